What follows belongs to an exercise in optimizing a design on an open flow for small area, a short achievable clock period and few clock cycles; a production flow would make more cautious choices.
The RTL was checked by simulation tests, not by an equivalence proof against the original design.
Runs are listed by start time; runs that overlapped did not see each other's results, and the first one shown may already differ from the original design.
Not every run is shown, and edits may drop behaviour that the tests do not exercise.

==> flow/design.v <==
module  IP(input [1:64] in,
		   output [1:32] L_i_var,
		   output [1:32] R_i_var);	
assign  {L_i_var, R_i_var} = {in[58],in[50],in[42],in[34],in[26],in[18],in[10],in[2],
						              		  in[60],in[52],in[44],in[36],in[28],in[20],in[12],in[4],
					               			  in[62],in[54],in[46],in[38],in[30],in[22],in[14],in[6],
							                in[64],in[56],in[48],in[40],in[32],in[24],in[16],in[8],
								              in[57],in[49],in[41],in[33],in[25],in[17],in[9],in[1],
								              in[59],in[51],in[43],in[35],in[27],in[19],in[11],in[3],
								              in[61],in[53],in[45],in[37],in[29],in[21],in[13],in[5],
								              in[63],in[55],in[47],in[39],in[31],in[23],in[15],in[7]};
endmodule 
module IP_ni(input [1:64] in,
			       output [1:64] out);
	assign   out = {in[40],in[8],in[48],in[16],in[56],in[24],in[64],in[32],
				         	in[39],in[7],in[47],in[15],in[55],in[23],in[63],in[31],
					        in[38],in[6],in[46],in[14],in[54],in[22],in[62],in[30],
				          in[37],in[5],in[45],in[13],in[53],in[21],in[61],in[29],
					        in[36],in[4],in[44],in[12],in[52],in[20],in[60],in[28],
					        in[35],in[3],in[43],in[11],in[51],in[19],in[59],in[27],
				         	in[34],in[2],in[42],in[10],in[50],in[18],in[58],in[26],
				         	in[33],in[1],in[41],in[9],in[49],in[17],in[57],in[25]};
endmodule 
module pc_1(input [1:64] key_i,
	          output [1:28] C0,
	          output [1:28] D0);
assign     C0={key_i[57],key_i[49],key_i[41],key_i[33],key_i[25],key_i[17],key_i[9],
				       key_i[1],key_i[58],key_i[50],key_i[42],key_i[34],key_i[26],key_i[18],
				       key_i[10],key_i[2],key_i[59],key_i[51],key_i[43],key_i[35],key_i[27],
				       key_i[19],key_i[11],key_i[3],key_i[60],key_i[52],key_i[44],key_i[36]};
assign         D0={key_i[63],key_i[55],key_i[47],key_i[39],key_i[31],key_i[33],key_i[15],
				           key_i[7],key_i[62],key_i[54],key_i[46],key_i[38],key_i[30],key_i[22],
				           key_i[14],key_i[6],key_i[61],key_i[53],key_i[45],key_i[37],key_i[29],
				           key_i[21],key_i[13],key_i[5],key_i[28],key_i[20],key_i[12],key_i[4]};
endmodule
module s1(stage1_input,stage1_output);
input [5:0] stage1_input;
output [3:0] stage1_output;
reg [3:0] stage1_output;
always @(  stage1_input)
begin
   case(stage1_input)					 
	    0: stage1_output = 4'd14; 
        1: stage1_output = 4'd0; 
        2: stage1_output = 4'd4; 
        3: stage1_output = 4'd15; 
        4: stage1_output = 4'd13; 
        5: stage1_output = 4'd7; 
        6: stage1_output = 4'd1; 
        7: stage1_output = 4'd4; 
        8: stage1_output = 4'd2; 
        9: stage1_output = 4'd14; 
        10: stage1_output = 4'd15; 
        11: stage1_output = 4'd2; 
        12: stage1_output = 4'd11; 
        13: stage1_output = 4'd13; 
        14: stage1_output = 4'd8; 
        15: stage1_output = 4'd1; 
        16: stage1_output = 4'd3; 
        17: stage1_output = 4'd10; 
        18: stage1_output = 4'd10; 
        19: stage1_output = 4'd6; 
        20: stage1_output = 4'd6; 
        21: stage1_output = 4'd12; 
        22: stage1_output = 4'd12; 
        23: stage1_output = 4'd11; 
        24: stage1_output = 4'd5; 
        25: stage1_output = 4'd9; 
        26: stage1_output = 4'd9; 
        27: stage1_output = 4'd5; 
        28: stage1_output = 4'd0; 
        29: stage1_output = 4'd3; 
        30: stage1_output = 4'd7; 
        31: stage1_output = 4'd8; 
        32: stage1_output = 4'd4; 
        33: stage1_output = 4'd15; 
        34: stage1_output = 4'd1; 
        35: stage1_output = 4'd12; 
        36: stage1_output = 4'd14; 
        37: stage1_output = 4'd8; 
        38: stage1_output = 4'd8; 
        39: stage1_output = 4'd2; 
        40: stage1_output = 4'd13; 
        41: stage1_output = 4'd4; 
        42: stage1_output = 4'd6; 
        43: stage1_output = 4'd9; 
        44: stage1_output = 4'd2; 
        45: stage1_output = 4'd1; 
        46: stage1_output = 4'd11; 
        47: stage1_output = 4'd7; 
        48: stage1_output = 4'd15; 
        49: stage1_output = 4'd5; 
        50: stage1_output = 4'd12; 
        51: stage1_output = 4'd11; 
        52: stage1_output = 4'd9; 
        53: stage1_output = 4'd3; 
        54: stage1_output = 4'd7; 
        55: stage1_output = 4'd14; 
        56: stage1_output = 4'd3; 
        57: stage1_output = 4'd10; 
        58: stage1_output = 4'd10; 
        59: stage1_output = 4'd0; 
        60: stage1_output = 4'd5; 
        61: stage1_output = 4'd6; 
        62: stage1_output = 4'd0; 
        63: stage1_output = 4'd13;   
   endcase
end
endmodule
module s2(stage1_input,stage1_output);
input [5:0] stage1_input;
output [3:0] stage1_output;
reg [3:0] stage1_output;
always @( stage1_input)
begin
   case(stage1_input)			 
        0: stage1_output = 4'd15; 
        1: stage1_output = 4'd3; 
        2: stage1_output = 4'd1; 
        3: stage1_output = 4'd13; 
        4: stage1_output = 4'd8; 
        5: stage1_output = 4'd4; 
        6: stage1_output = 4'd14; 
        7: stage1_output = 4'd7; 
        8: stage1_output = 4'd6; 
        9: stage1_output = 4'd15; 
        10: stage1_output = 4'd11; 
        11: stage1_output = 4'd2; 
        12: stage1_output = 4'd3; 
        13: stage1_output = 4'd8; 
        14: stage1_output = 4'd4; 
        15: stage1_output = 4'd14; 
        16: stage1_output = 4'd9; 
        17: stage1_output = 4'd12; 
        18: stage1_output = 4'd7; 
        19: stage1_output = 4'd0; 
        20: stage1_output = 4'd2; 
        21: stage1_output = 4'd1; 
        22: stage1_output = 4'd13; 
        23: stage1_output = 4'd10; 
        24: stage1_output = 4'd12; 
        25: stage1_output = 4'd6; 
        26: stage1_output = 4'd0; 
        27: stage1_output = 4'd9; 
        28: stage1_output = 4'd5; 
        29: stage1_output = 4'd11; 
        30: stage1_output = 4'd10; 
        31: stage1_output = 4'd5; 
        32: stage1_output = 4'd0; 
        33: stage1_output = 4'd13; 
        34: stage1_output = 4'd14; 
        35: stage1_output = 4'd8; 
        36: stage1_output = 4'd7; 
        37: stage1_output = 4'd10; 
        38: stage1_output = 4'd11; 
        39: stage1_output = 4'd1; 
        40: stage1_output = 4'd10; 
        41: stage1_output = 4'd3; 
        42: stage1_output = 4'd4; 
        43: stage1_output = 4'd15; 
        44: stage1_output = 4'd13; 
        45: stage1_output = 4'd4; 
        46: stage1_output = 4'd1; 
        47: stage1_output = 4'd2; 
        48: stage1_output = 4'd5; 
        49: stage1_output = 4'd11; 
        50: stage1_output = 4'd8; 
        51: stage1_output = 4'd6; 
        52: stage1_output = 4'd12; 
        53: stage1_output = 4'd7; 
        54: stage1_output = 4'd6; 
        55: stage1_output = 4'd12; 
        56: stage1_output = 4'd9; 
        57: stage1_output = 4'd0; 
        58: stage1_output = 4'd3; 
        59: stage1_output = 4'd5; 
        60: stage1_output = 4'd2; 
        61: stage1_output = 4'd14; 
        62: stage1_output = 4'd15; 
        63: stage1_output = 4'd9;   
  endcase
end
endmodule 
module s3(stage1_input,stage1_output);
input [5:0] stage1_input;
output [3:0] stage1_output;
reg [3:0] stage1_output;
always @(  stage1_input)
begin
   case(stage1_input)   			 
        0: stage1_output = 4'd10 ; 
        1: stage1_output = 4'd13 ; 
        2: stage1_output = 4'd0 ; 
        3: stage1_output = 4'd7 ; 
        4: stage1_output = 4'd9 ; 
        5: stage1_output = 4'd0 ; 
        6: stage1_output = 4'd14 ; 
        7: stage1_output = 4'd9 ; 
        8: stage1_output = 4'd6 ; 
        9: stage1_output = 4'd3 ; 
        10: stage1_output = 4'd3 ; 
        11: stage1_output = 4'd4 ; 
        12: stage1_output = 4'd15 ; 
        13: stage1_output = 4'd6 ; 
        14: stage1_output = 4'd5 ; 
        15: stage1_output = 4'd10 ; 
        16: stage1_output = 4'd1 ; 
        17: stage1_output = 4'd2 ; 
        18: stage1_output = 4'd13 ; 
        19: stage1_output = 4'd8 ; 
        20: stage1_output = 4'd12 ; 
        21: stage1_output = 4'd5 ; 
        22: stage1_output = 4'd7 ; 
        23: stage1_output = 4'd14 ; 
        24: stage1_output = 4'd11 ; 
        25: stage1_output = 4'd12 ; 
        26: stage1_output = 4'd4 ; 
        27: stage1_output = 4'd11 ; 
        28: stage1_output = 4'd2 ; 
        29: stage1_output = 4'd15 ; 
        30: stage1_output = 4'd8 ; 
        31: stage1_output = 4'd1 ; 
        32: stage1_output = 4'd13 ; 
        33: stage1_output = 4'd1 ; 
        34: stage1_output = 4'd6 ; 
        35: stage1_output = 4'd10 ; 
        36: stage1_output = 4'd4 ; 
        37: stage1_output = 4'd13 ; 
        38: stage1_output = 4'd9 ; 
        39: stage1_output = 4'd0 ; 
        40: stage1_output = 4'd8 ; 
        41: stage1_output = 4'd6 ; 
        42: stage1_output = 4'd15 ; 
        43: stage1_output = 4'd9 ; 
        44: stage1_output = 4'd3 ; 
        45: stage1_output = 4'd8 ; 
        46: stage1_output = 4'd0 ; 
        47: stage1_output = 4'd7 ; 
        48: stage1_output = 4'd11 ; 
        49: stage1_output = 4'd4 ; 
        50: stage1_output = 4'd1 ; 
        51: stage1_output = 4'd15 ; 
        52: stage1_output = 4'd2 ; 
        53: stage1_output = 4'd14 ; 
        54: stage1_output = 4'd12 ; 
        55: stage1_output = 4'd3 ; 
        56: stage1_output = 4'd5 ; 
        57: stage1_output = 4'd11 ; 
        58: stage1_output = 4'd10 ; 
        59: stage1_output = 4'd5 ; 
        60: stage1_output = 4'd14 ; 
        61: stage1_output = 4'd2 ; 
        62: stage1_output = 4'd7 ; 
        63: stage1_output = 4'd12 ; 
   endcase
end
endmodule
module s4(stage1_input,stage1_output);
input [5:0] stage1_input;
output [3:0] stage1_output;
reg [3:0] stage1_output;
always @(  stage1_input)
begin
   case(stage1_input)			 
        0: stage1_output = 4'd7; 
        1: stage1_output = 4'd13; 
        2: stage1_output = 4'd13; 
        3: stage1_output = 4'd8; 
        4: stage1_output = 4'd14; 
        5: stage1_output = 4'd11; 
        6: stage1_output = 4'd3; 
        7: stage1_output = 4'd5; 
        8: stage1_output = 4'd0; 
        9: stage1_output = 4'd6; 
        10: stage1_output = 4'd6; 
        11: stage1_output = 4'd15; 
        12: stage1_output = 4'd9; 
        13: stage1_output = 4'd0; 
        14: stage1_output = 4'd10; 
        15: stage1_output = 4'd3; 
        16: stage1_output = 4'd1; 
        17: stage1_output = 4'd4; 
        18: stage1_output = 4'd2; 
        19: stage1_output = 4'd7; 
        20: stage1_output = 4'd8; 
        21: stage1_output = 4'd2; 
        22: stage1_output = 4'd5; 
        23: stage1_output = 4'd12; 
        24: stage1_output = 4'd11; 
        25: stage1_output = 4'd1; 
        26: stage1_output = 4'd12; 
        27: stage1_output = 4'd10; 
        28: stage1_output = 4'd4; 
        29: stage1_output = 4'd14; 
        30: stage1_output = 4'd15; 
        31: stage1_output = 4'd9; 
        32: stage1_output = 4'd10; 
        33: stage1_output = 4'd3; 
        34: stage1_output = 4'd6; 
        35: stage1_output = 4'd15; 
        36: stage1_output = 4'd9; 
        37: stage1_output = 4'd0; 
        38: stage1_output = 4'd0; 
        39: stage1_output = 4'd6; 
        40: stage1_output = 4'd12; 
        41: stage1_output = 4'd10; 
        42: stage1_output = 4'd11; 
        43: stage1_output = 4'd1; 
        44: stage1_output = 4'd7; 
        45: stage1_output = 4'd13; 
        46: stage1_output = 4'd13; 
        47: stage1_output = 4'd8; 
        48: stage1_output = 4'd15; 
        49: stage1_output = 4'd9; 
        50: stage1_output = 4'd1; 
        51: stage1_output = 4'd4; 
        52: stage1_output = 4'd3; 
        53: stage1_output = 4'd5; 
        54: stage1_output = 4'd14; 
        55: stage1_output = 4'd11; 
        56: stage1_output = 4'd5; 
        57: stage1_output = 4'd12; 
        58: stage1_output = 4'd2; 
        59: stage1_output = 4'd7; 
        60: stage1_output = 4'd8; 
        61: stage1_output = 4'd2; 
        62: stage1_output = 4'd4; 
        63: stage1_output = 4'd14; 
   endcase
end
endmodule
module s5(stage1_input,stage1_output);
input [5:0] stage1_input;
output [3:0] stage1_output;
reg [3:0] stage1_output;
always @(  stage1_input)
begin
   case(stage1_input)			 
        0: stage1_output = 4'd2; 
        1: stage1_output = 4'd14; 
        2: stage1_output = 4'd12; 
        3: stage1_output = 4'd11; 
        4: stage1_output = 4'd4; 
        5: stage1_output = 4'd2; 
        6: stage1_output = 4'd1; 
        7: stage1_output = 4'd12; 
        8: stage1_output = 4'd7; 
        9: stage1_output = 4'd4; 
        10: stage1_output = 4'd10; 
        11: stage1_output = 4'd7; 
        12: stage1_output = 4'd11; 
        13: stage1_output = 4'd13; 
        14: stage1_output = 4'd6; 
        15: stage1_output = 4'd1; 
        16: stage1_output = 4'd8; 
        17: stage1_output = 4'd5; 
        18: stage1_output = 4'd5; 
        19: stage1_output = 4'd0; 
        20: stage1_output = 4'd3; 
        21: stage1_output = 4'd15; 
        22: stage1_output = 4'd15; 
        23: stage1_output = 4'd10; 
        24: stage1_output = 4'd13; 
        25: stage1_output = 4'd3; 
        26: stage1_output = 4'd0; 
        27: stage1_output = 4'd9; 
        28: stage1_output = 4'd14; 
        29: stage1_output = 4'd8; 
        30: stage1_output = 4'd9; 
        31: stage1_output = 4'd6; 
        32: stage1_output = 4'd4; 
        33: stage1_output = 4'd11; 
        34: stage1_output = 4'd2; 
        35: stage1_output = 4'd8; 
        36: stage1_output = 4'd1; 
        37: stage1_output = 4'd12; 
        38: stage1_output = 4'd11; 
        39: stage1_output = 4'd7; 
        40: stage1_output = 4'd10; 
        41: stage1_output = 4'd1; 
        42: stage1_output = 4'd13; 
        43: stage1_output = 4'd14; 
        44: stage1_output = 4'd7; 
        45: stage1_output = 4'd2; 
        46: stage1_output = 4'd8; 
        47: stage1_output = 4'd13; 
        48: stage1_output = 4'd15; 
        49: stage1_output = 4'd6; 
        50: stage1_output = 4'd9; 
        51: stage1_output = 4'd15; 
        52: stage1_output = 4'd12; 
        53: stage1_output = 4'd0; 
        54: stage1_output = 4'd5; 
        55: stage1_output = 4'd9; 
        56: stage1_output = 4'd6; 
        57: stage1_output = 4'd10; 
        58: stage1_output = 4'd3; 
        59: stage1_output = 4'd4; 
        60: stage1_output = 4'd0; 
        61: stage1_output = 4'd5; 
        62: stage1_output = 4'd14; 
        63: stage1_output = 4'd3; 
   endcase
end
endmodule 
module s6(stage1_input,stage1_output);
input [5:0] stage1_input;
output [3:0] stage1_output;
reg [3:0] stage1_output;
always @(  stage1_input)
begin
   case(stage1_input)			 
        0: stage1_output = 4'd12; 
        1: stage1_output = 4'd10; 
        2: stage1_output = 4'd1; 
        3: stage1_output = 4'd15; 
        4: stage1_output = 4'd10; 
        5: stage1_output = 4'd4; 
        6: stage1_output = 4'd15; 
        7: stage1_output = 4'd2; 
        8: stage1_output = 4'd9; 
        9: stage1_output = 4'd7; 
        10: stage1_output = 4'd2; 
        11: stage1_output = 4'd12; 
        12: stage1_output = 4'd6; 
        13: stage1_output = 4'd9; 
        14: stage1_output = 4'd8; 
        15: stage1_output = 4'd5; 
        16: stage1_output = 4'd0; 
        17: stage1_output = 4'd6; 
        18: stage1_output = 4'd13; 
        19: stage1_output = 4'd1; 
        20: stage1_output = 4'd3; 
        21: stage1_output = 4'd13; 
        22: stage1_output = 4'd4; 
        23: stage1_output = 4'd14; 
        24: stage1_output = 4'd14; 
        25: stage1_output = 4'd0; 
        26: stage1_output = 4'd7; 
        27: stage1_output = 4'd11; 
        28: stage1_output = 4'd5; 
        29: stage1_output = 4'd3; 
        30: stage1_output = 4'd11; 
        31: stage1_output = 4'd8; 
        32: stage1_output = 4'd9; 
        33: stage1_output = 4'd4; 
        34: stage1_output = 4'd14; 
        35: stage1_output = 4'd3; 
        36: stage1_output = 4'd15; 
        37: stage1_output = 4'd2; 
        38: stage1_output = 4'd5; 
        39: stage1_output = 4'd12; 
        40: stage1_output = 4'd2; 
        41: stage1_output = 4'd9; 
        42: stage1_output = 4'd8; 
        43: stage1_output = 4'd5; 
        44: stage1_output = 4'd12; 
        45: stage1_output = 4'd15; 
        46: stage1_output = 4'd3; 
        47: stage1_output = 4'd10; 
        48: stage1_output = 4'd7; 
        49: stage1_output = 4'd11; 
        50: stage1_output = 4'd0; 
        51: stage1_output = 4'd14; 
        52: stage1_output = 4'd4; 
        53: stage1_output = 4'd1; 
        54: stage1_output = 4'd10; 
        55: stage1_output = 4'd7; 
        56: stage1_output = 4'd1; 
        57: stage1_output = 4'd6; 
        58: stage1_output = 4'd13; 
        59: stage1_output = 4'd0; 
        60: stage1_output = 4'd11; 
        61: stage1_output = 4'd8; 
        62: stage1_output = 4'd6; 
        63: stage1_output = 4'd13; 
   endcase
end
endmodule
module s7(stage1_input,stage1_output);
input [5:0] stage1_input;
output [3:0] stage1_output;
reg [3:0] stage1_output;
always @(  stage1_input)
begin
   case(stage1_input)			 
        0: stage1_output = 4'd4; 
        1: stage1_output = 4'd13; 
        2: stage1_output = 4'd11; 
        3: stage1_output = 4'd0; 
        4: stage1_output = 4'd2; 
        5: stage1_output = 4'd11; 
        6: stage1_output = 4'd14; 
        7: stage1_output = 4'd7; 
        8: stage1_output = 4'd15; 
        9: stage1_output = 4'd4; 
        10: stage1_output = 4'd0; 
        11: stage1_output = 4'd9; 
        12: stage1_output = 4'd8; 
        13: stage1_output = 4'd1; 
        14: stage1_output = 4'd13; 
        15: stage1_output = 4'd10; 
        16: stage1_output = 4'd3; 
        17: stage1_output = 4'd14; 
        18: stage1_output = 4'd12; 
        19: stage1_output = 4'd3; 
        20: stage1_output = 4'd9; 
        21: stage1_output = 4'd5; 
        22: stage1_output = 4'd7; 
        23: stage1_output = 4'd12; 
        24: stage1_output = 4'd5; 
        25: stage1_output = 4'd2; 
        26: stage1_output = 4'd10; 
        27: stage1_output = 4'd15; 
        28: stage1_output = 4'd6; 
        29: stage1_output = 4'd8; 
        30: stage1_output = 4'd1; 
        31: stage1_output = 4'd6; 
        32: stage1_output = 4'd1; 
        33: stage1_output = 4'd6; 
        34: stage1_output = 4'd4; 
        35: stage1_output = 4'd11; 
        36: stage1_output = 4'd11; 
        37: stage1_output = 4'd13; 
        38: stage1_output = 4'd13; 
        39: stage1_output = 4'd8; 
        40: stage1_output = 4'd12; 
        41: stage1_output = 4'd1; 
        42: stage1_output = 4'd3; 
        43: stage1_output = 4'd4; 
        44: stage1_output = 4'd7; 
        45: stage1_output = 4'd10; 
        46: stage1_output = 4'd14; 
        47: stage1_output = 4'd7; 
        48: stage1_output = 4'd10; 
        49: stage1_output = 4'd9; 
        50: stage1_output = 4'd15; 
        51: stage1_output = 4'd5; 
        52: stage1_output = 4'd6; 
        53: stage1_output = 4'd0; 
        54: stage1_output = 4'd8; 
        55: stage1_output = 4'd15; 
        56: stage1_output = 4'd0; 
        57: stage1_output = 4'd14; 
        58: stage1_output = 4'd5; 
        59: stage1_output = 4'd2; 
        60: stage1_output = 4'd9; 
        61: stage1_output = 4'd3; 
        62: stage1_output = 4'd2; 
        63: stage1_output = 4'd12; 
   endcase
end
endmodule
module s8(stage1_input,stage1_output);
input [5:0] stage1_input;
output [3:0] stage1_output;
reg [3:0] stage1_output;
always @(stage1_input)
begin
   case(stage1_input)			 
        0: stage1_output = 4'd13; 
        1: stage1_output = 4'd1; 
        2: stage1_output = 4'd2; 
        3: stage1_output = 4'd15; 
        4: stage1_output = 4'd8; 
        5: stage1_output = 4'd13; 
        6: stage1_output = 4'd4; 
        7: stage1_output = 4'd8; 
        8: stage1_output = 4'd6; 
        9: stage1_output = 4'd10; 
        10: stage1_output = 4'd15; 
        11: stage1_output = 4'd3; 
        12: stage1_output = 4'd11; 
        13: stage1_output = 4'd7; 
        14: stage1_output = 4'd1; 
        15: stage1_output = 4'd4; 
        16: stage1_output = 4'd10; 
        17: stage1_output = 4'd12; 
        18: stage1_output = 4'd9; 
        19: stage1_output = 4'd5; 
        20: stage1_output = 4'd3; 
        21: stage1_output = 4'd6; 
        22: stage1_output = 4'd14; 
        23: stage1_output = 4'd11; 
        24: stage1_output = 4'd5; 
        25: stage1_output = 4'd0; 
        26: stage1_output = 4'd0; 
        27: stage1_output = 4'd14; 
        28: stage1_output = 4'd12; 
        29: stage1_output = 4'd9; 
        30: stage1_output = 4'd7; 
        31: stage1_output = 4'd2; 
        32: stage1_output = 4'd7; 
        33: stage1_output = 4'd2; 
        34: stage1_output = 4'd11; 
        35: stage1_output = 4'd1; 
        36: stage1_output = 4'd4; 
        37: stage1_output = 4'd14; 
        38: stage1_output = 4'd1; 
        39: stage1_output = 4'd7; 
        40: stage1_output = 4'd9; 
        41: stage1_output = 4'd4; 
        42: stage1_output = 4'd12; 
        43: stage1_output = 4'd10; 
        44: stage1_output = 4'd14; 
        45: stage1_output = 4'd8; 
        46: stage1_output = 4'd2; 
        47: stage1_output = 4'd13; 
        48: stage1_output = 4'd0; 
        49: stage1_output = 4'd15; 
        50: stage1_output = 4'd6; 
        51: stage1_output = 4'd12; 
        52: stage1_output = 4'd10; 
        53: stage1_output = 4'd9; 
        54: stage1_output = 4'd13; 
        55: stage1_output = 4'd0; 
        56: stage1_output = 4'd15; 
        57: stage1_output = 4'd3; 
        58: stage1_output = 4'd3; 
        59: stage1_output = 4'd5; 
        60: stage1_output = 4'd5; 
        61: stage1_output = 4'd6; 
        62: stage1_output = 4'd8; 
        63: stage1_output = 4'd11; 
   endcase
end
endmodule
module key_get(input [1:56] pre_key,
			   input des_mode,
               input [3:0] inter_num,
               output wire [1:48] new_key,
               output reg [1:56] out_key);
  reg pre_key_0, pre_key_1;
  reg [1:56] pre_key_var;
  always @(*)
  begin
  pre_key_0 = 1'b0;
  pre_key_1 = 1'b0;
  pre_key_var = pre_key;
  if(des_mode == 1'b0)
	  begin
		case(inter_num)
		 4'd0, 4'd1, 4'd8, 4'd15:
		 begin
		   pre_key_var = pre_key;
		   pre_key_0 = pre_key_var[1];
		   pre_key_var[1:28] =  pre_key_var[1:28] << 1;
		   pre_key_var[28] = pre_key_0;
		   pre_key_0 = pre_key_var[29];
		   pre_key_var[29:56] =  pre_key_var[29:56] << 1;
		   pre_key_var[56] = pre_key_0;  
		 end     
		4'd2, 4'd3, 4'd4, 4'd5, 4'd6, 4'd7, 4'd9, 4'd10, 4'd11, 4'd12, 4'd13, 4'd14:
		 begin
		   pre_key_var = pre_key;
		   {pre_key_1, pre_key_0} = pre_key_var[1:2];
		   pre_key_var[1:28] =  pre_key_var[1:28] << 2;
		   pre_key_var[27:28] = {pre_key_1, pre_key_0};
		   {pre_key_1, pre_key_0} = pre_key_var[29:30];
		   pre_key_var[29:56] =  pre_key_var[29:56] << 2;
		   pre_key_var[55:56] = {pre_key_1, pre_key_0};  
		end  
	  endcase
	  end
	else
	begin
	    case(inter_num)
			4'd0: pre_key_var = pre_key;
			4'd1, 4'd8, 4'd15:
			begin
			   pre_key_var = pre_key;
			   pre_key_0 = pre_key_var[28];
			   pre_key_var[1:28] =  pre_key_var[1:28] >> 1;
			   pre_key_var[1] = pre_key_0;
			   pre_key_0 = pre_key_var[56];
			   pre_key_var[29:56] =  pre_key_var[29:56] >> 1;
			   pre_key_var[29] = pre_key_0;  
			 end     
			default: 
			 begin   
			   pre_key_var = pre_key;
			   {pre_key_1, pre_key_0} = pre_key_var[27:28];
			   pre_key_var[1:28] =  pre_key_var[1:28] >> 2;
			   pre_key_var[1:2] = {pre_key_1, pre_key_0};
			   {pre_key_1, pre_key_0} = pre_key_var[55:56];
			   pre_key_var[29:56] =  pre_key_var[29:56] >> 2;
			   pre_key_var[29:30] = {pre_key_1, pre_key_0};  
			end  
		endcase
	end
	out_key = pre_key_var;
  end
    assign   new_key  =  {pre_key_var[14],pre_key_var[17],pre_key_var[11],pre_key_var[24],pre_key_var[1],pre_key_var[5],
						  pre_key_var[3],pre_key_var[28],pre_key_var[15],pre_key_var[6],pre_key_var[21],pre_key_var[10],
					      pre_key_var[23],pre_key_var[19],pre_key_var[12],pre_key_var[4],pre_key_var[26],pre_key_var[8],
					      pre_key_var[16],pre_key_var[7],pre_key_var[27],pre_key_var[20],pre_key_var[13],pre_key_var[2],
					      pre_key_var[41],pre_key_var[52],pre_key_var[31],pre_key_var[37],pre_key_var[47],pre_key_var[55],
				          pre_key_var[30],pre_key_var[40],pre_key_var[51],pre_key_var[45],pre_key_var[33],pre_key_var[48],
				          pre_key_var[44],pre_key_var[49],pre_key_var[39],pre_key_var[56],pre_key_var[34],pre_key_var[53],
				          pre_key_var[46],pre_key_var[42],pre_key_var[50],pre_key_var[36],pre_key_var[29],pre_key_var[32]};
endmodule 
module des_f(input clk,
		     input reset,
			 input des_mode,
			 input hold,
		     input [3:0] inter_num_i,
		     input [1:32] R_i,
			 input [1:32] L_i,
			 input [1:56] Key_i,
			 output reg [1:32] R_o,
			 output reg [1:32] L_o,
			 output reg [1:56] Key_o);
	reg [1:32] next_R;
	wire [1:48] expandedR;
	reg [1:56] pre_key;
	reg [1:48] new_key_tmp;
	reg [3:0] inter_num;
	wire [1:32] p;
	reg [1:48] address_s;
	reg [1:32] Soutput;
	wire [1:32] Soutput_wire;
	wire [1:48] new_key;
	wire [1:56] out_key;
	key_get  key_get(.pre_key(pre_key), .des_mode(des_mode), .inter_num(inter_num), .new_key(new_key), .out_key(out_key));
	s1 sbox1(.stage1_input(address_s[1:6]), .stage1_output(Soutput_wire[1:4]));
	s2 sbox2(.stage1_input(address_s[7:12]), .stage1_output(Soutput_wire[5:8]));
	s3 sbox3(.stage1_input(address_s[13:18]), .stage1_output(Soutput_wire[9:12]));
	s4 sbox4(.stage1_input(address_s[19:24]), .stage1_output(Soutput_wire[13:16]));
	s5 sbox5(.stage1_input(address_s[25:30]), .stage1_output(Soutput_wire[17:20]));
	s6 sbox6(.stage1_input(address_s[31:36]), .stage1_output(Soutput_wire[21:24]));
	s7 sbox7(.stage1_input(address_s[37:42]),  .stage1_output(Soutput_wire[25:28]));
	s8 sbox8(.stage1_input(address_s[43:48]),   .stage1_output(Soutput_wire[29:32]));
	always @(posedge clk or negedge reset)
	begin
		if(reset == 1'b0)
		begin
			R_o <= 32'd0;
			L_o <= 32'd0;
			Key_o <= 56'd0;
		end
		else if(!hold)
		begin
			Key_o <= out_key;
			if(inter_num == 4'b1111)
			begin
			R_o <= R_i;
			L_o <= next_R;			
			end
			else
			begin
			R_o <= next_R;
			L_o <= R_i;
			end			
		end
	end
	assign   expandedR  ={R_i[32],R_i[1],R_i[2],R_i[3],R_i[4],R_i[5],
			              		 	R_i[4],R_i[5],R_i[6],R_i[7],R_i[8],R_i[9],
					              R_i[8],R_i[9],R_i[10],R_i[11],R_i[12],R_i[13],
					              R_i[12],R_i[13],R_i[14],R_i[15],R_i[16],R_i[17],
				              		R_i[16],R_i[17],R_i[18],R_i[19],R_i[20],R_i[21],
				               	R_i[20],R_i[21],R_i[22],R_i[23],R_i[24],R_i[25],
				              		R_i[24],R_i[25],R_i[26],R_i[27],R_i[28],R_i[29],
				              		R_i[28],R_i[29],R_i[30],R_i[31],R_i[32],R_i[1]};
	assign    p = {Soutput[16],Soutput[7],Soutput[20],Soutput[21],
				         Soutput[29],Soutput[12],Soutput[28],Soutput[17],
			           Soutput[1],Soutput[15],Soutput[23],Soutput[26],
				         Soutput[5],Soutput[18],Soutput[31],Soutput[10],
			           Soutput[2],Soutput[8],Soutput[24],Soutput[14],
				         Soutput[32],Soutput[27],Soutput[3],Soutput[9],
				         Soutput[19],Soutput[13],Soutput[30],Soutput[6],
				         Soutput[22],Soutput[11],Soutput[4],Soutput[25]};  
	always @(*)
	begin
	pre_key = Key_i;
	inter_num = inter_num_i;
	new_key_tmp = new_key;
	address_s = new_key_tmp ^ expandedR;
	Soutput = Soutput_wire;
	next_R = (L_i^p); 
	end
endmodule
module contrl(output [1:64] data_o_var_t,
			        output reg [3:0] inter_num_curr,
		          output reg [1:56] Key_i_var_out,
		          output reg [1:32] R_i, L_i,
		          output reg ready_o,
		          input [1:32] L_o,
		          input [1:32] R_o,
		          input [1:32] R_i_var, L_i_var,
			        input [1:56] Key_o,
		          input [1:28] C0, D0,
		          input clk, reset, des_enable);
  reg [3:0] inter_num_next;
	assign data_o_var_t = (ready_o == 1'b1)?{L_o,R_o}:64'h0000000000000000;
	always @(posedge clk or negedge reset)
		if(reset == 1'b0)
			begin  
				inter_num_curr <= 4'd0; 
			end
		else  if(des_enable)
				begin
				if(ready_o == 1'b0)
					inter_num_curr <= inter_num_next;
				end
	always @(posedge clk or negedge reset)
		  begin
			if(reset == 1'b0)	ready_o <= 1'b0;
			else if(inter_num_curr == 4'd15)  ready_o <= 1'b1;
				 else ready_o <= 1'b0;
		  end
		always @(*)	
		    begin
				R_i = R_o;
				L_i = L_o;
				Key_i_var_out = Key_o;
				inter_num_next = inter_num_curr;
				case(inter_num_curr)
				4'd0:begin
						 R_i = R_i_var;
						 L_i = L_i_var;
						 Key_i_var_out = {C0, D0};
						 inter_num_next = 4'd1;
					   end
				4'd1: begin
						R_i = R_o;
						L_i = L_o;
						Key_i_var_out = Key_o;
						inter_num_next = 4'd2;
						end
				4'd2: begin
						R_i = R_o;
						L_i = L_o;
						Key_i_var_out = Key_o;
						inter_num_next = 4'd3;
						end
				4'd3: begin
						R_i = R_o;
						L_i = L_o;
						Key_i_var_out = Key_o;
						inter_num_next = 4'd4;
						end
				4'd4: begin
						R_i = R_o;
						L_i = L_o;
						Key_i_var_out = Key_o;
						inter_num_next = 4'd5;
						end
				4'd5: begin
						R_i = R_o;
						L_i = L_o;
						Key_i_var_out = Key_o;
						inter_num_next = 4'd6;
						end
				4'd6: begin
						R_i = R_o;
						L_i = L_o;
						Key_i_var_out = Key_o;
						inter_num_next = 4'd7;
						end						
				4'd7: begin
						R_i = R_o;
						L_i = L_o;
						Key_i_var_out = Key_o;
						inter_num_next = 4'd8;
						end
				4'd8: begin
						R_i = R_o;
						L_i = L_o;
						Key_i_var_out = Key_o;
						inter_num_next = 4'd9;
						end
				4'd9: begin
						R_i = R_o;
						L_i = L_o;
						Key_i_var_out = Key_o;
						inter_num_next = 4'd10;
						end
				4'd10: begin
						R_i = R_o;
						L_i = L_o;
						Key_i_var_out = Key_o;
						inter_num_next = 4'd11;
						end	
				4'd11: begin
						R_i = R_o;
						L_i = L_o;
						Key_i_var_out = Key_o;
						inter_num_next = 4'd12;
						end
				4'd12: begin
						R_i = R_o;
						L_i = L_o;
						Key_i_var_out = Key_o;
						inter_num_next = 4'd13;
						end	
				4'd13: begin
						R_i = R_o;
						L_i = L_o;
						Key_i_var_out = Key_o;
						inter_num_next = 4'd14;
						end						
				4'd14: begin
						R_i = R_o;
						L_i = L_o;
						Key_i_var_out = Key_o;
						inter_num_next = 4'd15;
						end
				4'd15:if(ready_o == 1'b0)
				      begin
					    R_i = R_o;  
					    L_i = L_o;
					    Key_i_var_out = Key_o;
					   end
			  endcase
		end
endmodule
module  des(input clk,
			    input des_enable,
			    input reset,
			    input des_mode,
		        input [1:64] data_i,
		        input [1:64] key_i,
			    output wire [1:64] data_o,
				output ready_o);
	wire [3:0] inter_num_curr;
	wire [1:32] R_i_var, L_i_var;
	wire [1:56] Key_i_var_out;
	wire [1:64] data_o_var_t;
	wire [1:32] R_i, L_i;
	wire [1:32] R_o, L_o;
	wire [1:56] Key_o;
	wire [1:28] C0, D0;
	IP IP1(.in(data_i), 
	       .L_i_var(L_i_var),
	       .R_i_var(R_i_var));
	IP_ni	IP_ni(.in(data_o_var_t), 
	            .out(data_o));	
	pc_1 pc_1(.key_i(key_i), 
	          .C0(C0), 
	          .D0(D0));
	des_f  des_f1(.clk(clk), 
	              .reset(reset),
				        .des_mode(des_mode),
				        .hold(ready_o),
	              .inter_num_i(inter_num_curr),
	              .R_i(R_i), 
				        .L_i(L_i), 
				        .Key_i(Key_i_var_out), 
			       	  .R_o(R_o), .L_o(L_o), 
				        .Key_o(Key_o)); 
	contrl contrl1(.data_o_var_t(data_o_var_t),
				         .inter_num_curr(inter_num_curr),
		             .Key_i_var_out(Key_i_var_out),
		             .R_i(R_i),
		             .L_i(L_i),
		             .ready_o(ready_o),
		             .L_o(L_o),
		             .R_o(R_o),
		             .R_i_var(R_i_var),
		             .L_i_var(L_i_var),
			           .Key_o(Key_o),
		             .C0(C0),
		             .D0(D0),
		             .clk(clk),
		             .reset(reset),
					       .des_enable(des_enable));
endmodule	
==> flow/run.sh <==
#!/bin/bash
# synth_recipe.tcl (not shown) runs the flow's synth.tcl, then flattens the netlist and writes it again
# the make line also repeats each setting of config.mk as NAME=value (left out here)
make -C /OpenROAD-flow-scripts/flow DESIGN_CONFIG=/design/flow/config.mk WORK_HOME=/design/flow/orfs CLKGATE_MAP_FILE= SYNTH_SCRIPT=/design/flow/synth_recipe.tcl finish
==> flow/config.mk <==
export PLATFORM = sky130hd
export DESIGN_NAME = des
export DESIGN_NICKNAME = des
export VERILOG_FILES = /design/flow/design.v
export SDC_FILE = /design/flow/constraint.sdc
export NUM_CORES = 4
export LEC_CHECK = 0
export CAP_MARGIN = 20
export CORE_MARGIN = 2
export CORE_UTILIZATION = 40
export PLACE_DENSITY = 0.6
export SLEW_MARGIN = 20
==> flow/constraint.sdc <==
create_clock -name core_clock -period 5.0 [get_ports {clk}]
set_input_delay 1.0000 -clock core_clock [delete_from_list [all_inputs] [get_ports {clk}]]
set_output_delay 1.0000 -clock core_clock [all_outputs]
set_load 0.01 [all_outputs]
==> reports/metrics.csv, run 1 <==
stage,metric,value,unit
setup_path,path_buf_inv,4,
clock_tree,cts_max_level,4,
clock_tree,clk_path_buf_depth,2,
timing,fin_crit,4.755,ns
logic_synthesis,yosysSeqAreaShare,0.2061,
grt,grt_pass1_vias,15630,
die,die_h,198.8,um
setup_path,cp-end-kind,register,
layout,num-fill-cells,3689,
clock_tree,clock_sinks,125,
clock_tree,cts_tree,built,
grt,grt_max_degree,83,
timing,worst_slew_pin_slew,1.104,ns
grt,antenna_found_initial,0,
die,start_util,0.4049,
layout,finalNetCount,2350,
setup_path,path_cells,buf_4 -> nand4_4 -> buf_4 -> o21ai_4 -> buf_4 -> a221oi_1 -> a22o_1 -> xor2_1 -> inv_1 -> ha_1 -> nor2_1 -> nor2_1 -> o21ai_0 -> a311oi_1 -> or3_1 -> nor3b_1 -> or4_1,
die,pin_count,197,
logic_synthesis,syn-cell-area,15180,um^2
drt,drtAntennaViolNets,0,
logic_synthesis,synth_nets,2141,
layout,finish.utilization,0.5030,
logic_synthesis,ys.flop_type,dfrtp_1,
setup_path,crit_path_top_delay_cell,dfrtp_1,
clock_tree,cts_root_buffer,clkbuf_16,
place,numPortBuffers,187,
setup_path,criticalPathCategory,reg -> reg,
timing,slew-limit-headroom,0.2587,
logic_synthesis,syn_avg_cell_area,7.741,um^2
drt,dr.pass1.iters,8,
logic_synthesis,yosysWarningCount,11,
setup_path,cpMostUsedCell,buf_4,
clock_tree,numCtsBuffers,17,
grt,grt_usage,0.3065,
setup_path,worst-endpoint-required,5.33,ns
layout,syn_to_final_growth,24.22,%
drt,wl,60710,um
die,rows,71,
setup_path,crit_family,simple AND/OR/NAND/NOR gates,
die,core,37490,um^2
clock_tree,clock_latency,0.46,ns
clock_tree,postCtsHoldBufs,0,
flow_run,maxCapViolations,0,
timing,setup_violations,0,
timing,finClkSkew,0.01254,ns
die,dieArea,39520,um^2
place,gp_congestion,0.9440,
timing,period_share,0.9510,
logic_synthesis,synthCells,1961,
timing,hold_violations,0,
hold_path,holdCritPathClass,in -> async,
clock_tree,cts_setup_buffers,0,
layout,drive_gt1_frac,0.1354,
drt,first_iter_violations,1622,
die,die_x,198.8,um
drt,drc,0,
timing,grt_setup_unrepaired,false,
grt,grt_overflow,0,
setup_path,slowest_delay,0.50,ns
logic_synthesis,ys_types,96,
place,dp_hpwl,45290,um
setup_path,cp_max_fo,17,
drt,detail_route.wl_per_cell,22.56,um
clock_tree,clk_pin_slew,0.06,ns
outcome,status,finished clean,
drt,vias,16740,
logic_synthesis,synth_edf_count,0,
setup_path,crit_arrival,5.08,ns
drt,viasPerCell,6.221,
logic_synthesis,async_flop_share,1.000,
grt,grt_pass1_wl,93040,um
setup_path,startpoint_type,register,
timing,fmax,210.3,MHz
logic_synthesis,ys_ff_latch,125,
timing,slew_violations,0,
-- synth_stat cells, types with 7 or more instances --
cell	n	area, um^2
o22ai_1	22	137.6
a211oi_1	30	225.2
a211o_1	18	157.7
nor2_1	104	390.4
dfrtp_1	125	3128
and2_1	69	431.7
a21o_1	20	150.1
a22o_1	13	113.9
o221ai_1	21	183.9
xor2_1	31	271.5
o21ai_0	133	665.6
buf_4	16	120.1
nand4_1	8	50.05
inv_1	40	150.1
and3_1	30	187.7
a21oi_1	127	635.6
nand3b_1	9	67.56
o31ai_1	8	60.06
or3_1	17	106.4
a2111oi_0	12	105.1
clkbuf_1	87	326.6
nor3_1	59	295.3
nor3b_1	9	67.56
a22oi_1	11	82.58
mux2i_1	97	970.9
o211ai_1	24	180.2
buf_1	11	41.29
or4_1	11	82.58
mux4_2	15	337.8
nand2_1	261	979.7
a221o_1	13	130.1
a31o_2	7	61.31
xnor2_1	62	543.0
ha_1	48	600.6
nand2b_1	10	62.56
buf_2	49	245.2
nand3_1	78	390.4
a221oi_1	46	402.9
mux2_2	22	247.7
o21bai_1	9	67.56
a32oi_1	16	140.1
a31oi_1	23	143.9
o211a_1	9	90.09
o21a_1	8	60.06
-- sequential cells by signal, indices dropped and copies added (netlist names) --
signal                  flops
des_f1.Key_o               56
des_f1.L_o                 32
des_f1.R_o                 32
contrl1.inter_num_curr      4
contrl1.ready_o             1
-- layout by cell type (no fill, tap or decap), types with 10 or more instances in the layout --
cell | synthesis | routed
a2111oi_0 | 12 | 11
a211o_1 | 18 | 18
a211oi_1 | 30 | 30
a21o_1 | 20 | 20
a21oi_1 | 127 | 127
a221o_1 | 13 | 13
a221oi_1 | 46 | 46
a22o_1 | 13 | 13
a22oi_1 | 11 | 11
a31oi_1 | 23 | 23
a32oi_1 | 16 | 16
and2_1 | 69 | 69
and3_1 | 30 | 30
buf_4 | 16 | 164
clkbuf_16 | 0 | 17
clkdlybuf4s50_1 | 0 | 185
dfrtp_1 | 125 | 124
ha_1 | 48 | 48
inv_1 | 40 | 40
mux2_2 | 22 | 22
mux2i_1 | 97 | 97
mux4_2 | 15 | 15
nand2_1 | 261 | 260
nand2b_1 | 10 | 10
nand3_1 | 78 | 78
nor2_1 | 104 | 101
nor3_1 | 59 | 59
o211ai_1 | 24 | 24
o21ai_0 | 133 | 133
o221ai_1 | 21 | 21
o22ai_1 | 22 | 22
or3_1 | 17 | 17
or4_1 | 11 | 11
xnor2_1 | 62 | 61
xor2_1 | 31 | 31
-- worst register-to-register path: cells and delay by family (launching register included) --
| family | cells | cell delay, ns |
|---|---|---|
| XOR/XNOR | 1 | 0.32 |
| adder cells (fa/ha/maj) | 1 | 0.29 |
| AND/OR/NAND/NOR | 6 | 1.50 |
| buffers and inverters | 4 | 0.85 |
| flip-flops | 1 | 0.50 |
| AO/OA/AOI/OAI | 5 | 1.18 |
-- final cells by class --
class                           instances  area, um^2  area share
Clock inverter                          8       95.09    0.005043
Timing Repair Buffer                  358        3239      0.1718
Multi-Input combinational cell       1621       11110      0.5894
Antenna cell                            1       2.502   0.0001327
Inverter                               47       176.4    0.009356
Clock buffer                           20       456.7     0.02422
Tap cell                              511       639.4     0.03391
Sequential cell                       125        3132      0.1661
-- path summary, 6_finish.rpt --
check / startpoint / cells after the start / slack [ns] / to
setup / recovery: contrl1.inter_num_curr[1] / 17 / 0.24 / des_f1.L_o[27]
hold / removal: reset / 1 / 0.49 / des_f1.Key_o[22]
setup reg to reg: contrl1.inter_num_curr[1] / 17 / 0.24 / des_f1.L_o[27]
hold reg to reg: des_f1.Key_o[45] / 2 / 0.51 / des_f1.Key_o[45]
max in group asynchronous: reset / 2 / 3.46 / des_f1.L_o[21]
min in group core_clock: des_f1.Key_o[45] / 2 / 0.51 / des_f1.Key_o[45]
-- kinds of logic after synthesis --
group,Yosys count,synth area share
AOI/OAI and AO/OA,645,0.2994
DFF,125,0.2061
buffers and inverters,215,0.06363
xor gates and xnor gates,105,0.06841
and+or+nand+nor,685,0.2169
adders and majority gates,51,0.04154
muxes,135,0.1040
-- through the flow --
stage                     area, um^2  hold WS, ns  instances  setup WS [ns]  setup TNS, ns
after floorplan                15180       0.4594       1961         0.1390              0
after global placement         18290       0.4857       2662        0.03896              0
after detailed placement       18290       0.4989       2662       -0.04112       -0.04112
after CTS                      18840       0.4901       2690         0.1490              0
after global routing           18850       0.5172       2690        0.02790              0
final                          18860       0.4939       2691         0.2450              0
-- per-layer routing --
layer | vias up | share of wire | GRT usage
met1 | 8100 | 0.46 | 0.4432
li1 | 7763 | - | -
met2 | 805 | 0.45 | 0.4724
met5 | - | 0 | 0
met4 | 0 | 0.019 | 0.08651
met3 | 74 | 0.076 | 0.04476
-- repair_timing --
| action | in CTS | in global routing |
|---|---|---|
| endpoints found under the setup margin | 0 | 1 |
| endpoints found under the hold margin | 0 | 0 |
| resized for setup | 0 | 2 |
Testbench counts, summed over its fixed seeds: cycles 40,800.
Power of run 1 is not shown: default switching activity piles up to over one toggle a cycle in this logic, so the estimate is an artifact.
==> run 2, diff against run 1 <==
--- a/flow/design.v
+++ b/flow/design.v
@@ -625,343 +625,104 @@
    endcase
 end
 endmodule
-module key_get(input [1:56] pre_key,
-			   input des_mode,
-               input [3:0] inter_num,
-               output wire [1:48] new_key,
-               output reg [1:56] out_key);
-  reg pre_key_0, pre_key_1;
-  reg [1:56] pre_key_var;
-  always @(*)
-  begin
-  pre_key_0 = 1'b0;
-  pre_key_1 = 1'b0;
-  pre_key_var = pre_key;
-  if(des_mode == 1'b0)
-	  begin
-		case(inter_num)
-		 4'd0, 4'd1, 4'd8, 4'd15:
-		 begin
-		   pre_key_var = pre_key;
-		   pre_key_0 = pre_key_var[1];
-		   pre_key_var[1:28] =  pre_key_var[1:28] << 1;
-		   pre_key_var[28] = pre_key_0;
-		   pre_key_0 = pre_key_var[29];
-		   pre_key_var[29:56] =  pre_key_var[29:56] << 1;
-		   pre_key_var[56] = pre_key_0;  
-		 end     
-		4'd2, 4'd3, 4'd4, 4'd5, 4'd6, 4'd7, 4'd9, 4'd10, 4'd11, 4'd12, 4'd13, 4'd14:
-		 begin
-		   pre_key_var = pre_key;
-		   {pre_key_1, pre_key_0} = pre_key_var[1:2];
-		   pre_key_var[1:28] =  pre_key_var[1:28] << 2;
-		   pre_key_var[27:28] = {pre_key_1, pre_key_0};
-		   {pre_key_1, pre_key_0} = pre_key_var[29:30];
-		   pre_key_var[29:56] =  pre_key_var[29:56] << 2;
-		   pre_key_var[55:56] = {pre_key_1, pre_key_0};  
-		end  
-	  endcase
-	  end
-	else
-	begin
-	    case(inter_num)
-			4'd0: pre_key_var = pre_key;
-			4'd1, 4'd8, 4'd15:
-			begin
-			   pre_key_var = pre_key;
-			   pre_key_0 = pre_key_var[28];
-			   pre_key_var[1:28] =  pre_key_var[1:28] >> 1;
-			   pre_key_var[1] = pre_key_0;
-			   pre_key_0 = pre_key_var[56];
-			   pre_key_var[29:56] =  pre_key_var[29:56] >> 1;
-			   pre_key_var[29] = pre_key_0;  
-			 end     
-			default: 
-			 begin   
-			   pre_key_var = pre_key;
-			   {pre_key_1, pre_key_0} = pre_key_var[27:28];
-			   pre_key_var[1:28] =  pre_key_var[1:28] >> 2;
-			   pre_key_var[1:2] = {pre_key_1, pre_key_0};
-			   {pre_key_1, pre_key_0} = pre_key_var[55:56];
-			   pre_key_var[29:56] =  pre_key_var[29:56] >> 2;
-			   pre_key_var[29:30] = {pre_key_1, pre_key_0};  
-			end  
-		endcase
-	end
-	out_key = pre_key_var;
-  end
-    assign   new_key  =  {pre_key_var[14],pre_key_var[17],pre_key_var[11],pre_key_var[24],pre_key_var[1],pre_key_var[5],
-						  pre_key_var[3],pre_key_var[28],pre_key_var[15],pre_key_var[6],pre_key_var[21],pre_key_var[10],
-					      pre_key_var[23],pre_key_var[19],pre_key_var[12],pre_key_var[4],pre_key_var[26],pre_key_var[8],
-					      pre_key_var[16],pre_key_var[7],pre_key_var[27],pre_key_var[20],pre_key_var[13],pre_key_var[2],
-					      pre_key_var[41],pre_key_var[52],pre_key_var[31],pre_key_var[37],pre_key_var[47],pre_key_var[55],
-				          pre_key_var[30],pre_key_var[40],pre_key_var[51],pre_key_var[45],pre_key_var[33],pre_key_var[48],
-				          pre_key_var[44],pre_key_var[49],pre_key_var[39],pre_key_var[56],pre_key_var[34],pre_key_var[53],
-				          pre_key_var[46],pre_key_var[42],pre_key_var[50],pre_key_var[36],pre_key_var[29],pre_key_var[32]};
-endmodule 
-module des_f(input clk,
-		     input reset,
-			 input des_mode,
-			 input hold,
-		     input [3:0] inter_num_i,
-		     input [1:32] R_i,
-			 input [1:32] L_i,
-			 input [1:56] Key_i,
-			 output reg [1:32] R_o,
-			 output reg [1:32] L_o,
-			 output reg [1:56] Key_o);
-	reg [1:32] next_R;
-	wire [1:48] expandedR;
-	reg [1:56] pre_key;
-	reg [1:48] new_key_tmp;
-	reg [3:0] inter_num;
-	wire [1:32] p;
-	reg [1:48] address_s;
-	reg [1:32] Soutput;
-	wire [1:32] Soutput_wire;
-	wire [1:48] new_key;
-	wire [1:56] out_key;
-	key_get  key_get(.pre_key(pre_key), .des_mode(des_mode), .inter_num(inter_num), .new_key(new_key), .out_key(out_key));
-	s1 sbox1(.stage1_input(address_s[1:6]), .stage1_output(Soutput_wire[1:4]));
-	s2 sbox2(.stage1_input(address_s[7:12]), .stage1_output(Soutput_wire[5:8]));
-	s3 sbox3(.stage1_input(address_s[13:18]), .stage1_output(Soutput_wire[9:12]));
-	s4 sbox4(.stage1_input(address_s[19:24]), .stage1_output(Soutput_wire[13:16]));
-	s5 sbox5(.stage1_input(address_s[25:30]), .stage1_output(Soutput_wire[17:20]));
-	s6 sbox6(.stage1_input(address_s[31:36]), .stage1_output(Soutput_wire[21:24]));
-	s7 sbox7(.stage1_input(address_s[37:42]),  .stage1_output(Soutput_wire[25:28]));
-	s8 sbox8(.stage1_input(address_s[43:48]),   .stage1_output(Soutput_wire[29:32]));
-	always @(posedge clk or negedge reset)
-	begin
-		if(reset == 1'b0)
-		begin
-			R_o <= 32'd0;
-			L_o <= 32'd0;
-			Key_o <= 56'd0;
-		end
-		else if(!hold)
-		begin
-			Key_o <= out_key;
-			if(inter_num == 4'b1111)
-			begin
-			R_o <= R_i;
-			L_o <= next_R;			
-			end
-			else
-			begin
-			R_o <= next_R;
-			L_o <= R_i;
-			end			
-		end
-	end
-	assign   expandedR  ={R_i[32],R_i[1],R_i[2],R_i[3],R_i[4],R_i[5],
-			              		 	R_i[4],R_i[5],R_i[6],R_i[7],R_i[8],R_i[9],
-					              R_i[8],R_i[9],R_i[10],R_i[11],R_i[12],R_i[13],
-					              R_i[12],R_i[13],R_i[14],R_i[15],R_i[16],R_i[17],
-				              		R_i[16],R_i[17],R_i[18],R_i[19],R_i[20],R_i[21],
-				               	R_i[20],R_i[21],R_i[22],R_i[23],R_i[24],R_i[25],
-				              		R_i[24],R_i[25],R_i[26],R_i[27],R_i[28],R_i[29],
-				              		R_i[28],R_i[29],R_i[30],R_i[31],R_i[32],R_i[1]};
-	assign    p = {Soutput[16],Soutput[7],Soutput[20],Soutput[21],
-				         Soutput[29],Soutput[12],Soutput[28],Soutput[17],
-			           Soutput[1],Soutput[15],Soutput[23],Soutput[26],
-				         Soutput[5],Soutput[18],Soutput[31],Soutput[10],
-			           Soutput[2],Soutput[8],Soutput[24],Soutput[14],
-				         Soutput[32],Soutput[27],Soutput[3],Soutput[9],
-				         Soutput[19],Soutput[13],Soutput[30],Soutput[6],
-				         Soutput[22],Soutput[11],Soutput[4],Soutput[25]};  
-	always @(*)
-	begin
-	pre_key = Key_i;
-	inter_num = inter_num_i;
-	new_key_tmp = new_key;
-	address_s = new_key_tmp ^ expandedR;
-	Soutput = Soutput_wire;
-	next_R = (L_i^p); 
-	end
+module key_get(input [1:56] K,
+               input [1:28] C0, D0,
+               input des_mode,
+               input idle,
+               input [3:0] cnt,
+               output [1:56] K_next);
+	wire one = (cnt == 4'd0) || (cnt == 4'd7) || (cnt == 4'd14);
+	wire [1:28] C = K[1:28];
+	wire [1:28] D = K[29:56];
+	wire [1:56] load = des_mode ? {C0, D0} : {C0[2:28], C0[1], D0[2:28], D0[1]};
+	wire [1:56] rl1 = {C[2:28], C[1], D[2:28], D[1]};
+	wire [1:56] rl2 = {C[3:28], C[1:2], D[3:28], D[1:2]};
+	wire [1:56] rr1 = {C[28], C[1:27], D[28], D[1:27]};
+	wire [1:56] rr2 = {C[27:28], C[1:26], D[27:28], D[1:26]};
+	assign K_next = idle ? load :
+	                des_mode ? (one ? rr1 : rr2) : (one ? rl1 : rl2);
 endmodule
-module contrl(output [1:64] data_o_var_t,
-			        output reg [3:0] inter_num_curr,
-		          output reg [1:56] Key_i_var_out,
-		          output reg [1:32] R_i, L_i,
-		          output reg ready_o,
-		          input [1:32] L_o,
-		          input [1:32] R_o,
-		          input [1:32] R_i_var, L_i_var,
-			        input [1:56] Key_o,
-		          input [1:28] C0, D0,
-		          input clk, reset, des_enable);
-  reg [3:0] inter_num_next;
-	assign data_o_var_t = (ready_o == 1'b1)?{L_o,R_o}:64'h0000000000000000;
-	always @(posedge clk or negedge reset)
-		if(reset == 1'b0)
-			begin  
-				inter_num_curr <= 4'd0; 
-			end
-		else  if(des_enable)
-				begin
-				if(ready_o == 1'b0)
-					inter_num_curr <= inter_num_next;
-				end
+module des_f(input [1:32] R,
+             input [1:56] K,
+             output [1:32] f);
+	wire [1:48] expandedR = {R[32],R[1],R[2],R[3],R[4],R[5],
+	                         R[4],R[5],R[6],R[7],R[8],R[9],
+	                         R[8],R[9],R[10],R[11],R[12],R[13],
+	                         R[12],R[13],R[14],R[15],R[16],R[17],
+	                         R[16],R[17],R[18],R[19],R[20],R[21],
+	                         R[20],R[21],R[22],R[23],R[24],R[25],
+	                         R[24],R[25],R[26],R[27],R[28],R[29],
+	                         R[28],R[29],R[30],R[31],R[32],R[1]};
+	wire [1:48] subkey = {K[14],K[17],K[11],K[24],K[1],K[5],
+	                      K[3],K[28],K[15],K[6],K[21],K[10],
+	                      K[23],K[19],K[12],K[4],K[26],K[8],
+	                      K[16],K[7],K[27],K[20],K[13],K[2],
+	                      K[41],K[52],K[31],K[37],K[47],K[55],
+	                      K[30],K[40],K[51],K[45],K[33],K[48],
+	                      K[44],K[49],K[39],K[56],K[34],K[53],
+	                      K[46],K[42],K[50],K[36],K[29],K[32]};
+	wire [1:48] a = expandedR ^ subkey;
+	wire [1:32] s;
+	s1 sbox1(.stage1_input(a[1:6]),   .stage1_output(s[1:4]));
+	s2 sbox2(.stage1_input(a[7:12]),  .stage1_output(s[5:8]));
+	s3 sbox3(.stage1_input(a[13:18]), .stage1_output(s[9:12]));
+	s4 sbox4(.stage1_input(a[19:24]), .stage1_output(s[13:16]));
+	s5 sbox5(.stage1_input(a[25:30]), .stage1_output(s[17:20]));
+	s6 sbox6(.stage1_input(a[31:36]), .stage1_output(s[21:24]));
+	s7 sbox7(.stage1_input(a[37:42]), .stage1_output(s[25:28]));
+	s8 sbox8(.stage1_input(a[43:48]), .stage1_output(s[29:32]));
+	assign f = {s[16],s[7],s[20],s[21],s[29],s[12],s[28],s[17],
+	            s[1],s[15],s[23],s[26],s[5],s[18],s[31],s[10],
+	            s[2],s[8],s[24],s[14],s[32],s[27],s[3],s[9],
+	            s[19],s[13],s[30],s[6],s[22],s[11],s[4],s[25]};
+endmodule
+module contrl(input clk,
+              input reset,
+              input des_enable,
+              input idle,
+              input last,
+              output reg active,
+              output reg ready_o);
 	always @(posedge clk or negedge reset)
-		  begin
-			if(reset == 1'b0)	ready_o <= 1'b0;
-			else if(inter_num_curr == 4'd15)  ready_o <= 1'b1;
-				 else ready_o <= 1'b0;
-		  end
-		always @(*)	
-		    begin
-				R_i = R_o;
-				L_i = L_o;
-				Key_i_var_out = Key_o;
-				inter_num_next = inter_num_curr;
-				case(inter_num_curr)
-				4'd0:begin
-						 R_i = R_i_var;
-						 L_i = L_i_var;
-						 Key_i_var_out = {C0, D0};
-						 inter_num_next = 4'd1;
-					   end
-				4'd1: begin
-						R_i = R_o;
-						L_i = L_o;
-						Key_i_var_out = Key_o;
-						inter_num_next = 4'd2;
-						end
-				4'd2: begin
-						R_i = R_o;
-						L_i = L_o;
-						Key_i_var_out = Key_o;
-						inter_num_next = 4'd3;
-						end
-				4'd3: begin
-						R_i = R_o;
-						L_i = L_o;
-						Key_i_var_out = Key_o;
-						inter_num_next = 4'd4;
-						end
-				4'd4: begin
-						R_i = R_o;
-						L_i = L_o;
-						Key_i_var_out = Key_o;
-						inter_num_next = 4'd5;
-						end
-				4'd5: begin
-						R_i = R_o;
-						L_i = L_o;
-						Key_i_var_out = Key_o;
-						inter_num_next = 4'd6;
-						end
-				4'd6: begin
-						R_i = R_o;
-						L_i = L_o;
-						Key_i_var_out = Key_o;
-						inter_num_next = 4'd7;
-						end						
-				4'd7: begin
-						R_i = R_o;
-						L_i = L_o;
-						Key_i_var_out = Key_o;
-						inter_num_next = 4'd8;
-						end
-				4'd8: begin
-						R_i = R_o;
-						L_i = L_o;
-						Key_i_var_out = Key_o;
-						inter_num_next = 4'd9;
-						end
-				4'd9: begin
-						R_i = R_o;
-						L_i = L_o;
-						Key_i_var_out = Key_o;
-						inter_num_next = 4'd10;
-						end
-				4'd10: begin
-						R_i = R_o;
-						L_i = L_o;
-						Key_i_var_out = Key_o;
-						inter_num_next = 4'd11;
-						end	
-				4'd11: begin
-						R_i = R_o;
-						L_i = L_o;
-						Key_i_var_out = Key_o;
-						inter_num_next = 4'd12;
-						end
-				4'd12: begin
-						R_i = R_o;
-						L_i = L_o;
-						Key_i_var_out = Key_o;
-						inter_num_next = 4'd13;
-						end	
-				4'd13: begin
-						R_i = R_o;
-						L_i = L_o;
-						Key_i_var_out = Key_o;
-						inter_num_next = 4'd14;
-						end						
-				4'd14: begin
-						R_i = R_o;
-						L_i = L_o;
-						Key_i_var_out = Key_o;
-						inter_num_next = 4'd15;
-						end
-				4'd15:if(ready_o == 1'b0)
-				      begin
-					    R_i = R_o;  
-					    L_i = L_o;
-					    Key_i_var_out = Key_o;
-					   end
-			  endcase
+		if (reset == 1'b0) begin
+			active <= 1'b0;
+			ready_o <= 1'b0;
+		end else begin
+			active <= idle ? des_enable : (active & ~last);
+			ready_o <= ready_o | (active & last);
 		end
 endmodule
 module  des(input clk,
-			    input des_enable,
-			    input reset,
-			    input des_mode,
-		        input [1:64] data_i,
-		        input [1:64] key_i,
-			    output wire [1:64] data_o,
-				output ready_o);
-	wire [3:0] inter_num_curr;
-	wire [1:32] R_i_var, L_i_var;
-	wire [1:56] Key_i_var_out;
-	wire [1:64] data_o_var_t;
-	wire [1:32] R_i, L_i;
-	wire [1:32] R_o, L_o;
-	wire [1:56] Key_o;
+            input des_enable,
+            input reset,
+            input des_mode,
+            input [1:64] data_i,
+            input [1:64] key_i,
+            output wire [1:64] data_o,
+            output reg ready_o);
+	wire [1:32] L_i_var, R_i_var;
 	wire [1:28] C0, D0;
-	IP IP1(.in(data_i), 
-	       .L_i_var(L_i_var),
-	       .R_i_var(R_i_var));
-	IP_ni	IP_ni(.in(data_o_var_t), 
-	            .out(data_o));	
-	pc_1 pc_1(.key_i(key_i), 
-	          .C0(C0), 
-	          .D0(D0));
-	des_f  des_f1(.clk(clk), 
-	              .reset(reset),
-				        .des_mode(des_mode),
-				        .hold(ready_o),
-	              .inter_num_i(inter_num_curr),
-	              .R_i(R_i), 
-				        .L_i(L_i), 
-				        .Key_i(Key_i_var_out), 
-			       	  .R_o(R_o), .L_o(L_o), 
-				        .Key_o(Key_o)); 
-	contrl contrl1(.data_o_var_t(data_o_var_t),
-				         .inter_num_curr(inter_num_curr),
-		             .Key_i_var_out(Key_i_var_out),
-		             .R_i(R_i),
-		             .L_i(L_i),
-		             .ready_o(ready_o),
-		             .L_o(L_o),
-		             .R_o(R_o),
-		             .R_i_var(R_i_var),
-		             .L_i_var(L_i_var),
-			           .Key_o(Key_o),
-		             .C0(C0),
-		             .D0(D0),
-		             .clk(clk),
-		             .reset(reset),
-					       .des_enable(des_enable));
-endmodule	
+	wire [1:32] f;
+	wire [1:56] Key_next;
+	reg [1:32] L, R;
+	reg [1:56] K;
+	reg active;
+	reg [3:0] cnt;
+	wire idle = ~active & ~ready_o;
+	wire last = (cnt == 4'd15);
+	IP IP1(.in(data_i), .L_i_var(L_i_var), .R_i_var(R_i_var));
+	IP_ni IP_ni(.in({R, L}), .out(data_o));
+	pc_1 pc_1(.key_i(key_i), .C0(C0), .D0(D0));
+	des_f des_f1(.R(R), .K(K), .f(f));
+	key_get key_get(.K(K), .C0(C0), .D0(D0), .des_mode(des_mode), .idle(idle),
+	                .cnt(cnt), .K_next(Key_next));
+	wire [1:32] L_sel = idle ? R_i_var : (ready_o ? R : L);
+	always @(posedge clk) begin
+		R <= L_sel ^ (f & {32{active}});
+		L <= idle ? L_i_var : (ready_o ? L : R);
+		K <= Key_next;
+		cnt <= active ? cnt + 4'd1 : 4'd0;
+	end
+	contrl contrl1(.clk(clk), .reset(reset), .des_enable(des_enable), .idle(idle),
+	               .last(last), .active(active), .ready_o(ready_o));
+endmodule
==> run 2 against run 1 <==
Compared with the run above: synthesized cell count shrank 28%; final cell count shrank 28%; first-iteration DRC count is 26% lower.
==> reports/metrics.csv, run 2 <==
stage,metric,value,unit
layout,finalNetCount,1728,
setup_path,cp_max_fo,10,
drt,drtAntennaViolNets,0,
setup_path,crit_path_top_delay_cell,xnor2_1,
layout,finalNonFillerCells,1949,
logic_synthesis,synth_common_cells,"nor2_1 (138), nand2_1 (104), mux2i_1 (102)",
timing,finClkSkew,0.01072,ns
hold_path,holdCritStartpoint,cnt[0],
logic_synthesis,ys_ff_latch,126,
drt,first_iter_violations,1205,
place,dp_cells,1917,
clock_tree,cts_resized,0,
clock_tree,numCtsBuffers,17,
layout,diodes,0,
die,start_util,0.4077,
place,numPortBuffers,187,
layout,largest_reg_flops,56,
clock_tree,clock_sinks,126,
outcome,status,finished clean,
flow_run,maxCapViolations,0,
clock_tree,cts_setup_buffers,0,
clock_tree,cts_tree,built,
layout,reg_top3,"K (56), L (32), R (32)",
logic_synthesis,synth_nets,1600,
layout,regMostFlops,K,
timing,fmax,288.0,MHz
grt,grt_max_degree,74,
logic_synthesis,syn-cell-area,12930,um^2
timing,hold_violations,0,
timing,slew_violations,0,
grt,grt_pass1_vias,11220,
die,rows,65,
setup_path,worst-endpoint-required,5.35,ns
timing,slew-limit-headroom,0.2259,
logic_synthesis,ys_types,74,
logic_synthesis,yosysTopAreaCell,mux4_2,
timing,period_share,0.6945,
die,die_h,183.8,um
setup_path,slowest_delay,0.77,ns
die,dieArea,33780,um^2
setup_path,crit_arrival,3.83,ns
place,place_ws,1.584,ns
timing,worst_slew_pin_slew,1.153,ns
drt,dr.pass1.iters,7,
clock_tree,postCtsHoldBufs,0,
logic_synthesis,synthCells,1406,
setup_path,cp-end-kind,register,
die,core,31720,um^2
logic_synthesis,ys.flop_type,dfxtp_1,
drt,viasPerCell,5.989,
layout,layout_commonest_cell,clkdlybuf4s50_1,
grt,antenna_found_initial,0,
setup_path,criticalPathCategory,reg -> reg,
logic_synthesis,synth.top_cell.area_share,0.1428,
drt,vias,11670,
timing,grt_setup_unrepaired,false,
grt,grt_overflow,0,
layout,drive_gt1_frac,0.1429,
logic_synthesis,yosysSeqAreaShare,0.2206,
place,gp_congestion,0.9253,
logic_synthesis,syn_avg_cell_area,9.197,um^2
timing,fin_crit,3.472,ns
drt,detail_route.wl_per_cell,21.14,um
setup_path,cpMostUsedCell,xnor2_1,
die,pin_count,197,
setup_path,startpoint_type,register,
drt,drc,0,
setup_path,path_cells,xnor2_1 -> inv_1 -> ha_1 -> clkinv_1 -> xnor2_1 -> mux4_2 -> nor2_1 -> a31oi_1 -> xor2_1 -> a32oi_1,
timing,finalSetupTns,0,ns
timing,setup_slack,1.528,ns
logic_synthesis,synth_edf_count,32,
clock_tree,clk_path_buf_depth,2,
logic_synthesis,async_flop_share,0.01587,
logic_synthesis,synth.most_common_cell,nor2_1,
grt,grt_usage,0.2432,
setup_path,cp-startpoint,R[5],
layout,syn_to_final_growth,21.43,%
setup_path,regToRegStartpoint,R[5],
clock_tree,cts_max_level,4,
timing,whs,0.4493,ns
clock_tree,clk_pin_slew,0.06,ns
hold_path,holdCritPathClass,reg -> reg,
grt,grt_pass1_wl,63710,um
drt,wl,41200,um
timing,setup_violations,0,
clock_tree,cts_root_buffer,clkbuf_16,
place,dp_hpwl,30300,um
die,die_x,183.8,um
clock_tree,clock_latency,0.44,ns
logic_synthesis,netlist_top_cells_area,"mux4_2 (14%), dfxtp_1 (14%), mux2i_1 (7.9%)",
logic_synthesis,yosysWarningCount,10,
layout,mostFrequentLayoutCells,"clkdlybuf4s50_1 (186), nor2_1 (137), nand2_1 (104)",
## run 2: through the flow
stage | area [um^2] | utilization
finish | 15700 | 0.4951
global route | 15700 | 0.4951
CTS | 15700 | 0.4951
detailed placement | 15110 | 0.4763
global placement | 15110 | 0.4763
floorplan | 12930 | -
## run 2: final timing paths
kind	endpoint	slack [ns]	cells past startpoint
worst max-delay path	R[17]	1.53	10
worst min-delay path	cnt[0]	0.45	1
worst max register to register	R[17]	1.53	10
worst min register to register	cnt[0]	0.45	1
max in group asynchronous	contrl1.ready_o	4.14	1
min in group asynchronous	contrl1.active	0.72	1
## run 2: logic make-up (layout without fill, tap and decap cells)
kind of cell,count (synthesis),count (layout),share of synthesized area
simple gates,344,344,0.1137
compound gates,330,330,0.1734
mux,233,233,0.2668
xor+xnor,160,160,0.1179
buf+inv,151,292,0.04761
flops,126,126,0.2206
fa+ha+maj,62,62,0.05999
## run 2: per-layer routing
layer | wire length [um] | GRT usage | vias up | share of wire
met5 | 0 | 0 | - | 0
met2 | 19310 | 0.3953 | 380 | 0.47
met4 | 1818 | 0.1114 | 0 | 0.044
met1 | 18030 | 0.3175 | 5714 | 0.44
met3 | 2043 | 0.03942 | 80 | 0.050
li1 | - | - | 5499 | -
## run 2: critical path, delay by kind of cell (launching register included)
family / cells / cell delay [ns]
compound gates: 2 / 0.23
xor+xnor: 3 / 1.14
fa+ha+maj: 1 / 0.44
buf+inv: 2 / 0.49
flops: 1 / 0.45
mux: 1 / 0.52
simple gates: 1 / 0.12
## run 2: final cells by class
class                   instances  area [um^2]
repair buffers                215         2092
clock buffers                  18        450.4
well taps                     402        503.0
clock inverters                14        143.9
multi-input cells            1129         9489
inverters                      45        168.9
flip-flops and latches        126         2855
fillers                      2941        16020
Testbench counts for the RTL of run 2, summed over its fixed seeds: cycles 43,200.
Power of run 2 is left out for the same reason.
==> run 3, diff against run 2 <==
==> flow/config.mk (replaced) <==
export PLATFORM = sky130hd
export DESIGN_NAME = des
export DESIGN_NICKNAME = des
export VERILOG_FILES = /design/flow/design.v
export SDC_FILE = /design/flow/constraint.sdc
export NUM_CORES = 4
export LEC_CHECK = 0
export ABC_CLOCK_PERIOD_IN_PS = 1500
export CAP_MARGIN = 20
export CORE_MARGIN = 2
export CORE_UTILIZATION = 60
export PLACE_DENSITY = 0.7
export SETUP_SLACK_MARGIN = 3.2
export SLEW_MARGIN = 20
==> run 3 against run 2 <==
Compared with the run above: the flow now stops in global routing (5_1_grt); synthesized area unchanged; synthesized cell count unchanged.
==> reports/metrics.csv, run 3 <==
stage,metric,value,unit
logic_synthesis,netlist_top_cells_area,"mux4_2 (14%), dfxtp_1 (14%), mux2i_1 (7.9%)",
place,numPortBuffers,187,
die,pin_count,197,
logic_synthesis,synth_common_cells,"nor2_1 (138), nand2_1 (104), mux2i_1 (102)",
clock_tree,cts_root_buffer,clkbuf_16,
logic_synthesis,ys_types,74,
grt,grt_max_degree,79,
clock_tree,clk_path_buf_depth,2,
timing,grt-worst-endpoint,R[27]$_DFF_P_/D,
clock_tree,clock_sinks,126,
logic_synthesis,async_flop_share,0.01587,
logic_synthesis,ys.flop_type,dfxtp_1,
logic_synthesis,yosysTopAreaCell,mux4_2,
clock_tree,postCtsHoldBufs,0,
die,die_x,150.8,um
logic_synthesis,synth.most_common_cell,nor2_1,
place,dp_cells,1784,
grt,grt_overflow,2183,
clock_tree,cts_max_level,4,
logic_synthesis,synthCells,1406,
die,start_util,0.6132,
logic_synthesis,yosysSeqAreaShare,0.2206,
place,gp_congestion,0.9595,
outcome,lastStage,global routing (5_1_grt),
clock_tree,numCtsBuffers,17,
die,die_h,150.8,um
logic_synthesis,synth_edf_count,32,
logic_synthesis,yosysWarningCount,10,
die,rows,53,
logic_synthesis,ys_ff_latch,126,
grt,grt_usage,1.063,
outcome,firstError,[ERROR GRT-0232] Routing congestion too high. Check the congestion heatmap in the GUI.,
logic_synthesis,synth_nets,1600,
logic_synthesis,syn_avg_cell_area,9.197,um^2
logic_synthesis,synth.top_cell.area_share,0.1428,
outcome,status,did not finish,
timing,worst-ep-kind,register data pin,
place,dp_hpwl,28570,um
logic_synthesis,syn-cell-area,12930,um^2
run 3: timing repair:
action                                  CTS
gates cloned                             11
endpoints found under the setup margin  203
pin swaps                                75
buffers inserted                        214
resized for setup                       577
run 3: layer usage:
layer	GRT usage	overflow
met1	0.9274	59
met2	1.335	1522
met3	0.8633	75
met4	1.208	522
met5	0.7114	5
run 3: cell families after synthesis:
group	after synthesis	share of synthesized area
buffers and inverters	151	0.04761
AO/OA/AOI/OAI	330	0.1734
multiplexers	233	0.2668
AND/OR/NAND/NOR	344	0.1137
flip-flops	126	0.2206
XOR/XNOR	160	0.1179
adder cells (fa/ha/maj)	62	0.05999
run 3: worst min path at each step:
| stage | slack [ns] | cells after the start | to | startpoint |
|---|---|---|---|---|
| 3_3_place_gp | 0.43 | 1 | cnt[0] | cnt[0] |
| 3_5_place_dp | 0.43 | 1 | cnt[0] | cnt[0] |
| 2_1_floorplan | 0.41 | 1 | cnt[0] | cnt[0] |
| 4_1_cts | 0.46 | 1 | cnt[0] | cnt[0] |
run 3: per-stage QoR:
stage,instance area [um^2],setup slack (ns)
4_1_cts,19290,2.541
3_5_place_dp,15500,2.060
3_3_place_gp,15490,2.110
2_1_floorplan,13940,2.577
==> run 4, diff against run 3 <==
==> flow/config.mk (replaced) <==
export PLATFORM = sky130hd
export DESIGN_NAME = des
export DESIGN_NICKNAME = des
export VERILOG_FILES = /design/flow/design.v
export SDC_FILE = /design/flow/constraint.sdc
export NUM_CORES = 4
export LEC_CHECK = 0
export ABC_CLOCK_PERIOD_IN_PS = 2000
export CAP_MARGIN = 20
export CORE_MARGIN = 2
export CORE_UTILIZATION = 40
export PLACE_DENSITY = 0.6
export SETUP_SLACK_MARGIN = 3.0
export SLEW_MARGIN = 20
==> run 4 against run 3 <==
Compared with the run above: the run now finishes clean; synthesized cell count stayed put; synthesized area stayed put.
==> reports/metrics.csv, run 4 <==
stage,metric,value,unit
logic_synthesis,synth_common_cells,"nor2_1 (138), nand2_1 (104), mux2i_1 (102)",
layout,finalNetCount,2009,
setup_path,cp_max_fo,5,
setup_path,cp-end-kind,register,
grt,grt_max_degree,78,
clock_tree,clock_sinks,126,
layout,reg_top3,"K (56), L (32), R (32)",
timing,finalSetupTns,0,ns
logic_synthesis,yosysSeqAreaShare,0.2206,
logic_synthesis,yosysWarningCount,10,
logic_synthesis,synthCells,1406,
drt,met1_length,20780,um
drt,highest_layer,met4,
grt,grt_usage,0.2777,
die,core,31720,um^2
outcome,status,finished clean,
grt,antenna_found_initial,2,
die,rows,65,
grt,grt_pass1_wl,71500,um
logic_synthesis,ys_ff_latch,126,
logic_synthesis,synth_nets,1600,
setup_path,crit_arrival,2.84,ns
clock_tree,cts_tree,built,
drt,drc,0,
die,start_util,0.4077,
setup_path,startpoint_type,register,
layout,finalNonFillerCells,2231,
grt,grt_pass1_vias,12410,
timing,hold_violations,0,
timing,finClkSkew,0.01777,ns
logic_synthesis,yosysTopAreaCell,mux4_2,
die,pin_count,197,
setup_path,criticalPathCategory,reg -> reg,
drt,route.met3.wl,3997,um
setup_path,crit_path_top_delay_cell,mux4_2,
drt,dr.pass1.iters,6,
logic_synthesis,syn-cell-area,12930,um^2
timing,period_share,0.5043,
logic_synthesis,synth.most_common_cell,nor2_1,
logic_synthesis,syn_avg_cell_area,9.197,um^2
logic_synthesis,netlist_top_cells_area,"mux4_2 (14%), dfxtp_1 (14%), mux2i_1 (7.9%)",
setup_path,cpMostUsedCell,mux4_2,
clock_tree,cts_root_buffer,clkbuf_16,
timing,worst_slew_pin_slew,0.6859,ns
setup_path,path_cells,xor2_4 -> buf_6 -> ha_4 -> mux4_2 -> mux4_2 -> nand2_2 -> xor2_2 -> a22oi_2,
place,gp_congestion,0.9306,
timing,setup_violations,0,
drt,vias,13540,
logic_synthesis,ys_types,74,
flow_run,maxCapViolations,0,
drt,wl,50370,um
logic_synthesis,async_flop_share,0.01587,
timing,slew_violations,0,
grt,grt_overflow,0,
timing,fmax,396.6,MHz
logic_synthesis,synth_edf_count,32,
place,dp_hpwl,30080,um
logic_synthesis,synth.top_cell.area_share,0.1428,
drt,viasPerCell,6.069,
setup_path,crit_family,multiplexers,
layout,drive_gt1_frac,0.4748,
layout,layout_commonest_cell,buf_4,
layout,mostFrequentLayoutCells,"buf_4 (223), clkdlybuf4s50_1 (121), nor2_1 (102)",
place,dp_cells,1912,
clock_tree,clock_latency,0.45,ns
die,die_h,183.8,um
setup_path,path_buf_inv,1,
drt,first_iter_violations,1447,
clock_tree,cts_max_level,4,
setup_path,worst-endpoint-required,5.32,ns
timing,slew-limit-headroom,0.5422,
timing,grt_setup_unrepaired,true,
drt,wl_met2,23890,um
hold_path,holdCritPathClass,reg -> reg,
clock_tree,postCtsHoldBufs,0,
layout,syn_to_final_growth,58.09,%
timing,fin_crit,2.522,ns
clock_tree,clk_pin_slew,0.06,ns
layout,regMostFlops,K,
drt,drtAntennaViolNets,0,
setup_path,slowest_delay,0.53,ns
die,dieArea,33780,um^2
drt,detail_route.wl_per_cell,22.58,um
die,die_x,183.8,um
place,numPortBuffers,187,
logic_synthesis,ys.flop_type,dfxtp_1,
clock_tree,clk_path_buf_depth,2,
layout,largest_reg_flops,56,
clock_tree,numCtsBuffers,17,
## run 4: cell counts after synthesis
Identical to the previous run, type by type.
## run 4: final timing paths
kind                        start         endpoint  slack, ns  depth (start not counted)
max                         K[48]            R[11]       2.48                          8
min                        cnt[0]           cnt[0]       0.46                          1
min in group asynchronous   reset   contrl1.active       0.73                          1
min reg2reg                cnt[0]           cnt[0]       0.46                          1
max in group asynchronous   reset  contrl1.ready_o       4.14                          1
max reg2reg                 K[48]            R[11]       2.48                          8
## run 4: layout make-up
type,count,area (um^2)
multi-input combinational,1132,11530
fill,2425,11270
timing repair buffer,493,4582
sequential,126,3058
clock buffer,27,525.5
tap,402,503.0
inverter,45,219.0
clock inverter,5,26.28
antenna,1,2.502
## run 4: logic make-up (layout without fill, tap and decap cells)
group / count (synthesis) / count (layout) / share of synthesized area
other: 0 / 1 / 0
flip-flops: 126 / 126 / 0.2206
multiplexers: 233 / 233 / 0.2668
buffers and inverters: 151 / 570 / 0.04761
adder cells (fa/ha/maj): 62 / 62 / 0.05999
AO/OA/AOI/OAI: 330 / 330 / 0.1734
AND/OR/NAND/NOR: 344 / 345 / 0.1137
XOR/XNOR: 160 / 162 / 0.1179
## run 4: timing repair
action / in CTS / in global routing
pin swaps: 71 / 79
cloned: 5 / 6
gates resized for setup: 529 / 208
setup buffers: 191 / 84
endpoints found under the setup margin: 186 / 145
## run 4: per-stage QoR
stage / instance area [um^2] / utilization / hold slack [ns] / setup slack, ns
6_report: 20440 / 0.6445 / 0.4610 / 2.478
3_3_place_gp: 15660 / 0.4938 / 0.4335 / 2.085
4_1_cts: 18690 / 0.5892 / 0.4588 / 2.514
5_1_grt: 20440 / 0.6445 / 0.4751 / 2.436
2_1_floorplan: 13830 / - / 0.4145 / 2.576
3_5_place_dp: 15660 / 0.4938 / 0.4341 / 2.002
## run 4: layer usage
layer  track usage  vias up
li1              -     6071
met1        0.3697     6682
met2        0.4460      705
met3       0.05388       81
met4        0.1072        0
met5             0        -
Power of run 4 is left out for the same reason.
==> run 5, diff against run 4 <==
==> flow/design.v (replaced) <==
module  IP(input [1:64] in,
		   output [1:32] L_i_var,
		   output [1:32] R_i_var);	
assign  {L_i_var, R_i_var} = {in[58],in[50],in[42],in[34],in[26],in[18],in[10],in[2],
						              		  in[60],in[52],in[44],in[36],in[28],in[20],in[12],in[4],
					               			  in[62],in[54],in[46],in[38],in[30],in[22],in[14],in[6],
							                in[64],in[56],in[48],in[40],in[32],in[24],in[16],in[8],
								              in[57],in[49],in[41],in[33],in[25],in[17],in[9],in[1],
								              in[59],in[51],in[43],in[35],in[27],in[19],in[11],in[3],
								              in[61],in[53],in[45],in[37],in[29],in[21],in[13],in[5],
								              in[63],in[55],in[47],in[39],in[31],in[23],in[15],in[7]};
endmodule 
module IP_ni(input [1:64] in,
			       output [1:64] out);
	assign   out = {in[40],in[8],in[48],in[16],in[56],in[24],in[64],in[32],
				         	in[39],in[7],in[47],in[15],in[55],in[23],in[63],in[31],
					        in[38],in[6],in[46],in[14],in[54],in[22],in[62],in[30],
				          in[37],in[5],in[45],in[13],in[53],in[21],in[61],in[29],
					        in[36],in[4],in[44],in[12],in[52],in[20],in[60],in[28],
					        in[35],in[3],in[43],in[11],in[51],in[19],in[59],in[27],
				         	in[34],in[2],in[42],in[10],in[50],in[18],in[58],in[26],
				         	in[33],in[1],in[41],in[9],in[49],in[17],in[57],in[25]};
endmodule 
module pc_1(input [1:64] key_i,
	          output [1:28] C0,
	          output [1:28] D0);
assign     C0={key_i[57],key_i[49],key_i[41],key_i[33],key_i[25],key_i[17],key_i[9],
				       key_i[1],key_i[58],key_i[50],key_i[42],key_i[34],key_i[26],key_i[18],
				       key_i[10],key_i[2],key_i[59],key_i[51],key_i[43],key_i[35],key_i[27],
				       key_i[19],key_i[11],key_i[3],key_i[60],key_i[52],key_i[44],key_i[36]};
assign         D0={key_i[63],key_i[55],key_i[47],key_i[39],key_i[31],key_i[33],key_i[15],
				           key_i[7],key_i[62],key_i[54],key_i[46],key_i[38],key_i[30],key_i[22],
				           key_i[14],key_i[6],key_i[61],key_i[53],key_i[45],key_i[37],key_i[29],
				           key_i[21],key_i[13],key_i[5],key_i[28],key_i[20],key_i[12],key_i[4]};
endmodule
module s1_core ( 
    x5, x4, x3, x2, x1, x0,
    y3, y2, y1, y0  );
  input  x5, x4, x3, x2, x1, x0;
  output y3, y2, y1, y0;
  wire new_n11, new_n12, new_n13, new_n14, new_n15, new_n16, new_n17,
    new_n18, new_n19, new_n20, new_n21, new_n22, new_n23, new_n24, new_n25,
    new_n26, new_n27, new_n28, new_n29, new_n30, new_n31, new_n32, new_n33,
    new_n34, new_n35, new_n36, new_n37, new_n38, new_n39, new_n40, new_n41,
    new_n42, new_n43, new_n44, new_n45, new_n46, new_n47, new_n48, new_n49,
    new_n50, new_n51, new_n52, new_n54, new_n55, new_n56, new_n57, new_n58,
    new_n59, new_n60, new_n61, new_n62, new_n63, new_n64, new_n65, new_n66,
    new_n67, new_n68, new_n69, new_n70, new_n71, new_n72, new_n73, new_n74,
    new_n75, new_n76, new_n77, new_n78, new_n79, new_n80, new_n81, new_n83,
    new_n84, new_n85, new_n86, new_n87, new_n88, new_n89, new_n90, new_n91,
    new_n92, new_n93, new_n94, new_n95, new_n96, new_n97, new_n98, new_n99,
    new_n100, new_n101, new_n102, new_n103, new_n104, new_n106, new_n107,
    new_n108, new_n109, new_n110, new_n111, new_n112, new_n113, new_n114,
    new_n115, new_n116, new_n117, new_n118, new_n119, new_n120, new_n121,
    new_n122, new_n123, new_n124;
  assign new_n11 = x1 & ~x0;
  assign new_n12 = ~x1 & x0;
  assign new_n13 = ~new_n11 & ~new_n12;
  assign new_n14 = ~x5 & x3;
  assign new_n15 = ~x2 & new_n14;
  assign new_n16 = ~x4 & x2;
  assign new_n17 = ~x5 & x2;
  assign new_n18 = ~x4 & new_n17;
  assign new_n19 = x1 & ~new_n18;
  assign new_n20 = ~x0 & ~new_n19;
  assign new_n21 = new_n16 & ~new_n20;
  assign new_n22 = ~new_n15 & ~new_n21;
  assign new_n23 = new_n13 & ~new_n22;
  assign new_n24 = x2 & ~x1;
  assign new_n25 = x4 & ~x2;
  assign new_n26 = ~new_n16 & ~new_n25;
  assign new_n27 = ~new_n13 & new_n26;
  assign new_n28 = ~new_n24 & ~new_n27;
  assign new_n29 = x3 & ~new_n28;
  assign new_n30 = ~x5 & ~x4;
  assign new_n31 = new_n29 & ~new_n30;
  assign new_n32 = x5 & ~x0;
  assign new_n33 = ~x5 & x0;
  assign new_n34 = ~new_n32 & ~new_n33;
  assign new_n35 = new_n26 & ~new_n34;
  assign new_n36 = x5 & ~x3;
  assign new_n37 = x4 & ~new_n12;
  assign new_n38 = ~x2 & x0;
  assign new_n39 = x1 & ~new_n38;
  assign new_n40 = new_n37 & ~new_n39;
  assign new_n41 = new_n36 & ~new_n40;
  assign new_n42 = new_n35 & new_n41;
  assign new_n43 = ~x4 & ~x3;
  assign new_n44 = ~new_n36 & ~new_n43;
  assign new_n45 = x5 & ~x4;
  assign new_n46 = ~new_n32 & ~new_n45;
  assign new_n47 = ~new_n13 & new_n46;
  assign new_n48 = ~new_n44 & new_n47;
  assign new_n49 = ~new_n36 & new_n40;
  assign new_n50 = ~new_n48 & ~new_n49;
  assign new_n51 = ~new_n42 & new_n50;
  assign new_n52 = ~new_n31 & new_n51;
  assign y3 = ~new_n23 & new_n52;
  assign new_n54 = ~new_n36 & ~new_n45;
  assign new_n55 = x2 & ~new_n14;
  assign new_n56 = new_n54 & new_n55;
  assign new_n57 = ~x2 & ~new_n54;
  assign new_n58 = ~x0 & new_n43;
  assign new_n59 = ~new_n57 & ~new_n58;
  assign new_n60 = ~new_n56 & new_n59;
  assign new_n61 = x0 & new_n18;
  assign new_n62 = ~x1 & ~new_n61;
  assign new_n63 = new_n60 & new_n62;
  assign new_n64 = x5 & x2;
  assign new_n65 = ~new_n43 & new_n64;
  assign new_n66 = x1 & x0;
  assign new_n67 = new_n43 & ~new_n64;
  assign new_n68 = new_n66 & ~new_n67;
  assign new_n69 = ~new_n65 & new_n68;
  assign new_n70 = ~x5 & ~new_n38;
  assign new_n71 = ~new_n13 & new_n70;
  assign new_n72 = ~new_n28 & new_n71;
  assign new_n73 = x4 & new_n36;
  assign new_n74 = new_n11 & ~new_n73;
  assign new_n75 = ~new_n72 & new_n74;
  assign new_n76 = ~new_n69 & ~new_n75;
  assign new_n77 = ~new_n63 & new_n76;
  assign new_n78 = ~x2 & new_n29;
  assign new_n79 = ~new_n15 & ~new_n33;
  assign new_n80 = new_n40 & ~new_n79;
  assign new_n81 = ~new_n78 & ~new_n80;
  assign y2 = new_n77 | ~new_n81;
  assign new_n83 = ~x3 & new_n11;
  assign new_n84 = ~new_n60 & new_n83;
  assign new_n85 = ~new_n14 & new_n35;
  assign new_n86 = ~x1 & ~new_n85;
  assign new_n87 = new_n38 & new_n45;
  assign new_n88 = new_n19 & ~new_n87;
  assign new_n89 = ~new_n86 & ~new_n88;
  assign new_n90 = ~new_n37 & ~new_n87;
  assign new_n91 = ~x0 & ~new_n24;
  assign new_n92 = ~new_n64 & new_n91;
  assign new_n93 = x3 & ~new_n92;
  assign new_n94 = ~new_n90 & new_n93;
  assign new_n95 = ~x2 & new_n36;
  assign new_n96 = ~new_n16 & ~new_n95;
  assign new_n97 = new_n12 & ~new_n67;
  assign new_n98 = ~new_n96 & new_n97;
  assign new_n99 = ~new_n94 & ~new_n98;
  assign new_n100 = ~new_n89 & new_n99;
  assign new_n101 = ~new_n84 & new_n100;
  assign new_n102 = new_n17 & new_n58;
  assign new_n103 = new_n14 & new_n25;
  assign new_n104 = ~new_n102 & ~new_n103;
  assign y1 = new_n101 & new_n104;
  assign new_n106 = new_n95 & new_n101;
  assign new_n107 = x5 & ~new_n25;
  assign new_n108 = new_n66 & new_n107;
  assign new_n109 = ~x2 & ~x1;
  assign new_n110 = new_n32 & new_n109;
  assign new_n111 = ~new_n108 & ~new_n110;
  assign new_n112 = ~new_n21 & new_n111;
  assign new_n113 = ~new_n72 & new_n112;
  assign new_n114 = x3 & ~new_n113;
  assign new_n115 = x4 & ~x0;
  assign new_n116 = ~new_n17 & new_n115;
  assign new_n117 = ~new_n18 & ~new_n73;
  assign new_n118 = ~new_n116 & new_n117;
  assign new_n119 = ~x1 & ~new_n118;
  assign new_n120 = ~x3 & x1;
  assign new_n121 = new_n35 & new_n120;
  assign new_n122 = new_n104 & ~new_n121;
  assign new_n123 = ~new_n119 & new_n122;
  assign new_n124 = ~new_n114 & new_n123;
  assign y0 = new_n106 | ~new_n124;
endmodule
module s1(input [5:0] stage1_input, output [3:0] stage1_output);
  s1_core c(.x5(stage1_input[5]), .x4(stage1_input[4]), .x3(stage1_input[3]), .x2(stage1_input[2]), .x1(stage1_input[1]), .x0(stage1_input[0]),
    .y3(stage1_output[3]), .y2(stage1_output[2]), .y1(stage1_output[1]), .y0(stage1_output[0]));
endmodule
module s2_core ( 
    x5, x4, x3, x2, x1, x0,
    y3, y2, y1, y0  );
  input  x5, x4, x3, x2, x1, x0;
  output y3, y2, y1, y0;
  wire new_n11, new_n12, new_n13, new_n14, new_n15, new_n16, new_n17,
    new_n18, new_n19, new_n20, new_n21, new_n22, new_n23, new_n24, new_n25,
    new_n26, new_n27, new_n28, new_n29, new_n30, new_n31, new_n32, new_n33,
    new_n34, new_n35, new_n36, new_n37, new_n38, new_n39, new_n40, new_n41,
    new_n42, new_n43, new_n44, new_n45, new_n46, new_n47, new_n48, new_n49,
    new_n50, new_n51, new_n52, new_n53, new_n54, new_n55, new_n56, new_n57,
    new_n58, new_n59, new_n60, new_n61, new_n62, new_n63, new_n64, new_n65,
    new_n66, new_n67, new_n68, new_n70, new_n71, new_n72, new_n73, new_n74,
    new_n75, new_n76, new_n77, new_n78, new_n79, new_n80, new_n81, new_n82,
    new_n83, new_n85, new_n86, new_n87, new_n88, new_n89, new_n90, new_n91,
    new_n92, new_n93, new_n94, new_n95, new_n96, new_n97, new_n98, new_n99,
    new_n100, new_n101, new_n102, new_n103, new_n104, new_n105, new_n106,
    new_n108, new_n109, new_n110, new_n111, new_n112, new_n113, new_n114,
    new_n115, new_n116, new_n117, new_n118, new_n119, new_n120, new_n121,
    new_n122;
  assign new_n11 = x5 & ~x0;
  assign new_n12 = ~x2 & ~x1;
  assign new_n13 = new_n11 & ~new_n12;
  assign new_n14 = x4 & ~x0;
  assign new_n15 = ~x5 & ~x1;
  assign new_n16 = x5 & x1;
  assign new_n17 = ~new_n15 & ~new_n16;
  assign new_n18 = new_n14 & new_n17;
  assign new_n19 = ~new_n14 & ~new_n17;
  assign new_n20 = x2 & ~new_n19;
  assign new_n21 = ~new_n18 & new_n20;
  assign new_n22 = new_n13 & ~new_n21;
  assign new_n23 = x4 & x2;
  assign new_n24 = ~x1 & ~new_n23;
  assign new_n25 = ~x5 & ~x4;
  assign new_n26 = new_n24 & ~new_n25;
  assign new_n27 = ~new_n11 & new_n26;
  assign new_n28 = ~x5 & x2;
  assign new_n29 = ~x0 & new_n28;
  assign new_n30 = x1 & new_n29;
  assign new_n31 = ~new_n27 & ~new_n30;
  assign new_n32 = ~new_n22 & new_n31;
  assign new_n33 = ~x3 & ~new_n32;
  assign new_n34 = ~x4 & x0;
  assign new_n35 = ~new_n14 & ~new_n34;
  assign new_n36 = ~x3 & ~new_n35;
  assign new_n37 = ~x1 & ~new_n14;
  assign new_n38 = ~x3 & x1;
  assign new_n39 = x0 & ~new_n38;
  assign new_n40 = ~new_n37 & ~new_n39;
  assign new_n41 = ~new_n17 & ~new_n40;
  assign new_n42 = ~new_n36 & new_n41;
  assign new_n43 = x3 & ~x0;
  assign new_n44 = new_n25 & ~new_n43;
  assign new_n45 = new_n42 & new_n44;
  assign new_n46 = ~new_n28 & new_n34;
  assign new_n47 = x4 & x0;
  assign new_n48 = x1 & ~new_n47;
  assign new_n49 = ~new_n37 & ~new_n48;
  assign new_n50 = ~x0 & ~new_n23;
  assign new_n51 = x3 & ~new_n50;
  assign new_n52 = ~new_n24 & new_n51;
  assign new_n53 = ~new_n49 & new_n52;
  assign new_n54 = ~new_n46 & new_n53;
  assign new_n55 = new_n26 & new_n43;
  assign new_n56 = ~new_n54 & ~new_n55;
  assign new_n57 = ~new_n45 & new_n56;
  assign new_n58 = ~new_n33 & new_n57;
  assign new_n59 = ~x5 & x3;
  assign new_n60 = x1 & new_n35;
  assign new_n61 = new_n59 & ~new_n60;
  assign new_n62 = new_n47 & ~new_n59;
  assign new_n63 = x2 & ~new_n62;
  assign new_n64 = ~x2 & ~new_n34;
  assign new_n65 = ~new_n59 & new_n64;
  assign new_n66 = x1 & ~new_n65;
  assign new_n67 = ~new_n63 & new_n66;
  assign new_n68 = ~new_n61 & new_n67;
  assign y3 = ~new_n58 | new_n68;
  assign new_n70 = ~x5 & new_n49;
  assign new_n71 = new_n17 & ~new_n21;
  assign new_n72 = new_n46 & ~new_n71;
  assign new_n73 = ~new_n70 & ~new_n72;
  assign new_n74 = ~x3 & ~new_n73;
  assign new_n75 = ~new_n36 & new_n71;
  assign new_n76 = ~x1 & new_n23;
  assign new_n77 = ~x2 & ~x0;
  assign new_n78 = ~x4 & new_n77;
  assign new_n79 = ~new_n76 & ~new_n78;
  assign new_n80 = new_n22 & new_n79;
  assign new_n81 = x2 & new_n42;
  assign new_n82 = ~new_n80 & ~new_n81;
  assign new_n83 = ~new_n75 & new_n82;
  assign y2 = ~new_n74 & new_n83;
  assign new_n85 = ~x5 & ~x3;
  assign new_n86 = new_n14 & new_n85;
  assign new_n87 = new_n58 & new_n86;
  assign new_n88 = x5 & ~x3;
  assign new_n89 = x0 & new_n88;
  assign new_n90 = x5 & ~new_n89;
  assign new_n91 = ~new_n79 & new_n90;
  assign new_n92 = new_n12 & ~new_n88;
  assign new_n93 = ~new_n38 & ~new_n92;
  assign new_n94 = new_n47 & ~new_n93;
  assign new_n95 = ~x4 & x2;
  assign new_n96 = x5 & ~new_n95;
  assign new_n97 = ~new_n29 & ~new_n96;
  assign new_n98 = ~x3 & ~new_n17;
  assign new_n99 = ~new_n97 & new_n98;
  assign new_n100 = ~new_n94 & ~new_n99;
  assign new_n101 = ~new_n91 & new_n100;
  assign new_n102 = ~x1 & ~new_n77;
  assign new_n103 = new_n61 & ~new_n102;
  assign new_n104 = ~new_n30 & ~new_n39;
  assign new_n105 = new_n95 & ~new_n104;
  assign new_n106 = ~new_n103 & ~new_n105;
  assign y0 = new_n101 & new_n106;
  assign new_n108 = ~x4 & x3;
  assign new_n109 = ~x5 & new_n108;
  assign new_n110 = y0 & new_n109;
  assign new_n111 = ~x3 & new_n21;
  assign new_n112 = ~new_n14 & ~new_n62;
  assign new_n113 = new_n92 & new_n112;
  assign new_n114 = x4 & ~x3;
  assign new_n115 = ~new_n108 & ~new_n114;
  assign new_n116 = new_n13 & new_n115;
  assign new_n117 = new_n64 & new_n89;
  assign new_n118 = ~new_n116 & ~new_n117;
  assign new_n119 = ~new_n113 & new_n118;
  assign new_n120 = ~new_n53 & new_n119;
  assign new_n121 = ~new_n111 & new_n120;
  assign new_n122 = ~new_n110 & new_n121;
  assign y1 = new_n87 | ~new_n122;
endmodule
module s2(input [5:0] stage1_input, output [3:0] stage1_output);
  s2_core c(.x5(stage1_input[5]), .x4(stage1_input[4]), .x3(stage1_input[3]), .x2(stage1_input[2]), .x1(stage1_input[1]), .x0(stage1_input[0]),
    .y3(stage1_output[3]), .y2(stage1_output[2]), .y1(stage1_output[1]), .y0(stage1_output[0]));
endmodule
module s3_core ( 
    x5, x4, x3, x2, x1, x0,
    y3, y2, y1, y0  );
  input  x5, x4, x3, x2, x1, x0;
  output y3, y2, y1, y0;
  wire new_n11, new_n12, new_n13, new_n14, new_n15, new_n16, new_n17,
    new_n18, new_n19, new_n20, new_n21, new_n22, new_n23, new_n24, new_n25,
    new_n26, new_n27, new_n28, new_n29, new_n30, new_n31, new_n32, new_n33,
    new_n34, new_n35, new_n36, new_n37, new_n38, new_n39, new_n40, new_n41,
    new_n42, new_n43, new_n44, new_n45, new_n46, new_n47, new_n48, new_n49,
    new_n50, new_n51, new_n52, new_n53, new_n54, new_n55, new_n57, new_n58,
    new_n59, new_n60, new_n61, new_n62, new_n63, new_n64, new_n65, new_n66,
    new_n67, new_n68, new_n69, new_n70, new_n71, new_n72, new_n73, new_n75,
    new_n76, new_n77, new_n78, new_n79, new_n80, new_n81, new_n82, new_n83,
    new_n84, new_n85, new_n86, new_n87, new_n88, new_n89, new_n90, new_n91,
    new_n92, new_n93, new_n94, new_n95, new_n96, new_n98, new_n99,
    new_n100, new_n101, new_n102, new_n103, new_n104, new_n105, new_n106,
    new_n107, new_n108;
  assign new_n11 = x3 & x1;
  assign new_n12 = ~x3 & ~x1;
  assign new_n13 = ~new_n11 & ~new_n12;
  assign new_n14 = x5 & new_n13;
  assign new_n15 = ~x5 & new_n11;
  assign new_n16 = x5 & ~x1;
  assign new_n17 = ~x5 & x1;
  assign new_n18 = ~new_n16 & ~new_n17;
  assign new_n19 = x2 & ~new_n11;
  assign new_n20 = new_n18 & new_n19;
  assign new_n21 = ~new_n15 & ~new_n20;
  assign new_n22 = ~new_n14 & new_n21;
  assign new_n23 = ~x2 & ~x0;
  assign new_n24 = ~x4 & new_n11;
  assign new_n25 = x4 & ~new_n11;
  assign new_n26 = ~new_n24 & ~new_n25;
  assign new_n27 = x3 & ~new_n17;
  assign new_n28 = new_n26 & new_n27;
  assign new_n29 = new_n23 & ~new_n28;
  assign new_n30 = ~new_n22 & new_n29;
  assign new_n31 = x4 & x3;
  assign new_n32 = new_n16 & ~new_n31;
  assign new_n33 = ~x5 & x4;
  assign new_n34 = ~new_n11 & ~new_n33;
  assign new_n35 = ~new_n32 & new_n34;
  assign new_n36 = x2 & ~x0;
  assign new_n37 = ~new_n13 & new_n33;
  assign new_n38 = new_n36 & ~new_n37;
  assign new_n39 = ~new_n35 & new_n38;
  assign new_n40 = ~new_n30 & ~new_n39;
  assign new_n41 = ~new_n28 & ~new_n32;
  assign new_n42 = ~x2 & x0;
  assign new_n43 = ~new_n41 & new_n42;
  assign new_n44 = ~new_n18 & ~new_n31;
  assign new_n45 = x2 & x0;
  assign new_n46 = new_n18 & new_n31;
  assign new_n47 = new_n45 & ~new_n46;
  assign new_n48 = ~new_n44 & new_n47;
  assign new_n49 = x4 & ~new_n12;
  assign new_n50 = ~x4 & new_n12;
  assign new_n51 = ~x5 & ~x2;
  assign new_n52 = ~new_n50 & new_n51;
  assign new_n53 = ~new_n49 & new_n52;
  assign new_n54 = ~new_n48 & ~new_n53;
  assign new_n55 = ~new_n43 & new_n54;
  assign y3 = new_n40 & new_n55;
  assign new_n57 = ~x3 & ~new_n54;
  assign new_n58 = x1 & ~new_n36;
  assign new_n59 = ~new_n12 & ~new_n58;
  assign new_n60 = ~x4 & new_n42;
  assign new_n61 = x4 & ~x0;
  assign new_n62 = ~new_n60 & ~new_n61;
  assign new_n63 = x5 & ~new_n62;
  assign new_n64 = ~x5 & new_n62;
  assign new_n65 = ~new_n63 & ~new_n64;
  assign new_n66 = new_n59 & new_n65;
  assign new_n67 = ~new_n59 & ~new_n65;
  assign new_n68 = ~new_n66 & ~new_n67;
  assign new_n69 = ~new_n57 & new_n68;
  assign new_n70 = x4 & x2;
  assign new_n71 = ~new_n60 & ~new_n70;
  assign new_n72 = ~x5 & ~x3;
  assign new_n73 = ~new_n71 & new_n72;
  assign y2 = new_n69 | new_n73;
  assign new_n75 = ~new_n41 & new_n61;
  assign new_n76 = ~new_n33 & new_n42;
  assign new_n77 = ~x1 & new_n36;
  assign new_n78 = ~new_n76 & ~new_n77;
  assign new_n79 = ~new_n12 & ~new_n78;
  assign new_n80 = new_n17 & new_n36;
  assign new_n81 = ~x5 & ~x1;
  assign new_n82 = x4 & new_n45;
  assign new_n83 = ~new_n81 & new_n82;
  assign new_n84 = ~new_n80 & ~new_n83;
  assign new_n85 = ~new_n79 & new_n84;
  assign new_n86 = ~new_n11 & ~new_n85;
  assign new_n87 = new_n24 & ~new_n36;
  assign new_n88 = x3 & new_n81;
  assign new_n89 = ~new_n87 & ~new_n88;
  assign new_n90 = ~new_n42 & ~new_n89;
  assign new_n91 = ~x4 & new_n23;
  assign new_n92 = new_n18 & new_n91;
  assign new_n93 = new_n37 & new_n42;
  assign new_n94 = ~new_n92 & ~new_n93;
  assign new_n95 = ~new_n90 & new_n94;
  assign new_n96 = ~new_n86 & new_n95;
  assign y1 = new_n75 | ~new_n96;
  assign new_n98 = ~x4 & x0;
  assign new_n99 = ~new_n61 & ~new_n98;
  assign new_n100 = new_n22 & ~new_n99;
  assign new_n101 = ~new_n75 & new_n100;
  assign new_n102 = new_n21 & ~new_n79;
  assign new_n103 = new_n99 & ~new_n102;
  assign new_n104 = new_n28 & new_n36;
  assign new_n105 = ~new_n16 & new_n26;
  assign new_n106 = new_n29 & ~new_n105;
  assign new_n107 = ~new_n104 & ~new_n106;
  assign new_n108 = ~new_n103 & new_n107;
  assign y0 = new_n101 | ~new_n108;
endmodule
module s3(input [5:0] stage1_input, output [3:0] stage1_output);
  s3_core c(.x5(stage1_input[5]), .x4(stage1_input[4]), .x3(stage1_input[3]), .x2(stage1_input[2]), .x1(stage1_input[1]), .x0(stage1_input[0]),
    .y3(stage1_output[3]), .y2(stage1_output[2]), .y1(stage1_output[1]), .y0(stage1_output[0]));
endmodule
module s4_core ( 
    x5, x4, x3, x2, x1, x0,
    y3, y2, y1, y0  );
  input  x5, x4, x3, x2, x1, x0;
  output y3, y2, y1, y0;
  wire new_n11, new_n12, new_n13, new_n14, new_n15, new_n16, new_n17,
    new_n18, new_n19, new_n20, new_n21, new_n22, new_n23, new_n24, new_n25,
    new_n26, new_n27, new_n28, new_n29, new_n30, new_n31, new_n32, new_n33,
    new_n34, new_n35, new_n36, new_n37, new_n38, new_n39, new_n40, new_n41,
    new_n42, new_n43, new_n44, new_n45, new_n46, new_n47, new_n48, new_n49,
    new_n50, new_n51, new_n52, new_n53, new_n54, new_n55, new_n56, new_n57,
    new_n58, new_n59, new_n60, new_n61, new_n62, new_n63, new_n64, new_n65,
    new_n66, new_n68, new_n69, new_n70, new_n71, new_n72, new_n73, new_n74,
    new_n75, new_n76, new_n77, new_n78, new_n79, new_n80, new_n81, new_n82,
    new_n83, new_n84, new_n85, new_n87, new_n88, new_n89, new_n90, new_n91,
    new_n92, new_n93, new_n94, new_n95, new_n96, new_n97, new_n98, new_n99,
    new_n100, new_n101, new_n102, new_n103, new_n104, new_n105, new_n106,
    new_n107, new_n108, new_n109, new_n110, new_n112, new_n113, new_n114,
    new_n115, new_n116, new_n117;
  assign new_n11 = x1 & x0;
  assign new_n12 = x5 & new_n11;
  assign new_n13 = x3 & ~new_n12;
  assign new_n14 = ~x1 & ~x0;
  assign new_n15 = ~x5 & new_n14;
  assign new_n16 = ~x3 & ~new_n15;
  assign new_n17 = ~new_n13 & ~new_n16;
  assign new_n18 = x2 & new_n17;
  assign new_n19 = x4 & ~x2;
  assign new_n20 = x1 & new_n19;
  assign new_n21 = new_n13 & new_n20;
  assign new_n22 = ~x4 & x2;
  assign new_n23 = ~new_n19 & ~new_n22;
  assign new_n24 = x5 & ~x2;
  assign new_n25 = new_n14 & new_n24;
  assign new_n26 = x3 & ~x1;
  assign new_n27 = ~new_n25 & ~new_n26;
  assign new_n28 = new_n23 & ~new_n27;
  assign new_n29 = ~new_n21 & ~new_n28;
  assign new_n30 = ~new_n18 & new_n29;
  assign new_n31 = x4 & x2;
  assign new_n32 = ~x1 & new_n31;
  assign new_n33 = new_n30 & new_n32;
  assign new_n34 = x5 & x4;
  assign new_n35 = ~x5 & ~x4;
  assign new_n36 = ~new_n34 & ~new_n35;
  assign new_n37 = x2 & new_n36;
  assign new_n38 = new_n26 & new_n37;
  assign new_n39 = x3 & ~x2;
  assign new_n40 = ~new_n36 & new_n39;
  assign new_n41 = ~new_n38 & ~new_n40;
  assign new_n42 = ~x0 & ~new_n41;
  assign new_n43 = ~x1 & x0;
  assign new_n44 = ~x4 & x3;
  assign new_n45 = ~new_n19 & ~new_n44;
  assign new_n46 = x5 & ~new_n45;
  assign new_n47 = ~x5 & new_n45;
  assign new_n48 = ~new_n46 & ~new_n47;
  assign new_n49 = new_n43 & new_n48;
  assign new_n50 = ~x3 & ~new_n23;
  assign new_n51 = x1 & new_n50;
  assign new_n52 = ~x5 & x2;
  assign new_n53 = new_n11 & new_n52;
  assign new_n54 = ~x4 & new_n53;
  assign new_n55 = ~new_n51 & ~new_n54;
  assign new_n56 = ~new_n49 & new_n55;
  assign new_n57 = ~x2 & new_n17;
  assign new_n58 = x3 & ~new_n34;
  assign new_n59 = ~new_n24 & ~new_n52;
  assign new_n60 = ~x3 & new_n59;
  assign new_n61 = ~new_n58 & ~new_n60;
  assign new_n62 = x1 & ~x0;
  assign new_n63 = new_n61 & new_n62;
  assign new_n64 = ~new_n57 & ~new_n63;
  assign new_n65 = new_n56 & new_n64;
  assign new_n66 = ~new_n42 & new_n65;
  assign y3 = ~new_n33 & new_n66;
  assign new_n68 = ~new_n50 & ~new_n61;
  assign new_n69 = new_n11 & ~new_n68;
  assign new_n70 = ~x4 & ~x3;
  assign new_n71 = new_n25 & ~new_n70;
  assign new_n72 = ~new_n38 & ~new_n71;
  assign new_n73 = ~x2 & new_n62;
  assign new_n74 = ~new_n15 & ~new_n73;
  assign new_n75 = new_n70 & ~new_n74;
  assign new_n76 = x0 & new_n40;
  assign new_n77 = ~new_n75 & ~new_n76;
  assign new_n78 = new_n72 & new_n77;
  assign new_n79 = new_n43 & new_n60;
  assign new_n80 = ~new_n37 & new_n79;
  assign new_n81 = x3 & new_n59;
  assign new_n82 = ~new_n31 & ~new_n81;
  assign new_n83 = new_n62 & ~new_n82;
  assign new_n84 = ~new_n80 & ~new_n83;
  assign new_n85 = new_n78 & new_n84;
  assign y2 = new_n69 | ~new_n85;
  assign new_n87 = ~x3 & new_n37;
  assign new_n88 = x3 & new_n23;
  assign new_n89 = x5 & ~x3;
  assign new_n90 = ~new_n70 & ~new_n89;
  assign new_n91 = ~new_n81 & new_n90;
  assign new_n92 = ~new_n88 & ~new_n91;
  assign new_n93 = ~x1 & ~new_n92;
  assign new_n94 = ~new_n87 & ~new_n93;
  assign new_n95 = ~x0 & ~new_n94;
  assign new_n96 = ~x3 & ~x2;
  assign new_n97 = x1 & new_n96;
  assign new_n98 = ~new_n36 & new_n97;
  assign new_n99 = new_n19 & new_n43;
  assign new_n100 = ~new_n44 & new_n53;
  assign new_n101 = ~new_n99 & ~new_n100;
  assign new_n102 = ~new_n98 & new_n101;
  assign new_n103 = ~new_n35 & new_n62;
  assign new_n104 = new_n81 & new_n103;
  assign new_n105 = x2 & new_n43;
  assign new_n106 = ~new_n12 & ~new_n105;
  assign new_n107 = new_n44 & ~new_n106;
  assign new_n108 = ~new_n79 & ~new_n107;
  assign new_n109 = ~new_n104 & new_n108;
  assign new_n110 = new_n102 & new_n109;
  assign y1 = ~new_n95 & new_n110;
  assign new_n112 = ~new_n87 & ~new_n98;
  assign new_n113 = x0 & ~new_n112;
  assign new_n114 = new_n48 & new_n62;
  assign new_n115 = new_n43 & new_n91;
  assign new_n116 = ~new_n114 & ~new_n115;
  assign new_n117 = new_n30 & new_n116;
  assign y0 = ~new_n113 & new_n117;
endmodule
module s4(input [5:0] stage1_input, output [3:0] stage1_output);
  s4_core c(.x5(stage1_input[5]), .x4(stage1_input[4]), .x3(stage1_input[3]), .x2(stage1_input[2]), .x1(stage1_input[1]), .x0(stage1_input[0]),
    .y3(stage1_output[3]), .y2(stage1_output[2]), .y1(stage1_output[1]), .y0(stage1_output[0]));
endmodule
module s5_core ( 
    x5, x4, x3, x2, x1, x0,
    y3, y2, y1, y0  );
  input  x5, x4, x3, x2, x1, x0;
  output y3, y2, y1, y0;
  wire new_n11, new_n12, new_n13, new_n14, new_n15, new_n16, new_n17,
    new_n18, new_n19, new_n20, new_n21, new_n22, new_n23, new_n24, new_n25,
    new_n26, new_n27, new_n28, new_n29, new_n30, new_n31, new_n32, new_n33,
    new_n34, new_n35, new_n36, new_n37, new_n38, new_n39, new_n40, new_n41,
    new_n42, new_n43, new_n44, new_n45, new_n46, new_n47, new_n48, new_n49,
    new_n50, new_n51, new_n52, new_n53, new_n54, new_n55, new_n56, new_n57,
    new_n58, new_n60, new_n61, new_n62, new_n63, new_n64, new_n65, new_n66,
    new_n67, new_n68, new_n69, new_n70, new_n71, new_n72, new_n73, new_n74,
    new_n75, new_n76, new_n77, new_n78, new_n79, new_n80, new_n81, new_n82,
    new_n83, new_n84, new_n85, new_n86, new_n87, new_n88, new_n89, new_n90,
    new_n91, new_n93, new_n94, new_n95, new_n96, new_n97, new_n98, new_n99,
    new_n100, new_n101, new_n102, new_n103, new_n104, new_n105, new_n106,
    new_n107, new_n108, new_n109, new_n110, new_n111, new_n112, new_n113,
    new_n114, new_n115, new_n117, new_n118, new_n119, new_n120, new_n121,
    new_n122, new_n123, new_n124, new_n125, new_n126, new_n127, new_n128,
    new_n129, new_n130, new_n131, new_n132, new_n133, new_n134, new_n135,
    new_n136, new_n137;
  assign new_n11 = ~x3 & x1;
  assign new_n12 = x3 & ~x1;
  assign new_n13 = ~new_n11 & ~new_n12;
  assign new_n14 = x5 & new_n13;
  assign new_n15 = x5 & ~x0;
  assign new_n16 = x2 & ~x0;
  assign new_n17 = new_n15 & ~new_n16;
  assign new_n18 = ~new_n14 & ~new_n17;
  assign new_n19 = ~x3 & ~x0;
  assign new_n20 = ~x4 & ~new_n19;
  assign new_n21 = x4 & ~x3;
  assign new_n22 = ~x0 & new_n21;
  assign new_n23 = ~new_n20 & ~new_n22;
  assign new_n24 = ~new_n18 & ~new_n23;
  assign new_n25 = x4 & x1;
  assign new_n26 = ~x4 & ~x1;
  assign new_n27 = ~new_n25 & ~new_n26;
  assign new_n28 = ~x5 & ~x2;
  assign new_n29 = ~x0 & new_n28;
  assign new_n30 = new_n27 & new_n29;
  assign new_n31 = x5 & ~x4;
  assign new_n32 = x2 & x0;
  assign new_n33 = ~new_n31 & new_n32;
  assign new_n34 = new_n11 & new_n33;
  assign new_n35 = ~new_n30 & ~new_n34;
  assign new_n36 = ~x2 & x0;
  assign new_n37 = ~x4 & new_n36;
  assign new_n38 = ~x3 & new_n37;
  assign new_n39 = x1 & new_n15;
  assign new_n40 = x2 & ~new_n21;
  assign new_n41 = new_n39 & new_n40;
  assign new_n42 = ~new_n38 & ~new_n41;
  assign new_n43 = new_n35 & new_n42;
  assign new_n44 = ~new_n24 & new_n43;
  assign new_n45 = ~x3 & x0;
  assign new_n46 = new_n25 & ~new_n45;
  assign new_n47 = ~x5 & ~new_n46;
  assign new_n48 = x4 & new_n36;
  assign new_n49 = ~new_n14 & new_n48;
  assign new_n50 = ~new_n47 & new_n49;
  assign new_n51 = ~x1 & x0;
  assign new_n52 = x1 & ~x0;
  assign new_n53 = ~new_n51 & ~new_n52;
  assign new_n54 = x4 & ~new_n53;
  assign new_n55 = ~new_n12 & ~new_n54;
  assign new_n56 = ~x5 & x2;
  assign new_n57 = ~new_n55 & new_n56;
  assign new_n58 = ~new_n50 & ~new_n57;
  assign y3 = ~new_n44 | ~new_n58;
  assign new_n60 = new_n12 & new_n16;
  assign new_n61 = ~new_n12 & ~new_n16;
  assign new_n62 = new_n31 & ~new_n61;
  assign new_n63 = ~new_n60 & new_n62;
  assign new_n64 = new_n13 & new_n29;
  assign new_n65 = ~new_n17 & ~new_n37;
  assign new_n66 = new_n11 & ~new_n65;
  assign new_n67 = ~new_n64 & ~new_n66;
  assign new_n68 = ~new_n63 & new_n67;
  assign new_n69 = x5 & x2;
  assign new_n70 = x4 & new_n12;
  assign new_n71 = new_n16 & ~new_n70;
  assign new_n72 = new_n21 & ~new_n36;
  assign new_n73 = ~new_n16 & ~new_n25;
  assign new_n74 = ~new_n72 & new_n73;
  assign new_n75 = ~new_n71 & ~new_n74;
  assign new_n76 = new_n69 & new_n75;
  assign new_n77 = ~x4 & x2;
  assign new_n78 = new_n53 & new_n77;
  assign new_n79 = ~new_n54 & ~new_n78;
  assign new_n80 = ~x3 & new_n56;
  assign new_n81 = new_n79 & new_n80;
  assign new_n82 = ~new_n76 & ~new_n81;
  assign new_n83 = x3 & ~new_n69;
  assign new_n84 = ~new_n79 & new_n83;
  assign new_n85 = ~x5 & x4;
  assign new_n86 = x5 & ~new_n25;
  assign new_n87 = ~new_n85 & ~new_n86;
  assign new_n88 = ~new_n27 & ~new_n87;
  assign new_n89 = new_n36 & new_n88;
  assign new_n90 = ~new_n84 & ~new_n89;
  assign new_n91 = new_n82 & new_n90;
  assign y2 = new_n68 & new_n91;
  assign new_n93 = ~x0 & new_n87;
  assign new_n94 = new_n25 & new_n32;
  assign new_n95 = ~new_n93 & ~new_n94;
  assign new_n96 = x3 & ~new_n95;
  assign new_n97 = ~x5 & new_n53;
  assign new_n98 = ~x4 & ~new_n97;
  assign new_n99 = ~x2 & ~new_n85;
  assign new_n100 = ~new_n46 & new_n99;
  assign new_n101 = ~new_n98 & new_n100;
  assign new_n102 = ~new_n13 & new_n36;
  assign new_n103 = new_n13 & ~new_n36;
  assign new_n104 = new_n31 & ~new_n103;
  assign new_n105 = ~new_n102 & new_n104;
  assign new_n106 = ~new_n101 & ~new_n105;
  assign new_n107 = new_n12 & new_n48;
  assign new_n108 = ~new_n38 & ~new_n56;
  assign new_n109 = x3 & x0;
  assign new_n110 = ~x1 & ~new_n19;
  assign new_n111 = ~new_n109 & new_n110;
  assign new_n112 = ~new_n21 & ~new_n111;
  assign new_n113 = ~new_n108 & ~new_n112;
  assign new_n114 = ~new_n107 & ~new_n113;
  assign new_n115 = new_n106 & new_n114;
  assign y1 = new_n96 | ~new_n115;
  assign new_n117 = new_n33 & ~new_n85;
  assign new_n118 = ~new_n39 & ~new_n97;
  assign new_n119 = ~x2 & ~new_n118;
  assign new_n120 = ~new_n117 & ~new_n119;
  assign new_n121 = ~x3 & ~new_n37;
  assign new_n122 = ~new_n120 & ~new_n121;
  assign new_n123 = new_n75 & ~new_n106;
  assign new_n124 = ~new_n37 & ~new_n78;
  assign new_n125 = new_n88 & ~new_n124;
  assign new_n126 = ~new_n13 & new_n71;
  assign new_n127 = x2 & new_n12;
  assign new_n128 = ~new_n16 & ~new_n51;
  assign new_n129 = new_n85 & ~new_n128;
  assign new_n130 = ~new_n127 & new_n129;
  assign new_n131 = x5 & new_n32;
  assign new_n132 = ~new_n22 & ~new_n131;
  assign new_n133 = x1 & ~new_n132;
  assign new_n134 = ~new_n130 & ~new_n133;
  assign new_n135 = ~new_n126 & new_n134;
  assign new_n136 = ~new_n125 & new_n135;
  assign new_n137 = ~new_n123 & new_n136;
  assign y0 = new_n122 | ~new_n137;
endmodule
module s5(input [5:0] stage1_input, output [3:0] stage1_output);
  s5_core c(.x5(stage1_input[5]), .x4(stage1_input[4]), .x3(stage1_input[3]), .x2(stage1_input[2]), .x1(stage1_input[1]), .x0(stage1_input[0]),
    .y3(stage1_output[3]), .y2(stage1_output[2]), .y1(stage1_output[1]), .y0(stage1_output[0]));
endmodule
module s6_core ( 
    x5, x4, x3, x2, x1, x0,
    y3, y2, y1, y0  );
  input  x5, x4, x3, x2, x1, x0;
  output y3, y2, y1, y0;
  wire new_n11, new_n12, new_n13, new_n14, new_n15, new_n16, new_n17,
    new_n18, new_n19, new_n20, new_n21, new_n22, new_n23, new_n24, new_n25,
    new_n26, new_n27, new_n28, new_n29, new_n30, new_n31, new_n32, new_n33,
    new_n34, new_n35, new_n36, new_n37, new_n38, new_n39, new_n40, new_n41,
    new_n42, new_n43, new_n44, new_n45, new_n46, new_n47, new_n48, new_n49,
    new_n50, new_n51, new_n52, new_n54, new_n55, new_n56, new_n57, new_n58,
    new_n59, new_n60, new_n61, new_n62, new_n63, new_n64, new_n65, new_n66,
    new_n67, new_n68, new_n69, new_n70, new_n71, new_n72, new_n73, new_n74,
    new_n75, new_n76, new_n77, new_n78, new_n79, new_n80, new_n81, new_n82,
    new_n83, new_n84, new_n86, new_n87, new_n88, new_n89, new_n90, new_n91,
    new_n92, new_n93, new_n94, new_n95, new_n96, new_n97, new_n98, new_n99,
    new_n100, new_n101, new_n102, new_n103, new_n104, new_n105, new_n106,
    new_n107, new_n108, new_n109, new_n110, new_n111, new_n112, new_n113,
    new_n114, new_n115, new_n116, new_n118, new_n119, new_n120, new_n121,
    new_n122, new_n123, new_n124, new_n125, new_n126, new_n127, new_n128;
  assign new_n11 = x1 & ~x0;
  assign new_n12 = x4 & ~x3;
  assign new_n13 = x2 & ~x1;
  assign new_n14 = x3 & ~x1;
  assign new_n15 = x5 & x0;
  assign new_n16 = ~x5 & ~x0;
  assign new_n17 = ~new_n15 & ~new_n16;
  assign new_n18 = new_n14 & new_n17;
  assign new_n19 = ~new_n13 & ~new_n18;
  assign new_n20 = ~new_n12 & new_n19;
  assign new_n21 = ~new_n11 & ~new_n20;
  assign new_n22 = x5 & x2;
  assign new_n23 = ~x5 & ~x2;
  assign new_n24 = ~new_n22 & ~new_n23;
  assign new_n25 = new_n11 & ~new_n12;
  assign new_n26 = ~new_n24 & ~new_n25;
  assign new_n27 = ~new_n21 & new_n26;
  assign new_n28 = x3 & x0;
  assign new_n29 = ~x4 & ~x1;
  assign new_n30 = new_n28 & new_n29;
  assign new_n31 = x0 & new_n12;
  assign new_n32 = ~new_n25 & ~new_n31;
  assign new_n33 = ~new_n30 & new_n32;
  assign new_n34 = new_n24 & ~new_n33;
  assign new_n35 = ~x4 & x2;
  assign new_n36 = x4 & ~x2;
  assign new_n37 = ~new_n35 & ~new_n36;
  assign new_n38 = x1 & x0;
  assign new_n39 = new_n37 & new_n38;
  assign new_n40 = ~x4 & ~x3;
  assign new_n41 = ~new_n36 & ~new_n40;
  assign new_n42 = ~x1 & ~x0;
  assign new_n43 = ~new_n41 & new_n42;
  assign new_n44 = ~new_n39 & ~new_n43;
  assign new_n45 = x4 & new_n28;
  assign new_n46 = ~x4 & ~x0;
  assign new_n47 = ~new_n45 & ~new_n46;
  assign new_n48 = ~new_n44 & ~new_n47;
  assign new_n49 = x5 & x3;
  assign new_n50 = new_n13 & new_n49;
  assign new_n51 = ~new_n48 & ~new_n50;
  assign new_n52 = ~new_n34 & new_n51;
  assign y3 = new_n27 | ~new_n52;
  assign new_n54 = ~x5 & x3;
  assign new_n55 = x2 & new_n54;
  assign new_n56 = ~new_n33 & new_n55;
  assign new_n57 = x4 & new_n42;
  assign new_n58 = new_n49 & new_n57;
  assign new_n59 = ~new_n56 & ~new_n58;
  assign new_n60 = ~x4 & ~x2;
  assign new_n61 = x5 & ~x3;
  assign new_n62 = new_n60 & ~new_n61;
  assign new_n63 = ~new_n60 & new_n61;
  assign new_n64 = ~new_n62 & ~new_n63;
  assign new_n65 = ~new_n35 & ~new_n64;
  assign new_n66 = ~x3 & ~x1;
  assign new_n67 = ~x0 & ~new_n66;
  assign new_n68 = new_n65 & new_n67;
  assign new_n69 = ~new_n17 & new_n60;
  assign new_n70 = new_n17 & ~new_n60;
  assign new_n71 = ~new_n69 & ~new_n70;
  assign new_n72 = new_n66 & new_n71;
  assign new_n73 = ~x2 & x1;
  assign new_n74 = ~new_n13 & ~new_n73;
  assign new_n75 = ~x4 & new_n49;
  assign new_n76 = new_n74 & new_n75;
  assign new_n77 = ~new_n72 & ~new_n76;
  assign new_n78 = ~new_n68 & new_n77;
  assign new_n79 = new_n59 & new_n78;
  assign new_n80 = new_n38 & ~new_n41;
  assign new_n81 = new_n64 & new_n80;
  assign new_n82 = x5 & ~new_n13;
  assign new_n83 = new_n45 & ~new_n82;
  assign new_n84 = ~new_n81 & ~new_n83;
  assign y2 = new_n79 & new_n84;
  assign new_n86 = ~x3 & ~x2;
  assign new_n87 = ~x0 & new_n86;
  assign new_n88 = ~new_n79 & new_n87;
  assign new_n89 = ~new_n15 & ~new_n61;
  assign new_n90 = ~new_n74 & new_n89;
  assign new_n91 = new_n15 & new_n66;
  assign new_n92 = x4 & ~new_n91;
  assign new_n93 = ~new_n90 & new_n92;
  assign new_n94 = ~new_n31 & ~new_n93;
  assign new_n95 = ~new_n19 & ~new_n94;
  assign new_n96 = new_n42 & ~new_n49;
  assign new_n97 = new_n29 & ~new_n96;
  assign new_n98 = ~new_n71 & new_n97;
  assign new_n99 = new_n11 & new_n12;
  assign new_n100 = ~x3 & x1;
  assign new_n101 = new_n23 & new_n100;
  assign new_n102 = ~new_n99 & ~new_n101;
  assign new_n103 = ~new_n65 & ~new_n102;
  assign new_n104 = x1 & new_n28;
  assign new_n105 = ~new_n96 & ~new_n104;
  assign new_n106 = ~new_n12 & new_n37;
  assign new_n107 = ~new_n105 & new_n106;
  assign new_n108 = ~new_n54 & ~new_n61;
  assign new_n109 = x1 & new_n35;
  assign new_n110 = ~new_n108 & new_n109;
  assign new_n111 = new_n49 & new_n73;
  assign new_n112 = ~new_n110 & ~new_n111;
  assign new_n113 = ~new_n107 & new_n112;
  assign new_n114 = ~new_n103 & new_n113;
  assign new_n115 = ~new_n98 & new_n114;
  assign new_n116 = ~new_n95 & new_n115;
  assign y1 = ~new_n88 & new_n116;
  assign new_n118 = new_n59 & new_n93;
  assign new_n119 = ~new_n23 & new_n46;
  assign new_n120 = ~x4 & ~new_n14;
  assign new_n121 = ~new_n55 & new_n120;
  assign new_n122 = ~new_n119 & ~new_n121;
  assign new_n123 = ~new_n118 & new_n122;
  assign new_n124 = x5 & ~new_n44;
  assign new_n125 = new_n11 & new_n35;
  assign new_n126 = ~new_n54 & new_n125;
  assign new_n127 = ~new_n101 & ~new_n126;
  assign new_n128 = ~new_n124 & new_n127;
  assign y0 = new_n123 | ~new_n128;
endmodule
module s6(input [5:0] stage1_input, output [3:0] stage1_output);
  s6_core c(.x5(stage1_input[5]), .x4(stage1_input[4]), .x3(stage1_input[3]), .x2(stage1_input[2]), .x1(stage1_input[1]), .x0(stage1_input[0]),
    .y3(stage1_output[3]), .y2(stage1_output[2]), .y1(stage1_output[1]), .y0(stage1_output[0]));
endmodule
module s7_core ( 
    x5, x4, x3, x2, x1, x0,
    y3, y2, y1, y0  );
  input  x5, x4, x3, x2, x1, x0;
  output y3, y2, y1, y0;
  wire new_n11, new_n12, new_n13, new_n14, new_n15, new_n16, new_n17,
    new_n18, new_n19, new_n20, new_n21, new_n22, new_n23, new_n24, new_n25,
    new_n26, new_n27, new_n28, new_n29, new_n30, new_n31, new_n32, new_n33,
    new_n34, new_n35, new_n36, new_n37, new_n38, new_n39, new_n40, new_n41,
    new_n42, new_n43, new_n44, new_n45, new_n46, new_n47, new_n48, new_n49,
    new_n50, new_n51, new_n52, new_n53, new_n55, new_n56, new_n57, new_n58,
    new_n59, new_n60, new_n61, new_n62, new_n63, new_n64, new_n65, new_n66,
    new_n67, new_n68, new_n69, new_n70, new_n71, new_n72, new_n73, new_n74,
    new_n75, new_n76, new_n77, new_n78, new_n80, new_n81, new_n82, new_n83,
    new_n84, new_n85, new_n86, new_n87, new_n88, new_n89, new_n90, new_n91,
    new_n92, new_n93, new_n94, new_n95, new_n96, new_n97, new_n98, new_n99,
    new_n100, new_n102, new_n103, new_n104, new_n105, new_n106, new_n107,
    new_n108, new_n109, new_n110, new_n111, new_n112, new_n113, new_n114,
    new_n115, new_n116, new_n117, new_n118, new_n119, new_n120, new_n121,
    new_n122;
  assign new_n11 = x5 & x2;
  assign new_n12 = ~x1 & ~x0;
  assign new_n13 = new_n11 & new_n12;
  assign new_n14 = ~x2 & x1;
  assign new_n15 = x2 & ~x1;
  assign new_n16 = ~new_n14 & ~new_n15;
  assign new_n17 = ~x5 & new_n16;
  assign new_n18 = x5 & ~new_n16;
  assign new_n19 = ~new_n17 & ~new_n18;
  assign new_n20 = x0 & new_n19;
  assign new_n21 = ~new_n13 & ~new_n20;
  assign new_n22 = x3 & ~new_n21;
  assign new_n23 = ~x3 & ~x2;
  assign new_n24 = x3 & x2;
  assign new_n25 = ~x5 & ~new_n24;
  assign new_n26 = ~new_n23 & ~new_n25;
  assign new_n27 = ~x0 & ~new_n17;
  assign new_n28 = ~new_n26 & new_n27;
  assign new_n29 = x0 & new_n16;
  assign new_n30 = ~x3 & new_n29;
  assign new_n31 = x4 & ~new_n30;
  assign new_n32 = ~new_n28 & new_n31;
  assign new_n33 = ~new_n22 & new_n32;
  assign new_n34 = x3 & ~x0;
  assign new_n35 = x2 & new_n34;
  assign new_n36 = ~x2 & ~new_n34;
  assign new_n37 = ~new_n35 & ~new_n36;
  assign new_n38 = x5 & ~new_n37;
  assign new_n39 = ~x3 & x0;
  assign new_n40 = ~x5 & ~new_n39;
  assign new_n41 = ~new_n34 & new_n40;
  assign new_n42 = ~x1 & ~new_n41;
  assign new_n43 = ~new_n38 & new_n42;
  assign new_n44 = x5 & new_n39;
  assign new_n45 = ~new_n35 & ~new_n44;
  assign new_n46 = ~new_n41 & new_n45;
  assign new_n47 = x1 & ~new_n46;
  assign new_n48 = ~x4 & ~new_n47;
  assign new_n49 = ~new_n43 & new_n48;
  assign new_n50 = ~new_n33 & ~new_n49;
  assign new_n51 = x5 & ~x3;
  assign new_n52 = x2 & x1;
  assign new_n53 = new_n51 & new_n52;
  assign y3 = new_n50 | new_n53;
  assign new_n55 = ~new_n25 & ~new_n35;
  assign new_n56 = new_n16 & ~new_n55;
  assign new_n57 = x1 & x0;
  assign new_n58 = ~new_n12 & ~new_n57;
  assign new_n59 = x3 & ~new_n58;
  assign new_n60 = ~x3 & new_n58;
  assign new_n61 = ~new_n59 & ~new_n60;
  assign new_n62 = x5 & ~new_n61;
  assign new_n63 = ~new_n56 & ~new_n62;
  assign new_n64 = ~x4 & ~new_n63;
  assign new_n65 = new_n12 & new_n51;
  assign new_n66 = ~new_n57 & ~new_n65;
  assign new_n67 = x2 & ~new_n66;
  assign new_n68 = ~x5 & x3;
  assign new_n69 = ~new_n57 & new_n68;
  assign new_n70 = ~new_n51 & ~new_n69;
  assign new_n71 = ~new_n11 & new_n58;
  assign new_n72 = new_n70 & new_n71;
  assign new_n73 = ~new_n58 & new_n68;
  assign new_n74 = new_n14 & new_n51;
  assign new_n75 = ~new_n73 & ~new_n74;
  assign new_n76 = ~new_n72 & new_n75;
  assign new_n77 = ~new_n67 & new_n76;
  assign new_n78 = x4 & ~new_n77;
  assign y2 = new_n64 | new_n78;
  assign new_n80 = x1 & ~x0;
  assign new_n81 = ~x2 & ~new_n80;
  assign new_n82 = ~x5 & ~new_n81;
  assign new_n83 = ~new_n14 & new_n61;
  assign new_n84 = new_n14 & ~new_n61;
  assign new_n85 = ~new_n83 & ~new_n84;
  assign new_n86 = ~new_n82 & ~new_n85;
  assign new_n87 = ~new_n23 & ~new_n35;
  assign new_n88 = x1 & ~new_n39;
  assign new_n89 = ~new_n87 & new_n88;
  assign new_n90 = new_n87 & ~new_n88;
  assign new_n91 = ~x5 & ~new_n90;
  assign new_n92 = ~new_n89 & new_n91;
  assign new_n93 = x4 & ~new_n92;
  assign new_n94 = ~new_n86 & new_n93;
  assign new_n95 = ~new_n70 & new_n81;
  assign new_n96 = new_n85 & new_n95;
  assign new_n97 = ~new_n65 & ~new_n70;
  assign new_n98 = ~new_n81 & ~new_n97;
  assign new_n99 = ~x4 & ~new_n98;
  assign new_n100 = ~new_n96 & new_n99;
  assign y1 = ~new_n94 & ~new_n100;
  assign new_n102 = ~x0 & ~new_n19;
  assign new_n103 = x5 & ~x4;
  assign new_n104 = ~x5 & x4;
  assign new_n105 = ~new_n103 & ~new_n104;
  assign new_n106 = new_n15 & new_n105;
  assign new_n107 = ~x5 & new_n14;
  assign new_n108 = ~new_n106 & ~new_n107;
  assign new_n109 = x0 & ~new_n108;
  assign new_n110 = new_n29 & new_n103;
  assign new_n111 = x3 & ~new_n110;
  assign new_n112 = ~new_n109 & new_n111;
  assign new_n113 = ~new_n102 & new_n112;
  assign new_n114 = ~new_n82 & ~new_n108;
  assign new_n115 = ~x0 & ~new_n14;
  assign new_n116 = new_n105 & ~new_n115;
  assign new_n117 = ~new_n114 & new_n116;
  assign new_n118 = ~x0 & new_n14;
  assign new_n119 = ~new_n105 & ~new_n118;
  assign new_n120 = ~new_n29 & new_n119;
  assign new_n121 = ~x3 & ~new_n120;
  assign new_n122 = ~new_n117 & new_n121;
  assign y0 = ~new_n113 & ~new_n122;
endmodule
module s7(input [5:0] stage1_input, output [3:0] stage1_output);
  s7_core c(.x5(stage1_input[5]), .x4(stage1_input[4]), .x3(stage1_input[3]), .x2(stage1_input[2]), .x1(stage1_input[1]), .x0(stage1_input[0]),
    .y3(stage1_output[3]), .y2(stage1_output[2]), .y1(stage1_output[1]), .y0(stage1_output[0]));
endmodule
module s8_core ( 
    x5, x4, x3, x2, x1, x0,
    y3, y2, y1, y0  );
  input  x5, x4, x3, x2, x1, x0;
  output y3, y2, y1, y0;
  wire new_n11, new_n12, new_n13, new_n14, new_n15, new_n16, new_n17,
    new_n18, new_n19, new_n20, new_n21, new_n22, new_n23, new_n24, new_n25,
    new_n26, new_n27, new_n28, new_n29, new_n30, new_n31, new_n32, new_n33,
    new_n34, new_n35, new_n36, new_n37, new_n38, new_n39, new_n40, new_n41,
    new_n42, new_n43, new_n44, new_n45, new_n46, new_n47, new_n48, new_n49,
    new_n50, new_n51, new_n52, new_n53, new_n54, new_n55, new_n56, new_n57,
    new_n58, new_n59, new_n60, new_n61, new_n62, new_n63, new_n64, new_n65,
    new_n67, new_n68, new_n69, new_n70, new_n71, new_n72, new_n73, new_n74,
    new_n75, new_n76, new_n77, new_n78, new_n79, new_n80, new_n81, new_n82,
    new_n83, new_n84, new_n85, new_n86, new_n87, new_n88, new_n89, new_n90,
    new_n91, new_n92, new_n94, new_n95, new_n96, new_n97, new_n98, new_n99,
    new_n100, new_n101, new_n102, new_n103, new_n104, new_n105, new_n106,
    new_n107, new_n108, new_n110, new_n111, new_n112, new_n113, new_n114,
    new_n115, new_n116, new_n117, new_n118, new_n119, new_n120, new_n121,
    new_n122, new_n123, new_n124, new_n125, new_n126;
  assign new_n11 = x5 & x4;
  assign new_n12 = x3 & new_n11;
  assign new_n13 = ~x3 & ~x1;
  assign new_n14 = ~x4 & new_n13;
  assign new_n15 = ~new_n12 & ~new_n14;
  assign new_n16 = ~x3 & x1;
  assign new_n17 = ~x5 & ~x4;
  assign new_n18 = ~new_n11 & ~new_n17;
  assign new_n19 = new_n16 & new_n18;
  assign new_n20 = x4 & new_n19;
  assign new_n21 = new_n15 & ~new_n20;
  assign new_n22 = ~x2 & x0;
  assign new_n23 = ~new_n21 & new_n22;
  assign new_n24 = x1 & ~x0;
  assign new_n25 = ~x1 & x0;
  assign new_n26 = ~new_n24 & ~new_n25;
  assign new_n27 = x3 & ~new_n26;
  assign new_n28 = x4 & ~x2;
  assign new_n29 = new_n27 & new_n28;
  assign new_n30 = x5 & ~x4;
  assign new_n31 = ~x3 & new_n30;
  assign new_n32 = new_n26 & new_n31;
  assign new_n33 = x3 & ~x1;
  assign new_n34 = ~x5 & x2;
  assign new_n35 = ~new_n33 & new_n34;
  assign new_n36 = ~new_n16 & new_n35;
  assign new_n37 = new_n15 & new_n36;
  assign new_n38 = ~new_n32 & ~new_n37;
  assign new_n39 = ~new_n29 & new_n38;
  assign new_n40 = x1 & new_n17;
  assign new_n41 = x5 & ~x2;
  assign new_n42 = ~x1 & new_n41;
  assign new_n43 = ~new_n40 & ~new_n42;
  assign new_n44 = ~x2 & ~x0;
  assign new_n45 = ~new_n11 & ~new_n44;
  assign new_n46 = new_n33 & ~new_n45;
  assign new_n47 = new_n43 & ~new_n46;
  assign new_n48 = ~x3 & ~x0;
  assign new_n49 = x3 & x0;
  assign new_n50 = ~new_n48 & ~new_n49;
  assign new_n51 = ~new_n43 & new_n50;
  assign new_n52 = ~new_n47 & ~new_n51;
  assign new_n53 = ~x4 & x2;
  assign new_n54 = ~x2 & new_n11;
  assign new_n55 = ~new_n53 & ~new_n54;
  assign new_n56 = new_n24 & ~new_n55;
  assign new_n57 = x2 & x0;
  assign new_n58 = x3 & ~new_n17;
  assign new_n59 = new_n57 & ~new_n58;
  assign new_n60 = x5 & x1;
  assign new_n61 = ~x3 & ~new_n60;
  assign new_n62 = new_n59 & ~new_n61;
  assign new_n63 = ~new_n56 & ~new_n62;
  assign new_n64 = ~new_n52 & new_n63;
  assign new_n65 = new_n39 & new_n64;
  assign y3 = ~new_n23 & new_n65;
  assign new_n67 = ~x1 & ~new_n54;
  assign new_n68 = new_n52 & new_n67;
  assign new_n69 = ~new_n26 & new_n34;
  assign new_n70 = x4 & ~new_n57;
  assign new_n71 = ~new_n48 & new_n70;
  assign new_n72 = ~new_n69 & ~new_n71;
  assign new_n73 = x4 & ~x0;
  assign new_n74 = new_n13 & new_n73;
  assign new_n75 = ~new_n35 & ~new_n74;
  assign new_n76 = new_n55 & ~new_n75;
  assign new_n77 = new_n27 & ~new_n59;
  assign new_n78 = ~new_n76 & new_n77;
  assign new_n79 = ~new_n72 & ~new_n78;
  assign new_n80 = ~new_n44 & ~new_n57;
  assign new_n81 = ~x4 & ~new_n16;
  assign new_n82 = ~new_n33 & new_n81;
  assign new_n83 = ~new_n80 & new_n82;
  assign new_n84 = x5 & new_n53;
  assign new_n85 = new_n26 & new_n84;
  assign new_n86 = ~new_n11 & ~new_n22;
  assign new_n87 = x5 & x0;
  assign new_n88 = new_n16 & ~new_n87;
  assign new_n89 = ~new_n86 & new_n88;
  assign new_n90 = ~new_n85 & ~new_n89;
  assign new_n91 = ~new_n83 & new_n90;
  assign new_n92 = ~new_n79 & new_n91;
  assign y2 = new_n68 | ~new_n92;
  assign new_n94 = ~new_n18 & ~new_n73;
  assign new_n95 = new_n33 & new_n94;
  assign new_n96 = ~x3 & new_n41;
  assign new_n97 = ~new_n26 & new_n96;
  assign new_n98 = ~new_n12 & ~new_n31;
  assign new_n99 = new_n44 & ~new_n98;
  assign new_n100 = ~new_n97 & ~new_n99;
  assign new_n101 = ~new_n95 & new_n100;
  assign new_n102 = x1 & new_n49;
  assign new_n103 = new_n55 & new_n102;
  assign new_n104 = new_n101 & ~new_n103;
  assign new_n105 = ~x2 & new_n40;
  assign new_n106 = new_n50 & new_n84;
  assign new_n107 = ~new_n105 & ~new_n106;
  assign new_n108 = ~new_n76 & new_n107;
  assign y1 = ~new_n104 | ~new_n108;
  assign new_n110 = ~x2 & ~new_n104;
  assign new_n111 = ~new_n50 & new_n60;
  assign new_n112 = ~new_n110 & new_n111;
  assign new_n113 = x2 & ~x0;
  assign new_n114 = new_n39 & ~new_n113;
  assign new_n115 = ~new_n101 & ~new_n114;
  assign new_n116 = new_n13 & new_n94;
  assign new_n117 = ~new_n19 & ~new_n116;
  assign new_n118 = ~new_n113 & ~new_n117;
  assign new_n119 = ~new_n27 & ~new_n74;
  assign new_n120 = new_n34 & ~new_n119;
  assign new_n121 = new_n46 & ~new_n94;
  assign new_n122 = ~new_n48 & new_n105;
  assign new_n123 = ~new_n121 & ~new_n122;
  assign new_n124 = ~new_n120 & new_n123;
  assign new_n125 = ~new_n118 & new_n124;
  assign new_n126 = ~new_n115 & new_n125;
  assign y0 = new_n112 | ~new_n126;
endmodule
module s8(input [5:0] stage1_input, output [3:0] stage1_output);
  s8_core c(.x5(stage1_input[5]), .x4(stage1_input[4]), .x3(stage1_input[3]), .x2(stage1_input[2]), .x1(stage1_input[1]), .x0(stage1_input[0]),
    .y3(stage1_output[3]), .y2(stage1_output[2]), .y1(stage1_output[1]), .y0(stage1_output[0]));
endmodule
module key_get(input [1:56] K,
               input [1:28] C0, D0,
               input des_mode,
               input idle,
               input one_l, one_r, two_l, two_r,
               output [1:56] K_next);
	wire [1:28] C = K[1:28];
	wire [1:28] D = K[29:56];
	wire [1:56] load = des_mode ? {C0, D0} : {C0[2:28], C0[1], D0[2:28], D0[1]};
	wire [1:56] rl1 = {C[2:28], C[1], D[2:28], D[1]};
	wire [1:56] rl2 = {C[3:28], C[1:2], D[3:28], D[1:2]};
	wire [1:56] rr1 = {C[28], C[1:27], D[28], D[1:27]};
	wire [1:56] rr2 = {C[27:28], C[1:26], D[27:28], D[1:26]};
	assign K_next = idle ? load :
	                (rl1 & {56{one_l}}) | (rl2 & {56{two_l}}) |
	                (rr1 & {56{one_r}}) | (rr2 & {56{two_r}});
endmodule
module des_f(input [1:48] A,
             output [1:32] f);
	wire [1:32] s;
	s1 sbox1(.stage1_input(A[1:6]),   .stage1_output(s[1:4]));
	s2 sbox2(.stage1_input(A[7:12]),  .stage1_output(s[5:8]));
	s3 sbox3(.stage1_input(A[13:18]), .stage1_output(s[9:12]));
	s4 sbox4(.stage1_input(A[19:24]), .stage1_output(s[13:16]));
	s5 sbox5(.stage1_input(A[25:30]), .stage1_output(s[17:20]));
	s6 sbox6(.stage1_input(A[31:36]), .stage1_output(s[21:24]));
	s7 sbox7(.stage1_input(A[37:42]), .stage1_output(s[25:28]));
	s8 sbox8(.stage1_input(A[43:48]), .stage1_output(s[29:32]));
	assign f = {s[16],s[7],s[20],s[21],s[29],s[12],s[28],s[17],
	            s[1],s[15],s[23],s[26],s[5],s[18],s[31],s[10],
	            s[2],s[8],s[24],s[14],s[32],s[27],s[3],s[9],
	            s[19],s[13],s[30],s[6],s[22],s[11],s[4],s[25]};
endmodule
module contrl(input clk,
              input reset,
              input des_enable,
              input des_mode,
              output reg idle,
              output reg active,
              output reg ready_o,
              output reg one_l,
              output reg one_r,
              output reg two_l,
              output reg two_r);
	reg [3:0] cnt;
	wire last = (cnt == 4'd15);
	wire [3:0] cnt_n = active ? cnt + 4'd1 : 4'd0;
	wire one_n = (cnt_n == 4'd0) || (cnt_n == 4'd7) || (cnt_n == 4'd14);
	always @(posedge clk or negedge reset)
		if (reset == 1'b0) begin
			idle <= 1'b1;
			active <= 1'b0;
			ready_o <= 1'b0;
		end else begin
			idle <= idle & ~des_enable;
			active <= idle ? des_enable : (active & ~last);
			ready_o <= ready_o | (active & last);
		end
	always @(posedge clk) begin
		cnt <= cnt_n;
		one_l <= one_n & ~des_mode;
		one_r <= one_n & des_mode;
		two_l <= ~one_n & ~des_mode;
		two_r <= ~one_n & des_mode;
	end
endmodule
module  des(input clk,
            input des_enable,
            input reset,
            input des_mode,
            input [1:64] data_i,
            input [1:64] key_i,
            output wire [1:64] data_o,
            output reg ready_o);
	wire [1:32] L_i_var, R_i_var;
	wire [1:28] C0, D0;
	wire [1:32] f;
	wire [1:56] Key_next;
	reg [1:32] L, R;
	reg [1:48] A;
	reg [1:56] K;
	wire idle, active, one_l, one_r, two_l, two_r;
	IP IP1(.in(data_i), .L_i_var(L_i_var), .R_i_var(R_i_var));
	IP_ni IP_ni(.in({R, L}), .out(data_o));
	pc_1 pc_1(.key_i(key_i), .C0(C0), .D0(D0));
	des_f des_f1(.A(A), .f(f));
	key_get key_get(.K(K), .C0(C0), .D0(D0), .des_mode(des_mode), .idle(idle),
	                .one_l(one_l), .one_r(one_r), .two_l(two_l), .two_r(two_r),
	                .K_next(Key_next));
	wire [1:32] L_sel = idle ? R_i_var : (ready_o ? R : L);
	wire [1:32] g = f & {32{active}};
	wire [1:32] R_next = L_sel ^ g;
	wire [1:48] A_pre = expand(L_sel) ^ pc2(Key_next);
	always @(posedge clk) begin
		R <= R_next;
		A <= A_pre ^ expand(g);
		L <= idle ? L_i_var : (ready_o ? L : R);
		K <= Key_next;
	end
	contrl contrl1(.clk(clk), .reset(reset), .des_enable(des_enable), .des_mode(des_mode),
	               .idle(idle), .active(active), .ready_o(ready_o),
	               .one_l(one_l), .one_r(one_r), .two_l(two_l), .two_r(two_r));
	function [1:48] expand(input [1:32] x);
		expand = {x[32],x[1],x[2],x[3],x[4],x[5],
		          x[4],x[5],x[6],x[7],x[8],x[9],
		          x[8],x[9],x[10],x[11],x[12],x[13],
		          x[12],x[13],x[14],x[15],x[16],x[17],
		          x[16],x[17],x[18],x[19],x[20],x[21],
		          x[20],x[21],x[22],x[23],x[24],x[25],
		          x[24],x[25],x[26],x[27],x[28],x[29],
		          x[28],x[29],x[30],x[31],x[32],x[1]};
	endfunction
	function [1:48] pc2(input [1:56] k);
		pc2 = {k[14],k[17],k[11],k[24],k[1],k[5],
		       k[3],k[28],k[15],k[6],k[21],k[10],
		       k[23],k[19],k[12],k[4],k[26],k[8],
		       k[16],k[7],k[27],k[20],k[13],k[2],
		       k[41],k[52],k[31],k[37],k[47],k[55],
		       k[30],k[40],k[51],k[45],k[33],k[48],
		       k[44],k[49],k[39],k[56],k[34],k[53],
		       k[46],k[42],k[50],k[36],k[29],k[32]};
	endfunction
endmodule
==> flow/config.mk (replaced) <==
export PLATFORM = sky130hd
export DESIGN_NAME = des
export DESIGN_NICKNAME = des
export VERILOG_FILES = /design/flow/design.v
export SDC_FILE = /design/flow/constraint.sdc
export NUM_CORES = 4
export LEC_CHECK = 0
export CAP_MARGIN = 20
export CORE_MARGIN = 2
export CORE_UTILIZATION = 40
export PLACE_DENSITY = 0.6
export SETUP_SLACK_MARGIN = 2.8
export SLEW_MARGIN = 20
==> run 5 against run 4 <==
Compared with the run above: worst setup slack improved by 0.30 ns; synthesized area decreased by 2.3%; critical path depth increased by 1; via count decreased by 11%; register-to-register slack improved by 0.30 ns; flip-flop and latch count increased by 53; wire length decreased by 18%; non-clock buffer count decreased by 214.
==> reports/metrics.csv, run 5 <==
stage,metric,value,unit
drt,drc,0,
die,pin_count,197,
grt,grt_usage,0.2361,
layout,num-fill-cells,2835,
grt,antenna_found_initial,2,
timing,period_share,0.4447,
die,die_x,181.7,um
place,place_ws,2.195,ns
hold_path,holdCritStartpoint,contrl1.cnt[0],
setup_path,crit_arrival,2.58,ns
layout,finalNetCount,1818,
timing,hold_violations,0,
clock_tree,clk_path_buf_depth,2,
clock_tree,cts_max_level,4,
flow_run,maxCapViolations,0,
logic_synthesis,yosysSeqAreaShare,0.3103,
outcome,status,finished clean,
grt,grt_overflow,0,
setup_path,cp-end-kind,register,
place,dp_cells,1929,
clock_tree,clk_pin_slew,0.07,ns
logic_synthesis,synth_common_cells,"dfxtp_1 (144), a21oi_1 (123), a22o_1 (113)",
hold_path,holdCritPathClass,reg -> reg,
timing,fmax,449.7,MHz
timing,grt_setup_unrepaired,true,
layout,mostFrequentLayoutCells,"clkdlybuf4s50_1 (121), a21oi_1 (118), a22o_1 (113)",
setup_path,cpMostUsedCell,xnor2_2,
setup_path,path_cells,inv_1 -> ha_4 -> xnor2_2 -> o22a_1 -> a311oi_2 -> o221a_2 -> o41ai_2 -> xnor2_2 -> xor2_1,
timing,finalSetupTns,0,ns
clock_tree,cts_tree,built,
grt,grt_max_degree,109,
setup_path,cp_max_fo,3,
setup_path,regToRegStartpoint,A[32],
drt,dr.pass1.iters,5,
clock_tree,clock_sinks,179,
logic_synthesis,synth.top_cell.area_share,0.2282,
setup_path,worst-endpoint-required,5.36,ns
logic_synthesis,syn_avg_cell_area,8.773,um^2
clock_tree,numCtsBuffers,17,
logic_synthesis,netlist_top_cells_area,"dfxtp_1 (23%), a22o_1 (7.8%), edfxtp_1 (7.6%)",
logic_synthesis,async_flop_share,0.01676,
layout,syn_to_final_growth,34.12,%
timing,slew-limit-headroom,0.4555,
drt,viasPerCell,5.878,
logic_synthesis,ys_types,95,
die,core,31310,um^2
setup_path,startpoint_type,register,
logic_synthesis,syn-cell-area,12630,um^2
clock_tree,postCtsHoldBufs,0,
timing,setup_violations,0,
logic_synthesis,synthCells,1440,
drt,vias,12030,
drt,wl,41210,um
timing,slew_violations,0,
layout,reg_top3,"K (56), A (48)",
grt,grt_pass1_vias,11220,
logic_synthesis,yosysWarningCount,2,
logic_synthesis,synth_edf_count,32,
timing,fin_crit,2.224,ns
setup_path,cp-startpoint,A[32],
logic_synthesis,yosysTopAreaCell,dfxtp_1,
place,numPortBuffers,187,
clock_tree,cts_root_buffer,clkbuf_16,
die,die_h,181.7,um
logic_synthesis,ys.flop_type,dfxtp_1,
grt,grt_pass1_wl,61840,um
place,gp_congestion,0.9233,
setup_path,r2r_cells,9,
hold_path,hold_depth,1,
logic_synthesis,synth.most_common_cell,dfxtp_1,
timing,finClkSkew,0.01714,ns
setup_path,slowest_delay,0.36,ns
logic_synthesis,synth_nets,1628,
die,dieArea,33020,um^2
place,dp_hpwl,27700,um
setup_path,criticalPathCategory,reg -> reg,
logic_synthesis,ys_ff_latch,179,
die,start_util,0.4035,
timing,worst_slew_pin_slew,0.8159,ns
setup_path,crit_path_top_delay_cell,dfxtp_4,
drt,detail_route.wl_per_cell,20.14,um
layout,largest_reg_flops,56,
clock_tree,clock_latency,0.44,ns
drt,first_iter_violations,987,
drt,drtAntennaViolNets,0,
die,rows,65,
layout,drive_gt1_frac,0.2222,
layout,finalNonFillerCells,2046,
layout,regMostFlops,K,
timing,setup_slack,2.776,ns
layout,layout_commonest_cell,clkdlybuf4s50_1,
[run 5: cell types whose count changed after synthesis, moves of 15 or more]
cell | previous run | this run
mux4_2 | 82 | 0
xnor2_1 | 88 | 40
a21oi_1 | 99 | 123
o21ai_0 | 32 | 58
dfxtp_1 | 92 | 144
a22o_1 | 5 | 113
nor2b_1 | 1 | 24
clkbuf_1 | 60 | 45
nand2_1 | 104 | 72
a211oi_1 | 26 | 7
nor3_1 | 33 | 81
nor2_1 | 138 | 76
nand2b_1 | 8 | 31
o211ai_1 | 33 | 12
[run 5: logic make-up after synthesis]
kind of cell | synth area share
AO/OA/AOI/OAI | 0.2453
AND/OR/NAND/NOR | 0.1536
flip-flops | 0.3103
buffers and inverters | 0.05407
multiplexers | 0.1054
XOR/XNOR | 0.07339
adder cells (fa/ha/maj) | 0.05794
[run 5: area by class of cell]
class,instances,area (um^2),area share
sequential,179,4085,0.2411
clock buffer,21,493.0,0.02909
clock inverter,11,87.58,0.005169
tap,402,503.0,0.02969
inverter,52,222.7,0.01314
multi-input combinational,1101,8970,0.5294
timing repair buffer,279,2580,0.1523
antenna,1,2.502,0.0001477
[run 5: routing by layer]
metal	GRT usage	share of wire	wire length (um)	vias up
li1	-	-	-	5738
met1	0.3297	0.45	18640	5736
met2	0.3709	0.46	18930	505
met3	0.03630	0.064	2656	47
met4	0.08228	0.024	990	0
met5	0	0	0	-
[run 5: stage by stage]
step	area (um^2)	utilization	hold WS, ns
final	16940	0.5411	0.4995
after CTS	16160	0.5162	0.5035
after global routing	16940	0.5411	0.5290
after detailed placement	14630	0.4671	0.4868
after floorplan	12680	-	0.4503
after global placement	14630	0.4671	0.4752
[run 5: worst max-delay path, delay by kind of cell (launching register included)]
| kind | cells | cell delay, ns |
|---|---|---|
| compound gates | 4 | 0.83 |
| xor+xnor | 3 | 0.67 |
| fa+ha+maj | 1 | 0.20 |
| buf+inv | 1 | 0.10 |
| flops | 1 | 0.36 |
[run 5: what timing repair did]
| action | CTS | global route |
|---|---|---|
| gates cloned | 0 | 1 |
| endpoints found under the setup margin | 147 | 65 |
| gates resized for setup | 225 | 109 |
| buffers inserted | 53 | 30 |
| pin swaps | 36 | 58 |
[run 5: final timing paths]
| path | to | slack, ns |
|---|---|---|
| max | A[16] | 2.78 |
| min in group asynchronous | contrl1.ready_o | 0.76 |
| max in group asynchronous | contrl1.idle | 4.01 |
| min | contrl1.cnt[0] | 0.50 |
| max reg2reg | A[16] | 2.78 |
| min reg2reg | contrl1.cnt[0] | 0.50 |
Testbench counts for the RTL of run 5, summed over its fixed seeds: cycles 43,200.
Power of run 5 is not shown: the default activity estimate is doubtful for this run.
==> run 6, diff against run 5 <==
--- a/flow/config.mk
+++ b/flow/config.mk
@@ -9,5 +9,5 @@
 export CORE_MARGIN = 2
 export CORE_UTILIZATION = 40
 export PLACE_DENSITY = 0.6
-export SETUP_SLACK_MARGIN = 2.8
+export SETUP_SLACK_MARGIN = 2.4
 export SLEW_MARGIN = 20
==> run 6 against run 5 <==
Compared with the run above: sequential share of layout area increased by 1.5 points; global-route usage down 0.67 points; still clean; die area unchanged; critical path type unchanged; largest cell class unchanged.
==> reports/metrics.csv, run 6 <==
stage,metric,value,unit
outcome,status,finished clean,
die,pin_count,197,
clock_tree,postCtsHoldBufs,0,
drt,wl,38310,um
setup_path,crit_arrival,2.91,ns
setup_path,cp.depth,10,
timing,grt_setup_unrepaired,true,
logic_synthesis,netlist_top_cells_area,"dfxtp_1 (23%), a22o_1 (7.8%), edfxtp_1 (7.6%)",
drt,drtAntennaViolNets,0,
clock_tree,clock_latency,0.44,ns
setup_path,path_buf_inv,1,
grt,grt_usage,0.2294,
die,die_h,181.7,um
layout,mostFrequentLayoutCells,"clkdlybuf4s50_1 (186), a21oi_1 (123), a22o_1 (113)",
layout,largest_reg_flops,56,
timing,slew-limit-headroom,0.3125,
clock_tree,numCtsBuffers,17,
grt,grt_pass1_vias,10950,
setup_path,startpoint_type,register,
layout,finalNetCount,1748,
clock_tree,cts_root_buffer,clkbuf_16,
grt,grt_overflow,0,
die,rows,65,
setup_path,slowest_delay,0.36,ns
logic_synthesis,yosysSeqAreaShare,0.3103,
hold_path,hold_depth,1,
logic_synthesis,synth_common_cells,"dfxtp_1 (144), a21oi_1 (123), a22o_1 (113)",
drt,first_iter_violations,1003,
timing,hold_violations,0,
logic_synthesis,ys.flop_type,dfxtp_1,
timing,fin_crit,2.570,ns
place,numPortBuffers,187,
layout,num-fill-cells,2971,
setup_path,r2r_cells,10,
timing,finalSetupTns,0,ns
setup_path,path_cells,inv_1 -> ha_4 -> ha_1 -> a32oi_1 -> nor2_1 -> a311oi_1 -> a22oi_1 -> o21ai_2 -> xnor2_4 -> xor2_2,
die,dieArea,33020,um^2
timing,worst_slew_pin_slew,1.031,ns
logic_synthesis,synth.most_common_cell,dfxtp_1,
clock_tree,clk_path_buf_depth,2,
setup_path,worst-endpoint-required,5.34,ns
place,dp_hpwl,27620,um
drt,vias,11520,
logic_synthesis,synth_edf_count,32,
layout,layout_commonest_cell,clkdlybuf4s50_1,
clock_tree,clock_sinks,179,
drt,dr.pass1.iters,8,
setup_path,criticalPathCategory,reg -> reg,
logic_synthesis,synthCells,1440,
logic_synthesis,synth.top_cell.area_share,0.2282,
layout,drive_gt1_frac,0.1151,
logic_synthesis,async_flop_share,0.01676,
timing,finClkSkew,0.01302,ns
die,die_x,181.7,um
setup_path,crit_path_top_delay_cell,o21ai_2,
clock_tree,clk_pin_slew,0.07,ns
grt,grt_pass1_wl,60500,um
setup_path,crit_family,compound AO/OA/AOI/OAI gates,
die,start_util,0.4035,
flow_run,maxCapViolations,0,
layout,regMostFlops,K,
timing,period_share,0.5139,
drt,drc,0,
clock_tree,cts_tree,built,
logic_synthesis,yosysWarningCount,2,
logic_synthesis,syn-cell-area,12630,um^2
logic_synthesis,ys_types,95,
layout,syn_to_final_growth,23.10,%
grt,grt_max_degree,74,
logic_synthesis,synth_nets,1628,
timing,setup_violations,0,
die,core,31310,um^2
grt,met2_usage,0.3664,
grt,gr-usage-met1,0.3217,
timing,fmax,389.2,MHz
hold_path,holdCritPathClass,reg -> reg,
layout,diodes,0,
setup_path,cp_max_fo,5,
grt,antenna_found_initial,0,
drt,viasPerCell,5.833,
place,gp_congestion,0.9235,
grt,grt.busiest_layer,met2,
setup_path,cp-end-kind,register,
logic_synthesis,ys_ff_latch,179,
logic_synthesis,yosysTopAreaCell,dfxtp_1,
layout,reg_top3,"K (56), A (48)",
clock_tree,cts_max_level,4,
timing,slew_violations,0,
grt,globalRouteMet3Util,0.03771,
logic_synthesis,syn_avg_cell_area,8.773,um^2
drt,detail_route.wl_per_cell,19.40,um
[run 6: cell counts after synthesis]
Identical to the previous run, type by type.
[run 6: kinds of logic (layout without fill, tap and decap cells)]
family,count (synthesis),count (layout),share of synthesized area
AO/OA/AOI/OAI,436,436,0.2453
AND/OR/NAND/NOR,379,379,0.1536
flip-flops,179,179,0.3103
buffers and inverters,160,293,0.05407
multiplexers,128,128,0.1054
XOR/XNOR,99,99,0.07339
adder cells (fa/ha/maj),59,59,0.05794
[run 6: path summary, 6_finish.rpt]
path	from	slack (ns)	end
max in group asynchronous	reset	4.05	contrl1.idle
worst max-delay path	A[41]	2.43	A[47]
worst max register to register	A[41]	2.43	A[47]
min in group asynchronous	reset	0.73	contrl1.ready_o
worst min register to register	contrl1.cnt[0]	0.50	contrl1.cnt[0]
worst min-delay path	contrl1.cnt[0]	0.50	contrl1.cnt[0]
[run 6: final cells by class]
| type | count | area [um^2] | area share |
|---|---|---|---|
| clock buffers | 19 | 452.9 | 0.02913 |
| well taps | 402 | 503.0 | 0.03234 |
| repair buffers | 209 | 2059 | 0.1324 |
| flip-flops and latches | 179 | 3989 | 0.2565 |
| inverters | 52 | 198.9 | 0.01279 |
| multi-input cells | 1101 | 8253 | 0.5307 |
| clock inverters | 13 | 95.09 | 0.006115 |
[run 6: what timing repair did]
action	CTS	global route
setup buffers	2	10
pin swaps	6	10
resized for setup	35	42
setup endpoints to repair	37	46
[run 6: metrics by stage]
step | setup slack [ns] | cells | instance area, um^2 | hold slack, ns | util
3_5_place_dp | 1.869 | 1931 | 14610 | 0.4805 | 0.4667
6_report | 2.430 | 1975 | 15550 | 0.5013 | 0.4967
4_1_cts | 2.401 | 1965 | 15330 | 0.4989 | 0.4897
2_1_floorplan | 2.693 | 1440 | 12640 | 0.4503 | -
3_3_place_gp | 1.911 | 1931 | 14610 | 0.4773 | 0.4667
5_1_grt | 2.292 | 1975 | 15550 | 0.5540 | 0.4967
[run 6: worst register-to-register path, stage by stage, from the launching register on]
cell and delay [ns]:
dfxtp_4 0.34, inv_1 0.12, ha_4 0.24, ha_1 0.31, a32oi_1 0.17, nor2_1 0.06
a311oi_1 0.26, a22oi_1 0.14, o21ai_2 0.36, xnor2_4 0.22, xor2_2 0.25
[run 6: layer usage]
metal	routed length, um	vias to the layer above	share of wire
met4	731	0	0.019
met5	0	-	0
met1	17970	5461	0.47
met2	17340	435	0.45
met3	2272	40	0.059
li1	-	5584	-
Power of run 6 is not shown: the default activity estimate is doubtful for this run.
==> run 7, diff against run 6 <==
--- a/flow/design.v
+++ b/flow/design.v
@@ -1182,6 +1182,7 @@
               input des_enable,
               input des_mode,
               output reg idle,
+              output reg first,
               output reg active,
               output reg ready_o,
               output reg one_l,
@@ -1204,6 +1205,7 @@
 		end
 	always @(posedge clk) begin
 		cnt <= cnt_n;
+		first <= idle;
 		one_l <= one_n & ~des_mode;
 		one_r <= one_n & des_mode;
 		two_l <= ~one_n & ~des_mode;
@@ -1225,7 +1227,7 @@
 	reg [1:32] L, R;
 	reg [1:48] A;
 	reg [1:56] K;
-	wire idle, active, one_l, one_r, two_l, two_r;
+	wire idle, first, active, one_l, one_r, two_l, two_r;
 	IP IP1(.in(data_i), .L_i_var(L_i_var), .R_i_var(R_i_var));
 	IP_ni IP_ni(.in({R, L}), .out(data_o));
 	pc_1 pc_1(.key_i(key_i), .C0(C0), .D0(D0));
@@ -1233,18 +1235,18 @@
 	key_get key_get(.K(K), .C0(C0), .D0(D0), .des_mode(des_mode), .idle(idle),
 	                .one_l(one_l), .one_r(one_r), .two_l(two_l), .two_r(two_r),
 	                .K_next(Key_next));
-	wire [1:32] L_sel = idle ? R_i_var : (ready_o ? R : L);
+	wire [1:32] L_sel = idle ? R_i_var : first ? L_i_var : (ready_o ? R : L);
 	wire [1:32] g = f & {32{active}};
 	wire [1:32] R_next = L_sel ^ g;
 	wire [1:48] A_pre = expand(L_sel) ^ pc2(Key_next);
 	always @(posedge clk) begin
 		R <= R_next;
 		A <= A_pre ^ expand(g);
-		L <= idle ? L_i_var : (ready_o ? L : R);
+		if (!ready_o) L <= R;
 		K <= Key_next;
 	end
 	contrl contrl1(.clk(clk), .reset(reset), .des_enable(des_enable), .des_mode(des_mode),
-	               .idle(idle), .active(active), .ready_o(ready_o),
+	               .idle(idle), .first(first), .active(active), .ready_o(ready_o),
 	               .one_l(one_l), .one_r(one_r), .two_l(two_l), .two_r(two_r));
 	function [1:48] expand(input [1:32] x);
 		expand = {x[32],x[1],x[2],x[3],x[4],x[5],
--- a/flow/config.mk
+++ b/flow/config.mk
@@ -9,5 +9,5 @@
 export CORE_MARGIN = 2
 export CORE_UTILIZATION = 40
 export PLACE_DENSITY = 0.6
-export SETUP_SLACK_MARGIN = 2.4
+export SETUP_SLACK_MARGIN = 3.0
 export SLEW_MARGIN = 20
==> run 7 against run 6 <==
Compared with the run above: still clean; utilization grew 8.1 points; critical path depth decreased by 1; hold slack got worse by 0.058 ns; clock skew decreased by 0.0011 ns; synthesized area down 1.9%; worst setup slack gained 0.16 ns; register-to-register slack gained 0.16 ns; fmax rose by 6.5%; critical endpoint is now A[30]; highest routed layer unchanged.
==> reports/metrics.csv, run 7 <==
stage,metric,value,unit
layout,reg_top3,"K (56), A (48)",
logic_synthesis,syn-cell-area,12400,um^2
clock_tree,clk_pin_slew,0.07,ns
drt,drc,0,
layout,num-fill-cells,2639,
drt,viasPerCell,5.942,
die,die_x,180.1,um
clock_tree,numCtsBuffers,17,
logic_synthesis,async_flop_share,0.01667,
timing,slew-limit-headroom,0.5486,
logic_synthesis,synth_top_family_by_area,compound AO/OA/AOI/OAI gates,
setup_path,cp_max_fo,7,
setup_path,r2r_slack,2.59,ns
clock_tree,clk_path_buf_depth,2,
logic_synthesis,ys.flop_type,dfxtp_1,
logic_synthesis,synth_xor_area_frac,0.07468,
hold_path,holdCritStartpoint,R[8],
setup_path,path_cells,inv_2 -> ha_4 -> or4_4 -> a31oi_1 -> nor3_1 -> o41ai_4 -> xnor2_2 -> buf_6 -> xor2_2,
setup_path,timing.rr.end,A[30],
logic_synthesis,yosysWarningCount,2,
die,dieArea,32420,um^2
logic_synthesis,synth_edf_count,32,
setup_path,crit_arrival,2.74,ns
hold_path,holdCritPathClass,reg -> reg,
clock_tree,clock_latency,0.43,ns
grt,grt_usage,0.2526,
setup_path,crit_path_top_delay_cell,or4_4,
drt,drtAntennaViolNets,0,
timing,worst_slew_pin_slew,0.6771,ns
timing,period_share,0.4828,
layout,regMostFlops,K,
setup_path,r2r_cells,9,
setup_path,cp-end-kind,register,
layout,finalNetCount,1907,
timing,grt_setup_unrepaired,true,
die,rows,64,
outcome,status,finished clean,
logic_synthesis,synth.top_cell.area_share,0.2341,
grt,grt_pass1_vias,11680,
place,numPortBuffers,187,
clock_tree,cts_root_buffer,clkbuf_16,
logic_synthesis,yosysSeqAreaShare,0.3178,
logic_synthesis,ys_ff_latch,180,
die,core,30590,um^2
logic_synthesis,synth_compound_area_frac,0.2564,
die,start_util,0.4053,
timing,slew_violations,0,
drt,dr.pass1.iters,6,
drt,detail_route.wl_per_cell,21.00,um
layout,mostFrequentLayoutCells,"buf_4 (131), clkdlybuf4s50_1 (121), a22o_1 (113)",
timing,fin_crit,2.414,ns
layout,layout_commonest_cell,buf_4,
logic_synthesis,synth-simple-area-share,0.1562,
timing,finalSetupTns,0,ns
hold_path,hold_depth,0,
layout,syn_to_final_growth,42.59,%
logic_synthesis,syn_avg_cell_area,8.469,um^2
logic_synthesis,synth_mux_area_frac,0.07952,
die,pin_count,197,
clock_tree,cts_tree,built,
logic_synthesis,ys_types,83,
drt,vias,12640,
setup_path,regToRegStartpoint,A[43],
flow_run,maxCapViolations,0,
setup_path,startpoint_type,register,
layout,largest_reg_flops,56,
place,dp_hpwl,27720,um
setup_path,slowest_delay,0.49,ns
logic_synthesis,netlist_top_cells_area,"dfxtp_1 (23%), a22o_1 (8.0%), edfxtp_1 (7.8%)",
layout,drive_gt1_frac,0.3233,
setup_path,path_buf_inv,2,
setup_path,worst-endpoint-required,5.33,ns
grt,grt_overflow,0,
setup_path,crit_family,simple AND/OR/NAND/NOR gates,
logic_synthesis,synth_common_cells,"dfxtp_1 (145), a21oi_1 (134), a22o_1 (113)",
die,die_h,180.1,um
timing,hold_violations,0,
logic_synthesis,synthCells,1464,
hold_path,holdPathEnd,L[8],
logic_synthesis,synth_nets,1652,
timing,setup_violations,0,
grt,grt_max_degree,63,
logic_synthesis,synth.most_common_cell,dfxtp_1,
drt,first_iter_violations,1339,
grt,antenna_found_initial,1,
clock_tree,clock_sinks,180,
clock_tree,cts_max_level,4,
setup_path,criticalPathCategory,reg -> reg,
layout,diodes,0,
place,gp_congestion,0.9208,
drt,wl,44690,um
grt,grt_pass1_wl,66060,um
logic_synthesis,yosysTopAreaCell,dfxtp_1,
timing,finClkSkew,0.01189,ns
logic_synthesis,synthAdderAreaFrac,0.05813,
timing,fmax,414.3,MHz
## run 7: changes by cell type in the layout (fill, tap and decap cells not counted), moves of 19 or more
cell             previous run  this run
ha_1                       52        26
o21ai_1                     6        26
dfxtp_4                     9        43
ha_4                        2        29
clkdlybuf4s50_1           186       121
buf_4                      21       131
buf_2                       0        62
buf_6                       0        20
dfxtp_1                   111        67
mux2_2                     36         4
inv_1                      47        28
a21oi_2                     1        22
## run 7: layout make-up
cell class | count | area (um^2) | area share
Clock buffer | 21 | 460.4 | 0.02605
Clock inverter | 11 | 77.57 | 0.004388
Inverter | 56 | 282.8 | 0.01600
Multi-Input combinational cell | 1113 | 9153 | 0.5177
Sequential cell | 180 | 4153 | 0.2349
Tap cell | 396 | 495.5 | 0.02803
Timing Repair Buffer | 351 | 3057 | 0.1729
## run 7: worst reg2reg max path: stages (launching register included)
cell and delay, ns:
dfxtp_4 0.41, inv_2 0.07, ha_4 0.23, or4_4 0.49, a31oi_1 0.17, nor3_1 0.11
o41ai_4 0.32, xnor2_2 0.16, buf_6 0.14, xor2_2 0.21
## run 7: how the worst max path moves through the flow
stage             to  startpoint  slack, ns  cells after the start
2_1_floorplan  A[30]       A[44]       2.92                      8
3_3_place_gp    A[7]       A[35]       2.08                      8
3_5_place_dp    A[1]   data_i[8]       2.09                      5
4_1_cts        A[30]       A[43]       2.71                      8
5_1_grt        A[30]       A[44]       2.53                     10
6_report       A[30]       A[43]       2.59                      9
## run 7: cell families (layout without fill, tap and decap cells)
| family | after synthesis | count (layout) |
|---|---|---|
| mux | 97 | 97 |
| compound gates | 468 | 468 |
| xor+xnor | 104 | 104 |
| buf+inv | 171 | 439 |
| flops | 180 | 180 |
| simple gates | 386 | 386 |
| fa+ha+maj | 58 | 58 |
## run 7: per-layer routing
| metal | share of wire | track usage |
|---|---|---|
| met3 | 0.071 | 0.04365 |
| met4 | 0.024 | 0.06548 |
| met2 | 0.46 | 0.4070 |
| met1 | 0.44 | 0.3506 |
| met5 | 0 | 0 |
## run 7: per-stage QoR
stage          utilization  area (um^2)  setup slack [ns]  instances  hold WS (ns)
3_5_place_dp        0.4762        14570             2.086       1945        0.4527
3_3_place_gp        0.4762        14570             2.082       1945        0.4447
2_1_floorplan            -        12690             2.916       1464        0.3942
6_report            0.5779        17680             2.586       2128        0.4432
4_1_cts             0.5454        16680             2.715       2067        0.4448
5_1_grt             0.5779        17680             2.532       2128        0.4511
## run 7: repair_timing
action,in CTS,in global routing
cloned,0,1
resized for setup,524,157
setup endpoints to repair,203,110
pin swaps,83,80
hold endpoints to repair,0,0
buffers inserted,90,60
hold buffers,0,0
Testbench counts for the RTL of run 7, summed over its fixed seeds: cycles 43,200.
Power of run 7 is not shown: the default activity estimate is doubtful for this run.
==> run 8, diff against run 7 <==
--- a/flow/config.mk
+++ b/flow/config.mk
@@ -9,5 +9,5 @@
 export CORE_MARGIN = 2
 export CORE_UTILIZATION = 40
 export PLACE_DENSITY = 0.6
-export SETUP_SLACK_MARGIN = 3.0
+export SETUP_SLACK_MARGIN = 2.8
 export SLEW_MARGIN = 20
==> run 8 against run 7 <==
Compared with the run above: synthesized area unchanged; still clean on timing, DRC and antenna; clock skew up 0.00085 ns; die area did not move; highest routed layer unchanged; sequential share of layout area grew 0.88 points; final cell count is 3.0% lower; utilization fell by 2.8 points; via count decreased by 4.4%; register-to-register slack better by 0.06 ns; flip-flop and latch count did not move; critical path type unchanged.
==> reports/metrics.csv, run 8 <==
stage,metric,value,unit
outcome,status,finished clean,
setup_path,cp-end-kind,register,
logic_synthesis,ys_types,83,
timing,whs,0.4510,ns
layout,regMostFlops,K,
setup_path,r2r_slack,2.65,ns
timing,period_share,0.4699,
grt,grt_pass1_vias,10950,
logic_synthesis,synth_edf_count,32,
setup_path,slowest_delay,0.38,ns
hold_path,holdCritPathClass,reg -> reg,
layout,diodes,0,
setup_path,regToRegStartpoint,A[48],
timing,setup_violations,0,
clock_tree,clk_pin_slew,0.07,ns
setup_path,cpMostUsedCell,buf_4,
drt,detail_route.wl_per_cell,20.15,um
timing,finClkSkew,0.01274,ns
timing,slew-limit-headroom,0.5578,
grt,grt_pass1_wl,61840,um
layout,reg_top3,"K (56), A (48)",
logic_synthesis,synth_nets,1652,
grt,antenna_found_initial,0,
layout,drive_gt1_frac,0.1989,
drt,drc,0,
place,gp_congestion,0.9145,
timing,fmax,425.6,MHz
grt,grt_overflow,0,
logic_synthesis,syn-cell-area,12400,um^2
place,dp_cells,1944,
grt,grt_usage,0.2385,
setup_path,crit_arrival,2.66,ns
logic_synthesis,yosysSeqAreaShare,0.3178,
layout,mostFrequentLayoutCells,"a21oi_1 (129), clkdlybuf4s50_1 (121), a22o_1 (113)",
logic_synthesis,yosysWarningCount,2,
logic_synthesis,synth.most_common_cell,dfxtp_1,
setup_path,worst-endpoint-required,5.31,ns
drt,vias,12090,
die,start_util,0.4053,
timing,fin_crit,2.350,ns
die,rows,64,
clock_tree,cts_root_buffer,clkbuf_16,
grt,grt_max_degree,63,
setup_path,criticalPathCategory,reg -> reg,
clock_tree,clk_path_buf_depth,2,
setup_path,cp_max_fo,3,
logic_synthesis,syn_avg_cell_area,8.469,um^2
timing,finalSetupTns,0,ns
layout,num-fill-cells,2765,
logic_synthesis,netlist_top_cells_area,"dfxtp_1 (23%), a22o_1 (8.0%), edfxtp_1 (7.8%)",
timing,hold_violations,0,
layout,finalNetCount,1845,
layout,syn_to_final_growth,35.71,%
logic_synthesis,ys_ff_latch,180,
clock_tree,cts_tree,built,
die,dieArea,32420,um^2
die,die_x,180.1,um
drt,wl,41620,um
clock_tree,clock_latency,0.43,ns
drt,first_iter_violations,1168,
clock_tree,clock_sinks,180,
die,core,30590,um^2
drt,viasPerCell,5.856,
logic_synthesis,async_flop_share,0.01667,
drt,dr.pass1.iters,8,
logic_synthesis,ys.flop_type,dfxtp_1,
flow_run,maxCapViolations,0,
die,pin_count,197,
logic_synthesis,yosysTopAreaCell,dfxtp_1,
logic_synthesis,synth.top_cell.area_share,0.2341,
setup_path,cp-startpoint,A[48],
setup_path,r2r_cells,10,
logic_synthesis,synth_common_cells,"dfxtp_1 (145), a21oi_1 (134), a22o_1 (113)",
layout,layout_commonest_cell,a21oi_1,
die,die_h,180.1,um
place,dp_hpwl,27880,um
drt,drtAntennaViolNets,0,
clock_tree,numCtsBuffers,17,
setup_path,startpoint_type,register,
layout,finalNonFillerCells,2065,
clock_tree,cts_max_level,4,
place,numPortBuffers,187,
setup_path,crit_path_top_delay_cell,dfxtp_4,
setup_path,path_cells,inv_6 -> ha_4 -> nor2_4 -> and3_4 -> a311oi_4 -> buf_4 -> nand4_1 -> xnor2_2 -> buf_4 -> xor2_1,
timing,slew_violations,0,
setup_path,timing.rr.end,A[6],
logic_synthesis,synthCells,1464,
timing,worst_slew_pin_slew,0.6634,ns
layout,largest_reg_flops,56,
timing,grt_setup_unrepaired,true,
setup_path,crit_path_end,A[6],
run 8: cell counts after synthesis:
No cell type changed its count.
run 8: kinds of logic after synthesis:
| group | after synthesis | share of synthesized area |
|---|---|---|
| fa+ha+maj | 58 | 0.05813 |
| xor+xnor | 104 | 0.07468 |
| simple gates | 386 | 0.1562 |
| compound gates | 468 | 0.2564 |
| buf+inv | 171 | 0.05722 |
| flops | 180 | 0.3178 |
| mux | 97 | 0.07952 |
run 8: worst min path at each step:
stage | startpoint | end | slack [ns] | cells past startpoint
CTS | R[6] | L[6] | 0.46 | 0
global route | R[20] | L[20] | 0.47 | 0
global placement | R[21] | L[21] | 0.44 | 0
floorplan | contrl1.idle | contrl1.first | 0.39 | 0
detailed placement | R[16] | L[16] | 0.44 | 0
finish | R[6] | L[6] | 0.45 | 0
run 8: repair_timing:
item / in CTS / in global routing
setup endpoints to repair: 151 / 58
setup buffers: 51 / 38
resized for setup: 260 / 92
pin swaps: 50 / 40
hold buffers: 0 / 0
gates cloned: 1 / 0
run 8: cell type report:
cell class | instances | area, um^2 | share of cell area
Clock buffer | 26 | 550.5 | 0.03272
Clock inverter | 5 | 38.79 | 0.002305
Inverter | 56 | 251.5 | 0.01495
Multi-Input combinational cell | 1113 | 8706 | 0.5174
Sequential cell | 180 | 4101 | 0.2438
Tap cell | 396 | 495.5 | 0.02945
Timing Repair Buffer | 289 | 2683 | 0.1594
run 8: metal layers:
metal | GRT usage | share of wire | vias up
met5 | 0 | 0 | -
met4 | 0.07097 | 0.024 | 0
met3 | 0.03496 | 0.061 | 66
met2 | 0.3798 | 0.46 | 504
met1 | 0.3350 | 0.45 | 5737
li1 | - | - | 5785
run 8: metrics by stage:
| step | util | cell area [um^2] | worst slack [ns] |
|---|---|---|---|
| 2_1_floorplan | - | 12420 | 2.753 |
| 3_3_place_gp | 0.4700 | 14380 | 1.864 |
| 3_5_place_dp | 0.4700 | 14380 | 1.899 |
| 4_1_cts | 0.5273 | 16130 | 2.591 |
| 5_1_grt | 0.5501 | 16830 | 2.590 |
| 6_report | 0.5501 | 16830 | 2.650 |
run 8: critical path, delay by kind of cell (launching register included):
family	cells	cell delay (ns)
AOI/OAI and AO/OA	1	0.30
xor gates and xnor gates	2	0.38
adders and majority gates	1	0.28
DFF	1	0.38
and+or+nand+nor	3	0.51
buffers and inverters	3	0.37
Power of run 8 is not shown: the default activity estimate is doubtful for this run.
==> run 9, diff against run 8 <==
--- a/flow/config.mk
+++ b/flow/config.mk
@@ -7,7 +7,7 @@
 export LEC_CHECK = 0
 export CAP_MARGIN = 20
 export CORE_MARGIN = 2
-export CORE_UTILIZATION = 40
-export PLACE_DENSITY = 0.6
+export CORE_UTILIZATION = 50
+export PLACE_DENSITY = 0.65
 export SETUP_SLACK_MARGIN = 2.8
 export SLEW_MARGIN = 20
==> run 9 against run 8 <==
Compared with the run above: clock-buffer cell count shrank 5; largest cell class unchanged; critical path type unchanged; first-iteration DRC count shrank 4.8%; still clean on timing, DRC and antenna; worst setup slack gained 0.054 ns; synthesized area is the same; via count is essentially flat.
==> reports/metrics.csv, run 9 <==
stage,metric,value,unit
timing,slew-limit-headroom,0.5532,
drt,detail_route.wl_per_cell,20.58,um
clock_tree,clk_pin_slew,0.07,ns
setup_path,cp-startpoint,A[43],
timing,fmax,435.6,MHz
grt,grt_overflow,0,
setup_path,cp_max_fo,7,
layout,multi_input_area,8707,um^2
clock_tree,clock_sinks,180,
place,gp_congestion,0.9474,
grt,antenna_found_initial,2,
layout,largest_reg_flops,56,
grt,grt_pass1_vias,11220,
clock_tree,clock_latency,0.44,ns
logic_synthesis,ys.flop_type,dfxtp_1,
logic_synthesis,synth.most_common_cell,dfxtp_1,
timing,fin_crit,2.295,ns
logic_synthesis,ys_ff_latch,180,
die,dieArea,26070,um^2
outcome,status,finished clean,
layout,layout_commonest_cell,a21oi_1,
logic_synthesis,synth.top_cell.area_share,0.2341,
die,die_h,161.5,um
drt,drtAntennaViolNets,0,
die,rows,57,
clock_tree,clk_path_buf_depth,2,
clock_tree,numCtsBuffers,17,
logic_synthesis,ys_types,83,
setup_path,regToRegStartpoint,A[43],
timing,whs,0.4535,ns
setup_path,worst-endpoint-required,5.33,ns
place,dp_cells,1871,
layout,regMostFlops,K,
logic_synthesis,synthCells,1464,
layout,drive_gt1_frac,0.2000,
grt,grt_pass1_wl,61790,um
timing,finalSetupTns,0,ns
drt,vias,12090,
die,die_x,161.5,um
logic_synthesis,yosysWarningCount,2,
place,dp_hpwl,26610,um
grt,grt_max_degree,66,
logic_synthesis,syn_avg_cell_area,8.469,um^2
timing,hold_violations,0,
timing,setup_violations,0,
hold_path,holdCritStartpoint,R[4],
place,numPortBuffers,187,
logic_synthesis,async_flop_share,0.01667,
timing,finClkSkew,0.01334,ns
logic_synthesis,syn-cell-area,12400,um^2
setup_path,startpoint_type,register,
layout,finalNetCount,1840,
drt,drc,0,
layout,ff_latch_area,4113,um^2
drt,first_iter_violations,1112,
layout,syn_to_final_growth,34.96,%
place,dpl_cell_area,14290,um^2
grt,grt_usage,0.2980,
layout,num-fill-cells,2056,
clock_tree,cts_max_level,4,
setup_path,criticalPathCategory,reg -> reg,
clock_tree,cts_root_buffer,clkbuf_16,
clock_tree,postCtsHoldBufs,0,
timing,grt_setup_unrepaired,true,
flow_run,maxCapViolations,0,
layout,finalNonFillerCells,1991,
clock_tree,cts_tree,built,
logic_synthesis,synth_edf_count,32,
drt,viasPerCell,6.072,
layout,fin_area,16730,um^2
layout,reg_top3,"K (56), A (48)",
logic_synthesis,yosysSeqAreaShare,0.3178,
timing,period_share,0.4591,
logic_synthesis,yosysTopAreaCell,dfxtp_1,
timing,slew_violations,0,
timing,worst_slew_pin_slew,0.6702,ns
die,start_util,0.5098,
setup_path,crit_arrival,2.63,ns
die,core,24320,um^2
setup_path,cp-end-kind,register,
die,pin_count,197,
drt,dr.pass1.iters,7,
logic_synthesis,synth_nets,1652,
logic_synthesis,synth_common_cells,"dfxtp_1 (145), a21oi_1 (134), a22o_1 (113)",
layout,mostFrequentLayoutCells,"a21oi_1 (130), clkdlybuf4s50_1 (121), a22o_1 (113)",
logic_synthesis,netlist_top_cells_area,"dfxtp_1 (23%), a22o_1 (8.0%), edfxtp_1 (7.8%)",
hold_path,holdCritPathClass,reg -> reg,
drt,wl,40980,um
## run 9: logic make-up after synthesis
kind of cell    Yosys count  share of synthesized area
flops                   180                     0.3178
mux                      97                    0.07952
buf+inv                 171                    0.05722
compound gates          468                     0.2564
xor+xnor                104                    0.07468
simple gates            386                     0.1562
fa+ha+maj                58                    0.05813
## run 9: worst paths after layout
check                      cells past startpoint              to  slack, ns
hold / removal                                 0            L[4]       0.45
setup / recovery                               8           A[32]       2.70
min in group asynchronous                      1  contrl1.active       0.75
hold reg to reg                                0            L[4]       0.45
max in group asynchronous                      1    contrl1.idle       4.03
setup reg to reg                               8           A[32]       2.70
## run 9: timing repair
action                                  CTS  global route
buffers inserted                         54            31
pin swaps                                54            61
hold endpoints to repair                  0             0
gates resized for setup                 258           118
endpoints found under the setup margin  173            52
gates cloned                              1             0
## run 9: critical path, stage by stage, from the launching register on
cell     delay [ns]
dfxtp_4        0.40
inv_4          0.05
ha_4           0.23
or4_4          0.48
a31oi_1        0.16
nor3_1         0.08
o41ai_2        0.36
xnor2_2        0.19
xor2_1         0.25
## run 9: final cells by class
class | instances | share of cell area
inverters | 56 | 0.01563
well taps | 324 | 0.02423
repair buffers | 284 | 0.1602
flip-flops and latches | 180 | 0.2458
multi-input cells | 1113 | 0.5204
clock inverters | 11 | 0.005234
diodes | 2 | 0.0002991
clock buffers | 21 | 0.02819
## run 9: metrics by stage
stage            util  setup slack, ns
4_1_cts        0.6565            2.760
3_5_place_dp   0.5877            1.950
5_1_grt        0.6878            2.656
6_report       0.6880            2.705
2_1_floorplan       -            2.753
3_3_place_gp   0.5877            1.969
## run 9: layer usage
layer	up-vias	share of wire	track usage
met5	-	0	0
met4	0	0.020	0.08888
met1	5759	0.44	0.4159
met2	487	0.47	0.4767
met3	58	0.066	0.04597
li1	5785	-	-
Power of run 9 is not shown: the default activity estimate is doubtful for this run.
==> run 10, diff against run 9 <==
--- a/flow/design.v
+++ b/flow/design.v
@@ -1224,7 +1224,8 @@
 	wire [1:28] C0, D0;
 	wire [1:32] f;
 	wire [1:56] Key_next;
-	reg [1:32] L, R;
+	reg [1:32] L;
+	wire [1:32] R = unexpand(A ^ pc2(K));
 	reg [1:48] A;
 	reg [1:56] K;
 	wire idle, first, active, one_l, one_r, two_l, two_r;
@@ -1237,10 +1238,8 @@
 	                .K_next(Key_next));
 	wire [1:32] L_sel = idle ? R_i_var : first ? L_i_var : (ready_o ? R : L);
 	wire [1:32] g = f & {32{active}};
-	wire [1:32] R_next = L_sel ^ g;
 	wire [1:48] A_pre = expand(L_sel) ^ pc2(Key_next);
 	always @(posedge clk) begin
-		R <= R_next;
 		A <= A_pre ^ expand(g);
 		if (!ready_o) L <= R;
 		K <= Key_next;
@@ -1258,6 +1257,9 @@
 		          x[24],x[25],x[26],x[27],x[28],x[29],
 		          x[28],x[29],x[30],x[31],x[32],x[1]};
 	endfunction
+	function [1:32] unexpand(input [1:48] x);
+		unexpand = {x[2],x[3],x[4],x[5],x[6],x[9],x[10],x[11],x[12],x[15],x[16],x[17],x[18],x[21],x[22],x[23],x[24],x[27],x[28],x[29],x[30],x[33],x[34],x[35],x[36],x[39],x[40],x[41],x[42],x[45],x[46],x[1]};
+	endfunction
 	function [1:48] pc2(input [1:56] k);
 		pc2 = {k[14],k[17],k[11],k[24],k[1],k[5],
 		       k[3],k[28],k[15],k[6],k[21],k[10],
--- a/flow/config.mk
+++ b/flow/config.mk
@@ -7,7 +7,7 @@
 export LEC_CHECK = 0
 export CAP_MARGIN = 20
 export CORE_MARGIN = 2
-export CORE_UTILIZATION = 50
-export PLACE_DENSITY = 0.65
+export CORE_UTILIZATION = 40
+export PLACE_DENSITY = 0.6
 export SETUP_SLACK_MARGIN = 2.8
 export SLEW_MARGIN = 20
==> run 10 against run 9 <==
Compared with the run above: sequential share of layout area down 4.7 points; cell area increased by 8.7%; first-iteration DRC count is 29% higher; flip-flop and latch count down 32; largest cell class unchanged.
==> reports/metrics.csv, run 10 <==
stage,metric,value,unit
place,dp_hpwl,31680,um
timing,worst_slew_pin_slew,0.5558,ns
layout,multi_input_area,9926,um^2
logic_synthesis,ys_ff_latch,148,
grt,grt_pass1_vias,12410,
logic_synthesis,netlist_top_cells_area,"dfxtp_1 (18%), edfxtp_1 (7.7%), a22o_1 (6.2%)",
clock_tree,numCtsBuffers,17,
flow_run,maxCapViolations,0,
setup_path,cp-end-kind,register,
clock_tree,clock_latency,0.43,ns
setup_path,crit_arrival,2.63,ns
clock_tree,clk_pin_slew,0.07,ns
layout,reg_top3,"K (56), A (48), L (32)",
grt,grt_pass1_wl,72980,um
clock_tree,cts_root_buffer,clkbuf_16,
logic_synthesis,yosysWarningCount,2,
place,gp_congestion,0.9011,
layout,diodes,0,
setup_path,worst-endpoint-required,5.34,ns
setup_path,crit_path_end,A[32],
die,start_util,0.4071,
die,die_h,180.4,um
die,rows,64,
clock_tree,cts_tree,built,
grt,antenna_found_initial,0,
grt,grt_overflow,0,
grt,globalRouteMet3Util,0.05457,
die,dieArea,32560,um^2
layout,layout_commonest_cell,buf_4,
logic_synthesis,synth.most_common_cell,a21oi_1,
logic_synthesis,synth.top_cell.area_share,0.1817,
timing,finalSetupTns,0,ns
setup_path,r2r_slack,2.71,ns
hold_path,holdCritPathClass,reg -> reg,
layout,mostFrequentLayoutCells,"buf_4 (133), a21oi_1 (127), clkdlybuf4s50_1 (121)",
grt,grt_usage,0.2851,
drt,vias,13340,
logic_synthesis,synthCells,1528,
grt,grt.busiest_layer,met2,
clock_tree,clock_sinks,148,
drt,detail_route.wl_per_cell,22.46,um
layout,drive_gt1_frac,0.2781,
logic_synthesis,ys.flop_type,dfxtp_1,
timing,period_share,0.4585,
layout,ff_latch_area,3607,um^2
timing,slew-limit-headroom,0.6295,
timing,setup_violations,0,
timing,fmax,436.2,MHz
logic_synthesis,ys_types,79,
drt,drc,0,
logic_synthesis,synth_common_cells,"a21oi_1 (135), nor2_1 (121), dfxtp_1 (113)",
drt,viasPerCell,6.099,
clock_tree,clk_path_buf_depth,2,
setup_path,cp_max_fo,4,
timing,hold_violations,0,
timing,fin_crit,2.292,ns
place,numPortBuffers,187,
grt,met2_usage,0.4472,
drt,first_iter_violations,1436,
grt,grt_max_degree,77,
layout,largest_reg_flops,56,
drt,wl,49130,um
outcome,status,finished clean,
die,die_x,180.4,um
logic_synthesis,yosysTopAreaCell,dfxtp_1,
grt,gr-usage-met1,0.3876,
setup_path,timing.rr.end,A[32],
setup_path,regToRegStartpoint,A[48],
logic_synthesis,synth_nets,1716,
setup_path,criticalPathCategory,reg -> reg,
timing,grt_setup_unrepaired,true,
setup_path,startpoint_type,register,
layout,regMostFlops,K,
die,core,30590,um^2
die,pin_count,197,
logic_synthesis,synth_edf_count,32,
timing,slew_violations,0,
logic_synthesis,yosysSeqAreaShare,0.2649,
logic_synthesis,syn-cell-area,12450,um^2
drt,dr.pass1.iters,6,
drt,drtAntennaViolNets,0,
setup_path,r2r_cells,8,
timing,finClkSkew,0.01078,ns
setup_path,cp-startpoint,A[48],
clock_tree,cts_max_level,4,
logic_synthesis,async_flop_share,0.02027,
logic_synthesis,syn_avg_cell_area,8.150,um^2
layout,finalNetCount,1966,
layout,num-fill-cells,2623,
layout,syn_to_final_growth,46.07,%
==> run 10: changes by cell type after synthesis, moves of 11 or more <==
| cell | change |
|---|---|
| mux2i_1 | -26 |
| nor2b_1 | +18 |
| o21ai_0 | -45 |
| o31a_1 | +14 |
| buf_2 | +16 |
| xor2_1 | +32 |
| a22o_1 | -25 |
| nor2_1 | +40 |
| dfxtp_1 | -32 |
| or3_1 | +18 |
| a221oi_1 | +12 |
| xnor2_1 | -11 |
| a22oi_1 | +29 |
==> run 10: worst min path at each step <==
| stage | slack (ns) | endpoint | cells past startpoint | start |
|---|---|---|---|---|
| floorplan | 0.39 | contrl1.first | 0 | contrl1.idle |
| finish | 0.48 | contrl1.cnt[0] | 1 | contrl1.cnt[0] |
| global placement | 0.46 | contrl1.cnt[0] | 1 | contrl1.cnt[0] |
| detailed placement | 0.46 | contrl1.cnt[0] | 1 | contrl1.cnt[0] |
| CTS | 0.48 | contrl1.cnt[0] | 1 | contrl1.cnt[0] |
| global route | 0.52 | contrl1.cnt[0] | 1 | contrl1.cnt[0] |
==> run 10: logic make-up (layout without fill, tap and decap cells) <==
group / after synthesis / after routing / synth area share
AND/OR/NAND/NOR: 461 / 461 / 0.1859
adder cells (fa/ha/maj): 58 / 58 / 0.05787
flip-flops: 148 / 148 / 0.2649
AO/OA/AOI/OAI: 487 / 487 / 0.2780
XOR/XNOR: 131 / 131 / 0.1011
buffers and inverters: 176 / 439 / 0.05787
multiplexers: 67 / 67 / 0.05436
==> run 10: cell type report <==
class	count	share of cell area
clock buffer	19	0.02490
clock inverter	13	0.008598
inverter	51	0.01314
multi-input combinational	1204	0.5457
sequential	148	0.1983
tap	396	0.02724
timing repair buffer	356	0.1821
==> run 10: timing repair <==
item                       4_1_cts  5_1_grt
gates resized for setup        496      115
cloned                           1        0
hold buffers                     0        0
pin swaps                       66       53
setup endpoints to repair      137       61
buffers inserted               104       51
==> run 10: stage by stage <==
stage	instance area [um^2]	cells	util	worst slack (ns)	hold WS [ns]
5_1_grt	18190	2187	0.5947	2.649	0.5177
3_5_place_dp	14410	1999	0.4712	1.953	0.4647
4_1_cts	17230	2136	0.5632	2.613	0.4814
2_1_floorplan	12490	1528	-	2.740	0.3942
6_report	18190	2187	0.5947	2.708	0.4751
3_3_place_gp	14410	1999	0.4712	1.962	0.4552
==> run 10: critical path: stages, from the launching register on <==
cell and delay (ns):
dfxtp_4 0.37, clkinvlp_4 0.11, ha_4 0.30, nor2_2 0.04
a221oi_2 0.25, a31oi_2 0.10, or4_4 0.56, a31oi_4 0.24
xor2_2 0.21
==> run 10: per-layer routing <==
metal / up-vias / share of wire
li1: 6165 / -
met1: 6442 / 0.43
met2: 641 / 0.46
met3: 91 / 0.073
met4: 0 / 0.038
met5: - / 0
Testbench counts for the RTL of run 10, summed over its fixed seeds: cycles 43,200.
Power of run 10 is not shown: the default activity estimate is doubtful for this run.
==> run 11, diff against run 10 <==
--- a/flow/design.v
+++ b/flow/design.v
@@ -1224,8 +1224,7 @@
 	wire [1:28] C0, D0;
 	wire [1:32] f;
 	wire [1:56] Key_next;
-	reg [1:32] L;
-	wire [1:32] R = unexpand(A ^ pc2(K));
+	reg [1:32] L, R;
 	reg [1:48] A;
 	reg [1:56] K;
 	wire idle, first, active, one_l, one_r, two_l, two_r;
@@ -1238,8 +1237,10 @@
 	                .K_next(Key_next));
 	wire [1:32] L_sel = idle ? R_i_var : first ? L_i_var : (ready_o ? R : L);
 	wire [1:32] g = f & {32{active}};
+	wire [1:32] R_next = L_sel ^ g;
 	wire [1:48] A_pre = expand(L_sel) ^ pc2(Key_next);
 	always @(posedge clk) begin
+		R <= R_next;
 		A <= A_pre ^ expand(g);
 		if (!ready_o) L <= R;
 		K <= Key_next;
@@ -1257,9 +1258,6 @@
 		          x[24],x[25],x[26],x[27],x[28],x[29],
 		          x[28],x[29],x[30],x[31],x[32],x[1]};
 	endfunction
-	function [1:32] unexpand(input [1:48] x);
-		unexpand = {x[2],x[3],x[4],x[5],x[6],x[9],x[10],x[11],x[12],x[15],x[16],x[17],x[18],x[21],x[22],x[23],x[24],x[27],x[28],x[29],x[30],x[33],x[34],x[35],x[36],x[39],x[40],x[41],x[42],x[45],x[46],x[1]};
-	endfunction
 	function [1:48] pc2(input [1:56] k);
 		pc2 = {k[14],k[17],k[11],k[24],k[1],k[5],
 		       k[3],k[28],k[15],k[6],k[21],k[10],
--- a/flow/config.mk
+++ b/flow/config.mk
@@ -9,5 +9,6 @@
 export CORE_MARGIN = 2
 export CORE_UTILIZATION = 40
 export PLACE_DENSITY = 0.6
-export SETUP_SLACK_MARGIN = 2.8
+export SETUP_SLACK_MARGIN = 3.0
 export SLEW_MARGIN = 20
+export TNS_END_PERCENT = 0
==> run 11 against run 10 <==
Compared with the run above: still clean on timing, DRC and antenna; register-to-register slack worse by 0.10 ns; sequential share of layout area up 6.1 points; synthesized cell count down 4.2%; wire length down 19%; cell area down 14%; non-clock buffer count down 127; synthesized area down 0.44%; via count down 11%; global-route usage down 4.7 points; fmax down 4.2%; critical path depth up 2; worst setup slack worse by 0.10 ns; critical endpoint is now A[16].
==> reports/metrics.csv, run 11 <==
stage,metric,value,unit
logic_synthesis,syn-cell-area,12400,um^2
layout,finish.utilization,0.5111,
setup_path,worst-endpoint-required,5.30,ns
place,dp_hpwl,28260,um
setup_path,cp-end-kind,register,
clock_tree,clk_pin_slew,0.08,ns
die,die_x,180.1,um
logic_synthesis,async_flop_share,0.01667,
clock_tree,cts_max_level,4,
timing,fin_crit,2.394,ns
die,dieArea,32420,um^2
timing,slew-limit-headroom,0.3888,
setup_path,cp_max_fo,5,
clock_tree,clock_latency,0.44,ns
grt,gr-usage-met1,0.3511,
timing,hold_violations,0,
logic_synthesis,yosysSeqAreaShare,0.3178,
drt,drtAntennaViolNets,0,
setup_path,r2r_cells,10,
grt,antenna_found_initial,0,
drt,dr.pass1.iters,7,
layout,reg_top3,"K (56), A (48)",
layout,drive_gt1_frac,0.1236,
setup_path,regToRegStartpoint,A[33],
timing,fmax,417.7,MHz
timing,grt_setup_unrepaired,true,
die,start_util,0.4053,
logic_synthesis,synth_common_cells,"dfxtp_1 (145), a21oi_1 (134), a22o_1 (113)",
grt,met2_usage,0.3562,
setup_path,criticalPathCategory,reg -> reg,
logic_synthesis,yosysTopAreaCell,dfxtp_1,
layout,syn_to_final_growth,26.10,%
timing,finClkSkew,0.01501,ns
layout,finalNetCount,1785,
timing,finalSetupTns,0,ns
timing,worst_slew_pin_slew,0.9168,ns
setup_path,r2r_slack,2.61,ns
layout,largest_reg_flops,56,
grt,grt_pass1_vias,10870,
hold_path,holdCritPathClass,reg -> reg,
place,gp_congestion,0.9183,
die,core,30590,um^2
drt,detail_route.wl_per_cell,19.78,um
setup_path,timing.rr.end,A[16],
timing,setup_violations,0,
drt,first_iter_violations,1146,
hold_path,holdCritStartpoint,R[18],
grt,grt.busiest_layer,met2,
logic_synthesis,synth_edf_count,32,
timing,period_share,0.4788,
logic_synthesis,synth.most_common_cell,dfxtp_1,
clock_tree,cts_root_buffer,clkbuf_16,
grt,grt_overflow,0,
logic_synthesis,ys_ff_latch,180,
grt,grt_usage,0.2377,
die,pin_count,197,
die,die_h,180.1,um
logic_synthesis,syn_avg_cell_area,8.469,um^2
logic_synthesis,ys.flop_type,dfxtp_1,
setup_path,startpoint_type,register,
logic_synthesis,synthCells,1464,
drt,viasPerCell,5.889,
place,numPortBuffers,187,
layout,layout_commonest_cell,a21oi_1,
die,rows,64,
flow_run,maxCapViolations,0,
logic_synthesis,yosysWarningCount,2,
drt,vias,11820,
clock_tree,clock_sinks,180,
logic_synthesis,ys_types,83,
logic_synthesis,synth_nets,1652,
clock_tree,cts_tree,built,
drt,drc,0,
drt,wl,39690,um
logic_synthesis,synth.top_cell.area_share,0.2341,
outcome,status,finished clean,
setup_path,crit_path_end,A[16],
grt,globalRouteMet3Util,0.03234,
grt,grt_max_degree,63,
logic_synthesis,netlist_top_cells_area,"dfxtp_1 (23%), a22o_1 (8.0%), edfxtp_1 (7.8%)",
grt,grt_pass1_wl,61650,um
setup_path,cp-startpoint,A[33],
layout,regMostFlops,K,
timing,slew_violations,0,
clock_tree,numCtsBuffers,17,
setup_path,crit_arrival,2.70,ns
layout,mostFrequentLayoutCells,"a21oi_1 (133), clkdlybuf4s50_1 (125), a22o_1 (113)",
clock_tree,clk_path_buf_depth,2,
==> run 11: changes by cell type after synthesis, sizes merged, moves of 11 or more <==
cell | previous run | this run
o21ai | 49 | 88
nor2b | 49 | 31
a22o | 88 | 113
xor2 | 76 | 43
xnor2 | 48 | 61
nor2 | 121 | 81
dfxtp | 113 | 145
a221oi | 18 | 7
or3 | 21 | 3
mux2i | 62 | 88
o31a | 16 | 2
a22oi | 32 | 3
==> run 11: cell type report <==
type / count / area [um^2]
fillers: 2952 / 14960
multi-input cells: 1113 / 8130
flip-flops and latches: 180 / 4053
repair buffers: 229 / 2141
well taps: 396 / 495.5
clock buffers: 17 / 425.4
inverters: 56 / 227.7
clock inverters: 15 / 158.9
diodes: 1 / 2.502
==> run 11: logic make-up after synthesis <==
family                   synth area share
AO/OA/AOI/OAI                      0.2564
XOR/XNOR                          0.07468
adder cells (fa/ha/maj)           0.05813
buffers and inverters             0.05722
flip-flops                         0.3178
multiplexers                      0.07952
AND/OR/NAND/NOR                    0.1562
==> run 11: per-layer routing <==
layer | part of all wire | wire, um
met2 | 0.43 | 17200
met5 | 0 | 0
met3 | 0.067 | 2653
met4 | 0.028 | 1111
met1 | 0.47 | 18730
==> run 11: how the worst min path moves through the flow <==
stage	slack, ns	depth (start not counted)	to
final	0.45	0	L[18]
after global routing	0.47	0	L[18]
after CTS	0.46	0	L[18]
after detailed placement	0.45	0	L[18]
after global placement	0.44	0	L[17]
after floorplan	0.39	0	contrl1.first
==> run 11: what timing repair did <==
item	4_1_cts	5_1_grt
resized for setup	169	4
endpoints found under the setup margin	198	198
setup buffers	29	1
pin swaps	28	2
hold buffers	0	0
==> run 11: critical path, stage by stage, from the launching register on <==
cell       delay (ns)
dfxtp_4          0.35
inv_1            0.10
ha_1             0.26
xnor2_2          0.21
a2111oi_0        0.10
a311oi_1         0.26
nand3_1          0.15
a311o_1          0.38
xnor2_2          0.14
buf_4            0.17
xor2_1           0.14
==> run 11: through the flow <==
stage,hold WS (ns),area (um^2),instances,setup slack (ns)
3_3_place_gp,0.4442,14460,1944,1.921
5_1_grt,0.4664,15630,2006,2.485
2_1_floorplan,0.3942,12520,1464,2.911
3_5_place_dp,0.4451,14460,1944,1.881
6_report,0.4546,15630,2007,2.606
4_1_cts,0.4573,15610,2005,2.665
Testbench counts for the RTL of run 11, summed over its fixed seeds: cycles 43,200.
Power of run 11 is not shown: the default activity estimate is doubtful for this run.
==> run 12, diff against run 11 <==
--- a/flow/design.v
+++ b/flow/design.v
@@ -1182,7 +1182,6 @@
               input des_enable,
               input des_mode,
               output reg idle,
-              output reg first,
               output reg active,
               output reg ready_o,
               output reg one_l,
@@ -1205,7 +1204,6 @@
 		end
 	always @(posedge clk) begin
 		cnt <= cnt_n;
-		first <= idle;
 		one_l <= one_n & ~des_mode;
 		one_r <= one_n & des_mode;
 		two_l <= ~one_n & ~des_mode;
@@ -1227,7 +1225,7 @@
 	reg [1:32] L, R;
 	reg [1:48] A;
 	reg [1:56] K;
-	wire idle, first, active, one_l, one_r, two_l, two_r;
+	wire idle, active, one_l, one_r, two_l, two_r;
 	IP IP1(.in(data_i), .L_i_var(L_i_var), .R_i_var(R_i_var));
 	IP_ni IP_ni(.in({R, L}), .out(data_o));
 	pc_1 pc_1(.key_i(key_i), .C0(C0), .D0(D0));
@@ -1235,18 +1233,18 @@
 	key_get key_get(.K(K), .C0(C0), .D0(D0), .des_mode(des_mode), .idle(idle),
 	                .one_l(one_l), .one_r(one_r), .two_l(two_l), .two_r(two_r),
 	                .K_next(Key_next));
-	wire [1:32] L_sel = idle ? R_i_var : first ? L_i_var : (ready_o ? R : L);
+	wire [1:32] L_sel = idle ? R_i_var : (ready_o ? R : L);
 	wire [1:32] g = f & {32{active}};
 	wire [1:32] R_next = L_sel ^ g;
 	wire [1:48] A_pre = expand(L_sel) ^ pc2(Key_next);
 	always @(posedge clk) begin
 		R <= R_next;
 		A <= A_pre ^ expand(g);
-		if (!ready_o) L <= R;
+		L <= idle ? L_i_var : (ready_o ? L : R);
 		K <= Key_next;
 	end
 	contrl contrl1(.clk(clk), .reset(reset), .des_enable(des_enable), .des_mode(des_mode),
-	               .idle(idle), .first(first), .active(active), .ready_o(ready_o),
+	               .idle(idle), .active(active), .ready_o(ready_o),
 	               .one_l(one_l), .one_r(one_r), .two_l(two_l), .two_r(two_r));
 	function [1:48] expand(input [1:32] x);
 		expand = {x[32],x[1],x[2],x[3],x[4],x[5],
==> run 12 against run 11 <==
Compared with the run above: hold slack improved by 0.058 ns; via count shrank 0.71%; clock skew is 0.0038 ns lower; cell area grew 3.5%; worst setup slack gained 0.15 ns; critical path depth decreased by 2; sequential share of layout area down 0.84 points; wire length shrank 0.41%; critical path type unchanged; largest cell class unchanged.
==> reports/metrics.csv, run 12 <==
stage,metric,value,unit
outcome,status,finished clean,
grt,grt_pass1_vias,10970,
drt,wl_met2,18030,um
setup_path,slowest_delay,0.49,ns
timing,worst_slew_pin_slew,0.6695,ns
logic_synthesis,synthCells,1440,
layout,finalNetCount,1773,
grt,grt_pass1_wl,61060,um
timing,hold_violations,0,
setup_path,cp-end-kind,register,
setup_path,worst-endpoint-required,5.30,ns
setup_path,crit_path_top_delay_cell,dfxtp_2,
drt,route.met3.wl,2359,um
clock_tree,numCtsBuffers,17,
timing,grt_setup_unrepaired,true,
clock_tree,postCtsHoldBufs,0,
clock_tree,clock_sinks,179,
grt,antenna_found_initial,1,
grt,grt_usage,0.2324,
clock_tree,cts_tree,built,
drt,met1_length,18260,um
logic_synthesis,yosysTopAreaCell,dfxtp_1,
hold_path,holdCritStartpoint,contrl1.cnt[0],
setup_path,path_buf_inv,1,
hold_path,holdPathEnd,contrl1.cnt[0],
die,dieArea,33020,um^2
layout,syn_to_final_growth,28.10,%
timing,fin_crit,2.245,ns
layout,mostFrequentLayoutCells,"clkdlybuf4s50_1 (121), a21oi_1 (120), a22o_1 (113)",
place,numPortBuffers,187,
hold_path,holdCritPathClass,reg -> reg,
drt,viasPerCell,5.865,
setup_path,regToRegStartpoint,A[45],
logic_synthesis,synth-simple-area-share,0.1536,
setup_path,r2r_cells,8,
setup_path,r2r_slack,2.75,ns
logic_synthesis,ys_types,95,
logic_synthesis,synth.most_common_cell,dfxtp_1,
setup_path,crit_family,compound AO/OA/AOI/OAI gates,
timing,setup_slack,2.755,ns
die,die_h,181.7,um
logic_synthesis,synth_nets,1628,
drt,wl,39530,um
setup_path,timing.rr.end,A[30],
logic_synthesis,synth_common_cells,"dfxtp_1 (144), a21oi_1 (123), a22o_1 (113)",
layout,reg_top3,"K (56), A (48)",
clock_tree,cts_max_level,4,
drt,first_iter_violations,1156,
drt,vias,11740,
timing,slew-limit-headroom,0.5537,
logic_synthesis,ys.flop_type,dfxtp_1,
logic_synthesis,syn-cell-area,12630,um^2
logic_synthesis,synth_top_family_by_area,compound AO/OA/AOI/OAI gates,
timing,slew_violations,0,
clock_tree,clk_pin_slew,0.08,ns
setup_path,path_cells,mux2_2 -> a32oi_2 -> and2_4 -> nor2_2 -> o41ai_4 -> xnor2_2 -> buf_6 -> xor2_2,
logic_synthesis,synthAdderAreaFrac,0.05794,
timing,finalSetupTns,0,ns
logic_synthesis,synth_edf_count,32,
drt,drtAntennaViolNets,0,
die,start_util,0.4035,
logic_synthesis,async_flop_share,0.01676,
drt,highest_layer,met4,
grt,grt_max_degree,83,
logic_synthesis,synth.top_cell.area_share,0.2282,
layout,regMostFlops,K,
timing,fmax,445.4,MHz
drt,drc,0,
setup_path,cp_max_fo,13,
die,core,31310,um^2
timing,period_share,0.4490,
logic_synthesis,synth_mux_area_frac,0.1054,
timing,setup_violations,0,
logic_synthesis,synth_compound_area_frac,0.2453,
die,rows,65,
clock_tree,clock_latency,0.43,ns
logic_synthesis,yosysSeqAreaShare,0.3103,
setup_path,crit_arrival,2.55,ns
place,gp_congestion,0.9164,
clock_tree,clk_path_buf_depth,2,
layout,layout_commonest_cell,clkdlybuf4s50_1,
logic_synthesis,synth_xor_area_frac,0.07339,
logic_synthesis,netlist_top_cells_area,"dfxtp_1 (23%), a22o_1 (7.8%), edfxtp_1 (7.6%)",
setup_path,startpoint_type,register,
clock_tree,cts_root_buffer,clkbuf_16,
place,dp_hpwl,27410,um
logic_synthesis,ys_ff_latch,179,
logic_synthesis,syn_avg_cell_area,8.773,um^2
logic_synthesis,yosysWarningCount,2,
hold_path,hold_depth,1,
grt,grt_overflow,0,
setup_path,criticalPathCategory,reg -> reg,
die,die_x,181.7,um
timing,finClkSkew,0.01120,ns
place,place_ws,2.185,ns
flow_run,maxCapViolations,0,
die,pin_count,197,
layout,drive_gt1_frac,0.1690,
drt,dr.pass1.iters,5,
layout,largest_reg_flops,56,
drt,detail_route.wl_per_cell,19.75,um
-- run 12: cell types whose count changed in the layout (fill, tap and decap cells not counted), sizes merged, moves of 7 or more --
cell,delta
a21oi,-10
o21ai,-26
mux2,+28
nand2b,+7
xor2,+9
xnor2,-14
nand2,-15
-- run 12: logic make-up after synthesis --
family                   after synthesis
multiplexers                         128
adder cells (fa/ha/maj)               59
AND/OR/NAND/NOR                      379
buffers and inverters                160
XOR/XNOR                              99
flip-flops                           179
AO/OA/AOI/OAI                        436
-- run 12: how the worst max path moves through the flow --
stage | startpoint | to | slack [ns] | cells after the start
detailed placement | A[36] | A[7] | 2.18 | 7
finish | A[45] | A[30] | 2.75 | 8
global placement | A[36] | A[7] | 2.20 | 7
floorplan | A[17] | A[23] | 2.91 | 11
global route | A[2] | A[14] | 2.66 | 8
CTS | A[41] | A[47] | 2.77 | 10
-- run 12: layout make-up --
class | instances | area (um^2)
inverter | 52 | 202.7
clock buffer | 20 | 489.2
fill | 2872 | 15130
timing repair buffer | 234 | 2211
sequential | 179 | 4059
antenna | 1 | 2.502
tap | 402 | 503.0
multi-input combinational | 1101 | 8587
clock inverter | 12 | 128.9
-- run 12: worst reg2reg max path: stages, from the launching register on --
cell     delay, ns
dfxtp_2       0.49
mux2_2        0.38
a32oi_2       0.20
and2_4        0.19
nor2_2        0.05
o41ai_4       0.36
xnor2_2       0.11
buf_6         0.15
xor2_2        0.18
-- run 12: layer usage --
| metal | up-vias | global-route usage |
|---|---|---|
| met2 | 415 | 0.3718 |
| met5 | - | 0 |
| met1 | 5634 | 0.3256 |
| met3 | 35 | 0.03410 |
| li1 | 5651 | - |
| met4 | 0 | 0.06667 |
-- run 12: repair_timing --
action / CTS / global route
setup buffers: 38 / 0
resized for setup: 204 / 23
pin swaps: 32 / 15
endpoints found under the setup margin: 214 / 181
-- run 12: per-stage QoR --
stage,hold WS (ns),std cells,instance area [um^2],utilization
finish,0.5127,2001,16180,0.5168
global placement,0.4786,1930,14680,0.4690
global route,0.5446,2000,16180,0.5168
CTS,0.5151,2000,16090,0.5140
floorplan,0.4503,1440,12730,-
detailed placement,0.4984,1930,14680,0.4690
Testbench counts for the RTL of run 12, summed over its fixed seeds: cycles 43,200.
Power of run 12 is not shown: the default activity estimate is doubtful for this run.
## Run 13: large edit since run 12, in outline
flow/design.v: 1269 -> 1516 lines; modules unchanged: 13
  s1_core: edited, 136 -> 164 lines
  s2_core: edited, 134 -> 161 lines
  s3_core: edited, 118 -> 167 lines, not shown
  s4_core: edited, 128 -> 161 lines
  s5_core: edited, 151 -> 162 lines
  s6_core: edited, 140 -> 168 lines, not shown
  s7_core: edited, 134 -> 174 lines, shown in part
  s8_core: edited, 138 -> 167 lines, not shown
  contrl: edited, 33 -> 35 lines
  des: edited, 57 -> 57 lines
==> module s1_core as of run 13 <==
module s1_core ( 
    x5, x4, x3, x2, x1, x0,
    y3, y2, y1, y0  );
  input  x5, x4, x3, x2, x1, x0;
  output y3, y2, y1, y0;
  wire new_n11, new_n12, new_n13, new_n14, new_n15, new_n16, new_n17,
    new_n18, new_n19, new_n20, new_n21, new_n22, new_n23, new_n24, new_n25,
    new_n26, new_n27, new_n28, new_n29, new_n30, new_n31, new_n32, new_n33,
    new_n34, new_n35, new_n36, new_n37, new_n38, new_n39, new_n40, new_n41,
    new_n42, new_n43, new_n44, new_n45, new_n46, new_n47, new_n48, new_n49,
    new_n50, new_n51, new_n52, new_n53, new_n54, new_n56, new_n57, new_n58,
    new_n59, new_n60, new_n61, new_n62, new_n63, new_n64, new_n65, new_n66,
    new_n67, new_n68, new_n69, new_n70, new_n71, new_n72, new_n73, new_n74,
    new_n75, new_n76, new_n77, new_n78, new_n79, new_n80, new_n81, new_n82,
    new_n83, new_n84, new_n85, new_n86, new_n88, new_n89, new_n90, new_n91,
    new_n92, new_n93, new_n94, new_n95, new_n96, new_n97, new_n98, new_n99,
    new_n100, new_n101, new_n102, new_n103, new_n104, new_n105, new_n106,
    new_n107, new_n108, new_n109, new_n110, new_n111, new_n112, new_n113,
    new_n114, new_n115, new_n116, new_n117, new_n119, new_n120, new_n121,
    new_n122, new_n123, new_n124, new_n125, new_n126, new_n127, new_n128,
    new_n129, new_n130, new_n131, new_n132, new_n133, new_n134, new_n135,
    new_n136, new_n137, new_n138, new_n139, new_n140, new_n141, new_n142,
    new_n143, new_n144, new_n145, new_n146, new_n147, new_n148, new_n149;
  assign new_n11 = x5 & ~x3;
  assign new_n12 = x4 & ~x0;
  assign new_n13 = ~x1 & new_n12;
  assign new_n14 = ~new_n11 & new_n13;
  assign new_n15 = ~x2 & ~x1;
  assign new_n16 = ~x5 & x3;
  assign new_n17 = ~x0 & new_n15;
  assign new_n18 = new_n16 & new_n17;
  assign new_n19 = ~x4 & x0;
  assign new_n20 = ~x1 & x0;
  assign new_n21 = ~x4 & ~x2;
  assign new_n22 = ~new_n20 & ~new_n21;
  assign new_n23 = new_n11 & ~new_n19;
  assign new_n24 = ~new_n22 & new_n23;
  assign new_n25 = ~new_n11 & ~new_n16;
  assign new_n26 = ~x4 & new_n20;
  assign new_n27 = new_n25 & new_n26;
  assign new_n28 = ~x5 & ~x4;
  assign new_n29 = x3 & x0;
  assign new_n30 = ~x3 & ~x0;
  assign new_n31 = ~new_n29 & ~new_n30;
  assign new_n32 = x1 & ~new_n31;
  assign new_n33 = new_n28 & new_n32;
  assign new_n34 = x2 & new_n12;
  assign new_n35 = x2 & ~x1;
  assign new_n36 = ~new_n28 & new_n35;
  assign new_n37 = ~new_n34 & ~new_n36;
  assign new_n38 = x3 & ~new_n37;
  assign new_n39 = x1 & ~x0;
  assign new_n40 = x4 & ~x2;
  assign new_n41 = ~x4 & x2;
  assign new_n42 = ~new_n40 & ~new_n41;
  assign new_n43 = x5 & new_n42;
  assign new_n44 = new_n39 & new_n43;
  assign new_n45 = x1 & x0;
  assign new_n46 = ~x2 & new_n11;
  assign new_n47 = ~new_n42 & new_n45;
  assign new_n48 = ~new_n46 & new_n47;
  assign new_n49 = ~new_n14 & ~new_n18;
  assign new_n50 = ~new_n24 & ~new_n27;
  assign new_n51 = new_n49 & new_n50;
  assign new_n52 = ~new_n33 & ~new_n38;
  assign new_n53 = ~new_n44 & ~new_n48;
  assign new_n54 = new_n52 & new_n53;
  assign y3 = new_n51 & new_n54;
  assign new_n56 = x0 & ~new_n40;
  assign new_n57 = ~x0 & ~new_n42;
  assign new_n58 = ~x5 & x1;
  assign new_n59 = ~new_n56 & new_n58;
  assign new_n60 = ~new_n57 & new_n59;
  assign new_n61 = ~x4 & ~x3;
  assign new_n62 = x5 & x2;
  assign new_n63 = new_n45 & new_n62;
  assign new_n64 = ~new_n61 & new_n63;
  assign new_n65 = ~x1 & ~x0;
  assign new_n66 = new_n61 & new_n65;
  assign new_n67 = x5 & ~x4;
  assign new_n68 = new_n35 & ~new_n67;
  assign new_n69 = new_n25 & new_n68;
  assign new_n70 = x5 & new_n21;
  assign new_n71 = ~new_n32 & new_n70;
  assign new_n72 = new_n13 & new_n16;
  assign new_n73 = ~x2 & new_n72;
  assign new_n74 = ~x3 & ~new_n45;
  assign new_n75 = x3 & ~new_n20;
  assign new_n76 = new_n28 & ~new_n74;
  assign new_n77 = ~new_n75 & new_n76;
  assign new_n78 = x1 & ~new_n12;
  assign new_n79 = new_n11 & ~new_n35;
  assign new_n80 = ~new_n78 & new_n79;
  assign new_n81 = ~new_n64 & ~new_n66;
  assign new_n82 = ~new_n69 & ~new_n80;
  assign new_n83 = new_n81 & new_n82;
  assign new_n84 = ~new_n60 & ~new_n71;
  assign new_n85 = ~new_n73 & ~new_n77;
  assign new_n86 = new_n84 & new_n85;
  assign y2 = ~new_n83 | ~new_n86;
  assign new_n88 = ~x5 & ~x3;
  assign new_n89 = new_n20 & new_n42;
  assign new_n90 = x2 & new_n39;
  assign new_n91 = ~new_n89 & ~new_n90;
  assign new_n92 = new_n88 & ~new_n91;
  assign new_n93 = ~new_n46 & ~new_n61;
  assign new_n94 = new_n39 & ~new_n93;
  assign new_n95 = x4 & x3;
  assign new_n96 = new_n45 & new_n95;
  assign new_n97 = x5 & new_n20;
  assign new_n98 = new_n41 & new_n97;
  assign new_n99 = x5 & x3;
  assign new_n100 = new_n34 & new_n99;
  assign new_n101 = ~new_n29 & ~new_n45;
  assign new_n102 = new_n70 & ~new_n101;
  assign new_n103 = ~x3 & ~new_n20;
  assign new_n104 = ~new_n25 & new_n40;
  assign new_n105 = ~new_n103 & new_n104;
  assign new_n106 = new_n43 & new_n65;
  assign new_n107 = x2 & new_n28;
  assign new_n108 = ~x1 & new_n31;
  assign new_n109 = new_n107 & ~new_n108;
  assign new_n110 = ~new_n72 & ~new_n96;
  assign new_n111 = ~new_n98 & ~new_n100;
  assign new_n112 = ~new_n102 & new_n111;
  assign new_n113 = ~new_n94 & new_n110;
  assign new_n114 = ~new_n105 & ~new_n106;
  assign new_n115 = ~new_n109 & new_n114;
  assign new_n116 = new_n112 & new_n113;
  assign new_n117 = ~new_n92 & new_n116;
  assign y1 = new_n115 & new_n117;
  assign new_n119 = ~new_n39 & ~new_n40;
  assign new_n120 = new_n16 & ~new_n41;
  assign new_n121 = ~new_n119 & new_n120;
  assign new_n122 = new_n30 & new_n107;
  assign new_n123 = x2 & new_n99;
  assign new_n124 = new_n78 & new_n123;
  assign new_n125 = x5 & ~new_n29;
  assign new_n126 = x1 & ~new_n29;
  assign new_n127 = new_n41 & ~new_n125;
  assign new_n128 = ~new_n126 & new_n127;
  assign new_n129 = ~x5 & new_n29;
  assign new_n130 = ~new_n125 & ~new_n129;
  assign new_n131 = x4 & ~x1;
  assign new_n132 = ~new_n130 & new_n131;
  assign new_n133 = ~new_n30 & new_n125;
  assign new_n134 = ~new_n12 & ~new_n133;
  assign new_n135 = new_n15 & ~new_n134;
  assign new_n136 = new_n42 & new_n88;
  assign new_n137 = ~x4 & new_n99;
  assign new_n138 = ~new_n136 & ~new_n137;
  assign new_n139 = new_n45 & ~new_n138;
  assign new_n140 = new_n15 & ~new_n40;
  assign new_n141 = new_n11 & ~new_n56;
  assign new_n142 = ~new_n140 & new_n141;
  assign new_n143 = ~new_n57 & new_n142;
  assign new_n144 = ~new_n121 & ~new_n122;
  assign new_n145 = ~new_n124 & new_n144;
  assign new_n146 = ~new_n128 & ~new_n132;
  assign new_n147 = new_n145 & new_n146;
  assign new_n148 = ~new_n135 & ~new_n139;
  assign new_n149 = ~new_n143 & new_n148;
  assign y0 = ~new_n147 | ~new_n149;
endmodule
==> module s2_core as of run 13 <==
module s2_core ( 
    x5, x4, x3, x2, x1, x0,
    y3, y2, y1, y0  );
  input  x5, x4, x3, x2, x1, x0;
  output y3, y2, y1, y0;
  wire new_n11, new_n12, new_n13, new_n14, new_n15, new_n16, new_n17,
    new_n18, new_n19, new_n20, new_n21, new_n22, new_n23, new_n24, new_n25,
    new_n26, new_n27, new_n28, new_n29, new_n30, new_n31, new_n32, new_n33,
    new_n34, new_n35, new_n36, new_n37, new_n38, new_n39, new_n40, new_n41,
    new_n42, new_n43, new_n44, new_n45, new_n46, new_n47, new_n48, new_n49,
    new_n50, new_n51, new_n52, new_n54, new_n55, new_n56, new_n57, new_n58,
    new_n59, new_n60, new_n61, new_n62, new_n63, new_n64, new_n65, new_n66,
    new_n67, new_n68, new_n69, new_n70, new_n71, new_n72, new_n73, new_n74,
    new_n75, new_n76, new_n77, new_n78, new_n79, new_n80, new_n81, new_n82,
    new_n83, new_n84, new_n85, new_n86, new_n87, new_n88, new_n89, new_n90,
    new_n91, new_n92, new_n94, new_n95, new_n96, new_n97, new_n98, new_n99,
    new_n100, new_n101, new_n102, new_n103, new_n104, new_n105, new_n106,
    new_n107, new_n108, new_n109, new_n110, new_n111, new_n112, new_n113,
    new_n114, new_n115, new_n116, new_n117, new_n118, new_n119, new_n120,
    new_n121, new_n122, new_n124, new_n125, new_n126, new_n127, new_n128,
    new_n129, new_n130, new_n131, new_n132, new_n133, new_n134, new_n135,
    new_n136, new_n137, new_n138, new_n139, new_n140, new_n141, new_n142,
    new_n143, new_n144, new_n145, new_n146;
  assign new_n11 = ~x3 & ~x0;
  assign new_n12 = x3 & x0;
  assign new_n13 = ~new_n11 & ~new_n12;
  assign new_n14 = x5 & ~x4;
  assign new_n15 = ~x1 & new_n14;
  assign new_n16 = x2 & ~x1;
  assign new_n17 = ~x2 & x1;
  assign new_n18 = x4 & ~new_n16;
  assign new_n19 = ~new_n17 & new_n18;
  assign new_n20 = ~new_n15 & ~new_n19;
  assign new_n21 = new_n13 & ~new_n20;
  assign new_n22 = ~x5 & x3;
  assign new_n23 = x0 & new_n22;
  assign new_n24 = x4 & ~x2;
  assign new_n25 = x1 & new_n24;
  assign new_n26 = ~x1 & ~new_n24;
  assign new_n27 = ~new_n25 & ~new_n26;
  assign new_n28 = new_n23 & ~new_n27;
  assign new_n29 = ~x0 & ~new_n22;
  assign new_n30 = ~x4 & new_n17;
  assign new_n31 = ~new_n23 & new_n30;
  assign new_n32 = ~new_n29 & new_n31;
  assign new_n33 = x5 & x4;
  assign new_n34 = x2 & new_n33;
  assign new_n35 = new_n12 & new_n34;
  assign new_n36 = ~x5 & ~x4;
  assign new_n37 = x2 & new_n36;
  assign new_n38 = ~new_n13 & new_n37;
  assign new_n39 = x5 & ~x1;
  assign new_n40 = ~x5 & x1;
  assign new_n41 = ~new_n39 & ~new_n40;
  assign new_n42 = ~x2 & new_n41;
  assign new_n43 = x2 & x1;
  assign new_n44 = ~new_n33 & new_n43;
  assign new_n45 = ~x1 & new_n34;
  assign new_n46 = ~new_n42 & ~new_n44;
  assign new_n47 = ~new_n45 & new_n46;
  assign new_n48 = new_n11 & ~new_n47;
  assign new_n49 = ~new_n35 & ~new_n38;
  assign new_n50 = ~new_n28 & new_n49;
  assign new_n51 = ~new_n32 & new_n50;
  assign new_n52 = ~new_n21 & new_n51;
  assign y3 = new_n48 | ~new_n52;
  assign new_n54 = ~x3 & x0;
  assign new_n55 = new_n33 & new_n54;
  assign new_n56 = x1 & new_n55;
  assign new_n57 = new_n12 & new_n17;
  assign new_n58 = new_n11 & new_n16;
  assign new_n59 = ~new_n57 & ~new_n58;
  assign new_n60 = x5 & ~new_n59;
  assign new_n61 = x2 & new_n12;
  assign new_n62 = x4 & new_n11;
  assign new_n63 = ~new_n61 & ~new_n62;
  assign new_n64 = ~new_n41 & ~new_n63;
  assign new_n65 = ~x4 & ~x0;
  assign new_n66 = new_n42 & new_n65;
  assign new_n67 = ~x2 & ~x1;
  assign new_n68 = ~new_n43 & ~new_n54;
  assign new_n69 = new_n36 & ~new_n67;
  assign new_n70 = ~new_n68 & new_n69;
  assign new_n71 = x1 & ~x0;
  assign new_n72 = x3 & ~new_n71;
  assign new_n73 = new_n34 & ~new_n72;
  assign new_n74 = new_n14 & new_n54;
  assign new_n75 = ~x5 & x4;
  assign new_n76 = x0 & new_n75;
  assign new_n77 = ~new_n22 & ~new_n74;
  assign new_n78 = ~new_n76 & new_n77;
  assign new_n79 = new_n67 & ~new_n78;
  assign new_n80 = x4 & x3;
  assign new_n81 = ~x1 & ~x0;
  assign new_n82 = ~x5 & new_n80;
  assign new_n83 = new_n81 & new_n82;
  assign new_n84 = x3 & new_n14;
  assign new_n85 = new_n16 & new_n84;
  assign new_n86 = ~new_n56 & ~new_n70;
  assign new_n87 = ~new_n73 & ~new_n83;
  assign new_n88 = ~new_n85 & new_n87;
  assign new_n89 = ~new_n60 & new_n86;
  assign new_n90 = ~new_n64 & ~new_n66;
  assign new_n91 = new_n89 & new_n90;
  assign new_n92 = ~new_n79 & new_n88;
  assign y2 = ~new_n91 | ~new_n92;
  assign new_n94 = x2 & ~new_n81;
  assign new_n95 = new_n22 & ~new_n94;
  assign new_n96 = ~new_n16 & new_n72;
  assign new_n97 = ~new_n95 & ~new_n96;
  assign new_n98 = ~x4 & ~new_n97;
  assign new_n99 = ~x2 & new_n55;
  assign new_n100 = ~x5 & new_n11;
  assign new_n101 = new_n25 & new_n100;
  assign new_n102 = x2 & new_n54;
  assign new_n103 = ~new_n41 & new_n102;
  assign new_n104 = ~new_n12 & ~new_n100;
  assign new_n105 = new_n16 & ~new_n104;
  assign new_n106 = x3 & ~x0;
  assign new_n107 = ~x5 & ~new_n43;
  assign new_n108 = ~new_n67 & new_n106;
  assign new_n109 = ~new_n107 & new_n108;
  assign new_n110 = ~new_n105 & ~new_n109;
  assign new_n111 = x4 & ~new_n110;
  assign new_n112 = new_n14 & ~new_n67;
  assign new_n113 = new_n43 & ~new_n75;
  assign new_n114 = ~new_n112 & ~new_n113;
  assign new_n115 = new_n11 & ~new_n114;
  assign new_n116 = ~new_n23 & ~new_n36;
  assign new_n117 = new_n67 & ~new_n116;
  assign new_n118 = ~new_n99 & ~new_n101;
  assign new_n119 = ~new_n103 & new_n118;
  assign new_n120 = ~new_n115 & ~new_n117;
  assign new_n121 = new_n119 & new_n120;
  assign new_n122 = ~new_n98 & new_n121;
  assign y1 = new_n111 | ~new_n122;
  assign new_n124 = x1 & ~new_n104;
  assign new_n125 = x2 & new_n23;
  assign new_n126 = ~new_n124 & ~new_n125;
  assign new_n127 = x4 & ~new_n126;
  assign new_n128 = new_n41 & new_n106;
  assign new_n129 = ~x0 & new_n14;
  assign new_n130 = ~new_n128 & ~new_n129;
  assign new_n131 = x2 & ~new_n130;
  assign new_n132 = x5 & new_n57;
  assign new_n133 = ~x4 & ~new_n43;
  assign new_n134 = ~new_n18 & new_n54;
  assign new_n135 = ~new_n133 & new_n134;
  assign new_n136 = new_n36 & ~new_n72;
  assign new_n137 = new_n33 & new_n106;
  assign new_n138 = ~new_n136 & ~new_n137;
  assign new_n139 = ~x2 & ~new_n138;
  assign new_n140 = ~new_n65 & new_n67;
  assign new_n141 = ~new_n80 & new_n140;
  assign new_n142 = ~new_n76 & new_n141;
  assign new_n143 = ~new_n132 & ~new_n135;
  assign new_n144 = ~new_n142 & new_n143;
  assign new_n145 = ~new_n131 & ~new_n139;
  assign new_n146 = new_n144 & new_n145;
  assign y0 = new_n127 | ~new_n146;
endmodule
==> module s4_core as of run 13 <==
module s4_core ( 
    x5, x4, x3, x2, x1, x0,
    y3, y2, y1, y0  );
  input  x5, x4, x3, x2, x1, x0;
  output y3, y2, y1, y0;
  wire new_n11, new_n12, new_n13, new_n14, new_n15, new_n16, new_n17,
    new_n18, new_n19, new_n20, new_n21, new_n22, new_n23, new_n24, new_n25,
    new_n26, new_n27, new_n28, new_n29, new_n30, new_n31, new_n32, new_n33,
    new_n34, new_n35, new_n36, new_n37, new_n38, new_n39, new_n40, new_n41,
    new_n42, new_n43, new_n44, new_n45, new_n46, new_n47, new_n48, new_n49,
    new_n50, new_n51, new_n52, new_n53, new_n54, new_n55, new_n56, new_n57,
    new_n58, new_n59, new_n61, new_n62, new_n63, new_n64, new_n65, new_n66,
    new_n67, new_n68, new_n69, new_n70, new_n71, new_n72, new_n73, new_n74,
    new_n75, new_n76, new_n77, new_n78, new_n79, new_n80, new_n81, new_n82,
    new_n83, new_n84, new_n85, new_n86, new_n87, new_n88, new_n90, new_n91,
    new_n92, new_n93, new_n94, new_n95, new_n96, new_n97, new_n98, new_n99,
    new_n100, new_n101, new_n102, new_n103, new_n104, new_n105, new_n106,
    new_n107, new_n108, new_n109, new_n110, new_n111, new_n112, new_n113,
    new_n114, new_n115, new_n116, new_n117, new_n118, new_n119, new_n120,
    new_n122, new_n123, new_n124, new_n125, new_n126, new_n127, new_n128,
    new_n129, new_n130, new_n131, new_n132, new_n133, new_n134, new_n135,
    new_n136, new_n137, new_n138, new_n139, new_n140, new_n141, new_n142,
    new_n143, new_n144, new_n145, new_n146;
  assign new_n11 = x5 & x4;
  assign new_n12 = ~x5 & ~x4;
  assign new_n13 = ~new_n11 & ~new_n12;
  assign new_n14 = x1 & x0;
  assign new_n15 = ~x1 & ~x0;
  assign new_n16 = ~new_n14 & ~new_n15;
  assign new_n17 = ~x3 & new_n16;
  assign new_n18 = x2 & ~x1;
  assign new_n19 = x3 & ~x0;
  assign new_n20 = new_n18 & new_n19;
  assign new_n21 = ~new_n17 & ~new_n20;
  assign new_n22 = new_n13 & ~new_n21;
  assign new_n23 = ~x5 & x0;
  assign new_n24 = x3 & ~new_n23;
  assign new_n25 = ~x4 & x1;
  assign new_n26 = x2 & new_n25;
  assign new_n27 = ~new_n24 & new_n26;
  assign new_n28 = ~x5 & ~x2;
  assign new_n29 = ~x4 & ~x1;
  assign new_n30 = ~x0 & new_n29;
  assign new_n31 = new_n28 & new_n30;
  assign new_n32 = x4 & ~x1;
  assign new_n33 = x5 & x2;
  assign new_n34 = ~new_n28 & ~new_n33;
  assign new_n35 = x0 & new_n32;
  assign new_n36 = ~new_n34 & new_n35;
  assign new_n37 = ~x2 & ~new_n13;
  assign new_n38 = new_n19 & new_n37;
  assign new_n39 = x5 & ~x3;
  assign new_n40 = new_n18 & new_n39;
  assign new_n41 = ~x3 & new_n28;
  assign new_n42 = ~new_n40 & ~new_n41;
  assign new_n43 = x4 & ~new_n42;
  assign new_n44 = x4 & x1;
  assign new_n45 = x5 & ~x2;
  assign new_n46 = x5 & new_n19;
  assign new_n47 = ~new_n45 & ~new_n46;
  assign new_n48 = new_n44 & ~new_n47;
  assign new_n49 = ~x1 & ~new_n12;
  assign new_n50 = x3 & x0;
  assign new_n51 = x1 & ~new_n45;
  assign new_n52 = ~new_n49 & new_n50;
  assign new_n53 = ~new_n51 & new_n52;
  assign new_n54 = ~new_n27 & ~new_n31;
  assign new_n55 = ~new_n36 & new_n54;
  assign new_n56 = ~new_n38 & ~new_n43;
  assign new_n57 = ~new_n48 & ~new_n53;
  assign new_n58 = new_n56 & new_n57;
  assign new_n59 = ~new_n22 & new_n55;
  assign y3 = new_n58 & new_n59;
  assign new_n61 = ~x5 & x3;
  assign new_n62 = ~new_n39 & ~new_n61;
  assign new_n63 = new_n30 & new_n62;
  assign new_n64 = ~x2 & new_n12;
  assign new_n65 = new_n16 & new_n64;
  assign new_n66 = x3 & new_n18;
  assign new_n67 = new_n13 & new_n66;
  assign new_n68 = new_n19 & ~new_n32;
  assign new_n69 = ~new_n45 & new_n68;
  assign new_n70 = new_n13 & new_n69;
  assign new_n71 = ~x2 & new_n62;
  assign new_n72 = ~x3 & x0;
  assign new_n73 = x2 & ~new_n72;
  assign new_n74 = new_n25 & ~new_n73;
  assign new_n75 = ~new_n71 & new_n74;
  assign new_n76 = new_n16 & ~new_n50;
  assign new_n77 = x4 & new_n45;
  assign new_n78 = ~new_n76 & new_n77;
  assign new_n79 = x0 & new_n43;
  assign new_n80 = x0 & ~new_n62;
  assign new_n81 = x2 & new_n44;
  assign new_n82 = ~new_n80 & new_n81;
  assign new_n83 = ~new_n63 & ~new_n65;
  assign new_n84 = ~new_n67 & new_n83;
  assign new_n85 = ~new_n70 & ~new_n75;
  assign new_n86 = ~new_n78 & ~new_n82;
  assign new_n87 = new_n85 & new_n86;
  assign new_n88 = ~new_n79 & new_n84;
  assign y2 = ~new_n87 | ~new_n88;
  assign new_n90 = ~x4 & ~new_n50;
  assign new_n91 = new_n62 & new_n90;
  assign new_n92 = x4 & x0;
  assign new_n93 = ~new_n39 & new_n92;
  assign new_n94 = ~new_n91 & ~new_n93;
  assign new_n95 = new_n18 & ~new_n94;
  assign new_n96 = new_n44 & new_n45;
  assign new_n97 = ~x5 & new_n25;
  assign new_n98 = ~new_n96 & ~new_n97;
  assign new_n99 = x3 & ~new_n98;
  assign new_n100 = ~x2 & ~new_n32;
  assign new_n101 = ~x5 & ~new_n18;
  assign new_n102 = new_n19 & new_n101;
  assign new_n103 = ~new_n100 & new_n102;
  assign new_n104 = x2 & ~new_n14;
  assign new_n105 = ~x4 & new_n39;
  assign new_n106 = ~new_n104 & new_n105;
  assign new_n107 = ~x0 & new_n25;
  assign new_n108 = new_n34 & new_n107;
  assign new_n109 = ~x3 & new_n15;
  assign new_n110 = ~new_n13 & new_n109;
  assign new_n111 = ~new_n34 & new_n44;
  assign new_n112 = ~x2 & new_n29;
  assign new_n113 = x3 & new_n112;
  assign new_n114 = ~new_n111 & ~new_n113;
  assign new_n115 = ~new_n19 & ~new_n114;
  assign new_n116 = ~new_n106 & ~new_n108;
  assign new_n117 = ~new_n110 & new_n116;
  assign new_n118 = ~new_n99 & ~new_n103;
  assign new_n119 = new_n117 & new_n118;
  assign new_n120 = ~new_n95 & ~new_n115;
  assign y1 = ~new_n119 | ~new_n120;
  assign new_n122 = x1 & new_n37;
  assign new_n123 = new_n13 & ~new_n100;
  assign new_n124 = ~new_n122 & ~new_n123;
  assign new_n125 = new_n72 & ~new_n124;
  assign new_n126 = ~new_n13 & new_n16;
  assign new_n127 = new_n28 & new_n44;
  assign new_n128 = ~new_n112 & ~new_n127;
  assign new_n129 = ~new_n126 & new_n128;
  assign new_n130 = x3 & ~new_n129;
  assign new_n131 = new_n39 & new_n107;
  assign new_n132 = ~x3 & ~x0;
  assign new_n133 = ~x4 & ~new_n132;
  assign new_n134 = ~x5 & new_n18;
  assign new_n135 = ~new_n133 & new_n134;
  assign new_n136 = ~x0 & new_n111;
  assign new_n137 = ~x4 & ~new_n14;
  assign new_n138 = x4 & ~x3;
  assign new_n139 = new_n33 & ~new_n138;
  assign new_n140 = ~new_n137 & new_n139;
  assign new_n141 = new_n30 & new_n45;
  assign new_n142 = ~new_n131 & ~new_n135;
  assign new_n143 = ~new_n140 & ~new_n141;
  assign new_n144 = new_n142 & new_n143;
  assign new_n145 = ~new_n136 & new_n144;
  assign new_n146 = ~new_n130 & new_n145;
  assign y0 = ~new_n125 & new_n146;
endmodule
==> module s5_core as of run 13 <==
module s5_core ( 
    x5, x4, x3, x2, x1, x0,
    y3, y2, y1, y0  );
  input  x5, x4, x3, x2, x1, x0;
  output y3, y2, y1, y0;
  wire new_n11, new_n12, new_n13, new_n14, new_n15, new_n16, new_n17,
    new_n18, new_n19, new_n20, new_n21, new_n22, new_n23, new_n24, new_n25,
    new_n26, new_n27, new_n28, new_n29, new_n30, new_n31, new_n32, new_n33,
    new_n34, new_n35, new_n36, new_n37, new_n38, new_n39, new_n40, new_n41,
    new_n42, new_n43, new_n44, new_n45, new_n46, new_n47, new_n48, new_n49,
    new_n50, new_n51, new_n52, new_n53, new_n54, new_n55, new_n56, new_n58,
    new_n59, new_n60, new_n61, new_n62, new_n63, new_n64, new_n65, new_n66,
    new_n67, new_n68, new_n69, new_n70, new_n71, new_n72, new_n73, new_n74,
    new_n75, new_n76, new_n77, new_n78, new_n79, new_n80, new_n81, new_n82,
    new_n83, new_n84, new_n85, new_n86, new_n87, new_n88, new_n89, new_n90,
    new_n91, new_n92, new_n93, new_n94, new_n95, new_n96, new_n97, new_n99,
    new_n100, new_n101, new_n102, new_n103, new_n104, new_n105, new_n106,
    new_n107, new_n108, new_n109, new_n110, new_n111, new_n112, new_n113,
    new_n114, new_n115, new_n116, new_n117, new_n118, new_n119, new_n120,
    new_n121, new_n122, new_n123, new_n125, new_n126, new_n127, new_n128,
    new_n129, new_n130, new_n131, new_n132, new_n133, new_n134, new_n135,
    new_n136, new_n137, new_n138, new_n139, new_n140, new_n141, new_n142,
    new_n143, new_n144, new_n145, new_n146, new_n147;
  assign new_n11 = x5 & ~x0;
  assign new_n12 = x4 & ~x3;
  assign new_n13 = x2 & x1;
  assign new_n14 = ~new_n12 & new_n13;
  assign new_n15 = ~x4 & ~x2;
  assign new_n16 = x3 & new_n15;
  assign new_n17 = ~new_n14 & ~new_n16;
  assign new_n18 = new_n11 & ~new_n17;
  assign new_n19 = new_n11 & ~new_n13;
  assign new_n20 = x5 & x1;
  assign new_n21 = x0 & new_n20;
  assign new_n22 = ~new_n19 & ~new_n21;
  assign new_n23 = new_n12 & ~new_n22;
  assign new_n24 = ~x4 & x3;
  assign new_n25 = new_n20 & new_n24;
  assign new_n26 = ~x4 & ~x3;
  assign new_n27 = ~x2 & x0;
  assign new_n28 = new_n26 & new_n27;
  assign new_n29 = ~x5 & ~x1;
  assign new_n30 = ~new_n20 & ~new_n29;
  assign new_n31 = x0 & new_n26;
  assign new_n32 = x4 & x3;
  assign new_n33 = new_n27 & new_n32;
  assign new_n34 = ~new_n31 & ~new_n33;
  assign new_n35 = new_n30 & ~new_n34;
  assign new_n36 = x4 & ~x2;
  assign new_n37 = ~x4 & x2;
  assign new_n38 = ~new_n36 & ~new_n37;
  assign new_n39 = ~x5 & ~x0;
  assign new_n40 = x1 & new_n39;
  assign new_n41 = new_n38 & new_n40;
  assign new_n42 = new_n36 & new_n39;
  assign new_n43 = ~x1 & new_n42;
  assign new_n44 = ~x5 & x0;
  assign new_n45 = new_n12 & new_n44;
  assign new_n46 = x2 & new_n45;
  assign new_n47 = x3 & ~x1;
  assign new_n48 = x2 & new_n47;
  assign new_n49 = ~x5 & new_n48;
  assign new_n50 = ~new_n25 & ~new_n28;
  assign new_n51 = ~new_n41 & new_n50;
  assign new_n52 = ~new_n43 & ~new_n46;
  assign new_n53 = ~new_n49 & new_n52;
  assign new_n54 = ~new_n18 & new_n51;
  assign new_n55 = ~new_n23 & ~new_n35;
  assign new_n56 = new_n54 & new_n55;
  assign y3 = ~new_n53 | ~new_n56;
  assign new_n58 = ~x3 & new_n37;
  assign new_n59 = new_n39 & new_n58;
  assign new_n60 = ~new_n45 & ~new_n59;
  assign new_n61 = ~x1 & ~new_n60;
  assign new_n62 = x1 & new_n12;
  assign new_n63 = ~new_n37 & new_n47;
  assign new_n64 = ~new_n62 & ~new_n63;
  assign new_n65 = new_n39 & ~new_n64;
  assign new_n66 = new_n13 & new_n31;
  assign new_n67 = ~x4 & ~x1;
  assign new_n68 = ~new_n24 & ~new_n67;
  assign new_n69 = ~x5 & new_n27;
  assign new_n70 = ~new_n68 & new_n69;
  assign new_n71 = ~x4 & new_n47;
  assign new_n72 = new_n44 & new_n71;
  assign new_n73 = ~x2 & new_n25;
  assign new_n74 = x5 & x0;
  assign new_n75 = ~new_n47 & new_n74;
  assign new_n76 = ~new_n38 & new_n75;
  assign new_n77 = ~x0 & new_n30;
  assign new_n78 = x2 & ~new_n24;
  assign new_n79 = x3 & ~x2;
  assign new_n80 = ~new_n78 & ~new_n79;
  assign new_n81 = new_n77 & new_n80;
  assign new_n82 = x2 & new_n32;
  assign new_n83 = x0 & new_n30;
  assign new_n84 = new_n82 & new_n83;
  assign new_n85 = ~x1 & new_n36;
  assign new_n86 = x4 & x2;
  assign new_n87 = ~new_n47 & new_n86;
  assign new_n88 = ~new_n85 & ~new_n87;
  assign new_n89 = new_n11 & ~new_n88;
  assign new_n90 = ~new_n66 & ~new_n70;
  assign new_n91 = ~new_n72 & ~new_n73;
  assign new_n92 = ~new_n76 & new_n91;
  assign new_n93 = ~new_n65 & new_n90;
  assign new_n94 = ~new_n81 & ~new_n84;
  assign new_n95 = ~new_n89 & new_n94;
  assign new_n96 = new_n92 & new_n93;
  assign new_n97 = ~new_n61 & new_n96;
  assign y2 = ~new_n95 | ~new_n97;
  assign new_n99 = new_n25 & ~new_n27;
  assign new_n100 = ~x4 & new_n13;
  assign new_n101 = ~new_n48 & ~new_n100;
  assign new_n102 = new_n44 & ~new_n101;
  assign new_n103 = x1 & ~new_n12;
  assign new_n104 = x5 & new_n78;
  assign new_n105 = ~new_n103 & new_n104;
  assign new_n106 = ~x2 & new_n12;
  assign new_n107 = ~x5 & new_n106;
  assign new_n108 = ~new_n27 & ~new_n39;
  assign new_n109 = ~x2 & ~new_n20;
  assign new_n110 = ~new_n108 & ~new_n109;
  assign new_n111 = ~new_n77 & ~new_n110;
  assign new_n112 = new_n26 & ~new_n111;
  assign new_n113 = new_n11 & new_n62;
  assign new_n114 = new_n27 & new_n71;
  assign new_n115 = x1 & new_n32;
  assign new_n116 = ~new_n108 & new_n115;
  assign new_n117 = ~new_n42 & ~new_n99;
  assign new_n118 = ~new_n107 & ~new_n113;
  assign new_n119 = ~new_n114 & ~new_n116;
  assign new_n120 = new_n118 & new_n119;
  assign new_n121 = ~new_n102 & new_n117;
  assign new_n122 = ~new_n105 & new_n121;
  assign new_n123 = ~new_n112 & new_n120;
  assign y1 = new_n122 & new_n123;
  assign new_n125 = ~x1 & new_n45;
  assign new_n126 = ~new_n71 & ~new_n87;
  assign new_n127 = new_n39 & ~new_n126;
  assign new_n128 = new_n15 & new_n83;
  assign new_n129 = ~x3 & ~x0;
  assign new_n130 = new_n13 & new_n129;
  assign new_n131 = ~new_n44 & new_n62;
  assign new_n132 = ~x1 & new_n37;
  assign new_n133 = ~new_n106 & ~new_n132;
  assign new_n134 = new_n11 & ~new_n133;
  assign new_n135 = ~new_n13 & ~new_n82;
  assign new_n136 = new_n74 & ~new_n135;
  assign new_n137 = ~new_n38 & new_n44;
  assign new_n138 = ~x2 & ~x0;
  assign new_n139 = ~new_n30 & new_n138;
  assign new_n140 = ~new_n137 & ~new_n139;
  assign new_n141 = x3 & ~new_n140;
  assign new_n142 = ~new_n125 & ~new_n130;
  assign new_n143 = ~new_n131 & new_n142;
  assign new_n144 = ~new_n127 & ~new_n128;
  assign new_n145 = ~new_n134 & ~new_n136;
  assign new_n146 = new_n144 & new_n145;
  assign new_n147 = ~new_n141 & new_n143;
  assign y0 = ~new_n146 | ~new_n147;
endmodule
==> module s7_core as of run 13, first 32 of 174 lines <==
module s7_core ( 
    x5, x4, x3, x2, x1, x0,
    y3, y2, y1, y0  );
  input  x5, x4, x3, x2, x1, x0;
  output y3, y2, y1, y0;
  wire new_n11, new_n12, new_n13, new_n14, new_n15, new_n16, new_n17,
    new_n18, new_n19, new_n20, new_n21, new_n22, new_n23, new_n24, new_n25,
    new_n26, new_n27, new_n28, new_n29, new_n30, new_n31, new_n32, new_n33,
    new_n34, new_n35, new_n36, new_n37, new_n38, new_n39, new_n40, new_n41,
    new_n42, new_n43, new_n44, new_n45, new_n46, new_n47, new_n48, new_n49,
    new_n50, new_n51, new_n52, new_n53, new_n54, new_n55, new_n56, new_n57,
    new_n58, new_n59, new_n60, new_n61, new_n62, new_n64, new_n65, new_n66,
    new_n67, new_n68, new_n69, new_n70, new_n71, new_n72, new_n73, new_n74,
    new_n75, new_n76, new_n77, new_n78, new_n79, new_n80, new_n81, new_n82,
    new_n83, new_n84, new_n85, new_n86, new_n87, new_n88, new_n89, new_n90,
    new_n91, new_n92, new_n94, new_n95, new_n96, new_n97, new_n98, new_n99,
    new_n100, new_n101, new_n102, new_n103, new_n104, new_n105, new_n106,
    new_n107, new_n108, new_n109, new_n110, new_n111, new_n112, new_n113,
    new_n114, new_n115, new_n116, new_n117, new_n118, new_n119, new_n120,
    new_n121, new_n123, new_n124, new_n125, new_n126, new_n127, new_n128,
    new_n129, new_n130, new_n131, new_n132, new_n133, new_n134, new_n135,
    new_n136, new_n137, new_n138, new_n139, new_n140, new_n141, new_n142,
    new_n143, new_n144, new_n145, new_n146, new_n147, new_n148, new_n149,
    new_n150, new_n151, new_n152, new_n153, new_n154, new_n155, new_n156,
    new_n157;
  assign new_n11 = ~x5 & ~x3;
  assign new_n12 = x5 & x3;
  assign new_n13 = ~new_n11 & ~new_n12;
  assign new_n14 = x2 & ~x1;
  assign new_n15 = x4 & new_n14;
  assign new_n16 = ~x0 & new_n15;
  assign new_n17 = ~new_n13 & new_n16;
==> module contrl, changes in run 13 <==
@@ -3,6 +3,7 @@
               input des_enable,
               input des_mode,
               output reg idle,
+              output reg first,
               output reg active,
               output reg ready_o,
               output reg one_l,
@@ -25,6 +26,7 @@
 		end
 	always @(posedge clk) begin
 		cnt <= cnt_n;
+		first <= idle;
 		one_l <= one_n & ~des_mode;
 		one_r <= one_n & des_mode;
 		two_l <= ~one_n & ~des_mode;
==> module des, changes in run 13 <==
@@ -13,7 +13,7 @@
 	reg [1:32] L, R;
 	reg [1:48] A;
 	reg [1:56] K;
-	wire idle, active, one_l, one_r, two_l, two_r;
+	wire idle, first, active, one_l, one_r, two_l, two_r;
 	IP IP1(.in(data_i), .L_i_var(L_i_var), .R_i_var(R_i_var));
 	IP_ni IP_ni(.in({R, L}), .out(data_o));
 	pc_1 pc_1(.key_i(key_i), .C0(C0), .D0(D0));
@@ -21,18 +21,18 @@
 	key_get key_get(.K(K), .C0(C0), .D0(D0), .des_mode(des_mode), .idle(idle),
 	                .one_l(one_l), .one_r(one_r), .two_l(two_l), .two_r(two_r),
 	                .K_next(Key_next));
-	wire [1:32] L_sel = idle ? R_i_var : (ready_o ? R : L);
+	wire [1:32] L_sel = idle ? R_i_var : first ? L_i_var : (ready_o ? R : L);
 	wire [1:32] g = f & {32{active}};
 	wire [1:32] R_next = L_sel ^ g;
 	wire [1:48] A_pre = expand(L_sel) ^ pc2(Key_next);
 	always @(posedge clk) begin
 		R <= R_next;
 		A <= A_pre ^ expand(g);
-		L <= idle ? L_i_var : (ready_o ? L : R);
+		if (!ready_o) L <= R;
 		K <= Key_next;
 	end
 	contrl contrl1(.clk(clk), .reset(reset), .des_enable(des_enable), .des_mode(des_mode),
-	               .idle(idle), .active(active), .ready_o(ready_o),
+	               .idle(idle), .first(first), .active(active), .ready_o(ready_o),
 	               .one_l(one_l), .one_r(one_r), .two_l(two_l), .two_r(two_r));
 	function [1:48] expand(input [1:32] x);
 		expand = {x[32],x[1],x[2],x[3],x[4],x[5],
==> run 13 against run 12 <==
Compared with the run above: hold slack lost 0.055 ns; still clean on timing, DRC and antenna; synthesized area grew 3.6%; non-clock buffer count grew 35; sequential share of layout area shrank 1.0 points; first-iteration DRC count grew 28%; clock skew grew 0.0024 ns; wire length grew 11%; synthesized cell count grew 9.2%; fmax grew 1.1%; critical path depth grew 1; final cell count grew 8.8%; utilization grew 0.80 points.
==> reports/metrics.csv, run 13 <==
stage,metric,value,unit
clock_tree,postCtsHoldBufs,0,
layout,num-fill-cells,3049,
grt,antenna_found_initial,1,
timing,slew-limit-headroom,0.5248,
timing,setup_violations,0,
die,die_x,184.9,um
layout,syn_to_final_growth,29.83,%
drt,drc,0,
place,gp_congestion,0.9251,
outcome,status,finished clean,
die,core,32370,um^2
grt,grt_max_degree,97,
clock_tree,cts_tree,built,
layout,finalNetCount,1913,
logic_synthesis,synth_compound_area_frac,0.2891,
die,pin_count,197,
timing,hold_violations,0,
layout,reg_top3,"K (56), A (48)",
clock_tree,cts_root_buffer,clkbuf_16,
timing,worst_slew_pin_slew,0.6930,ns
clock_tree,clk_path_buf_depth,2,
layout,drive_gt1_frac,0.1597,
setup_path,crit_path_end,A[30],
layout,ff_latch_area,4088,um^2
logic_synthesis,synthCells,1572,
clock_tree,clock_latency,0.44,ns
logic_synthesis,synth_top_family_by_area,compound AO/OA/AOI/OAI gates,
place,numPortBuffers,187,
setup_path,regToRegStartpoint,A[43],
logic_synthesis,yosysTopAreaCell,dfxtp_1,
logic_synthesis,syn_avg_cell_area,8.324,um^2
clock_tree,clock_sinks,180,
setup_path,worst-endpoint-required,5.34,ns
logic_synthesis,synthAdderAreaFrac,0.05871,
drt,viasPerCell,6.003,
logic_synthesis,synth_edf_count,32,
setup_path,r2r_cells,9,
timing,period_share,0.4443,
logic_synthesis,ys_ff_latch,180,
logic_synthesis,synth.most_common_cell,dfxtp_1,
logic_synthesis,synth_common_cells,"dfxtp_1 (145), a22oi_1 (119), clkbuf_1 (95), nand2_1 (95), a21oi_1 (87)",
hold_path,holdCritPathClass,reg -> reg,
logic_synthesis,yosysWarningCount,2,
logic_synthesis,synth.top_cell.area_share,0.2218,
setup_path,crit_arrival,2.56,ns
timing,fmax,450.1,MHz
timing,fin_crit,2.222,ns
logic_synthesis,synth_xor_area_frac,0.06426,
die,dieArea,34180,um^2
setup_path,timing.rr.end,A[30],
logic_synthesis,netlist_top_cells_area,"dfxtp_1 (22%), edfxtp_1 (7.3%), a22oi_1 (6.8%)",
die,start_util,0.4042,
setup_path,cp-end-kind,register,
layout,finish.utilization,0.5248,
setup_path,r2r_slack,2.78,ns
logic_synthesis,yosysSeqAreaShare,0.3011,
die,rows,66,
timing,finClkSkew,0.01365,ns
logic_synthesis,ys_types,85,
timing,grt_setup_unrepaired,true,
setup_path,criticalPathCategory,reg -> reg,
logic_synthesis,async_flop_share,0.01667,
drt,dr.pass1.iters,5,
drt,drtAntennaViolNets,0,
logic_synthesis,ys.flop_type,dfxtp_1,
setup_path,cp-startpoint,A[43],
setup_path,cp_max_fo,5,
drt,detail_route.wl_per_cell,20.14,um
layout,mostFrequentLayoutCells,"clkdlybuf4s50_1 (121), a22oi_1 (119), dfxtp_1 (94), nand2_1 (94), a21oi_1 (86)",
layout,largest_reg_flops,56,
logic_synthesis,syn-cell-area,13090,um^2
drt,vias,13080,
layout,layout_commonest_cell,clkdlybuf4s50_1,
place,dp_hpwl,29850,um
flow_run,maxCapViolations,0,
clock_tree,clk_pin_slew,0.07,ns
timing,finalSetupTns,0,ns
logic_synthesis,synth_nets,1763,
drt,wl,43860,um
clock_tree,cts_max_level,4,
grt,grt_usage,0.2514,
layout,regMostFlops,K,
clock_tree,numCtsBuffers,17,
logic_synthesis,synth-simple-area-share,0.1670,
die,die_h,184.9,um
grt,grt_pass1_wl,67300,um
logic_synthesis,synth_mux_area_frac,0.05842,
drt,first_iter_violations,1482,
layout,multi_input_area,8982,um^2
grt,grt_pass1_vias,11980,
timing,slew_violations,0,
setup_path,startpoint_type,register,
grt,grt_overflow,0,
-- run 13: changes by cell type in the layout (fill, tap and decap cells not counted), sizes merged, moves of 37 or more --
cell,delta
a211oi,+37
a21oi,-37
a22o,-112
a22oi,+117
a31oi,+39
nor2b,+52
nor3,-69
-- run 13: area by class of cell --
class,count,share of cell area
antenna,1,0.0001473
clock buffer,19,0.02673
clock inverter,13,0.007070
inverter,63,0.01650
multi-input combinational,1191,0.5287
sequential,180,0.2406
tap,442,0.03255
timing repair buffer,269,0.1477
-- run 13: metal layers --
layer / part of all wire / global-route usage / vias up
met2: 0.44 / 0.3889 / 564
met4: 0.035 / 0.09587 / 0
li1: - / - / 6165
met3: 0.072 / 0.04974 / 73
met5: 0 / 0 / -
met1: 0.45 / 0.3450 / 6273
-- run 13: critical path, cell delays in order (launching register included) --
cell and delay, ns:
dfxtp_4 0.37, clkinvlp_4 0.17, ha_4 0.34, inv_1 0.05, a221oi_1 0.31, a211oi_1 0.10
o41ai_2 0.27, xor2_1 0.18, buf_4 0.16, xnor2_1 0.15
-- run 13: worst min path at each step --
stage                      start             to  slack (ns)  cells past startpoint
finish                     R[15]          L[15]        0.46                      0
global route               R[12]          L[12]        0.47                      0
CTS                        R[12]          L[12]        0.46                      0
detailed placement         R[11]          L[11]        0.45                      0
global placement           R[15]          L[15]        0.44                      0
floorplan           contrl1.idle  contrl1.first        0.39                      0
-- run 13: through the flow --
step,area [um^2],worst slack [ns],cells,hold slack [ns]
2_1_floorplan,13150,2.782,1572,0.3942
3_3_place_gp,15080,1.804,2074,0.4421
3_5_place_dp,15080,1.797,2074,0.4509
4_1_cts,16900,2.842,2172,0.4584
5_1_grt,16990,2.674,2177,0.4697
6_report,16990,2.778,2178,0.4581
-- run 13: logic make-up (layout without fill, tap and decap cells) --
logic type               Yosys count  after routing
AND/OR/NAND/NOR                  408            408
multiplexers                      76             76
adder cells (fa/ha/maj)           62             62
flip-flops                       180            180
other                              0              1
XOR/XNOR                          96             96
AO/OA/AOI/OAI                    549            549
buffers and inverters            201            364
-- run 13: repair_timing --
action | CTS | global route
pin swaps | 39 | 10
endpoints found under the setup margin | 199 | 145
buffers inserted | 66 | 5
resized for setup | 267 | 8
Testbench counts for the RTL of run 13, summed over its fixed seeds: cycles 43,200.
Power of run 13 is not shown: the default activity estimate is doubtful for this run.
==> run 14, diff against run 13 <==
--- a/flow/design.v
+++ b/flow/design.v
@@ -1427,7 +1427,6 @@
               input des_enable,
               input des_mode,
               output reg idle,
-              output reg first,
               output reg active,
               output reg ready_o,
               output reg one_l,
@@ -1450,7 +1449,6 @@
 		end
 	always @(posedge clk) begin
 		cnt <= cnt_n;
-		first <= idle;
 		one_l <= one_n & ~des_mode;
 		one_r <= one_n & des_mode;
 		two_l <= ~one_n & ~des_mode;
@@ -1472,7 +1470,7 @@
 	reg [1:32] L, R;
 	reg [1:48] A;
 	reg [1:56] K;
-	wire idle, first, active, one_l, one_r, two_l, two_r;
+	wire idle, active, one_l, one_r, two_l, two_r;
 	IP IP1(.in(data_i), .L_i_var(L_i_var), .R_i_var(R_i_var));
 	IP_ni IP_ni(.in({R, L}), .out(data_o));
 	pc_1 pc_1(.key_i(key_i), .C0(C0), .D0(D0));
@@ -1480,18 +1478,18 @@
 	key_get key_get(.K(K), .C0(C0), .D0(D0), .des_mode(des_mode), .idle(idle),
 	                .one_l(one_l), .one_r(one_r), .two_l(two_l), .two_r(two_r),
 	                .K_next(Key_next));
-	wire [1:32] L_sel = idle ? R_i_var : first ? L_i_var : (ready_o ? R : L);
+	wire [1:32] L_sel = idle ? R_i_var : (ready_o ? R : L);
 	wire [1:32] g = f & {32{active}};
 	wire [1:32] R_next = L_sel ^ g;
 	wire [1:48] A_pre = expand(L_sel) ^ pc2(Key_next);
 	always @(posedge clk) begin
 		R <= R_next;
 		A <= A_pre ^ expand(g);
-		if (!ready_o) L <= R;
+		L <= idle ? L_i_var : (ready_o ? L : R);
 		K <= Key_next;
 	end
 	contrl contrl1(.clk(clk), .reset(reset), .des_enable(des_enable), .des_mode(des_mode),
-	               .idle(idle), .first(first), .active(active), .ready_o(ready_o),
+	               .idle(idle), .active(active), .ready_o(ready_o),
 	               .one_l(one_l), .one_r(one_r), .two_l(two_l), .two_r(two_r));
 	function [1:48] expand(input [1:32] x);
 		expand = {x[32],x[1],x[2],x[3],x[4],x[5],
==> run 14 against run 13 <==
Compared with the run above: die area rose by 1.9%; fmax fell by 1.2%; synthesized area rose by 2.0%; non-clock buffer count fell by 15; flip-flop and latch count fell by 1; global-route usage fell by 1.3 points; critical path depth did not move; critical endpoint is now A[1].
==> reports/metrics.csv, run 14 <==
stage,metric,value,unit
outcome,status,finished clean,
layout,num-fill-cells,3120,
logic_synthesis,synth_nets,1747,
drt,first_iter_violations,1603,
clock_tree,clock_sinks,179,
logic_synthesis,syn_avg_cell_area,8.574,um^2
layout,diodes,0,
timing,slew-limit-headroom,0.5677,
grt,grt_pass1_vias,11850,
timing,fmax,444.7,MHz
drt,drc,0,
layout,regMostFlops,K,
logic_synthesis,netlist_top_cells_area,"dfxtp_1 (22%), a22o_1 (7.4%), edfxtp_1 (7.2%)",
setup_path,cp_max_fo,4,
layout,drive_gt1_frac,0.1703,
logic_synthesis,synth.most_common_cell,dfxtp_1,
drt,detail_route.wl_per_cell,19.96,um
timing,finClkSkew,0.02035,ns
grt,grt_max_degree,71,
timing,hold_violations,0,
clock_tree,cts_root_buffer,clkbuf_16,
clock_tree,numCtsBuffers,17,
layout,reg_top3,"K (56), A (48)",
die,pin_count,197,
setup_path,worst-endpoint-required,5.31,ns
hold_path,holdCritPathClass,reg -> reg,
timing,setup_violations,0,
logic_synthesis,yosysTopAreaCell,dfxtp_1,
timing,fin_crit,2.249,ns
clock_tree,cts_tree,built,
die,start_util,0.4080,
drt,viasPerCell,5.907,
layout,layout_commonest_cell,clkdlybuf4s50_1,
clock_tree,cts_max_level,4,
layout,syn_to_final_growth,26.74,%
clock_tree,postCtsHoldBufs,0,
grt,grt_pass1_wl,67110,um
drt,drtAntennaViolNets,0,
die,core,32700,um^2
layout,largest_reg_flops,56,
logic_synthesis,synthCells,1556,
grt,grt_usage,0.2385,
timing,period_share,0.4497,
logic_synthesis,async_flop_share,0.01676,
die,dieArea,34830,um^2
setup_path,criticalPathCategory,reg -> reg,
logic_synthesis,yosysSeqAreaShare,0.2938,
grt,grt_overflow,0,
timing,finalSetupTns,0,ns
logic_synthesis,synth_common_cells,"dfxtp_1 (144), a21oi_1 (125), a22o_1 (113)",
die,rows,66,
drt,dr.pass1.iters,5,
setup_path,cp-end-kind,register,
clock_tree,clock_latency,0.45,ns
setup_path,crit_arrival,2.56,ns
timing,grt_setup_unrepaired,true,
timing,slew_violations,0,
logic_synthesis,ys_types,88,
layout,finalNetCount,1887,
logic_synthesis,yosysWarningCount,2,
die,die_x,186.6,um
logic_synthesis,syn-cell-area,13340,um^2
die,die_h,186.6,um
place,gp_congestion,0.9159,
place,numPortBuffers,187,
clock_tree,clk_path_buf_depth,2,
logic_synthesis,ys_ff_latch,179,
logic_synthesis,synth_edf_count,32,
drt,wl,42930,um
logic_synthesis,synth.top_cell.area_share,0.2161,
place,dp_hpwl,29690,um
timing,worst_slew_pin_slew,0.6430,ns
layout,mostFrequentLayoutCells,"clkdlybuf4s50_1 (121), a21oi_1 (120), a22o_1 (113)",
clock_tree,clk_pin_slew,0.08,ns
grt,antenna_found_initial,1,
setup_path,startpoint_type,register,
logic_synthesis,ys.flop_type,dfxtp_1,
drt,vias,12710,
flow_run,maxCapViolations,0,
-- run 14: cell types whose count changed in the layout (fill, tap and decap cells not counted), sizes merged, moves of 38 or more --
cell / delta
a21oi: +38
a22o: +112
a22oi: -109
mux2: +38
nor2b: -47
nor3: +62
-- run 14: through the flow --
stage / area (um^2) / hold slack (ns) / util / std cells / setup WS [ns]
6_report: 16910 / 0.5037 / 0.5171 / 2151 / 2.752
5_1_grt: 16910 / 0.5241 / 0.5171 / 2151 / 2.699
4_1_cts: 16790 / 0.5016 / 0.5133 / 2141 / 2.807
3_5_place_dp: 15290 / 0.4842 / 0.4675 / 2065 / 2.055
3_3_place_gp: 15290 / 0.4709 / 0.4675 / 2065 / 2.070
2_1_floorplan: 13410 / 0.4473 / - / 1556 / 2.875
-- run 14: critical path: stages, from the launching register on --
cell	delay, ns
dfxtp_4	0.38
inv_4	0.06
ha_4	0.28
or4b_1	0.12
o21ai_1	0.07
a221o_1	0.36
o41ai_4	0.41
xnor2_2	0.13
buf_4	0.17
xor2_2	0.14
-- run 14: area by class of cell --
class                           count  area, um^2  share of cell area
Clock buffer                       20       479.2             0.02834
Tap cell                          442       553.0             0.03271
Timing Repair Buffer              254        2355              0.1393
Clock inverter                     12       130.1            0.007696
Multi-Input combinational cell   1179        9045              0.5349
Sequential cell                   179        4083              0.2415
Inverter                           65       264.0             0.01561
-- run 14: cell families after synthesis --
group / count (synthesis) / synth area share
AOI/OAI and AO/OA: 507 / 0.2688
xor gates and xnor gates: 92 / 0.06321
adders and majority gates: 60 / 0.05608
buffers and inverters: 198 / 0.06415
DFF: 179 / 0.2938
muxes: 132 / 0.1029
and+or+nand+nor: 388 / 0.1511
-- run 14: worst paths after layout --
path | cells after the start | start | to | slack, ns
min in group asynchronous | 1 | reset | contrl1.active | 0.74
worst max register to register | 9 | A[39] | A[1] | 2.75
worst min-delay path | 1 | contrl1.cnt[0] | contrl1.cnt[0] | 0.50
max in group asynchronous | 1 | reset | contrl1.idle | 4.05
worst max-delay path | 9 | A[39] | A[1] | 2.75
worst min register to register | 1 | contrl1.cnt[0] | contrl1.cnt[0] | 0.50
-- run 14: what timing repair did --
item | 4_1_cts | 5_1_grt
gates resized for setup | 235 | 13
cloned | 0 | 0
hold endpoints to repair | 0 | 0
pin swaps | 29 | 9
setup buffers | 44 | 10
endpoints found under the setup margin | 232 | 160
-- run 14: layer usage --
metal | track usage | routed length, um
met1 | 0.3418 | 20170
met2 | 0.3729 | 19290
met3 | 0.03423 | 2599
met4 | 0.06563 | 877
met5 | 0 | 0
Testbench counts for the RTL of run 14, summed over its fixed seeds: cycles 43,200.
Power of run 14 is not shown: the default activity estimate is doubtful for this run.
==> run 15, diff against run 14 <==
==> flow/design.v: back to that of run 5 <==
==> flow/flow/run.sh (new file) <==
#!/bin/bash
# The standard layout, with the port buffers that the standard flow puts on
# every input and output made as sky130_fd_sc_hd__buf_1 cells (plain buffers)
# instead of the delay buffers buffer_ports picks by default.
set -euo pipefail
echo 'export BUFFER_PORTS_ARGS = -buffer_cell sky130_fd_sc_hd__buf_1' >> config.mk
bash standard.sh > standard.log 2>&1
==> flow/standard.sh (new file) <==
#!/bin/bash
# synth_recipe.tcl (not shown) runs the flow's synth.tcl, then flattens the netlist and writes it again
# the make line also repeats each setting of config.mk as NAME=value (left out here)
make -C /OpenROAD-flow-scripts/flow DESIGN_CONFIG=/design/flow/config.mk WORK_HOME=/design/flow/orfs CLKGATE_MAP_FILE= SYNTH_SCRIPT=/design/flow/synth_recipe.tcl "${@:-finish}"
--- a/flow/config.mk
+++ b/flow/config.mk
@@ -12,3 +12,4 @@
 export SETUP_SLACK_MARGIN = 3.0
 export SLEW_MARGIN = 20
 export TNS_END_PERCENT = 0
+export BUFFER_PORTS_ARGS = -buffer_cell sky130_fd_sc_hd__buf_1
removed: flow/run.sh
==> run 15 against run 14 <==
Compared with the run above: still clean on timing, DRC and antenna; cell area is 11% lower; utilization is 3.8 points lower; register-to-register slack worse by 0.08 ns; via count is 8.5% lower; hold slack worse by 0.14 ns; die area is 5.2% lower; non-clock buffer count is 20 lower; first-iteration DRC count is 28% lower.
==> reports/metrics.csv, run 15 <==
stage,metric,value,unit
outcome,status,finished clean,
clock_tree,cts_max_level,4,
logic_synthesis,ys_ff_latch,179,
drt,viasPerCell,5.814,
layout,multi_input_area,8532,um^2
grt,grt_max_degree,73,
place,gp_congestion,0.9003,
layout,syn_to_final_growth,18.80,%
setup_path,path_cells,inv_1 -> ha_4 -> and3b_2 -> nor2_1 -> a311oi_2 -> o21ai_2 -> xor2_2 -> buf_4 -> xor2_1,
hold_path,holdCritPathClass,in -> async,
layout,reg_top3,"K (56), A (48)",
timing,slew-limit-headroom,0.5901,
grt,grt_overflow,0,
place,numPortBuffers,187,
drt,vias,11630,
setup_path,cp_max_fo,11,
layout,fin_area,15010,um^2
die,die_h,181.7,um
clock_tree,clock_latency,0.45,ns
timing,slew_violations,0,
clock_tree,clk_pin_slew,0.07,ns
clock_tree,cts_tree,built,
drt,first_iter_violations,1147,
logic_synthesis,yosysSeqAreaShare,0.3103,
logic_synthesis,synth_common_cells,"dfxtp_1 (144), a21oi_1 (123), a22o_1 (113)",
timing,finClkSkew,0.01516,ns
logic_synthesis,syn-cell-area,12630,um^2
logic_synthesis,async_flop_share,0.01676,
logic_synthesis,ys.flop_type,dfxtp_1,
logic_synthesis,netlist_top_cells_area,"dfxtp_1 (23%), a22o_1 (7.8%), edfxtp_1 (7.6%)",
flow_run,maxCapViolations,0,
logic_synthesis,synthCells,1440,
logic_synthesis,yosysTopAreaCell,dfxtp_1,
die,rows,65,
layout,num-fill-cells,3013,
place,dp_hpwl,27350,um
timing,grt_setup_unrepaired,true,
setup_path,crit_path_top_delay_cell,dfxtp_2,
drt,dr.pass1.iters,5,
layout,regMostFlops,K,
logic_synthesis,syn_avg_cell_area,8.773,um^2
setup_path,slowest_delay,0.46,ns
grt,grt_usage,0.2332,
die,pin_count,197,
grt,grt_pass1_wl,60930,um
setup_path,cp-end-kind,register,
setup_path,worst-endpoint-required,5.31,ns
die,dieArea,33020,um^2
drt,drtAntennaViolNets,0,
timing,hold_violations,0,
setup_path,startpoint_type,register,
clock_tree,clk_path_buf_depth,2,
logic_synthesis,synth_edf_count,32,
clock_tree,cts_root_buffer,clkbuf_16,
clock_tree,numCtsBuffers,17,
timing,finalSetupTns,0,ns
logic_synthesis,synth.top_cell.area_share,0.2282,
timing,setup_violations,0,
layout,drive_gt1_frac,0.1615,
layout,ff_latch_area,4044,um^2
setup_path,r2r_cells,9,
drt,detail_route.wl_per_cell,19.50,um
logic_synthesis,synth_nets,1628,
drt,wl,39000,um
timing,period_share,0.4653,
grt,antenna_found_initial,0,
die,start_util,0.4035,
drt,drc,0,
layout,mostFrequentLayoutCells,"buf_1 (186), a21oi_1 (121), a22o_1 (113)",
logic_synthesis,yosysWarningCount,2,
clock_tree,clock_sinks,179,
place,dpl_cell_area,13520,um^2
grt,grt_pass1_vias,10890,
layout,diodes,0,
die,die_x,181.7,um
layout,finalNetCount,1773,
setup_path,crit_arrival,2.63,ns
layout,largest_reg_flops,56,
timing,worst_slew_pin_slew,0.6141,ns
layout,layout_commonest_cell,buf_1,
timing,fmax,429.9,MHz
timing,fin_crit,2.326,ns
die,core,31310,um^2
setup_path,criticalPathCategory,reg -> reg,
logic_synthesis,synth.most_common_cell,dfxtp_1,
logic_synthesis,ys_types,95,
-- run 15: cell types whose count changed in the layout (fill, tap and decap cells not counted), moves of 12 or more --
cell / change
nand2b_1: -12
o21ai_0: -22
dlygate4sd2_1: -62
buf_1: +186
buf_4: -17
inv_1: -14
clkdlybuf4s50_1: -121
-- run 15: area by class of cell --
type	count	area share
tap	402	0.03351
clock buffer	21	0.03285
sequential	179	0.2694
clock inverter	11	0.006669
multi-input combinational	1101	0.5685
timing repair buffer	234	0.07553
inverter	52	0.01351
-- run 15: cell families after synthesis --
logic type,Yosys count,share of synthesized area
xor gates and xnor gates,99,0.07339
muxes,128,0.1054
DFF,179,0.3103
and+or+nand+nor,379,0.1536
adders and majority gates,59,0.05794
AOI/OAI and AO/OA,436,0.2453
buffers and inverters,160,0.05407
-- run 15: stage by stage --
step           hold slack [ns]    util  setup WS, ns  cells
3_5_place_dp            0.4923  0.4319         2.052   1932
5_1_grt                 0.3690  0.4793         2.583   2000
3_3_place_gp            0.4808  0.4319         2.088   1932
4_1_cts                 0.3440  0.4780         2.723   1997
6_report                0.3601  0.4793         2.674   2000
2_1_floorplan           0.4503       -         2.911   1440
-- run 15: worst paths after layout --
kind / endpoint / start / slack (ns)
setup / recovery: A[9] / A[14] / 2.67
hold / removal: contrl1.active / reset / 0.36
setup reg to reg: A[9] / A[14] / 2.67
hold reg to reg: contrl1.cnt[0] / contrl1.cnt[0] / 0.51
max in group asynchronous: contrl1.idle / reset / 4.41
min in group core_clock: contrl1.cnt[0] / contrl1.cnt[0] / 0.51
-- run 15: routing by layer --
metal	share of wire	track usage
met1	0.47	0.3316
met2	0.45	0.3689
met5	0	0
met4	0.023	0.07024
met3	0.053	0.02988
-- run 15: worst max-delay path, delay by kind of cell (launching register included) --
family | cells | cell delay, ns
compound gates | 2 | 0.46
xor+xnor | 2 | 0.34
fa+ha+maj | 1 | 0.30
buf+inv | 2 | 0.34
flops | 1 | 0.46
simple gates | 2 | 0.29
-- run 15: repair_timing --
| item | in CTS | in global routing |
|---|---|---|
| setup endpoints to repair | 168 | 157 |
| hold endpoints to repair | 0 | 0 |
| pin swaps | 31 | 9 |
| hold buffers | 0 | 0 |
| setup buffers | 33 | 3 |
| resized for setup | 131 | 9 |
Testbench counts for the RTL of run 15, summed over its fixed seeds: cycles 43,200.
Power of run 15 is not shown: the default activity estimate is doubtful for this run.
==> run 16, diff against run 15 <==
==> flow/flow/run.sh (replaced) <==
#!/bin/bash
# The standard layout, with the port buffers that the standard flow puts on
# every input and output made as sky130_fd_sc_hd__buf_2 cells (plain buffers)
# instead of the delay buffers buffer_ports picks by default.
set -euo pipefail
echo 'export BUFFER_PORTS_ARGS = -buffer_cell sky130_fd_sc_hd__buf_2' >> config.mk
bash standard.sh > standard.log 2>&1
--- a/flow/config.mk
+++ b/flow/config.mk
@@ -12,4 +12,4 @@
 export SETUP_SLACK_MARGIN = 3.0
 export SLEW_MARGIN = 20
 export TNS_END_PERCENT = 0
-export BUFFER_PORTS_ARGS = -buffer_cell sky130_fd_sc_hd__buf_1
+export BUFFER_PORTS_ARGS = -buffer_cell sky130_fd_sc_hd__buf_2
==> run 16 against run 15 <==
Compared with the run above: still clean on timing, DRC and antenna; synthesized cell count unchanged; utilization up 2.3 points; clock skew about the same; critical path depth unchanged; die area unchanged; clock-buffer cell count down 1; synthesized area unchanged; sequential share of layout area down 1.1 points; critical endpoint unchanged; highest routed layer unchanged.
==> reports/metrics.csv, run 16 <==
stage,metric,value,unit
logic_synthesis,syn-cell-area,12630,um^2
layout,layout_commonest_cell,buf_2,
grt,grt_max_degree,63,
grt,grt_pass1_vias,11160,
logic_synthesis,synth_nets,1628,
setup_path,path_cells,clkinvlp_4 -> ha_4 -> nand2b_4 -> mux2_4 -> a31oi_2 -> a31oi_1 -> o21ai_2 -> xor2_2 -> xor2_1,
setup_path,crit_family,XOR/XNOR gates,
drt,wl,39920,um
die,die_x,181.7,um
timing,period_share,0.4531,
clock_tree,clk_pin_slew,0.07,ns
setup_path,r2r_slack,2.73,ns
logic_synthesis,yosysSeqAreaShare,0.3103,
clock_tree,cts_tree,built,
setup_path,worst-endpoint-required,5.36,ns
timing,hold_violations,0,
outcome,status,finished clean,
drt,dr.pass1.iters,5,
logic_synthesis,synthCells,1440,
hold_path,holdCritPathClass,in -> async,
die,core,31310,um^2
setup_path,criticalPathCategory,reg -> reg,
clock_tree,clk_path_buf_depth,2,
clock_tree,clock_sinks,179,
drt,drtAntennaViolNets,0,
setup_path,timing.rr.end,A[9],
setup_path,crit_path_top_delay_cell,dfxtp_4,
layout,mostFrequentLayoutCells,"buf_2 (187), a21oi_1 (121), a22o_1 (113)",
timing,fmax,441.4,MHz
layout,num-fill-cells,2936,
logic_synthesis,ys.flop_type,dfxtp_1,
layout,syn_to_final_growth,24.53,%
setup_path,startpoint_type,register,
setup_path,crit_path_end,A[9],
place,gp_congestion,0.8818,
timing,whs,0.3500,ns
clock_tree,cts_root_buffer,clkbuf_16,
layout,finalNetCount,1810,
logic_synthesis,async_flop_share,0.01676,
die,start_util,0.4035,
logic_synthesis,yosysWarningCount,2,
die,dieArea,33020,um^2
layout,drive_gt1_frac,0.3111,
setup_path,regToRegStartpoint,A[13],
logic_synthesis,yosysTopAreaCell,dfxtp_1,
grt,grt_overflow,0,
logic_synthesis,syn_avg_cell_area,8.773,um^2
timing,grt_setup_unrepaired,true,
timing,fin_crit,2.265,ns
drt,detail_route.wl_per_cell,19.62,um
logic_synthesis,synth.top_cell.area_share,0.2282,
clock_tree,cts_max_level,4,
setup_path,cp.depth,9,
die,rows,65,
flow_run,maxCapViolations,0,
grt,antenna_found_initial,0,
drt,viasPerCell,5.839,
logic_synthesis,synth_common_cells,"dfxtp_1 (144), a21oi_1 (123), a22o_1 (113)",
drt,vias,11880,
drt,drc,0,
layout,reg_top3,"K (56), A (48)",
place,dp_hpwl,27270,um
logic_synthesis,synth.most_common_cell,dfxtp_1,
grt,grt_usage,0.2351,
setup_path,r2r_cells,9,
clock_tree,clock_latency,0.44,ns
die,die_h,181.7,um
timing,slew_violations,0,
logic_synthesis,ys_types,95,
logic_synthesis,synth_edf_count,32,
timing,worst_slew_pin_slew,0.8352,ns
setup_path,crit_arrival,2.62,ns
timing,finClkSkew,0.01536,ns
timing,finalSetupTns,0,ns
clock_tree,numCtsBuffers,17,
logic_synthesis,netlist_top_cells_area,"dfxtp_1 (23%), a22o_1 (7.8%), edfxtp_1 (7.6%)",
logic_synthesis,ys_ff_latch,179,
setup_path,cp_max_fo,6,
setup_path,cp-startpoint,A[13],
die,pin_count,197,
place,numPortBuffers,187,
setup_path,cp-end-kind,register,
grt,grt_pass1_wl,61850,um
clock_tree,postCtsHoldBufs,0,
timing,setup_violations,0,
layout,diodes,0,
drt,first_iter_violations,1113,
layout,largest_reg_flops,56,
layout,regMostFlops,K,
layout,finish.utilization,0.5025,
setup_path,path_buf_inv,1,
timing,slew-limit-headroom,0.4426,
setup_path,slowest_delay,0.39,ns
## run 16: changes by cell type in the layout (fill, tap and decap cells not counted), moves of 4 or more
cell        previous run  this run
dfxtp_4               25        34
ha_1                  39        35
buf_1                186         0
buf_2                  0       187
nor2_1                75        71
inv_4                  3         7
dfxtp_2               18        13
dfxtp_1              101        97
ha_4                  13        18
clkinvlp_4             0         5
buf_4                 42        74
## run 16: how the worst min path moves through the flow
stage              startpoint              end  slack (ns)  cells after the start
2_1_floorplan  contrl1.cnt[0]   contrl1.cnt[0]        0.45                      1
3_3_place_gp   contrl1.cnt[0]   contrl1.cnt[0]        0.48                      1
3_5_place_dp   contrl1.cnt[0]   contrl1.cnt[0]        0.49                      1
4_1_cts                 reset  contrl1.ready_o        0.34                      1
5_1_grt                 reset   contrl1.active        0.34                      1
6_report                reset  contrl1.ready_o        0.35                      1
## run 16: layer usage
metal	vias up	wire length [um]	global-route usage
met5	-	0	0
met4	0	1127	0.07740
met3	65	2755	0.04272
met2	492	17920	0.3701
met1	5625	18110	0.3255
li1	5700	-	-
## run 16: layout make-up
cell class,instances,area (um^2),area share
clock buffer,20,446.7,0.02839
clock inverter,10,77.57,0.004931
inverter,52,216.5,0.01376
multi-input combinational,1101,8751,0.5562
sequential,179,4071,0.2588
tap,402,503.0,0.03197
timing repair buffer,271,1667,0.1059
## run 16: per-stage QoR
step | instances | cell area (um^2) | setup WS, ns
floorplan | 1440 | 12730 | 2.911
global placement | 1931 | 13740 | 2.061
detailed placement | 1931 | 13740 | 2.061
CTS | 2023 | 15550 | 2.774
global route | 2035 | 15730 | 2.624
finish | 2035 | 15730 | 2.735
## run 16: timing repair
action / 4_1_cts / 5_1_grt
setup endpoints to repair: 183 / 127
gates resized for setup: 178 / 19
pin swaps: 47 / 16
setup buffers: 62 / 12
## run 16: kinds of logic after synthesis
family | share of synthesized area
DFF | 0.3103
xor gates and xnor gates | 0.07339
AOI/OAI and AO/OA | 0.2453
muxes | 0.1054
and+or+nand+nor | 0.1536
adders and majority gates | 0.05794
buffers and inverters | 0.05407
Power of run 16 is not shown: the default activity estimate is doubtful for this run.
==> run 17, diff against run 16 <==
==> flow/flow/run.sh (replaced) <==
#!/bin/bash
# The standard layout, with the port buffers that the standard flow puts on
# every input and output made as sky130_fd_sc_hd__buf_1 cells (plain buffers)
# instead of the delay buffers buffer_ports picks by default.
set -euo pipefail
echo 'export BUFFER_PORTS_ARGS = -buffer_cell sky130_fd_sc_hd__buf_1' >> config.mk
bash standard.sh > standard.log 2>&1
--- a/flow/config.mk
+++ b/flow/config.mk
@@ -7,9 +7,9 @@
 export LEC_CHECK = 0
 export CAP_MARGIN = 20
 export CORE_MARGIN = 2
-export CORE_UTILIZATION = 40
-export PLACE_DENSITY = 0.6
+export CORE_UTILIZATION = 50
+export PLACE_DENSITY = 0.65
 export SETUP_SLACK_MARGIN = 3.0
 export SLEW_MARGIN = 20
 export TNS_END_PERCENT = 0
-export BUFFER_PORTS_ARGS = -buffer_cell sky130_fd_sc_hd__buf_2
+export BUFFER_PORTS_ARGS = -buffer_cell sky130_fd_sc_hd__buf_1
==> run 17 against run 16 <==
Compared with the run above: wire length down 2.6%; largest cell class unchanged; critical path type unchanged; non-clock buffer count shrank 6; global-route usage is 5.0 points higher; fmax up 0.90%; highest routed layer is now met5; still clean; hold slack better by 0.0070 ns.
==> reports/metrics.csv, run 17 <==
stage,metric,value,unit
outcome,status,finished clean,
logic_synthesis,synth_edf_count,32,
clock_tree,clk_path_buf_depth,2,
logic_synthesis,yosysWarningCount,2,
logic_synthesis,synth_top_family_by_area,compound AO/OA/AOI/OAI gates,
logic_synthesis,synth_compound_area_frac,0.2453,
timing,finalSetupTns,0,ns
place,numPortBuffers,187,
timing,period_share,0.4490,
drt,vias,12030,
layout,mostFrequentLayoutCells,"buf_1 (186), a21oi_1 (122), a22o_1 (113)",
die,die_h,163.0,um
timing,finClkSkew,0.01160,ns
grt,grt_max_degree,66,
setup_path,cp-end-kind,register,
clock_tree,postCtsHoldBufs,0,
grt,grt_overflow,0,
logic_synthesis,synth.most_common_cell,dfxtp_1,
clock_tree,clock_sinks,179,
place,gp_congestion,0.9263,
die,start_util,0.5061,
die,dieArea,26550,um^2
layout,finalNetCount,1804,
setup_path,cp_max_fo,4,
clock_tree,cts_max_level,4,
timing,slew-limit-headroom,0.5900,
setup_path,worst-endpoint-required,5.30,ns
die,pin_count,197,
setup_path,crit_arrival,2.55,ns
drt,first_iter_violations,1142,
timing,grt_setup_unrepaired,true,
layout,regMostFlops,K,
drt,drc,0,
layout,multi_input_area,8651,um^2
layout,ff_latch_area,4066,um^2
layout,finish.utilization,0.6118,
grt,grt_pass1_vias,11020,
timing,setup_violations,0,
timing,hold_violations,0,
die,die_x,163.0,um
setup_path,criticalPathCategory,reg -> reg,
logic_synthesis,ys.flop_type,dfxtp_1,
place,dpl_cell_area,13440,um^2
logic_synthesis,ys_ff_latch,179,
grt,grt_usage,0.2855,
logic_synthesis,synth-simple-area-share,0.1536,
logic_synthesis,synthCells,1440,
drt,drtAntennaViolNets,0,
layout,diodes,0,
place,dp_hpwl,25870,um
clock_tree,cts_root_buffer,clkbuf_16,
grt,grt_pass1_wl,60040,um
logic_synthesis,syn_avg_cell_area,8.773,um^2
timing,worst_slew_pin_slew,0.6150,ns
drt,detail_route.wl_per_cell,19.85,um
flow_run,maxCapViolations,0,
die,core,24960,um^2
logic_synthesis,synth_nets,1628,
die,rows,58,
logic_synthesis,syn-cell-area,12630,um^2
layout,reg_top3,"K (56), A (48)",
layout,num-fill-cells,2190,
drt,wl,38880,um
layout,drive_gt1_frac,0.1866,
logic_synthesis,netlist_top_cells_area,"dfxtp_1 (23%), a22o_1 (7.8%), edfxtp_1 (7.6%)",
logic_synthesis,synth_common_cells,"dfxtp_1 (144), a21oi_1 (123), a22o_1 (113)",
logic_synthesis,synth_xor_area_frac,0.07339,
layout,fin_area,15270,um^2
layout,largest_reg_flops,56,
timing,fin_crit,2.245,ns
drt,viasPerCell,6.142,
logic_synthesis,synth.top_cell.area_share,0.2282,
logic_synthesis,synthAdderAreaFrac,0.05794,
logic_synthesis,async_flop_share,0.01676,
setup_path,cp-startpoint,A[33],
logic_synthesis,yosysSeqAreaShare,0.3103,
layout,syn_to_final_growth,20.89,%
layout,layout_commonest_cell,buf_1,
setup_path,startpoint_type,register,
setup_path,regToRegStartpoint,A[33],
clock_tree,clock_latency,0.44,ns
timing,slew_violations,0,
drt,dr.pass1.iters,5,
clock_tree,cts_tree,built,
clock_tree,numCtsBuffers,17,
clock_tree,clk_pin_slew,0.07,ns
timing,fmax,445.4,MHz
logic_synthesis,synth_mux_area_frac,0.1054,
grt,antenna_found_initial,1,
hold_path,holdCritPathClass,in -> async,
logic_synthesis,yosysTopAreaCell,dfxtp_1,
logic_synthesis,ys_types,95,
-- run 17: metal layers --
metal | up-vias | global-route usage | wire [um]
li1 | 5695 | - | -
met1 | 5718 | 0.3983 | 17310
met4 | 2 | 0.07442 | 729
met2 | 554 | 0.4545 | 17990
met5 | - | 0 | 12
met3 | 64 | 0.05322 | 2841
-- run 17: logic make-up after synthesis --
group                    count (synthesis)
AND/OR/NAND/NOR                        379
XOR/XNOR                                99
buffers and inverters                  160
flip-flops                             179
multiplexers                           128
adder cells (fa/ha/maj)                 59
AO/OA/AOI/OAI                          436
-- run 17: worst paths after layout --
check	end	slack, ns	cells past startpoint
max in group asynchronous	contrl1.idle	4.41	1
setup / recovery	A[16]	2.75	9
hold / removal	contrl1.active	0.36	1
setup reg to reg	A[16]	2.75	9
min in group core_clock	contrl1.cnt[0]	0.50	1
hold reg to reg	contrl1.cnt[0]	0.50	1
-- run 17: critical path: stages, from the launching register on --
cell	delay (ns)
dfxtp_4	0.37
buf_4	0.15
ha_4	0.16
nand2_1	0.07
or4_1	0.43
nand3_2	0.11
a311oi_2	0.06
o41ai_2	0.42
xnor2_2	0.18
xor2_1	0.18
-- run 17: timing repair --
action,4_1_cts,5_1_grt
pin swaps,49,19
setup endpoints to repair,155,137
gates resized for setup,148,29
endpoints found under the hold margin,0,0
setup buffers,52,16
-- run 17: layout make-up --
| type | instances | share of cell area |
|---|---|---|
| multi-input combinational | 1101 | 0.5664 |
| sequential | 179 | 0.2663 |
| timing repair buffer | 265 | 0.08922 |
| clock buffer | 21 | 0.03162 |
| tap | 330 | 0.02704 |
| inverter | 52 | 0.01385 |
| clock inverter | 11 | 0.005571 |
-- run 17: per-stage QoR --
| step | instances | hold slack, ns | worst slack (ns) |
|---|---|---|---|
| detailed placement | 1859 | 0.4845 | 2.067 |
| global route | 1959 | 0.3614 | 2.670 |
| global placement | 1859 | 0.4758 | 2.082 |
| floorplan | 1440 | 0.4503 | 2.911 |
| finish | 1959 | 0.3570 | 2.755 |
| CTS | 1943 | 0.3510 | 2.818 |
Power of run 17 is not shown: the default activity estimate is doubtful for this run.
==> run 18, diff against run 17 <==
--- a/flow/design.v
+++ b/flow/design.v
@@ -1182,6 +1182,7 @@
               input des_enable,
               input des_mode,
               output reg idle,
+              output reg first,
               output reg active,
               output reg ready_o,
               output reg one_l,
@@ -1204,6 +1205,7 @@
 		end
 	always @(posedge clk) begin
 		cnt <= cnt_n;
+		first <= idle;
 		one_l <= one_n & ~des_mode;
 		one_r <= one_n & des_mode;
 		two_l <= ~one_n & ~des_mode;
@@ -1225,7 +1227,7 @@
 	reg [1:32] L, R;
 	reg [1:48] A;
 	reg [1:56] K;
-	wire idle, active, one_l, one_r, two_l, two_r;
+	wire idle, first, active, one_l, one_r, two_l, two_r;
 	IP IP1(.in(data_i), .L_i_var(L_i_var), .R_i_var(R_i_var));
 	IP_ni IP_ni(.in({R, L}), .out(data_o));
 	pc_1 pc_1(.key_i(key_i), .C0(C0), .D0(D0));
@@ -1233,18 +1235,18 @@
 	key_get key_get(.K(K), .C0(C0), .D0(D0), .des_mode(des_mode), .idle(idle),
 	                .one_l(one_l), .one_r(one_r), .two_l(two_l), .two_r(two_r),
 	                .K_next(Key_next));
-	wire [1:32] L_sel = idle ? R_i_var : (ready_o ? R : L);
+	wire [1:32] L_sel = idle ? R_i_var : first ? L_i_var : (ready_o ? R : L);
 	wire [1:32] g = f & {32{active}};
 	wire [1:32] R_next = L_sel ^ g;
 	wire [1:48] A_pre = expand(L_sel) ^ pc2(Key_next);
 	always @(posedge clk) begin
 		R <= R_next;
 		A <= A_pre ^ expand(g);
-		L <= idle ? L_i_var : (ready_o ? L : R);
+		if (!ready_o) L <= R;
 		K <= Key_next;
 	end
 	contrl contrl1(.clk(clk), .reset(reset), .des_enable(des_enable), .des_mode(des_mode),
-	               .idle(idle), .active(active), .ready_o(ready_o),
+	               .idle(idle), .first(first), .active(active), .ready_o(ready_o),
 	               .one_l(one_l), .one_r(one_r), .two_l(two_l), .two_r(two_r));
 	function [1:48] expand(input [1:32] x);
 		expand = {x[32],x[1],x[2],x[3],x[4],x[5],
--- a/flow/config.mk
+++ b/flow/config.mk
@@ -7,8 +7,8 @@
 export LEC_CHECK = 0
 export CAP_MARGIN = 20
 export CORE_MARGIN = 2
-export CORE_UTILIZATION = 50
-export PLACE_DENSITY = 0.65
+export CORE_UTILIZATION = 55
+export PLACE_DENSITY = 0.7
 export SETUP_SLACK_MARGIN = 3.0
 export SLEW_MARGIN = 20
 export TNS_END_PERCENT = 0
==> run 18 against run 17 <==
Compared with the run above: largest cell class unchanged; cell area shrank 2.2%; via count up 1.1%; synthesized cell count increased by 1.7%; still clean; worst setup slack worse by 0.048 ns; global-route usage rose by 3.4 points.
==> reports/metrics.csv, run 18 <==
stage,metric,value,unit
clock_tree,clk_path_buf_depth,2,
setup_path,r2r_cells,8,
clock_tree,cts_tree,built,
place,gp_congestion,0.9361,
die,rows,54,
setup_path,r2r_slack,2.71,ns
drt,first_iter_violations,1258,
timing,grt_setup_unrepaired,true,
grt,grt_overflow,0,
timing,period_share,0.4586,
clock_tree,cts_root_buffer,clkbuf_16,
drt,viasPerCell,6.329,
logic_synthesis,netlist_top_cells_area,"dfxtp_1 (23%), a22o_1 (8.0%), edfxtp_1 (7.8%)",
layout,drive_gt1_frac,0.1627,
setup_path,regToRegStartpoint,A[46],
setup_path,cp_max_fo,12,
layout,largest_reg_flops,56,
logic_synthesis,ys_ff_latch,180,
drt,vias,12160,
logic_synthesis,ys.flop_type,dfxtp_1,
logic_synthesis,synthCells,1464,
die,start_util,0.5646,
place,numPortBuffers,187,
flow_run,maxCapViolations,0,
layout,ff_latch_area,4093,um^2
grt,grt_usage,0.3191,
grt,grt_pass1_wl,61000,um
logic_synthesis,synth_edf_count,32,
logic_synthesis,syn-cell-area,12400,um^2
place,dp_hpwl,25300,um
setup_path,cp-startpoint,A[46],
drt,drtAntennaViolNets,0,
grt,grt_pass1_vias,11500,
place,dpl_cell_area,13140,um^2
clock_tree,clock_latency,0.45,ns
layout,num-fill-cells,1767,
setup_path,cp-end-kind,register,
logic_synthesis,syn_avg_cell_area,8.469,um^2
layout,fin_area,14940,um^2
layout,regMostFlops,K,
die,pin_count,197,
clock_tree,clock_sinks,180,
die,die_x,154.1,um
logic_synthesis,yosysSeqAreaShare,0.3178,
die,core,21960,um^2
clock_tree,clk_pin_slew,0.07,ns
logic_synthesis,synth_nets,1652,
outcome,status,finished clean,
layout,multi_input_area,8369,um^2
clock_tree,postCtsHoldBufs,0,
place,place_ws,1.973,ns
drt,detail_route.wl_per_cell,20.08,um
timing,setup_violations,0,
timing,fin_crit,2.293,ns
grt,grt_max_degree,63,
timing,slew-limit-headroom,0.5097,
logic_synthesis,async_flop_share,0.01667,
layout,reg_top3,"K (56), A (48)",
setup_path,timing.rr.end,A[40],
clock_tree,numCtsBuffers,17,
logic_synthesis,yosysWarningCount,2,
logic_synthesis,yosysTopAreaCell,dfxtp_1,
layout,syn_to_final_growth,20.53,%
timing,fmax,436.1,MHz
logic_synthesis,synth_common_cells,"dfxtp_1 (145), a21oi_1 (134), a22o_1 (113)",
setup_path,crit_arrival,2.63,ns
drt,dr.pass1.iters,6,
logic_synthesis,synth.top_cell.area_share,0.2341,
logic_synthesis,ys_types,83,
timing,slew_violations,0,
timing,hold_violations,0,
setup_path,criticalPathCategory,reg -> reg,
drt,drc,0,
setup_path,crit_path_end,A[40],
timing,worst_slew_pin_slew,0.7278,ns
logic_synthesis,synth.most_common_cell,dfxtp_1,
hold_path,holdCritPathClass,in -> async,
setup_path,startpoint_type,register,
grt,antenna_found_initial,0,
timing,whs,0.3577,ns
layout,mostFrequentLayoutCells,"buf_1 (185), a21oi_1 (129), a22o_1 (113)",
timing,setup_slack,2.707,ns
layout,layout_commonest_cell,buf_1,
die,die_h,154.1,um
die,dieArea,23760,um^2
clock_tree,cts_max_level,4,
timing,finalSetupTns,0,ns
drt,wl,38600,um
setup_path,worst-endpoint-required,5.34,ns
layout,finalNetCount,1816,
timing,finClkSkew,0.01494,ns
## run 18: cell types whose count changed after synthesis, moves of 11 or more
cell      change
xnor2_1      +19
o21ai_0      +28
clkbuf_1     +16
mux2_2       -28
nand2_1      +15
a21oi_1      +11
## run 18: area by class of cell
cell class | instances | area share
Antenna cell | 1 | 0.0001675
Timing Repair Buffer | 260 | 0.08817
Clock inverter | 14 | 0.009796
Inverter | 56 | 0.01574
Multi-Input combinational cell | 1113 | 0.5601
Tap cell | 280 | 0.02344
Clock buffer | 18 | 0.02872
Sequential cell | 180 | 0.2739
## run 18: logic make-up after synthesis
group	Yosys count	synth area share
XOR/XNOR	104	0.07468
AND/OR/NAND/NOR	386	0.1562
flip-flops	180	0.3178
AO/OA/AOI/OAI	468	0.2564
multiplexers	97	0.07952
buffers and inverters	171	0.05722
adder cells (fa/ha/maj)	58	0.05813
## run 18: through the flow
step           utilization  cells
2_1_floorplan            -   1464
6_report            0.6805   1922
3_3_place_gp        0.5985   1827
3_5_place_dp        0.5985   1827
5_1_grt             0.6804   1921
4_1_cts             0.6728   1915
## run 18: worst min-delay path by stage
stage / start / to / slack, ns / cells past startpoint
2_1_floorplan: contrl1.idle / contrl1.first / 0.39 / 0
3_3_place_gp: R[20] / L[20] / 0.44 / 0
3_5_place_dp: R[11] / L[11] / 0.45 / 0
4_1_cts: reset / contrl1.ready_o / 0.36 / 1
5_1_grt: reset / contrl1.ready_o / 0.36 / 1
6_report: reset / contrl1.ready_o / 0.36 / 1
## run 18: worst max-delay path, cell delays in order, from the launching register on
cell and delay [ns]:
dfxtp_2 0.50, inv_1 0.15, ha_1 0.33, nor3_1 0.34, a31oi_1 0.11, nor2_1 0.16
o41ai_2 0.10, xnor2_1 0.26, xor2_1 0.25
## run 18: metal layers
metal	track usage	wire, um	share of wire
met5	0	0	0
met3	0.05524	3060	0.079
met2	0.5142	17760	0.46
met1	0.4366	16720	0.43
met4	0.1019	1059	0.027
## run 18: timing repair
item,CTS,global route
gates resized for setup,166,28
buffers inserted,56,6
endpoints found under the setup margin,133,170
endpoints found under the hold margin,0,0
pin swaps,51,23
Testbench counts for the RTL of run 18, summed over its fixed seeds: cycles 43,200.
Power of run 18 is not shown: the default activity estimate is doubtful for this run.
==> run 19, diff against run 18 <==
--- a/flow/config.mk
+++ b/flow/config.mk
@@ -5,6 +5,7 @@
 export SDC_FILE = /design/flow/constraint.sdc
 export NUM_CORES = 4
 export LEC_CHECK = 0
+export ABC_AREA = 1
 export CAP_MARGIN = 20
 export CORE_MARGIN = 2
 export CORE_UTILIZATION = 55
==> run 19 against run 18 <==
Compared with the run above: synthesized area grew 8.8%; worst setup slack improved by 0.14 ns; register-to-register slack better by 0.21 ns; non-clock buffer count is 40 lower; utilization decreased by 4.8 points; clock-buffer cell count fell by 1; final cell count grew 33%; fmax rose by 6.6%.
==> reports/metrics.csv, run 19 <==
stage,metric,value,unit
outcome,status,finished clean,
logic_synthesis,synth.top_cell.area_share,0.2151,
timing,worst_slew_pin_slew,0.6328,ns
timing,slew-limit-headroom,0.5715,
drt,first_iter_violations,1618,
layout,finalNetCount,2407,
clock_tree,postCtsHoldBufs,0,
grt,grt_max_degree,66,
clock_tree,clock_latency,0.46,ns
timing,grt_setup_unrepaired,true,
setup_path,timing.rr.end,R[7],
logic_synthesis,synth_common_cells,"nand2_1 (651), inv_1 (194), nor2_1 (189)",
clock_tree,clk_path_buf_depth,2,
place,place_ws,2.078,ns
clock_tree,clk_pin_slew,0.07,ns
die,core,24180,um^2
place,gp_congestion,1.001,
flow_run,maxCapViolations,0,
layout,mostFrequentLayoutCells,"nand2_1 (649), inv_1 (191), nor2_1 (187)",
drt,drtAntennaViolNets,0,
drt,wl,45620,um
logic_synthesis,synth_edf_count,32,
setup_path,startpoint_type,register,
logic_synthesis,yosysSeqAreaShare,0.2920,
setup_path,r2r_cells,7,
logic_synthesis,syn-cell-area,13490,um^2
drt,dr.pass1.iters,6,
logic_synthesis,yosysTopAreaCell,dfxtp_1,
clock_tree,cts_tree,built,
timing,period_share,0.4303,
hold_path,holdCritPathClass,in -> async,
setup_path,cp_max_fo,5,
clock_tree,numCtsBuffers,17,
layout,layout_commonest_cell,nand2_1,
grt,grt_pass1_wl,69680,um
grt,grt_overflow,0,
clock_tree,cts_max_level,4,
layout,ff_latch_area,3983,um^2
layout,reg_top3,"K (56), A (48)",
die,die_h,160.6,um
setup_path,crit_path_top_delay_cell,dfrtp_2,
grt,grt_pass1_vias,12930,
timing,whs,0.3588,ns
timing,fin_crit,2.152,ns
timing,setup_slack,2.848,ns
place,numPortBuffers,187,
timing,slew_violations,0,
die,start_util,0.5581,
grt,grt_usage,0.3431,
logic_synthesis,ys_types,61,
logic_synthesis,netlist_top_cells_area,"dfxtp_1 (22%), nand2_1 (18%), edfxtp_1 (7.1%)",
drt,vias,14530,
drt,viasPerCell,5.682,
logic_synthesis,synthCells,2070,
layout,drive_gt1_frac,0.08781,
drt,detail_route.wl_per_cell,17.84,um
die,die_x,160.6,um
die,pin_count,197,
layout,finish.utilization,0.6323,
place,dp_hpwl,32400,um
layout,regMostFlops,K,
layout,multi_input_area,8347,um^2
logic_synthesis,synth_nets,2258,
die,dieArea,25800,um^2
setup_path,cp-end-kind,output pin,
setup_path,regToRegStartpoint,A[40],
setup_path,crit_arrival,1.15,ns
setup_path,path_cells,buf_12 -> buf_6,
timing,finClkSkew,0.01366,ns
setup_path,slowest_delay,0.43,ns
drt,drc,0,
timing,finalSetupTns,0,ns
setup_path,r2r_slack,2.92,ns
logic_synthesis,ys.flop_type,dfxtp_1,
timing,hold_violations,0,
layout,num-fill-cells,2332,
logic_synthesis,yosysWarningCount,2,
layout,syn_to_final_growth,13.29,%
clock_tree,cts_root_buffer,clkbuf_16,
setup_path,worst-endpoint-required,4.00,ns
logic_synthesis,syn_avg_cell_area,6.518,um^2
setup_path,criticalPathCategory,reg -> out,
timing,setup_violations,0,
logic_synthesis,ys_ff_latch,180,
timing,fmax,464.8,MHz
grt,antenna_found_initial,0,
logic_synthesis,async_flop_share,0.01667,
logic_synthesis,synth.most_common_cell,nand2_1,
die,rows,57,
clock_tree,clock_sinks,180,
layout,largest_reg_flops,56,
-- run 19: logic make-up after synthesis --
logic type	after synthesis	synth area share
adders and majority gates	56	0.05193
xor gates and xnor gates	73	0.04794
DFF	180	0.2920
AOI/OAI and AO/OA	358	0.1635
and+or+nand+nor	1096	0.3395
buffers and inverters	307	0.1052
-- run 19: critical path, delay by kind of cell (launching register included) --
kind	cells	cell delay [ns]
buf+inv	2	0.27
flops	1	0.43
-- run 19: what timing repair did --
| action | CTS | global route |
|---|---|---|
| pin swaps | 5 | 2 |
| cloned | 2 | 1 |
| setup endpoints to repair | 91 | 126 |
| hold endpoints to repair | 0 | 0 |
| resized for setup | 42 | 58 |
| setup buffers | 10 | 10 |
-- run 19: area by class of cell --
class,count,share of cell area
antenna,1,0.0001637
clock buffer,17,0.02783
clock inverter,15,0.008840
inverter,217,0.05574
multi-input combinational,1583,0.5460
sequential,180,0.2605
tap,324,0.02652
timing repair buffer,220,0.07432
-- run 19: per-stage QoR --
step | instance area (um^2) | instances
finish | 15290 | 2557
global route | 15280 | 2556
CTS | 14970 | 2545
detailed placement | 14110 | 2501
global placement | 14110 | 2501
floorplan | 13500 | 2070
-- run 19: layer usage --
metal  global-route usage  vias to the layer above  routed length [um]
met1               0.4756                     6607               19720
met3              0.06844                       80                4428
met5                    0                        -                   0
li1                     -                     7082                   -
met4               0.1286                        0                1450
met2               0.5292                      759               20010
-- run 19: how the worst max path moves through the flow --
stage	from	end	slack, ns	cells past startpoint
floorplan	des_mode	A[28]	2.98	9
global placement	des_mode	A[43]	2.11	7
detailed placement	des_mode	A[43]	2.08	7
CTS	contrl1.ready_o	ready_o	2.86	2
global route	A[12]	A[43]	2.81	10
finish	contrl1.ready_o	ready_o	2.85	2
Power of run 19 is not shown: the default activity estimate is doubtful for this run.
==> run 20, diff against run 19 <==
--- a/flow/config.mk
+++ b/flow/config.mk
@@ -5,10 +5,10 @@
 export SDC_FILE = /design/flow/constraint.sdc
 export NUM_CORES = 4
 export LEC_CHECK = 0
-export ABC_AREA = 1
 export CAP_MARGIN = 20
 export CORE_MARGIN = 2
 export CORE_UTILIZATION = 55
+export CTS_BUF_LIST = sky130_fd_sc_hd__clkbuf_8
 export PLACE_DENSITY = 0.7
 export SETUP_SLACK_MARGIN = 3.0
 export SLEW_MARGIN = 20
==> run 20 against run 19 <==
Compared with the run above: still clean on timing, DRC and antenna; final cell count is 25% lower; clock skew is 0.0010 ns higher; first-iteration DRC count is 24% lower; sequential share of layout area is 1.9 points higher; hold slack worse by 0.049 ns; synthesized area is 8.1% lower; worst setup slack worse by 0.16 ns; clock-buffer cell count stayed put; flip-flop and latch count stayed put; critical path depth is 7 higher; global-route usage is 2.8 points lower; critical endpoint is now A[16].
==> reports/metrics.csv, run 20 <==
stage,metric,value,unit
logic_synthesis,synth.top_cell.area_share,0.2341,
setup_path,worst-endpoint-required,5.41,ns
setup_path,crit_family,XOR/XNOR gates,
setup_path,startpoint_type,register,
logic_synthesis,synth_common_cells,"dfxtp_1 (145), a21oi_1 (134), a22o_1 (113)",
clock_tree,clk_path_buf_depth,2,
layout,mostFrequentLayoutCells,"buf_1 (185), a21oi_1 (133), a22o_1 (113)",
logic_synthesis,synth_top_family_by_area,compound AO/OA/AOI/OAI gates,
logic_synthesis,synth_compound_area_frac,0.2564,
layout,drive_gt1_frac,0.1473,
logic_synthesis,async_flop_share,0.01667,
die,die_h,154.1,um
drt,viasPerCell,6.322,
timing,setup_slack,2.685,ns
timing,worst_slew_pin_slew,0.6023,ns
layout,layout_commonest_cell,buf_1,
setup_path,cp-end-kind,register,
die,pin_count,197,
logic_synthesis,yosysTopAreaCell,dfxtp_1,
timing,slew-limit-headroom,0.5966,
logic_synthesis,synth_nets,1652,
logic_synthesis,synth.most_common_cell,dfxtp_1,
grt,antenna_found_initial,0,
clock_tree,clock_latency,0.49,ns
setup_path,r2r_slack,2.68,ns
logic_synthesis,synthAdderAreaFrac,0.05813,
place,place_ws,1.973,ns
die,core,21960,um^2
setup_path,crit_path_top_delay_cell,dfxtp_4,
timing,finClkSkew,0.01469,ns
drt,drc,0,
logic_synthesis,ys.flop_type,dfxtp_1,
clock_tree,cts_max_level,4,
setup_path,criticalPathCategory,reg -> reg,
layout,syn_to_final_growth,17.66,%
layout,finalNetCount,1811,
drt,wl,37720,um
grt,grt_pass1_vias,11320,
clock_tree,clock_sinks,180,
logic_synthesis,netlist_top_cells_area,"dfxtp_1 (23%), a22o_1 (8.0%), edfxtp_1 (7.8%)",
logic_synthesis,synth-simple-area-share,0.1562,
setup_path,crit_path_end,A[16],
drt,drtAntennaViolNets,0,
logic_synthesis,yosysSeqAreaShare,0.3178,
clock_tree,clk_pin_slew,0.10,ns
logic_synthesis,ys_ff_latch,180,
logic_synthesis,synth_edf_count,32,
logic_synthesis,syn_avg_cell_area,8.469,um^2
clock_tree,numCtsBuffers,17,
logic_synthesis,synth_mux_area_frac,0.07952,
setup_path,r2r_cells,9,
grt,grt_max_degree,63,
clock_tree,cts_root_buffer,clkbuf_8,
timing,setup_violations,0,
setup_path,cp_max_fo,5,
layout,diodes,0,
grt,grt_pass1_wl,60230,um
timing,period_share,0.4631,
die,start_util,0.5646,
outcome,status,finished clean,
layout,regMostFlops,K,
drt,first_iter_violations,1233,
setup_path,crit_arrival,2.73,ns
drt,dr.pass1.iters,6,
setup_path,cp-startpoint,A[32],
grt,grt_overflow,0,
layout,largest_reg_flops,56,
place,gp_congestion,0.9361,
setup_path,regToRegStartpoint,A[32],
hold_path,holdCritPathClass,in -> async,
timing,finalSetupTns,0,ns
layout,reg_top3,"K (56), A (48)",
timing,fmax,431.9,MHz
logic_synthesis,synthCells,1464,
die,rows,54,
clock_tree,cts_tree,built,
timing,hold_violations,0,
logic_synthesis,yosysWarningCount,2,
setup_path,timing.rr.end,A[16],
logic_synthesis,ys_types,83,
timing,fin_crit,2.315,ns
setup_path,path_buf_inv,1,
die,dieArea,23760,um^2
timing,grt_setup_unrepaired,true,
logic_synthesis,synth_xor_area_frac,0.07468,
grt,grt_usage,0.3153,
flow_run,maxCapViolations,0,
die,die_x,154.1,um
setup_path,cp.depth,9,
drt,detail_route.wl_per_cell,19.69,um
place,numPortBuffers,187,
timing,slew_violations,0,
logic_synthesis,syn-cell-area,12400,um^2
setup_path,slowest_delay,0.38,ns
drt,vias,12110,
setup_path,path_cells,clkinvlp_4 -> ha_4 -> xor2_2 -> o21ai_1 -> nor3_1 -> or3_1 -> a311o_1 -> xnor2_2 -> xor2_1,
place,dp_hpwl,25300,um
-- run 20: cell count changes after synthesis, sizes merged, moves of 71 or more --
cell,delta
inv,-162
o21ai,-71
nand3,-144
nor2,-113
a22o,+106
nand2,-572
mux2i,+88
-- run 20: area by class of cell --
| cell class | count | area (um^2) |
|---|---|---|
| Clock buffer | 17 | 234.0 |
| Clock inverter | 15 | 150.1 |
| Fill cell | 1851 | 7371 |
| Inverter | 56 | 236.5 |
| Multi-Input combinational cell | 1113 | 8245 |
| Sequential cell | 180 | 4083 |
| Tap cell | 280 | 350.3 |
| Timing Repair Buffer | 255 | 1289 |
-- run 20: metrics by stage --
step	hold WS, ns	utilization	instance area (um^2)	instances
CTS	0.3041	0.6590	14470	1910
floorplan	0.3942	-	12520	1464
global placement	0.4363	0.5985	13140	1827
finish	0.3102	0.6643	14590	1916
detailed placement	0.4465	0.5985	13140	1827
global route	0.3021	0.6643	14590	1916
-- run 20: worst min-delay path by stage --
stage	start	endpoint	cells past startpoint
finish	reset	contrl1.ready_o	1
floorplan	contrl1.idle	contrl1.first	0
global placement	R[20]	L[20]	0
detailed placement	R[11]	L[11]	0
CTS	reset	contrl1.ready_o	1
global route	reset	contrl1.ready_o	1
-- run 20: metal layers --
metal  part of all wire  up-vias  track usage  wire [um]
met5                  0        -            0          0
met4              0.027        0       0.1050       1027
li1                   -     5712            -          -
met1               0.44     5751       0.4426      16740
met3              0.077       54      0.04369       2886
met2               0.45      596       0.5010      17070
-- run 20: cell families (layout without fill, tap and decap cells) --
family                   count (synthesis)  after routing
multiplexers                            97             97
buffers and inverters                  171            343
AND/OR/NAND/NOR                        386            386
flip-flops                             180            180
adder cells (fa/ha/maj)                 58             58
AO/OA/AOI/OAI                          468            468
XOR/XNOR                               104            104
-- run 20: what timing repair did --
item                       in CTS  in global routing
resized for setup             141                 18
setup endpoints to repair     189                155
pin swaps                      42                  5
setup buffers                  51                  6
hold buffers                    0                  0
Power of run 20 is not shown: the default activity estimate is doubtful for this run.
==> run 21, diff against run 20 <==
--- a/flow/config.mk
+++ b/flow/config.mk
@@ -5,6 +5,7 @@
 export SDC_FILE = /design/flow/constraint.sdc
 export NUM_CORES = 4
 export LEC_CHECK = 0
+export ABC_AREA = 1
 export CAP_MARGIN = 20
 export CORE_MARGIN = 2
 export CORE_UTILIZATION = 55
==> run 21 against run 20 <==
Compared with the run above: critical path type is now reg -> out; hold slack gained 0.0013 ns; via count rose by 19%; still clean on timing, DRC and antenna; sequential share of layout area down 1.4 points; first-iteration DRC count is 31% higher; non-clock buffer count decreased by 42; critical path depth shrank 7; clock skew rose by 0.0086 ns; die area rose by 8.6%.
==> reports/metrics.csv, run 21 <==
stage,metric,value,unit
outcome,status,finished clean,
drt,drc,0,
grt,grt_pass1_vias,12780,
layout,layout_commonest_cell,nand2_1,
timing,finalSetupTns,0,ns
grt,grt_usage,0.3368,
logic_synthesis,synth_nets,2258,
logic_synthesis,yosysTopAreaCell,dfxtp_1,
timing,fmax,455.0,MHz
drt,first_iter_violations,1614,
die,die_h,160.6,um
drt,viasPerCell,5.658,
timing,period_share,0.4395,
setup_path,startpoint_type,register,
place,dp_hpwl,32400,um
drt,drtAntennaViolNets,0,
logic_synthesis,synth.most_common_cell,nand2_1,
logic_synthesis,yosysWarningCount,2,
timing,slew-limit-headroom,0.5713,
layout,regMostFlops,K,
setup_path,worst-endpoint-required,4.00,ns
timing,fin_crit,2.198,ns
timing,slew_violations,0,
logic_synthesis,synthCells,2070,
flow_run,maxCapViolations,0,
setup_path,cp_max_fo,4,
logic_synthesis,ys.flop_type,dfxtp_1,
die,dieArea,25800,um^2
logic_synthesis,ys_ff_latch,180,
clock_tree,clk_path_buf_depth,2,
timing,hold_violations,0,
hold_path,holdCritPathClass,in -> async,
clock_tree,postCtsHoldBufs,0,
logic_synthesis,syn-cell-area,13490,um^2
timing,setup_violations,0,
drt,dr.pass1.iters,6,
logic_synthesis,synth_edf_count,32,
logic_synthesis,syn_avg_cell_area,6.518,um^2
setup_path,path_cells,buf_12 -> buf_6,
timing,worst_slew_pin_slew,0.6331,ns
layout,syn_to_final_growth,10.84,%
drt,vias,14430,
logic_synthesis,async_flop_share,0.01667,
timing,grt_setup_unrepaired,true,
logic_synthesis,synth.top_cell.area_share,0.2151,
place,numPortBuffers,187,
layout,reg_top3,"K (56), A (48)",
grt,grt_max_degree,66,
logic_synthesis,ys_types,61,
logic_synthesis,netlist_top_cells_area,"dfxtp_1 (22%), nand2_1 (18%), edfxtp_1 (7.1%)",
setup_path,criticalPathCategory,reg -> out,
drt,detail_route.wl_per_cell,17.48,um
drt,wl,44570,um
layout,finalNetCount,2400,
layout,drive_gt1_frac,0.07820,
clock_tree,clock_latency,0.49,ns
grt,grt_overflow,0,
grt,antenna_found_initial,0,
die,pin_count,197,
die,start_util,0.5581,
clock_tree,cts_max_level,4,
clock_tree,cts_root_buffer,clkbuf_8,
logic_synthesis,yosysSeqAreaShare,0.2920,
die,core,24180,um^2
timing,finClkSkew,0.02328,ns
clock_tree,clk_pin_slew,0.11,ns
logic_synthesis,synth_common_cells,"nand2_1 (651), inv_1 (194), nor2_1 (189)",
grt,grt_pass1_wl,68480,um
setup_path,cp-end-kind,output pin,
setup_path,crit_arrival,1.20,ns
layout,mostFrequentLayoutCells,"nand2_1 (649), inv_1 (193), nor2_1 (187)",
layout,largest_reg_flops,56,
clock_tree,cts_tree,built,
place,gp_congestion,1.001,
clock_tree,numCtsBuffers,17,
setup_path,crit_path_top_delay_cell,dfrtp_2,
setup_path,slowest_delay,0.44,ns
die,die_x,160.6,um
die,rows,57,
clock_tree,clock_sinks,180,
==> run 21: metal layers <==
| metal | share of wire | up-vias | GRT usage | wire length [um] |
|---|---|---|---|---|
| li1 | - | 7062 | - | - |
| met1 | 0.44 | 6582 | 0.4815 | 19410 |
| met2 | 0.44 | 715 | 0.5202 | 19740 |
| met4 | 0.025 | 0 | 0.1036 | 1111 |
| met5 | 0 | - | 0 | 0 |
| met3 | 0.097 | 69 | 0.05708 | 4308 |
==> run 21: repair_timing <==
item	CTS	global route
setup buffers	4	10
pin swaps	1	3
gates resized for setup	30	43
endpoints found under the hold margin	0	0
cloned	2	0
setup endpoints to repair	148	149
==> run 21: cells by family (layout without fill, tap and decap cells) <==
group,after synthesis,count (layout),share of synthesized area
xor gates and xnor gates,73,73,0.04794
AOI/OAI and AO/OA,358,358,0.1635
and+or+nand+nor,1096,1096,0.3395
DFF,180,180,0.2920
other,0,1,0
buffers and inverters,307,462,0.1052
adders and majority gates,56,56,0.05193
==> run 21: path summary, 6_finish.rpt <==
| path | slack [ns] | start | to | cells after the start |
|---|---|---|---|---|
| max | 2.80 | contrl1.ready_o | ready_o | 2 |
| min | 0.31 | reset | contrl1.active | 1 |
| max reg2reg | 2.86 | contrl1.idle | A[43] | 7 |
| min reg2reg | 0.46 | R[18] | L[18] | 0 |
| max in group asynchronous | 4.45 | reset | contrl1.idle | 1 |
| min in group core_clock | 0.46 | R[18] | L[18] | 0 |
==> run 21: cell type report <==
| cell class | count | area (um^2) |
|---|---|---|
| fillers | 2358 | 9221 |
| multi-input cells | 1583 | 8293 |
| flip-flops and latches | 180 | 3974 |
| repair buffers | 213 | 1062 |
| inverters | 217 | 849.6 |
| well taps | 324 | 405.4 |
| clock buffers | 17 | 234.0 |
| clock inverters | 15 | 135.1 |
| diodes | 1 | 2.502 |
==> run 21: through the flow <==
stage | cells | utilization | setup WS [ns] | hold slack (ns) | instance area, um^2
floorplan | 2070 | - | 2.976 | 0.4024 | 13500
global placement | 2501 | 0.5835 | 2.107 | 0.4376 | 14110
detailed placement | 2501 | 0.5835 | 2.078 | 0.4442 | 14110
CTS | 2539 | 0.6077 | 2.795 | 0.2945 | 14690
global route | 2549 | 0.6185 | 2.771 | 0.3070 | 14950
finish | 2550 | 0.6186 | 2.802 | 0.3115 | 14960
==> run 21: critical path: cells and delay by family (launching register included) <==
family                 cells  cell delay (ns)
DFF                        1             0.44
buffers and inverters      2             0.27
Power of run 21 is not shown: the default activity estimate is doubtful for this run.
==> run 22, diff against run 21 <==
--- a/flow/design.v
+++ b/flow/design.v
@@ -1182,7 +1182,6 @@
               input des_enable,
               input des_mode,
               output reg idle,
-              output reg first,
               output reg active,
               output reg ready_o,
               output reg one_l,
@@ -1205,7 +1204,6 @@
 		end
 	always @(posedge clk) begin
 		cnt <= cnt_n;
-		first <= idle;
 		one_l <= one_n & ~des_mode;
 		one_r <= one_n & des_mode;
 		two_l <= ~one_n & ~des_mode;
@@ -1227,7 +1225,7 @@
 	reg [1:32] L, R;
 	reg [1:48] A;
 	reg [1:56] K;
-	wire idle, first, active, one_l, one_r, two_l, two_r;
+	wire idle, active, one_l, one_r, two_l, two_r;
 	IP IP1(.in(data_i), .L_i_var(L_i_var), .R_i_var(R_i_var));
 	IP_ni IP_ni(.in({R, L}), .out(data_o));
 	pc_1 pc_1(.key_i(key_i), .C0(C0), .D0(D0));
@@ -1235,18 +1233,18 @@
 	key_get key_get(.K(K), .C0(C0), .D0(D0), .des_mode(des_mode), .idle(idle),
 	                .one_l(one_l), .one_r(one_r), .two_l(two_l), .two_r(two_r),
 	                .K_next(Key_next));
-	wire [1:32] L_sel = idle ? R_i_var : first ? L_i_var : (ready_o ? R : L);
+	wire [1:32] L_sel = idle ? R_i_var : (ready_o ? R : L);
 	wire [1:32] g = f & {32{active}};
 	wire [1:32] R_next = L_sel ^ g;
 	wire [1:48] A_pre = expand(L_sel) ^ pc2(Key_next);
 	always @(posedge clk) begin
 		R <= R_next;
 		A <= A_pre ^ expand(g);
-		if (!ready_o) L <= R;
+		L <= idle ? L_i_var : (ready_o ? L : R);
 		K <= Key_next;
 	end
 	contrl contrl1(.clk(clk), .reset(reset), .des_enable(des_enable), .des_mode(des_mode),
-	               .idle(idle), .first(first), .active(active), .ready_o(ready_o),
+	               .idle(idle), .active(active), .ready_o(ready_o),
 	               .one_l(one_l), .one_r(one_r), .two_l(two_l), .two_r(two_r));
 	function [1:48] expand(input [1:32] x);
 		expand = {x[32],x[1],x[2],x[3],x[4],x[5],
==> run 22 against run 21 <==
Compared with the run above: critical path type unchanged; synthesized area rose by 1.2%; synthesized cell count rose by 1.2%; clock-buffer cell count did not move; sequential share of layout area fell by 0.30 points; fmax rose by 5.0%; cell area up 1.3%; die area rose by 1.1%; register-to-register slack gained 0.05 ns; non-clock buffer count up 5; global-route usage shrank 2.1 points; final cell count grew 1.1%.
==> reports/metrics.csv, run 22 <==
stage,metric,value,unit
timing,fmax,477.6,MHz
clock_tree,clock_latency,0.49,ns
clock_tree,clk_path_buf_depth,2,
logic_synthesis,synth.top_cell.area_share,0.2112,
logic_synthesis,yosysTopAreaCell,dfxtp_1,
grt,grt_pass1_wl,65710,um
layout,regMostFlops,K,
timing,period_share,0.4187,
setup_path,path_cells,buf_6,
logic_synthesis,synth_nets,2283,
setup_path,cp_max_fo,2,
die,dieArea,26090,um^2
logic_synthesis,syn_avg_cell_area,6.515,um^2
grt,grt_max_degree,82,
layout,largest_reg_flops,56,
die,start_util,0.5612,
clock_tree,cts_max_level,4,
logic_synthesis,async_flop_share,0.01676,
grt,grt_pass1_vias,12670,
setup_path,r2r_slack,2.91,ns
timing,setup_violations,0,
setup_path,startpoint_type,register,
setup_path,slowest_delay,0.50,ns
logic_synthesis,ys.flop_type,dfxtp_1,
clock_tree,numCtsBuffers,17,
outcome,status,finished clean,
logic_synthesis,synth.most_common_cell,nand2_1,
setup_path,timing.rr.end,A[22],
timing,grt_setup_unrepaired,true,
setup_path,crit_family,flip-flops,
layout,num-fill-cells,2355,
logic_synthesis,yosysWarningCount,2,
logic_synthesis,synthAdderAreaFrac,0.05133,
setup_path,crit_arrival,1.09,ns
setup_path,path_buf_inv,1,
layout,mostFrequentLayoutCells,"nand2_1 (740), inv_1 (205), buf_1 (184)",
timing,hold_violations,0,
die,core,24320,um^2
setup_path,r2r_cells,7,
drt,first_iter_violations,1494,
clock_tree,cts_tree,built,
logic_synthesis,synth_mux_area_frac,0,
timing,finClkSkew,0.02407,ns
logic_synthesis,synth_edf_count,32,
flow_run,maxCapViolations,0,
timing,finalSetupTns,0,ns
clock_tree,clk_pin_slew,0.09,ns
grt,antenna_found_initial,2,
logic_synthesis,ys_ff_latch,179,
drt,viasPerCell,5.567,
drt,vias,14360,
logic_synthesis,synthCells,2095,
die,die_h,161.5,um
place,numPortBuffers,187,
logic_synthesis,synth_compound_area_frac,0.1335,
timing,slew-limit-headroom,0.3771,
die,rows,57,
layout,reg_top3,"K (56), A (48)",
logic_synthesis,synth-simple-area-share,0.3625,
setup_path,criticalPathCategory,reg -> out,
place,gp_congestion,0.9609,
logic_synthesis,syn-cell-area,13650,um^2
timing,worst_slew_pin_slew,0.9311,ns
logic_synthesis,netlist_top_cells_area,"dfxtp_1 (21%), nand2_1 (20%), edfxtp_1 (7.0%)",
drt,wl,43780,um
timing,fin_crit,2.094,ns
grt,grt_overflow,0,
layout,diodes,0,
die,pin_count,197,
logic_synthesis,synth_common_cells,"nand2_1 (745), inv_1 (207), nand3_1 (149)",
logic_synthesis,yosysSeqAreaShare,0.2872,
layout,drive_gt1_frac,0.09401,
setup_path,crit_path_top_delay_cell,dfrtp_4,
layout,finalNetCount,2431,
logic_synthesis,synth_top_family_by_area,simple AND/OR/NAND/NOR gates,
clock_tree,cts_root_buffer,clkbuf_8,
drt,detail_route.wl_per_cell,16.97,um
drt,drtAntennaViolNets,0,
setup_path,regToRegStartpoint,contrl1.idle,
setup_path,worst-endpoint-required,4.00,ns
logic_synthesis,ys_types,64,
layout,layout_commonest_cell,nand2_1,
clock_tree,clock_sinks,179,
hold_path,holdCritPathClass,in -> async,
layout,syn_to_final_growth,11.02,%
grt,grt_usage,0.3156,
drt,dr.pass1.iters,6,
drt,drc,0,
setup_path,cp-end-kind,output pin,
timing,slew_violations,0,
logic_synthesis,synth_xor_area_frac,0.05518,
die,die_x,161.5,um
place,dp_hpwl,30780,um
[run 22: changes by cell type after synthesis, sizes merged, moves of 10 or more]
cell,delta
nand2,+104
nor2,-80
a21oi,-22
xnor2,+20
o21ai,-18
inv,+16
o211ai,+16
a22oi,-12
nand3b,+12
nand4,+11
clkbuf,+10
[run 22: through the flow]
stage,util,area [um^2],hold WS (ns),instances,setup WS [ns]
floorplan,-,13650,0.4453,2095,3.077
global placement,0.5848,14220,0.4696,2524,2.184
detailed placement,0.5848,14220,0.4747,2524,2.131
CTS,0.6070,14760,0.2897,2563,2.894
global route,0.6231,15150,0.3023,2579,2.871
finish,0.6231,15150,0.3106,2579,2.906
[run 22: per-layer routing]
layer / part of all wire / up-vias / global-route usage
met3: 0.088 / 48 / 0.04956
met4: 0.012 / 0 / 0.07995
li1: - / 7079 / -
met1: 0.45 / 6519 / 0.4450
met2: 0.45 / 711 / 0.5052
met5: 0 / - / 0
[run 22: what timing repair did]
item                                    4_1_cts  5_1_grt
pin swaps                                     1        4
setup buffers                                 8       12
cloned                                        0        4
gates resized for setup                      30       66
endpoints found under the setup margin      216      176
hold buffers                                  0        0
[run 22: final cells by class]
| class | instances | area, um^2 | area share |
|---|---|---|---|
| clock buffers | 17 | 234.0 | 0.01544 |
| clock inverters | 14 | 145.1 | 0.009578 |
| inverters | 234 | 925.9 | 0.06110 |
| multi-input cells | 1591 | 8334 | 0.5500 |
| flip-flops and latches | 179 | 3981 | 0.2627 |
| well taps | 324 | 405.4 | 0.02675 |
| repair buffers | 218 | 1105 | 0.07291 |
| repair inverters | 2 | 22.52 | 0.001486 |
[run 22: how the worst max path moves through the flow]
stage	start	depth (start not counted)	to
finish	contrl1.ready_o	1	ready_o
global route	contrl1.ready_o	1	ready_o
CTS	contrl1.ready_o	1	ready_o
detailed placement	des_mode	9	A[25]
global placement	des_mode	9	A[25]
floorplan	des_mode	9	A[4]
[run 22: cell families (layout without fill, tap and decap cells)]
family / count (synthesis) / after routing
adders and majority gates: 56 / 56
buffers and inverters: 325 / 485
and+or+nand+nor: 1149 / 1149
AOI/OAI and AO/OA: 300 / 300
xor gates and xnor gates: 86 / 86
DFF: 179 / 179
Testbench counts for the RTL of run 22, summed over its fixed seeds: cycles 43,200.
Power of run 22 is not shown: the default activity estimate is doubtful for this run.
==> run 23, diff against run 22 <==
==> flow/design.v (replaced) <==
module  IP(input [1:64] in,
		   output [1:32] L_i_var,
		   output [1:32] R_i_var);	
assign  {L_i_var, R_i_var} = {in[58],in[50],in[42],in[34],in[26],in[18],in[10],in[2],
						              		  in[60],in[52],in[44],in[36],in[28],in[20],in[12],in[4],
					               			  in[62],in[54],in[46],in[38],in[30],in[22],in[14],in[6],
							                in[64],in[56],in[48],in[40],in[32],in[24],in[16],in[8],
								              in[57],in[49],in[41],in[33],in[25],in[17],in[9],in[1],
								              in[59],in[51],in[43],in[35],in[27],in[19],in[11],in[3],
								              in[61],in[53],in[45],in[37],in[29],in[21],in[13],in[5],
								              in[63],in[55],in[47],in[39],in[31],in[23],in[15],in[7]};
endmodule 
module IP_ni(input [1:64] in,
			       output [1:64] out);
	assign   out = {in[40],in[8],in[48],in[16],in[56],in[24],in[64],in[32],
				         	in[39],in[7],in[47],in[15],in[55],in[23],in[63],in[31],
					        in[38],in[6],in[46],in[14],in[54],in[22],in[62],in[30],
				          in[37],in[5],in[45],in[13],in[53],in[21],in[61],in[29],
					        in[36],in[4],in[44],in[12],in[52],in[20],in[60],in[28],
					        in[35],in[3],in[43],in[11],in[51],in[19],in[59],in[27],
				         	in[34],in[2],in[42],in[10],in[50],in[18],in[58],in[26],
				         	in[33],in[1],in[41],in[9],in[49],in[17],in[57],in[25]};
endmodule 
module pc_1(input [1:64] key_i,
	          output [1:28] C0,
	          output [1:28] D0);
assign     C0={key_i[57],key_i[49],key_i[41],key_i[33],key_i[25],key_i[17],key_i[9],
				       key_i[1],key_i[58],key_i[50],key_i[42],key_i[34],key_i[26],key_i[18],
				       key_i[10],key_i[2],key_i[59],key_i[51],key_i[43],key_i[35],key_i[27],
				       key_i[19],key_i[11],key_i[3],key_i[60],key_i[52],key_i[44],key_i[36]};
assign         D0={key_i[63],key_i[55],key_i[47],key_i[39],key_i[31],key_i[33],key_i[15],
				           key_i[7],key_i[62],key_i[54],key_i[46],key_i[38],key_i[30],key_i[22],
				           key_i[14],key_i[6],key_i[61],key_i[53],key_i[45],key_i[37],key_i[29],
				           key_i[21],key_i[13],key_i[5],key_i[28],key_i[20],key_i[12],key_i[4]};
endmodule
module s1_core ( 
    x5, x4, x3, x2, x1, x0,
    y3, y2, y1, y0  );
  input  x5, x4, x3, x2, x1, x0;
  output y3, y2, y1, y0;
  wire new_n11, new_n12, new_n13, new_n14, new_n15, new_n16, new_n17,
    new_n18, new_n19, new_n20, new_n21, new_n22, new_n23, new_n24, new_n25,
    new_n26, new_n27, new_n28, new_n29, new_n30, new_n31, new_n32, new_n33,
    new_n34, new_n35, new_n36, new_n37, new_n38, new_n39, new_n40, new_n41,
    new_n42, new_n43, new_n44, new_n45, new_n46, new_n47, new_n48, new_n49,
    new_n50, new_n51, new_n52, new_n53, new_n54, new_n55, new_n56, new_n57,
    new_n58, new_n60, new_n61, new_n62, new_n63, new_n64, new_n65, new_n66,
    new_n67, new_n68, new_n69, new_n70, new_n71, new_n72, new_n73, new_n74,
    new_n75, new_n76, new_n77, new_n78, new_n79, new_n80, new_n81, new_n82,
    new_n83, new_n85, new_n86, new_n87, new_n88, new_n89, new_n90, new_n91,
    new_n92, new_n93, new_n94, new_n95, new_n96, new_n97, new_n98, new_n99,
    new_n100, new_n101, new_n102, new_n103, new_n104, new_n106, new_n107,
    new_n108, new_n109, new_n110, new_n111, new_n112, new_n113, new_n114,
    new_n115, new_n116, new_n117, new_n118, new_n119, new_n120, new_n121,
    new_n122, new_n123;
  assign new_n11 = x1 & x0;
  assign new_n12 = ~x1 & ~x0;
  assign new_n13 = ~new_n11 & ~new_n12;
  assign new_n14 = ~x5 & ~new_n13;
  assign new_n15 = ~x3 & ~x0;
  assign new_n16 = ~x4 & new_n15;
  assign new_n17 = x3 & x0;
  assign new_n18 = ~new_n16 & ~new_n17;
  assign new_n19 = ~x4 & x2;
  assign new_n20 = x5 & ~new_n19;
  assign new_n21 = new_n18 & new_n20;
  assign new_n22 = ~new_n14 & ~new_n21;
  assign new_n23 = x5 & x2;
  assign new_n24 = ~x4 & ~x3;
  assign new_n25 = ~new_n23 & new_n24;
  assign new_n26 = new_n22 & new_n25;
  assign new_n27 = x5 & ~x2;
  assign new_n28 = ~x4 & x0;
  assign new_n29 = ~new_n15 & ~new_n28;
  assign new_n30 = new_n27 & ~new_n29;
  assign new_n31 = ~new_n23 & ~new_n30;
  assign new_n32 = x3 & ~new_n31;
  assign new_n33 = ~x1 & new_n32;
  assign new_n34 = x4 & x2;
  assign new_n35 = ~x4 & ~x2;
  assign new_n36 = ~new_n34 & ~new_n35;
  assign new_n37 = x5 & ~new_n36;
  assign new_n38 = x1 & ~x0;
  assign new_n39 = new_n37 & new_n38;
  assign new_n40 = ~new_n33 & ~new_n39;
  assign new_n41 = ~new_n26 & new_n40;
  assign new_n42 = x3 & new_n34;
  assign new_n43 = ~new_n11 & new_n42;
  assign new_n44 = x4 & x0;
  assign new_n45 = x5 & ~x3;
  assign new_n46 = ~x1 & new_n45;
  assign new_n47 = new_n44 & new_n46;
  assign new_n48 = x4 & ~new_n45;
  assign new_n49 = new_n12 & new_n48;
  assign new_n50 = ~new_n47 & ~new_n49;
  assign new_n51 = ~new_n43 & new_n50;
  assign new_n52 = x3 & ~x2;
  assign new_n53 = new_n14 & new_n52;
  assign new_n54 = x4 & new_n45;
  assign new_n55 = new_n11 & new_n36;
  assign new_n56 = ~new_n54 & new_n55;
  assign new_n57 = ~new_n53 & ~new_n56;
  assign new_n58 = new_n51 & new_n57;
  assign y3 = new_n41 & new_n58;
  assign new_n60 = ~new_n18 & ~new_n28;
  assign new_n61 = ~new_n27 & ~new_n60;
  assign new_n62 = ~new_n48 & ~new_n61;
  assign new_n63 = ~x5 & x2;
  assign new_n64 = ~new_n42 & ~new_n63;
  assign new_n65 = ~x5 & x3;
  assign new_n66 = ~new_n28 & new_n65;
  assign new_n67 = ~new_n64 & ~new_n66;
  assign new_n68 = ~new_n62 & ~new_n67;
  assign new_n69 = ~x1 & ~new_n68;
  assign new_n70 = x4 & ~new_n14;
  assign new_n71 = ~x4 & ~new_n13;
  assign new_n72 = ~x2 & new_n44;
  assign new_n73 = ~new_n52 & ~new_n72;
  assign new_n74 = ~new_n71 & ~new_n73;
  assign new_n75 = ~new_n70 & new_n74;
  assign new_n76 = new_n23 & ~new_n24;
  assign new_n77 = ~new_n25 & ~new_n76;
  assign new_n78 = new_n11 & ~new_n77;
  assign new_n79 = ~x5 & ~new_n36;
  assign new_n80 = ~new_n54 & ~new_n79;
  assign new_n81 = new_n38 & ~new_n80;
  assign new_n82 = ~new_n78 & ~new_n81;
  assign new_n83 = ~new_n75 & new_n82;
  assign y2 = new_n69 | ~new_n83;
  assign new_n85 = x4 & ~new_n15;
  assign new_n86 = new_n63 & ~new_n85;
  assign new_n87 = x1 & ~new_n30;
  assign new_n88 = ~new_n86 & new_n87;
  assign new_n89 = ~new_n60 & new_n88;
  assign new_n90 = new_n28 & new_n32;
  assign new_n91 = ~new_n17 & ~new_n37;
  assign new_n92 = ~x5 & new_n36;
  assign new_n93 = x0 & ~new_n92;
  assign new_n94 = new_n91 & new_n93;
  assign new_n95 = ~new_n91 & ~new_n93;
  assign new_n96 = ~x1 & ~new_n95;
  assign new_n97 = ~new_n94 & new_n96;
  assign new_n98 = ~new_n90 & new_n97;
  assign new_n99 = ~new_n89 & ~new_n98;
  assign new_n100 = ~new_n22 & new_n43;
  assign new_n101 = ~new_n16 & ~new_n52;
  assign new_n102 = ~new_n63 & ~new_n92;
  assign new_n103 = ~new_n101 & ~new_n102;
  assign new_n104 = ~new_n100 & ~new_n103;
  assign y1 = ~new_n99 & new_n104;
  assign new_n106 = new_n32 & new_n41;
  assign new_n107 = ~x3 & new_n79;
  assign new_n108 = ~x0 & new_n34;
  assign new_n109 = ~new_n72 & ~new_n108;
  assign new_n110 = ~new_n102 & new_n109;
  assign new_n111 = ~new_n107 & new_n110;
  assign new_n112 = ~new_n21 & ~new_n111;
  assign new_n113 = ~x1 & ~new_n112;
  assign new_n114 = new_n11 & new_n107;
  assign new_n115 = new_n17 & new_n19;
  assign new_n116 = ~new_n103 & ~new_n115;
  assign new_n117 = ~new_n114 & new_n116;
  assign new_n118 = x3 & new_n81;
  assign new_n119 = ~new_n39 & new_n109;
  assign new_n120 = new_n45 & ~new_n119;
  assign new_n121 = ~new_n118 & ~new_n120;
  assign new_n122 = new_n117 & new_n121;
  assign new_n123 = ~new_n113 & new_n122;
  assign y0 = new_n106 | ~new_n123;
endmodule
module s1(input [5:0] stage1_input, output [3:0] stage1_output);
  s1_core c(.x5(stage1_input[5]), .x4(stage1_input[4]), .x3(stage1_input[3]), .x2(stage1_input[2]), .x1(stage1_input[1]), .x0(stage1_input[0]),
    .y3(stage1_output[3]), .y2(stage1_output[2]), .y1(stage1_output[1]), .y0(stage1_output[0]));
endmodule
module s2_core ( 
    x5, x4, x3, x2, x1, x0,
    y3, y2, y1, y0  );
  input  x5, x4, x3, x2, x1, x0;
  output y3, y2, y1, y0;
  wire new_n11, new_n12, new_n13, new_n14, new_n15, new_n16, new_n17,
    new_n18, new_n19, new_n20, new_n21, new_n22, new_n23, new_n24, new_n25,
    new_n26, new_n27, new_n28, new_n29, new_n30, new_n31, new_n32, new_n33,
    new_n34, new_n35, new_n36, new_n37, new_n38, new_n39, new_n40, new_n41,
    new_n42, new_n43, new_n44, new_n46, new_n47, new_n48, new_n49, new_n50,
    new_n51, new_n52, new_n53, new_n54, new_n55, new_n56, new_n57, new_n58,
    new_n59, new_n60, new_n61, new_n62, new_n63, new_n64, new_n65, new_n66,
    new_n67, new_n68, new_n69, new_n70, new_n72, new_n73, new_n74, new_n75,
    new_n76, new_n77, new_n78, new_n79, new_n80, new_n81, new_n82, new_n83,
    new_n84, new_n85, new_n86, new_n87, new_n88, new_n89, new_n90, new_n91,
    new_n92, new_n93, new_n94, new_n95, new_n96, new_n97, new_n98, new_n99,
    new_n100, new_n101, new_n102, new_n103, new_n104, new_n105, new_n106,
    new_n107, new_n108, new_n109, new_n110, new_n111, new_n112, new_n114,
    new_n115, new_n116;
  assign new_n11 = ~x1 & ~x0;
  assign new_n12 = x5 & ~x3;
  assign new_n13 = x4 & new_n12;
  assign new_n14 = new_n11 & new_n13;
  assign new_n15 = x5 & ~x1;
  assign new_n16 = ~x5 & x3;
  assign new_n17 = x0 & ~new_n16;
  assign new_n18 = ~new_n15 & ~new_n17;
  assign new_n19 = ~x4 & ~new_n18;
  assign new_n20 = ~x4 & x3;
  assign new_n21 = x1 & new_n16;
  assign new_n22 = ~new_n20 & ~new_n21;
  assign new_n23 = x4 & x0;
  assign new_n24 = ~x4 & ~x0;
  assign new_n25 = ~new_n23 & ~new_n24;
  assign new_n26 = ~new_n22 & ~new_n25;
  assign new_n27 = ~x5 & x1;
  assign new_n28 = x1 & x0;
  assign new_n29 = ~new_n27 & ~new_n28;
  assign new_n30 = x3 & ~new_n11;
  assign new_n31 = x4 & ~new_n30;
  assign new_n32 = new_n29 & new_n31;
  assign new_n33 = ~new_n26 & ~new_n32;
  assign new_n34 = ~new_n19 & new_n33;
  assign new_n35 = ~new_n14 & ~new_n34;
  assign new_n36 = ~x4 & new_n29;
  assign new_n37 = ~x2 & ~new_n36;
  assign new_n38 = ~x3 & x0;
  assign new_n39 = ~new_n26 & ~new_n38;
  assign new_n40 = ~x4 & new_n15;
  assign new_n41 = ~new_n39 & new_n40;
  assign new_n42 = ~new_n37 & ~new_n41;
  assign new_n43 = new_n35 & ~new_n42;
  assign new_n44 = ~new_n35 & ~new_n37;
  assign y3 = new_n43 | new_n44;
  assign new_n46 = ~x3 & new_n25;
  assign new_n47 = ~new_n15 & ~new_n27;
  assign new_n48 = x4 & ~x0;
  assign new_n49 = x2 & ~new_n48;
  assign new_n50 = ~new_n47 & ~new_n49;
  assign new_n51 = ~new_n46 & new_n50;
  assign new_n52 = ~x2 & ~x1;
  assign new_n53 = x5 & ~new_n52;
  assign new_n54 = ~x5 & new_n52;
  assign new_n55 = ~new_n53 & ~new_n54;
  assign new_n56 = ~x4 & new_n38;
  assign new_n57 = ~new_n55 & new_n56;
  assign new_n58 = ~new_n11 & ~new_n28;
  assign new_n59 = ~x5 & ~x3;
  assign new_n60 = x4 & new_n59;
  assign new_n61 = ~new_n58 & new_n60;
  assign new_n62 = ~new_n57 & ~new_n61;
  assign new_n63 = ~new_n51 & new_n62;
  assign new_n64 = ~x5 & new_n46;
  assign new_n65 = ~new_n13 & new_n47;
  assign new_n66 = new_n49 & new_n65;
  assign new_n67 = ~new_n64 & new_n66;
  assign new_n68 = ~x0 & new_n53;
  assign new_n69 = new_n37 & new_n68;
  assign new_n70 = ~new_n67 & ~new_n69;
  assign y2 = new_n63 & new_n70;
  assign new_n72 = new_n48 & new_n59;
  assign new_n73 = ~y3 & new_n72;
  assign new_n74 = ~x1 & ~new_n16;
  assign new_n75 = ~new_n38 & new_n74;
  assign new_n76 = ~new_n30 & ~new_n58;
  assign new_n77 = ~new_n75 & new_n76;
  assign new_n78 = x4 & ~new_n75;
  assign new_n79 = x5 & new_n24;
  assign new_n80 = x2 & ~new_n79;
  assign new_n81 = ~new_n78 & new_n80;
  assign new_n82 = ~new_n77 & new_n81;
  assign new_n83 = x3 & new_n28;
  assign new_n84 = new_n23 & ~new_n83;
  assign new_n85 = ~x2 & ~new_n12;
  assign new_n86 = ~x1 & ~new_n85;
  assign new_n87 = new_n84 & ~new_n86;
  assign new_n88 = x1 & new_n25;
  assign new_n89 = ~x2 & new_n11;
  assign new_n90 = ~new_n88 & ~new_n89;
  assign new_n91 = new_n16 & ~new_n90;
  assign new_n92 = ~new_n87 & ~new_n91;
  assign new_n93 = ~new_n82 & new_n92;
  assign new_n94 = ~x5 & new_n20;
  assign new_n95 = new_n93 & new_n94;
  assign new_n96 = ~new_n46 & new_n68;
  assign new_n97 = ~new_n24 & new_n59;
  assign new_n98 = ~new_n58 & ~new_n97;
  assign new_n99 = new_n58 & new_n97;
  assign new_n100 = x2 & ~new_n99;
  assign new_n101 = ~new_n98 & new_n100;
  assign new_n102 = ~new_n96 & ~new_n101;
  assign new_n103 = ~new_n20 & ~new_n102;
  assign new_n104 = ~x2 & ~new_n59;
  assign new_n105 = new_n84 & new_n104;
  assign new_n106 = new_n78 & new_n105;
  assign new_n107 = ~x1 & new_n85;
  assign new_n108 = ~new_n83 & ~new_n107;
  assign new_n109 = ~x4 & ~new_n108;
  assign new_n110 = ~new_n106 & ~new_n109;
  assign new_n111 = ~new_n103 & new_n110;
  assign new_n112 = ~new_n95 & new_n111;
  assign y1 = new_n73 | ~new_n112;
  assign new_n114 = x1 & new_n12;
  assign new_n115 = ~new_n79 & ~new_n114;
  assign new_n116 = ~new_n49 & ~new_n115;
  assign y0 = new_n93 & ~new_n116;
endmodule
module s2(input [5:0] stage1_input, output [3:0] stage1_output);
  s2_core c(.x5(stage1_input[5]), .x4(stage1_input[4]), .x3(stage1_input[3]), .x2(stage1_input[2]), .x1(stage1_input[1]), .x0(stage1_input[0]),
    .y3(stage1_output[3]), .y2(stage1_output[2]), .y1(stage1_output[1]), .y0(stage1_output[0]));
endmodule
module s3_core ( 
    x5, x4, x3, x2, x1, x0,
    y3, y2, y1, y0  );
  input  x5, x4, x3, x2, x1, x0;
  output y3, y2, y1, y0;
  wire new_n11, new_n12, new_n13, new_n14, new_n15, new_n16, new_n17,
    new_n18, new_n19, new_n20, new_n21, new_n22, new_n23, new_n24, new_n25,
    new_n26, new_n27, new_n28, new_n29, new_n30, new_n31, new_n32, new_n33,
    new_n34, new_n35, new_n36, new_n37, new_n38, new_n39, new_n40, new_n41,
    new_n42, new_n43, new_n44, new_n45, new_n47, new_n48, new_n49, new_n50,
    new_n51, new_n52, new_n53, new_n54, new_n55, new_n56, new_n57, new_n58,
    new_n59, new_n60, new_n61, new_n62, new_n63, new_n64, new_n65, new_n66,
    new_n67, new_n69, new_n70, new_n71, new_n72, new_n73, new_n74, new_n75,
    new_n76, new_n77, new_n78, new_n79, new_n80, new_n81, new_n82, new_n83,
    new_n84, new_n85, new_n86, new_n87, new_n88, new_n90, new_n91, new_n92,
    new_n93, new_n94, new_n95, new_n96, new_n97, new_n98, new_n99,
    new_n100, new_n101, new_n102;
  assign new_n11 = x2 & ~x0;
  assign new_n12 = ~x4 & x1;
  assign new_n13 = x4 & x3;
  assign new_n14 = ~x5 & ~x1;
  assign new_n15 = x5 & x1;
  assign new_n16 = ~new_n14 & ~new_n15;
  assign new_n17 = new_n13 & ~new_n16;
  assign new_n18 = ~new_n13 & new_n16;
  assign new_n19 = ~new_n17 & ~new_n18;
  assign new_n20 = ~new_n12 & ~new_n19;
  assign new_n21 = x3 & x1;
  assign new_n22 = ~x4 & new_n21;
  assign new_n23 = ~new_n20 & ~new_n22;
  assign new_n24 = new_n11 & ~new_n23;
  assign new_n25 = ~x2 & ~x0;
  assign new_n26 = ~new_n22 & new_n25;
  assign new_n27 = ~x3 & ~x1;
  assign new_n28 = new_n26 & ~new_n27;
  assign new_n29 = x2 & x0;
  assign new_n30 = ~new_n28 & ~new_n29;
  assign new_n31 = new_n19 & ~new_n30;
  assign new_n32 = ~x4 & x0;
  assign new_n33 = x4 & ~x0;
  assign new_n34 = ~new_n32 & ~new_n33;
  assign new_n35 = ~x5 & new_n34;
  assign new_n36 = ~x2 & x0;
  assign new_n37 = ~new_n35 & new_n36;
  assign new_n38 = new_n20 & new_n37;
  assign new_n39 = x4 & ~new_n27;
  assign new_n40 = ~x5 & ~x2;
  assign new_n41 = ~x4 & new_n27;
  assign new_n42 = new_n40 & ~new_n41;
  assign new_n43 = ~new_n39 & new_n42;
  assign new_n44 = ~new_n38 & ~new_n43;
  assign new_n45 = ~new_n31 & new_n44;
  assign y3 = ~new_n24 & new_n45;
  assign new_n47 = x5 & ~new_n34;
  assign new_n48 = ~new_n35 & ~new_n47;
  assign new_n49 = ~new_n29 & ~new_n48;
  assign new_n50 = ~x2 & x1;
  assign new_n51 = ~new_n27 & ~new_n50;
  assign new_n52 = new_n49 & new_n51;
  assign new_n53 = x5 & new_n27;
  assign new_n54 = ~new_n50 & ~new_n53;
  assign new_n55 = new_n48 & ~new_n54;
  assign new_n56 = ~new_n21 & ~new_n27;
  assign new_n57 = x5 & ~new_n56;
  assign new_n58 = x3 & new_n14;
  assign new_n59 = ~new_n57 & ~new_n58;
  assign new_n60 = new_n29 & ~new_n59;
  assign new_n61 = ~x2 & ~new_n32;
  assign new_n62 = ~x4 & x2;
  assign new_n63 = ~x5 & ~x3;
  assign new_n64 = ~new_n62 & new_n63;
  assign new_n65 = ~new_n61 & new_n64;
  assign new_n66 = ~new_n60 & ~new_n65;
  assign new_n67 = ~new_n55 & new_n66;
  assign y2 = new_n52 | ~new_n67;
  assign new_n69 = ~x3 & x1;
  assign new_n70 = new_n48 & new_n69;
  assign new_n71 = ~new_n16 & ~new_n70;
  assign new_n72 = x4 & ~new_n21;
  assign new_n73 = x2 & new_n72;
  assign new_n74 = ~new_n71 & new_n73;
  assign new_n75 = x4 & ~new_n56;
  assign new_n76 = new_n49 & new_n75;
  assign new_n77 = new_n11 & ~new_n15;
  assign new_n78 = ~new_n37 & ~new_n77;
  assign new_n79 = new_n56 & ~new_n78;
  assign new_n80 = ~new_n53 & ~new_n72;
  assign new_n81 = new_n26 & new_n80;
  assign new_n82 = ~new_n16 & new_n81;
  assign new_n83 = ~new_n11 & new_n22;
  assign new_n84 = ~new_n58 & ~new_n83;
  assign new_n85 = ~new_n36 & ~new_n84;
  assign new_n86 = ~new_n82 & ~new_n85;
  assign new_n87 = ~new_n79 & new_n86;
  assign new_n88 = ~new_n76 & new_n87;
  assign y1 = new_n74 | ~new_n88;
  assign new_n90 = ~new_n25 & ~new_n70;
  assign new_n91 = ~new_n81 & ~new_n90;
  assign new_n92 = new_n11 & new_n80;
  assign new_n93 = new_n20 & new_n92;
  assign new_n94 = ~x1 & new_n40;
  assign new_n95 = ~new_n57 & ~new_n94;
  assign new_n96 = new_n32 & ~new_n95;
  assign new_n97 = new_n13 & new_n37;
  assign new_n98 = ~new_n69 & ~new_n94;
  assign new_n99 = new_n35 & new_n98;
  assign new_n100 = ~new_n97 & ~new_n99;
  assign new_n101 = ~new_n96 & new_n100;
  assign new_n102 = ~new_n93 & new_n101;
  assign y0 = new_n91 | ~new_n102;
endmodule
module s3(input [5:0] stage1_input, output [3:0] stage1_output);
  s3_core c(.x5(stage1_input[5]), .x4(stage1_input[4]), .x3(stage1_input[3]), .x2(stage1_input[2]), .x1(stage1_input[1]), .x0(stage1_input[0]),
    .y3(stage1_output[3]), .y2(stage1_output[2]), .y1(stage1_output[1]), .y0(stage1_output[0]));
endmodule
module s4_core ( 
    x5, x4, x3, x2, x1, x0,
    y3, y2, y1, y0  );
  input  x5, x4, x3, x2, x1, x0;
  output y3, y2, y1, y0;
  wire new_n11, new_n12, new_n13, new_n14, new_n15, new_n16, new_n17,
    new_n18, new_n19, new_n20, new_n21, new_n22, new_n23, new_n24, new_n25,
    new_n26, new_n27, new_n28, new_n29, new_n30, new_n31, new_n32, new_n33,
    new_n34, new_n35, new_n36, new_n37, new_n38, new_n39, new_n40, new_n41,
    new_n42, new_n43, new_n44, new_n45, new_n46, new_n47, new_n48, new_n49,
    new_n50, new_n51, new_n52, new_n53, new_n54, new_n55, new_n56, new_n57,
    new_n58, new_n59, new_n60, new_n61, new_n62, new_n63, new_n64, new_n65,
    new_n66, new_n67, new_n68, new_n69, new_n70, new_n71, new_n72, new_n74,
    new_n75, new_n76, new_n77, new_n78, new_n79, new_n80, new_n81, new_n82,
    new_n83, new_n84, new_n85, new_n86, new_n87, new_n88, new_n89, new_n90,
    new_n91, new_n93, new_n94, new_n95, new_n96, new_n97, new_n99,
    new_n100, new_n101, new_n102, new_n103, new_n104, new_n105, new_n106,
    new_n107, new_n108, new_n109, new_n110, new_n111;
  assign new_n11 = x4 & ~x2;
  assign new_n12 = ~x4 & x2;
  assign new_n13 = ~new_n11 & ~new_n12;
  assign new_n14 = x3 & ~x1;
  assign new_n15 = new_n13 & new_n14;
  assign new_n16 = ~x3 & x1;
  assign new_n17 = ~x5 & ~x4;
  assign new_n18 = x5 & x4;
  assign new_n19 = ~new_n17 & ~new_n18;
  assign new_n20 = ~x2 & ~new_n19;
  assign new_n21 = new_n16 & new_n20;
  assign new_n22 = x2 & new_n19;
  assign new_n23 = ~x3 & ~new_n22;
  assign new_n24 = x3 & x1;
  assign new_n25 = x5 & ~x2;
  assign new_n26 = ~x5 & x2;
  assign new_n27 = ~new_n25 & ~new_n26;
  assign new_n28 = x3 & new_n27;
  assign new_n29 = ~new_n24 & ~new_n28;
  assign new_n30 = ~new_n23 & new_n29;
  assign new_n31 = ~new_n21 & ~new_n30;
  assign new_n32 = ~new_n15 & new_n31;
  assign new_n33 = ~x0 & ~new_n32;
  assign new_n34 = ~x1 & ~x0;
  assign new_n35 = new_n25 & new_n34;
  assign new_n36 = ~x3 & ~new_n11;
  assign new_n37 = ~x1 & ~new_n17;
  assign new_n38 = new_n36 & new_n37;
  assign new_n39 = ~new_n35 & new_n38;
  assign new_n40 = ~new_n33 & new_n39;
  assign new_n41 = new_n16 & ~new_n27;
  assign new_n42 = x3 & new_n20;
  assign new_n43 = ~new_n41 & ~new_n42;
  assign new_n44 = new_n14 & new_n22;
  assign new_n45 = new_n43 & ~new_n44;
  assign new_n46 = ~x0 & ~new_n45;
  assign new_n47 = x4 & new_n27;
  assign new_n48 = x2 & x1;
  assign new_n49 = x5 & x3;
  assign new_n50 = ~x0 & new_n49;
  assign new_n51 = ~x5 & x0;
  assign new_n52 = ~x4 & x3;
  assign new_n53 = new_n51 & ~new_n52;
  assign new_n54 = ~new_n50 & ~new_n53;
  assign new_n55 = new_n48 & ~new_n54;
  assign new_n56 = ~x1 & x0;
  assign new_n57 = ~new_n55 & ~new_n56;
  assign new_n58 = new_n47 & ~new_n57;
  assign new_n59 = ~x5 & ~x3;
  assign new_n60 = ~new_n24 & ~new_n59;
  assign new_n61 = x1 & ~x0;
  assign new_n62 = ~new_n51 & ~new_n61;
  assign new_n63 = ~new_n60 & new_n62;
  assign new_n64 = ~x2 & new_n63;
  assign new_n65 = ~new_n13 & new_n16;
  assign new_n66 = ~new_n14 & ~new_n48;
  assign new_n67 = x0 & new_n17;
  assign new_n68 = ~new_n66 & new_n67;
  assign new_n69 = ~new_n65 & ~new_n68;
  assign new_n70 = ~new_n64 & new_n69;
  assign new_n71 = ~new_n58 & new_n70;
  assign new_n72 = ~new_n46 & new_n71;
  assign y3 = ~new_n40 & new_n72;
  assign new_n74 = new_n43 & ~new_n65;
  assign new_n75 = x0 & ~new_n74;
  assign new_n76 = new_n19 & new_n63;
  assign new_n77 = ~new_n13 & new_n56;
  assign new_n78 = ~new_n36 & new_n77;
  assign new_n79 = ~new_n76 & ~new_n78;
  assign new_n80 = new_n63 & new_n79;
  assign new_n81 = ~x3 & new_n56;
  assign new_n82 = new_n27 & new_n81;
  assign new_n83 = ~new_n35 & ~new_n82;
  assign new_n84 = ~new_n38 & ~new_n83;
  assign new_n85 = new_n13 & ~new_n52;
  assign new_n86 = ~new_n28 & ~new_n85;
  assign new_n87 = ~new_n61 & ~new_n82;
  assign new_n88 = ~new_n86 & ~new_n87;
  assign new_n89 = ~new_n44 & ~new_n88;
  assign new_n90 = ~new_n84 & new_n89;
  assign new_n91 = ~new_n80 & new_n90;
  assign y2 = new_n75 | ~new_n91;
  assign new_n93 = new_n11 & new_n88;
  assign new_n94 = ~new_n55 & ~new_n82;
  assign new_n95 = ~new_n21 & new_n94;
  assign new_n96 = new_n79 & new_n95;
  assign new_n97 = ~new_n93 & new_n96;
  assign y1 = ~new_n33 & new_n97;
  assign new_n99 = x0 & ~new_n31;
  assign new_n100 = ~new_n61 & ~new_n84;
  assign new_n101 = new_n47 & ~new_n100;
  assign new_n102 = new_n11 & new_n24;
  assign new_n103 = ~new_n63 & ~new_n102;
  assign new_n104 = ~new_n64 & ~new_n103;
  assign new_n105 = ~new_n49 & new_n61;
  assign new_n106 = ~new_n59 & new_n105;
  assign new_n107 = ~new_n35 & ~new_n106;
  assign new_n108 = ~x4 & ~new_n107;
  assign new_n109 = ~new_n15 & ~new_n108;
  assign new_n110 = ~new_n104 & new_n109;
  assign new_n111 = ~new_n101 & new_n110;
  assign y0 = ~new_n99 & new_n111;
endmodule
module s4(input [5:0] stage1_input, output [3:0] stage1_output);
  s4_core c(.x5(stage1_input[5]), .x4(stage1_input[4]), .x3(stage1_input[3]), .x2(stage1_input[2]), .x1(stage1_input[1]), .x0(stage1_input[0]),
    .y3(stage1_output[3]), .y2(stage1_output[2]), .y1(stage1_output[1]), .y0(stage1_output[0]));
endmodule
module s5_core ( 
    x5, x4, x3, x2, x1, x0,
    y3, y2, y1, y0  );
  input  x5, x4, x3, x2, x1, x0;
  output y3, y2, y1, y0;
  wire new_n11, new_n12, new_n13, new_n14, new_n15, new_n16, new_n17,
    new_n18, new_n19, new_n20, new_n21, new_n22, new_n23, new_n24, new_n25,
    new_n26, new_n27, new_n28, new_n29, new_n30, new_n31, new_n32, new_n33,
    new_n34, new_n35, new_n36, new_n37, new_n38, new_n39, new_n40, new_n41,
    new_n42, new_n43, new_n44, new_n45, new_n46, new_n47, new_n48, new_n49,
    new_n50, new_n51, new_n52, new_n54, new_n55, new_n56, new_n57, new_n58,
    new_n59, new_n60, new_n61, new_n62, new_n63, new_n64, new_n65, new_n66,
    new_n67, new_n68, new_n69, new_n70, new_n71, new_n72, new_n73, new_n74,
    new_n75, new_n76, new_n77, new_n78, new_n79, new_n80, new_n81, new_n82,
    new_n83, new_n84, new_n85, new_n86, new_n87, new_n88, new_n89, new_n90,
    new_n91, new_n92, new_n93, new_n94, new_n95, new_n96, new_n97, new_n98,
    new_n99, new_n100, new_n102, new_n103, new_n104, new_n105, new_n106,
    new_n107, new_n108, new_n109, new_n110, new_n111, new_n112, new_n113,
    new_n114, new_n115, new_n116, new_n117, new_n118, new_n119, new_n120,
    new_n121, new_n122, new_n124, new_n125, new_n126, new_n127, new_n128;
  assign new_n11 = x2 & x1;
  assign new_n12 = x5 & ~x0;
  assign new_n13 = ~new_n11 & ~new_n12;
  assign new_n14 = x1 & ~x0;
  assign new_n15 = x2 & new_n14;
  assign new_n16 = ~x3 & ~new_n15;
  assign new_n17 = ~new_n13 & new_n16;
  assign new_n18 = x4 & ~x1;
  assign new_n19 = ~x4 & x1;
  assign new_n20 = ~new_n18 & ~new_n19;
  assign new_n21 = ~x5 & ~new_n20;
  assign new_n22 = x3 & ~x1;
  assign new_n23 = ~x1 & x0;
  assign new_n24 = ~new_n14 & ~new_n23;
  assign new_n25 = x4 & ~new_n24;
  assign new_n26 = ~new_n22 & ~new_n25;
  assign new_n27 = ~new_n21 & new_n26;
  assign new_n28 = ~x2 & ~x0;
  assign new_n29 = ~new_n27 & ~new_n28;
  assign new_n30 = x5 & ~x4;
  assign new_n31 = ~new_n21 & ~new_n30;
  assign new_n32 = ~new_n29 & ~new_n31;
  assign new_n33 = x3 & x1;
  assign new_n34 = x5 & ~new_n33;
  assign new_n35 = x2 & ~new_n34;
  assign new_n36 = ~new_n26 & new_n35;
  assign new_n37 = ~new_n32 & ~new_n36;
  assign new_n38 = ~new_n17 & ~new_n37;
  assign new_n39 = new_n17 & ~new_n32;
  assign new_n40 = ~x2 & x0;
  assign new_n41 = ~x3 & ~x1;
  assign new_n42 = ~new_n33 & ~new_n41;
  assign new_n43 = x5 & new_n42;
  assign new_n44 = x3 & ~new_n18;
  assign new_n45 = new_n43 & ~new_n44;
  assign new_n46 = ~x4 & ~x3;
  assign new_n47 = ~x5 & x4;
  assign new_n48 = new_n33 & new_n47;
  assign new_n49 = ~new_n46 & ~new_n48;
  assign new_n50 = ~new_n45 & new_n49;
  assign new_n51 = new_n40 & ~new_n50;
  assign new_n52 = ~new_n39 & ~new_n51;
  assign y3 = new_n38 | ~new_n52;
  assign new_n54 = x5 & new_n28;
  assign new_n55 = x5 & x1;
  assign new_n56 = ~new_n14 & ~new_n55;
  assign new_n57 = ~new_n54 & new_n56;
  assign new_n58 = x4 & ~new_n57;
  assign new_n59 = new_n16 & ~new_n58;
  assign new_n60 = ~x5 & ~x2;
  assign new_n61 = new_n24 & new_n60;
  assign new_n62 = ~new_n30 & ~new_n47;
  assign new_n63 = x2 & x0;
  assign new_n64 = new_n62 & new_n63;
  assign new_n65 = x3 & ~new_n64;
  assign new_n66 = ~new_n61 & new_n65;
  assign new_n67 = ~new_n59 & ~new_n66;
  assign new_n68 = new_n21 & new_n40;
  assign new_n69 = x2 & ~x0;
  assign new_n70 = ~new_n40 & ~new_n69;
  assign new_n71 = ~x3 & ~x2;
  assign new_n72 = new_n55 & ~new_n71;
  assign new_n73 = new_n70 & new_n72;
  assign new_n74 = ~new_n68 & ~new_n73;
  assign new_n75 = ~new_n67 & new_n74;
  assign new_n76 = new_n22 & new_n69;
  assign new_n77 = ~x1 & ~new_n70;
  assign new_n78 = ~new_n22 & ~new_n69;
  assign new_n79 = ~new_n77 & new_n78;
  assign new_n80 = ~new_n76 & ~new_n79;
  assign new_n81 = ~new_n62 & new_n80;
  assign new_n82 = new_n75 & new_n81;
  assign new_n83 = ~new_n46 & ~new_n47;
  assign new_n84 = new_n40 & ~new_n83;
  assign new_n85 = ~x4 & new_n69;
  assign new_n86 = x4 & new_n63;
  assign new_n87 = ~new_n54 & ~new_n86;
  assign new_n88 = ~new_n85 & new_n87;
  assign new_n89 = ~x3 & ~new_n88;
  assign new_n90 = ~new_n84 & ~new_n89;
  assign new_n91 = x1 & ~new_n90;
  assign new_n92 = x2 & ~new_n62;
  assign new_n93 = ~new_n12 & ~new_n42;
  assign new_n94 = new_n70 & new_n93;
  assign new_n95 = ~new_n76 & ~new_n94;
  assign new_n96 = ~new_n92 & ~new_n95;
  assign new_n97 = x3 & ~x2;
  assign new_n98 = new_n25 & new_n97;
  assign new_n99 = ~new_n96 & ~new_n98;
  assign new_n100 = ~new_n91 & new_n99;
  assign y2 = ~new_n82 & new_n100;
  assign new_n102 = ~new_n40 & new_n43;
  assign new_n103 = new_n40 & ~new_n42;
  assign new_n104 = ~new_n61 & ~new_n103;
  assign new_n105 = ~new_n102 & new_n104;
  assign new_n106 = ~x4 & ~new_n105;
  assign new_n107 = ~x1 & new_n35;
  assign new_n108 = ~new_n80 & new_n107;
  assign new_n109 = x2 & new_n47;
  assign new_n110 = ~x3 & new_n109;
  assign new_n111 = x3 & new_n23;
  assign new_n112 = ~new_n34 & ~new_n111;
  assign new_n113 = new_n86 & new_n112;
  assign new_n114 = ~new_n110 & ~new_n113;
  assign new_n115 = ~x0 & new_n44;
  assign new_n116 = new_n62 & new_n115;
  assign new_n117 = x4 & ~x2;
  assign new_n118 = ~new_n14 & new_n117;
  assign new_n119 = ~new_n112 & new_n118;
  assign new_n120 = ~new_n116 & ~new_n119;
  assign new_n121 = new_n114 & new_n120;
  assign new_n122 = ~new_n108 & new_n121;
  assign y1 = new_n106 | ~new_n122;
  assign new_n124 = ~new_n30 & ~new_n116;
  assign new_n125 = new_n77 & ~new_n124;
  assign new_n126 = ~new_n14 & ~new_n41;
  assign new_n127 = new_n109 & ~new_n126;
  assign new_n128 = ~new_n125 & ~new_n127;
  assign y0 = ~new_n75 | ~new_n128;
endmodule
module s5(input [5:0] stage1_input, output [3:0] stage1_output);
  s5_core c(.x5(stage1_input[5]), .x4(stage1_input[4]), .x3(stage1_input[3]), .x2(stage1_input[2]), .x1(stage1_input[1]), .x0(stage1_input[0]),
    .y3(stage1_output[3]), .y2(stage1_output[2]), .y1(stage1_output[1]), .y0(stage1_output[0]));
endmodule
module s6_core ( 
    x5, x4, x3, x2, x1, x0,
    y3, y2, y1, y0  );
  input  x5, x4, x3, x2, x1, x0;
  output y3, y2, y1, y0;
  wire new_n11, new_n12, new_n13, new_n14, new_n15, new_n16, new_n17,
    new_n18, new_n19, new_n20, new_n21, new_n22, new_n23, new_n24, new_n25,
    new_n26, new_n27, new_n28, new_n29, new_n30, new_n31, new_n32, new_n33,
    new_n34, new_n35, new_n36, new_n37, new_n38, new_n39, new_n40, new_n41,
    new_n42, new_n43, new_n44, new_n45, new_n46, new_n47, new_n48, new_n49,
    new_n50, new_n52, new_n53, new_n54, new_n55, new_n56, new_n57, new_n58,
    new_n59, new_n60, new_n61, new_n62, new_n63, new_n64, new_n65, new_n66,
    new_n67, new_n68, new_n69, new_n70, new_n71, new_n72, new_n73, new_n74,
    new_n75, new_n76, new_n77, new_n78, new_n79, new_n80, new_n81, new_n82,
    new_n84, new_n85, new_n86, new_n87, new_n88, new_n89, new_n90, new_n91,
    new_n92, new_n93, new_n94, new_n95, new_n96, new_n97, new_n98, new_n99,
    new_n100, new_n101, new_n102, new_n103, new_n104, new_n105, new_n106,
    new_n108, new_n109, new_n110, new_n111, new_n112, new_n113, new_n114,
    new_n115, new_n116, new_n117, new_n118, new_n119, new_n120, new_n121,
    new_n122, new_n123, new_n124;
  assign new_n11 = ~x1 & x0;
  assign new_n12 = ~x5 & ~x3;
  assign new_n13 = new_n11 & new_n12;
  assign new_n14 = x1 & x0;
  assign new_n15 = x3 & new_n14;
  assign new_n16 = ~new_n13 & ~new_n15;
  assign new_n17 = x5 & x3;
  assign new_n18 = ~x4 & ~x2;
  assign new_n19 = ~new_n17 & new_n18;
  assign new_n20 = ~x5 & x3;
  assign new_n21 = x4 & new_n20;
  assign new_n22 = ~x4 & x2;
  assign new_n23 = ~new_n20 & new_n22;
  assign new_n24 = ~new_n21 & ~new_n23;
  assign new_n25 = x3 & x2;
  assign new_n26 = ~new_n24 & new_n25;
  assign new_n27 = ~new_n19 & ~new_n26;
  assign new_n28 = ~new_n16 & ~new_n27;
  assign new_n29 = x5 & x2;
  assign new_n30 = ~x5 & ~x2;
  assign new_n31 = ~new_n29 & ~new_n30;
  assign new_n32 = ~x4 & new_n31;
  assign new_n33 = new_n11 & new_n32;
  assign new_n34 = ~new_n29 & ~new_n33;
  assign new_n35 = x3 & ~x1;
  assign new_n36 = ~new_n34 & new_n35;
  assign new_n37 = ~new_n28 & ~new_n36;
  assign new_n38 = ~x3 & ~x0;
  assign new_n39 = new_n31 & ~new_n38;
  assign new_n40 = new_n32 & ~new_n39;
  assign new_n41 = x4 & ~x3;
  assign new_n42 = x1 & ~x0;
  assign new_n43 = ~new_n41 & ~new_n42;
  assign new_n44 = new_n39 & ~new_n43;
  assign new_n45 = new_n41 & new_n42;
  assign new_n46 = ~new_n43 & ~new_n45;
  assign new_n47 = ~new_n11 & ~new_n31;
  assign new_n48 = ~new_n46 & new_n47;
  assign new_n49 = ~new_n44 & ~new_n48;
  assign new_n50 = ~new_n40 & new_n49;
  assign y3 = ~new_n37 | ~new_n50;
  assign new_n52 = x4 & ~new_n37;
  assign new_n53 = x5 & new_n41;
  assign new_n54 = ~x4 & x3;
  assign new_n55 = ~new_n53 & ~new_n54;
  assign new_n56 = x4 & ~x2;
  assign new_n57 = ~new_n32 & ~new_n56;
  assign new_n58 = new_n55 & ~new_n57;
  assign new_n59 = new_n14 & new_n58;
  assign new_n60 = ~new_n18 & ~new_n20;
  assign new_n61 = new_n44 & ~new_n60;
  assign new_n62 = ~x4 & new_n30;
  assign new_n63 = ~new_n53 & ~new_n62;
  assign new_n64 = new_n42 & ~new_n63;
  assign new_n65 = x1 & new_n22;
  assign new_n66 = ~x1 & new_n18;
  assign new_n67 = ~new_n65 & ~new_n66;
  assign new_n68 = new_n17 & ~new_n67;
  assign new_n69 = ~new_n64 & ~new_n68;
  assign new_n70 = ~new_n61 & new_n69;
  assign new_n71 = ~new_n12 & ~new_n17;
  assign new_n72 = x0 & new_n71;
  assign new_n73 = ~x0 & ~new_n54;
  assign new_n74 = ~new_n71 & new_n73;
  assign new_n75 = ~new_n72 & ~new_n74;
  assign new_n76 = ~x1 & ~new_n18;
  assign new_n77 = ~new_n75 & new_n76;
  assign new_n78 = ~x1 & new_n19;
  assign new_n79 = new_n75 & new_n78;
  assign new_n80 = ~new_n77 & ~new_n79;
  assign new_n81 = new_n70 & new_n80;
  assign new_n82 = ~new_n59 & new_n81;
  assign y2 = ~new_n52 & new_n82;
  assign new_n84 = x4 & x2;
  assign new_n85 = ~x1 & new_n84;
  assign new_n86 = new_n11 & new_n21;
  assign new_n87 = ~new_n45 & ~new_n74;
  assign new_n88 = ~new_n86 & new_n87;
  assign new_n89 = new_n85 & new_n88;
  assign new_n90 = ~x2 & x1;
  assign new_n91 = new_n12 & new_n90;
  assign new_n92 = ~new_n45 & ~new_n91;
  assign new_n93 = new_n63 & ~new_n92;
  assign new_n94 = new_n17 & new_n90;
  assign new_n95 = new_n65 & new_n71;
  assign new_n96 = ~new_n94 & ~new_n95;
  assign new_n97 = ~new_n33 & new_n96;
  assign new_n98 = ~new_n93 & new_n97;
  assign new_n99 = ~new_n89 & new_n98;
  assign new_n100 = ~x1 & ~x0;
  assign new_n101 = ~new_n27 & new_n100;
  assign new_n102 = ~new_n16 & new_n67;
  assign new_n103 = ~new_n58 & new_n102;
  assign new_n104 = ~x2 & ~new_n88;
  assign new_n105 = ~new_n103 & ~new_n104;
  assign new_n106 = ~new_n101 & new_n105;
  assign y1 = new_n99 & new_n106;
  assign new_n108 = new_n11 & ~new_n55;
  assign new_n109 = ~new_n91 & ~new_n108;
  assign new_n110 = new_n20 & ~new_n42;
  assign new_n111 = ~new_n67 & new_n110;
  assign new_n112 = ~new_n24 & new_n42;
  assign new_n113 = ~new_n111 & ~new_n112;
  assign new_n114 = new_n109 & new_n113;
  assign new_n115 = x1 & new_n56;
  assign new_n116 = ~new_n85 & ~new_n115;
  assign new_n117 = x5 & ~new_n74;
  assign new_n118 = ~new_n116 & ~new_n117;
  assign new_n119 = ~new_n54 & new_n100;
  assign new_n120 = ~new_n14 & ~new_n119;
  assign new_n121 = x5 & ~new_n65;
  assign new_n122 = new_n116 & new_n121;
  assign new_n123 = ~new_n120 & new_n122;
  assign new_n124 = ~new_n118 & ~new_n123;
  assign y0 = ~new_n114 | ~new_n124;
endmodule
module s6(input [5:0] stage1_input, output [3:0] stage1_output);
  s6_core c(.x5(stage1_input[5]), .x4(stage1_input[4]), .x3(stage1_input[3]), .x2(stage1_input[2]), .x1(stage1_input[1]), .x0(stage1_input[0]),
    .y3(stage1_output[3]), .y2(stage1_output[2]), .y1(stage1_output[1]), .y0(stage1_output[0]));
endmodule
module s7_core ( 
    x5, x4, x3, x2, x1, x0,
    y3, y2, y1, y0  );
  input  x5, x4, x3, x2, x1, x0;
  output y3, y2, y1, y0;
  wire new_n11, new_n12, new_n13, new_n14, new_n15, new_n16, new_n17,
    new_n18, new_n19, new_n20, new_n21, new_n22, new_n23, new_n24, new_n25,
    new_n26, new_n27, new_n28, new_n29, new_n30, new_n31, new_n32, new_n33,
    new_n34, new_n35, new_n36, new_n37, new_n38, new_n39, new_n40, new_n41,
    new_n42, new_n43, new_n44, new_n45, new_n46, new_n47, new_n48, new_n49,
    new_n50, new_n51, new_n52, new_n53, new_n54, new_n55, new_n56, new_n57,
    new_n58, new_n59, new_n60, new_n61, new_n62, new_n63, new_n64, new_n66,
    new_n67, new_n68, new_n69, new_n70, new_n71, new_n72, new_n73, new_n74,
    new_n75, new_n76, new_n77, new_n78, new_n79, new_n80, new_n81, new_n82,
    new_n83, new_n84, new_n85, new_n86, new_n87, new_n88, new_n89, new_n91,
    new_n92, new_n93, new_n94, new_n95, new_n96, new_n97, new_n98, new_n99,
    new_n100, new_n101, new_n102, new_n103, new_n104, new_n105, new_n106,
    new_n107, new_n108, new_n109, new_n110, new_n111, new_n113, new_n114,
    new_n115, new_n116, new_n117, new_n118, new_n119, new_n120;
  assign new_n11 = x2 & ~x1;
  assign new_n12 = x3 & ~x0;
  assign new_n13 = x4 & ~new_n12;
  assign new_n14 = new_n11 & ~new_n13;
  assign new_n15 = ~x5 & x1;
  assign new_n16 = x5 & ~x1;
  assign new_n17 = ~new_n15 & ~new_n16;
  assign new_n18 = x5 & x4;
  assign new_n19 = ~x5 & ~x4;
  assign new_n20 = ~new_n18 & ~new_n19;
  assign new_n21 = new_n17 & ~new_n20;
  assign new_n22 = ~x4 & ~new_n21;
  assign new_n23 = ~x2 & x1;
  assign new_n24 = ~new_n11 & ~new_n23;
  assign new_n25 = x0 & new_n24;
  assign new_n26 = ~new_n22 & new_n25;
  assign new_n27 = ~new_n14 & ~new_n26;
  assign new_n28 = ~x5 & x3;
  assign new_n29 = ~x4 & ~x0;
  assign new_n30 = ~new_n28 & ~new_n29;
  assign new_n31 = ~new_n27 & new_n30;
  assign new_n32 = x4 & ~x2;
  assign new_n33 = x1 & ~x0;
  assign new_n34 = new_n32 & new_n33;
  assign new_n35 = ~x3 & x0;
  assign new_n36 = ~new_n12 & ~new_n35;
  assign new_n37 = ~x4 & x2;
  assign new_n38 = ~new_n24 & ~new_n37;
  assign new_n39 = new_n36 & new_n38;
  assign new_n40 = ~new_n34 & ~new_n39;
  assign new_n41 = ~x5 & ~new_n40;
  assign new_n42 = x5 & ~x3;
  assign new_n43 = ~new_n28 & ~new_n42;
  assign new_n44 = ~x4 & x0;
  assign new_n45 = x1 & new_n44;
  assign new_n46 = x2 & x1;
  assign new_n47 = ~new_n37 & ~new_n46;
  assign new_n48 = ~new_n32 & new_n47;
  assign new_n49 = ~x3 & ~x0;
  assign new_n50 = ~new_n48 & new_n49;
  assign new_n51 = ~new_n45 & ~new_n50;
  assign new_n52 = ~new_n43 & ~new_n51;
  assign new_n53 = x4 & x0;
  assign new_n54 = x5 & x3;
  assign new_n55 = new_n53 & new_n54;
  assign new_n56 = new_n23 & ~new_n55;
  assign new_n57 = ~new_n44 & ~new_n54;
  assign new_n58 = new_n11 & ~new_n57;
  assign new_n59 = ~new_n56 & ~new_n58;
  assign new_n60 = ~x3 & ~x1;
  assign new_n61 = new_n29 & ~new_n60;
  assign new_n62 = new_n59 & new_n61;
  assign new_n63 = ~new_n52 & ~new_n62;
  assign new_n64 = ~new_n41 & new_n63;
  assign y3 = new_n31 | ~new_n64;
  assign new_n66 = x1 & new_n53;
  assign new_n67 = x2 & new_n29;
  assign new_n68 = ~new_n66 & ~new_n67;
  assign new_n69 = ~new_n26 & new_n68;
  assign new_n70 = x5 & ~new_n69;
  assign new_n71 = ~x5 & x2;
  assign new_n72 = new_n68 & new_n71;
  assign new_n73 = ~new_n70 & ~new_n72;
  assign new_n74 = ~x3 & ~new_n73;
  assign new_n75 = new_n68 & ~new_n74;
  assign new_n76 = new_n46 & ~new_n75;
  assign new_n77 = new_n21 & ~new_n39;
  assign new_n78 = new_n13 & new_n41;
  assign new_n79 = ~new_n77 & ~new_n78;
  assign new_n80 = ~x2 & ~new_n79;
  assign new_n81 = ~new_n51 & new_n54;
  assign new_n82 = new_n39 & new_n42;
  assign new_n83 = new_n20 & ~new_n36;
  assign new_n84 = ~x2 & new_n55;
  assign new_n85 = ~new_n83 & ~new_n84;
  assign new_n86 = ~x1 & ~new_n85;
  assign new_n87 = ~new_n82 & ~new_n86;
  assign new_n88 = ~new_n81 & new_n87;
  assign new_n89 = ~new_n80 & new_n88;
  assign y2 = new_n76 | ~new_n89;
  assign new_n91 = ~new_n32 & new_n83;
  assign new_n92 = ~new_n62 & ~new_n91;
  assign new_n93 = ~new_n33 & ~new_n37;
  assign new_n94 = ~new_n32 & ~new_n93;
  assign new_n95 = ~new_n43 & ~new_n94;
  assign new_n96 = ~new_n92 & new_n95;
  assign new_n97 = ~x0 & ~new_n15;
  assign new_n98 = x3 & new_n97;
  assign new_n99 = ~x3 & ~new_n97;
  assign new_n100 = new_n32 & ~new_n99;
  assign new_n101 = ~new_n98 & new_n100;
  assign new_n102 = ~x5 & ~x2;
  assign new_n103 = ~new_n43 & new_n46;
  assign new_n104 = ~new_n102 & ~new_n103;
  assign new_n105 = new_n53 & ~new_n104;
  assign new_n106 = new_n43 & new_n94;
  assign new_n107 = x2 & new_n36;
  assign new_n108 = ~new_n17 & new_n107;
  assign new_n109 = ~new_n106 & ~new_n108;
  assign new_n110 = ~new_n105 & new_n109;
  assign new_n111 = ~new_n101 & new_n110;
  assign y1 = new_n96 | ~new_n111;
  assign new_n113 = ~x4 & new_n43;
  assign new_n114 = ~x0 & ~new_n18;
  assign new_n115 = ~new_n113 & new_n114;
  assign new_n116 = new_n43 & new_n44;
  assign new_n117 = ~new_n115 & ~new_n116;
  assign new_n118 = ~new_n59 & new_n117;
  assign new_n119 = new_n24 & ~new_n117;
  assign new_n120 = ~new_n118 & ~new_n119;
  assign y0 = new_n74 | ~new_n120;
endmodule
module s7(input [5:0] stage1_input, output [3:0] stage1_output);
  s7_core c(.x5(stage1_input[5]), .x4(stage1_input[4]), .x3(stage1_input[3]), .x2(stage1_input[2]), .x1(stage1_input[1]), .x0(stage1_input[0]),
    .y3(stage1_output[3]), .y2(stage1_output[2]), .y1(stage1_output[1]), .y0(stage1_output[0]));
endmodule
module s8_core ( 
    x5, x4, x3, x2, x1, x0,
    y3, y2, y1, y0  );
  input  x5, x4, x3, x2, x1, x0;
  output y3, y2, y1, y0;
  wire new_n11, new_n12, new_n13, new_n14, new_n15, new_n16, new_n17,
    new_n18, new_n19, new_n20, new_n21, new_n22, new_n23, new_n24, new_n25,
    new_n26, new_n27, new_n28, new_n29, new_n30, new_n31, new_n32, new_n33,
    new_n34, new_n35, new_n36, new_n37, new_n38, new_n39, new_n40, new_n41,
    new_n42, new_n43, new_n44, new_n45, new_n46, new_n47, new_n48, new_n49,
    new_n50, new_n51, new_n52, new_n53, new_n54, new_n55, new_n56, new_n57,
    new_n58, new_n59, new_n60, new_n61, new_n63, new_n64, new_n65, new_n66,
    new_n67, new_n68, new_n69, new_n70, new_n71, new_n72, new_n73, new_n74,
    new_n75, new_n76, new_n77, new_n78, new_n79, new_n80, new_n81, new_n82,
    new_n83, new_n84, new_n85, new_n86, new_n88, new_n89, new_n90, new_n91,
    new_n92, new_n93, new_n94, new_n95, new_n96, new_n97, new_n98, new_n99,
    new_n100, new_n101, new_n102, new_n104, new_n105, new_n106, new_n107,
    new_n108, new_n109, new_n110, new_n111, new_n112, new_n113, new_n114,
    new_n115, new_n116, new_n117, new_n118, new_n119, new_n120, new_n121,
    new_n122;
  assign new_n11 = x1 & ~x0;
  assign new_n12 = ~x1 & x0;
  assign new_n13 = ~new_n11 & ~new_n12;
  assign new_n14 = ~x2 & ~new_n13;
  assign new_n15 = x3 & new_n14;
  assign new_n16 = x3 & ~x1;
  assign new_n17 = ~x3 & x1;
  assign new_n18 = ~new_n16 & ~new_n17;
  assign new_n19 = ~x5 & x2;
  assign new_n20 = new_n18 & new_n19;
  assign new_n21 = ~new_n15 & ~new_n20;
  assign new_n22 = x4 & ~new_n21;
  assign new_n23 = ~x5 & ~x4;
  assign new_n24 = ~new_n17 & ~new_n23;
  assign new_n25 = x2 & x0;
  assign new_n26 = ~x5 & ~x3;
  assign new_n27 = new_n25 & ~new_n26;
  assign new_n28 = ~new_n24 & new_n27;
  assign new_n29 = ~new_n22 & ~new_n28;
  assign new_n30 = x5 & x4;
  assign new_n31 = x3 & new_n30;
  assign new_n32 = x4 & ~x1;
  assign new_n33 = ~x3 & ~new_n32;
  assign new_n34 = x1 & new_n23;
  assign new_n35 = ~new_n30 & ~new_n34;
  assign new_n36 = new_n33 & new_n35;
  assign new_n37 = ~new_n31 & ~new_n36;
  assign new_n38 = ~x2 & x0;
  assign new_n39 = ~new_n37 & new_n38;
  assign new_n40 = ~x2 & ~x1;
  assign new_n41 = x5 & new_n40;
  assign new_n42 = ~new_n34 & ~new_n41;
  assign new_n43 = ~x2 & ~x0;
  assign new_n44 = ~new_n30 & ~new_n43;
  assign new_n45 = new_n16 & ~new_n44;
  assign new_n46 = new_n42 & ~new_n45;
  assign new_n47 = ~x3 & x0;
  assign new_n48 = x3 & ~x0;
  assign new_n49 = ~new_n47 & ~new_n48;
  assign new_n50 = ~new_n42 & ~new_n49;
  assign new_n51 = ~new_n46 & ~new_n50;
  assign new_n52 = ~x4 & x2;
  assign new_n53 = ~x2 & new_n30;
  assign new_n54 = ~new_n52 & ~new_n53;
  assign new_n55 = new_n11 & ~new_n54;
  assign new_n56 = x5 & ~x3;
  assign new_n57 = ~x4 & new_n56;
  assign new_n58 = new_n13 & new_n57;
  assign new_n59 = ~new_n55 & ~new_n58;
  assign new_n60 = ~new_n51 & new_n59;
  assign new_n61 = ~new_n39 & new_n60;
  assign y3 = new_n29 & new_n61;
  assign new_n63 = x3 & new_n29;
  assign new_n64 = ~new_n13 & new_n19;
  assign new_n65 = ~new_n63 & new_n64;
  assign new_n66 = ~x1 & new_n54;
  assign new_n67 = new_n51 & new_n66;
  assign new_n68 = ~x3 & ~x0;
  assign new_n69 = x3 & ~new_n13;
  assign new_n70 = ~new_n68 & ~new_n69;
  assign new_n71 = x4 & ~new_n25;
  assign new_n72 = new_n70 & new_n71;
  assign new_n73 = ~new_n25 & ~new_n43;
  assign new_n74 = ~x4 & new_n18;
  assign new_n75 = ~new_n73 & new_n74;
  assign new_n76 = x5 & new_n52;
  assign new_n77 = new_n13 & new_n76;
  assign new_n78 = ~x5 & ~x2;
  assign new_n79 = x0 & ~new_n78;
  assign new_n80 = ~x0 & ~new_n30;
  assign new_n81 = new_n17 & ~new_n80;
  assign new_n82 = ~new_n79 & new_n81;
  assign new_n83 = ~new_n77 & ~new_n82;
  assign new_n84 = ~new_n75 & new_n83;
  assign new_n85 = ~new_n72 & new_n84;
  assign new_n86 = ~new_n67 & new_n85;
  assign y2 = new_n65 | ~new_n86;
  assign new_n88 = ~new_n11 & ~new_n47;
  assign new_n89 = ~new_n19 & ~new_n88;
  assign new_n90 = ~new_n23 & ~new_n89;
  assign new_n91 = ~new_n34 & ~new_n90;
  assign new_n92 = ~new_n16 & new_n54;
  assign new_n93 = ~new_n91 & new_n92;
  assign new_n94 = x3 & new_n53;
  assign new_n95 = ~new_n76 & ~new_n94;
  assign new_n96 = ~new_n49 & ~new_n95;
  assign new_n97 = x0 & new_n30;
  assign new_n98 = ~new_n23 & ~new_n97;
  assign new_n99 = new_n16 & ~new_n98;
  assign new_n100 = new_n14 & new_n56;
  assign new_n101 = ~new_n99 & ~new_n100;
  assign new_n102 = ~new_n96 & new_n101;
  assign y1 = new_n93 | ~new_n102;
  assign new_n104 = x1 & x0;
  assign new_n105 = ~new_n43 & ~new_n78;
  assign new_n106 = ~new_n104 & new_n105;
  assign new_n107 = ~new_n37 & ~new_n106;
  assign new_n108 = new_n19 & ~new_n33;
  assign new_n109 = ~new_n70 & new_n108;
  assign new_n110 = ~x1 & ~new_n23;
  assign new_n111 = ~new_n44 & new_n110;
  assign new_n112 = ~new_n49 & new_n111;
  assign new_n113 = new_n23 & ~new_n40;
  assign new_n114 = x2 & x1;
  assign new_n115 = ~new_n68 & ~new_n114;
  assign new_n116 = new_n113 & new_n115;
  assign new_n117 = x5 & new_n114;
  assign new_n118 = new_n49 & new_n117;
  assign new_n119 = ~new_n94 & ~new_n118;
  assign new_n120 = ~new_n116 & new_n119;
  assign new_n121 = ~new_n112 & new_n120;
  assign new_n122 = ~new_n109 & new_n121;
  assign y0 = new_n107 | ~new_n122;
endmodule
module s8(input [5:0] stage1_input, output [3:0] stage1_output);
  s8_core c(.x5(stage1_input[5]), .x4(stage1_input[4]), .x3(stage1_input[3]), .x2(stage1_input[2]), .x1(stage1_input[1]), .x0(stage1_input[0]),
    .y3(stage1_output[3]), .y2(stage1_output[2]), .y1(stage1_output[1]), .y0(stage1_output[0]));
endmodule
module key_get(input [1:56] K,
               input [1:28] C0, D0,
               input des_mode,
               input idle,
               input one_l, one_r, two_l, two_r,
               output [1:56] K_next);
	wire [1:28] C = K[1:28];
	wire [1:28] D = K[29:56];
	wire [1:56] load = des_mode ? {C0, D0} : {C0[2:28], C0[1], D0[2:28], D0[1]};
	wire [1:56] rl1 = {C[2:28], C[1], D[2:28], D[1]};
	wire [1:56] rl2 = {C[3:28], C[1:2], D[3:28], D[1:2]};
	wire [1:56] rr1 = {C[28], C[1:27], D[28], D[1:27]};
	wire [1:56] rr2 = {C[27:28], C[1:26], D[27:28], D[1:26]};
	assign K_next = idle ? load :
	                (rl1 & {56{one_l}}) | (rl2 & {56{two_l}}) |
	                (rr1 & {56{one_r}}) | (rr2 & {56{two_r}});
endmodule
module des_f(input [1:48] A,
             output [1:32] f);
	wire [1:32] s;
	s1 sbox1(.stage1_input(A[1:6]),   .stage1_output(s[1:4]));
	s2 sbox2(.stage1_input(A[7:12]),  .stage1_output(s[5:8]));
	s3 sbox3(.stage1_input(A[13:18]), .stage1_output(s[9:12]));
	s4 sbox4(.stage1_input(A[19:24]), .stage1_output(s[13:16]));
	s5 sbox5(.stage1_input(A[25:30]), .stage1_output(s[17:20]));
	s6 sbox6(.stage1_input(A[31:36]), .stage1_output(s[21:24]));
	s7 sbox7(.stage1_input(A[37:42]), .stage1_output(s[25:28]));
	s8 sbox8(.stage1_input(A[43:48]), .stage1_output(s[29:32]));
	assign f = {s[16],s[7],s[20],s[21],s[29],s[12],s[28],s[17],
	            s[1],s[15],s[23],s[26],s[5],s[18],s[31],s[10],
	            s[2],s[8],s[24],s[14],s[32],s[27],s[3],s[9],
	            s[19],s[13],s[30],s[6],s[22],s[11],s[4],s[25]};
endmodule
module contrl(input clk,
              input reset,
              input des_enable,
              input des_mode,
              output reg idle,
              output reg active,
              output reg ready_o,
              output reg one_l,
              output reg one_r,
              output reg two_l,
              output reg two_r);
	reg [3:0] cnt;
	wire last = (cnt == 4'd15);
	wire [3:0] cnt_n = active ? cnt + 4'd1 : 4'd0;
	wire one_n = (cnt_n == 4'd0) || (cnt_n == 4'd7) || (cnt_n == 4'd14);
	always @(posedge clk or negedge reset)
		if (reset == 1'b0) begin
			idle <= 1'b1;
			active <= 1'b0;
			ready_o <= 1'b0;
		end else begin
			idle <= idle & ~des_enable;
			active <= idle ? des_enable : (active & ~last);
			ready_o <= ready_o | (active & last);
		end
	always @(posedge clk) begin
		cnt <= cnt_n;
		one_l <= one_n & ~des_mode;
		one_r <= one_n & des_mode;
		two_l <= ~one_n & ~des_mode;
		two_r <= ~one_n & des_mode;
	end
endmodule
module  des(input clk,
            input des_enable,
            input reset,
            input des_mode,
            input [1:64] data_i,
            input [1:64] key_i,
            output wire [1:64] data_o,
            output reg ready_o);
	wire [1:32] L_i_var, R_i_var;
	wire [1:28] C0, D0;
	wire [1:32] f;
	wire [1:56] Key_next;
	reg [1:32] L, R;
	reg [1:48] A;
	reg [1:56] K;
	wire idle, active, one_l, one_r, two_l, two_r;
	IP IP1(.in(data_i), .L_i_var(L_i_var), .R_i_var(R_i_var));
	IP_ni IP_ni(.in({R, L}), .out(data_o));
	pc_1 pc_1(.key_i(key_i), .C0(C0), .D0(D0));
	des_f des_f1(.A(A), .f(f));
	key_get key_get(.K(K), .C0(C0), .D0(D0), .des_mode(des_mode), .idle(idle),
	                .one_l(one_l), .one_r(one_r), .two_l(two_l), .two_r(two_r),
	                .K_next(Key_next));
	wire [1:32] L_sel = idle ? R_i_var : (ready_o ? R : L);
	wire [1:32] g = f & {32{active}};
	wire [1:32] R_next = L_sel ^ g;
	wire [1:48] A_pre = expand(L_sel) ^ pc2(Key_next);
	always @(posedge clk) begin
		R <= R_next;
		A <= A_pre ^ expand(g);
		L <= idle ? L_i_var : (ready_o ? L : R);
		K <= Key_next;
	end
	contrl contrl1(.clk(clk), .reset(reset), .des_enable(des_enable), .des_mode(des_mode),
	               .idle(idle), .active(active), .ready_o(ready_o),
	               .one_l(one_l), .one_r(one_r), .two_l(two_l), .two_r(two_r));
	function [1:48] expand(input [1:32] x);
		expand = {x[32],x[1],x[2],x[3],x[4],x[5],
		          x[4],x[5],x[6],x[7],x[8],x[9],
		          x[8],x[9],x[10],x[11],x[12],x[13],
		          x[12],x[13],x[14],x[15],x[16],x[17],
		          x[16],x[17],x[18],x[19],x[20],x[21],
		          x[20],x[21],x[22],x[23],x[24],x[25],
		          x[24],x[25],x[26],x[27],x[28],x[29],
		          x[28],x[29],x[30],x[31],x[32],x[1]};
	endfunction
	function [1:48] pc2(input [1:56] k);
		pc2 = {k[14],k[17],k[11],k[24],k[1],k[5],
		       k[3],k[28],k[15],k[6],k[21],k[10],
		       k[23],k[19],k[12],k[4],k[26],k[8],
		       k[16],k[7],k[27],k[20],k[13],k[2],
		       k[41],k[52],k[31],k[37],k[47],k[55],
		       k[30],k[40],k[51],k[45],k[33],k[48],
		       k[44],k[49],k[39],k[56],k[34],k[53],
		       k[46],k[42],k[50],k[36],k[29],k[32]};
	endfunction
endmodule
--- a/flow/config.mk
+++ b/flow/config.mk
@@ -9,7 +9,6 @@
 export CAP_MARGIN = 20
 export CORE_MARGIN = 2
 export CORE_UTILIZATION = 55
-export CTS_BUF_LIST = sky130_fd_sc_hd__clkbuf_8
 export PLACE_DENSITY = 0.7
 export SETUP_SLACK_MARGIN = 3.0
 export SLEW_MARGIN = 20
==> run 23 against run 22 <==
Compared with the run above: sequential share of layout area rose by 0.054 points; utilization up 0.62 points; flip-flop and latch count unchanged; fmax up 0.92%; cell area grew 0.11%; final cell count decreased by 1.5%; die area down 2.1%; global-route usage rose by 2.1 points; clock-buffer cell count rose by 4; worst setup slack improved by 0.019 ns; clock skew fell by 0.012 ns; first-iteration DRC count up 3.0%; critical path type is now in -> reg.
==> reports/metrics.csv, run 23 <==
stage,metric,value,unit
logic_synthesis,yosysSeqAreaShare,0.2937,
grt,grt_usage,0.3363,
grt,grt_max_degree,77,
setup_path,cp-startpoint,des_mode,
die,start_util,0.5538,
drt,detail_route.wl_per_cell,17.39,um
logic_synthesis,synth_common_cells,"nand2_1 (726), inv_1 (209), dfxtp_1 (144)",
logic_synthesis,ys.flop_type,dfxtp_1,
layout,syn_to_final_growth,13.64,%
setup_path,worst-endpoint-required,5.34,ns
layout,regMostFlops,K,
layout,layout_commonest_cell,nand2_1,
logic_synthesis,async_flop_share,0.01676,
setup_path,r2r_cells,9,
drt,dr.pass1.iters,6,
clock_tree,cts_max_level,4,
clock_tree,clk_path_buf_depth,2,
timing,finalSetupTns,0,ns
layout,finalNetCount,2396,
drt,first_iter_violations,1539,
setup_path,startpoint_type,input pin,
clock_tree,clock_sinks,179,
timing,period_share,0.4149,
timing,fin_crit,2.075,ns
drt,vias,14450,
clock_tree,clk_pin_slew,0.07,ns
setup_path,r2r_slack,2.94,ns
clock_tree,cts_root_buffer,clkbuf_16,
timing,fmax,482.0,MHz
logic_synthesis,synth_edf_count,32,
grt,antenna_found_initial,0,
clock_tree,postCtsHoldBufs,0,
timing,slew-limit-headroom,0.3415,
layout,reg_top3,"K (56), A (48)",
die,core,24110,um^2
clock_tree,cts_tree,built,
timing,finClkSkew,0.01212,ns
drt,drc,0,
die,die_h,159.8,um
logic_synthesis,ys_ff_latch,179,
timing,slew_violations,0,
layout,diodes,0,
timing,hold_violations,0,
logic_synthesis,synth.top_cell.area_share,0.2160,
layout,drive_gt1_frac,0.09116,
setup_path,cp_max_fo,29,
logic_synthesis,synth_nets,2240,
layout,largest_reg_flops,56,
die,dieArea,25530,um^2
setup_path,cp-end-kind,register,
die,die_x,159.8,um
place,gp_congestion,0.9878,
logic_synthesis,syn-cell-area,13350,um^2
clock_tree,numCtsBuffers,17,
drt,wl,44160,um
timing,grt_setup_unrepaired,true,
drt,drtAntennaViolNets,0,
place,dp_hpwl,32330,um
setup_path,criticalPathCategory,in -> reg,
timing,worst_slew_pin_slew,0.9843,ns
drt,viasPerCell,5.689,
logic_synthesis,netlist_top_cells_area,"dfxtp_1 (22%), nand2_1 (20%), edfxtp_1 (7.2%)",
logic_synthesis,synth.most_common_cell,nand2_1,
clock_tree,clock_latency,0.44,ns
grt,grt_pass1_vias,12960,
grt,grt_overflow,0,
outcome,status,finished clean,
logic_synthesis,yosysWarningCount,2,
logic_synthesis,ys_types,60,
setup_path,crit_arrival,2.41,ns
die,pin_count,197,
timing,setup_violations,0,
logic_synthesis,yosysTopAreaCell,dfxtp_1,
die,rows,57,
flow_run,maxCapViolations,0,
setup_path,regToRegStartpoint,A[29],
grt,grt_pass1_wl,68630,um
layout,mostFrequentLayoutCells,"nand2_1 (719), inv_1 (205), buf_1 (186)",
logic_synthesis,synthCells,2047,
logic_synthesis,syn_avg_cell_area,6.521,um^2
place,numPortBuffers,187,
hold_path,holdCritPathClass,in -> async,
## run 23: cell count changes after synthesis, moves of 10 or more
| cell | before | now |
|---|---|---|
| nand3_1 | 149 | 138 |
| nand4_1 | 44 | 54 |
| buf_2 | 35 | 48 |
| nor2_1 | 103 | 93 |
| nand2_1 | 745 | 726 |
| xor2_1 | 47 | 28 |
## run 23: final timing paths
kind	end
max	A[35]
min	contrl1.active
max reg2reg	A[11]
min reg2reg	contrl1.cnt[0]
max in group asynchronous	contrl1.idle
min in group core_clock	contrl1.cnt[0]
## run 23: timing repair
action / CTS / global route
gates cloned: 1 / 1
gates resized for setup: 59 / 51
setup endpoints to repair: 188 / 136
pin swaps: 10 / 9
setup buffers: 12 / 9
## run 23: worst max-delay path: stages
cell and delay, ns:
clkbuf_4 0.18, buf_12 0.19, o21ai_0 0.33, o21ai_2 0.17
xnor2_1 0.29, xor2_2 0.23
## run 23: kinds of logic after synthesis
logic type / share of synthesized area
flip-flops: 0.2937
AO/OA/AOI/OAI: 0.1360
AND/OR/NAND/NOR: 0.3585
XOR/XNOR: 0.05043
adder cells (fa/ha/maj): 0.05717
buffers and inverters: 0.1042
## run 23: metal layers
| layer | GRT usage | vias to the layer above | wire length, um |
|---|---|---|---|
| li1 | - | 6993 | - |
| met1 | 0.4475 | 6599 | 18280 |
| met2 | 0.5494 | 753 | 20130 |
| met3 | 0.04831 | 105 | 3835 |
| met4 | 0.1405 | 0 | 1915 |
| met5 | 0 | - | 0 |
## run 23: layout make-up
cell class,instances,area [um^2]
clock buffers,21,460.4
clock inverters,11,102.6
fillers,2285,8936
inverters,231,897.1
multi-input cells,1553,8218
flip-flops and latches,179,3994
well taps,324,405.4
repair buffers,221,1092
## run 23: through the flow
| step | cells | utilization | area (um^2) | setup slack, ns | hold WS, ns |
|---|---|---|---|---|---|
| detailed placement | 2485 | 0.5825 | 14040 | 1.913 | 0.4827 |
| floorplan | 2047 | - | 13350 | 2.945 | 0.4449 |
| global route | 2540 | 0.6293 | 15170 | 2.837 | 0.3590 |
| global placement | 2485 | 0.5825 | 14040 | 1.948 | 0.4671 |
| finish | 2540 | 0.6293 | 15170 | 2.925 | 0.3637 |
| CTS | 2530 | 0.6190 | 14920 | 2.922 | 0.3601 |
Testbench counts for the RTL of run 23, summed over its fixed seeds: cycles 43,200.
Power of run 23 is not shown: the default activity estimate is doubtful for this run.
==> run 24, diff against run 23 <==
==> flow/design.v: back to that of run 5 <==
==> run 24 against run 23 <==
Compared with the run above: synthesized area up 2.2%; die area up 2.2%; hold slack worse by 0.0044 ns; final cell count up 1.8%; critical endpoint is now R[26].
==> reports/metrics.csv, run 24 <==
stage,metric,value,unit
outcome,status,finished clean,
place,numPortBuffers,187,
setup_path,r2r_cells,11,
drt,viasPerCell,5.547,
grt,antenna_found_initial,2,
die,die_x,161.5,um
logic_synthesis,async_flop_share,0.01676,
setup_path,worst-endpoint-required,5.32,ns
layout,layout_commonest_cell,nand2_1,
logic_synthesis,synth.top_cell.area_share,0.2112,
clock_tree,clock_sinks,179,
place,dp_hpwl,30780,um
timing,setup_slack,2.956,ns
clock_tree,clock_latency,0.45,ns
timing,finClkSkew,0.01810,ns
drt,detail_route.wl_per_cell,17.00,um
layout,finish.utilization,0.6330,
timing,finalSetupTns,0,ns
die,die_h,161.5,um
setup_path,crit_arrival,2.36,ns
layout,drive_gt1_frac,0.09695,
grt,grt_max_degree,82,
timing,setup_violations,0,
timing,slew-limit-headroom,0.3880,
logic_synthesis,netlist_top_cells_area,"dfxtp_1 (21%), nand2_1 (20%), edfxtp_1 (7.0%)",
timing,slew_violations,0,
clock_tree,numCtsBuffers,17,
layout,mostFrequentLayoutCells,"nand2_1 (740), inv_1 (203), buf_1 (185)",
die,start_util,0.5612,
logic_synthesis,synth_edf_count,32,
setup_path,startpoint_type,register,
die,dieArea,26090,um^2
grt,grt_pass1_wl,65410,um
place,place_ws,2.131,ns
die,pin_count,197,
clock_tree,cts_tree,built,
drt,vias,14340,
logic_synthesis,ys.flop_type,dfxtp_1,
grt,grt_overflow,0,
logic_synthesis,ys_ff_latch,179,
logic_synthesis,synth_common_cells,"nand2_1 (745), inv_1 (207), nand3_1 (149)",
timing,fmax,489.2,MHz
logic_synthesis,yosysSeqAreaShare,0.2872,
grt,grt_usage,0.3158,
setup_path,criticalPathCategory,reg -> reg,
drt,dr.pass1.iters,6,
clock_tree,clk_pin_slew,0.07,ns
drt,first_iter_violations,1394,
layout,num-fill-cells,2324,
drt,wl,43940,um
timing,fin_crit,2.044,ns
drt,drtAntennaViolNets,0,
layout,regMostFlops,K,
clock_tree,cts_root_buffer,clkbuf_16,
logic_synthesis,syn-cell-area,13650,um^2
logic_synthesis,ys_types,64,
flow_run,maxCapViolations,0,
grt,grt_pass1_vias,12670,
die,core,24320,um^2
logic_synthesis,synthCells,2095,
clock_tree,clk_path_buf_depth,2,
layout,finalNetCount,2435,
setup_path,cp-end-kind,register,
place,dp_cells,2524,
logic_synthesis,syn_avg_cell_area,6.515,um^2
logic_synthesis,yosysWarningCount,2,
logic_synthesis,synth.most_common_cell,nand2_1,
hold_path,holdCritPathClass,in -> async,
logic_synthesis,synth_nets,2283,
layout,syn_to_final_growth,12.79,%
layout,reg_top3,"K (56), A (48)",
die,rows,57,
timing,period_share,0.4089,
setup_path,cp_max_fo,5,
layout,largest_reg_flops,56,
timing,worst_slew_pin_slew,0.9148,ns
drt,drc,0,
layout,finalNonFillerCells,2585,
timing,grt_setup_unrepaired,true,
timing,hold_violations,0,
logic_synthesis,yosysTopAreaCell,dfxtp_1,
clock_tree,cts_max_level,4,
place,gp_congestion,0.9609,
-- run 24: cell types whose count changed after synthesis, moves of 6 or more --
cell / delta
a21oi_1: -7
buf_2: -13
buf_6: +9
nand2_1: +19
nand3_1: +11
nand3_2: +6
nand4_1: -10
nor2_1: +10
o21ai_2: +6
xnor2_1: -8
xor2_1: +19
-- run 24: what timing repair did --
| action | CTS | global route |
|---|---|---|
| hold buffers | 0 | 0 |
| setup endpoints to repair | 163 | 132 |
| buffers inserted | 8 | 16 |
| cloned | 0 | 4 |
| pin swaps | 2 | 8 |
| resized for setup | 36 | 65 |
-- run 24: worst paths after layout --
kind	start	end	slack (ns)
max reg2reg	A[20]	R[26]	2.96
max in group asynchronous	reset	contrl1.idle	4.42
min reg2reg	contrl1.cnt[0]	contrl1.cnt[0]	0.50
min	reset	contrl1.ready_o	0.36
min in group core_clock	contrl1.cnt[0]	contrl1.cnt[0]	0.50
max	A[20]	R[26]	2.96
-- run 24: cells by family after synthesis --
logic type               after synthesis  synth area share
AO/OA/AOI/OAI                        300            0.1335
XOR/XNOR                              86           0.05518
adder cells (fa/ha/maj)               56           0.05133
buffers and inverters                325            0.1104
flip-flops                           179            0.2872
AND/OR/NAND/NOR                     1149            0.3625
-- run 24: layout make-up --
class                      instances  area (um^2)  area share
clock buffer                      17        425.4     0.02763
clock inverter                    14        145.1    0.009428
antenna                            2        5.005   0.0003251
timing repair buffer             222         1111     0.07217
multi-input combinational       1591         8364      0.5433
sequential                       179         3984      0.2588
timing repair inverter             2        22.52    0.001463
tap                              324        405.4     0.02633
inverter                         234        932.1     0.06055
-- run 24: routing by layer --
metal	wire [um]	share of wire	vias to the layer above	GRT usage
li1	-	-	7094	-
met1	19400	0.44	6431	0.4360
met2	19430	0.44	733	0.4957
met3	4016	0.091	82	0.06369
met4	1085	0.025	0	0.1019
met5	0	0	-	0
-- run 24: worst max-delay path, stage by stage (launching register included) --
cell,delay (ns)
dfxtp_2,0.41
inv_1,0.13
ha_1,0.33
nand2_1,0.07
inv_1,0.06
nand3_1,0.09
nand2_1,0.06
nand2_1,0.06
nand3_1,0.07
nor3_1,0.30
nand2_2,0.17
xor2_1,0.17
-- run 24: metrics by stage --
stage	cell area, um^2	hold WS (ns)
2_1_floorplan	13650	0.4453
3_3_place_gp	14220	0.4696
3_5_place_dp	14220	0.4747
4_1_cts	14970	0.3391
5_1_grt	15390	0.3589
6_report	15390	0.3593
Testbench counts for the RTL of run 24, summed over its fixed seeds: cycles 43,200.
Power of run 24 is not shown: the default activity estimate is doubtful for this run.
==> run 25, diff against run 24 <==
--- a/flow/config.mk
+++ b/flow/config.mk
@@ -8,8 +8,8 @@
 export ABC_AREA = 1
 export CAP_MARGIN = 20
 export CORE_MARGIN = 2
-export CORE_UTILIZATION = 55
-export PLACE_DENSITY = 0.7
+export CORE_UTILIZATION = 60
+export PLACE_DENSITY = 0.75
 export SETUP_SLACK_MARGIN = 3.0
 export SLEW_MARGIN = 20
 export TNS_END_PERCENT = 0
==> run 25 against run 24 <==
Compared with the run above: still clean; critical path depth fell by 5; register-to-register slack lost 0.08 ns; global-route usage grew 2.4 points; synthesized cell count unchanged; utilization is 3.6 points higher; cell area is 2.1% lower; via count up 0.10%; clock-buffer cell count grew 5; flip-flop and latch count stayed put; synthesized area is the same; largest cell class unchanged; highest routed layer unchanged.
==> reports/metrics.csv, run 25 <==
stage,metric,value,unit
die,pin_count,197,
clock_tree,clk_path_buf_depth,2,
die,core,22500,um^2
timing,grt_setup_unrepaired,true,
setup_path,cp_max_fo,67,
grt,grt_overflow,0,
clock_tree,cts_root_buffer,clkbuf_16,
die,start_util,0.6066,
layout,largest_reg_flops,56,
drt,dr.pass1.iters,5,
timing,setup_violations,0,
drt,wl,42250,um
logic_synthesis,yosysSeqAreaShare,0.2872,
clock_tree,clock_latency,0.44,ns
logic_synthesis,ys.flop_type,dfxtp_1,
logic_synthesis,synth_nets,2283,
timing,fmax,470.4,MHz
drt,first_iter_violations,1495,
clock_tree,clk_pin_slew,0.07,ns
drt,detail_route.wl_per_cell,16.69,um
logic_synthesis,syn_avg_cell_area,6.515,um^2
setup_path,startpoint_type,register,
logic_synthesis,synth_compound_area_frac,0.1335,
timing,whs,0.3749,ns
logic_synthesis,synth_mux_area_frac,0,
logic_synthesis,synth_edf_count,32,
logic_synthesis,synthCells,2095,
logic_synthesis,synth.top_cell.area_share,0.2112,
die,die_h,154.8,um
logic_synthesis,async_flop_share,0.01676,
die,dieArea,23970,um^2
layout,syn_to_final_growth,10.38,%
clock_tree,clock_sinks,179,
logic_synthesis,synth_xor_area_frac,0.05518,
logic_synthesis,synth_common_cells,"nand2_1 (745), inv_1 (207), nand3_1 (149)",
layout,reg_top3,"K (56), A (48)",
die,rows,55,
drt,drtAntennaViolNets,0,
drt,drc,0,
layout,diodes,0,
outcome,status,finished clean,
logic_synthesis,synthAdderAreaFrac,0.05133,
setup_path,cp-end-kind,register,
logic_synthesis,netlist_top_cells_area,"dfxtp_1 (21%), nand2_1 (20%), edfxtp_1 (7.0%)",
setup_path,criticalPathCategory,reg -> reg,
grt,grt_max_degree,77,
timing,finalSetupTns,0,ns
clock_tree,cts_tree,built,
logic_synthesis,ys_ff_latch,179,
clock_tree,cts_max_level,4,
logic_synthesis,yosysTopAreaCell,dfxtp_1,
place,dp_hpwl,30390,um
logic_synthesis,syn-cell-area,13650,um^2
layout,finalNonFillerCells,2531,
setup_path,crit_arrival,2.43,ns
clock_tree,numCtsBuffers,17,
drt,vias,14360,
logic_synthesis,yosysWarningCount,2,
layout,drive_gt1_frac,0.07925,
timing,slew-limit-headroom,0.5762,
layout,mostFrequentLayoutCells,"nand2_1 (742), inv_1 (205), buf_1 (186)",
drt,viasPerCell,5.672,
layout,finalNetCount,2421,
hold_path,holdCritPathClass,in -> async,
grt,grt_pass1_wl,64730,um
timing,finClkSkew,0.01501,ns
timing,worst_slew_pin_slew,0.6290,ns
die,die_x,154.8,um
grt,antenna_found_initial,0,
layout,regMostFlops,K,
grt,grt_pass1_vias,12830,
layout,layout_commonest_cell,nand2_1,
place,gp_congestion,1.061,
clock_tree,postCtsHoldBufs,0,
place,numPortBuffers,187,
logic_synthesis,synth-simple-area-share,0.3625,
timing,fin_crit,2.126,ns
grt,grt_usage,0.3400,
timing,period_share,0.4252,
timing,slew_violations,0,
timing,hold_violations,0,
place,dp_cells,2485,
setup_path,worst-endpoint-required,5.31,ns
logic_synthesis,ys_types,64,
logic_synthesis,synth.most_common_cell,nand2_1,
logic_synthesis,synth_top_family_by_area,simple AND/OR/NAND/NOR gates,
flow_run,maxCapViolations,0,
-- run 25: cell count changes in the layout (fill, tap and decap cells not counted), sizes merged --
cell / before / now
buf: 218 / 207
clkbuf: 21 / 25
inv: 239 / 235
clkinvlp: 4 / 1
diode: 2 / 0
bufinv: 1 / 2
-- run 25: through the flow --
stage                 util  cell area [um^2]  setup slack [ns]
global route        0.6695             15070             2.821
global placement    0.6298             14170             2.112
CTS                 0.6598             14850             2.742
finish              0.6695             15070             2.874
detailed placement  0.6298             14170             2.127
floorplan                -             13650             3.077
-- run 25: routing by layer --
layer | vias to the layer above | share of wire | GRT usage
li1 | 7076 | - | -
met1 | 6472 | 0.43 | 0.4601
met2 | 729 | 0.44 | 0.5304
met3 | 78 | 0.10 | 0.07453
met4 | 0 | 0.031 | 0.1336
met5 | - | 0 | 0
-- run 25: worst paths after layout --
check	to	start	slack, ns	depth (start not counted)
worst min register to register	contrl1.cnt[0]	contrl1.cnt[0]	0.48	1
worst max register to register	A[19]	contrl1.idle	2.87	6
worst max-delay path	A[19]	contrl1.idle	2.87	6
min in group core_clock	contrl1.cnt[0]	contrl1.cnt[0]	0.48	1
max in group asynchronous	contrl1.idle	reset	4.39	1
worst min-delay path	contrl1.ready_o	reset	0.37	1
-- run 25: final cells by class --
type,instances,area (um^2)
Timing Repair Buffer,210,970.9
Clock inverter,10,123.9
Multi-Input combinational cell,1591,8284
Fill cell,2055,7437
Sequential cell,179,3954
Tap cell,285,356.6
Inverter,234,912.1
Clock buffer,22,464.2
-- run 25: worst max-delay path, stage by stage, from the launching register on --
cell,delay [ns]
dfstp_4,0.81
inv_16,0.15
buf_8,0.23
o211ai_1,0.11
nand2_1,0.14
xnor2_1,0.39
xnor2_1,0.13
-- run 25: repair_timing --
action | 4_1_cts | 5_1_grt
gates cloned | 0 | 1
pin swaps | 0 | 2
endpoints found under the setup margin | 171 | 147
setup buffers | 3 | 10
resized for setup | 11 | 44
-- run 25: cells by family after synthesis --
| kind of cell | count (synthesis) |
|---|---|
| buf+inv | 325 |
| flops | 179 |
| xor+xnor | 86 |
| compound gates | 300 |
| simple gates | 1149 |
| fa+ha+maj | 56 |
Power of run 25 is not shown: the default activity estimate is doubtful for this run.
==> run 26, diff against run 25 <==
--- a/flow/config.mk
+++ b/flow/config.mk
@@ -8,9 +8,9 @@
 export ABC_AREA = 1
 export CAP_MARGIN = 20
 export CORE_MARGIN = 2
-export CORE_UTILIZATION = 60
-export PLACE_DENSITY = 0.75
-export SETUP_SLACK_MARGIN = 3.0
+export CORE_UTILIZATION = 55
+export PLACE_DENSITY = 0.7
+export SETUP_SLACK_MARGIN = 3.3
 export SLEW_MARGIN = 20
 export TNS_END_PERCENT = 0
 export BUFFER_PORTS_ARGS = -buffer_cell sky130_fd_sc_hd__buf_1
==> run 26 against run 25 <==
Compared with the run above: still clean; sequential share of layout area decreased by 0.14 points; critical path type is now reg -> out; final cell count up 1.6%; clock-buffer cell count is 1 lower; fmax rose by 2.7%; via count up 1.1%; wire length is 3.6% higher; die area up 8.9%; synthesized area did not move; hold slack lost 0.019 ns; first-iteration DRC count is 13% higher; cell area grew 1.2%.
==> reports/metrics.csv, run 26 <==
stage,metric,value,unit
grt,grt_pass1_vias,12990,
setup_path,r2r_slack,2.95,ns
logic_synthesis,synth_mux_area_frac,0,
setup_path,r2r_cells,7,
setup_path,startpoint_type,register,
setup_path,cp_max_fo,2,
drt,first_iter_violations,1691,
setup_path,path_buf_inv,1,
drt,viasPerCell,5.644,
layout,mostFrequentLayoutCells,"nand2_1 (738), inv_1 (204), buf_1 (185)",
timing,grt_setup_unrepaired,true,
grt,grt_max_degree,62,
layout,finish.utilization,0.6272,
setup_path,cp-end-kind,output pin,
setup_path,slowest_delay,0.46,ns
drt,drc,0,
place,dp_hpwl,31440,um
clock_tree,clk_path_buf_depth,2,
logic_synthesis,synth_top_family_by_area,simple AND/OR/NAND/NOR gates,
layout,reg_top3,"K (56), A (48)",
logic_synthesis,yosysWarningCount,2,
logic_synthesis,ys.flop_type,dfxtp_1,
die,start_util,0.5612,
drt,drtAntennaViolNets,0,
grt,grt_pass1_wl,67890,um
timing,fin_crit,2.070,ns
die,dieArea,26090,um^2
flow_run,maxCapViolations,0,
timing,setup_slack,2.930,ns
setup_path,timing.rr.end,A[42],
logic_synthesis,synth-simple-area-share,0.3625,
setup_path,worst-endpoint-required,4.00,ns
place,numPortBuffers,187,
timing,slew-limit-headroom,0.3376,
timing,worst_slew_pin_slew,0.9901,ns
die,rows,57,
timing,period_share,0.4141,
layout,regMostFlops,K,
setup_path,path_cells,buf_1,
clock_tree,cts_root_buffer,clkbuf_16,
layout,drive_gt1_frac,0.09208,
logic_synthesis,synth_nets,2283,
outcome,status,finished clean,
setup_path,crit_arrival,1.07,ns
logic_synthesis,synth_xor_area_frac,0.05518,
logic_synthesis,synthAdderAreaFrac,0.05133,
grt,grt_overflow,0,
timing,fmax,483.0,MHz
setup_path,crit_family,flip-flops,
die,pin_count,197,
timing,finalSetupTns,0,ns
clock_tree,clock_sinks,179,
setup_path,criticalPathCategory,reg -> out,
layout,diodes,0,
hold_path,holdCritPathClass,in -> async,
clock_tree,clk_pin_slew,0.07,ns
grt,grt_usage,0.3290,
die,core,24320,um^2
layout,fin_area,15250,um^2
place,gp_congestion,0.9539,
drt,vias,14520,
timing,slew_violations,0,
logic_synthesis,netlist_top_cells_area,"dfxtp_1 (21%), nand2_1 (20%), edfxtp_1 (7.0%)",
logic_synthesis,async_flop_share,0.01676,
layout,largest_reg_flops,56,
timing,hold_violations,0,
logic_synthesis,synth.top_cell.area_share,0.2112,
drt,dr.pass1.iters,9,
clock_tree,cts_tree,built,
clock_tree,clock_latency,0.44,ns
timing,setup_violations,0,
drt,detail_route.wl_per_cell,17.02,um
die,die_x,161.5,um
logic_synthesis,synth_edf_count,32,
clock_tree,postCtsHoldBufs,0,
logic_synthesis,syn-cell-area,13650,um^2
logic_synthesis,yosysSeqAreaShare,0.2872,
layout,syn_to_final_growth,11.74,%
logic_synthesis,ys_ff_latch,179,
place,dpl_cell_area,14250,um^2
logic_synthesis,synth_compound_area_frac,0.1335,
place,place_ws,2.071,ns
timing,finClkSkew,0.02109,ns
logic_synthesis,synth.most_common_cell,nand2_1,
setup_path,crit_path_top_delay_cell,edfxtp_1,
layout,finalNetCount,2423,
setup_path,regToRegStartpoint,A[35],
die,die_h,161.5,um
layout,layout_commonest_cell,nand2_1,
clock_tree,cts_max_level,4,
logic_synthesis,syn_avg_cell_area,6.515,um^2
drt,wl,43780,um
logic_synthesis,yosysTopAreaCell,dfxtp_1,
logic_synthesis,ys_types,64,
grt,antenna_found_initial,1,
logic_synthesis,synth_common_cells,"nand2_1 (745), inv_1 (207), nand3_1 (149)",
clock_tree,numCtsBuffers,17,
logic_synthesis,synthCells,2095,
[run 26: cell count changes in the layout (fill, tap and decap cells not counted), sizes merged]
cell / previous run / this run
buf: 207 / 211
clkinvlp: 1 / 0
bufinv: 2 / 1
clkinv: 6 / 7
clkbuf: 25 / 22
inv: 235 / 237
[run 26: worst max-delay path by stage]
stage / start / to / cells past startpoint
6_report: L[5] / data_o[25] / 1
2_1_floorplan: des_mode / A[40] / 10
3_3_place_gp: contrl1.idle / A[30] / 10
4_1_cts: L[5] / data_o[25] / 1
5_1_grt: A[6] / A[24] / 10
3_5_place_dp: contrl1.idle / A[30] / 10
[run 26: final cells by class]
class | count | area (um^2)
clock inverter | 11 | 97.59
multi-input combinational | 1591 | 8374
inverter | 234 | 918.4
clock buffer | 21 | 471.7
fill | 2294 | 9067
timing repair buffer | 212 | 1003
sequential | 179 | 3981
tap | 324 | 405.4
[run 26: kinds of logic after synthesis]
kind of cell             Yosys count
AND/OR/NAND/NOR                 1149
adder cells (fa/ha/maj)           56
flip-flops                       179
buffers and inverters            325
AO/OA/AOI/OAI                    300
XOR/XNOR                          86
[run 26: metal layers]
metal  GRT usage  wire, um
met2      0.5016     18900
met4      0.1335      1660
met1      0.4525     18940
met3     0.07191      4280
met5           0         0
[run 26: stage by stage]
stage | hold slack (ns) | std cells
2_1_floorplan | 0.4453 | 2095
3_3_place_gp | 0.4693 | 2526
3_5_place_dp | 0.4714 | 2526
4_1_cts | 0.3437 | 2570
5_1_grt | 0.3460 | 2572
6_report | 0.3560 | 2572
[run 26: timing repair]
item	4_1_cts	5_1_grt
pin swaps	0	7
gates resized for setup	36	50
endpoints found under the setup margin	268	206
buffers inserted	12	2
[run 26: worst reg2reg max path: stages (launching register included)]
cell and delay [ns]:
dfxtp_2 0.46, inv_1 0.14, ha_1 0.35, nand3_1 0.09
o21ai_0 0.11, nor3_1 0.28, nand2_1 0.24, xnor2_1 0.28
Power of run 26 is not shown: the default activity estimate is doubtful for this run.
==> run 27, diff against run 26 <==
--- a/flow/config.mk
+++ b/flow/config.mk
@@ -8,8 +8,8 @@
 export ABC_AREA = 1
 export CAP_MARGIN = 20
 export CORE_MARGIN = 2
-export CORE_UTILIZATION = 55
-export PLACE_DENSITY = 0.7
+export CORE_UTILIZATION = 50
+export PLACE_DENSITY = 0.65
 export SETUP_SLACK_MARGIN = 3.3
 export SLEW_MARGIN = 20
 export TNS_END_PERCENT = 0
==> run 27 against run 26 <==
Compared with the run above: flip-flop and latch count is the same; synthesized cell count is the same; synthesized area is the same; global-route usage shrank 2.9 points; die area grew 9.7%; still clean on timing, DRC and antenna; worst setup slack gained 0.032 ns; register-to-register slack gained 0.03 ns; fmax grew 1.6%.
==> reports/metrics.csv, run 27 <==
stage,metric,value,unit
clock_tree,cts_max_level,4,
setup_path,crit_arrival,1.04,ns
grt,grt_pass1_vias,12830,
setup_path,criticalPathCategory,reg -> out,
logic_synthesis,ys.flop_type,dfxtp_1,
drt,drc,0,
grt,grt_max_degree,67,
timing,setup_violations,0,
logic_synthesis,synth_top_family_by_area,simple AND/OR/NAND/NOR gates,
clock_tree,cts_root_buffer,clkbuf_16,
logic_synthesis,synth-simple-area-share,0.3625,
logic_synthesis,yosysWarningCount,2,
place,gp_congestion,0.9516,
setup_path,cp_max_fo,2,
die,start_util,0.5079,
layout,layout_commonest_cell,nand2_1,
logic_synthesis,yosysTopAreaCell,dfxtp_1,
clock_tree,clock_sinks,179,
timing,finClkSkew,0.01660,ns
setup_path,path_cells,buf_6,
layout,regMostFlops,K,
setup_path,worst-endpoint-required,4.00,ns
timing,fmax,490.7,MHz
setup_path,slowest_delay,0.49,ns
logic_synthesis,synth.top_cell.area_share,0.2112,
logic_synthesis,synth_xor_area_frac,0.05518,
logic_synthesis,synth_common_cells,"nand2_1 (745), inv_1 (207), nand3_1 (149)",
logic_synthesis,yosysSeqAreaShare,0.2872,
hold_path,holdCritPathClass,in -> async,
layout,syn_to_final_growth,13.64,%
logic_synthesis,synthAdderAreaFrac,0.05133,
layout,mostFrequentLayoutCells,"nand2_1 (733), inv_1 (204), buf_1 (185)",
layout,finalNetCount,2430,
timing,slew_violations,0,
die,die_h,169.2,um
logic_synthesis,synth_compound_area_frac,0.1335,
grt,grt_pass1_wl,67980,um
grt,antenna_found_initial,0,
logic_synthesis,netlist_top_cells_area,"dfxtp_1 (21%), nand2_1 (20%), edfxtp_1 (7.0%)",
flow_run,maxCapViolations,0,
logic_synthesis,synth_nets,2283,
logic_synthesis,synth_mux_area_frac,0,
clock_tree,cts_tree,built,
logic_synthesis,synth.most_common_cell,nand2_1,
setup_path,cp-end-kind,output pin,
layout,drive_gt1_frac,0.1007,
setup_path,regToRegStartpoint,contrl1.ready_o,
setup_path,cp-startpoint,contrl1.ready_o,
place,dp_hpwl,31500,um
timing,hold_violations,0,
outcome,status,finished clean,
grt,grt_overflow,0,
die,core,26880,um^2
clock_tree,clk_pin_slew,0.07,ns
timing,slew-limit-headroom,0.5619,
place,dp_cells,2541,
drt,dr.pass1.iters,6,
logic_synthesis,ys_ff_latch,179,
logic_synthesis,syn-cell-area,13650,um^2
grt,grt_usage,0.3001,
logic_synthesis,async_flop_share,0.01676,
drt,drtAntennaViolNets,0,
die,rows,60,
timing,grt_setup_unrepaired,true,
clock_tree,clk_path_buf_depth,2,
setup_path,startpoint_type,register,
drt,detail_route.wl_per_cell,17.35,um
setup_path,crit_family,flip-flops,
clock_tree,numCtsBuffers,17,
drt,first_iter_violations,1408,
timing,worst_slew_pin_slew,0.6527,ns
clock_tree,clock_latency,0.44,ns
die,die_x,169.2,um
setup_path,path_buf_inv,1,
layout,finalNonFillerCells,2597,
drt,vias,14340,
drt,wl,45050,um
logic_synthesis,synthCells,2095,
setup_path,crit_path_top_delay_cell,dfrtp_4,
die,pin_count,197,
layout,largest_reg_flops,56,
place,numPortBuffers,187,
timing,fin_crit,2.038,ns
logic_synthesis,ys_types,64,
timing,finalSetupTns,0,ns
layout,reg_top3,"K (56), A (48)",
logic_synthesis,synth_edf_count,32,
die,dieArea,28640,um^2
logic_synthesis,syn_avg_cell_area,6.515,um^2
drt,viasPerCell,5.522,
timing,period_share,0.4076,
-- run 27: routing by layer --
layer  vias to the layer above  track usage  part of all wire
met5                         -            0                 0
met4                         0      0.09290             0.022
met3                        58      0.03731             0.069
met2                       611       0.4697              0.44
met1                      6572       0.4310              0.47
li1                       7100            -                 -
-- run 27: timing repair --
item                       in CTS  in global routing
resized for setup              39                 67
pin swaps                       1                 10
gates cloned                    1                  4
setup buffers                  10                  8
setup endpoints to repair     261                243
hold buffers                    0                  0
-- run 27: cell type report --
class | instances | area [um^2]
Antenna cell | 1 | 2.502
Clock buffer | 19 | 464.2
Multi-Input combinational cell | 1591 | 8426
Sequential cell | 179 | 3986
Fill cell | 2678 | 11360
Timing Repair Buffer | 217 | 1137
Clock inverter | 13 | 113.9
Timing Repair inverter | 2 | 22.52
Inverter | 234 | 932.1
Tap cell | 341 | 426.7
-- run 27: path summary, 6_finish.rpt --
kind,to,slack [ns],depth (start not counted)
hold / removal,contrl1.active,0.38,1
max in group asynchronous,contrl1.idle,4.38,1
setup reg to reg,A[8],2.98,6
min in group core_clock,contrl1.ready_o,0.48,2
setup / recovery,ready_o,2.96,1
hold reg to reg,contrl1.ready_o,0.48,2
-- run 27: kinds of logic after synthesis --
group,Yosys count
AO/OA/AOI/OAI,300
XOR/XNOR,86
adder cells (fa/ha/maj),56
buffers and inverters,325
flip-flops,179
AND/OR/NAND/NOR,1149
-- run 27: stage by stage --
stage	utilization	instance area, um^2	setup slack [ns]	hold WS [ns]
floorplan	-	13690	3.144	0.4453
global placement	0.5309	14270	2.040	0.4655
detailed placement	0.5309	14270	2.034	0.4780
CTS	0.5627	15120	2.945	0.3584
global route	0.5770	15510	2.910	0.3854
finish	0.5771	15510	2.962	0.3798
Power of run 27 is not shown: the default activity estimate is doubtful for this run.
==> run 28, diff against run 27 <==
--- a/flow/config.mk
+++ b/flow/config.mk
@@ -8,9 +8,9 @@
 export ABC_AREA = 1
 export CAP_MARGIN = 20
 export CORE_MARGIN = 2
-export CORE_UTILIZATION = 50
-export PLACE_DENSITY = 0.65
-export SETUP_SLACK_MARGIN = 3.3
+export CORE_UTILIZATION = 55
+export PLACE_DENSITY = 0.7
+export SETUP_SLACK_MARGIN = 3.6
 export SLEW_MARGIN = 20
 export TNS_END_PERCENT = 0
 export BUFFER_PORTS_ARGS = -buffer_cell sky130_fd_sc_hd__buf_1
==> run 28 against run 27 <==
Compared with the run above: register-to-register slack got worse by 0.03 ns; synthesized cell count unchanged; first-iteration DRC count rose by 20%; sequential share of layout area increased by 0.40 points; critical path type unchanged.
==> reports/metrics.csv, run 28 <==
stage,metric,value,unit
outcome,status,finished clean,
drt,viasPerCell,5.644,
logic_synthesis,syn_avg_cell_area,6.515,um^2
clock_tree,cts_tree,built,
layout,syn_to_final_growth,11.74,%
place,gp_congestion,0.9539,
layout,mostFrequentLayoutCells,"nand2_1 (738), inv_1 (204), buf_1 (185)",
flow_run,maxCapViolations,0,
logic_synthesis,yosysTopAreaCell,dfxtp_1,
drt,drc,0,
setup_path,slowest_delay,0.46,ns
setup_path,startpoint_type,register,
layout,largest_reg_flops,56,
layout,drive_gt1_frac,0.09208,
setup_path,r2r_slack,2.95,ns
die,die_h,161.5,um
layout,layout_commonest_cell,nand2_1,
logic_synthesis,synth_common_cells,"nand2_1 (745), inv_1 (207), nand3_1 (149)",
timing,fmax,483.0,MHz
clock_tree,clock_latency,0.44,ns
logic_synthesis,yosysWarningCount,2,
timing,whs,0.3560,ns
timing,hold_violations,0,
clock_tree,cts_max_level,4,
logic_synthesis,syn-cell-area,13650,um^2
drt,vias,14520,
drt,first_iter_violations,1691,
timing,setup_violations,0,
place,dp_cells,2526,
logic_synthesis,synth_nets,2283,
setup_path,crit_path_top_delay_cell,edfxtp_1,
layout,reg_top3,"K (56), A (48)",
setup_path,crit_family,flip-flops,
die,core,24320,um^2
timing,worst_slew_pin_slew,0.9901,ns
logic_synthesis,synthCells,2095,
grt,grt_overflow,0,
die,start_util,0.5612,
timing,grt_setup_unrepaired,true,
drt,wl,43780,um
grt,grt_usage,0.3290,
drt,dr.pass1.iters,9,
clock_tree,postCtsHoldBufs,0,
logic_synthesis,synth.top_cell.area_share,0.2112,
logic_synthesis,synth.most_common_cell,nand2_1,
setup_path,path_buf_inv,1,
grt,grt_max_degree,62,
logic_synthesis,ys.flop_type,dfxtp_1,
clock_tree,clock_sinks,179,
logic_synthesis,synth_edf_count,32,
setup_path,path_cells,buf_1,
grt,grt_pass1_wl,67890,um
timing,slew-limit-headroom,0.3376,
place,dp_hpwl,31440,um
layout,finalNonFillerCells,2572,
setup_path,crit_arrival,1.07,ns
hold_path,holdCritPathClass,in -> async,
clock_tree,cts_root_buffer,clkbuf_16,
layout,num-fill-cells,2294,
die,pin_count,197,
timing,period_share,0.4141,
die,rows,57,
setup_path,cp-end-kind,output pin,
grt,grt_pass1_vias,12990,
clock_tree,clk_path_buf_depth,2,
logic_synthesis,ys_types,64,
timing,fin_crit,2.070,ns
die,dieArea,26090,um^2
timing,slew_violations,0,
clock_tree,numCtsBuffers,17,
logic_synthesis,async_flop_share,0.01676,
clock_tree,clk_pin_slew,0.07,ns
layout,finalNetCount,2423,
grt,antenna_found_initial,1,
timing,finClkSkew,0.02109,ns
logic_synthesis,yosysSeqAreaShare,0.2872,
layout,diodes,0,
timing,finalSetupTns,0,ns
drt,drtAntennaViolNets,0,
setup_path,cp_max_fo,2,
logic_synthesis,netlist_top_cells_area,"dfxtp_1 (21%), nand2_1 (20%), edfxtp_1 (7.0%)",
setup_path,criticalPathCategory,reg -> out,
layout,regMostFlops,K,
setup_path,worst-endpoint-required,4.00,ns
place,numPortBuffers,187,
logic_synthesis,ys_ff_latch,179,
drt,detail_route.wl_per_cell,17.02,um
die,die_x,161.5,um
==> run 28: changes by cell type in the layout (fill, tap and decap cells not counted), moves of 3 or more <==
cell,previous run,this run
inv_8,5,1
clkinv_4,4,1
xnor2_1,34,37
o21ai_2,18,15
buf_16,3,0
nand2_2,27,23
nand2_1,733,738
==> run 28: path summary, 6_finish.rpt <==
| check | start | to | cells after the start |
|---|---|---|---|
| worst max-delay path | L[5] | data_o[25] | 1 |
| worst min-delay path | reset | contrl1.ready_o | 1 |
| worst max register to register | A[35] | A[42] | 7 |
| worst min register to register | contrl1.cnt[0] | contrl1.cnt[0] | 1 |
| max in group asynchronous | reset | contrl1.idle | 1 |
| min in group core_clock | contrl1.cnt[0] | contrl1.cnt[0] | 1 |
==> run 28: cells by family after synthesis <==
kind of cell / Yosys count / synth area share
compound gates: 300 / 0.1335
xor+xnor: 86 / 0.05518
fa+ha+maj: 56 / 0.05133
buf+inv: 325 / 0.1104
flops: 179 / 0.2872
simple gates: 1149 / 0.3625
==> run 28: routing by layer <==
metal | track usage | wire length, um | up-vias
met2 | 0.5016 | 18900 | 756
li1 | - | - | 7085
met5 | 0 | 0 | -
met1 | 0.4525 | 18940 | 6568
met4 | 0.1335 | 1660 | 0
met3 | 0.07191 | 4280 | 107
==> run 28: final cells by class <==
type                            count  area, um^2  share of cell area
Clock buffer                       21       471.7             0.03093
Clock inverter                     11       97.59            0.006399
Inverter                          234       918.4             0.06021
Timing Repair Buffer              212        1003             0.06579
Multi-Input combinational cell   1591        8374              0.5491
Tap cell                          324       405.4             0.02658
Sequential cell                   179        3981              0.2610
==> run 28: per-stage QoR <==
stage / instance area [um^2] / util / setup slack [ns]
final: 15250 / 0.6272 / 2.930
after global placement: 14250 / 0.5859 / 2.077
after global routing: 15250 / 0.6272 / 2.878
after CTS: 15070 / 0.6196 / 2.934
after detailed placement: 14250 / 0.5859 / 2.071
after floorplan: 13690 / - / 3.144
==> run 28: timing repair <==
action | 4_1_cts | 5_1_grt
pin swaps | 0 | 7
resized for setup | 36 | 50
buffers inserted | 12 | 2
endpoints found under the hold margin | 0 | 0
endpoints found under the setup margin | 272 | 271
Power of run 28 is not shown: the default activity estimate is doubtful for this run.
==> run 29, diff against run 28 <==
--- a/flow/design.v
+++ b/flow/design.v
@@ -1182,6 +1182,7 @@
               input des_enable,
               input des_mode,
               output reg idle,
+              output reg first,
               output reg active,
               output reg ready_o,
               output reg one_l,
@@ -1204,6 +1205,7 @@
 		end
 	always @(posedge clk) begin
 		cnt <= cnt_n;
+		first <= idle;
 		one_l <= one_n & ~des_mode;
 		one_r <= one_n & des_mode;
 		two_l <= ~one_n & ~des_mode;
@@ -1225,7 +1227,7 @@
 	reg [1:32] L, R;
 	reg [1:48] A;
 	reg [1:56] K;
-	wire idle, active, one_l, one_r, two_l, two_r;
+	wire idle, first, active, one_l, one_r, two_l, two_r;
 	IP IP1(.in(data_i), .L_i_var(L_i_var), .R_i_var(R_i_var));
 	IP_ni IP_ni(.in({R, L}), .out(data_o));
 	pc_1 pc_1(.key_i(key_i), .C0(C0), .D0(D0));
@@ -1233,18 +1235,18 @@
 	key_get key_get(.K(K), .C0(C0), .D0(D0), .des_mode(des_mode), .idle(idle),
 	                .one_l(one_l), .one_r(one_r), .two_l(two_l), .two_r(two_r),
 	                .K_next(Key_next));
-	wire [1:32] L_sel = idle ? R_i_var : (ready_o ? R : L);
+	wire [1:32] L_sel = idle ? R_i_var : first ? L_i_var : (ready_o ? R : L);
 	wire [1:32] g = f & {32{active}};
 	wire [1:32] R_next = L_sel ^ g;
 	wire [1:48] A_pre = expand(L_sel) ^ pc2(Key_next);
 	always @(posedge clk) begin
 		R <= R_next;
 		A <= A_pre ^ expand(g);
-		L <= idle ? L_i_var : (ready_o ? L : R);
+		if (!ready_o) L <= R;
 		K <= Key_next;
 	end
 	contrl contrl1(.clk(clk), .reset(reset), .des_enable(des_enable), .des_mode(des_mode),
-	               .idle(idle), .active(active), .ready_o(ready_o),
+	               .idle(idle), .first(first), .active(active), .ready_o(ready_o),
 	               .one_l(one_l), .one_r(one_r), .two_l(two_l), .two_r(two_r));
 	function [1:48] expand(input [1:32] x);
 		expand = {x[32],x[1],x[2],x[3],x[4],x[5],
--- a/flow/config.mk
+++ b/flow/config.mk
@@ -10,7 +10,7 @@
 export CORE_MARGIN = 2
 export CORE_UTILIZATION = 55
 export PLACE_DENSITY = 0.7
-export SETUP_SLACK_MARGIN = 3.6
+export SETUP_SLACK_MARGIN = 3.3
 export SLEW_MARGIN = 20
 export TNS_END_PERCENT = 0
 export BUFFER_PORTS_ARGS = -buffer_cell sky130_fd_sc_hd__buf_1
==> run 29 against run 28 <==
Compared with the run above: synthesized cell count fell by 1.2%; final cell count shrank 0.78%; worst setup slack got worse by 0.14 ns; clock-buffer cell count shrank 4.
==> reports/metrics.csv, run 29 <==
stage,metric,value,unit
setup_path,crit_arrival,1.21,ns
logic_synthesis,yosysTopAreaCell,dfxtp_1,
layout,drive_gt1_frac,0.08169,
die,die_h,160.6,um
logic_synthesis,syn-cell-area,13490,um^2
grt,grt_usage,0.3341,
layout,fin_area,15150,um^2
die,dieArea,25800,um^2
drt,first_iter_violations,1684,
die,start_util,0.5581,
flow_run,maxCapViolations,0,
logic_synthesis,synth.top_cell.area_share,0.2151,
timing,finalSetupTns,0,ns
drt,wl,44310,um
clock_tree,clk_path_buf_depth,2,
logic_synthesis,ys_types,61,
layout,diodes,0,
layout,finalNetCount,2403,
timing,setup_slack,2.793,ns
grt,grt_pass1_vias,13070,
place,gp_congestion,0.9843,
clock_tree,cts_root_buffer,clkbuf_16,
logic_synthesis,ys_ff_latch,180,
logic_synthesis,async_flop_share,0.01667,
logic_synthesis,syn_avg_cell_area,6.518,um^2
clock_tree,clk_pin_slew,0.08,ns
hold_path,holdCritPathClass,in -> async,
timing,finClkSkew,0.01601,ns
logic_synthesis,synth_common_cells,"nand2_1 (651), inv_1 (194), nor2_1 (189)",
logic_synthesis,yosysWarningCount,2,
timing,setup_violations,0,
place,numPortBuffers,187,
place,dp_hpwl,32070,um
logic_synthesis,synthCells,2070,
outcome,status,finished clean,
layout,reg_top3,"K (56), A (48)",
drt,detail_route.wl_per_cell,17.36,um
timing,fmax,453.1,MHz
layout,layout_commonest_cell,nand2_1,
setup_path,criticalPathCategory,reg -> out,
clock_tree,clock_sinks,180,
layout,regMostFlops,K,
clock_tree,clock_latency,0.44,ns
clock_tree,cts_tree,built,
die,rows,57,
logic_synthesis,synth_nets,2258,
setup_path,cp_max_fo,3,
place,dpl_cell_area,14110,um^2
drt,viasPerCell,5.699,
grt,grt_pass1_wl,68340,um
logic_synthesis,synth_edf_count,32,
timing,worst_slew_pin_slew,0.5942,ns
place,place_ws,2.039,ns
drt,drc,0,
layout,num-fill-cells,2288,
die,core,24180,um^2
drt,drtAntennaViolNets,0,
logic_synthesis,netlist_top_cells_area,"dfxtp_1 (22%), nand2_1 (18%), edfxtp_1 (7.1%)",
layout,mostFrequentLayoutCells,"nand2_1 (648), inv_1 (193), nor2_1 (187)",
timing,fin_crit,2.207,ns
timing,slew_violations,0,
die,die_x,160.6,um
logic_synthesis,synth.most_common_cell,nand2_1,
grt,antenna_found_initial,0,
logic_synthesis,ys.flop_type,dfxtp_1,
setup_path,cp-end-kind,output pin,
timing,slew-limit-headroom,0.6038,
grt,grt_overflow,0,
clock_tree,postCtsHoldBufs,0,
logic_synthesis,yosysSeqAreaShare,0.2920,
grt,grt_max_degree,66,
drt,dr.pass1.iters,6,
setup_path,startpoint_type,register,
clock_tree,cts_max_level,4,
timing,grt_setup_unrepaired,true,
die,pin_count,197,
timing,period_share,0.4414,
timing,whs,0.3424,ns
setup_path,worst-endpoint-required,4.00,ns
drt,vias,14540,
clock_tree,numCtsBuffers,17,
timing,hold_violations,0,
layout,syn_to_final_growth,12.26,%
layout,largest_reg_flops,56,
==> run 29: per-stage QoR <==
| stage | util | instances |
|---|---|---|
| floorplan | - | 2070 |
| global placement | 0.5836 | 2501 |
| detailed placement | 0.5836 | 2501 |
| CTS | 0.6181 | 2542 |
| global route | 0.6265 | 2552 |
| finish | 0.6265 | 2552 |
==> run 29: repair_timing <==
| action | 4_1_cts | 5_1_grt |
|---|---|---|
| setup buffers | 7 | 10 |
| resized for setup | 39 | 37 |
| hold endpoints to repair | 0 | 0 |
| setup endpoints to repair | 230 | 200 |
| cloned | 2 | 0 |
| pin swaps | 3 | 5 |
==> run 29: final timing paths <==
| path | startpoint | slack [ns] | cells after the start | to |
|---|---|---|---|---|
| max | contrl1.ready_o | 2.79 | 2 | ready_o |
| min | reset | 0.34 | 1 | contrl1.active |
| max reg2reg | contrl1.idle | 2.85 | 7 | A[4] |
| min reg2reg | R[29] | 0.46 | 0 | L[29] |
| max in group asynchronous | reset | 4.43 | 1 | contrl1.idle |
| min in group core_clock | R[29] | 0.46 | 0 | L[29] |
==> run 29: layer usage <==
| layer | track usage | part of all wire | vias to the layer above |
|---|---|---|---|
| li1 | - | - | 7068 |
| met1 | 0.4664 | 0.43 | 6652 |
| met2 | 0.5288 | 0.44 | 741 |
| met3 | 0.03693 | 0.091 | 83 |
| met4 | 0.1368 | 0.035 | 0 |
| met5 | 0 | 0 | - |
==> run 29: final cells by class <==
class                   count  area [um^2]  share of cell area
clock buffers              17        425.4             0.02809
well taps                 324        405.4             0.02676
multi-input cells        1583         8304              0.5482
clock inverters            15        135.1            0.008921
repair buffers            216         1047             0.06914
inverters                 217        850.8             0.05617
flip-flops and latches    180         3979              0.2627
==> run 29: cells by family after synthesis <==
family / after synthesis / synth area share
buf+inv: 307 / 0.1052
compound gates: 358 / 0.1635
fa+ha+maj: 56 / 0.05193
flops: 180 / 0.2920
xor+xnor: 73 / 0.04794
simple gates: 1096 / 0.3395
==> run 29: critical path, stage by stage, from the launching register on <==
cell     delay, ns
dfrtp_4       0.52
buf_12        0.14
buf_6         0.11
Testbench counts for the RTL of run 29, summed over its fixed seeds: cycles 43,200.
Power of run 29 is not shown: the default activity estimate is doubtful for this run.
==> run 30, diff against run 29 <==
==> flow/design.v: back to that of run 23 <==
==> run 30 against run 29 <==
Compared with the run above: fmax is 4.4% higher; worst setup slack better by 0.092 ns; clock skew is 0.0026 ns higher; first-iteration DRC count is 18% lower; non-clock buffer count is 1 lower; global-route usage is 0.37 points lower; register-to-register slack better by 0.09 ns; cell area is 0.16% higher; sequential share of layout area is 0.074 points lower; flip-flop and latch count is 1 lower; critical endpoint is now A[7].
==> reports/metrics.csv, run 30 <==
stage,metric,value,unit
setup_path,crit_family,compound AO/OA/AOI/OAI gates,
timing,fmax,472.8,MHz
setup_path,cp-end-kind,register,
layout,finalNetCount,2390,
die,start_util,0.5538,
logic_synthesis,ys_ff_latch,179,
timing,slew_violations,0,
timing,fin_crit,2.115,ns
setup_path,cp_max_fo,58,
layout,syn_to_final_growth,13.65,%
setup_path,worst-endpoint-required,5.32,ns
timing,hold_violations,0,
setup_path,cp.depth,7,
layout,regMostFlops,K,
layout,mostFrequentLayoutCells,"nand2_1 (720), inv_1 (204), buf_1 (185)",
clock_tree,cts_root_buffer,clkbuf_16,
place,dp_cells,2485,
setup_path,slowest_delay,0.35,ns
timing,finClkSkew,0.01864,ns
grt,grt_pass1_vias,12810,
logic_synthesis,synthCells,2047,
logic_synthesis,yosysTopAreaCell,dfxtp_1,
die,die_x,159.8,um
logic_synthesis,yosysWarningCount,2,
logic_synthesis,synth_edf_count,32,
layout,reg_top3,"K (56), A (48)",
clock_tree,cts_max_level,4,
outcome,status,finished clean,
clock_tree,clock_latency,0.44,ns
layout,drive_gt1_frac,0.08235,
setup_path,r2r_cells,8,
setup_path,cpMostUsedCell,xnor2_1,
die,die_h,159.8,um
place,gp_congestion,0.9935,
logic_synthesis,async_flop_share,0.01676,
grt,grt_pass1_wl,67160,um
drt,drtAntennaViolNets,0,
die,pin_count,197,
logic_synthesis,synth.most_common_cell,nand2_1,
setup_path,crit_path_top_delay_cell,o21ai_1,
timing,finalSetupTns,0,ns
logic_synthesis,syn_avg_cell_area,6.521,um^2
clock_tree,clk_path_buf_depth,2,
grt,antenna_found_initial,1,
logic_synthesis,syn-cell-area,13350,um^2
clock_tree,cts_tree,built,
drt,dr.pass1.iters,6,
clock_tree,postCtsHoldBufs,0,
flow_run,maxCapViolations,0,
setup_path,criticalPathCategory,in -> reg,
timing,setup_violations,0,
setup_path,path_buf_inv,2,
layout,layout_commonest_cell,nand2_1,
logic_synthesis,synth_common_cells,"nand2_1 (726), inv_1 (209), dfxtp_1 (144)",
timing,grt_setup_unrepaired,true,
setup_path,crit_arrival,2.43,ns
drt,first_iter_violations,1376,
die,rows,57,
drt,wl,43160,um
drt,detail_route.wl_per_cell,17.03,um
timing,slew-limit-headroom,0.5662,
drt,drc,0,
drt,vias,14100,
clock_tree,clk_pin_slew,0.08,ns
logic_synthesis,synth_nets,2240,
logic_synthesis,yosysSeqAreaShare,0.2937,
place,numPortBuffers,187,
logic_synthesis,netlist_top_cells_area,"dfxtp_1 (22%), nand2_1 (20%), edfxtp_1 (7.2%)",
setup_path,path_cells,clkbuf_2 -> buf_12 -> o21ai_1 -> a21o_1 -> nand2_1 -> xnor2_1 -> xnor2_1,
clock_tree,numCtsBuffers,17,
timing,period_share,0.4230,
logic_synthesis,synth.top_cell.area_share,0.2160,
place,dp_hpwl,30880,um
grt,grt_max_degree,78,
layout,finalNonFillerCells,2535,
hold_path,holdCritPathClass,in -> async,
die,core,24110,um^2
layout,largest_reg_flops,56,
die,dieArea,25530,um^2
timing,worst_slew_pin_slew,0.6464,ns
logic_synthesis,ys_types,60,
clock_tree,clock_sinks,179,
grt,grt_usage,0.3304,
grt,grt_overflow,0,
logic_synthesis,ys.flop_type,dfxtp_1,
drt,viasPerCell,5.563,
setup_path,startpoint_type,input pin,
## run 30: routing by layer
metal / part of all wire / GRT usage / vias to the layer above
met5: 0 / 0 / -
met4: 0.028 / 0.1196 / 0
met3: 0.10 / 0.07481 / 75
met2: 0.44 / 0.5234 / 714
met1: 0.43 / 0.4430 / 6326
li1: - / - / 6987
## run 30: worst register-to-register path, stage by stage (launching register included)
cell,delay (ns)
dfstp_4,0.73
inv_8,0.14
buf_12,0.23
o211ai_1,0.28
nand2_2,0.16
xnor2_1,0.23
inv_1,0.06
nand2_1,0.06
nand2_1,0.06
## run 30: cell families after synthesis
family	Yosys count	share of synthesized area
and+or+nand+nor	1110	0.3585
xor gates and xnor gates	76	0.05043
DFF	179	0.2937
buffers and inverters	315	0.1042
AOI/OAI and AO/OA	306	0.1360
adders and majority gates	61	0.05717
## run 30: worst paths after layout
path,slack (ns),from,endpoint
max in group asynchronous,4.42,reset,contrl1.idle
worst min-delay path,0.35,reset,contrl1.active
worst max register to register,2.94,contrl1.idle,A[8]
worst min register to register,0.49,contrl1.cnt[3],contrl1.ready_o
min in group core_clock,0.49,contrl1.cnt[3],contrl1.ready_o
worst max-delay path,2.88,des_mode,A[7]
## run 30: final cells by class
| cell class | instances | area, um^2 |
|---|---|---|
| Fill cell | 2324 | 8935 |
| Inverter | 231 | 889.6 |
| Clock inverter | 15 | 160.2 |
| Timing Repair Buffer | 215 | 1125 |
| Clock buffer | 17 | 425.4 |
| Antenna cell | 1 | 2.502 |
| Tap cell | 324 | 405.4 |
| Multi-Input combinational cell | 1553 | 8189 |
| Sequential cell | 179 | 3974 |
## run 30: through the flow
step / utilization / worst slack [ns] / hold WS [ns] / cell area, um^2
2_1_floorplan: - / 3.015 / 0.4449 / 13370
3_3_place_gp: 0.5837 / 2.122 / 0.4667 / 14070
3_5_place_dp: 0.5837 / 2.079 / 0.4759 / 14070
5_1_grt: 0.6292 / 2.860 / 0.3558 / 15170
4_1_cts: 0.6209 / 2.880 / 0.3460 / 14970
6_report: 0.6293 / 2.885 / 0.3542 / 15170
## run 30: timing repair
action | 4_1_cts | 5_1_grt
endpoints found under the setup margin | 244 | 202
gates resized for setup | 39 | 45
setup buffers | 7 | 5
gates cloned | 4 | 1
pin swaps | 6 | 5
Testbench counts for the RTL of run 30, summed over its fixed seeds: cycles 43,200.
Power of run 30 is not shown: the default activity estimate is doubtful for this run.

port drivers added, routing unchanged:
In the flow no input, the clock included, has a driving cell. The finished layouts below were timed again as built, in two steps.
Step 1 assumes that a clkbuf_16 drives the clock port and a buf_2 every other input.
Step 2 times the ports against the registers' clock, not the clock port: input delays grow and output delays shrink by t, the midpoint of the rising clock arrivals with the driver on.
Slacks: no drivers / after step 1 / after step 2; pairs: no drivers / after step 1.
| run | t (ns) | setup slack, ns | pins driven straight from the clock port |
|---|---|---|---|
| run 1 | 0.510 | 0.245 / 0.245 / 0.068 | 1 |
| run 2 | 0.489 | 1.528 / 1.528 / 1.528 | 1 |
| run 4 | 0.495 | 2.478 / 2.478 / 2.478 | 1 |
| run 5 | 0.477 | 2.776 / 2.776 / 2.342 | 1 |
| run 6 | 0.485 | 2.430 / 2.430 / 2.083 | 1 |
| run 7 | 0.475 | 2.586 / 2.586 / 2.484 | 1 |
| run 8 | 0.475 | 2.650 / 2.650 / 2.390 | 1 |
| run 9 | 0.478 | 2.705 / 2.705 / 2.422 | 1 |
| run 10 | 0.475 | 2.708 / 2.679 / 2.328 | 1 |
| run 11 | 0.484 | 2.606 / 2.606 / 2.209 | 1 |
| run 12 | 0.479 | 2.755 / 2.755 / 2.327 | 1 |
| run 13 | 0.483 | 2.778 / 2.778 / 2.373 | 1 |
| run 14 | 0.487 | 2.751 / 2.751 / 2.324 | 1 |
| run 15 | 0.488 | 2.674 / 2.674 / 2.469 | 1 |
| run 16 | 0.481 | 2.735 / 2.735 / 2.413 | 1 |
| run 17 | 0.484 | 2.755 / 2.755 / 2.494 | 1 |
| run 18 | 0.490 | 2.707 / 2.707 / 2.453 | 1 |
| run 19 | 0.499 | 2.848 / 2.797 / 2.456 | 1 |
| run 20 | 0.524 | 2.685 / 2.685 / 2.455 | 1 |
| run 21 | 0.528 | 2.802 / 2.756 / 2.331 | 1 |
| run 22 | 0.521 | 2.906 / 2.864 / 2.459 | 1 |
| run 23 | 0.481 | 2.925 / 2.893 / 2.472 | 1 |
| run 24 | 0.486 | 2.956 / 2.913 / 2.588 | 1 |
| run 25 | 0.483 | 2.874 / 2.874 / 2.512 | 1 |
| run 26 | 0.479 | 2.930 / 2.883 / 2.552 | 1 |
| run 27 | 0.477 | 2.962 / 2.912 / 2.617 | 1 |
| run 28 | 0.479 | 2.930 / 2.883 / 2.552 | 1 |
| run 29 | 0.485 | 2.793 / 2.742 / 2.433 | 1 |
| run 30 | 0.483 | 2.885 / 2.839 / 2.428 | 1 |
After both steps setup and hold are still met in every run listed. The setup slack of run 21, which loses most, moves by -0.046 ns with the drivers and by -0.471 ns with both steps.
